Background: an optimization exercise with open tools, aiming at small area and a short achievable clock period. Do not read the settings as production practice.
Where RTL was checked, it was by simulation tests only, not by an equivalence proof against the original.
Runs are listed by start time; runs that overlapped did not see each other's results, and the first one shown may already differ from the original design.
The series may have gaps, and a smaller design here may also do less where the tests do not look.
Only the layout flow was run in runs 2, 4 to 13, 15, 18, 22, 24 and 25; the RTL was not checked for function there.

[design/flow/design.v]
`timescale 1ns / 1ps
module get_conv_target_angle(
input signed [19:0] target_angle,
output reg signed [19:0] target_angle_conv,
output reg [2:0] quadrant_loc
    );
  always@(*)
    begin
        if ((target_angle >{16'd90,4'd0}) && (target_angle <= {16'd180,4'd0})) target_angle_conv = target_angle - {16'd90,4'd0};
        else if ((target_angle >{16'd180,4'd0}) && (target_angle <= {16'd270,4'd0})) target_angle_conv = target_angle - {16'd180,4'd0};
        else if ((target_angle > {16'd270,4'd0}) && (target_angle <= {16'd360,4'd0})) target_angle_conv = target_angle - {16'd360,4'd0};
        else target_angle_conv = target_angle;
    end 
  always@(*)
    begin
        if ((target_angle >{16'd90,4'd0}) && (target_angle <= {16'd180,4'd0})) quadrant_loc = 3'd2;
        else if ((target_angle >{16'd180,4'd0}) && (target_angle <= {16'd270,4'd0})) quadrant_loc = 3'd3;
        else if ((target_angle > {16'd270,4'd0}) && (target_angle <= {16'd360,4'd0})) quadrant_loc = 3'd4;
        else quadrant_loc = 3'd1;
    end    
endmodule
`timescale 1ns / 1ps
module output_mapping(
input signed [19:0] x, 
input signed [19:0] y,
input [2:0] quadrant_loc,
output reg signed [19:0] x_res,
output reg signed [19:0] y_res
    );
always@(*)
    begin
        if (quadrant_loc == 3'd2) x_res = -y;
        else if (quadrant_loc == 3'd3) x_res = -x;
        else  x_res = x; 
    end
 always@(*)
   begin
     if (quadrant_loc == 3'd2)       y_res = x;
     else if (quadrant_loc == 3'd3)  y_res = -y;
     else                            y_res = y; 
   end
endmodule
`timescale 1ns / 1ps
module cordic_sin_cos(clk,rst,target_angle,x_res,y_res);
 input clk,rst;   
 input signed [19:0] target_angle;    
 output reg signed [19:0] x_res;  
 output reg signed [19:0] y_res;  
 wire signed [19:0] x_res_comb;  
 wire signed [19:0] y_res_comb;  
 reg signed [19:0] x [9:0];   
 reg signed [19:0] y [9:0];   
 wire signed[19:0] arc_tan [8:0];   
 reg  signed[19:0] z[8:0];   
 reg  d[8:0];  
 wire signed [19:0] target_angle_conv;   
 wire [2:0] quadrant_loc;  
 assign arc_tan[0] = {{6{1'b0}},10'b0000101101,4'b0000};    
 assign arc_tan[1] = {{6{1'b0}},10'b0000011010,4'b1001};    
 assign arc_tan[2] = {{6{1'b0}},10'b0000001110,4'b0000};    
 assign arc_tan[3] = {{6{1'b0}},10'b0000000111,4'b0010};    
 assign arc_tan[4] = {{6{1'b0}},10'b0000000011,4'b1001};    
 assign arc_tan[5] = {{6{1'b0}},10'b0000000001,4'b1100};    
 assign arc_tan[6] = {{6{1'b0}},10'b0000000000,4'b1110};    
 assign arc_tan[7] = {{6{1'b0}},10'b0000000000,4'b0111};    
 assign arc_tan[8] = {{6{1'b0}},10'b0000000000,4'b0011};    
 get_conv_target_angle conv_angle(.target_angle(target_angle),.target_angle_conv(target_angle_conv),.quadrant_loc(quadrant_loc));
 output_mapping out_map(.x(x[9][19:0]),.y(y[9][19:0]),.quadrant_loc(quadrant_loc),.x_res(x_res_comb),.y_res(y_res_comb));
 always@(posedge clk)
  begin
    if (rst == 0)
       begin
         x_res [19:0]     <= 20'b0;
         y_res [19:0]     <= 20'b0;  
       end 
    else 
       begin
         x_res [19:0] <= x_res_comb;
         y_res [19:0] <= y_res_comb;
       end
  end
 always@(*)
   begin
      x[0] = 20'b00001001101101110001;  
      y[0] = 20'b00000000000000000000;  
      z[0] = target_angle_conv;  
      d[0] = (z[0][19] == 0) ? 1 : 0;   
   end
 always@(*)
   begin
     x[1] = (d[0] == 1) ? (x[0] - y[0]) : (x[0]+y[0]);
     y[1] = (d[0] == 1) ? (y[0] + x[0]) : (y[0]-x[0]);
     z[1] = (d[0] == 1) ? (z[0] - arc_tan[0]) : (z[0]+arc_tan[0]);
     d[1] = (z[1][19] == 0) ? 1 : 0;
     x[2] = (d[1] == 1) ? (x[1] - (y[1]>>>1)) : (x[1]+(y[1]>>>1));
     y[2] = (d[1] == 1) ? (y[1] + (x[1]>>>1)) : (y[1]-(x[1]>>>1));
     z[2] = (d[1] == 1) ? (z[1] - arc_tan[1]) : (z[1]+arc_tan[1]);
     d[2] = (z[2][19] == 0) ? 1 : 0;   
     x[3] = (d[2] == 1) ? (x[2] - (y[2]>>>2)) : (x[2]+(y[2]>>>2));
     y[3] = (d[2] == 1) ? (y[2] + (x[2]>>>2)) : (y[2]-(x[2]>>>2));
     z[3] = (d[2] == 1) ? (z[2] - arc_tan[2]) : (z[2]+arc_tan[2]);
     d[3] = (z[3][19] == 0) ? 1 : 0; 
     x[4] = (d[3] == 1) ? (x[3] - (y[3]>>>3)) : (x[3]+(y[3]>>>3));
     y[4] = (d[3] == 1) ? (y[3] + (x[3]>>>3)) : (y[3]-(x[3]>>>3));
     z[4] = (d[3] == 1) ? (z[3] - arc_tan[3]) : (z[3]+arc_tan[3]);
     d[4] = (z[4][19] == 0) ? 1 : 0; 
     x[5] = (d[4] == 1) ? (x[4] - (y[4]>>>4)) : (x[4]+(y[4]>>>4));
     y[5] = (d[4] == 1) ? (y[4] + (x[4]>>>4)) : (y[4]-(x[4]>>>4));
     z[5] = (d[4] == 1) ? (z[4] - arc_tan[4]) : (z[4]+arc_tan[4]);
     d[5] = (z[5][19] == 0) ? 1 : 0; 
     x[6] = (d[5] == 1) ? (x[5] - (y[5]>>>5)) : (x[5]+(y[5]>>>5));
     y[6] = (d[5] == 1) ? (y[5] + (x[5]>>>5)) : (y[5]-(x[5]>>>5));
     z[6] = (d[5] == 1) ? (z[5] - arc_tan[5]) : (z[5]+arc_tan[5]);
     d[6] = (z[6][19] == 0) ? 1 : 0; 
     x[7] = (d[6] == 1) ? (x[6] - (y[6]>>>6)) : (x[6]+(y[6]>>>6));
     y[7] = (d[6] == 1) ? (y[6] + (x[6]>>>6)) : (y[6]-(x[6]>>>6));
     z[7] = (d[6] == 1) ? (z[6] - arc_tan[6]) : (z[6]+arc_tan[6]);
     d[7] = (z[7][19] == 0) ? 1 : 0; 
     x[8] = (d[7] == 1) ? (x[7] - (y[7]>>>7)) : (x[7]+(y[7]>>>7));
     y[8] = (d[7] == 1) ? (y[7] + (x[7]>>>7)) : (y[7]-(x[7]>>>7));
     z[8] = (d[7] == 1) ? (z[7] - arc_tan[7]) : (z[7]+arc_tan[7]);
     d[8] = (z[8][19] == 0) ? 1 : 0; 
     x[9] = (d[8] == 1) ? (x[8] - (y[8]>>>8)) : (x[8]+(y[8]>>>8));
     y[9] = (d[8] == 1) ? (y[8] + (x[8]>>>8)) : (y[8]-(x[8]>>>8));
     z[9] = (d[8] == 1) ? (z[8] - arc_tan[8]) : (z[8]+arc_tan[8]);
     d[9] = (z[9][19] == 0) ? 1 : 0; 
   end
endmodule
[design/flow/constraint.sdc]
create_clock -name core_clock -period 35.0 [get_ports {clk}]
set_input_delay 7.0000 -clock core_clock [delete_from_list [all_inputs] [get_ports {clk}]]
set_output_delay 7.0000 -clock core_clock [all_outputs]
set_load 0.01 [all_outputs]
[design/flow/run.sh]
#!/bin/bash
# synth_recipe.tcl (not shown) runs the flow's synth.tcl, then flattens the netlist and writes it again
# the make line also repeats each setting of config.mk as NAME=value (left out here)
make -C /OpenROAD-flow-scripts/flow DESIGN_CONFIG=/design/flow/config.mk WORK_HOME=/design/flow/orfs CLKGATE_MAP_FILE= SYNTH_SCRIPT=/design/flow/synth_recipe.tcl finish
[design/flow/config.mk]
export PLATFORM = sky130hd
export DESIGN_NAME = cordic_sin_cos
export DESIGN_NICKNAME = cordic_sin_cos
export VERILOG_FILES = /design/flow/design.v
export SDC_FILE = /design/flow/constraint.sdc
export NUM_CORES = 4
export LEC_CHECK = 0
export CAP_MARGIN = 20
export CORE_MARGIN = 2
export CORE_UTILIZATION = 40
export SLEW_MARGIN = 20
==> run_results.csv, run 1 <==
group,metric,value,unit
status,status,"no timing/DRC/antenna violations",
setup_path,cp_common_cell,"a21oi_1",
setup_path,criticalPathCategory,"in2reg",
clock_tree,h-tree-depth,2,
worst_hold_path,hold_path_class,"in2reg",
drt,drc,0,
cells_and_area,diodes,0,
synthesis,async_reset_ff_frac,0,
synthesis,synth_top_area_cell,"ha_1",
synthesis,synth.area.top_cells,"ha_1 (23%), xnor2_1 (13%), a21oi_1 (6.4%)",
drt,drtIter0Drc,1362,
synthesis,synth_edf_count,0,
global_routing,grt_overflow,0,
drt,vias,21800,
setup_path,required,35.22,ns
worst_hold_path,hold_path_depth,4,
global_routing,grt_usage,0.209,
placed_design,dp_cells,3894,
synthesis,yosysSeqAreaShare,0.0355,
drt,via_per_inst,5.55,
synthesis,synth_top_area_frac,0.226,
flow_run,max_cap_viol_count,0,
synthesis,synth_area_per_cell,7.25,um2
setup_path,slowest_stage,"or4_4",
timing,setup_ws,1.89,ns
worst_hold_path,hold_end,"y_res[2]$_SDFF_PN0_",
clock_tree,cts_buffers,5,
cells_and_area,final_common_cell,"ha_1",
setup_path,worstSetupEndpointType,"flop",
synthesis,synth_fa_ha_area_frac,0.243,
placed_design,pre_cts_ws,0.215,ns
drt,drtPass1Iterations,9,
clock_tree,clk_pin_slew_worst_paths,0.06,ns
global_routing,antenna_found_initial,0,
setup_path,max_stage_delay,0.61,ns
timing,tightest_slew,1.11,ns
worst_hold_path,min_from,"rst",
global_routing,grt_first_pass_wirelength,103000,um
cells_and_area,final_net_count,3612,
synthesis,netlist_area,22600,um2
synthesis,ys.flop_type,"dfxtp_1",
synthesis,yosysUniqueCellTypes,97,
placed_design,place.gp.congestion,0.932,
timing,fin_crit,33.11,ns
setup_path,cp_data_arrival_time,33.33,ns
floorplanning,core,56100,um2
clock_tree,clock_path_buffers,2,
clock_tree,hold_buffers,0,
drt,routed_wl,64200,um
synthesis,yosys.area_share.simple,0.195,
placed_design,dp_hpwl,54200,um
global_routing,grt_max_degree,44,
timing,post-route-period-util,0.946,
drt,post_drt_wl_per_cell,16.4,um
placed_design,numPortBuffers,61,
floorplanning,initial_core_util,0.403,
setup_path,cp-start-kind,"primary input",
synthesis,syn_nets,3562,
cells_and_area,final_cells,3920,
clock_tree,ctsRootBufferMaster,"clkbuf_16",
cells_and_area,drive_gt1_frac,0.0471,
synthesis,synth-compound-area-share,0.282,
floorplanning,dieArea,58300,um2
timing,final_hold_viol_count,0,
clock_tree,cts_tree,"built",
floorplanning,die_y,242,um
timing,drv_slew,0,
cells_and_area,final_cell_mix,"ha_1 (408), xnor2_1 (321), a21oi_1 (280), nor2_1 (270), nand2_1 (211)",
drt,detail-route-antenna-nets,0,
timing,setup_viol,0,
timing,slew_headroom,0.254,
floorplanning,die_w,242,um
timing,max_freq,30.2,MHz
synthesis,synthMuxAreaShare,0.0141,
setup_path,worstPathMaxFanout,23,
floorplanning,boundaryPins,62,
global_routing,first_global_vias,20100,
synthesis,synth_cells,3113,
synthesis,synth_top_family_by_area,"compound AO/OA/AOI/OAI gates",
timing,holdWs,7.56,ns
synthesis,synth_xor_area_frac,0.185,
floorplanning,placementRows,87,
clock_tree,clock-sinks,40,
synthesis,ys.warnings.count,11,
synthesis,ys_ff_latch,40,
cells_and_area,area_growth,9.43,%
[flip-flops by register name, indices dropped and copies added (netlist names)]
| signal | flops |
|---|---|
| x_res | 20 |
| y_res | 20 |
[critical path, delay by kind of cell]
family	cells	cell delay, ns
simple gates	34	7.83
buf+inv	9	1.79
xor+xnor	8	1.56
compound gates	65	12.05
fa+ha+maj	9	3.06
[cell type report]
class / count / area [um2]
Inverter: 215 / 822
Tap cell: 756 / 946
Multi-Input combinational cell: 2804 / 21000
Clock inverter: 2 / 38.8
Sequential cell: 40 / 801
Fill cell: 5839 / 31400
Timing Repair Buffer: 97 / 940
Clock buffer: 6 / 139
[worst max path at each step]
stage                    start              endpoint  cells past startpoint
6_report       target_angle[1]  x_res[19]$_SDFF_PN0_                    125
3_5_place_dp   target_angle[7]  x_res[19]$_SDFF_PN0_                    119
4_1_cts        target_angle[7]  x_res[19]$_SDFF_PN0_                    118
2_1_floorplan  target_angle[0]  x_res[18]$_SDFF_PN0_                    129
3_3_place_gp   target_angle[7]  x_res[18]$_SDFF_PN0_                    117
5_1_grt        target_angle[1]  x_res[18]$_SDFF_PN0_                    136
[cells by family after synthesis]
family,after synthesis
AO/OA/AOI/OAI,981
multiplexers,29
other,1
XOR/XNOR,470
AND/OR/NAND/NOR,895
buffers and inverters,270
adder cells (fa/ha/maj),427
flip-flops,40
[synth_stat cells, drive strengths merged, types with 42 or more instances]
master,count
a21o,104
a21oi,290
clkbuf,47
ha,408
inv,211
nand2,212
nand3,42
nor2,273
nor2b,57
nor3,73
o21a,71
o21ai,208
o21bai,78
or3,44
xnor2,327
xor2,141
[timing repair]
action / in CTS / in global routing
setup buffers: 0 / 17
gates resized for setup: 0 / 67
setup endpoints to repair: 0 / 33
hold endpoints to repair: 0 / 0
[metrics by stage]
stage	area, um2	setup TNS (ns)	utilization
6_report	24700	0	0.440
5_1_grt	24700	-0.0702	0.440
4_1_cts	24300	0	0.433
3_5_place_dp	24100	0	0.429
3_3_place_gp	24100	0	0.429
2_1_floorplan	22600	0	-
[metal layers]
metal,share of wire,vias up,global-route usage
met4,0.018,0,0.0354
met3,0.026,62,0.00566
met2,0.47,402,0.371
met1,0.48,9943,0.284
li1,-,11300,-
met5,0,-,0
Power of run 1 is left out: the tool's default activity adds up to more than one toggle a clock period on the data nets, which glitch-free logic cannot reach.
==> inputs of run 2 (changes only) <==
==> design/flow/design.v (replaced) <==
module get_conv_target_angle(
 input [19:0] target_angle,
 output [11:0] z0,
 output q2,
 output q3
);
 wire [19:0] a = target_angle;
 wire lowa = ~|a[19:13];
 wire gt1440 = (a[12] | (a[11] | (a[10] & (a[9] | (a[8] & (a[7] & (a[6] | (a[5] & (a[4] | (a[3] | (a[2] | (a[1] | a[0]))))))))))));
 wire gt2880 = (a[12] | (a[11] & (a[10] | (a[9] & (a[8] & (a[7] | (a[6] & (a[5] | (a[4] | (a[3] | (a[2] | (a[1] | a[0]))))))))))));
 wire gt4320 = (a[12] & (a[11] | (a[10] | (a[9] | (a[8] | (a[7] & (a[6] & (a[5] & (a[4] | (a[3] | (a[2] | (a[1] | a[0]))))))))))));
 wire gt5760 = (a[12] & (a[11] | (a[10] & (a[9] & (a[8] | (a[7] & (a[6] | (a[5] | (a[4] | (a[3] | (a[2] | (a[1] | a[0]))))))))))));
 assign q2 = lowa & gt1440 & ~gt2880;
 assign q3 = lowa & gt2880 & ~gt4320;
 wire q4 = lowa & gt4320 & ~gt5760;
 wire satp = ~a[19] & ~(lowa & ~gt5760);
 wire satn = a[19] & ~((a[18] & (a[17] & (a[16] & (a[15] & (a[14] & (a[13] & (a[12] & (a[11] & (a[10] | (a[9] | (a[8] & (a[7] & a[6])))))))))))));
 reg [6:0] zh;
 always @(*) begin
  if (satp) zh = 7'd50;
  else if (satn) zh = 7'd78;
  else if (q2) zh = a[11:5] - 7'd45;
  else if (q3) zh = a[11:5] - 7'd90;
  else if (q4) zh = a[11:5] - 7'd52;
  else zh = a[11:5];
 end
 assign z0 = {zh, a[4:0] & {5{~(satp | satn)}}};
endmodule
module output_mapping(
 input [16:0] x,
 input [16:0] y,
 input q2,
 input q3,
 output [16:0] x_res,
 output [16:0] y_res
);
 assign x_res = x + (q2 | q3);
 assign y_res = y + q3;
endmodule
module cordic_sin_cos(clk, rst, target_angle, x_res, y_res);
 input clk, rst;
 input [19:0] target_angle;
 output reg [19:0] x_res;
 output reg [19:0] y_res;
 wire [11:0] z0;
 wire q2, q3;
 get_conv_target_angle conv_angle(.target_angle(target_angle), .z0(z0), .q2(q2), .q3(q3));
 wire [8:0] d;   
 wire [11:0] zs0 = z0;
 wire [11:0] zs0_u = zs0 ^ 12'd2048;
 assign d[0] = ~zs0[11];
 reg dr1;
 always @(*) begin
  case (d[0:0])
   1'b0: dr1 = (zs0_u[11] | (zs0_u[10] & (zs0_u[9] | (zs0_u[8] & (zs0_u[7] | (zs0_u[6] | (zs0_u[5] & zs0_u[4])))))));
   1'b1: dr1 = (zs0_u[11] & (zs0_u[10] | (zs0_u[9] & (zs0_u[8] | (zs0_u[7] & (zs0_u[6] & (zs0_u[5] | zs0_u[4])))))));
  endcase
 end
 assign d[1] = dr1;
 reg dr2;
 always @(*) begin
  case (d[1:0])
   2'b00: dr2 = (zs0_u[11] | (zs0_u[10] | (zs0_u[9] & (zs0_u[8] & (zs0_u[7] & (zs0_u[6] | (zs0_u[5] | (zs0_u[4] | (zs0_u[3] | (zs0_u[2] & (zs0_u[1] & zs0_u[0])))))))))));
   2'b10: dr2 = (zs0_u[11] | (zs0_u[10] & (zs0_u[9] & (zs0_u[8] | (zs0_u[7] & (zs0_u[6] & (zs0_u[5] | (zs0_u[4] & (zs0_u[3] & (zs0_u[2] | (zs0_u[1] | zs0_u[0])))))))))));
   2'b01: dr2 = (zs0_u[11] & (zs0_u[10] | (zs0_u[9] | (zs0_u[8] & (zs0_u[7] | (zs0_u[6] | (zs0_u[5] & (zs0_u[4] | (zs0_u[3] | (zs0_u[2] & (zs0_u[1] & zs0_u[0])))))))))));
   2'b11: dr2 = (zs0_u[11] & (zs0_u[10] & (zs0_u[9] | (zs0_u[8] | (zs0_u[7] | (zs0_u[6] & (zs0_u[5] & (zs0_u[4] & (zs0_u[3] & (zs0_u[2] | (zs0_u[1] | zs0_u[0])))))))))));
  endcase
 end
 assign d[2] = dr2;
 reg dr3;
 always @(*) begin
  case (d[2:0])
   3'b000: dr3 = (zs0_u[11] | (zs0_u[10] | (zs0_u[9] & (zs0_u[8] | (zs0_u[7] & (zs0_u[6] | (zs0_u[5] & (zs0_u[4] | (zs0_u[3] | (zs0_u[2] & (zs0_u[1] & zs0_u[0])))))))))));
   3'b100: dr3 = (zs0_u[11] | (zs0_u[10] & (zs0_u[9] | (zs0_u[8] | (zs0_u[7] | (zs0_u[6] & (zs0_u[5] & (zs0_u[4] | (zs0_u[3] | (zs0_u[2] & (zs0_u[1] & zs0_u[0])))))))))));
   3'b010: dr3 = (zs0_u[11] | (zs0_u[10] & (zs0_u[9] | (zs0_u[8] & (zs0_u[7] & (zs0_u[6] & (zs0_u[5] & (zs0_u[4] & (zs0_u[3] & (zs0_u[2] | (zs0_u[1] | zs0_u[0])))))))))));
   3'b110: dr3 = (zs0_u[11] | (zs0_u[10] & (zs0_u[9] & (zs0_u[8] & (zs0_u[7] & (zs0_u[6] | (zs0_u[5] & (zs0_u[4] & (zs0_u[3] & (zs0_u[2] | (zs0_u[1] | zs0_u[0])))))))))));
   3'b001: dr3 = (zs0_u[11] & (zs0_u[10] | (zs0_u[9] | (zs0_u[8] | (zs0_u[7] | (zs0_u[6] & (zs0_u[5] | (zs0_u[4] | (zs0_u[3] | (zs0_u[2] & (zs0_u[1] & zs0_u[0])))))))))));
   3'b101: dr3 = (zs0_u[11] & (zs0_u[10] | (zs0_u[9] & (zs0_u[8] | (zs0_u[7] | (zs0_u[6] | (zs0_u[5] | (zs0_u[4] | (zs0_u[3] | (zs0_u[2] & (zs0_u[1] & zs0_u[0])))))))))));
   3'b011: dr3 = (zs0_u[11] & (zs0_u[10] | (zs0_u[9] & (zs0_u[8] & (zs0_u[7] & (zs0_u[6] | (zs0_u[5] | (zs0_u[4] & (zs0_u[3] & (zs0_u[2] | (zs0_u[1] | zs0_u[0])))))))))));
   3'b111: dr3 = (zs0_u[11] & (zs0_u[10] & (zs0_u[9] | (zs0_u[8] & (zs0_u[7] | (zs0_u[6] & (zs0_u[5] | (zs0_u[4] & (zs0_u[3] & (zs0_u[2] | (zs0_u[1] | zs0_u[0])))))))))));
  endcase
 end
 assign d[3] = dr3;
 reg [7:0] zk4;
 always @(*) begin
  case (d[3:0])
   4'b0000: zk4 = 8'd203;
   4'b1000: zk4 = 8'd231;
   4'b0100: zk4 = 8'd11;
   4'b1100: zk4 = 8'd39;
   4'b0010: zk4 = 8'd121;
   4'b1010: zk4 = 8'd149;
   4'b0110: zk4 = 8'd185;
   4'b1110: zk4 = 8'd213;
   4'b0001: zk4 = 8'd43;
   4'b1001: zk4 = 8'd71;
   4'b0101: zk4 = 8'd107;
   4'b1101: zk4 = 8'd135;
   4'b0011: zk4 = 8'd217;
   4'b1011: zk4 = 8'd245;
   4'b0111: zk4 = 8'd25;
   4'b1111: zk4 = 8'd53;
  endcase
 end
 wire [7:0] zs4 = zs0[7:0] + zk4;
 wire [7:0] zs4_u = zs4 ^ 8'd128;
 assign d[4] = ~zs4[7];
 reg dr5;
 always @(*) begin
  case (d[4:4])
   1'b0: dr5 = (zs4_u[7] | (zs4_u[6] & (zs4_u[5] | (zs4_u[4] | (zs4_u[3] | (zs4_u[2] & (zs4_u[1] & zs4_u[0])))))));
   1'b1: dr5 = (zs4_u[7] & (zs4_u[6] | (zs4_u[5] & (zs4_u[4] & (zs4_u[3] & (zs4_u[2] | (zs4_u[1] | zs4_u[0])))))));
  endcase
 end
 assign d[5] = dr5;
 reg dr6;
 always @(*) begin
  case (d[5:4])
   2'b00: dr6 = (zs4_u[7] | (zs4_u[6] | (zs4_u[5] & (zs4_u[4] | (zs4_u[3] & (zs4_u[2] | (zs4_u[1] & zs4_u[0])))))));
   2'b10: dr6 = (zs4_u[7] | (zs4_u[6] & (zs4_u[5] & (zs4_u[4] | (zs4_u[3] | (zs4_u[2] | (zs4_u[1] & zs4_u[0])))))));
   2'b01: dr6 = (zs4_u[7] & (zs4_u[6] | (zs4_u[5] | (zs4_u[4] & (zs4_u[3] & (zs4_u[2] & (zs4_u[1] | zs4_u[0])))))));
   2'b11: dr6 = (zs4_u[7] & (zs4_u[6] & (zs4_u[5] | (zs4_u[4] & (zs4_u[3] | (zs4_u[2] & (zs4_u[1] | zs4_u[0])))))));
  endcase
 end
 assign d[6] = dr6;
 reg [5:0] zk7;
 always @(*) begin
  case (d[6:4])
   3'b000: zk7 = 6'd35;
   3'b100: zk7 = 6'd7;
   3'b010: zk7 = 6'd43;
   3'b110: zk7 = 6'd15;
   3'b001: zk7 = 6'd49;
   3'b101: zk7 = 6'd21;
   3'b011: zk7 = 6'd57;
   3'b111: zk7 = 6'd29;
  endcase
 end
 wire [5:0] zs7 = zs4[5:0] + zk7;
 wire [5:0] zs7_u = zs7 ^ 6'd32;
 assign d[7] = ~zs7[5];
 reg dr8;
 always @(*) begin
  case (d[7:7])
   1'b0: dr8 = (zs7_u[5] | (zs7_u[4] & (zs7_u[3] & (zs7_u[2] | (zs7_u[1] | zs7_u[0])))));
   1'b1: dr8 = (zs7_u[5] & (zs7_u[4] | (zs7_u[3] | (zs7_u[2] & (zs7_u[1] & zs7_u[0])))));
  endcase
 end
 assign d[8] = dr8;
 wire [7:0] ti = {q3, q2, d[5:0]};
 wire [16:0] xt, yt;
 wire [255:0] tbx0 = 256'h302d4bf3302d4bf3302d4bf3302d4bf3daf46d09daf46d09cfd2b40ccfd2b40c;
 wire [255:0] tby0 = 256'hdaf46d09daf46d09daf46d09daf46d09cfd2b40ccfd2b40c250b92f6250b92f6;
 assign xt[0] = tbx0[ti];
 assign yt[0] = tby0[ti];
 wire [255:0] tbx1 = 256'h7e8a4ff96ce3264e7e8a4ff96ce3264eb08c9f283bb0a3e98175b006931cd9b1;
 wire [255:0] tby1 = 256'hb08c9f283bb0a3e9b08c9f283bb0a3e98175b006931cd9b14f7360d7c44f5c16;
 assign xt[1] = tbx1[ti];
 assign yt[1] = tby1[ti];
 wire [255:0] tbx2 = 256'ha52f6b6a35c4e59aa52f6b6a35c4e59ab74e4748fdadac1b5ad09495ca3b1a65;
 wire [255:0] tby2 = 256'hb74e4748fdadac1bb74e4748fdadac1b5ad09495ca3b1a6548b1b8b7025253e4;
 assign xt[2] = tbx2[ti];
 assign yt[2] = tby2[ti];
 wire [255:0] tbx3 = 256'h4ad0364e507e1b774ad0364e507e1b77c8b1e950e5c852e5b52fc9b1af81e488;
 wire [255:0] tby3 = 256'hc8b1e950e5c852e5c8b1e950e5c852e5b52fc9b1af81e488374e16af1a37ad1a;
 assign xt[3] = tbx3[ti];
 assign yt[3] = tby3[ti];
 wire [255:0] tbx4 = 256'h4623d7966bebc4624623d7966bebc462dc46bfbcc2829dc5b9dc286994143b9d;
 wire [255:0] tby4 = 256'hdc46bfbcc2829dc5dc46bfbcc2829dc5b9dc286994143b9d23b940433d7d623a;
 assign xt[4] = tbx4[ti];
 assign yt[4] = tby4[ti];
 wire [255:0] tbx5 = 256'h35258775aee1a4ac35258775aee1a4ac6f4f1fef08870d08cada788a511e5b53;
 wire [255:0] tby5 = 256'h6f4f1fef08870d086f4f1fef08870d08cada788a511e5b5390b0e010f778f2f7;
 assign xt[5] = tbx5[ti];
 assign yt[5] = tby5[ti];
 wire [255:0] tbx6 = 256'h2436286e76146c242436286e76146c244d6c40c8ec7dc94ddbc9d79189eb93db;
 wire [255:0] tby6 = 256'h4d6c40c8ec7dc94d4d6c40c8ec7dc94ddbc9d79189eb93dbb293bf37138236b2;
 assign xt[6] = tbx6[ti];
 assign yt[6] = tby6[ti];
 wire [255:0] tbx7 = 256'h69e0235e7ac4079669e0235e7ac40796c38546f8e09d5e3c961fdca1853bf869;
 wire [255:0] tby7 = 256'hc38546f8e09d5e3cc38546f8e09d5e3c961fdca1853bf8693c7ab9071f62a1c3;
 assign xt[7] = tbx7[ti];
 assign yt[7] = tby7[ti];
 wire [255:0] tbx8 = 256'h17703ab42d5c0ee817703ab42d5c0ee87ee5602d4bf95881e88fc54bd2a3f117;
 wire [255:0] tby8 = 256'h7ee5602d4bf958817ee5602d4bf95881e88fc54bd2a3f117811a9fd2b406a77e;
 assign xt[8] = tbx8[ti];
 assign yt[8] = tby8[ti];
 wire [255:0] tbx9 = 256'h76201a4c3258046e76201a4c3258046eec4570d964f15dc889dfe5b3cda7fb91;
 wire [255:0] tby9 = 256'hec4570d964f15dc8ec4570d964f15dc889dfe5b3cda7fb9113ba8f269b0ea237;
 assign xt[9] = tbx9[ti];
 assign yt[9] = tby9[ti];
 wire [255:0] tbx10 = 256'h8595a5edb7a5a9a18595a5edb7a5a9a11f3f0f8b2e0f03077a6a5a12485a565e;
 wire [255:0] tby10 = 256'h1f3f0f8b2e0f03071f3f0f8b2e0f03077a6a5a12485a565ee0c0f074d1f0fcf8;
 assign xt[10] = tbx10[ti];
 assign yt[10] = tby10[ti];
 wire [255:0] tbx11 = 256'h3e140c142830287c3e140c142830287c687d597d416541e9c1ebf3ebd7cfd783;
 wire [255:0] tby11 = 256'h687d597d416541e9687d597d416541e9c1ebf3ebd7cfd7839782a682be9abe16;
 assign xt[11] = tbx11[ti];
 assign yt[11] = tby11[ti];
 wire [255:0] tbx12 = 256'h119253dbca498800119253dbca4988057734f6b290d3115fee6dac2435b677f;
 wire [255:0] tby12 = 256'h57734f6b290d311557734f6b290d3115fee6dac2435b677fa88cb094d6f2ceea;
 assign xt[12] = tbx12[ti];
 assign yt[12] = tby12[ti];
 wire [255:0] tbx13 = 256'h89bd3004200cbd9189bd3004200cbd91132b655d45592b377642cffbdff3426e;
 wire [255:0] tby13 = 256'h132b655d45592b37132b655d45592b377642cffbdff3426eecd49aa2baa6d4c8;
 assign xt[13] = tbx13[ti];
 assign yt[13] = tby13[ti];
 wire [255:0] tbx14 = 256'h309911881188990c309911881188990c6533771177113359cf66ee77ee7766f3;
 wire [255:0] tby14 = 256'h65337711771133596533771177113359cf66ee77ee7766f39acc88ee88eecca6;
 assign xt[14] = tbx14[ti];
 assign yt[14] = tby14[ti];
 wire [255:0] tbx15 = 256'h98109900990819009810990099081905317533553351735f67ef66ff66f7e6f;
 wire [255:0] tby15 = 256'h53175335533517355317533553351735f67ef66ff66f7e6face8accaaccae8ca;
 assign xt[15] = tbx15[ti];
 assign yt[15] = tby15[ti];
 wire [255:0] tbx16 = 256'h7fff7ffe7ffefffe7fff7ffe7ffefffeeaaaeaa8eaa8aaa88000800180010001;
 wire [255:0] tby16 = 256'heaaaeaa8eaa8aaa8eaaaeaa8eaa8aaa880008001800100011555155715575557;
 assign xt[16] = tbx16[ti];
 assign yt[16] = tby16[ti];
 wire qn = q2 | q3;
 wire [16:0] tx6 = $signed(yt) >>> 6;
 wire [16:0] ty6 = $signed(xt) >>> 6;
 wire cx6 = d[6] ^ q3;
 wire cy6 = ~(d[6] ^ qn);
 wire [17:0] xs7 = {xt, 1'b1} + {tx6 ^ {17{d[6]}}, cx6};
 wire [17:0] ys7 = {yt, 1'b1} + {ty6 ^ {17{~d[6]}}, cy6};
 wire [16:0] x7 = xs7[17:1];
 wire [16:0] y7 = ys7[17:1];
 wire [16:0] tx7 = $signed(y7) >>> 7;
 wire [16:0] ty7 = $signed(x7) >>> 7;
 wire cx7 = d[7] ^ q3;
 wire cy7 = ~(d[7] ^ qn);
 wire [17:0] xs8 = {x7, 1'b1} + {tx7 ^ {17{d[7]}}, cx7};
 wire [17:0] ys8 = {y7, 1'b1} + {ty7 ^ {17{~d[7]}}, cy7};
 wire [16:0] x8 = xs8[17:1];
 wire [16:0] y8 = ys8[17:1];
 wire [16:0] tx8 = $signed(y8) >>> 8;
 wire [16:0] ty8 = $signed(x8) >>> 8;
 wire cx8 = d[8] ^ q3;
 wire cy8 = ~(d[8] ^ qn);
 wire [17:0] xs9 = {x8, 1'b1} + {tx8 ^ {17{d[8]}}, cx8};
 wire [17:0] ys9 = {y8, 1'b1} + {ty8 ^ {17{~d[8]}}, cy8};
 wire [16:0] x9 = xs9[17:1];
 wire [16:0] y9 = ys9[17:1];
 wire [16:0] xo, yo;
 output_mapping out_map(.x(x9), .y(y9), .q2(q2), .q3(q3), .x_res(xo), .y_res(yo));
 always @(posedge clk) begin
  if (rst == 1'b0) begin
   x_res <= 20'd0;
   y_res <= 20'd0;
  end else begin
   x_res <= {{3{xo[16]}}, xo};
   y_res <= {{3{yo[16]}}, yo};
  end
 end
endmodule
==> run_results.csv, run 2 <==
group,metric,value,unit
setup_path,crit_start,"target_angle[8]",
timing,setup_viol,0,
cells_and_area,final_common_cell,"nor2_1",
cells_and_area,final_net_count,1995,
synthesis,synth_top_area_frac,0.126,
cells_and_area,drive_gt1_frac,0.0445,
timing,post-route-period-util,0.719,
synthesis,ys.warnings.count,2,
clock_tree,clk_pin_slew_worst_paths,0.05,ns
drt,drtPass1Iterations,6,
synthesis,ys.flop_type,"dfxtp_1",
floorplanning,die_w,181,um
synthesis,synth_common_cells,"nor2_1 (188), a21oi_1 (183), nand2_1 (160), o21ai_0 (138), xnor2_1 (131)",
floorplanning,core,30700,um2
worst_hold_path,hold_path_class,"in2reg",
setup_path,criticalPathCategory,"in2reg",
placed_design,pre_cts_ws,10.09,ns
timing,holdWs,8.01,ns
placed_design,dp_hpwl,36500,um
synthesis,ys_ff_latch,34,
global_routing,grt_first_pass_wirelength,74900,um
global_routing,antenna_found_initial,0,
timing,fin_crit,25.18,ns
timing,max_freq,39.7,MHz
clock_tree,hold_buffers,0,
timing,rsz0062_at_grt,"no",
setup_path,max_stage_delay,0.77,ns
floorplanning,placementRows,64,
cells_and_area,fillCellCount,3206,
timing,setup_ws,9.82,ns
cells_and_area,diodes,0,
setup_path,slowest_stage,"clkdlybuf4s50_1",
global_routing,grt_overflow,0,
setup_path,cp_data_arrival_time,25.35,ns
floorplanning,initial_core_util,0.406,
placed_design,numPortBuffers,61,
clock_tree,ctsRootBufferMaster,"clkbuf_16",
timing,tightest_slew,1.19,ns
placed_design,place.gp.congestion,1.02,
setup_path,worstPathMaxFanout,46,
timing,tns,0,ns
setup_path,cp_common_cell,"a21o_1",
floorplanning,dieArea,32600,um2
global_routing,grt_max_degree,71,
timing,slew_headroom,0.199,
clock_tree,cts_setup_buffers,0,
global_routing,first_global_vias,13300,
floorplanning,die_y,181,um
synthesis,netlist_area,12500,um2
synthesis,synth_area_per_cell,6.75,um2
drt,drtIter0Drc,1442,
cells_and_area,final_cell_mix,"nor2_1 (186), a21oi_1 (183), nand2_1 (160), o21ai_0 (138), xnor2_1 (131)",
synthesis,synth_top_area_cell,"ha_1",
clock_tree,cts_buffers,5,
flow_run,max_cap_viol_count,0,
global_routing,grt_usage,0.279,
clock_tree,clock_path_buffers,2,
synthesis,synth.most_common_cell,"nor2_1",
setup_path,worstSetupEndpointType,"flop",
clock_tree,clock-sinks,34,
status,status,"no timing/DRC/antenna violations",
clock_tree,h-tree-depth,2,
clock_tree,cts_tree,"built",
drt,routed_wl,47200,um
timing,final_hold_viol_count,0,
cells_and_area,reg.largest.list,"x_res: 17 flops, y_res: 17 flops",
drt,detail-route-antenna-nets,0,
clock_tree,cts-resized-gates,0,
synthesis,yosysSeqAreaShare,0.0546,
synthesis,synth.area.top_cells,"ha_1 (13%), xnor2_1 (9.2%), a21oi_1 (7.3%)",
synthesis,syn_nets,1999,
synthesis,synth_cells,1845,
worst_hold_path,min_from,"rst",
synthesis,async_reset_ff_frac,0,
cells_and_area,area_growth,8.47,%
timing,drv_slew,0,
setup_path,required,35.17,ns
drt,vias,14400,
setup_path,cp-start-kind,"primary input",
floorplanning,boundaryPins,62,
synthesis,synth_edf_count,0,
drt,drc,0,
drt,post_drt_wl_per_cell,21.1,um
drt,via_per_inst,6.44,
synthesis,yosysUniqueCellTypes,97,
## run 2: cell types whose count changed in the layout (fill, tap and decap cells not counted), sizes merged, moves of 29 or more
cell	change
or3	-29
a21oi	-106
o21ai	-65
o21bai	-61
nor2	-84
nor2b	-44
ha	-283
nand2	-52
xnor2	-195
o21a	-54
xor2	-80
inv	-147
a21o	-57
## run 2: metal layers
layer,part of all wire,GRT usage,routed length [um]
met1,0.45,0.402,21500
met4,0.036,0.101,1710
met3,0.081,0.0289,3830
met5,0,0,0
met2,0.43,0.430,20200
## run 2: critical path, delay by kind of cell
family          cells  cell delay (ns)
compound gates     36             8.93
xor+xnor            8             1.79
fa+ha+maj           4             1.26
buf+inv             8             2.74
simple gates       14             3.52
## run 2: cells by family after synthesis
logic type,Yosys count,synth area share
flops,34,0.0546
fa+ha+maj,132,0.137
mux,18,0.0205
xor+xnor,195,0.141
simple gates,664,0.258
compound gates,640,0.336
buf+inv,162,0.0531
## run 2: metrics by stage
stage                     cell area (um2)  utilization  cells
after floorplan                     12500            -   1845
after global placement              13400        0.436   2230
after detailed placement            13400        0.436   2230
after CTS                           13500        0.441   2238
after global routing                13500        0.441   2238
final                               13500        0.441   2238
## run 2: final cells by class
| class | count | area, um2 | area share |
|---|---|---|---|
| clock inverter | 1 | 5.00 | 0.000370 |
| clock buffer | 7 | 143 | 0.0106 |
| timing repair buffer | 88 | 813 | 0.0602 |
| inverter | 63 | 244 | 0.0180 |
| multi-input combinational | 1649 | 11100 | 0.824 |
| sequential | 34 | 681 | 0.0504 |
| tap | 396 | 495 | 0.0367 |
## run 2: path summary, 6_finish.rpt
path | to | cells past startpoint
setup / recovery | x_res[16]$_SDFF_PN0_ | 70
hold / removal | y_res[13]$_SDFF_PN0_ | 2
Power of run 2 is left out for the same reason.
==> inputs of run 3 (changes only) <==
--- a/design/flow/design.v
+++ b/design/flow/design.v
@@ -219,6 +219,6 @@
  assign yt[16] = tby16[ti];
  wire qn = q2 | q3;
- wire [16:0] tx6 = $signed(yt) >>> 6;
- wire [16:0] ty6 = $signed(xt) >>> 6;
+ wire [16:0] tx6 = {{6{yt[16]}}, yt[16:6]};
+ wire [16:0] ty6 = {{6{xt[16]}}, xt[16:6]};
  wire cx6 = d[6] ^ q3;
  wire cy6 = ~(d[6] ^ qn);
@@ -227,6 +227,6 @@
  wire [16:0] x7 = xs7[17:1];
  wire [16:0] y7 = ys7[17:1];
- wire [16:0] tx7 = $signed(y7) >>> 7;
- wire [16:0] ty7 = $signed(x7) >>> 7;
+ wire [16:0] tx7 = {{7{y7[16]}}, y7[16:7]};
+ wire [16:0] ty7 = {{7{x7[16]}}, x7[16:7]};
  wire cx7 = d[7] ^ q3;
  wire cy7 = ~(d[7] ^ qn);
@@ -235,6 +235,6 @@
  wire [16:0] x8 = xs8[17:1];
  wire [16:0] y8 = ys8[17:1];
- wire [16:0] tx8 = $signed(y8) >>> 8;
- wire [16:0] ty8 = $signed(x8) >>> 8;
+ wire [16:0] tx8 = {{8{y8[16]}}, y8[16:8]};
+ wire [16:0] ty8 = {{8{x8[16]}}, x8[16:8]};
  wire cx8 = d[8] ^ q3;
  wire cy8 = ~(d[8] ^ qn);
==> run_results.csv, run 3 <==
group,metric,value,unit
floorplanning,initial_core_util,0.408,
drt,drc,0,
synthesis,synth_top_area_cell,"ha_1",
clock_tree,cts_buffers,5,
setup_path,worstSetupEndpointType,"flop",
synthesis,synth_top_area_frac,0.130,
drt,vias,13700,
placed_design,dp_cells,2145,
floorplanning,placementRows,63,
clock_tree,cts-resized-gates,0,
synthesis,synth_fa_ha_area_frac,0.141,
cells_and_area,diodes,0,
drt,detail-route-antenna-nets,0,
floorplanning,core,29800,um2
setup_path,crit_start,"target_angle[2]",
clock_tree,cts_tree,"built",
synthesis,synth_xor_area_frac,0.134,
timing,tightest_slew,1.20,ns
timing,rsz0062_at_grt,"no",
clock_tree,clk_pin_slew_worst_paths,0.06,ns
cells_and_area,reg.largest.list,"x_res: 17 flops, y_res: 17 flops",
setup_path,cp-start-kind,"primary input",
drt,routed_wl,45300,um
cells_and_area,final_cell_mix,"a21oi_1 (175), nand2_1 (154), nor2_1 (150), ha_1 (126), xnor2_1 (121)",
clock_tree,h-tree-depth,2,
synthesis,netlist_area,12200,um2
worst_hold_path,min_from,"rst",
setup_path,cp_data_arrival_time,26.90,ns
timing,drv_slew,0,
synthesis,synth_area_per_cell,6.92,um2
synthesis,yosysUniqueCellTypes,105,
clock_tree,clock_path_buffers,2,
floorplanning,dieArea,31800,um2
global_routing,first_global_vias,12600,
drt,post_drt_wl_per_cell,21.0,um
cells_and_area,final_net_count,1917,
placed_design,numPortBuffers,61,
setup_path,cp_top_family,"compound AO/OA/AOI/OAI gates",
synthesis,synth-compound-area-share,0.378,
global_routing,grt_max_degree,64,
clock_tree,clock-sinks,34,
cells_and_area,drive_gt1_frac,0.0584,
drt,via_per_inst,6.38,
synthesis,synth.most_common_cell,"a21oi_1",
drt,drtIter0Drc,1582,
synthesis,ys_ff_latch,34,
clock_tree,hold_buffers,0,
global_routing,grt_first_pass_wirelength,71400,um
setup_path,worstPathMaxFanout,63,
placed_design,place.gp.congestion,1.05,
synthesis,ys.flop_type,"dfxtp_1",
flow_run,max_cap_viol_count,0,
timing,post-route-period-util,0.764,
synthesis,synthMuxAreaShare,0.00504,
setup_path,cp_common_cell,"a21o_1",
timing,tns,0,ns
floorplanning,boundaryPins,62,
synthesis,async_reset_ff_frac,0,
synthesis,yosysSeqAreaShare,0.0560,
cells_and_area,final_cells,2153,
clock_tree,cts_setup_buffers,0,
setup_path,required,35.17,ns
placed_design,dp_hpwl,36100,um
timing,setup_viol,0,
setup_path,crit_buf_inv,8,
cells_and_area,final_common_cell,"a21oi_1",
timing,slew_headroom,0.199,
worst_hold_path,hold_end,"y_res[11]$_SDFF_PN0_",
timing,holdWs,7.95,ns
synthesis,ys.warnings.count,2,
synthesis,synth.area.top_cells,"ha_1 (13%), xnor2_1 (8.7%), a21oi_1 (7.2%)",
global_routing,antenna_found_initial,0,
synthesis,synth_common_cells,"a21oi_1 (175), nand2_1 (154), nor2_1 (153), ha_1 (126), xnor2_1 (121)",
worst_hold_path,hold_path_depth,2,
drt,drtPass1Iterations,7,
synthesis,yosys.area_share.simple,0.231,
synthesis,synth_edf_count,0,
floorplanning,die_y,178,um
synthesis,synth_top_family_by_area,"compound AO/OA/AOI/OAI gates",
cells_and_area,area_growth,8.75,%
worst_hold_path,hold_path_class,"in2reg",
timing,max_freq,37.4,MHz
timing,final_hold_viol_count,0,
clock_tree,ctsRootBufferMaster,"clkbuf_16",
floorplanning,die_w,178,um
global_routing,grt_usage,0.281,
synthesis,synth_cells,1758,
cells_and_area,fin_util,0.444,
setup_path,criticalPathCategory,"in2reg",
global_routing,grt_overflow,0,
timing,fin_crit,26.73,ns
status,status,"no timing/DRC/antenna violations",
synthesis,syn_nets,1913,
setup_path,slowest_stage,"nor2_1",
setup_path,max_stage_delay,0.96,ns
-- run 3: worst max-delay path by stage --
stage                           endpoint  slack [ns]  cells after the start
CTS                 x_res[16]$_SDFF_PN0_        8.82                     84
finish              x_res[16]$_SDFF_PN0_        8.27                     80
detailed placement  x_res[16]$_SDFF_PN0_        8.65                     84
floorplan           x_res[16]$_SDFF_PN0_       11.99                     83
global route        x_res[16]$_SDFF_PN0_        6.85                     86
global placement    x_res[16]$_SDFF_PN0_        8.73                     82
-- run 3: layer usage --
metal  track usage  share of wire
met3        0.0318          0.080
met1         0.403           0.46
met4        0.0830          0.032
met2         0.441           0.42
met5             0              0
-- run 3: layout make-up --
| class | instances | area, um2 |
|---|---|---|
| multi-input combinational | 1562 | 10800 |
| clock inverter | 3 | 21.3 |
| sequential | 34 | 681 |
| clock buffer | 5 | 125 |
| fill | 3115 | 16600 |
| tap | 390 | 488 |
| inverter | 71 | 267 |
| timing repair buffer | 88 | 813 |
-- run 3: cell families (layout without fill, tap and decap cells) --
family | Yosys count | after routing
DFF | 34 | 34
xor gates and xnor gates | 186 | 186
and+or+nand+nor | 570 | 570
AOI/OAI and AO/OA | 667 | 667
adders and majority gates | 133 | 133
muxes | 6 | 6
buffers and inverters | 162 | 167
-- run 3: stage by stage --
stage	worst slack, ns	cell area (um2)
floorplan	11.99	12200
global placement	8.73	13100
detailed placement	8.65	13100
CTS	8.82	13200
global route	6.85	13200
finish	8.27	13200
Power of run 3 is left out for the same reason.
==> inputs of run 4 (changes only) <==
--- a/design/flow/design.v
+++ b/design/flow/design.v
@@ -148,74 +148,76 @@
  end
  assign d[8] = dr8;
- wire [7:0] ti = {q3, q2, d[5:0]};
- wire [16:0] xt, yt;
- wire [255:0] tbx0 = 256'h302d4bf3302d4bf3302d4bf3302d4bf3daf46d09daf46d09cfd2b40ccfd2b40c;
- wire [255:0] tby0 = 256'hdaf46d09daf46d09daf46d09daf46d09cfd2b40ccfd2b40c250b92f6250b92f6;
- assign xt[0] = tbx0[ti];
- assign yt[0] = tby0[ti];
- wire [255:0] tbx1 = 256'h7e8a4ff96ce3264e7e8a4ff96ce3264eb08c9f283bb0a3e98175b006931cd9b1;
- wire [255:0] tby1 = 256'hb08c9f283bb0a3e9b08c9f283bb0a3e98175b006931cd9b14f7360d7c44f5c16;
- assign xt[1] = tbx1[ti];
- assign yt[1] = tby1[ti];
- wire [255:0] tbx2 = 256'ha52f6b6a35c4e59aa52f6b6a35c4e59ab74e4748fdadac1b5ad09495ca3b1a65;
- wire [255:0] tby2 = 256'hb74e4748fdadac1bb74e4748fdadac1b5ad09495ca3b1a6548b1b8b7025253e4;
- assign xt[2] = tbx2[ti];
- assign yt[2] = tby2[ti];
- wire [255:0] tbx3 = 256'h4ad0364e507e1b774ad0364e507e1b77c8b1e950e5c852e5b52fc9b1af81e488;
- wire [255:0] tby3 = 256'hc8b1e950e5c852e5c8b1e950e5c852e5b52fc9b1af81e488374e16af1a37ad1a;
- assign xt[3] = tbx3[ti];
- assign yt[3] = tby3[ti];
- wire [255:0] tbx4 = 256'h4623d7966bebc4624623d7966bebc462dc46bfbcc2829dc5b9dc286994143b9d;
- wire [255:0] tby4 = 256'hdc46bfbcc2829dc5dc46bfbcc2829dc5b9dc286994143b9d23b940433d7d623a;
- assign xt[4] = tbx4[ti];
- assign yt[4] = tby4[ti];
- wire [255:0] tbx5 = 256'h35258775aee1a4ac35258775aee1a4ac6f4f1fef08870d08cada788a511e5b53;
- wire [255:0] tby5 = 256'h6f4f1fef08870d086f4f1fef08870d08cada788a511e5b5390b0e010f778f2f7;
- assign xt[5] = tbx5[ti];
- assign yt[5] = tby5[ti];
- wire [255:0] tbx6 = 256'h2436286e76146c242436286e76146c244d6c40c8ec7dc94ddbc9d79189eb93db;
- wire [255:0] tby6 = 256'h4d6c40c8ec7dc94d4d6c40c8ec7dc94ddbc9d79189eb93dbb293bf37138236b2;
- assign xt[6] = tbx6[ti];
- assign yt[6] = tby6[ti];
- wire [255:0] tbx7 = 256'h69e0235e7ac4079669e0235e7ac40796c38546f8e09d5e3c961fdca1853bf869;
- wire [255:0] tby7 = 256'hc38546f8e09d5e3cc38546f8e09d5e3c961fdca1853bf8693c7ab9071f62a1c3;
- assign xt[7] = tbx7[ti];
- assign yt[7] = tby7[ti];
- wire [255:0] tbx8 = 256'h17703ab42d5c0ee817703ab42d5c0ee87ee5602d4bf95881e88fc54bd2a3f117;
- wire [255:0] tby8 = 256'h7ee5602d4bf958817ee5602d4bf95881e88fc54bd2a3f117811a9fd2b406a77e;
- assign xt[8] = tbx8[ti];
- assign yt[8] = tby8[ti];
- wire [255:0] tbx9 = 256'h76201a4c3258046e76201a4c3258046eec4570d964f15dc889dfe5b3cda7fb91;
- wire [255:0] tby9 = 256'hec4570d964f15dc8ec4570d964f15dc889dfe5b3cda7fb9113ba8f269b0ea237;
- assign xt[9] = tbx9[ti];
- assign yt[9] = tby9[ti];
- wire [255:0] tbx10 = 256'h8595a5edb7a5a9a18595a5edb7a5a9a11f3f0f8b2e0f03077a6a5a12485a565e;
- wire [255:0] tby10 = 256'h1f3f0f8b2e0f03071f3f0f8b2e0f03077a6a5a12485a565ee0c0f074d1f0fcf8;
- assign xt[10] = tbx10[ti];
- assign yt[10] = tby10[ti];
- wire [255:0] tbx11 = 256'h3e140c142830287c3e140c142830287c687d597d416541e9c1ebf3ebd7cfd783;
- wire [255:0] tby11 = 256'h687d597d416541e9687d597d416541e9c1ebf3ebd7cfd7839782a682be9abe16;
- assign xt[11] = tbx11[ti];
- assign yt[11] = tby11[ti];
- wire [255:0] tbx12 = 256'h119253dbca498800119253dbca4988057734f6b290d3115fee6dac2435b677f;
- wire [255:0] tby12 = 256'h57734f6b290d311557734f6b290d3115fee6dac2435b677fa88cb094d6f2ceea;
- assign xt[12] = tbx12[ti];
- assign yt[12] = tby12[ti];
- wire [255:0] tbx13 = 256'h89bd3004200cbd9189bd3004200cbd91132b655d45592b377642cffbdff3426e;
- wire [255:0] tby13 = 256'h132b655d45592b37132b655d45592b377642cffbdff3426eecd49aa2baa6d4c8;
- assign xt[13] = tbx13[ti];
- assign yt[13] = tby13[ti];
- wire [255:0] tbx14 = 256'h309911881188990c309911881188990c6533771177113359cf66ee77ee7766f3;
- wire [255:0] tby14 = 256'h65337711771133596533771177113359cf66ee77ee7766f39acc88ee88eecca6;
- assign xt[14] = tbx14[ti];
- assign yt[14] = tby14[ti];
- wire [255:0] tbx15 = 256'h98109900990819009810990099081905317533553351735f67ef66ff66f7e6f;
- wire [255:0] tby15 = 256'h53175335533517355317533553351735f67ef66ff66f7e6face8accaaccae8ca;
- assign xt[15] = tbx15[ti];
- assign yt[15] = tby15[ti];
- wire [255:0] tbx16 = 256'h7fff7ffe7ffefffe7fff7ffe7ffefffeeaaaeaa8eaa8aaa88000800180010001;
- wire [255:0] tby16 = 256'heaaaeaa8eaa8aaa8eaaaeaa8eaa8aaa880008001800100011555155715575557;
- assign xt[16] = tbx16[ti];
- assign yt[16] = tby16[ti];
+ wire [5:0] ti = d[5:0];
+ wire [16:0] xm, ym;
+ wire [63:0] tbx0 = 64'hcfd2b40ccfd2b40c;
+ wire [63:0] tby0 = 64'h250b92f6250b92f6;
+ assign xm[0] = tbx0[ti];
+ assign ym[0] = tby0[ti];
+ wire [63:0] tbx1 = 64'h8175b006931cd9b1;
+ wire [63:0] tby1 = 64'h4f7360d7c44f5c16;
+ assign xm[1] = tbx1[ti];
+ assign ym[1] = tby1[ti];
+ wire [63:0] tbx2 = 64'h5ad09495ca3b1a65;
+ wire [63:0] tby2 = 64'h48b1b8b7025253e4;
+ assign xm[2] = tbx2[ti];
+ assign ym[2] = tby2[ti];
+ wire [63:0] tbx3 = 64'hb52fc9b1af81e488;
+ wire [63:0] tby3 = 64'h374e16af1a37ad1a;
+ assign xm[3] = tbx3[ti];
+ assign ym[3] = tby3[ti];
+ wire [63:0] tbx4 = 64'hb9dc286994143b9d;
+ wire [63:0] tby4 = 64'h23b940433d7d623a;
+ assign xm[4] = tbx4[ti];
+ assign ym[4] = tby4[ti];
+ wire [63:0] tbx5 = 64'hcada788a511e5b53;
+ wire [63:0] tby5 = 64'h90b0e010f778f2f7;
+ assign xm[5] = tbx5[ti];
+ assign ym[5] = tby5[ti];
+ wire [63:0] tbx6 = 64'hdbc9d79189eb93db;
+ wire [63:0] tby6 = 64'hb293bf37138236b2;
+ assign xm[6] = tbx6[ti];
+ assign ym[6] = tby6[ti];
+ wire [63:0] tbx7 = 64'h961fdca1853bf869;
+ wire [63:0] tby7 = 64'h3c7ab9071f62a1c3;
+ assign xm[7] = tbx7[ti];
+ assign ym[7] = tby7[ti];
+ wire [63:0] tbx8 = 64'he88fc54bd2a3f117;
+ wire [63:0] tby8 = 64'h811a9fd2b406a77e;
+ assign xm[8] = tbx8[ti];
+ assign ym[8] = tby8[ti];
+ wire [63:0] tbx9 = 64'h89dfe5b3cda7fb91;
+ wire [63:0] tby9 = 64'h13ba8f269b0ea237;
+ assign xm[9] = tbx9[ti];
+ assign ym[9] = tby9[ti];
+ wire [63:0] tbx10 = 64'h7a6a5a12485a565e;
+ wire [63:0] tby10 = 64'he0c0f074d1f0fcf8;
+ assign xm[10] = tbx10[ti];
+ assign ym[10] = tby10[ti];
+ wire [63:0] tbx11 = 64'hc1ebf3ebd7cfd783;
+ wire [63:0] tby11 = 64'h9782a682be9abe16;
+ assign xm[11] = tbx11[ti];
+ assign ym[11] = tby11[ti];
+ wire [63:0] tbx12 = 64'hfee6dac2435b677f;
+ wire [63:0] tby12 = 64'ha88cb094d6f2ceea;
+ assign xm[12] = tbx12[ti];
+ assign ym[12] = tby12[ti];
+ wire [63:0] tbx13 = 64'h7642cffbdff3426e;
+ wire [63:0] tby13 = 64'hecd49aa2baa6d4c8;
+ assign xm[13] = tbx13[ti];
+ assign ym[13] = tby13[ti];
+ wire [63:0] tbx14 = 64'hcf66ee77ee7766f3;
+ wire [63:0] tby14 = 64'h9acc88ee88eecca6;
+ assign xm[14] = tbx14[ti];
+ assign ym[14] = tby14[ti];
+ wire [63:0] tbx15 = 64'hf67ef66ff66f7e6f;
+ wire [63:0] tby15 = 64'hace8accaaccae8ca;
+ assign xm[15] = tbx15[ti];
+ assign ym[15] = tby15[ti];
+ wire [63:0] tbx16 = 64'h8000800180010001;
+ wire [63:0] tby16 = 64'h1555155715575557;
+ assign xm[16] = tbx16[ti];
+ assign ym[16] = tby16[ti];
+ wire [16:0] xt = q2 ? ~ym : (q3 ? ~xm : xm);
+ wire [16:0] yt = q2 ? xm : (q3 ? ~ym : ym);
  wire qn = q2 | q3;
  wire [16:0] tx6 = {{6{yt[16]}}, yt[16:6]};
@@ -223,24 +225,18 @@
  wire cx6 = d[6] ^ q3;
  wire cy6 = ~(d[6] ^ qn);
- wire [17:0] xs7 = {xt, 1'b1} + {tx6 ^ {17{d[6]}}, cx6};
- wire [17:0] ys7 = {yt, 1'b1} + {ty6 ^ {17{~d[6]}}, cy6};
- wire [16:0] x7 = xs7[17:1];
- wire [16:0] y7 = ys7[17:1];
+ wire [16:0] x7 = xt + (tx6 ^ {17{d[6]}}) + cx6;
+ wire [16:0] y7 = yt + (ty6 ^ {17{~d[6]}}) + cy6;
  wire [16:0] tx7 = {{7{y7[16]}}, y7[16:7]};
  wire [16:0] ty7 = {{7{x7[16]}}, x7[16:7]};
  wire cx7 = d[7] ^ q3;
  wire cy7 = ~(d[7] ^ qn);
- wire [17:0] xs8 = {x7, 1'b1} + {tx7 ^ {17{d[7]}}, cx7};
- wire [17:0] ys8 = {y7, 1'b1} + {ty7 ^ {17{~d[7]}}, cy7};
- wire [16:0] x8 = xs8[17:1];
- wire [16:0] y8 = ys8[17:1];
+ wire [16:0] x8 = x7 + (tx7 ^ {17{d[7]}}) + cx7;
+ wire [16:0] y8 = y7 + (ty7 ^ {17{~d[7]}}) + cy7;
  wire [16:0] tx8 = {{8{y8[16]}}, y8[16:8]};
  wire [16:0] ty8 = {{8{x8[16]}}, x8[16:8]};
  wire cx8 = d[8] ^ q3;
  wire cy8 = ~(d[8] ^ qn);
- wire [17:0] xs9 = {x8, 1'b1} + {tx8 ^ {17{d[8]}}, cx8};
- wire [17:0] ys9 = {y8, 1'b1} + {ty8 ^ {17{~d[8]}}, cy8};
- wire [16:0] x9 = xs9[17:1];
- wire [16:0] y9 = ys9[17:1];
+ wire [16:0] x9 = x8 + (tx8 ^ {17{d[8]}}) + cx8;
+ wire [16:0] y9 = y8 + (ty8 ^ {17{~d[8]}}) + cy8;
  wire [16:0] xo, yo;
  output_mapping out_map(.x(x9), .y(y9), .q2(q2), .q3(q3), .x_res(xo), .y_res(yo));
--- a/design/flow/config.mk
+++ b/design/flow/config.mk
@@ -6,4 +6,5 @@
 export NUM_CORES = 4
 export LEC_CHECK = 0
+export ABC_AREA = 1
 export CAP_MARGIN = 20
 export CORE_MARGIN = 2
==> run_results.csv, run 4 <==
group,metric,value,unit
setup_path,cp-start-kind,"primary input",
synthesis,synth_top_area_cell,"ha_1",
global_routing,grt_first_pass_wirelength,63400,um
setup_path,criticalPathCategory,"in2reg",
floorplanning,initial_core_util,0.406,
timing,final_hold_viol_count,0,
cells_and_area,area_growth,7.89,%
synthesis,synth.most_common_cell,"nand2_1",
placed_design,numPortBuffers,61,
timing,tns,0,ns
clock_tree,cts_tree,"built",
placed_design,dp_hpwl,34000,um
status,status,"no timing/DRC/antenna violations",
setup_path,cp_data_arrival_time,23.42,ns
timing,fin_crit,23.24,ns
cells_and_area,reg.largest.list,"x_res: 17 flops, y_res: 17 flops",
synthesis,synth.area.top_cells,"ha_1 (16%), nand2_1 (12%), xor2_1 (8.9%)",
drt,routed_wl,41100,um
synthesis,yosysUniqueCellTypes,68,
clock_tree,cts_setup_buffers,0,
worst_hold_path,hold_end,"x_res[0]$_SDFF_PN0_",
setup_path,slowest_stage,"clkdlybuf4s50_1",
clock_tree,h-tree-depth,2,
worst_hold_path,hold_path_depth,4,
setup_path,worstPathMaxFanout,62,
timing,tightest_slew,0.796,ns
cells_and_area,fin_util,0.438,
floorplanning,dieArea,29500,um2
clock_tree,cts-resized-gates,0,
timing,rsz0062_at_grt,"no",
worst_hold_path,min_from,"rst",
drt,vias,11900,
drt,via_per_inst,5.49,
cells_and_area,seqCellArea,681,um2
synthesis,synth_edf_count,0,
cells_and_area,drive_gt1_frac,0.0834,
clock_tree,hold_buffers,0,
synthesis,ys.flop_type,"dfxtp_1",
drt,drtPass1Iterations,7,
flow_run,max_cap_viol_count,0,
cells_and_area,diodes,0,
global_routing,grt_overflow,0,
cells_and_area,fillCellCount,3028,
placed_design,place.gp.congestion,1.05,
synthesis,synth_cells,1785,
synthesis,synth_top_area_frac,0.162,
global_routing,grt_max_degree,63,
synthesis,async_reset_ff_frac,0,
timing,drv_slew,0,
setup_path,critical_path_cell_count,89,
clock_tree,clock_path_buffers,2,
synthesis,synth_common_cells,"nand2_1 (346), inv_1 (253), ha_1 (146), o21ai_0 (142), a21oi_1 (139)",
drt,detail-route-antenna-nets,0,
floorplanning,die_w,172,um
drt,drc,0,
floorplanning,placementRows,61,
cells_and_area,final_net_count,1979,
drt,post_drt_wl_per_cell,18.9,um
cells_and_area,multiInputGateArea,9140,um2
setup_path,max_stage_delay,0.61,ns
setup_path,cp_top_family,"simple AND/OR/NAND/NOR gates",
setup_path,worstSetupEndpointType,"flop",
timing,setup_viol,0,
clock_tree,clock-sinks,34,
floorplanning,die_y,172,um
timing,slew_headroom,0.466,
setup_path,cp_common_cell,"nand2_1",
floorplanning,core,27800,um2
clock_tree,ctsRootBufferMaster,"clkbuf_16",
clock_tree,cts_buffers,5,
worst_hold_path,hold_path_class,"in2reg",
global_routing,grt_usage,0.276,
drt,drtIter0Drc,1072,
synthesis,ys_ff_latch,34,
cells_and_area,final_common_cell,"nand2_1",
timing,post-route-period-util,0.664,
clock_tree,clk_pin_slew_worst_paths,0.05,ns
synthesis,netlist_area,11300,um2
timing,max_freq,43.0,MHz
cells_and_area,final_cell_mix,"nand2_1 (346), inv_1 (253), ha_1 (146), o21ai_0 (142), a21oi_1 (139)",
global_routing,antenna_found_initial,0,
setup_path,required,35.18,ns
synthesis,synth_area_per_cell,6.32,um2
synthesis,yosysSeqAreaShare,0.0604,
synthesis,ys.warnings.count,2,
global_routing,first_global_vias,11400,
floorplanning,boundaryPins,62,
synthesis,syn_nets,1966,
setup_path,crit_buf_inv,15,
## run 4: cell count changes in the layout (fill, tap and decap cells not counted), sizes merged, moves of 41 or more
cell	before	now
xor2	65	121
nand3	51	92
nand2	154	396
xnor2	121	34
inv	70	288
a21o	55	9
## run 4: area by class of cell
class / count / share of cell area
timing repair buffer: 64 / 0.0520
sequential: 34 / 0.0560
inverter: 290 / 0.0909
multi-input combinational: 1403 / 0.751
clock buffer: 7 / 0.0109
tap: 378 / 0.0389
## run 4: cells by family after synthesis
| kind of cell | after synthesis | share of synthesized area |
|---|---|---|
| buffers and inverters | 348 | 0.129 |
| flip-flops | 34 | 0.0604 |
| XOR/XNOR | 155 | 0.125 |
| AND/OR/NAND/NOR | 673 | 0.283 |
| AO/OA/AOI/OAI | 416 | 0.217 |
| adder cells (fa/ha/maj) | 159 | 0.185 |
## run 4: metrics by stage
stage          worst slack [ns]  std cells  cell area, um2  hold WS (ns)
3_3_place_gp              11.75       2169           12000          7.74
3_5_place_dp              11.73       2169           12000          7.74
6_report                  11.76       2176           12200          7.49
4_1_cts                   11.94       2176           12200          7.49
2_1_floorplan             15.62       1785           11300          7.14
5_1_grt                   10.11       2176           12200          7.55
## run 4: worst max-delay path by stage
stage | start | end | slack, ns
global placement | target_angle[9] | x_res[16]$_SDFF_PN0_ | 11.75
finish | target_angle[9] | x_res[16]$_SDFF_PN0_ | 11.76
global route | target_angle[8] | x_res[16]$_SDFF_PN0_ | 10.11
detailed placement | target_angle[8] | x_res[16]$_SDFF_PN0_ | 11.73
floorplan | target_angle[11] | x_res[16]$_SDFF_PN0_ | 15.62
CTS | target_angle[8] | x_res[16]$_SDFF_PN0_ | 11.94
## run 4: routing by layer
layer	wire length [um]	GRT usage	vias to the layer above
li1	-	-	5870
met1	16800	0.335	5440
met2	19400	0.482	491
met3	2700	0.0318	135
met4	2150	0.137	0
met5	0	0	-
Power of run 4 is left out for the same reason.
==> inputs of run 5 (changes only) <==
--- a/design/flow/design.v
+++ b/design/flow/design.v
@@ -225,18 +225,624 @@
  wire cx6 = d[6] ^ q3;
  wire cy6 = ~(d[6] ^ qn);
- wire [16:0] x7 = xt + (tx6 ^ {17{d[6]}}) + cx6;
- wire [16:0] y7 = yt + (ty6 ^ {17{~d[6]}}) + cy6;
+ wire ax6_p0 = xt[0] ^ (tx6[0] ^ d[6]);
+ wire ax6_g0 = xt[0] & (tx6[0] ^ d[6]);
+ wire ax6_p1 = xt[1] ^ (tx6[1] ^ d[6]);
+ wire ax6_g1 = xt[1] & (tx6[1] ^ d[6]);
+ wire ax6_p2 = xt[2] ^ (tx6[2] ^ d[6]);
+ wire ax6_g2 = xt[2] & (tx6[2] ^ d[6]);
+ wire ax6_p3 = xt[3] ^ (tx6[3] ^ d[6]);
+ wire ax6_g3 = xt[3] & (tx6[3] ^ d[6]);
+ wire ax6_p4 = xt[4] ^ (tx6[4] ^ d[6]);
+ wire ax6_g4 = xt[4] & (tx6[4] ^ d[6]);
+ wire ax6_p5 = xt[5] ^ (tx6[5] ^ d[6]);
+ wire ax6_g5 = xt[5] & (tx6[5] ^ d[6]);
+ wire ax6_p6 = xt[6] ^ (tx6[6] ^ d[6]);
+ wire ax6_g6 = xt[6] & (tx6[6] ^ d[6]);
+ wire ax6_p7 = xt[7] ^ (tx6[7] ^ d[6]);
+ wire ax6_g7 = xt[7] & (tx6[7] ^ d[6]);
+ wire ax6_p8 = xt[8] ^ (tx6[8] ^ d[6]);
+ wire ax6_g8 = xt[8] & (tx6[8] ^ d[6]);
+ wire ax6_p9 = xt[9] ^ (tx6[9] ^ d[6]);
+ wire ax6_g9 = xt[9] & (tx6[9] ^ d[6]);
+ wire ax6_p10 = xt[10] ^ (tx6[10] ^ d[6]);
+ wire ax6_g10 = xt[10] & (tx6[10] ^ d[6]);
+ wire ax6_p11 = xt[11] ^ (tx6[11] ^ d[6]);
+ wire ax6_g11 = xt[11] & (tx6[11] ^ d[6]);
+ wire ax6_p12 = xt[12] ^ (tx6[12] ^ d[6]);
+ wire ax6_g12 = xt[12] & (tx6[12] ^ d[6]);
+ wire ax6_p13 = xt[13] ^ (tx6[13] ^ d[6]);
+ wire ax6_g13 = xt[13] & (tx6[13] ^ d[6]);
+ wire ax6_p14 = xt[14] ^ (tx6[14] ^ d[6]);
+ wire ax6_g14 = xt[14] & (tx6[14] ^ d[6]);
+ wire ax6_p15 = xt[15] ^ (tx6[15] ^ d[6]);
+ wire ax6_g15 = xt[15] & (tx6[15] ^ d[6]);
+ wire ax6_p16 = xt[16] ^ (tx6[16] ^ d[6]);
+ wire ax6_g16 = xt[16] & (tx6[16] ^ d[6]);
+ wire ax6_G0_m1 = ax6_g0 | (ax6_p0 & cx6);
+ wire ax6_G2_1 = ax6_g2 | (ax6_p2 & ax6_g1);
+ wire ax6_P2_1 = ax6_p2 & ax6_p1;
+ wire ax6_G4_3 = ax6_g4 | (ax6_p4 & ax6_g3);
+ wire ax6_P4_3 = ax6_p4 & ax6_p3;
+ wire ax6_G6_5 = ax6_g6 | (ax6_p6 & ax6_g5);
+ wire ax6_P6_5 = ax6_p6 & ax6_p5;
+ wire ax6_G8_7 = ax6_g8 | (ax6_p8 & ax6_g7);
+ wire ax6_P8_7 = ax6_p8 & ax6_p7;
+ wire ax6_G10_9 = ax6_g10 | (ax6_p10 & ax6_g9);
+ wire ax6_P10_9 = ax6_p10 & ax6_p9;
+ wire ax6_G12_11 = ax6_g12 | (ax6_p12 & ax6_g11);
+ wire ax6_P12_11 = ax6_p12 & ax6_p11;
+ wire ax6_G14_13 = ax6_g14 | (ax6_p14 & ax6_g13);
+ wire ax6_P14_13 = ax6_p14 & ax6_p13;
+ wire ax6_G1_m1 = ax6_g1 | (ax6_p1 & ax6_G0_m1);
+ wire ax6_G2_m1 = ax6_G2_1 | (ax6_P2_1 & ax6_G0_m1);
+ wire ax6_G5_3 = ax6_g5 | (ax6_p5 & ax6_G4_3);
+ wire ax6_P5_3 = ax6_p5 & ax6_P4_3;
+ wire ax6_G6_3 = ax6_G6_5 | (ax6_P6_5 & ax6_G4_3);
+ wire ax6_P6_3 = ax6_P6_5 & ax6_P4_3;
+ wire ax6_G9_7 = ax6_g9 | (ax6_p9 & ax6_G8_7);
+ wire ax6_P9_7 = ax6_p9 & ax6_P8_7;
+ wire ax6_G10_7 = ax6_G10_9 | (ax6_P10_9 & ax6_G8_7);
+ wire ax6_P10_7 = ax6_P10_9 & ax6_P8_7;
+ wire ax6_G13_11 = ax6_g13 | (ax6_p13 & ax6_G12_11);
+ wire ax6_P13_11 = ax6_p13 & ax6_P12_11;
+ wire ax6_G14_11 = ax6_G14_13 | (ax6_P14_13 & ax6_G12_11);
+ wire ax6_P14_11 = ax6_P14_13 & ax6_P12_11;
+ wire ax6_G3_m1 = ax6_g3 | (ax6_p3 & ax6_G2_m1);
+ wire ax6_G4_m1 = ax6_G4_3 | (ax6_P4_3 & ax6_G2_m1);
+ wire ax6_G5_m1 = ax6_G5_3 | (ax6_P5_3 & ax6_G2_m1);
+ wire ax6_G6_m1 = ax6_G6_3 | (ax6_P6_3 & ax6_G2_m1);
+ wire ax6_G11_7 = ax6_g11 | (ax6_p11 & ax6_G10_7);
+ wire ax6_P11_7 = ax6_p11 & ax6_P10_7;
+ wire ax6_G12_7 = ax6_G12_11 | (ax6_P12_11 & ax6_G10_7);
+ wire ax6_P12_7 = ax6_P12_11 & ax6_P10_7;
+ wire ax6_G13_7 = ax6_G13_11 | (ax6_P13_11 & ax6_G10_7);
+ wire ax6_P13_7 = ax6_P13_11 & ax6_P10_7;
+ wire ax6_G14_7 = ax6_G14_11 | (ax6_P14_11 & ax6_G10_7);
+ wire ax6_P14_7 = ax6_P14_11 & ax6_P10_7;
+ wire ax6_G7_m1 = ax6_g7 | (ax6_p7 & ax6_G6_m1);
+ wire ax6_G8_m1 = ax6_G8_7 | (ax6_P8_7 & ax6_G6_m1);
+ wire ax6_G9_m1 = ax6_G9_7 | (ax6_P9_7 & ax6_G6_m1);
+ wire ax6_G10_m1 = ax6_G10_7 | (ax6_P10_7 & ax6_G6_m1);
+ wire ax6_G11_m1 = ax6_G11_7 | (ax6_P11_7 & ax6_G6_m1);
+ wire ax6_G12_m1 = ax6_G12_7 | (ax6_P12_7 & ax6_G6_m1);
+ wire ax6_G13_m1 = ax6_G13_7 | (ax6_P13_7 & ax6_G6_m1);
+ wire ax6_G14_m1 = ax6_G14_7 | (ax6_P14_7 & ax6_G6_m1);
+ wire ax6_G15_m1 = ax6_g15 | (ax6_p15 & ax6_G14_m1);
+ wire ax6_s0 = ax6_p0 ^ cx6;
+ wire ax6_s1 = ax6_p1 ^ ax6_G0_m1;
+ wire ax6_s2 = ax6_p2 ^ ax6_G1_m1;
+ wire ax6_s3 = ax6_p3 ^ ax6_G2_m1;
+ wire ax6_s4 = ax6_p4 ^ ax6_G3_m1;
+ wire ax6_s5 = ax6_p5 ^ ax6_G4_m1;
+ wire ax6_s6 = ax6_p6 ^ ax6_G5_m1;
+ wire ax6_s7 = ax6_p7 ^ ax6_G6_m1;
+ wire ax6_s8 = ax6_p8 ^ ax6_G7_m1;
+ wire ax6_s9 = ax6_p9 ^ ax6_G8_m1;
+ wire ax6_s10 = ax6_p10 ^ ax6_G9_m1;
+ wire ax6_s11 = ax6_p11 ^ ax6_G10_m1;
+ wire ax6_s12 = ax6_p12 ^ ax6_G11_m1;
+ wire ax6_s13 = ax6_p13 ^ ax6_G12_m1;
+ wire ax6_s14 = ax6_p14 ^ ax6_G13_m1;
+ wire ax6_s15 = ax6_p15 ^ ax6_G14_m1;
+ wire ax6_s16 = ax6_p16 ^ ax6_G15_m1;
+ wire ay6_p0 = yt[0] ^ (ty6[0] ^ ~d[6]);
+ wire ay6_g0 = yt[0] & (ty6[0] ^ ~d[6]);
+ wire ay6_p1 = yt[1] ^ (ty6[1] ^ ~d[6]);
+ wire ay6_g1 = yt[1] & (ty6[1] ^ ~d[6]);
+ wire ay6_p2 = yt[2] ^ (ty6[2] ^ ~d[6]);
+ wire ay6_g2 = yt[2] & (ty6[2] ^ ~d[6]);
+ wire ay6_p3 = yt[3] ^ (ty6[3] ^ ~d[6]);
+ wire ay6_g3 = yt[3] & (ty6[3] ^ ~d[6]);
+ wire ay6_p4 = yt[4] ^ (ty6[4] ^ ~d[6]);
+ wire ay6_g4 = yt[4] & (ty6[4] ^ ~d[6]);
+ wire ay6_p5 = yt[5] ^ (ty6[5] ^ ~d[6]);
+ wire ay6_g5 = yt[5] & (ty6[5] ^ ~d[6]);
+ wire ay6_p6 = yt[6] ^ (ty6[6] ^ ~d[6]);
+ wire ay6_g6 = yt[6] & (ty6[6] ^ ~d[6]);
+ wire ay6_p7 = yt[7] ^ (ty6[7] ^ ~d[6]);
+ wire ay6_g7 = yt[7] & (ty6[7] ^ ~d[6]);
+ wire ay6_p8 = yt[8] ^ (ty6[8] ^ ~d[6]);
+ wire ay6_g8 = yt[8] & (ty6[8] ^ ~d[6]);
+ wire ay6_p9 = yt[9] ^ (ty6[9] ^ ~d[6]);
+ wire ay6_g9 = yt[9] & (ty6[9] ^ ~d[6]);
+ wire ay6_p10 = yt[10] ^ (ty6[10] ^ ~d[6]);
+ wire ay6_g10 = yt[10] & (ty6[10] ^ ~d[6]);
+ wire ay6_p11 = yt[11] ^ (ty6[11] ^ ~d[6]);
+ wire ay6_g11 = yt[11] & (ty6[11] ^ ~d[6]);
+ wire ay6_p12 = yt[12] ^ (ty6[12] ^ ~d[6]);
+ wire ay6_g12 = yt[12] & (ty6[12] ^ ~d[6]);
+ wire ay6_p13 = yt[13] ^ (ty6[13] ^ ~d[6]);
+ wire ay6_g13 = yt[13] & (ty6[13] ^ ~d[6]);
+ wire ay6_p14 = yt[14] ^ (ty6[14] ^ ~d[6]);
+ wire ay6_g14 = yt[14] & (ty6[14] ^ ~d[6]);
+ wire ay6_p15 = yt[15] ^ (ty6[15] ^ ~d[6]);
+ wire ay6_g15 = yt[15] & (ty6[15] ^ ~d[6]);
+ wire ay6_p16 = yt[16] ^ (ty6[16] ^ ~d[6]);
+ wire ay6_g16 = yt[16] & (ty6[16] ^ ~d[6]);
+ wire ay6_G0_m1 = ay6_g0 | (ay6_p0 & cy6);
+ wire ay6_G2_1 = ay6_g2 | (ay6_p2 & ay6_g1);
+ wire ay6_P2_1 = ay6_p2 & ay6_p1;
+ wire ay6_G4_3 = ay6_g4 | (ay6_p4 & ay6_g3);
+ wire ay6_P4_3 = ay6_p4 & ay6_p3;
+ wire ay6_G6_5 = ay6_g6 | (ay6_p6 & ay6_g5);
+ wire ay6_P6_5 = ay6_p6 & ay6_p5;
+ wire ay6_G8_7 = ay6_g8 | (ay6_p8 & ay6_g7);
+ wire ay6_P8_7 = ay6_p8 & ay6_p7;
+ wire ay6_G10_9 = ay6_g10 | (ay6_p10 & ay6_g9);
+ wire ay6_P10_9 = ay6_p10 & ay6_p9;
+ wire ay6_G12_11 = ay6_g12 | (ay6_p12 & ay6_g11);
+ wire ay6_P12_11 = ay6_p12 & ay6_p11;
+ wire ay6_G14_13 = ay6_g14 | (ay6_p14 & ay6_g13);
+ wire ay6_P14_13 = ay6_p14 & ay6_p13;
+ wire ay6_G1_m1 = ay6_g1 | (ay6_p1 & ay6_G0_m1);
+ wire ay6_G2_m1 = ay6_G2_1 | (ay6_P2_1 & ay6_G0_m1);
+ wire ay6_G5_3 = ay6_g5 | (ay6_p5 & ay6_G4_3);
+ wire ay6_P5_3 = ay6_p5 & ay6_P4_3;
+ wire ay6_G6_3 = ay6_G6_5 | (ay6_P6_5 & ay6_G4_3);
+ wire ay6_P6_3 = ay6_P6_5 & ay6_P4_3;
+ wire ay6_G9_7 = ay6_g9 | (ay6_p9 & ay6_G8_7);
+ wire ay6_P9_7 = ay6_p9 & ay6_P8_7;
+ wire ay6_G10_7 = ay6_G10_9 | (ay6_P10_9 & ay6_G8_7);
+ wire ay6_P10_7 = ay6_P10_9 & ay6_P8_7;
+ wire ay6_G13_11 = ay6_g13 | (ay6_p13 & ay6_G12_11);
+ wire ay6_P13_11 = ay6_p13 & ay6_P12_11;
+ wire ay6_G14_11 = ay6_G14_13 | (ay6_P14_13 & ay6_G12_11);
+ wire ay6_P14_11 = ay6_P14_13 & ay6_P12_11;
+ wire ay6_G3_m1 = ay6_g3 | (ay6_p3 & ay6_G2_m1);
+ wire ay6_G4_m1 = ay6_G4_3 | (ay6_P4_3 & ay6_G2_m1);
+ wire ay6_G5_m1 = ay6_G5_3 | (ay6_P5_3 & ay6_G2_m1);
+ wire ay6_G6_m1 = ay6_G6_3 | (ay6_P6_3 & ay6_G2_m1);
+ wire ay6_G11_7 = ay6_g11 | (ay6_p11 & ay6_G10_7);
+ wire ay6_P11_7 = ay6_p11 & ay6_P10_7;
+ wire ay6_G12_7 = ay6_G12_11 | (ay6_P12_11 & ay6_G10_7);
+ wire ay6_P12_7 = ay6_P12_11 & ay6_P10_7;
+ wire ay6_G13_7 = ay6_G13_11 | (ay6_P13_11 & ay6_G10_7);
+ wire ay6_P13_7 = ay6_P13_11 & ay6_P10_7;
+ wire ay6_G14_7 = ay6_G14_11 | (ay6_P14_11 & ay6_G10_7);
+ wire ay6_P14_7 = ay6_P14_11 & ay6_P10_7;
+ wire ay6_G7_m1 = ay6_g7 | (ay6_p7 & ay6_G6_m1);
+ wire ay6_G8_m1 = ay6_G8_7 | (ay6_P8_7 & ay6_G6_m1);
+ wire ay6_G9_m1 = ay6_G9_7 | (ay6_P9_7 & ay6_G6_m1);
+ wire ay6_G10_m1 = ay6_G10_7 | (ay6_P10_7 & ay6_G6_m1);
+ wire ay6_G11_m1 = ay6_G11_7 | (ay6_P11_7 & ay6_G6_m1);
+ wire ay6_G12_m1 = ay6_G12_7 | (ay6_P12_7 & ay6_G6_m1);
+ wire ay6_G13_m1 = ay6_G13_7 | (ay6_P13_7 & ay6_G6_m1);
+ wire ay6_G14_m1 = ay6_G14_7 | (ay6_P14_7 & ay6_G6_m1);
+ wire ay6_G15_m1 = ay6_g15 | (ay6_p15 & ay6_G14_m1);
+ wire ay6_s0 = ay6_p0 ^ cy6;
+ wire ay6_s1 = ay6_p1 ^ ay6_G0_m1;
+ wire ay6_s2 = ay6_p2 ^ ay6_G1_m1;
+ wire ay6_s3 = ay6_p3 ^ ay6_G2_m1;
+ wire ay6_s4 = ay6_p4 ^ ay6_G3_m1;
+ wire ay6_s5 = ay6_p5 ^ ay6_G4_m1;
+ wire ay6_s6 = ay6_p6 ^ ay6_G5_m1;
+ wire ay6_s7 = ay6_p7 ^ ay6_G6_m1;
+ wire ay6_s8 = ay6_p8 ^ ay6_G7_m1;
+ wire ay6_s9 = ay6_p9 ^ ay6_G8_m1;
+ wire ay6_s10 = ay6_p10 ^ ay6_G9_m1;
+ wire ay6_s11 = ay6_p11 ^ ay6_G10_m1;
+ wire ay6_s12 = ay6_p12 ^ ay6_G11_m1;
+ wire ay6_s13 = ay6_p13 ^ ay6_G12_m1;
+ wire ay6_s14 = ay6_p14 ^ ay6_G13_m1;
+ wire ay6_s15 = ay6_p15 ^ ay6_G14_m1;
+ wire ay6_s16 = ay6_p16 ^ ay6_G15_m1;
+ wire [16:0] x7 = {ax6_s16, ax6_s15, ax6_s14, ax6_s13, ax6_s12, ax6_s11, ax6_s10, ax6_s9, ax6_s8, ax6_s7, ax6_s6, ax6_s5, ax6_s4, ax6_s3, ax6_s2, ax6_s1, ax6_s0};
+ wire [16:0] y7 = {ay6_s16, ay6_s15, ay6_s14, ay6_s13, ay6_s12, ay6_s11, ay6_s10, ay6_s9, ay6_s8, ay6_s7, ay6_s6, ay6_s5, ay6_s4, ay6_s3, ay6_s2, ay6_s1, ay6_s0};
  wire [16:0] tx7 = {{7{y7[16]}}, y7[16:7]};
  wire [16:0] ty7 = {{7{x7[16]}}, x7[16:7]};
  wire cx7 = d[7] ^ q3;
  wire cy7 = ~(d[7] ^ qn);
- wire [16:0] x8 = x7 + (tx7 ^ {17{d[7]}}) + cx7;
- wire [16:0] y8 = y7 + (ty7 ^ {17{~d[7]}}) + cy7;
+ wire ax7_p0 = x7[0] ^ (tx7[0] ^ d[7]);
+ wire ax7_g0 = x7[0] & (tx7[0] ^ d[7]);
+ wire ax7_p1 = x7[1] ^ (tx7[1] ^ d[7]);
+ wire ax7_g1 = x7[1] & (tx7[1] ^ d[7]);
+ wire ax7_p2 = x7[2] ^ (tx7[2] ^ d[7]);
+ wire ax7_g2 = x7[2] & (tx7[2] ^ d[7]);
+ wire ax7_p3 = x7[3] ^ (tx7[3] ^ d[7]);
+ wire ax7_g3 = x7[3] & (tx7[3] ^ d[7]);
+ wire ax7_p4 = x7[4] ^ (tx7[4] ^ d[7]);
+ wire ax7_g4 = x7[4] & (tx7[4] ^ d[7]);
+ wire ax7_p5 = x7[5] ^ (tx7[5] ^ d[7]);
+ wire ax7_g5 = x7[5] & (tx7[5] ^ d[7]);
+ wire ax7_p6 = x7[6] ^ (tx7[6] ^ d[7]);
+ wire ax7_g6 = x7[6] & (tx7[6] ^ d[7]);
+ wire ax7_p7 = x7[7] ^ (tx7[7] ^ d[7]);
+ wire ax7_g7 = x7[7] & (tx7[7] ^ d[7]);
+ wire ax7_p8 = x7[8] ^ (tx7[8] ^ d[7]);
+ wire ax7_g8 = x7[8] & (tx7[8] ^ d[7]);
+ wire ax7_p9 = x7[9] ^ (tx7[9] ^ d[7]);
+ wire ax7_g9 = x7[9] & (tx7[9] ^ d[7]);
+ wire ax7_p10 = x7[10] ^ (tx7[10] ^ d[7]);
+ wire ax7_g10 = x7[10] & (tx7[10] ^ d[7]);
+ wire ax7_p11 = x7[11] ^ (tx7[11] ^ d[7]);
+ wire ax7_g11 = x7[11] & (tx7[11] ^ d[7]);
+ wire ax7_p12 = x7[12] ^ (tx7[12] ^ d[7]);
+ wire ax7_g12 = x7[12] & (tx7[12] ^ d[7]);
+ wire ax7_p13 = x7[13] ^ (tx7[13] ^ d[7]);
+ wire ax7_g13 = x7[13] & (tx7[13] ^ d[7]);
+ wire ax7_p14 = x7[14] ^ (tx7[14] ^ d[7]);
+ wire ax7_g14 = x7[14] & (tx7[14] ^ d[7]);
+ wire ax7_p15 = x7[15] ^ (tx7[15] ^ d[7]);
+ wire ax7_g15 = x7[15] & (tx7[15] ^ d[7]);
+ wire ax7_p16 = x7[16] ^ (tx7[16] ^ d[7]);
+ wire ax7_g16 = x7[16] & (tx7[16] ^ d[7]);
+ wire ax7_G0_m1 = ax7_g0 | (ax7_p0 & cx7);
+ wire ax7_G2_1 = ax7_g2 | (ax7_p2 & ax7_g1);
+ wire ax7_P2_1 = ax7_p2 & ax7_p1;
+ wire ax7_G4_3 = ax7_g4 | (ax7_p4 & ax7_g3);
+ wire ax7_P4_3 = ax7_p4 & ax7_p3;
+ wire ax7_G6_5 = ax7_g6 | (ax7_p6 & ax7_g5);
+ wire ax7_P6_5 = ax7_p6 & ax7_p5;
+ wire ax7_G8_7 = ax7_g8 | (ax7_p8 & ax7_g7);
+ wire ax7_P8_7 = ax7_p8 & ax7_p7;
+ wire ax7_G10_9 = ax7_g10 | (ax7_p10 & ax7_g9);
+ wire ax7_P10_9 = ax7_p10 & ax7_p9;
+ wire ax7_G12_11 = ax7_g12 | (ax7_p12 & ax7_g11);
+ wire ax7_P12_11 = ax7_p12 & ax7_p11;
+ wire ax7_G14_13 = ax7_g14 | (ax7_p14 & ax7_g13);
+ wire ax7_P14_13 = ax7_p14 & ax7_p13;
+ wire ax7_G1_m1 = ax7_g1 | (ax7_p1 & ax7_G0_m1);
+ wire ax7_G2_m1 = ax7_G2_1 | (ax7_P2_1 & ax7_G0_m1);
+ wire ax7_G5_3 = ax7_g5 | (ax7_p5 & ax7_G4_3);
+ wire ax7_P5_3 = ax7_p5 & ax7_P4_3;
+ wire ax7_G6_3 = ax7_G6_5 | (ax7_P6_5 & ax7_G4_3);
+ wire ax7_P6_3 = ax7_P6_5 & ax7_P4_3;
+ wire ax7_G9_7 = ax7_g9 | (ax7_p9 & ax7_G8_7);
+ wire ax7_P9_7 = ax7_p9 & ax7_P8_7;
+ wire ax7_G10_7 = ax7_G10_9 | (ax7_P10_9 & ax7_G8_7);
+ wire ax7_P10_7 = ax7_P10_9 & ax7_P8_7;
+ wire ax7_G13_11 = ax7_g13 | (ax7_p13 & ax7_G12_11);
+ wire ax7_P13_11 = ax7_p13 & ax7_P12_11;
+ wire ax7_G14_11 = ax7_G14_13 | (ax7_P14_13 & ax7_G12_11);
+ wire ax7_P14_11 = ax7_P14_13 & ax7_P12_11;
+ wire ax7_G3_m1 = ax7_g3 | (ax7_p3 & ax7_G2_m1);
+ wire ax7_G4_m1 = ax7_G4_3 | (ax7_P4_3 & ax7_G2_m1);
+ wire ax7_G5_m1 = ax7_G5_3 | (ax7_P5_3 & ax7_G2_m1);
+ wire ax7_G6_m1 = ax7_G6_3 | (ax7_P6_3 & ax7_G2_m1);
+ wire ax7_G11_7 = ax7_g11 | (ax7_p11 & ax7_G10_7);
+ wire ax7_P11_7 = ax7_p11 & ax7_P10_7;
+ wire ax7_G12_7 = ax7_G12_11 | (ax7_P12_11 & ax7_G10_7);
+ wire ax7_P12_7 = ax7_P12_11 & ax7_P10_7;
+ wire ax7_G13_7 = ax7_G13_11 | (ax7_P13_11 & ax7_G10_7);
+ wire ax7_P13_7 = ax7_P13_11 & ax7_P10_7;
+ wire ax7_G14_7 = ax7_G14_11 | (ax7_P14_11 & ax7_G10_7);
+ wire ax7_P14_7 = ax7_P14_11 & ax7_P10_7;
+ wire ax7_G7_m1 = ax7_g7 | (ax7_p7 & ax7_G6_m1);
+ wire ax7_G8_m1 = ax7_G8_7 | (ax7_P8_7 & ax7_G6_m1);
+ wire ax7_G9_m1 = ax7_G9_7 | (ax7_P9_7 & ax7_G6_m1);
+ wire ax7_G10_m1 = ax7_G10_7 | (ax7_P10_7 & ax7_G6_m1);
+ wire ax7_G11_m1 = ax7_G11_7 | (ax7_P11_7 & ax7_G6_m1);
+ wire ax7_G12_m1 = ax7_G12_7 | (ax7_P12_7 & ax7_G6_m1);
+ wire ax7_G13_m1 = ax7_G13_7 | (ax7_P13_7 & ax7_G6_m1);
+ wire ax7_G14_m1 = ax7_G14_7 | (ax7_P14_7 & ax7_G6_m1);
+ wire ax7_G15_m1 = ax7_g15 | (ax7_p15 & ax7_G14_m1);
+ wire ax7_s0 = ax7_p0 ^ cx7;
+ wire ax7_s1 = ax7_p1 ^ ax7_G0_m1;
+ wire ax7_s2 = ax7_p2 ^ ax7_G1_m1;
+ wire ax7_s3 = ax7_p3 ^ ax7_G2_m1;
+ wire ax7_s4 = ax7_p4 ^ ax7_G3_m1;
+ wire ax7_s5 = ax7_p5 ^ ax7_G4_m1;
+ wire ax7_s6 = ax7_p6 ^ ax7_G5_m1;
+ wire ax7_s7 = ax7_p7 ^ ax7_G6_m1;
+ wire ax7_s8 = ax7_p8 ^ ax7_G7_m1;
+ wire ax7_s9 = ax7_p9 ^ ax7_G8_m1;
+ wire ax7_s10 = ax7_p10 ^ ax7_G9_m1;
+ wire ax7_s11 = ax7_p11 ^ ax7_G10_m1;
+ wire ax7_s12 = ax7_p12 ^ ax7_G11_m1;
+ wire ax7_s13 = ax7_p13 ^ ax7_G12_m1;
+ wire ax7_s14 = ax7_p14 ^ ax7_G13_m1;
+ wire ax7_s15 = ax7_p15 ^ ax7_G14_m1;
+ wire ax7_s16 = ax7_p16 ^ ax7_G15_m1;
+ wire ay7_p0 = y7[0] ^ (ty7[0] ^ ~d[7]);
+ wire ay7_g0 = y7[0] & (ty7[0] ^ ~d[7]);
+ wire ay7_p1 = y7[1] ^ (ty7[1] ^ ~d[7]);
+ wire ay7_g1 = y7[1] & (ty7[1] ^ ~d[7]);
+ wire ay7_p2 = y7[2] ^ (ty7[2] ^ ~d[7]);
+ wire ay7_g2 = y7[2] & (ty7[2] ^ ~d[7]);
+ wire ay7_p3 = y7[3] ^ (ty7[3] ^ ~d[7]);
+ wire ay7_g3 = y7[3] & (ty7[3] ^ ~d[7]);
+ wire ay7_p4 = y7[4] ^ (ty7[4] ^ ~d[7]);
+ wire ay7_g4 = y7[4] & (ty7[4] ^ ~d[7]);
+ wire ay7_p5 = y7[5] ^ (ty7[5] ^ ~d[7]);
+ wire ay7_g5 = y7[5] & (ty7[5] ^ ~d[7]);
+ wire ay7_p6 = y7[6] ^ (ty7[6] ^ ~d[7]);
+ wire ay7_g6 = y7[6] & (ty7[6] ^ ~d[7]);
+ wire ay7_p7 = y7[7] ^ (ty7[7] ^ ~d[7]);
+ wire ay7_g7 = y7[7] & (ty7[7] ^ ~d[7]);
+ wire ay7_p8 = y7[8] ^ (ty7[8] ^ ~d[7]);
+ wire ay7_g8 = y7[8] & (ty7[8] ^ ~d[7]);
+ wire ay7_p9 = y7[9] ^ (ty7[9] ^ ~d[7]);
+ wire ay7_g9 = y7[9] & (ty7[9] ^ ~d[7]);
+ wire ay7_p10 = y7[10] ^ (ty7[10] ^ ~d[7]);
+ wire ay7_g10 = y7[10] & (ty7[10] ^ ~d[7]);
+ wire ay7_p11 = y7[11] ^ (ty7[11] ^ ~d[7]);
+ wire ay7_g11 = y7[11] & (ty7[11] ^ ~d[7]);
+ wire ay7_p12 = y7[12] ^ (ty7[12] ^ ~d[7]);
+ wire ay7_g12 = y7[12] & (ty7[12] ^ ~d[7]);
+ wire ay7_p13 = y7[13] ^ (ty7[13] ^ ~d[7]);
+ wire ay7_g13 = y7[13] & (ty7[13] ^ ~d[7]);
+ wire ay7_p14 = y7[14] ^ (ty7[14] ^ ~d[7]);
+ wire ay7_g14 = y7[14] & (ty7[14] ^ ~d[7]);
+ wire ay7_p15 = y7[15] ^ (ty7[15] ^ ~d[7]);
+ wire ay7_g15 = y7[15] & (ty7[15] ^ ~d[7]);
+ wire ay7_p16 = y7[16] ^ (ty7[16] ^ ~d[7]);
+ wire ay7_g16 = y7[16] & (ty7[16] ^ ~d[7]);
+ wire ay7_G0_m1 = ay7_g0 | (ay7_p0 & cy7);
+ wire ay7_G2_1 = ay7_g2 | (ay7_p2 & ay7_g1);
+ wire ay7_P2_1 = ay7_p2 & ay7_p1;
+ wire ay7_G4_3 = ay7_g4 | (ay7_p4 & ay7_g3);
+ wire ay7_P4_3 = ay7_p4 & ay7_p3;
+ wire ay7_G6_5 = ay7_g6 | (ay7_p6 & ay7_g5);
+ wire ay7_P6_5 = ay7_p6 & ay7_p5;
+ wire ay7_G8_7 = ay7_g8 | (ay7_p8 & ay7_g7);
+ wire ay7_P8_7 = ay7_p8 & ay7_p7;
+ wire ay7_G10_9 = ay7_g10 | (ay7_p10 & ay7_g9);
+ wire ay7_P10_9 = ay7_p10 & ay7_p9;
+ wire ay7_G12_11 = ay7_g12 | (ay7_p12 & ay7_g11);
+ wire ay7_P12_11 = ay7_p12 & ay7_p11;
+ wire ay7_G14_13 = ay7_g14 | (ay7_p14 & ay7_g13);
+ wire ay7_P14_13 = ay7_p14 & ay7_p13;
+ wire ay7_G1_m1 = ay7_g1 | (ay7_p1 & ay7_G0_m1);
+ wire ay7_G2_m1 = ay7_G2_1 | (ay7_P2_1 & ay7_G0_m1);
+ wire ay7_G5_3 = ay7_g5 | (ay7_p5 & ay7_G4_3);
+ wire ay7_P5_3 = ay7_p5 & ay7_P4_3;
+ wire ay7_G6_3 = ay7_G6_5 | (ay7_P6_5 & ay7_G4_3);
+ wire ay7_P6_3 = ay7_P6_5 & ay7_P4_3;
+ wire ay7_G9_7 = ay7_g9 | (ay7_p9 & ay7_G8_7);
+ wire ay7_P9_7 = ay7_p9 & ay7_P8_7;
+ wire ay7_G10_7 = ay7_G10_9 | (ay7_P10_9 & ay7_G8_7);
+ wire ay7_P10_7 = ay7_P10_9 & ay7_P8_7;
+ wire ay7_G13_11 = ay7_g13 | (ay7_p13 & ay7_G12_11);
+ wire ay7_P13_11 = ay7_p13 & ay7_P12_11;
+ wire ay7_G14_11 = ay7_G14_13 | (ay7_P14_13 & ay7_G12_11);
+ wire ay7_P14_11 = ay7_P14_13 & ay7_P12_11;
+ wire ay7_G3_m1 = ay7_g3 | (ay7_p3 & ay7_G2_m1);
+ wire ay7_G4_m1 = ay7_G4_3 | (ay7_P4_3 & ay7_G2_m1);
+ wire ay7_G5_m1 = ay7_G5_3 | (ay7_P5_3 & ay7_G2_m1);
+ wire ay7_G6_m1 = ay7_G6_3 | (ay7_P6_3 & ay7_G2_m1);
+ wire ay7_G11_7 = ay7_g11 | (ay7_p11 & ay7_G10_7);
+ wire ay7_P11_7 = ay7_p11 & ay7_P10_7;
+ wire ay7_G12_7 = ay7_G12_11 | (ay7_P12_11 & ay7_G10_7);
+ wire ay7_P12_7 = ay7_P12_11 & ay7_P10_7;
+ wire ay7_G13_7 = ay7_G13_11 | (ay7_P13_11 & ay7_G10_7);
+ wire ay7_P13_7 = ay7_P13_11 & ay7_P10_7;
+ wire ay7_G14_7 = ay7_G14_11 | (ay7_P14_11 & ay7_G10_7);
+ wire ay7_P14_7 = ay7_P14_11 & ay7_P10_7;
+ wire ay7_G7_m1 = ay7_g7 | (ay7_p7 & ay7_G6_m1);
+ wire ay7_G8_m1 = ay7_G8_7 | (ay7_P8_7 & ay7_G6_m1);
+ wire ay7_G9_m1 = ay7_G9_7 | (ay7_P9_7 & ay7_G6_m1);
+ wire ay7_G10_m1 = ay7_G10_7 | (ay7_P10_7 & ay7_G6_m1);
+ wire ay7_G11_m1 = ay7_G11_7 | (ay7_P11_7 & ay7_G6_m1);
+ wire ay7_G12_m1 = ay7_G12_7 | (ay7_P12_7 & ay7_G6_m1);
+ wire ay7_G13_m1 = ay7_G13_7 | (ay7_P13_7 & ay7_G6_m1);
+ wire ay7_G14_m1 = ay7_G14_7 | (ay7_P14_7 & ay7_G6_m1);
+ wire ay7_G15_m1 = ay7_g15 | (ay7_p15 & ay7_G14_m1);
+ wire ay7_s0 = ay7_p0 ^ cy7;
+ wire ay7_s1 = ay7_p1 ^ ay7_G0_m1;
+ wire ay7_s2 = ay7_p2 ^ ay7_G1_m1;
+ wire ay7_s3 = ay7_p3 ^ ay7_G2_m1;
+ wire ay7_s4 = ay7_p4 ^ ay7_G3_m1;
+ wire ay7_s5 = ay7_p5 ^ ay7_G4_m1;
+ wire ay7_s6 = ay7_p6 ^ ay7_G5_m1;
+ wire ay7_s7 = ay7_p7 ^ ay7_G6_m1;
+ wire ay7_s8 = ay7_p8 ^ ay7_G7_m1;
+ wire ay7_s9 = ay7_p9 ^ ay7_G8_m1;
+ wire ay7_s10 = ay7_p10 ^ ay7_G9_m1;
+ wire ay7_s11 = ay7_p11 ^ ay7_G10_m1;
+ wire ay7_s12 = ay7_p12 ^ ay7_G11_m1;
+ wire ay7_s13 = ay7_p13 ^ ay7_G12_m1;
+ wire ay7_s14 = ay7_p14 ^ ay7_G13_m1;
+ wire ay7_s15 = ay7_p15 ^ ay7_G14_m1;
+ wire ay7_s16 = ay7_p16 ^ ay7_G15_m1;
+ wire [16:0] x8 = {ax7_s16, ax7_s15, ax7_s14, ax7_s13, ax7_s12, ax7_s11, ax7_s10, ax7_s9, ax7_s8, ax7_s7, ax7_s6, ax7_s5, ax7_s4, ax7_s3, ax7_s2, ax7_s1, ax7_s0};
+ wire [16:0] y8 = {ay7_s16, ay7_s15, ay7_s14, ay7_s13, ay7_s12, ay7_s11, ay7_s10, ay7_s9, ay7_s8, ay7_s7, ay7_s6, ay7_s5, ay7_s4, ay7_s3, ay7_s2, ay7_s1, ay7_s0};
  wire [16:0] tx8 = {{8{y8[16]}}, y8[16:8]};
  wire [16:0] ty8 = {{8{x8[16]}}, x8[16:8]};
  wire cx8 = d[8] ^ q3;
  wire cy8 = ~(d[8] ^ qn);
- wire [16:0] x9 = x8 + (tx8 ^ {17{d[8]}}) + cx8;
- wire [16:0] y9 = y8 + (ty8 ^ {17{~d[8]}}) + cy8;
+ wire ax8_p0 = x8[0] ^ (tx8[0] ^ d[8]);
+ wire ax8_g0 = x8[0] & (tx8[0] ^ d[8]);
+ wire ax8_p1 = x8[1] ^ (tx8[1] ^ d[8]);
+ wire ax8_g1 = x8[1] & (tx8[1] ^ d[8]);
+ wire ax8_p2 = x8[2] ^ (tx8[2] ^ d[8]);
+ wire ax8_g2 = x8[2] & (tx8[2] ^ d[8]);
+ wire ax8_p3 = x8[3] ^ (tx8[3] ^ d[8]);
+ wire ax8_g3 = x8[3] & (tx8[3] ^ d[8]);
+ wire ax8_p4 = x8[4] ^ (tx8[4] ^ d[8]);
+ wire ax8_g4 = x8[4] & (tx8[4] ^ d[8]);
+ wire ax8_p5 = x8[5] ^ (tx8[5] ^ d[8]);
+ wire ax8_g5 = x8[5] & (tx8[5] ^ d[8]);
+ wire ax8_p6 = x8[6] ^ (tx8[6] ^ d[8]);
+ wire ax8_g6 = x8[6] & (tx8[6] ^ d[8]);
+ wire ax8_p7 = x8[7] ^ (tx8[7] ^ d[8]);
+ wire ax8_g7 = x8[7] & (tx8[7] ^ d[8]);
+ wire ax8_p8 = x8[8] ^ (tx8[8] ^ d[8]);
+ wire ax8_g8 = x8[8] & (tx8[8] ^ d[8]);
+ wire ax8_p9 = x8[9] ^ (tx8[9] ^ d[8]);
+ wire ax8_g9 = x8[9] & (tx8[9] ^ d[8]);
+ wire ax8_p10 = x8[10] ^ (tx8[10] ^ d[8]);
+ wire ax8_g10 = x8[10] & (tx8[10] ^ d[8]);
+ wire ax8_p11 = x8[11] ^ (tx8[11] ^ d[8]);
+ wire ax8_g11 = x8[11] & (tx8[11] ^ d[8]);
+ wire ax8_p12 = x8[12] ^ (tx8[12] ^ d[8]);
+ wire ax8_g12 = x8[12] & (tx8[12] ^ d[8]);
+ wire ax8_p13 = x8[13] ^ (tx8[13] ^ d[8]);
+ wire ax8_g13 = x8[13] & (tx8[13] ^ d[8]);
+ wire ax8_p14 = x8[14] ^ (tx8[14] ^ d[8]);
+ wire ax8_g14 = x8[14] & (tx8[14] ^ d[8]);
+ wire ax8_p15 = x8[15] ^ (tx8[15] ^ d[8]);
+ wire ax8_g15 = x8[15] & (tx8[15] ^ d[8]);
+ wire ax8_p16 = x8[16] ^ (tx8[16] ^ d[8]);
+ wire ax8_g16 = x8[16] & (tx8[16] ^ d[8]);
+ wire ax8_G0_m1 = ax8_g0 | (ax8_p0 & cx8);
+ wire ax8_G2_1 = ax8_g2 | (ax8_p2 & ax8_g1);
+ wire ax8_P2_1 = ax8_p2 & ax8_p1;
+ wire ax8_G4_3 = ax8_g4 | (ax8_p4 & ax8_g3);
+ wire ax8_P4_3 = ax8_p4 & ax8_p3;
+ wire ax8_G6_5 = ax8_g6 | (ax8_p6 & ax8_g5);
+ wire ax8_P6_5 = ax8_p6 & ax8_p5;
+ wire ax8_G8_7 = ax8_g8 | (ax8_p8 & ax8_g7);
+ wire ax8_P8_7 = ax8_p8 & ax8_p7;
+ wire ax8_G10_9 = ax8_g10 | (ax8_p10 & ax8_g9);
+ wire ax8_P10_9 = ax8_p10 & ax8_p9;
+ wire ax8_G12_11 = ax8_g12 | (ax8_p12 & ax8_g11);
+ wire ax8_P12_11 = ax8_p12 & ax8_p11;
+ wire ax8_G14_13 = ax8_g14 | (ax8_p14 & ax8_g13);
+ wire ax8_P14_13 = ax8_p14 & ax8_p13;
+ wire ax8_G1_m1 = ax8_g1 | (ax8_p1 & ax8_G0_m1);
+ wire ax8_G2_m1 = ax8_G2_1 | (ax8_P2_1 & ax8_G0_m1);
+ wire ax8_G5_3 = ax8_g5 | (ax8_p5 & ax8_G4_3);
+ wire ax8_P5_3 = ax8_p5 & ax8_P4_3;
+ wire ax8_G6_3 = ax8_G6_5 | (ax8_P6_5 & ax8_G4_3);
+ wire ax8_P6_3 = ax8_P6_5 & ax8_P4_3;
+ wire ax8_G9_7 = ax8_g9 | (ax8_p9 & ax8_G8_7);
+ wire ax8_P9_7 = ax8_p9 & ax8_P8_7;
+ wire ax8_G10_7 = ax8_G10_9 | (ax8_P10_9 & ax8_G8_7);
+ wire ax8_P10_7 = ax8_P10_9 & ax8_P8_7;
+ wire ax8_G13_11 = ax8_g13 | (ax8_p13 & ax8_G12_11);
+ wire ax8_P13_11 = ax8_p13 & ax8_P12_11;
+ wire ax8_G14_11 = ax8_G14_13 | (ax8_P14_13 & ax8_G12_11);
+ wire ax8_P14_11 = ax8_P14_13 & ax8_P12_11;
+ wire ax8_G3_m1 = ax8_g3 | (ax8_p3 & ax8_G2_m1);
+ wire ax8_G4_m1 = ax8_G4_3 | (ax8_P4_3 & ax8_G2_m1);
+ wire ax8_G5_m1 = ax8_G5_3 | (ax8_P5_3 & ax8_G2_m1);
+ wire ax8_G6_m1 = ax8_G6_3 | (ax8_P6_3 & ax8_G2_m1);
+ wire ax8_G11_7 = ax8_g11 | (ax8_p11 & ax8_G10_7);
+ wire ax8_P11_7 = ax8_p11 & ax8_P10_7;
+ wire ax8_G12_7 = ax8_G12_11 | (ax8_P12_11 & ax8_G10_7);
+ wire ax8_P12_7 = ax8_P12_11 & ax8_P10_7;
+ wire ax8_G13_7 = ax8_G13_11 | (ax8_P13_11 & ax8_G10_7);
+ wire ax8_P13_7 = ax8_P13_11 & ax8_P10_7;
+ wire ax8_G14_7 = ax8_G14_11 | (ax8_P14_11 & ax8_G10_7);
+ wire ax8_P14_7 = ax8_P14_11 & ax8_P10_7;
+ wire ax8_G7_m1 = ax8_g7 | (ax8_p7 & ax8_G6_m1);
+ wire ax8_G8_m1 = ax8_G8_7 | (ax8_P8_7 & ax8_G6_m1);
+ wire ax8_G9_m1 = ax8_G9_7 | (ax8_P9_7 & ax8_G6_m1);
+ wire ax8_G10_m1 = ax8_G10_7 | (ax8_P10_7 & ax8_G6_m1);
+ wire ax8_G11_m1 = ax8_G11_7 | (ax8_P11_7 & ax8_G6_m1);
+ wire ax8_G12_m1 = ax8_G12_7 | (ax8_P12_7 & ax8_G6_m1);
+ wire ax8_G13_m1 = ax8_G13_7 | (ax8_P13_7 & ax8_G6_m1);
+ wire ax8_G14_m1 = ax8_G14_7 | (ax8_P14_7 & ax8_G6_m1);
+ wire ax8_G15_m1 = ax8_g15 | (ax8_p15 & ax8_G14_m1);
+ wire ax8_s0 = ax8_p0 ^ cx8;
+ wire ax8_s1 = ax8_p1 ^ ax8_G0_m1;
+ wire ax8_s2 = ax8_p2 ^ ax8_G1_m1;
+ wire ax8_s3 = ax8_p3 ^ ax8_G2_m1;
+ wire ax8_s4 = ax8_p4 ^ ax8_G3_m1;
+ wire ax8_s5 = ax8_p5 ^ ax8_G4_m1;
+ wire ax8_s6 = ax8_p6 ^ ax8_G5_m1;
+ wire ax8_s7 = ax8_p7 ^ ax8_G6_m1;
+ wire ax8_s8 = ax8_p8 ^ ax8_G7_m1;
+ wire ax8_s9 = ax8_p9 ^ ax8_G8_m1;
+ wire ax8_s10 = ax8_p10 ^ ax8_G9_m1;
+ wire ax8_s11 = ax8_p11 ^ ax8_G10_m1;
+ wire ax8_s12 = ax8_p12 ^ ax8_G11_m1;
+ wire ax8_s13 = ax8_p13 ^ ax8_G12_m1;
+ wire ax8_s14 = ax8_p14 ^ ax8_G13_m1;
+ wire ax8_s15 = ax8_p15 ^ ax8_G14_m1;
+ wire ax8_s16 = ax8_p16 ^ ax8_G15_m1;
+ wire ay8_p0 = y8[0] ^ (ty8[0] ^ ~d[8]);
+ wire ay8_g0 = y8[0] & (ty8[0] ^ ~d[8]);
+ wire ay8_p1 = y8[1] ^ (ty8[1] ^ ~d[8]);
+ wire ay8_g1 = y8[1] & (ty8[1] ^ ~d[8]);
+ wire ay8_p2 = y8[2] ^ (ty8[2] ^ ~d[8]);
+ wire ay8_g2 = y8[2] & (ty8[2] ^ ~d[8]);
+ wire ay8_p3 = y8[3] ^ (ty8[3] ^ ~d[8]);
+ wire ay8_g3 = y8[3] & (ty8[3] ^ ~d[8]);
+ wire ay8_p4 = y8[4] ^ (ty8[4] ^ ~d[8]);
+ wire ay8_g4 = y8[4] & (ty8[4] ^ ~d[8]);
+ wire ay8_p5 = y8[5] ^ (ty8[5] ^ ~d[8]);
+ wire ay8_g5 = y8[5] & (ty8[5] ^ ~d[8]);
+ wire ay8_p6 = y8[6] ^ (ty8[6] ^ ~d[8]);
+ wire ay8_g6 = y8[6] & (ty8[6] ^ ~d[8]);
+ wire ay8_p7 = y8[7] ^ (ty8[7] ^ ~d[8]);
+ wire ay8_g7 = y8[7] & (ty8[7] ^ ~d[8]);
+ wire ay8_p8 = y8[8] ^ (ty8[8] ^ ~d[8]);
+ wire ay8_g8 = y8[8] & (ty8[8] ^ ~d[8]);
+ wire ay8_p9 = y8[9] ^ (ty8[9] ^ ~d[8]);
+ wire ay8_g9 = y8[9] & (ty8[9] ^ ~d[8]);
+ wire ay8_p10 = y8[10] ^ (ty8[10] ^ ~d[8]);
+ wire ay8_g10 = y8[10] & (ty8[10] ^ ~d[8]);
+ wire ay8_p11 = y8[11] ^ (ty8[11] ^ ~d[8]);
+ wire ay8_g11 = y8[11] & (ty8[11] ^ ~d[8]);
+ wire ay8_p12 = y8[12] ^ (ty8[12] ^ ~d[8]);
+ wire ay8_g12 = y8[12] & (ty8[12] ^ ~d[8]);
+ wire ay8_p13 = y8[13] ^ (ty8[13] ^ ~d[8]);
+ wire ay8_g13 = y8[13] & (ty8[13] ^ ~d[8]);
+ wire ay8_p14 = y8[14] ^ (ty8[14] ^ ~d[8]);
+ wire ay8_g14 = y8[14] & (ty8[14] ^ ~d[8]);
+ wire ay8_p15 = y8[15] ^ (ty8[15] ^ ~d[8]);
+ wire ay8_g15 = y8[15] & (ty8[15] ^ ~d[8]);
+ wire ay8_p16 = y8[16] ^ (ty8[16] ^ ~d[8]);
+ wire ay8_g16 = y8[16] & (ty8[16] ^ ~d[8]);
+ wire ay8_G0_m1 = ay8_g0 | (ay8_p0 & cy8);
+ wire ay8_G2_1 = ay8_g2 | (ay8_p2 & ay8_g1);
+ wire ay8_P2_1 = ay8_p2 & ay8_p1;
+ wire ay8_G4_3 = ay8_g4 | (ay8_p4 & ay8_g3);
+ wire ay8_P4_3 = ay8_p4 & ay8_p3;
+ wire ay8_G6_5 = ay8_g6 | (ay8_p6 & ay8_g5);
+ wire ay8_P6_5 = ay8_p6 & ay8_p5;
+ wire ay8_G8_7 = ay8_g8 | (ay8_p8 & ay8_g7);
+ wire ay8_P8_7 = ay8_p8 & ay8_p7;
+ wire ay8_G10_9 = ay8_g10 | (ay8_p10 & ay8_g9);
+ wire ay8_P10_9 = ay8_p10 & ay8_p9;
+ wire ay8_G12_11 = ay8_g12 | (ay8_p12 & ay8_g11);
+ wire ay8_P12_11 = ay8_p12 & ay8_p11;
+ wire ay8_G14_13 = ay8_g14 | (ay8_p14 & ay8_g13);
+ wire ay8_P14_13 = ay8_p14 & ay8_p13;
+ wire ay8_G1_m1 = ay8_g1 | (ay8_p1 & ay8_G0_m1);
+ wire ay8_G2_m1 = ay8_G2_1 | (ay8_P2_1 & ay8_G0_m1);
+ wire ay8_G5_3 = ay8_g5 | (ay8_p5 & ay8_G4_3);
+ wire ay8_P5_3 = ay8_p5 & ay8_P4_3;
+ wire ay8_G6_3 = ay8_G6_5 | (ay8_P6_5 & ay8_G4_3);
+ wire ay8_P6_3 = ay8_P6_5 & ay8_P4_3;
+ wire ay8_G9_7 = ay8_g9 | (ay8_p9 & ay8_G8_7);
+ wire ay8_P9_7 = ay8_p9 & ay8_P8_7;
+ wire ay8_G10_7 = ay8_G10_9 | (ay8_P10_9 & ay8_G8_7);
+ wire ay8_P10_7 = ay8_P10_9 & ay8_P8_7;
+ wire ay8_G13_11 = ay8_g13 | (ay8_p13 & ay8_G12_11);
+ wire ay8_P13_11 = ay8_p13 & ay8_P12_11;
+ wire ay8_G14_11 = ay8_G14_13 | (ay8_P14_13 & ay8_G12_11);
+ wire ay8_P14_11 = ay8_P14_13 & ay8_P12_11;
+ wire ay8_G3_m1 = ay8_g3 | (ay8_p3 & ay8_G2_m1);
+ wire ay8_G4_m1 = ay8_G4_3 | (ay8_P4_3 & ay8_G2_m1);
+ wire ay8_G5_m1 = ay8_G5_3 | (ay8_P5_3 & ay8_G2_m1);
+ wire ay8_G6_m1 = ay8_G6_3 | (ay8_P6_3 & ay8_G2_m1);
+ wire ay8_G11_7 = ay8_g11 | (ay8_p11 & ay8_G10_7);
+ wire ay8_P11_7 = ay8_p11 & ay8_P10_7;
+ wire ay8_G12_7 = ay8_G12_11 | (ay8_P12_11 & ay8_G10_7);
+ wire ay8_P12_7 = ay8_P12_11 & ay8_P10_7;
+ wire ay8_G13_7 = ay8_G13_11 | (ay8_P13_11 & ay8_G10_7);
+ wire ay8_P13_7 = ay8_P13_11 & ay8_P10_7;
+ wire ay8_G14_7 = ay8_G14_11 | (ay8_P14_11 & ay8_G10_7);
+ wire ay8_P14_7 = ay8_P14_11 & ay8_P10_7;
+ wire ay8_G7_m1 = ay8_g7 | (ay8_p7 & ay8_G6_m1);
+ wire ay8_G8_m1 = ay8_G8_7 | (ay8_P8_7 & ay8_G6_m1);
+ wire ay8_G9_m1 = ay8_G9_7 | (ay8_P9_7 & ay8_G6_m1);
+ wire ay8_G10_m1 = ay8_G10_7 | (ay8_P10_7 & ay8_G6_m1);
+ wire ay8_G11_m1 = ay8_G11_7 | (ay8_P11_7 & ay8_G6_m1);
+ wire ay8_G12_m1 = ay8_G12_7 | (ay8_P12_7 & ay8_G6_m1);
+ wire ay8_G13_m1 = ay8_G13_7 | (ay8_P13_7 & ay8_G6_m1);
+ wire ay8_G14_m1 = ay8_G14_7 | (ay8_P14_7 & ay8_G6_m1);
+ wire ay8_G15_m1 = ay8_g15 | (ay8_p15 & ay8_G14_m1);
+ wire ay8_s0 = ay8_p0 ^ cy8;
+ wire ay8_s1 = ay8_p1 ^ ay8_G0_m1;
+ wire ay8_s2 = ay8_p2 ^ ay8_G1_m1;
+ wire ay8_s3 = ay8_p3 ^ ay8_G2_m1;
+ wire ay8_s4 = ay8_p4 ^ ay8_G3_m1;
+ wire ay8_s5 = ay8_p5 ^ ay8_G4_m1;
+ wire ay8_s6 = ay8_p6 ^ ay8_G5_m1;
+ wire ay8_s7 = ay8_p7 ^ ay8_G6_m1;
+ wire ay8_s8 = ay8_p8 ^ ay8_G7_m1;
+ wire ay8_s9 = ay8_p9 ^ ay8_G8_m1;
+ wire ay8_s10 = ay8_p10 ^ ay8_G9_m1;
+ wire ay8_s11 = ay8_p11 ^ ay8_G10_m1;
+ wire ay8_s12 = ay8_p12 ^ ay8_G11_m1;
+ wire ay8_s13 = ay8_p13 ^ ay8_G12_m1;
+ wire ay8_s14 = ay8_p14 ^ ay8_G13_m1;
+ wire ay8_s15 = ay8_p15 ^ ay8_G14_m1;
+ wire ay8_s16 = ay8_p16 ^ ay8_G15_m1;
+ wire [16:0] x9 = {ax8_s16, ax8_s15, ax8_s14, ax8_s13, ax8_s12, ax8_s11, ax8_s10, ax8_s9, ax8_s8, ax8_s7, ax8_s6, ax8_s5, ax8_s4, ax8_s3, ax8_s2, ax8_s1, ax8_s0};
+ wire [16:0] y9 = {ay8_s16, ay8_s15, ay8_s14, ay8_s13, ay8_s12, ay8_s11, ay8_s10, ay8_s9, ay8_s8, ay8_s7, ay8_s6, ay8_s5, ay8_s4, ay8_s3, ay8_s2, ay8_s1, ay8_s0};
  wire [16:0] xo, yo;
  output_mapping out_map(.x(x9), .y(y9), .q2(q2), .q3(q3), .x_res(xo), .y_res(yo));
==> run_results.csv, run 5 <==
group,metric,value,unit
status,status,"no timing/DRC/antenna violations",
timing,drv_slew,0,
flow_run,max_cap_viol_count,0,
cells_and_area,reg.largest.list,"x_res: 17 flops, y_res: 17 flops",
setup_path,critical_path_cell_count,92,
worst_hold_path,hold_path_class,"in2reg",
timing,setup_viol,0,
synthesis,synth.area.top_cells,"nand2_1 (13%), ha_1 (13%), xor2_1 (7.6%)",
clock_tree,cts_setup_buffers,0,
timing,fin_crit,25.78,ns
timing,rsz0062_at_grt,"no",
floorplanning,dieArea,28400,um2
floorplanning,core,26700,um2
setup_path,crit_buf_inv,11,
cells_and_area,final_net_count,1903,
placed_design,dp_hpwl,32400,um
drt,drtPass1Iterations,6,
floorplanning,die_w,168,um
worst_hold_path,hold_path_depth,3,
cells_and_area,final_cells,2080,
timing,max_freq,38.8,MHz
setup_path,cp-start-kind,"primary input",
floorplanning,boundaryPins,62,
cells_and_area,fin_util,0.438,
synthesis,synth_cells,1729,
drt,vias,11400,
synthesis,synth_edf_count,0,
cells_and_area,area_growth,8.28,%
synthesis,ys_ff_latch,34,
drt,drc,0,
setup_path,required,35.17,ns
drt,via_per_inst,5.48,
synthesis,netlist_area,10800,um2
floorplanning,die_y,168,um
global_routing,grt_first_pass_wirelength,61100,um
floorplanning,initial_core_util,0.405,
clock_tree,cts-resized-gates,0,
setup_path,cp_data_arrival_time,25.95,ns
drt,detail-route-antenna-nets,0,
timing,tns,0,ns
timing,slew_headroom,0.287,
clock_tree,h-tree-depth,2,
cells_and_area,final_cell_mix,"nand2_1 (385), inv_1 (218), nor2_1 (139), o21ai_0 (117), ha_1 (112)",
setup_path,worstPathMaxFanout,71,
setup_path,max_stage_delay,0.62,ns
clock_tree,cts_tree,"built",
global_routing,antenna_found_initial,0,
drt,post_drt_wl_per_cell,18.7,um
cells_and_area,diodes,0,
synthesis,syn_nets,1894,
global_routing,grt_max_degree,72,
setup_path,criticalPathCategory,"in2reg",
synthesis,synth_top_area_cell,"nand2_1",
global_routing,grt_overflow,0,
timing,tightest_slew,1.07,ns
placed_design,place.gp.congestion,1.05,
synthesis,ys.warnings.count,2,
timing,final_hold_viol_count,0,
setup_path,worstSetupEndpointType,"flop",
placed_design,dp_cells,2072,
global_routing,grt_usage,0.273,
setup_path,cp_common_cell,"nand2_1",
clock_tree,hold_buffers,0,
drt,drtIter0Drc,918,
worst_hold_path,min_from,"rst",
synthesis,synth_top_area_frac,0.134,
setup_path,crit_start,"target_angle[8]",
clock_tree,ctsRootBufferMaster,"clkbuf_16",
synthesis,yosysUniqueCellTypes,60,
synthesis,yosysSeqAreaShare,0.0629,
synthesis,ys.flop_type,"dfxtp_1",
synthesis,async_reset_ff_frac,0,
clock_tree,cts_buffers,5,
cells_and_area,drive_gt1_frac,0.0713,
synthesis,synth_area_per_cell,6.26,um2
synthesis,synth.most_common_cell,"nand2_1",
drt,routed_wl,38900,um
setup_path,slowest_stage,"xor2_1",
placed_design,numPortBuffers,61,
synthesis,synth_common_cells,"nand2_1 (385), inv_1 (218), nor2_1 (139), o21ai_0 (117), ha_1 (112)",
cells_and_area,final_common_cell,"nand2_1",
clock_tree,clock-sinks,34,
global_routing,first_global_vias,11000,
timing,post-route-period-util,0.737,
floorplanning,placementRows,60,
setup_path,cp_top_family,"simple AND/OR/NAND/NOR gates",
clock_tree,clk_pin_slew_worst_paths,0.06,ns
clock_tree,clock_path_buffers,2,
==> run 5: changes by cell type after synthesis, sizes merged, moves of 23 or more <==
cell	before	now
xnor2	34	59
a21oi	142	77
ha	146	112
xor2	121	94
inv	288	249
nand2	396	419
a21o	9	36
==> run 5: worst paths after layout <==
kind | end | slack (ns)
hold / removal | y_res[0]$_SDFF_PN0_ | 7.99
setup / recovery | y_res[16]$_SDFF_PN0_ | 9.22
==> run 5: layer usage <==
metal | share of wire | track usage | vias up | routed length, um
met5 | 0 | 0 | - | 0
met4 | 0.056 | 0.135 | 0 | 2170
met3 | 0.046 | 0.0203 | 109 | 1810
met2 | 0.48 | 0.491 | 398 | 18700
met1 | 0.42 | 0.327 | 5226 | 16300
li1 | - | - | 5657 | -
==> run 5: worst min-delay path, stage by stage <==
cell and delay [ns]:
clkdlybuf4s50_1 0.98, nand2_1 0.22, inv_1 0.03
==> run 5: kinds of logic after synthesis <==
family                   after synthesis  share of synthesized area
AND/OR/NAND/NOR                      737                      0.311
XOR/XNOR                             154                      0.126
flip-flops                            34                     0.0629
buffers and inverters                313                      0.121
AO/OA/AOI/OAI                        348                      0.192
adder cells (fa/ha/maj)              143                      0.187
==> run 5: through the flow <==
step	cell area (um2)	hold WS [ns]	worst slack, ns
after floorplan	10800	7.16	14.55
after global placement	11500	7.74	9.20
after detailed placement	11500	7.74	9.14
after CTS	11700	7.99	9.38
after global routing	11700	8.04	7.75
final	11700	7.99	9.22
==> run 5: final cells by class <==
| type | count | area [um2] |
|---|---|---|
| multi-input combinational | 1382 | 8830 |
| fill | 2879 | 15000 |
| tap | 341 | 427 |
| inverter | 250 | 943 |
| timing repair buffer | 65 | 641 |
| clock buffer | 5 | 125 |
| sequential | 34 | 681 |
| clock inverter | 3 | 68.8 |
Power of run 5 is left out for the same reason.
==> inputs of run 6 (changes only) <==
==> design/flow/design.v (replaced) <==
module get_conv_target_angle(
 input [19:0] target_angle,
 output [11:0] z0,
 output q2,
 output q3
);
 wire [19:0] a = target_angle;
 wire lowa = ~|a[19:13];
 wire gt1440 = (a[12] | (a[11] | (a[10] & (a[9] | (a[8] & (a[7] & (a[6] | (a[5] & (a[4] | (a[3] | (a[2] | (a[1] | a[0]))))))))))));
 wire gt2880 = (a[12] | (a[11] & (a[10] | (a[9] & (a[8] & (a[7] | (a[6] & (a[5] | (a[4] | (a[3] | (a[2] | (a[1] | a[0]))))))))))));
 wire gt4320 = (a[12] & (a[11] | (a[10] | (a[9] | (a[8] | (a[7] & (a[6] & (a[5] & (a[4] | (a[3] | (a[2] | (a[1] | a[0]))))))))))));
 wire gt5760 = (a[12] & (a[11] | (a[10] & (a[9] & (a[8] | (a[7] & (a[6] | (a[5] | (a[4] | (a[3] | (a[2] | (a[1] | a[0]))))))))))));
 assign q2 = lowa & gt1440 & ~gt2880;
 assign q3 = lowa & gt2880 & ~gt4320;
 wire q4 = lowa & gt4320 & ~gt5760;
 wire satp = ~a[19] & ~(lowa & ~gt5760);
 wire satn = a[19] & ~((a[18] & (a[17] & (a[16] & (a[15] & (a[14] & (a[13] & (a[12] & (a[11] & (a[10] | (a[9] | (a[8] & (a[7] & a[6])))))))))))));
 reg [6:0] zh;
 always @(*) begin
  if (satp) zh = 7'd50;
  else if (satn) zh = 7'd78;
  else if (q2) zh = a[11:5] - 7'd45;
  else if (q3) zh = a[11:5] - 7'd90;
  else if (q4) zh = a[11:5] - 7'd52;
  else zh = a[11:5];
 end
 assign z0 = {zh, a[4:0] & {5{~(satp | satn)}}};
endmodule
module output_mapping(
 input [16:0] x,
 input [16:0] y,
 input q2,
 input q3,
 output [16:0] x_res,
 output [16:0] y_res
);
 assign x_res = x + (q2 | q3);
 assign y_res = y + q3;
endmodule
module cordic_sin_cos(clk, rst, target_angle, x_res, y_res);
 input clk, rst;
 input [19:0] target_angle;
 output reg [19:0] x_res;
 output reg [19:0] y_res;
 wire [11:0] z0;
 wire q2, q3;
 get_conv_target_angle conv_angle(.target_angle(target_angle), .z0(z0), .q2(q2), .q3(q3));
 wire [8:0] d;   
 wire [11:0] zs0 = z0;
 wire [11:0] zs0_u = zs0 ^ 12'd2048;
 assign d[0] = ~zs0[11];
 reg dr1;
 always @(*) begin
  case (d[0:0])
   1'b0: dr1 = (zs0_u[11] | (zs0_u[10] & (zs0_u[9] | (zs0_u[8] & (zs0_u[7] | (zs0_u[6] | (zs0_u[5] & zs0_u[4])))))));
   1'b1: dr1 = (zs0_u[11] & (zs0_u[10] | (zs0_u[9] & (zs0_u[8] | (zs0_u[7] & (zs0_u[6] & (zs0_u[5] | zs0_u[4])))))));
  endcase
 end
 assign d[1] = dr1;
 reg dr2;
 always @(*) begin
  case (d[1:0])
   2'b00: dr2 = (zs0_u[11] | (zs0_u[10] | (zs0_u[9] & (zs0_u[8] & (zs0_u[7] & (zs0_u[6] | (zs0_u[5] | (zs0_u[4] | (zs0_u[3] | (zs0_u[2] & (zs0_u[1] & zs0_u[0])))))))))));
   2'b10: dr2 = (zs0_u[11] | (zs0_u[10] & (zs0_u[9] & (zs0_u[8] | (zs0_u[7] & (zs0_u[6] & (zs0_u[5] | (zs0_u[4] & (zs0_u[3] & (zs0_u[2] | (zs0_u[1] | zs0_u[0])))))))))));
   2'b01: dr2 = (zs0_u[11] & (zs0_u[10] | (zs0_u[9] | (zs0_u[8] & (zs0_u[7] | (zs0_u[6] | (zs0_u[5] & (zs0_u[4] | (zs0_u[3] | (zs0_u[2] & (zs0_u[1] & zs0_u[0])))))))))));
   2'b11: dr2 = (zs0_u[11] & (zs0_u[10] & (zs0_u[9] | (zs0_u[8] | (zs0_u[7] | (zs0_u[6] & (zs0_u[5] & (zs0_u[4] & (zs0_u[3] & (zs0_u[2] | (zs0_u[1] | zs0_u[0])))))))))));
  endcase
 end
 assign d[2] = dr2;
 reg dr3;
 always @(*) begin
  case (d[2:0])
   3'b000: dr3 = (zs0_u[11] | (zs0_u[10] | (zs0_u[9] & (zs0_u[8] | (zs0_u[7] & (zs0_u[6] | (zs0_u[5] & (zs0_u[4] | (zs0_u[3] | (zs0_u[2] & (zs0_u[1] & zs0_u[0])))))))))));
   3'b100: dr3 = (zs0_u[11] | (zs0_u[10] & (zs0_u[9] | (zs0_u[8] | (zs0_u[7] | (zs0_u[6] & (zs0_u[5] & (zs0_u[4] | (zs0_u[3] | (zs0_u[2] & (zs0_u[1] & zs0_u[0])))))))))));
   3'b010: dr3 = (zs0_u[11] | (zs0_u[10] & (zs0_u[9] | (zs0_u[8] & (zs0_u[7] & (zs0_u[6] & (zs0_u[5] & (zs0_u[4] & (zs0_u[3] & (zs0_u[2] | (zs0_u[1] | zs0_u[0])))))))))));
   3'b110: dr3 = (zs0_u[11] | (zs0_u[10] & (zs0_u[9] & (zs0_u[8] & (zs0_u[7] & (zs0_u[6] | (zs0_u[5] & (zs0_u[4] & (zs0_u[3] & (zs0_u[2] | (zs0_u[1] | zs0_u[0])))))))))));
   3'b001: dr3 = (zs0_u[11] & (zs0_u[10] | (zs0_u[9] | (zs0_u[8] | (zs0_u[7] | (zs0_u[6] & (zs0_u[5] | (zs0_u[4] | (zs0_u[3] | (zs0_u[2] & (zs0_u[1] & zs0_u[0])))))))))));
   3'b101: dr3 = (zs0_u[11] & (zs0_u[10] | (zs0_u[9] & (zs0_u[8] | (zs0_u[7] | (zs0_u[6] | (zs0_u[5] | (zs0_u[4] | (zs0_u[3] | (zs0_u[2] & (zs0_u[1] & zs0_u[0])))))))))));
   3'b011: dr3 = (zs0_u[11] & (zs0_u[10] | (zs0_u[9] & (zs0_u[8] & (zs0_u[7] & (zs0_u[6] | (zs0_u[5] | (zs0_u[4] & (zs0_u[3] & (zs0_u[2] | (zs0_u[1] | zs0_u[0])))))))))));
   3'b111: dr3 = (zs0_u[11] & (zs0_u[10] & (zs0_u[9] | (zs0_u[8] & (zs0_u[7] | (zs0_u[6] & (zs0_u[5] | (zs0_u[4] & (zs0_u[3] & (zs0_u[2] | (zs0_u[1] | zs0_u[0])))))))))));
  endcase
 end
 assign d[3] = dr3;
 reg [7:0] zk4;
 always @(*) begin
  case (d[3:0])
   4'b0000: zk4 = 8'd203;
   4'b1000: zk4 = 8'd231;
   4'b0100: zk4 = 8'd11;
   4'b1100: zk4 = 8'd39;
   4'b0010: zk4 = 8'd121;
   4'b1010: zk4 = 8'd149;
   4'b0110: zk4 = 8'd185;
   4'b1110: zk4 = 8'd213;
   4'b0001: zk4 = 8'd43;
   4'b1001: zk4 = 8'd71;
   4'b0101: zk4 = 8'd107;
   4'b1101: zk4 = 8'd135;
   4'b0011: zk4 = 8'd217;
   4'b1011: zk4 = 8'd245;
   4'b0111: zk4 = 8'd25;
   4'b1111: zk4 = 8'd53;
  endcase
 end
 wire [7:0] zs4 = zs0[7:0] + zk4;
 wire [7:0] zs4_u = zs4 ^ 8'd128;
 assign d[4] = ~zs4[7];
 reg dr5;
 always @(*) begin
  case (d[4:4])
   1'b0: dr5 = (zs4_u[7] | (zs4_u[6] & (zs4_u[5] | (zs4_u[4] | (zs4_u[3] | (zs4_u[2] & (zs4_u[1] & zs4_u[0])))))));
   1'b1: dr5 = (zs4_u[7] & (zs4_u[6] | (zs4_u[5] & (zs4_u[4] & (zs4_u[3] & (zs4_u[2] | (zs4_u[1] | zs4_u[0])))))));
  endcase
 end
 assign d[5] = dr5;
 reg dr6;
 always @(*) begin
  case (d[5:4])
   2'b00: dr6 = (zs4_u[7] | (zs4_u[6] | (zs4_u[5] & (zs4_u[4] | (zs4_u[3] & (zs4_u[2] | (zs4_u[1] & zs4_u[0])))))));
   2'b10: dr6 = (zs4_u[7] | (zs4_u[6] & (zs4_u[5] & (zs4_u[4] | (zs4_u[3] | (zs4_u[2] | (zs4_u[1] & zs4_u[0])))))));
   2'b01: dr6 = (zs4_u[7] & (zs4_u[6] | (zs4_u[5] | (zs4_u[4] & (zs4_u[3] & (zs4_u[2] & (zs4_u[1] | zs4_u[0])))))));
   2'b11: dr6 = (zs4_u[7] & (zs4_u[6] & (zs4_u[5] | (zs4_u[4] & (zs4_u[3] | (zs4_u[2] & (zs4_u[1] | zs4_u[0])))))));
  endcase
 end
 assign d[6] = dr6;
 reg [5:0] zk7;
 always @(*) begin
  case (d[6:4])
   3'b000: zk7 = 6'd35;
   3'b100: zk7 = 6'd7;
   3'b010: zk7 = 6'd43;
   3'b110: zk7 = 6'd15;
   3'b001: zk7 = 6'd49;
   3'b101: zk7 = 6'd21;
   3'b011: zk7 = 6'd57;
   3'b111: zk7 = 6'd29;
  endcase
 end
 wire [5:0] zs7 = zs4[5:0] + zk7;
 wire [5:0] zs7_u = zs7 ^ 6'd32;
 assign d[7] = ~zs7[5];
 reg dr8;
 always @(*) begin
  case (d[7:7])
   1'b0: dr8 = (zs7_u[5] | (zs7_u[4] & (zs7_u[3] & (zs7_u[2] | (zs7_u[1] | zs7_u[0])))));
   1'b1: dr8 = (zs7_u[5] & (zs7_u[4] | (zs7_u[3] | (zs7_u[2] & (zs7_u[1] & zs7_u[0])))));
  endcase
 end
 assign d[8] = dr8;
 wire [4:0] ti = d[4:0];
 wire [16:0] xm, ym;
 wire [31:0] tbx0 = 32'hddbbddbb;
 wire [31:0] tby0 = 32'hae37ae37;
 assign xm[0] = tbx0[ti];
 assign ym[0] = tby0[ti];
 wire [31:0] tbx1 = 32'h13bf3ef4;
 wire [31:0] tby1 = 32'hfa8bb85;
 assign xm[1] = tbx1[ti];
 assign ym[1] = tby1[ti];
 wire [31:0] tbx2 = 32'hd0febd3c;
 wire [31:0] tby2 = 32'h6d2aeb43;
 assign xm[2] = tbx2[ti];
 assign ym[2] = tby2[ti];
 wire [31:0] tbx3 = 32'h82c9d375;
 wire [31:0] tby3 = 32'hc9336c7;
 assign xm[3] = tbx3[ti];
 assign ym[3] = tby3[ti];
 wire [31:0] tbx4 = 32'h26d00b50;
 wire [31:0] tby4 = 32'h54b552dd;
 assign xm[4] = tbx4[ti];
 assign ym[4] = tby4[ti];
 wire [31:0] tbx5 = 32'h8b3c3cc1;
 wire [31:0] tby5 = 32'h126969b7;
 assign xm[5] = tbx5[ti];
 assign ym[5] = tby5[ti];
 wire [31:0] tbx6 = 32'hcaeff753;
 wire [31:0] tby6 = 32'h908aaef6;
 assign xm[6] = tbx6[ti];
 assign ym[6] = tby6[ti];
 wire [31:0] tbx7 = 32'haf37ecf5;
 wire [31:0] tby7 = 32'ha6e89af;
 assign xm[7] = tbx7[ti];
 assign ym[7] = tby7[ti];
 wire [31:0] tbx8 = 32'h94f3cf29;
 wire [31:0] tby8 = 32'h3da69a43;
 assign xm[8] = tbx8[ti];
 assign ym[8] = tby8[ti];
 wire [31:0] tbx9 = 32'hfbbffddf;
 wire [31:0] tby9 = 32'ha22aabba;
 assign xm[9] = tbx9[ti];
 assign ym[9] = tby9[ti];
 wire [31:0] tbx10 = 32'h5e6e767a;
 wire [31:0] tby10 = 32'hf8c8ece0;
 assign xm[10] = tbx10[ti];
 assign ym[10] = tby10[ti];
 wire [31:0] tbx11 = 32'h7c766e3e;
 wire [31:0] tby11 = 32'he9ecc868;
 assign xm[11] = tbx11[ti];
 assign ym[11] = tby11[ti];
 wire [31:0] tbx12 = 32'h6a7a5e56;
 wire [31:0] tby12 = 32'hc0e0f8fc;
 assign xm[12] = tbx12[ti];
 assign ym[12] = tby12[ti];
 wire [31:0] tbx13 = 32'hf6d24b6f;
 wire [31:0] tby13 = 32'hacb4d2ca;
 assign xm[13] = tbx13[ti];
 assign ym[13] = tby13[ti];
 wire [31:0] tbx14 = 32'hcf766ef3;
 wire [31:0] tby14 = 32'h9aecc8a6;
 assign xm[14] = tbx14[ti];
 assign ym[14] = tby14[ti];
 wire [31:0] tbx15 = 32'hf66e766f;
 wire [31:0] tby15 = 32'hacc8ecca;
 assign xm[15] = tbx15[ti];
 assign ym[15] = tby15[ti];
 wire [31:0] tbx16 = 32'h80000001;
 wire [31:0] tby16 = 32'h15555557;
 assign xm[16] = tbx16[ti];
 assign ym[16] = tby16[ti];
 wire [16:0] xt = q2 ? ~ym : (q3 ? ~xm : xm);
 wire [16:0] yt = q2 ? xm : (q3 ? ~ym : ym);
 wire qn = q2 | q3;
 wire [16:0] tx5 = {{5{yt[16]}}, yt[16:5]};
 wire [16:0] ty5 = {{5{xt[16]}}, xt[16:5]};
 wire cx5 = d[5] ^ q3;
 wire cy5 = ~(d[5] ^ qn);
 wire [16:0] x6 = xt + (tx5 ^ {17{d[5]}}) + cx5;
 wire [16:0] y6 = yt + (ty5 ^ {17{~d[5]}}) + cy5;
 wire [16:0] tx6 = {{6{y6[16]}}, y6[16:6]};
 wire [16:0] ty6 = {{6{x6[16]}}, x6[16:6]};
 wire cx6 = d[6] ^ q3;
 wire cy6 = ~(d[6] ^ qn);
 wire [16:0] x7 = x6 + (tx6 ^ {17{d[6]}}) + cx6;
 wire [16:0] y7 = y6 + (ty6 ^ {17{~d[6]}}) + cy6;
 wire [16:0] tx7 = {{7{y7[16]}}, y7[16:7]};
 wire [16:0] ty7 = {{7{x7[16]}}, x7[16:7]};
 wire cx7 = d[7] ^ q3;
 wire cy7 = ~(d[7] ^ qn);
 wire [16:0] x8 = x7 + (tx7 ^ {17{d[7]}}) + cx7;
 wire [16:0] y8 = y7 + (ty7 ^ {17{~d[7]}}) + cy7;
 wire [16:0] tx8 = {{8{y8[16]}}, y8[16:8]};
 wire [16:0] ty8 = {{8{x8[16]}}, x8[16:8]};
 wire cx8 = d[8] ^ q3;
 wire cy8 = ~(d[8] ^ qn);
 wire [16:0] x9 = x8 + (tx8 ^ {17{d[8]}}) + cx8;
 wire [16:0] y9 = y8 + (ty8 ^ {17{~d[8]}}) + cy8;
 wire [16:0] xo, yo;
 output_mapping out_map(.x(x9), .y(y9), .q2(q2), .q3(q3), .x_res(xo), .y_res(yo));
 always @(posedge clk) begin
  if (rst == 1'b0) begin
   x_res <= 20'd0;
   y_res <= 20'd0;
  end else begin
   x_res <= {{3{xo[16]}}, xo};
   y_res <= {{3{yo[16]}}, yo};
  end
 end
endmodule
==> run_results.csv, run 6 <==
group,metric,value,unit
cells_and_area,reg.largest.list,"x_res: 17 flops, y_res: 17 flops",
synthesis,ys.flop_type,"dfxtp_1",
setup_path,max_stage_delay,0.58,ns
placed_design,dp_hpwl,28300,um
global_routing,gr-usage-met3,0.00416,
timing,drv_slew,0,
clock_tree,cts_buffers,5,
placed_design,numPortBuffers,61,
cells_and_area,diodes,0,
global_routing,antenna_found_initial,0,
floorplanning,initial_core_util,0.405,
global_routing,grt_overflow,0,
cells_and_area,area_growth,8.57,%
synthesis,synth_edf_count,0,
setup_path,criticalPathCategory,"in2reg",
clock_tree,hold_buffers,0,
cells_and_area,final_net_count,2022,
synthesis,synth_fa_ha_area_frac,0.224,
synthesis,synth_common_cells,"inv_1 (298), nand2_1 (279), ha_1 (180), xor2_1 (174), a21oi_1 (144)",
synthesis,synth_top_family_by_area,"simple AND/OR/NAND/NOR gates",
floorplanning,die_w,174,um
global_routing,grt_usage,0.217,
synthesis,ys.warnings.count,2,
drt,via_per_inst,5.02,
synthesis,synth.area.top_cells,"ha_1 (19%), xor2_1 (13%), inv_1 (9.7%)",
synthesis,synth_top_area_frac,0.194,
floorplanning,placementRows,62,
timing,setup_viol,0,
clock_tree,ctsRootBufferMaster,"clkbuf_16",
floorplanning,boundaryPins,62,
setup_path,worstSetupEndpointType,"flop",
cells_and_area,final_common_cell,"inv_1",
clock_tree,clk_pin_slew_worst_paths,0.05,ns
synthesis,netlist_area,11600,um2
synthesis,synthMuxAreaShare,0,
synthesis,synth_cells,1776,
cells_and_area,final_cell_mix,"inv_1 (298), nand2_1 (279), ha_1 (180), xor2_1 (174), a21oi_1 (144)",
synthesis,synth_top_area_cell,"ha_1",
setup_path,required,35.16,ns
setup_path,cp-start-kind,"primary input",
synthesis,yosys.area_share.simple,0.233,
drt,drtIter0Drc,650,
synthesis,syn_nets,1995,
clock_tree,h-tree-depth,2,
floorplanning,core,28600,um2
global_routing,grt_util_met1,0.259,
global_routing,busiest_layer,"met2",
setup_path,cp_common_cell,"nand2_1",
drt,drtPass1Iterations,5,
synthesis,yosysUniqueCellTypes,58,
worst_hold_path,hold_path_class,"in2reg",
placed_design,place_area,12400,um2
drt,detail-route-antenna-nets,0,
clock_tree,clock_path_buffers,2,
timing,fin_crit,25.82,ns
timing,max_freq,38.7,MHz
cells_and_area,multiInputGateArea,9390,um2
synthesis,synth-compound-area-share,0.186,
drt,routed_wl,32800,um
global_routing,grt_first_pass_wirelength,53800,um
timing,slew_headroom,0.530,
synthesis,async_reset_ff_frac,0,
global_routing,grt_max_degree,49,
flow_run,max_cap_viol_count,0,
global_routing,first_global_vias,10600,
timing,tightest_slew,0.698,ns
synthesis,ys_ff_latch,34,
cells_and_area,fin_util,0.439,
setup_path,worstPathMaxFanout,48,
synthesis,synth.most_common_cell,"inv_1",
cells_and_area,fin_area,12600,um2
placed_design,place.gp.congestion,0.918,
timing,post-route-period-util,0.738,
status,status,"no timing/DRC/antenna violations",
setup_path,slowest_stage,"xor2_1",
synthesis,yosysSeqAreaShare,0.0588,
clock_tree,cts_setup_buffers,0,
setup_path,cp_data_arrival_time,25.97,ns
drt,drc,0,
floorplanning,dieArea,30300,um2
cells_and_area,drive_gt1_frac,0.0626,
timing,tns,0,ns
floorplanning,die_y,174,um
cells_and_area,fillCellCount,3006,
synthesis,synth_xor_area_frac,0.168,
drt,vias,11000,
clock_tree,cts-resized-gates,0,
clock_tree,cts_tree,"built",
drt,post_drt_wl_per_cell,15.0,um
timing,rsz0062_at_grt,"no",
clock_tree,clock-sinks,34,
timing,final_hold_viol_count,0,
synthesis,synth_area_per_cell,6.52,um2
global_routing,met2_usage,0.412,
cells_and_area,seqCellArea,681,um2
run 6: area by class of cell:
class                           count  area share
Clock inverter                      1    0.000398
Sequential cell                    34      0.0541
Tap cell                          384      0.0382
Clock buffer                        7      0.0113
Multi-Input combinational cell   1371       0.747
Inverter                          326      0.0980
Timing Repair Buffer               65      0.0509
run 6: final timing paths:
path,from,to,depth (start not counted)
worst min-delay path,rst,y_res[0]$_SDFF_PN0_,4
worst max-delay path,target_angle[2],y_res[16]$_SDFF_PN0_,118
run 6: critical path, delay by kind of cell:
kind / cells / cell delay (ns)
buf+inv: 18 / 3.39
xor+xnor: 5 / 1.36
fa+ha+maj: 8 / 2.86
simple gates: 57 / 6.24
compound gates: 30 / 5.01
run 6: cell families after synthesis:
logic type      count (synthesis)
compound gates                376
fa+ha+maj                     197
xor+xnor                      214
flops                          34
simple gates                  584
buf+inv                       371
run 6: layer usage:
layer | up-vias | wire [um]
li1 | 5819 | -
met1 | 4904 | 14200
met2 | 207 | 16500
met3 | 54 | 757
met4 | 0 | 1360
met5 | - | 0
run 6: metrics by stage:
step	cells	hold WS (ns)	setup WS [ns]
6_report	2188	7.49	9.18
5_1_grt	2188	7.53	7.08
4_1_cts	2188	7.48	9.26
3_5_place_dp	2180	7.73	9.04
3_3_place_gp	2180	7.74	9.42
2_1_floorplan	1776	7.14	13.58
Power of run 6 is left out for the same reason.
==> inputs of run 7 (changes only) <==
--- a/design/flow/design.v
+++ b/design/flow/design.v
@@ -30,11 +30,9 @@
  input [16:0] x,
  input [16:0] y,
- input q2,
- input q3,
  output [16:0] x_res,
  output [16:0] y_res
 );
- assign x_res = x + (q2 | q3);
- assign y_res = y + q3;
+ assign x_res = x;
+ assign y_res = y;
 endmodule
 module cordic_sin_cos(clk, rst, target_angle, x_res, y_res);
@@ -148,103 +146,101 @@
  end
  assign d[8] = dr8;
- wire [4:0] ti = d[4:0];
- wire [16:0] xm, ym;
- wire [31:0] tbx0 = 32'hddbbddbb;
- wire [31:0] tby0 = 32'hae37ae37;
- assign xm[0] = tbx0[ti];
- assign ym[0] = tby0[ti];
- wire [31:0] tbx1 = 32'h13bf3ef4;
- wire [31:0] tby1 = 32'hfa8bb85;
- assign xm[1] = tbx1[ti];
- assign ym[1] = tby1[ti];
- wire [31:0] tbx2 = 32'hd0febd3c;
- wire [31:0] tby2 = 32'h6d2aeb43;
- assign xm[2] = tbx2[ti];
- assign ym[2] = tby2[ti];
- wire [31:0] tbx3 = 32'h82c9d375;
- wire [31:0] tby3 = 32'hc9336c7;
- assign xm[3] = tbx3[ti];
- assign ym[3] = tby3[ti];
- wire [31:0] tbx4 = 32'h26d00b50;
- wire [31:0] tby4 = 32'h54b552dd;
- assign xm[4] = tbx4[ti];
- assign ym[4] = tby4[ti];
- wire [31:0] tbx5 = 32'h8b3c3cc1;
- wire [31:0] tby5 = 32'h126969b7;
- assign xm[5] = tbx5[ti];
- assign ym[5] = tby5[ti];
- wire [31:0] tbx6 = 32'hcaeff753;
- wire [31:0] tby6 = 32'h908aaef6;
- assign xm[6] = tbx6[ti];
- assign ym[6] = tby6[ti];
- wire [31:0] tbx7 = 32'haf37ecf5;
- wire [31:0] tby7 = 32'ha6e89af;
- assign xm[7] = tbx7[ti];
- assign ym[7] = tby7[ti];
- wire [31:0] tbx8 = 32'h94f3cf29;
- wire [31:0] tby8 = 32'h3da69a43;
- assign xm[8] = tbx8[ti];
- assign ym[8] = tby8[ti];
- wire [31:0] tbx9 = 32'hfbbffddf;
- wire [31:0] tby9 = 32'ha22aabba;
- assign xm[9] = tbx9[ti];
- assign ym[9] = tby9[ti];
- wire [31:0] tbx10 = 32'h5e6e767a;
- wire [31:0] tby10 = 32'hf8c8ece0;
- assign xm[10] = tbx10[ti];
- assign ym[10] = tby10[ti];
- wire [31:0] tbx11 = 32'h7c766e3e;
- wire [31:0] tby11 = 32'he9ecc868;
- assign xm[11] = tbx11[ti];
- assign ym[11] = tby11[ti];
- wire [31:0] tbx12 = 32'h6a7a5e56;
- wire [31:0] tby12 = 32'hc0e0f8fc;
- assign xm[12] = tbx12[ti];
- assign ym[12] = tby12[ti];
- wire [31:0] tbx13 = 32'hf6d24b6f;
- wire [31:0] tby13 = 32'hacb4d2ca;
- assign xm[13] = tbx13[ti];
- assign ym[13] = tby13[ti];
- wire [31:0] tbx14 = 32'hcf766ef3;
- wire [31:0] tby14 = 32'h9aecc8a6;
- assign xm[14] = tbx14[ti];
- assign ym[14] = tby14[ti];
- wire [31:0] tbx15 = 32'hf66e766f;
- wire [31:0] tby15 = 32'hacc8ecca;
- assign xm[15] = tbx15[ti];
- assign ym[15] = tby15[ti];
- wire [31:0] tbx16 = 32'h80000001;
- wire [31:0] tby16 = 32'h15555557;
- assign xm[16] = tbx16[ti];
- assign ym[16] = tby16[ti];
- wire [16:0] xt = q2 ? ~ym : (q3 ? ~xm : xm);
- wire [16:0] yt = q2 ? xm : (q3 ? ~ym : ym);
+ wire [7:0] ti = {q3, q2, d[5:0]};
+ wire [16:0] xt, yt;
+ wire [255:0] tbx0 = 256'hcfd2b40ccfd2b40ccfd2b40ccfd2b40c250b92f6250b92f6cfd2b40ccfd2b40c;
+ wire [255:0] tby0 = 256'h250b92f6250b92f6250b92f6250b92f6cfd2b40ccfd2b40c250b92f6250b92f6;
+ assign xt[0] = tbx0[ti];
+ assign yt[0] = tby0[ti];
+ wire [255:0] tbx1 = 256'h4ea7040a5cce6dbd4ea7040a5cce6dbd6a78f221e144cee08175b006931cd9b1;
+ wire [255:0] tby1 = 256'h6a78f221e144cee06a78f221e144cee08175b006931cd9b14f7360d7c44f5c16;
+ assign xt[1] = tbx1[ti];
+ assign yt[1] = tby1[ti];
+ wire [255:0] tbx2 = 256'h9527209b15e5e7d89527209b15e5e7d827ca4a40e71d8d125ad09495ca3b1a65;
+ wire [255:0] tby2 = 256'h27ca4a40e71d8d1227ca4a40e71d8d125ad09495ca3b1a6548b1b8b7025253e4;
+ assign xt[2] = tbx2[ti];
+ assign yt[2] = tby2[ti];
+ wire [255:0] tbx3 = 256'h6ad87d2e707e1b756ad87d2e707e1b7558b5ec58fd6872ecb52fc9b1af81e488;
+ wire [255:0] tby3 = 256'h58b5ec58fd6872ec58b5ec58fd6872ecb52fc9b1af81e488374e16af1a37ad1a;
+ assign xt[3] = tbx3[ti];
+ assign yt[3] = tby3[ti];
+ wire [255:0] tbx4 = 256'h4623d5d66bebc4604623d5d66bebc4605c46bebcc2029dc4b9dc286994143b9d;
+ wire [255:0] tby4 = 256'h5c46bebcc2029dc45c46bebcc2029dc4b9dc286994143b9d23b940433d7d623a;
+ assign xt[4] = tbx4[ti];
+ assign yt[4] = tby4[ti];
+ wire [255:0] tbx5 = 256'h35258575aee1a4ae35258575aee1a4aeef4f1eef08070d09cada788a511e5b53;
+ wire [255:0] tby5 = 256'hef4f1eef08070d09ef4f1eef08070d09cada788a511e5b5390b0e010f778f2f7;
+ assign xt[5] = tbx5[ti];
+ assign yt[5] = tby5[ti];
+ wire [255:0] tbx6 = 256'h24362a6e76146c2424362a6e76146c244d6c41c8ecfdc94ddbc9d79189eb93db;
+ wire [255:0] tby6 = 256'h4d6c41c8ecfdc94d4d6c41c8ecfdc94ddbc9d79189eb93dbb293bf37138236b2;
+ assign xt[6] = tbx6[ti];
+ assign yt[6] = tby6[ti];
+ wire [255:0] tbx7 = 256'h69e0235e7ac4079669e0235e7ac40796c38546f8e09d5e3c961fdca1853bf869;
+ wire [255:0] tby7 = 256'hc38546f8e09d5e3cc38546f8e09d5e3c961fdca1853bf8693c7ab9071f62a1c3;
+ assign xt[7] = tbx7[ti];
+ assign yt[7] = tby7[ti];
+ wire [255:0] tbx8 = 256'h17703ab42d5c0ee817703ab42d5c0ee87ee5602d4bf95881e88fc54bd2a3f117;
+ wire [255:0] tby8 = 256'h7ee5602d4bf958817ee5602d4bf95881e88fc54bd2a3f117811a9fd2b406a77e;
+ assign xt[8] = tbx8[ti];
+ assign yt[8] = tby8[ti];
+ wire [255:0] tbx9 = 256'h76201a4c3258046e76201a4c3258046eec4570d964f15dc889dfe5b3cda7fb91;
+ wire [255:0] tby9 = 256'hec4570d964f15dc8ec4570d964f15dc889dfe5b3cda7fb9113ba8f269b0ea237;
+ assign xt[9] = tbx9[ti];
+ assign yt[9] = tby9[ti];
+ wire [255:0] tbx10 = 256'h8595a5edb7a5a9a18595a5edb7a5a9a11f3f0f8b2e0f03077a6a5a12485a565e;
+ wire [255:0] tby10 = 256'h1f3f0f8b2e0f03071f3f0f8b2e0f03077a6a5a12485a565ee0c0f074d1f0fcf8;
+ assign xt[10] = tbx10[ti];
+ assign yt[10] = tby10[ti];
+ wire [255:0] tbx11 = 256'h3e140c142830287c3e140c142830287c687d597d416541e9c1ebf3ebd7cfd783;
+ wire [255:0] tby11 = 256'h687d597d416541e9687d597d416541e9c1ebf3ebd7cfd7839782a682be9abe16;
+ assign xt[11] = tbx11[ti];
+ assign yt[11] = tby11[ti];
+ wire [255:0] tbx12 = 256'h119253dbca498800119253dbca4988057734f6b290d3115fee6dac2435b677f;
+ wire [255:0] tby12 = 256'h57734f6b290d311557734f6b290d3115fee6dac2435b677fa88cb094d6f2ceea;
+ assign xt[12] = tbx12[ti];
+ assign yt[12] = tby12[ti];
+ wire [255:0] tbx13 = 256'h89bd3004200cbd9189bd3004200cbd91132b655d45592b377642cffbdff3426e;
+ wire [255:0] tby13 = 256'h132b655d45592b37132b655d45592b377642cffbdff3426eecd49aa2baa6d4c8;
+ assign xt[13] = tbx13[ti];
+ assign yt[13] = tby13[ti];
+ wire [255:0] tbx14 = 256'h309911881188990c309911881188990c6533771177113359cf66ee77ee7766f3;
+ wire [255:0] tby14 = 256'h65337711771133596533771177113359cf66ee77ee7766f39acc88ee88eecca6;
+ assign xt[14] = tbx14[ti];
+ assign yt[14] = tby14[ti];
+ wire [255:0] tbx15 = 256'h98109900990819009810990099081905317533553351735f67ef66ff66f7e6f;
+ wire [255:0] tby15 = 256'h53175335533517355317533553351735f67ef66ff66f7e6face8accaaccae8ca;
+ assign xt[15] = tbx15[ti];
+ assign yt[15] = tby15[ti];
+ wire [255:0] tbx16 = 256'h7fff7ffe7ffefffe7fff7ffe7ffefffeeaaaeaa8eaa8aaa88000800180010001;
+ wire [255:0] tby16 = 256'heaaaeaa8eaa8aaa8eaaaeaa8eaa8aaa880008001800100011555155715575557;
+ assign xt[16] = tbx16[ti];
+ assign yt[16] = tby16[ti];
  wire qn = q2 | q3;
- wire [16:0] tx5 = {{5{yt[16]}}, yt[16:5]};
- wire [16:0] ty5 = {{5{xt[16]}}, xt[16:5]};
- wire cx5 = d[5] ^ q3;
- wire cy5 = ~(d[5] ^ qn);
- wire [16:0] x6 = xt + (tx5 ^ {17{d[5]}}) + cx5;
- wire [16:0] y6 = yt + (ty5 ^ {17{~d[5]}}) + cy5;
- wire [16:0] tx6 = {{6{y6[16]}}, y6[16:6]};
- wire [16:0] ty6 = {{6{x6[16]}}, x6[16:6]};
- wire cx6 = d[6] ^ q3;
- wire cy6 = ~(d[6] ^ qn);
- wire [16:0] x7 = x6 + (tx6 ^ {17{d[6]}}) + cx6;
- wire [16:0] y7 = y6 + (ty6 ^ {17{~d[6]}}) + cy6;
+ wire [16:0] tx6 = {{6{yt[16]}}, yt[16:6]};
+ wire [16:0] ty6 = {{6{xt[16]}}, xt[16:6]};
+ wire zx6 = ~|xt[5:0];
+ wire zy6 = ~|yt[5:0];
+ wire cx6 = q3 ? ~(d[6] ^ zy6) : d[6];
+ wire cy6 = qn ? (d[6] ^ zx6) : ~d[6];
+ wire [16:0] x7 = xt + (tx6 ^ {17{d[6]}}) + cx6;
+ wire [16:0] y7 = yt + (ty6 ^ {17{~d[6]}}) + cy6;
  wire [16:0] tx7 = {{7{y7[16]}}, y7[16:7]};
  wire [16:0] ty7 = {{7{x7[16]}}, x7[16:7]};
- wire cx7 = d[7] ^ q3;
- wire cy7 = ~(d[7] ^ qn);
+ wire zx7 = ~|x7[6:0];
+ wire zy7 = ~|y7[6:0];
+ wire cx7 = q3 ? ~(d[7] ^ zy7) : d[7];
+ wire cy7 = qn ? (d[7] ^ zx7) : ~d[7];
  wire [16:0] x8 = x7 + (tx7 ^ {17{d[7]}}) + cx7;
  wire [16:0] y8 = y7 + (ty7 ^ {17{~d[7]}}) + cy7;
  wire [16:0] tx8 = {{8{y8[16]}}, y8[16:8]};
  wire [16:0] ty8 = {{8{x8[16]}}, x8[16:8]};
- wire cx8 = d[8] ^ q3;
- wire cy8 = ~(d[8] ^ qn);
+ wire zx8 = ~|x8[7:0];
+ wire zy8 = ~|y8[7:0];
+ wire cx8 = q3 ? ~(d[8] ^ zy8) : d[8];
+ wire cy8 = qn ? (d[8] ^ zx8) : ~d[8];
  wire [16:0] x9 = x8 + (tx8 ^ {17{d[8]}}) + cx8;
  wire [16:0] y9 = y8 + (ty8 ^ {17{~d[8]}}) + cy8;
  wire [16:0] xo, yo;
- output_mapping out_map(.x(x9), .y(y9), .q2(q2), .q3(q3), .x_res(xo), .y_res(yo));
+ output_mapping out_map(.x(x9), .y(y9), .x_res(xo), .y_res(yo));
  always @(posedge clk) begin
   if (rst == 1'b0) begin
==> run_results.csv, run 7 <==
group,metric,value,unit
synthesis,netlist_area,11300,um2
setup_path,worstSetupEndpointType,"flop",
timing,tns,0,ns
timing,rsz0062_at_grt,"no",
worst_hold_path,hold_end,"y_res[0]$_SDFF_PN0_",
synthesis,synth_area_per_cell,5.92,um2
timing,post-route-period-util,0.720,
floorplanning,dieArea,29600,um2
worst_hold_path,hold_path_class,"in2reg",
clock_tree,cts_tree,"built",
clock_tree,clock-sinks,34,
clock_tree,clock_path_buffers,2,
drt,wl_met3,3570,um
synthesis,synth_common_cells,"nand2_1 (400), inv_1 (213), nor2_1 (183), a21oi_1 (180), o21ai_0 (134)",
floorplanning,die_y,172,um
cells_and_area,final_cells,2293,
worst_hold_path,min_from,"rst",
timing,final_hold_viol_count,0,
placed_design,pre_cts_ws,9.87,ns
cells_and_area,final_net_count,2064,
floorplanning,die_w,172,um
global_routing,grt_max_degree,74,
drt,vias,13400,
clock_tree,ctsRootBufferMaster,"clkbuf_16",
cells_and_area,drive_gt1_frac,0.0642,
clock_tree,hold_buffers,0,
global_routing,grt_usage,0.335,
synthesis,synth.most_common_cell,"nand2_1",
setup_path,cp_common_cell,"nand2_1",
placed_design,place.gp.congestion,1.07,
timing,fin_crit,25.19,ns
clock_tree,cts_buffers,5,
timing,setup_viol,0,
timing,max_freq,39.7,MHz
floorplanning,boundaryPins,62,
clock_tree,h-tree-depth,2,
placed_design,dp_hpwl,41100,um
floorplanning,initial_core_util,0.407,
cells_and_area,reg.largest.list,"x_res: 17 flops, y_res: 17 flops",
drt,post_drt_wl_per_cell,21.7,um
synthesis,synth_top_area_frac,0.133,
clock_tree,clk_pin_slew_worst_paths,0.05,ns
setup_path,cp-start-kind,"primary input",
cells_and_area,diodes,0,
synthesis,synth_top_area_cell,"nand2_1",
worst_hold_path,hold_path_depth,4,
synthesis,async_reset_ff_frac,0,
clock_tree,cts_setup_buffers,0,
setup_path,max_stage_delay,0.76,ns
drt,via_per_inst,5.82,
drt,drc,0,
setup_path,required,35.17,ns
global_routing,antenna_found_initial,0,
synthesis,ys_ff_latch,34,
drt,drtPass1Iterations,8,
synthesis,synth.area.top_cells,"nand2_1 (13%), ha_1 (13%), xor2_1 (8.0%)",
synthesis,ys.warnings.count,2,
floorplanning,placementRows,61,
setup_path,cp_data_arrival_time,25.36,ns
synthesis,yosysUniqueCellTypes,62,
cells_and_area,final_cell_mix,"nand2_1 (400), inv_1 (213), nor2_1 (183), a21oi_1 (180), o21ai_0 (134)",
drt,wl_met2,22400,um
flow_run,max_cap_viol_count,0,
drt,drtIter0Drc,1429,
cells_and_area,fillCellCount,3120,
setup_path,worstPathMaxFanout,73,
synthesis,ys.flop_type,"dfxtp_1",
drt,dr.max_layer_used,"met4",
floorplanning,core,27800,um2
global_routing,grt_first_pass_wirelength,74800,um
status,status,"no timing/DRC/antenna violations",
timing,drv_slew,0,
timing,setup_ws,9.81,ns
timing,tightest_slew,1.12,ns
drt,wl_met1,19400,um
cells_and_area,area_growth,8.12,%
synthesis,syn_nets,2059,
drt,detail-route-antenna-nets,0,
cells_and_area,final_common_cell,"nand2_1",
global_routing,first_global_vias,12500,
synthesis,yosysSeqAreaShare,0.0602,
clock_tree,cts-resized-gates,0,
placed_design,numPortBuffers,61,
placed_design,dp_cells,2285,
timing,slew_headroom,0.245,
synthesis,synth_cells,1909,
setup_path,slowest_stage,"clkdlybuf4s50_1",
drt,routed_wl,49800,um
synthesis,synth_edf_count,0,
global_routing,grt_overflow,0,
setup_path,criticalPathCategory,"in2reg",
-- run 7: cell types whose count changed in the layout (fill, tap and decap cells not counted), moves of 13 or more --
cell      change
ha_1         -65
o21bai_1     -13
nor2_1       +79
o211ai_1     +23
nand2_1     +121
o21ai_0      +13
inv_1        -85
nand3_1      +24
a21oi_1      +36
xor2_1       -71
-- run 7: layer usage --
layer  GRT usage  up-vias
li1            -     6426
met1       0.404     6086
met2       0.552      654
met3      0.0332      188
met4       0.252        0
met5           0        -
-- run 7: cell type report --
| cell class | instances | area, um2 | share of cell area |
|---|---|---|---|
| timing repair buffer | 69 | 671 | 0.0549 |
| sequential | 34 | 681 | 0.0557 |
| multi-input combinational | 1556 | 9320 | 0.762 |
| tap | 378 | 473 | 0.0387 |
| inverter | 248 | 935 | 0.0765 |
| clock inverter | 2 | 12.5 | 0.00102 |
| clock buffer | 6 | 139 | 0.0114 |
-- run 7: through the flow --
stage | hold WS (ns) | area (um2) | utilization
global placement | 7.74 | 12100 | 0.435
CTS | 7.47 | 12200 | 0.440
floorplan | 7.29 | 11300 | -
detailed placement | 7.74 | 12100 | 0.435
global route | 7.52 | 12200 | 0.440
finish | 7.48 | 12200 | 0.440
-- run 7: logic make-up (layout without fill, tap and decap cells) --
logic type	Yosys count	after routing	synth area share
mux	1	1	0.000885
flops	34	34	0.0602
buf+inv	319	325	0.116
fa+ha+maj	128	128	0.150
xor+xnor	127	127	0.0984
compound gates	472	472	0.247
simple gates	828	828	0.327
-- run 7: worst max-delay path: cells and delay by family --
kind	cells	cell delay, ns
buffers and inverters	8	2.25
adders and majority gates	6	2.59
xor gates and xnor gates	5	1.19
and+or+nand+nor	39	7.17
AOI/OAI and AO/OA	25	5.02
-- run 7: worst max-delay path by stage --
stage | startpoint | end | slack [ns] | cells past startpoint
after floorplan | target_angle[8] | x_res[15]$_SDFF_PN0_ | 15.08 | 90
after global placement | target_angle[8] | x_res[16]$_SDFF_PN0_ | 9.83 | 83
after detailed placement | target_angle[8] | x_res[16]$_SDFF_PN0_ | 9.87 | 84
after CTS | target_angle[8] | x_res[16]$_SDFF_PN0_ | 10.10 | 84
after global routing | target_angle[8] | x_res[16]$_SDFF_PN0_ | 8.61 | 90
final | target_angle[8] | x_res[16]$_SDFF_PN0_ | 9.81 | 83
Power of run 7 is left out for the same reason.
==> inputs of run 8 (changes only) <==
--- a/design/flow/design.v
+++ b/design/flow/design.v
@@ -146,83 +146,99 @@
  end
  assign d[8] = dr8;
- wire [7:0] ti = {q3, q2, d[5:0]};
+ wire [5:0] ti = {q3, q2, d[3:0]};
  wire [16:0] xt, yt;
- wire [255:0] tbx0 = 256'hcfd2b40ccfd2b40ccfd2b40ccfd2b40c250b92f6250b92f6cfd2b40ccfd2b40c;
- wire [255:0] tby0 = 256'h250b92f6250b92f6250b92f6250b92f6cfd2b40ccfd2b40c250b92f6250b92f6;
+ wire [63:0] tbx0 = 64'hf0f0f0f01a1af0f0;
+ wire [63:0] tby0 = 64'h1a1a1a1af0f01a1a;
  assign xt[0] = tbx0[ti];
  assign yt[0] = tby0[ti];
- wire [255:0] tbx1 = 256'h4ea7040a5cce6dbd4ea7040a5cce6dbd6a78f221e144cee08175b006931cd9b1;
- wire [255:0] tby1 = 256'h6a78f221e144cee06a78f221e144cee08175b006931cd9b14f7360d7c44f5c16;
+ wire [63:0] tbx1 = 64'h828d828d33d6727d;
+ wire [63:0] tby1 = 64'h33d633d6727d29cc;
  assign xt[1] = tbx1[ti];
  assign yt[1] = tby1[ti];
- wire [255:0] tbx2 = 256'h9527209b15e5e7d89527209b15e5e7d827ca4a40e71d8d125ad09495ca3b1a65;
- wire [255:0] tby2 = 256'h27ca4a40e71d8d1227ca4a40e71d8d125ad09495ca3b1a6548b1b8b7025253e4;
+ wire [63:0] tbx2 = 64'h3eff3effeea9cc02;
+ wire [63:0] tby2 = 64'heea9eea9cc02d577;
  assign xt[2] = tbx2[ti];
  assign yt[2] = tby2[ti];
- wire [255:0] tbx3 = 256'h6ad87d2e707e1b756ad87d2e707e1b7558b5ec58fd6872ecb52fc9b1af81e488;
- wire [255:0] tby3 = 256'h58b5ec58fd6872ec58b5ec58fd6872ecb52fc9b1af81e488374e16af1a37ad1a;
+ wire [63:0] tbx3 = 64'h40824082d714be7d;
+ wire [63:0] tby3 = 64'hd714d714be7d28eb;
  assign xt[3] = tbx3[ti];
  assign yt[3] = tby3[ti];
- wire [255:0] tbx4 = 256'h4623d5d66bebc4604623d5d66bebc4605c46bebcc2029dc4b9dc286994143b9d;
- wire [255:0] tby4 = 256'h5c46bebcc2029dc45c46bebcc2029dc4b9dc286994143b9d23b940433d7d623a;
+ wire [63:0] tbx4 = 64'h4ad24ad2d2b4b42d;
+ wire [63:0] tby4 = 64'hd2b4d2b4b42d2d4b;
  assign xt[4] = tbx4[ti];
  assign yt[4] = tby4[ti];
- wire [255:0] tbx5 = 256'h35258575aee1a4ae35258575aee1a4aeef4f1eef08070d09cada788a511e5b53;
- wire [255:0] tby5 = 256'hef4f1eef08070d09ef4f1eef08070d09cada788a511e5b5390b0e010f778f2f7;
+ wire [63:0] tbx5 = 64'hc893c8939336366c;
+ wire [63:0] tby5 = 64'h93369336366c6cc9;
  assign xt[5] = tbx5[ti];
  assign yt[5] = tby5[ti];
- wire [255:0] tbx6 = 256'h24362a6e76146c2424362a6e76146c244d6c41c8ecfdc94ddbc9d79189eb93db;
- wire [255:0] tby6 = 256'h4d6c41c8ecfdc94d4d6c41c8ecfdc94ddbc9d79189eb93dbb293bf37138236b2;
+ wire [63:0] tbx6 = 64'h76ee76eeee888811;
+ wire [63:0] tby6 = 64'hee88ee8888111177;
  assign xt[6] = tbx6[ti];
  assign yt[6] = tby6[ti];
- wire [255:0] tbx7 = 256'h69e0235e7ac4079669e0235e7ac40796c38546f8e09d5e3c961fdca1853bf869;
- wire [255:0] tby7 = 256'hc38546f8e09d5e3cc38546f8e09d5e3c961fdca1853bf8693c7ab9071f62a1c3;
+ wire [63:0] tbx7 = 64'h4ad24ad2d2b4b42d;
+ wire [63:0] tby7 = 64'hd2b4d2b4b42d2d4b;
  assign xt[7] = tbx7[ti];
  assign yt[7] = tby7[ti];
- wire [255:0] tbx8 = 256'h17703ab42d5c0ee817703ab42d5c0ee87ee5602d4bf95881e88fc54bd2a3f117;
- wire [255:0] tby8 = 256'h7ee5602d4bf958817ee5602d4bf95881e88fc54bd2a3f117811a9fd2b406a77e;
+ wire [63:0] tbx8 = 64'h376c376c6cc9c993;
+ wire [63:0] tby8 = 64'h6cc96cc9c9939336;
  assign xt[8] = tbx8[ti];
  assign yt[8] = tby8[ti];
- wire [255:0] tbx9 = 256'h76201a4c3258046e76201a4c3258046eec4570d964f15dc889dfe5b3cda7fb91;
- wire [255:0] tby9 = 256'hec4570d964f15dc8ec4570d964f15dc889dfe5b3cda7fb9113ba8f269b0ea237;
+ wire [63:0] tbx9 = 64'h28142814417dd7eb;
+ wire [63:0] tby9 = 64'h417d417dd7ebbe82;
  assign xt[9] = tbx9[ti];
  assign yt[9] = tby9[ti];
- wire [255:0] tbx10 = 256'h8595a5edb7a5a9a18595a5edb7a5a9a11f3f0f8b2e0f03077a6a5a12485a565e;
- wire [255:0] tby10 = 256'h1f3f0f8b2e0f03071f3f0f8b2e0f03077a6a5a12485a565ee0c0f074d1f0fcf8;
+ wire [63:0] tbx10 = 64'h93c993c936936c36;
+ wire [63:0] tby10 = 64'h369336936c36c96c;
  assign xt[10] = tbx10[ti];
  assign yt[10] = tby10[ti];
- wire [255:0] tbx11 = 256'h3e140c142830287c3e140c142830287c687d597d416541e9c1ebf3ebd7cfd783;
- wire [255:0] tby11 = 256'h687d597d416541e9687d597d416541e9c1ebf3ebd7cfd7839782a682be9abe16;
+ wire [63:0] tbx11 = 64'hb5adb5ad2f0b4a52;
+ wire [63:0] tby11 = 64'h2f0b2f0b4a52d0f4;
  assign xt[11] = tbx11[ti];
  assign yt[11] = tby11[ti];
- wire [255:0] tbx12 = 256'h119253dbca498800119253dbca4988057734f6b290d3115fee6dac2435b677f;
- wire [255:0] tby12 = 256'h57734f6b290d311557734f6b290d3115fee6dac2435b677fa88cb094d6f2ceea;
+ wire [63:0] tbx12 = 64'h3c3c3c3c6969c3c3;
+ wire [63:0] tby12 = 64'h69696969c3c39696;
  assign xt[12] = tbx12[ti];
  assign yt[12] = tby12[ti];
- wire [255:0] tbx13 = 256'h89bd3004200cbd9189bd3004200cbd91132b655d45592b377642cffbdff3426e;
- wire [255:0] tby13 = 256'h132b655d45592b37132b655d45592b377642cffbdff3426eecd49aa2baa6d4c8;
+ wire [63:0] tbx13 = 64'h20042004455ddffb;
+ wire [63:0] tby13 = 64'h455d455ddffbbaa2;
  assign xt[13] = tbx13[ti];
  assign yt[13] = tby13[ti];
- wire [255:0] tbx14 = 256'h309911881188990c309911881188990c6533771177113359cf66ee77ee7766f3;
- wire [255:0] tby14 = 256'h65337711771133596533771177113359cf66ee77ee7766f39acc88ee88eecca6;
+ wire [63:0] tbx14 = 64'h118811887711ee77;
+ wire [63:0] tby14 = 64'h77117711ee7788ee;
  assign xt[14] = tbx14[ti];
  assign yt[14] = tby14[ti];
- wire [255:0] tbx15 = 256'h98109900990819009810990099081905317533553351735f67ef66ff66f7e6f;
- wire [255:0] tby15 = 256'h53175335533517355317533553351735f67ef66ff66f7e6face8accaaccae8ca;
+ wire [63:0] tbx15 = 64'h99009905335f66f;
+ wire [63:0] tby15 = 64'h53355335f66facca;
  assign xt[15] = tbx15[ti];
  assign yt[15] = tby15[ti];
- wire [255:0] tbx16 = 256'h7fff7ffe7ffefffe7fff7ffe7ffefffeeaaaeaa8eaa8aaa88000800180010001;
- wire [255:0] tby16 = 256'heaaaeaa8eaa8aaa8eaaaeaa8eaa8aaa880008001800100011555155715575557;
+ wire [63:0] tbx16 = 64'h7ffe7ffeeaa88001;
+ wire [63:0] tby16 = 64'heaa8eaa880011557;
  assign xt[16] = tbx16[ti];
  assign yt[16] = tby16[ti];
  wire qn = q2 | q3;
- wire [16:0] tx6 = {{6{yt[16]}}, yt[16:6]};
- wire [16:0] ty6 = {{6{xt[16]}}, xt[16:6]};
- wire zx6 = ~|xt[5:0];
- wire zy6 = ~|yt[5:0];
+ wire [16:0] tx4 = {{4{yt[16]}}, yt[16:4]};
+ wire [16:0] ty4 = {{4{xt[16]}}, xt[16:4]};
+ wire zx4 = ~|xt[3:0];
+ wire zy4 = ~|yt[3:0];
+ wire cx4 = q3 ? ~(d[4] ^ zy4) : d[4];
+ wire cy4 = qn ? (d[4] ^ zx4) : ~d[4];
+ wire [16:0] x5 = xt + (tx4 ^ {17{d[4]}}) + cx4;
+ wire [16:0] y5 = yt + (ty4 ^ {17{~d[4]}}) + cy4;
+ wire [16:0] tx5 = {{5{y5[16]}}, y5[16:5]};
+ wire [16:0] ty5 = {{5{x5[16]}}, x5[16:5]};
+ wire zx5 = ~|x5[4:0];
+ wire zy5 = ~|y5[4:0];
+ wire cx5 = q3 ? ~(d[5] ^ zy5) : d[5];
+ wire cy5 = qn ? (d[5] ^ zx5) : ~d[5];
+ wire [16:0] x6 = x5 + (tx5 ^ {17{d[5]}}) + cx5;
+ wire [16:0] y6 = y5 + (ty5 ^ {17{~d[5]}}) + cy5;
+ wire [16:0] tx6 = {{6{y6[16]}}, y6[16:6]};
+ wire [16:0] ty6 = {{6{x6[16]}}, x6[16:6]};
+ wire zx6 = ~|x6[5:0];
+ wire zy6 = ~|y6[5:0];
  wire cx6 = q3 ? ~(d[6] ^ zy6) : d[6];
  wire cy6 = qn ? (d[6] ^ zx6) : ~d[6];
- wire [16:0] x7 = xt + (tx6 ^ {17{d[6]}}) + cx6;
- wire [16:0] y7 = yt + (ty6 ^ {17{~d[6]}}) + cy6;
+ wire [16:0] x7 = x6 + (tx6 ^ {17{d[6]}}) + cx6;
+ wire [16:0] y7 = y6 + (ty6 ^ {17{~d[6]}}) + cy6;
  wire [16:0] tx7 = {{7{y7[16]}}, y7[16:7]};
  wire [16:0] ty7 = {{7{x7[16]}}, x7[16:7]};
==> run_results.csv, run 8 <==
group,metric,value,unit
cells_and_area,final_cell_mix,"inv_1 (263), nand2_1 (239), xor2_1 (205), a21oi_1 (181), ha_1 (169)",
timing,holdWs,7.83,ns
drt,drtIter0Drc,604,
worst_hold_path,hold_end,"y_res[16]$_SDFF_PN0_",
synthesis,synth_common_cells,"inv_1 (263), nand2_1 (239), xor2_1 (205), a21oi_1 (181), ha_1 (169)",
timing,tns,0,ns
cells_and_area,final_common_cell,"inv_1",
floorplanning,initial_core_util,0.406,
timing,tightest_slew,0.872,ns
setup_path,worstSetupEndpointType,"flop",
worst_hold_path,hold_path_class,"in2reg",
cells_and_area,reg.largest.list,"x_res: 17 flops, y_res: 17 flops",
synthesis,async_reset_ff_frac,0,
clock_tree,clk_pin_slew_worst_paths,0.06,ns
drt,via_per_inst,5.12,
flow_run,max_cap_viol_count,0,
timing,max_freq,39.0,MHz
placed_design,place.gp.congestion,0.929,
clock_tree,cts_buffers,5,
drt,wl_met2,15300,um
synthesis,yosysSeqAreaShare,0.0604,
drt,routed_wl,30700,um
setup_path,max_stage_delay,0.74,ns
status,status,"no timing/DRC/antenna violations",
timing,post-route-period-util,0.732,
drt,drtPass1Iterations,5,
timing,slew_headroom,0.415,
drt,dr.max_layer_used,"met4",
clock_tree,clock_path_buffers,2,
setup_path,required,35.21,ns
global_routing,grt_usage,0.210,
cells_and_area,drive_gt1_frac,0.0443,
clock_tree,clock-sinks,34,
synthesis,yosysUniqueCellTypes,56,
floorplanning,die_y,172,um
timing,rsz0062_at_grt,"no",
clock_tree,ctsRootBufferMaster,"clkbuf_16",
synthesis,synth.most_common_cell,"inv_1",
placed_design,pre_cts_ws,9.17,ns
setup_path,cp-start-kind,"primary input",
clock_tree,cts-resized-gates,0,
setup_path,slowest_stage,"clkdlybuf4s50_1",
floorplanning,core,27800,um2
drt,vias,10800,
global_routing,first_global_vias,10300,
floorplanning,boundaryPins,62,
clock_tree,hold_buffers,0,
timing,fin_crit,25.63,ns
synthesis,synth_edf_count,0,
drt,wl_met1,13700,um
drt,post_drt_wl_per_cell,14.5,um
floorplanning,placementRows,61,
drt,drc,0,
timing,final_hold_viol_count,0,
worst_hold_path,hold_path_depth,3,
setup_path,worstPathMaxFanout,31,
synthesis,synth_top_area_frac,0.187,
timing,drv_slew,0,
global_routing,grt_max_degree,32,
placed_design,numPortBuffers,61,
timing,setup_viol,0,
placed_design,dp_hpwl,26900,um
synthesis,ys.warnings.count,2,
setup_path,cp_data_arrival_time,25.85,ns
worst_hold_path,min_from,"rst",
synthesis,synth_top_area_cell,"ha_1",
cells_and_area,diodes,0,
synthesis,netlist_area,11300,um2
drt,wl_met3,1080,um
global_routing,grt_first_pass_wirelength,50400,um
setup_path,criticalPathCategory,"in2reg",
floorplanning,die_w,172,um
global_routing,grt_overflow,0,
synthesis,synth_area_per_cell,6.62,um2
synthesis,ys_ff_latch,34,
floorplanning,dieArea,29600,um2
synthesis,syn_nets,1915,
cells_and_area,final_net_count,1949,
synthesis,synth.area.top_cells,"ha_1 (19%), xor2_1 (16%), inv_1 (8.8%)",
drt,detail-route-antenna-nets,0,
cells_and_area,fillCellCount,2922,
global_routing,antenna_found_initial,0,
synthesis,synth_cells,1703,
cells_and_area,area_growth,9.27,%
clock_tree,h-tree-depth,2,
timing,setup_ws,9.37,ns
clock_tree,cts_tree,"built",
clock_tree,cts_setup_buffers,0,
synthesis,ys.flop_type,"dfxtp_1",
setup_path,cp_common_cell,"a21oi_1",
run 8: cell count changes after synthesis, sizes merged, moves of 19 or more:
cell | before | now
ha | 115 | 169
nand2 | 438 | 263
nor2 | 198 | 136
xnor2 | 24 | 43
o21ai | 142 | 90
nand3 | 142 | 85
inv | 241 | 286
o211ai | 30 | 7
buf | 57 | 24
o21bai | 24 | 52
xor2 | 103 | 207
run 8: critical path: cells and delay by family:
family | cells | cell delay, ns
AO/OA/AOI/OAI | 41 | 6.87
AND/OR/NAND/NOR | 30 | 3.72
buffers and inverters | 16 | 2.73
XOR/XNOR | 9 | 2.79
adder cells (fa/ha/maj) | 7 | 2.66
run 8: worst max path at each step:
stage | cells after the start | from | endpoint
floorplan | 96 | target_angle[9] | x_res[16]$_SDFF_PN0_
global placement | 103 | target_angle[8] | y_res[15]$_SDFF_PN0_
global route | 103 | target_angle[8] | y_res[15]$_SDFF_PN0_
detailed placement | 105 | target_angle[8] | y_res[15]$_SDFF_PN0_
CTS | 105 | target_angle[8] | y_res[15]$_SDFF_PN0_
finish | 103 | target_angle[8] | y_res[15]$_SDFF_PN0_
run 8: per-layer routing:
layer,vias up,GRT usage
li1,5656,-
met1,4853,0.260
met2,282,0.400
met3,44,0.00572
met4,0,0.0475
met5,-,0
run 8: final cells by class:
class	count	area, um2	area share
clock inverter	1	5.00	0.000406
multi-input combinational	1346	9330	0.757
inverter	289	1090	0.0882
sequential	34	681	0.0552
timing repair buffer	61	611	0.0495
clock buffer	7	143	0.0116
tap	378	473	0.0384
run 8: stage by stage:
step / instances / utilization / cell area (um2)
global route: 2116 / 0.444 / 12300
floorplan: 1703 / - / 11300
finish: 2116 / 0.444 / 12300
global placement: 2108 / 0.438 / 12200
CTS: 2116 / 0.444 / 12300
detailed placement: 2108 / 0.438 / 12200
run 8: cell families (layout without fill, tap and decap cells):
family,after synthesis,in the layout,share of synthesized area
flops,34,34,0.0604
xor+xnor,250,250,0.196
compound gates,394,394,0.204
simple gates,512,512,0.202
fa+ha+maj,190,190,0.225
buf+inv,323,358,0.113
Power of run 8 is left out for the same reason.
==> inputs of run 9 (changes only) <==
==> design/flow/design.v: back to that of run 4 <==
--- a/design/flow/config.mk
+++ b/design/flow/config.mk
@@ -9,4 +9,4 @@
 export CAP_MARGIN = 20
 export CORE_MARGIN = 2
-export CORE_UTILIZATION = 40
+export CORE_UTILIZATION = 60
 export SLEW_MARGIN = 20
==> run_results.csv, run 9 <==
group,metric,value,unit
drt,vias,12200,
clock_tree,clock-sinks,34,
floorplanning,core,18600,um2
global_routing,grt_usage,0.361,
worst_hold_path,hold_end,"x_res[0]$_SDFF_PN0_",
flow_run,max_cap_viol_count,0,
floorplanning,die_y,141,um
synthesis,async_reset_ff_frac,0,
timing,post-route-period-util,0.668,
status,status,"no timing/DRC/antenna violations",
cells_and_area,reg.largest.list,"x_res: 17 flops, y_res: 17 flops",
clock_tree,cts_tree,"built",
worst_hold_path,min_from,"rst",
synthesis,synth_area_per_cell,6.32,um2
setup_path,required,35.17,ns
placed_design,place.gp.congestion,1.13,
drt,routed_wl,36300,um
synthesis,netlist_area,11300,um2
timing,setup_viol,0,
clock_tree,cts_buffers,5,
synthesis,yosysUniqueCellTypes,68,
setup_path,worstPathMaxFanout,75,
global_routing,antenna_found_initial,0,
timing,tns,0,ns
global_routing,grt_overflow,0,
timing,holdWs,7.86,ns
setup_path,max_stage_delay,0.73,ns
clock_tree,ctsRootBufferMaster,"clkbuf_16",
setup_path,crit_start,"target_angle[8]",
synthesis,synth_top_area_cell,"ha_1",
clock_tree,cts_setup_buffers,0,
synthesis,synth_top_area_frac,0.162,
setup_path,cp-start-kind,"primary input",
timing,rsz0062_at_grt,"no",
floorplanning,die_w,141,um
cells_and_area,area_growth,6.84,%
setup_path,criticalPathCategory,"in2reg",
timing,final_hold_viol_count,0,
setup_path,slowest_stage,"clkdlybuf4s50_1",
drt,detail-route-antenna-nets,0,
timing,tightest_slew,0.881,ns
setup_path,cp_common_cell,"nand2_1",
timing,max_freq,42.8,MHz
drt,drc,0,
cells_and_area,final_net_count,1979,
clock_tree,clock_path_buffers,2,
timing,slew_headroom,0.411,
global_routing,grt_max_degree,76,
worst_hold_path,hold_path_depth,3,
synthesis,synth.most_common_cell,"nand2_1",
synthesis,synth.area.top_cells,"ha_1 (16%), nand2_1 (12%), xor2_1 (8.9%)",
worst_hold_path,hold_path_class,"in2reg",
placed_design,dp_hpwl,29500,um
synthesis,syn_nets,1966,
synthesis,ys.flop_type,"dfxtp_1",
clock_tree,h-tree-depth,2,
clock_tree,cts-resized-gates,0,
floorplanning,placementRows,50,
cells_and_area,final_cell_mix,"nand2_1 (346), inv_1 (253), ha_1 (146), o21ai_0 (142), a21oi_1 (139)",
floorplanning,boundaryPins,62,
drt,post_drt_wl_per_cell,17.9,um
cells_and_area,final_common_cell,"nand2_1",
global_routing,grt_first_pass_wirelength,58400,um
timing,fin_crit,23.37,ns
synthesis,ys_ff_latch,34,
synthesis,yosysSeqAreaShare,0.0604,
cells_and_area,fillCellCount,1723,
cells_and_area,drive_gt1_frac,0.0850,
setup_path,worstSetupEndpointType,"flop",
cells_and_area,diodes,0,
placed_design,numPortBuffers,61,
timing,drv_slew,0,
drt,drtPass1Iterations,9,
synthesis,synth_common_cells,"nand2_1 (346), inv_1 (253), ha_1 (146), o21ai_0 (142), a21oi_1 (139)",
drt,drtIter0Drc,1335,
drt,via_per_inst,6.00,
clock_tree,hold_buffers,0,
synthesis,ys.warnings.count,2,
floorplanning,initial_core_util,0.607,
synthesis,synth_edf_count,0,
clock_tree,clk_pin_slew_worst_paths,0.06,ns
global_routing,first_global_vias,11600,
synthesis,synth_cells,1785,
floorplanning,dieArea,19900,um2
setup_path,cp_data_arrival_time,23.54,ns
run 9: cell types whose count changed in the layout (fill, tap and decap cells not counted), sizes merged, moves of 23 or more:
cell	previous run	this run
xor2	207	121
a21oi	184	142
nand2	263	396
o21bai	52	24
o21ai	90	155
ha	169	146
run 9: worst max-delay path, delay by kind of cell:
kind	cells	cell delay, ns
AND/OR/NAND/NOR	40	5.67
AO/OA/AOI/OAI	19	3.76
adder cells (fa/ha/maj)	7	2.81
buffers and inverters	14	2.62
XOR/XNOR	7	1.60
run 9: how the worst max path moves through the flow:
stage / endpoint / slack (ns) / cells after the start
final: x_res[16]$_SDFF_PN0_ / 11.63 / 87
after global routing: x_res[16]$_SDFF_PN0_ / 10.21 / 90
after CTS: x_res[16]$_SDFF_PN0_ / 11.87 / 87
after detailed placement: x_res[16]$_SDFF_PN0_ / 11.64 / 87
after global placement: x_res[16]$_SDFF_PN0_ / 11.95 / 85
after floorplan: x_res[16]$_SDFF_PN0_ / 15.62 / 99
run 9: cell families after synthesis:
family / share of synthesized area
DFF: 0.0604
adders and majority gates: 0.185
xor gates and xnor gates: 0.125
AOI/OAI and AO/OA: 0.217
and+or+nand+nor: 0.283
buffers and inverters: 0.129
run 9: cell type report:
type | instances | area, um2 | share of cell area
flip-flops and latches | 34 | 681 | 0.0565
clock inverters | 3 | 68.8 | 0.00571
multi-input cells | 1403 | 9140 | 0.759
well taps | 234 | 293 | 0.0243
inverters | 290 | 1110 | 0.0918
clock buffers | 5 | 125 | 0.0104
repair buffers | 64 | 633 | 0.0526
run 9: routing by layer:
metal / global-route usage / vias to the layer above / share of wire
met5: 0 / - / 0
met4: 0.198 / 0 / 0.065
met3: 0.0554 / 167 / 0.079
met2: 0.625 / 603 / 0.46
met1: 0.429 / 5548 / 0.39
li1: - / 5881 / -
run 9: stage by stage:
| stage | setup WS (ns) | util | area [um2] | cells |
|---|---|---|---|---|
| finish | 11.63 | 0.648 | 12000 | 2033 |
| floorplan | 15.62 | - | 11300 | 1785 |
| CTS | 11.87 | 0.648 | 12000 | 2033 |
| global route | 10.21 | 0.648 | 12000 | 2033 |
| detailed placement | 11.64 | 0.638 | 11900 | 2025 |
| global placement | 11.95 | 0.638 | 11900 | 2025 |
Power of run 9 is left out for the same reason.
==> inputs of run 10 (changes only) <==
--- a/design/flow/design.v
+++ b/design/flow/design.v
@@ -148,72 +148,72 @@
  end
  assign d[8] = dr8;
- wire [5:0] ti = d[5:0];
+ wire [6:0] ti = d[6:0];
  wire [16:0] xm, ym;
- wire [63:0] tbx0 = 64'hcfd2b40ccfd2b40c;
- wire [63:0] tby0 = 64'h250b92f6250b92f6;
+ wire [127:0] tbx0 = 128'h7d410b3bdc5082be7d410b3bdc5082be;
+ wire [127:0] tby0 = 128'hfec24567ace0012dfec24567ace0012d;
  assign xm[0] = tbx0[ti];
  assign ym[0] = tby0[ti];
- wire [63:0] tbx1 = 64'h8175b006931cd9b1;
- wire [63:0] tby1 = 64'h4f7360d7c44f5c16;
+ wire [127:0] tbx1 = 128'h8d0e02329c7e7ac03f9dbd058ffc4c72;
+ wire [127:0] tby1 = 128'hd8652ee6407f36ad03acf977c994a576;
  assign xm[1] = tbx1[ti];
  assign ym[1] = tby1[ti];
- wire [63:0] tbx2 = 64'h5ad09495ca3b1a65;
- wire [63:0] tby2 = 64'h48b1b8b7025253e4;
+ wire [127:0] tbx2 = 128'he7c00074625f9fd95bb8bb416d3f0c9a;
+ wire [127:0] tby2 = 128'ha725ad6d55fa7aa132b2a0dd5941039a;
  assign xm[2] = tbx2[ti];
  assign ym[2] = tby2[ti];
- wire [63:0] tbx3 = 64'hb52fc9b1af81e488;
- wire [63:0] tby3 = 64'h374e16af1a37ad1a;
+ wire [127:0] tbx3 = 128'h39f4de500c9e16526c7d201a68df5da;
+ wire [127:0] tby3 = 128'hf60a238f559387dd0c1f36550e31f790;
  assign xm[3] = tbx3[ti];
  assign ym[3] = tby3[ti];
- wire [63:0] tbx4 = 64'hb9dc286994143b9d;
- wire [63:0] tby4 = 64'h23b940433d7d623a;
+ wire [127:0] tbx4 = 128'h5a86d77b55aa6412c82655abdee66540;
+ wire [127:0] tby4 = 128'h500ccee2ff00cd76d14cff00b886c7f5;
  assign xm[4] = tbx4[ti];
  assign ym[4] = tby4[ti];
- wire [63:0] tbx5 = 64'hcada788a511e5b53;
- wire [63:0] tby5 = 64'h90b0e010f778f2f7;
+ wire [127:0] tbx5 = 128'h1fda097ebe6e0137ec80767c7e945ff8;
+ wire [127:0] tby5 = 128'h7aa043e828c8576e8915ecebe835f2a1;
  assign xm[5] = tbx5[ti];
  assign ym[5] = tby5[ti];
- wire [63:0] tbx6 = 64'hdbc9d79189eb93db;
- wire [63:0] tby6 = 64'hb293bf37138236b2;
+ wire [127:0] tbx6 = 128'h64c7e073e1f3f907e09fcf87ce03e726;
+ wire [127:0] tby6 = 128'hcd8e95e687a6a35e853a9a1e985e864c;
  assign xm[6] = tbx6[ti];
  assign ym[6] = tby6[ti];
- wire [63:0] tbx7 = 64'h961fdca1853bf869;
- wire [63:0] tby7 = 64'h3c7ab9071f62a1c3;
+ wire [127:0] tbx7 = 128'h5e4de675c96fc087e103f693ae67b67a;
+ wire [127:0] tby7 = 128'hf8cb8cef93ca951e8756ac3608ce24e0;
  assign xm[7] = tbx7[ti];
  assign ym[7] = tby7[ti];
- wire [63:0] tbx8 = 64'he88fc54bd2a3f117;
- wire [63:0] tby8 = 64'h811a9fd2b406a77e;
+ wire [127:0] tbx8 = 128'h1e87efd3a0abf937ec9fd505cbf7e578;
+ wire [127:0] tby8 = 128'h780e8ab60502a36e893abf5f92ae87e1;
  assign xm[8] = tbx8[ti];
  assign ym[8] = tby8[ti];
- wire [63:0] tbx9 = 64'h89dfe5b3cda7fb91;
- wire [63:0] tby9 = 64'h13ba8f269b0ea237;
+ wire [127:0] tbx9 = 128'h3bf3e38fc983dffdbffbc193f1c7cbdc;
+ wire [127:0] tby9 = 128'h62b6861a9316baab2aa29736a79e9ab9;
  assign xm[9] = tbx9[ti];
  assign ym[9] = tby9[ti];
- wire [63:0] tbx10 = 64'h7a6a5a12485a565e;
- wire [63:0] tby10 = 64'he0c0f074d1f0fcf8;
+ wire [127:0] tbx10 = 128'h51dfe58bf5c7cfe7e7f3e3afd1a7fb8a;
+ wire [127:0] tby10 = 128'hf7ba8f12af9e9a8e8ea6860ab70ea210;
  assign xm[10] = tbx10[ti];
  assign ym[10] = tby10[ti];
- wire [63:0] tbx11 = 64'hc1ebf3ebd7cfd783;
- wire [63:0] tby11 = 64'h9782a682be9abe16;
+ wire [127:0] tbx11 = 128'hc16b4373775f4f33ccf2faeecec2d683;
+ wire [127:0] tby11 = 128'h97c2d6e6eefada6699a4a0889894bc16;
  assign xm[11] = tbx11[ti];
  assign ym[11] = tby11[ti];
- wire [63:0] tbx12 = 64'hfee6dac2435b677f;
- wire [63:0] tby12 = 64'ha88cb094d6f2ceea;
+ wire [127:0] tbx12 = 128'hfee6cac2635b7f5ffafedac64353677f;
+ wire [127:0] tby12 = 128'ha88c9094c6f2eafaa0a8b09cd6f6ceea;
  assign xm[12] = tbx12[ti];
  assign ym[12] = tby12[ti];
- wire [63:0] tbx13 = 64'h7642cffbdff3426e;
- wire [63:0] tby13 = 64'hecd49aa2baa6d4c8;
+ wire [127:0] tbx13 = 128'h7642dffbfff34a6e7652cfffdffb426e;
+ wire [127:0] tby13 = 128'hecd4baa2aaa6d0c8ecf49aaabaa2d4c8;
  assign xm[13] = tbx13[ti];
  assign ym[13] = tby13[ti];
- wire [63:0] tbx14 = 64'hcf66ee77ee7766f3;
- wire [63:0] tby14 = 64'h9acc88ee88eecca6;
+ wire [127:0] tbx14 = 128'hcf66ee77ce776ef3cf76ee73ee7766f3;
+ wire [127:0] tby14 = 128'h9acc88ee98eec8a69aec88e688eecca6;
  assign xm[14] = tbx14[ti];
  assign ym[14] = tby14[ti];
- wire [63:0] tbx15 = 64'hf67ef66ff66f7e6f;
- wire [63:0] tby15 = 64'hace8accaaccae8ca;
+ wire [127:0] tbx15 = 128'hf67ef66ff66f766ff66ef66ff66f7e6f;
+ wire [127:0] tby15 = 128'hace8accaaccaeccaacc8accaaccae8ca;
  assign xm[15] = tbx15[ti];
  assign ym[15] = tby15[ti];
- wire [63:0] tbx16 = 64'h8000800180010001;
- wire [63:0] tby16 = 64'h1555155715575557;
+ wire [127:0] tbx16 = 128'h80008001800100018000800180010001;
+ wire [127:0] tby16 = 128'h15551557155755571555155715575557;
  assign xm[16] = tbx16[ti];
  assign ym[16] = tby16[ti];
@@ -221,16 +221,10 @@
  wire [16:0] yt = q2 ? xm : (q3 ? ~ym : ym);
  wire qn = q2 | q3;
- wire [16:0] tx6 = {{6{yt[16]}}, yt[16:6]};
- wire [16:0] ty6 = {{6{xt[16]}}, xt[16:6]};
- wire cx6 = d[6] ^ q3;
- wire cy6 = ~(d[6] ^ qn);
- wire [16:0] x7 = xt + (tx6 ^ {17{d[6]}}) + cx6;
- wire [16:0] y7 = yt + (ty6 ^ {17{~d[6]}}) + cy6;
- wire [16:0] tx7 = {{7{y7[16]}}, y7[16:7]};
- wire [16:0] ty7 = {{7{x7[16]}}, x7[16:7]};
+ wire [16:0] tx7 = {{7{yt[16]}}, yt[16:7]};
+ wire [16:0] ty7 = {{7{xt[16]}}, xt[16:7]};
  wire cx7 = d[7] ^ q3;
  wire cy7 = ~(d[7] ^ qn);
- wire [16:0] x8 = x7 + (tx7 ^ {17{d[7]}}) + cx7;
- wire [16:0] y8 = y7 + (ty7 ^ {17{~d[7]}}) + cy7;
+ wire [16:0] x8 = xt + (tx7 ^ {17{d[7]}}) + cx7;
+ wire [16:0] y8 = yt + (ty7 ^ {17{~d[7]}}) + cy7;
  wire [16:0] tx8 = {{8{y8[16]}}, y8[16:8]};
  wire [16:0] ty8 = {{8{x8[16]}}, x8[16:8]};
--- a/design/flow/config.mk
+++ b/design/flow/config.mk
@@ -9,4 +9,4 @@
 export CAP_MARGIN = 20
 export CORE_MARGIN = 2
-export CORE_UTILIZATION = 60
+export CORE_UTILIZATION = 40
 export SLEW_MARGIN = 20
==> run_results.csv, run 10 <==
group,metric,value,unit
status,status,"no timing/DRC/antenna violations",
global_routing,grt_first_pass_wirelength,84400,um
clock_tree,cts-resized-gates,0,
global_routing,grt_overflow,0,
setup_path,max_stage_delay,0.74,ns
cells_and_area,drive_gt1_frac,0.0661,
cells_and_area,area_growth,7.90,%
setup_path,cp_common_cell,"nand2_1",
timing,final_hold_viol_count,0,
floorplanning,boundaryPins,62,
cells_and_area,diodes,0,
synthesis,ys.warnings.count,2,
drt,vias,14500,
setup_path,cp_data_arrival_time,24.08,ns
global_routing,grt_max_degree,72,
synthesis,ys.flop_type,"dfxtp_1",
drt,drtPass1Iterations,6,
worst_hold_path,hold_path_class,"in2reg",
setup_path,required,35.18,ns
clock_tree,cts_setup_buffers,0,
clock_tree,clk_pin_slew_worst_paths,0.06,ns
floorplanning,dieArea,30400,um2
cells_and_area,final_cells,2440,
drt,detail-route-antenna-nets,0,
worst_hold_path,hold_path_depth,4,
timing,tightest_slew,1.04,ns
timing,drv_slew,0,
drt,post_drt_wl_per_cell,23.4,um
clock_tree,ctsRootBufferMaster,"clkbuf_16",
clock_tree,cts_buffers,5,
setup_path,worstPathMaxFanout,71,
clock_tree,h-tree-depth,2,
placed_design,numPortBuffers,61,
drt,routed_wl,57200,um
clock_tree,clock_path_buffers,2,
synthesis,synth_edf_count,0,
synthesis,synth.area.top_cells,"nand2_1 (19%), ha_1 (12%), nand3_1 (7.3%)",
timing,rsz0062_at_grt,"no",
timing,max_freq,41.8,MHz
synthesis,synth_common_cells,"nand2_1 (589), inv_1 (225), nand3_1 (169), nor2_1 (160), o21ai_0 (152)",
floorplanning,die_w,174,um
setup_path,worstSetupEndpointType,"flop",
synthesis,ys_ff_latch,34,
cells_and_area,final_cell_mix,"nand2_1 (589), inv_1 (225), nand3_1 (169), nor2_1 (160), o21ai_0 (152)",
floorplanning,core,28600,um2
timing,fin_crit,23.90,ns
placed_design,place.gp.congestion,1.14,
synthesis,synth.most_common_cell,"nand2_1",
synthesis,synth_top_area_cell,"nand2_1",
global_routing,first_global_vias,13500,
flow_run,max_cap_viol_count,0,
timing,slew_headroom,0.300,
global_routing,antenna_found_initial,2,
placed_design,dp_hpwl,45200,um
synthesis,synth_cells,2050,
timing,post-route-period-util,0.683,
worst_hold_path,hold_end,"y_res[16]$_SDFF_PN0_",
synthesis,syn_nets,2197,
setup_path,criticalPathCategory,"in2reg",
floorplanning,placementRows,62,
timing,tns,0,ns
worst_hold_path,min_from,"rst",
synthesis,yosysUniqueCellTypes,61,
placed_design,dp_cells,2432,
drt,drc,0,
setup_path,slowest_stage,"clkdlybuf4s50_1",
clock_tree,cts_tree,"built",
clock_tree,clock-sinks,34,
synthesis,synth_area_per_cell,5.67,um2
clock_tree,hold_buffers,0,
synthesis,synth_top_area_frac,0.190,
cells_and_area,final_common_cell,"nand2_1",
drt,drtIter0Drc,1472,
cells_and_area,final_net_count,2202,
timing,setup_viol,0,
global_routing,grt_usage,0.368,
synthesis,async_reset_ff_frac,0,
drt,via_per_inst,5.93,
cells_and_area,reg.largest.list,"x_res: 17 flops, y_res: 17 flops",
floorplanning,initial_core_util,0.406,
synthesis,netlist_area,11600,um2
synthesis,yosysSeqAreaShare,0.0585,
setup_path,cp-start-kind,"primary input",
floorplanning,die_y,174,um
run 10: cell count changes after synthesis, moves of 14 or more:
cell	delta
o21ai_1	+14
o211ai_1	+17
xor2_1	-43
nand2_1	+243
xnor2_1	-24
ha_1	-30
nor2_1	+26
nand3_1	+96
inv_1	-28
run 10: cells by family (layout without fill, tap and decap cells):
logic type	Yosys count	in the layout	share of synthesized area
xor gates and xnor gates	81	81	0.0610
and+or+nand+nor	1020	1020	0.391
adders and majority gates	125	125	0.140
buffers and inverters	343	349	0.129
DFF	34	34	0.0585
AOI/OAI and AO/OA	447	447	0.219
run 10: critical path, delay by kind of cell:
kind / cells / cell delay (ns)
simple gates: 39 / 5.95
buf+inv: 17 / 3.64
compound gates: 17 / 3.32
fa+ha+maj: 8 / 3.15
xor+xnor: 5 / 0.93
run 10: layout make-up:
| type | count | area (um2) |
|---|---|---|
| clock inverter | 3 | 68.8 |
| timing repair buffer | 81 | 761 |
| tap | 384 | 480 |
| multi-input combinational | 1673 | 9440 |
| clock buffer | 5 | 125 |
| sequential | 34 | 681 |
| inverter | 260 | 988 |
| fill | 3127 | 16100 |
run 10: layer usage:
metal	global-route usage	part of all wire	up-vias
li1	-	-	6765
met1	0.440	0.38	6558
met2	0.586	0.43	882
met3	0.0674	0.098	262
met4	0.275	0.092	4
met5	0	0.00044	-
run 10: how the worst max path moves through the flow:
stage	from	end	slack [ns]	depth (start not counted)
floorplan	target_angle[8]	x_res[16]$_SDFF_PN0_	15.40	92
global placement	target_angle[8]	x_res[16]$_SDFF_PN0_	11.74	86
detailed placement	target_angle[8]	x_res[16]$_SDFF_PN0_	11.24	92
CTS	target_angle[8]	x_res[16]$_SDFF_PN0_	11.46	86
global route	target_angle[8]	x_res[16]$_SDFF_PN0_	9.63	92
finish	target_angle[8]	x_res[16]$_SDFF_PN0_	11.10	86
run 10: through the flow:
stage	instance area (um2)	setup slack, ns	hold slack, ns	utilization
finish	12500	11.10	7.48	0.438
global route	12500	9.63	7.52	0.438
CTS	12500	11.46	7.47	0.438
detailed placement	12400	11.24	7.73	0.431
global placement	12400	11.74	7.74	0.431
floorplan	11600	15.40	7.14	-
Power of run 10 is left out for the same reason.
==> inputs of run 11 (changes only) <==
==> design/flow/design.v: back to that of run 4 <==
--- a/design/flow/config.mk
+++ b/design/flow/config.mk
@@ -6,5 +6,4 @@
 export NUM_CORES = 4
 export LEC_CHECK = 0
-export ABC_AREA = 1
 export CAP_MARGIN = 20
 export CORE_MARGIN = 2
==> run_results.csv, run 11 <==
group,metric,value,unit
status,status,"no timing/DRC/antenna violations",
timing,max_freq,38.0,MHz
placed_design,dp_cells,2045,
worst_hold_path,min_from,"rst",
cells_and_area,final_common_cell,"ha_1",
floorplanning,core,29800,um2
cells_and_area,diodes,0,
synthesis,synth_top_area_frac,0.150,
worst_hold_path,hold_end,"x_res[5]$_SDFF_PN0_",
timing,final_hold_viol_count,0,
setup_path,cp_data_arrival_time,26.50,ns
global_routing,grt_overflow,0,
timing,rsz0062_at_grt,"no",
synthesis,ys.warnings.count,2,
clock_tree,cts_tree,"built",
clock_tree,ctsRootBufferMaster,"clkbuf_16",
timing,drv_slew,0,
floorplanning,placementRows,63,
worst_hold_path,hold_path_depth,2,
synthesis,synth_common_cells,"ha_1 (146), a21oi_1 (133), nor2_1 (130), xnor2_1 (128), nand2_1 (118)",
global_routing,grt_first_pass_wirelength,72100,um
timing,setup_viol,0,
timing,slew_headroom,0.268,
synthesis,synth.most_common_cell,"ha_1",
synthesis,yosysUniqueCellTypes,115,
worst_hold_path,hold_path_class,"in2reg",
drt,post_drt_wl_per_cell,22.5,um
floorplanning,die_w,178,um
timing,tns,0,ns
synthesis,yosysSeqAreaShare,0.0561,
synthesis,ys_ff_latch,34,
setup_path,worstPathMaxFanout,43,
cells_and_area,drive_gt1_frac,0.0746,
setup_path,required,35.16,ns
synthesis,synth_edf_count,0,
synthesis,netlist_area,12100,um2
setup_path,worstSetupEndpointType,"flop",
cells_and_area,final_cells,2053,
drt,routed_wl,46300,um
synthesis,ys.flop_type,"dfxtp_1",
setup_path,cp_common_cell,"o21ai_0",
flow_run,max_cap_viol_count,0,
placed_design,numPortBuffers,61,
clock_tree,cts_buffers,5,
synthesis,async_reset_ff_frac,0,
synthesis,synth_top_area_cell,"ha_1",
cells_and_area,reg.largest.list,"x_res: 17 flops, y_res: 17 flops",
floorplanning,initial_core_util,0.407,
global_routing,grt_usage,0.290,
cells_and_area,final_net_count,1843,
clock_tree,hold_buffers,0,
timing,post-route-period-util,0.753,
floorplanning,boundaryPins,62,
cells_and_area,final_cell_mix,"ha_1 (146), a21oi_1 (132), xnor2_1 (128), nor2_1 (127), nand2_1 (118)",
cells_and_area,area_growth,8.33,%
drt,drtIter0Drc,1303,
global_routing,antenna_found_initial,0,
drt,vias,13300,
drt,drtPass1Iterations,6,
clock_tree,h-tree-depth,2,
timing,fin_crit,26.35,ns
clock_tree,clock-sinks,34,
setup_path,criticalPathCategory,"in2reg",
synthesis,synth_cells,1660,
timing,tightest_slew,1.09,ns
synthesis,synth_area_per_cell,7.31,um2
drt,detail-route-antenna-nets,0,
clock_tree,cts-resized-gates,0,
drt,drc,0,
floorplanning,dieArea,31800,um2
setup_path,cp-start-kind,"primary input",
drt,via_per_inst,6.47,
synthesis,syn_nets,1841,
global_routing,first_global_vias,12600,
setup_path,max_stage_delay,0.85,ns
global_routing,grt_max_degree,78,
setup_path,slowest_stage,"a21oi_2",
floorplanning,die_y,178,um
clock_tree,clock_path_buffers,2,
clock_tree,clk_pin_slew_worst_paths,0.05,ns
synthesis,synth.area.top_cells,"ha_1 (15%), xnor2_1 (9.2%), dfxtp_1 (5.6%)",
setup_path,crit_start,"target_angle[5]",
placed_design,dp_hpwl,36200,um
placed_design,place.gp.congestion,1.02,
clock_tree,cts_setup_buffers,0,
[run 11: cell types whose count changed after synthesis, moves of 31 or more]
cell | previous run | this run
inv_1 | 225 | 106
mux2i_1 | 0 | 31
nand2_1 | 589 | 118
nand3_1 | 169 | 44
o21ai_0 | 152 | 112
xnor2_1 | 10 | 128
xor2_1 | 71 | 34
[run 11: worst max-delay path by stage]
stage	to
final	x_res[16]$_SDFF_PN0_
after global routing	x_res[16]$_SDFF_PN0_
after CTS	x_res[16]$_SDFF_PN0_
after detailed placement	x_res[16]$_SDFF_PN0_
after global placement	x_res[16]$_SDFF_PN0_
after floorplan	x_res[16]$_SDFF_PN0_
[run 11: kinds of logic after synthesis]
logic type,count (synthesis),synth area share
flops,34,0.0561
fa+ha+maj,159,0.172
buf+inv,203,0.0720
mux,37,0.0323
compound gates,587,0.349
simple gates,474,0.195
xor+xnor,166,0.125
[run 11: area by class of cell]
class,instances,area [um2]
fill,3064,16600
multi-input combinational,1423,10600
timing repair buffer,88,813
sequential,34,681
tap,390,488
inverter,110,413
clock buffer,7,143
clock inverter,1,5.00
[run 11: layer usage]
metal  wire length [um]  track usage  up-vias
met5                  0            0        -
met4               2170        0.122        0
met3               4850       0.0682      177
met2              20800        0.478      760
met1              18500        0.363     6180
li1                   -            -     6158
[run 11: critical path, delay by kind of cell]
kind                       cells  cell delay [ns]
AOI/OAI and AO/OA             33             7.81
and+or+nand+nor               17             5.17
adders and majority gates      6             2.36
xor gates and xnor gates       6             2.21
buffers and inverters          4             1.86
[run 11: through the flow]
stage | hold WS, ns | cell area, um2 | util | worst slack, ns
detailed placement | 7.74 | 13000 | 0.436 | 8.75
global placement | 7.74 | 13000 | 0.436 | 9.13
floorplan | 7.17 | 12100 | - | 13.80
global route | 7.78 | 13100 | 0.441 | 6.87
finish | 7.76 | 13100 | 0.441 | 8.65
CTS | 7.75 | 13100 | 0.441 | 8.96
Power of run 11 is left out for the same reason.
==> inputs of run 12 (changes only) <==
--- a/design/flow/design.v
+++ b/design/flow/design.v
@@ -124,25 +124,37 @@
  end
  assign d[6] = dr6;
- reg [5:0] zk7;
+ reg dr7;
  always @(*) begin
   case (d[6:4])
-   3'b000: zk7 = 6'd35;
-   3'b100: zk7 = 6'd7;
-   3'b010: zk7 = 6'd43;
-   3'b110: zk7 = 6'd15;
-   3'b001: zk7 = 6'd49;
-   3'b101: zk7 = 6'd21;
-   3'b011: zk7 = 6'd57;
-   3'b111: zk7 = 6'd29;
-  endcase
- end
- wire [5:0] zs7 = zs4[5:0] + zk7;
- wire [5:0] zs7_u = zs7 ^ 6'd32;
- assign d[7] = ~zs7[5];
+   3'b000: dr7 = (zs4_u[7] | (zs4_u[6] | (zs4_u[5] | (zs4_u[4] & (zs4_u[3] & (zs4_u[2] & (zs4_u[1] | zs4_u[0])))))));
+   3'b100: dr7 = (zs4_u[7] | (zs4_u[6] | (zs4_u[5] & (zs4_u[4] & (zs4_u[3] & (zs4_u[2] | (zs4_u[1] | zs4_u[0])))))));
+   3'b010: dr7 = (zs4_u[7] | (zs4_u[6] & (zs4_u[5] | (zs4_u[4] & (zs4_u[3] | (zs4_u[2] & (zs4_u[1] | zs4_u[0])))))));
+   3'b110: dr7 = (zs4_u[7] | (zs4_u[6] & (zs4_u[5] & (zs4_u[4] & (zs4_u[3] | (zs4_u[2] | (zs4_u[1] | zs4_u[0])))))));
+   3'b001: dr7 = (zs4_u[7] & (zs4_u[6] | (zs4_u[5] | (zs4_u[4] | (zs4_u[3] & (zs4_u[2] & (zs4_u[1] & zs4_u[0])))))));
+   3'b101: dr7 = (zs4_u[7] & (zs4_u[6] | (zs4_u[5] & (zs4_u[4] | (zs4_u[3] & (zs4_u[2] | (zs4_u[1] & zs4_u[0])))))));
+   3'b011: dr7 = (zs4_u[7] & (zs4_u[6] & (zs4_u[5] | (zs4_u[4] | (zs4_u[3] | (zs4_u[2] & (zs4_u[1] & zs4_u[0])))))));
+   3'b111: dr7 = (zs4_u[7] & (zs4_u[6] & (zs4_u[5] & (zs4_u[4] | (zs4_u[3] | (zs4_u[2] | (zs4_u[1] & zs4_u[0])))))));
+  endcase
+ end
+ assign d[7] = dr7;
  reg dr8;
  always @(*) begin
-  case (d[7:7])
-   1'b0: dr8 = (zs7_u[5] | (zs7_u[4] & (zs7_u[3] & (zs7_u[2] | (zs7_u[1] | zs7_u[0])))));
-   1'b1: dr8 = (zs7_u[5] & (zs7_u[4] | (zs7_u[3] | (zs7_u[2] & (zs7_u[1] & zs7_u[0])))));
+  case (d[7:4])
+   4'b0000: dr8 = (zs4_u[7] | (zs4_u[6] | (zs4_u[5] | (zs4_u[4] & (zs4_u[3] | (zs4_u[2] & zs4_u[1]))))));
+   4'b1000: dr8 = (zs4_u[7] | (zs4_u[6] | (zs4_u[5] & (zs4_u[4] | (zs4_u[3] | zs4_u[2])))));
+   4'b0100: dr8 = (zs4_u[7] | (zs4_u[6] | (zs4_u[5] & (zs4_u[4] & (zs4_u[3] | (zs4_u[2] | zs4_u[1]))))));
+   4'b1100: dr8 = (zs4_u[7] | zs4_u[6]);
+   4'b0010: dr8 = (zs4_u[7] | (zs4_u[6] & (zs4_u[5] | (zs4_u[4] | (zs4_u[3] & (zs4_u[2] & zs4_u[1]))))));
+   4'b1010: dr8 = (zs4_u[7] | (zs4_u[6] & (zs4_u[5] | (zs4_u[4] & (zs4_u[3] & zs4_u[2])))));
+   4'b0110: dr8 = (zs4_u[7] | (zs4_u[6] & (zs4_u[5] & (zs4_u[4] | (zs4_u[3] & (zs4_u[2] | zs4_u[1]))))));
+   4'b1110: dr8 = (zs4_u[7] | (zs4_u[6] & (zs4_u[5] & (zs4_u[4] & zs4_u[3]))));
+   4'b0001: dr8 = (zs4_u[7] & (zs4_u[6] | (zs4_u[5] | (zs4_u[4] | zs4_u[3]))));
+   4'b1001: dr8 = (zs4_u[7] & (zs4_u[6] | (zs4_u[5] | (zs4_u[4] & (zs4_u[3] | (zs4_u[2] & zs4_u[1]))))));
+   4'b0101: dr8 = (zs4_u[7] & (zs4_u[6] | (zs4_u[5] & (zs4_u[4] | (zs4_u[3] | zs4_u[2])))));
+   4'b1101: dr8 = (zs4_u[7] & (zs4_u[6] | (zs4_u[5] & (zs4_u[4] & (zs4_u[3] | (zs4_u[2] | zs4_u[1]))))));
+   4'b0011: dr8 = (zs4_u[7] & zs4_u[6]);
+   4'b1011: dr8 = (zs4_u[7] & (zs4_u[6] & (zs4_u[5] | (zs4_u[4] | (zs4_u[3] & (zs4_u[2] & zs4_u[1]))))));
+   4'b0111: dr8 = (zs4_u[7] & (zs4_u[6] & (zs4_u[5] | (zs4_u[4] & (zs4_u[3] & zs4_u[2])))));
+   4'b1111: dr8 = (zs4_u[7] & (zs4_u[6] & (zs4_u[5] & (zs4_u[4] | (zs4_u[3] & (zs4_u[2] | zs4_u[1]))))));
   endcase
  end
--- a/design/flow/config.mk
+++ b/design/flow/config.mk
@@ -6,4 +6,5 @@
 export NUM_CORES = 4
 export LEC_CHECK = 0
+export ABC_AREA = 1
 export CAP_MARGIN = 20
 export CORE_MARGIN = 2
==> run_results.csv, run 12 <==
group,metric,value,unit
global_routing,grt_usage,0.271,
clock_tree,cts_tree,"built",
synthesis,synth.area.top_cells,"ha_1 (16%), nand2_1 (11%), xor2_1 (8.1%)",
floorplanning,dieArea,28900,um2
drt,vias,11900,
drt,drc,0,
drt,drtPass1Iterations,6,
setup_path,max_stage_delay,0.67,ns
floorplanning,initial_core_util,0.408,
setup_path,crit_buf_inv,15,
synthesis,synth_top_area_frac,0.161,
synthesis,yosysSeqAreaShare,0.0618,
global_routing,first_global_vias,11300,
synthesis,yosysUniqueCellTypes,63,
worst_hold_path,hold_path_class,"in2reg",
cells_and_area,final_cell_mix,"nand2_1 (313), inv_1 (231), o21ai_0 (157), nor2_1 (156), a21oi_1 (153)",
cells_and_area,diodes,0,
drt,post_drt_wl_per_cell,18.4,um
global_routing,grt_max_degree,76,
synthesis,synth_cells,1775,
floorplanning,boundaryPins,62,
clock_tree,cts-resized-gates,0,
timing,drv_slew,0,
timing,tightest_slew,0.843,ns
floorplanning,die_w,170,um
timing,tns,0,ns
clock_tree,h-tree-depth,2,
global_routing,grt_overflow,0,
synthesis,synth_edf_count,0,
setup_path,worstPathMaxFanout,75,
cells_and_area,final_common_cell,"nand2_1",
clock_tree,ctsRootBufferMaster,"clkbuf_16",
setup_path,cp-start-kind,"primary input",
drt,routed_wl,39400,um
cells_and_area,drive_gt1_frac,0.0730,
clock_tree,cts_buffers,5,
setup_path,slowest_stage,"clkdlybuf4s50_1",
setup_path,cp_top_family,"simple AND/OR/NAND/NOR gates",
floorplanning,core,27000,um2
synthesis,synth_area_per_cell,6.21,um2
floorplanning,die_y,170,um
placed_design,place.gp.congestion,1.05,
synthesis,synth.most_common_cell,"nand2_1",
synthesis,ys.warnings.count,2,
timing,final_hold_viol_count,0,
status,status,"no timing/DRC/antenna violations",
synthesis,synth_top_area_cell,"ha_1",
timing,setup_viol,0,
cells_and_area,fillCellCount,2913,
setup_path,criticalPathCategory,"in2reg",
setup_path,cp_common_cell,"nand2_1",
timing,setup_ws,11.57,ns
drt,drtIter0Drc,1150,
clock_tree,clk_pin_slew_worst_paths,0.05,ns
synthesis,ys_ff_latch,34,
timing,max_freq,42.7,MHz
floorplanning,placementRows,60,
synthesis,ys.flop_type,"dfxtp_1",
global_routing,antenna_found_initial,0,
synthesis,netlist_area,11000,um2
setup_path,required,35.22,ns
timing,fin_crit,23.43,ns
clock_tree,clock_path_buffers,2,
clock_tree,cts_setup_buffers,0,
drt,detail-route-antenna-nets,0,
synthesis,async_reset_ff_frac,0,
timing,slew_headroom,0.436,
flow_run,max_cap_viol_count,0,
placed_design,numPortBuffers,61,
placed_design,dp_hpwl,32500,um
placed_design,pre_cts_ws,11.47,ns
clock_tree,hold_buffers,0,
cells_and_area,reg.largest.list,"x_res: 17 flops, y_res: 17 flops",
cells_and_area,final_net_count,1972,
synthesis,syn_nets,1952,
timing,rsz0062_at_grt,"no",
setup_path,worstSetupEndpointType,"flop",
drt,via_per_inst,5.58,
timing,post-route-period-util,0.669,
cells_and_area,area_growth,8.40,%
setup_path,cp_data_arrival_time,23.65,ns
global_routing,grt_first_pass_wirelength,61800,um
clock_tree,clock-sinks,34,
synthesis,synth_common_cells,"nand2_1 (313), inv_1 (231), o21ai_0 (157), nor2_1 (156), a21oi_1 (153)",
[run 12: layout make-up]
type | count | area, um2 | area share
multi-input combinational | 1427 | 9040 | 0.757
inverter | 255 | 962 | 0.0806
timing repair buffer | 72 | 693 | 0.0580
sequential | 34 | 681 | 0.0570
tap | 341 | 427 | 0.0357
clock buffer | 5 | 125 | 0.0105
clock inverter | 2 | 10.0 | 0.000838
[run 12: cells by family (layout without fill, tap and decap cells)]
| group | count (synthesis) | in the layout | synth area share |
|---|---|---|---|
| buffers and inverters | 314 | 334 | 0.117 |
| DFF | 34 | 34 | 0.0618 |
| adders and majority gates | 155 | 155 | 0.185 |
| and+or+nand+nor | 685 | 685 | 0.285 |
| xor gates and xnor gates | 135 | 135 | 0.111 |
| AOI/OAI and AO/OA | 452 | 452 | 0.239 |
[run 12: routing by layer]
layer	wire [um]	vias to the layer above	track usage
met1	16300	5353	0.328
met2	18900	461	0.490
li1	-	5980	-
met3	2110	127	0.0193
met5	0	-	0
met4	2030	0	0.125
[run 12: per-stage QoR]
| step | hold WS [ns] | util | instances | instance area [um2] |
|---|---|---|---|---|
| after floorplan | 7.28 | - | 1775 | 11000 |
| after global placement | 7.73 | 0.437 | 2129 | 11800 |
| after detailed placement | 7.73 | 0.437 | 2129 | 11800 |
| after CTS | 7.82 | 0.442 | 2136 | 11900 |
| after global routing | 7.91 | 0.442 | 2136 | 11900 |
| final | 7.82 | 0.442 | 2136 | 11900 |
[run 12: worst paths after layout]
check / startpoint / cells past startpoint / slack, ns / to
worst min-delay path: rst / 3 / 7.82 / x_res[1]$_SDFF_PN0_
worst max-delay path: target_angle[7] / 96 / 11.57 / x_res[16]$_SDFF_PN0_
Power of run 12 is left out for the same reason.
==> inputs of run 13 (changes only) <==
--- a/design/flow/design.v
+++ b/design/flow/design.v
@@ -47,4 +47,5 @@
  get_conv_target_angle conv_angle(.target_angle(target_angle), .z0(z0), .q2(q2), .q3(q3));
  wire [8:0] d;   
+ wire qn = q2 | q3;
  wire [11:0] zs0 = z0;
  wire [11:0] zs0_u = zs0 ^ 12'd2048;
@@ -124,37 +125,25 @@
  end
  assign d[6] = dr6;
- reg dr7;
+ reg [5:0] zk7;
  always @(*) begin
   case (d[6:4])
-   3'b000: dr7 = (zs4_u[7] | (zs4_u[6] | (zs4_u[5] | (zs4_u[4] & (zs4_u[3] & (zs4_u[2] & (zs4_u[1] | zs4_u[0])))))));
-   3'b100: dr7 = (zs4_u[7] | (zs4_u[6] | (zs4_u[5] & (zs4_u[4] & (zs4_u[3] & (zs4_u[2] | (zs4_u[1] | zs4_u[0])))))));
-   3'b010: dr7 = (zs4_u[7] | (zs4_u[6] & (zs4_u[5] | (zs4_u[4] & (zs4_u[3] | (zs4_u[2] & (zs4_u[1] | zs4_u[0])))))));
-   3'b110: dr7 = (zs4_u[7] | (zs4_u[6] & (zs4_u[5] & (zs4_u[4] & (zs4_u[3] | (zs4_u[2] | (zs4_u[1] | zs4_u[0])))))));
-   3'b001: dr7 = (zs4_u[7] & (zs4_u[6] | (zs4_u[5] | (zs4_u[4] | (zs4_u[3] & (zs4_u[2] & (zs4_u[1] & zs4_u[0])))))));
-   3'b101: dr7 = (zs4_u[7] & (zs4_u[6] | (zs4_u[5] & (zs4_u[4] | (zs4_u[3] & (zs4_u[2] | (zs4_u[1] & zs4_u[0])))))));
-   3'b011: dr7 = (zs4_u[7] & (zs4_u[6] & (zs4_u[5] | (zs4_u[4] | (zs4_u[3] | (zs4_u[2] & (zs4_u[1] & zs4_u[0])))))));
-   3'b111: dr7 = (zs4_u[7] & (zs4_u[6] & (zs4_u[5] & (zs4_u[4] | (zs4_u[3] | (zs4_u[2] | (zs4_u[1] & zs4_u[0])))))));
-  endcase
- end
- assign d[7] = dr7;
+   3'b000: zk7 = 6'd35;
+   3'b100: zk7 = 6'd7;
+   3'b010: zk7 = 6'd43;
+   3'b110: zk7 = 6'd15;
+   3'b001: zk7 = 6'd49;
+   3'b101: zk7 = 6'd21;
+   3'b011: zk7 = 6'd57;
+   3'b111: zk7 = 6'd29;
+  endcase
+ end
+ wire [5:0] zs7 = zs4[5:0] + zk7;
+ wire [5:0] zs7_u = zs7 ^ 6'd32;
+ assign d[7] = ~zs7[5];
  reg dr8;
  always @(*) begin
-  case (d[7:4])
-   4'b0000: dr8 = (zs4_u[7] | (zs4_u[6] | (zs4_u[5] | (zs4_u[4] & (zs4_u[3] | (zs4_u[2] & zs4_u[1]))))));
-   4'b1000: dr8 = (zs4_u[7] | (zs4_u[6] | (zs4_u[5] & (zs4_u[4] | (zs4_u[3] | zs4_u[2])))));
-   4'b0100: dr8 = (zs4_u[7] | (zs4_u[6] | (zs4_u[5] & (zs4_u[4] & (zs4_u[3] | (zs4_u[2] | zs4_u[1]))))));
-   4'b1100: dr8 = (zs4_u[7] | zs4_u[6]);
-   4'b0010: dr8 = (zs4_u[7] | (zs4_u[6] & (zs4_u[5] | (zs4_u[4] | (zs4_u[3] & (zs4_u[2] & zs4_u[1]))))));
-   4'b1010: dr8 = (zs4_u[7] | (zs4_u[6] & (zs4_u[5] | (zs4_u[4] & (zs4_u[3] & zs4_u[2])))));
-   4'b0110: dr8 = (zs4_u[7] | (zs4_u[6] & (zs4_u[5] & (zs4_u[4] | (zs4_u[3] & (zs4_u[2] | zs4_u[1]))))));
-   4'b1110: dr8 = (zs4_u[7] | (zs4_u[6] & (zs4_u[5] & (zs4_u[4] & zs4_u[3]))));
-   4'b0001: dr8 = (zs4_u[7] & (zs4_u[6] | (zs4_u[5] | (zs4_u[4] | zs4_u[3]))));
-   4'b1001: dr8 = (zs4_u[7] & (zs4_u[6] | (zs4_u[5] | (zs4_u[4] & (zs4_u[3] | (zs4_u[2] & zs4_u[1]))))));
-   4'b0101: dr8 = (zs4_u[7] & (zs4_u[6] | (zs4_u[5] & (zs4_u[4] | (zs4_u[3] | zs4_u[2])))));
-   4'b1101: dr8 = (zs4_u[7] & (zs4_u[6] | (zs4_u[5] & (zs4_u[4] & (zs4_u[3] | (zs4_u[2] | zs4_u[1]))))));
-   4'b0011: dr8 = (zs4_u[7] & zs4_u[6]);
-   4'b1011: dr8 = (zs4_u[7] & (zs4_u[6] & (zs4_u[5] | (zs4_u[4] | (zs4_u[3] & (zs4_u[2] & zs4_u[1]))))));
-   4'b0111: dr8 = (zs4_u[7] & (zs4_u[6] & (zs4_u[5] | (zs4_u[4] & (zs4_u[3] & zs4_u[2])))));
-   4'b1111: dr8 = (zs4_u[7] & (zs4_u[6] & (zs4_u[5] & (zs4_u[4] | (zs4_u[3] & (zs4_u[2] | zs4_u[1]))))));
+  case (d[7:7])
+   1'b0: dr8 = (zs7_u[5] | (zs7_u[4] & (zs7_u[3] & (zs7_u[2] | (zs7_u[1] | zs7_u[0])))));
+   1'b1: dr8 = (zs7_u[5] & (zs7_u[4] | (zs7_u[3] | (zs7_u[2] & (zs7_u[1] & zs7_u[0])))));
   endcase
  end
@@ -230,7 +219,6 @@
  assign xm[16] = tbx16[ti];
  assign ym[16] = tby16[ti];
- wire [16:0] xt = q2 ? ~ym : (q3 ? ~xm : xm);
- wire [16:0] yt = q2 ? xm : (q3 ? ~ym : ym);
- wire qn = q2 | q3;
+ wire [16:0] xt = (q2 ? ym : xm) ^ {17{qn}};
+ wire [16:0] yt = (q2 ? xm : ym) ^ {17{q3}};
  wire [16:0] tx6 = {{6{yt[16]}}, yt[16:6]};
  wire [16:0] ty6 = {{6{xt[16]}}, xt[16:6]};
==> run_results.csv, run 13 <==
group,metric,value,unit
placed_design,numPortBuffers,61,
drt,drc,0,
cells_and_area,diodes,0,
drt,detail-route-antenna-nets,0,
setup_path,cp-start-kind,"primary input",
worst_hold_path,hold_path_class,"in2reg",
clock_tree,h-tree-depth,2,
clock_tree,cts_setup_buffers,0,
cells_and_area,drive_gt1_frac,0.0636,
synthesis,synth_cells,1758,
floorplanning,core,27000,um2
cells_and_area,final_net_count,1961,
timing,max_freq,38.0,MHz
timing,tns,0,ns
setup_path,worstPathMaxFanout,78,
timing,fin_crit,26.29,ns
timing,final_hold_viol_count,0,
synthesis,synth.area.top_cells,"ha_1 (17%), nand2_1 (11%), xor2_1 (9.5%)",
synthesis,synth_top_family_by_area,"simple AND/OR/NAND/NOR gates",
synthesis,async_reset_ff_frac,0,
synthesis,synth_xor_area_frac,0.128,
clock_tree,clk_pin_slew_worst_paths,0.06,ns
placed_design,dp_hpwl,36100,um
synthesis,yosysSeqAreaShare,0.0617,
synthesis,ys.warnings.count,2,
setup_path,cp_common_cell,"a21oi_1",
setup_path,criticalPathCategory,"in2reg",
timing,post-route-period-util,0.751,
floorplanning,placementRows,60,
synthesis,synth_top_area_frac,0.171,
global_routing,grt_usage,0.299,
flow_run,max_cap_viol_count,0,
clock_tree,ctsRootBufferMaster,"clkbuf_16",
timing,rsz0062_at_grt,"no",
cells_and_area,final_common_cell,"nand2_1",
floorplanning,die_y,170,um
drt,drtIter0Drc,1005,
cells_and_area,reg.largest.list,"x_res: 17 flops, y_res: 17 flops",
setup_path,max_stage_delay,0.74,ns
synthesis,ys.flop_type,"dfxtp_1",
synthesis,synth_fa_ha_area_frac,0.193,
synthesis,synth_top_area_cell,"ha_1",
clock_tree,cts_tree,"built",
clock_tree,cts_buffers,5,
status,status,"no timing/DRC/antenna violations",
synthesis,syn_nets,1943,
synthesis,synth-compound-area-share,0.230,
global_routing,first_global_vias,11500,
synthesis,netlist_area,11000,um2
clock_tree,cts-resized-gates,0,
setup_path,cp_data_arrival_time,26.50,ns
synthesis,synth_area_per_cell,6.27,um2
floorplanning,initial_core_util,0.408,
synthesis,synth_edf_count,0,
drt,drtPass1Iterations,5,
drt,vias,12000,
global_routing,grt_first_pass_wirelength,66300,um
drt,via_per_inst,5.65,
drt,routed_wl,43500,um
timing,tightest_slew,0.793,ns
cells_and_area,area_growth,8.44,%
placed_design,place.gp.congestion,1.05,
setup_path,required,35.21,ns
floorplanning,die_w,170,um
drt,post_drt_wl_per_cell,20.5,um
synthesis,synthMuxAreaShare,0.000908,
synthesis,yosysUniqueCellTypes,66,
clock_tree,hold_buffers,0,
global_routing,grt_max_degree,79,
setup_path,slowest_stage,"clkinv_1",
clock_tree,clock-sinks,34,
synthesis,yosys.area_share.simple,0.275,
synthesis,synth.most_common_cell,"nand2_1",
synthesis,ys_ff_latch,34,
floorplanning,dieArea,28900,um2
synthesis,synth_common_cells,"nand2_1 (327), inv_1 (218), a21oi_1 (156), nor2_1 (154), ha_1 (151)",
floorplanning,boundaryPins,62,
clock_tree,clock_path_buffers,2,
setup_path,worstSetupEndpointType,"flop",
timing,slew_headroom,0.472,
cells_and_area,final_cell_mix,"nand2_1 (327), inv_1 (218), a21oi_1 (156), nor2_1 (154), ha_1 (151)",
global_routing,antenna_found_initial,0,
timing,drv_slew,0,
timing,setup_viol,0,
global_routing,grt_overflow,0,
==> run 13: cell types whose count changed in the layout (fill, tap and decap cells not counted), sizes merged, moves of 8 or more <==
cell	delta
xor2	+13
inv	-15
ha	+9
o211ai	+10
o22ai	-8
==> run 13: per-layer routing <==
metal,part of all wire,track usage,up-vias
met5,0,0,-
met3,0.061,0.0305,127
met2,0.47,0.520,481
li1,-,-,5894
met4,0.065,0.176,0
met1,0.41,0.357,5467
==> run 13: worst paths after layout <==
path                                to  cells after the start  slack (ns)            start
setup / recovery  y_res[15]$_SDFF_PN0_                    104        8.71  target_angle[8]
hold / removal     y_res[0]$_SDFF_PN0_                      4        7.50              rst
==> run 13: layout make-up <==
type                            instances  area (um2)
Clock buffer                            7         143
Clock inverter                          1        5.00
Fill cell                            2899       15100
Inverter                              243         918
Multi-Input combinational cell       1423        9110
Sequential cell                        34         681
Tap cell                              341         427
Timing Repair Buffer                   69         671
==> run 13: critical path: cells and delay by family <==
| family | cells | cell delay [ns] |
|---|---|---|
| AND/OR/NAND/NOR | 41 | 6.41 |
| buffers and inverters | 22 | 4.39 |
| AO/OA/AOI/OAI | 30 | 4.08 |
| adder cells (fa/ha/maj) | 7 | 2.93 |
| XOR/XNOR | 4 | 1.59 |
==> run 13: cells by family (layout without fill, tap and decap cells) <==
family	Yosys count	count (layout)
fa+ha+maj	163	163
buf+inv	301	320
simple gates	669	669
compound gates	435	435
xor+xnor	155	155
mux	1	1
flops	34	34
==> run 13: stage by stage <==
stage | cell area (um2) | std cells | util | hold slack, ns | setup slack, ns
after floorplan | 11000 | 1758 | - | 7.14 | 13.86
after global placement | 11800 | 2110 | 0.437 | 7.74 | 9.02
after detailed placement | 11800 | 2110 | 0.437 | 7.74 | 8.65
after CTS | 12000 | 2118 | 0.442 | 7.50 | 8.91
after global routing | 12000 | 2118 | 0.442 | 7.54 | 6.91
final | 12000 | 2118 | 0.442 | 7.50 | 8.71
Power of run 13 is left out for the same reason.
==> inputs of run 14 (changes only) <==
--- a/design/flow/design.v
+++ b/design/flow/design.v
@@ -30,11 +30,9 @@
  input [16:0] x,
  input [16:0] y,
- input q2,
- input q3,
  output [16:0] x_res,
  output [16:0] y_res
 );
- assign x_res = x + (q2 | q3);
- assign y_res = y + q3;
+ assign x_res = x;
+ assign y_res = y;
 endmodule
 module cordic_sin_cos(clk, rst, target_angle, x_res, y_res);
@@ -47,5 +45,4 @@
  get_conv_target_angle conv_angle(.target_angle(target_angle), .z0(z0), .q2(q2), .q3(q3));
  wire [8:0] d;   
- wire qn = q2 | q3;
  wire [11:0] zs0 = z0;
  wire [11:0] zs0_u = zs0 ^ 12'd2048;
@@ -150,95 +147,103 @@
  assign d[8] = dr8;
  wire [5:0] ti = d[5:0];
- wire [16:0] xm, ym;
- wire [63:0] tbx0 = 64'hcfd2b40ccfd2b40c;
- wire [63:0] tby0 = 64'h250b92f6250b92f6;
- assign xm[0] = tbx0[ti];
- assign ym[0] = tby0[ti];
- wire [63:0] tbx1 = 64'h8175b006931cd9b1;
- wire [63:0] tby1 = 64'h4f7360d7c44f5c16;
- assign xm[1] = tbx1[ti];
- assign ym[1] = tby1[ti];
- wire [63:0] tbx2 = 64'h5ad09495ca3b1a65;
- wire [63:0] tby2 = 64'h48b1b8b7025253e4;
- assign xm[2] = tbx2[ti];
- assign ym[2] = tby2[ti];
- wire [63:0] tbx3 = 64'hb52fc9b1af81e488;
- wire [63:0] tby3 = 64'h374e16af1a37ad1a;
- assign xm[3] = tbx3[ti];
- assign ym[3] = tby3[ti];
- wire [63:0] tbx4 = 64'hb9dc286994143b9d;
- wire [63:0] tby4 = 64'h23b940433d7d623a;
- assign xm[4] = tbx4[ti];
- assign ym[4] = tby4[ti];
- wire [63:0] tbx5 = 64'hcada788a511e5b53;
- wire [63:0] tby5 = 64'h90b0e010f778f2f7;
- assign xm[5] = tbx5[ti];
- assign ym[5] = tby5[ti];
- wire [63:0] tbx6 = 64'hdbc9d79189eb93db;
- wire [63:0] tby6 = 64'hb293bf37138236b2;
- assign xm[6] = tbx6[ti];
- assign ym[6] = tby6[ti];
- wire [63:0] tbx7 = 64'h961fdca1853bf869;
- wire [63:0] tby7 = 64'h3c7ab9071f62a1c3;
- assign xm[7] = tbx7[ti];
- assign ym[7] = tby7[ti];
- wire [63:0] tbx8 = 64'he88fc54bd2a3f117;
- wire [63:0] tby8 = 64'h811a9fd2b406a77e;
- assign xm[8] = tbx8[ti];
- assign ym[8] = tby8[ti];
- wire [63:0] tbx9 = 64'h89dfe5b3cda7fb91;
- wire [63:0] tby9 = 64'h13ba8f269b0ea237;
- assign xm[9] = tbx9[ti];
- assign ym[9] = tby9[ti];
- wire [63:0] tbx10 = 64'h7a6a5a12485a565e;
- wire [63:0] tby10 = 64'he0c0f074d1f0fcf8;
- assign xm[10] = tbx10[ti];
- assign ym[10] = tby10[ti];
- wire [63:0] tbx11 = 64'hc1ebf3ebd7cfd783;
- wire [63:0] tby11 = 64'h9782a682be9abe16;
- assign xm[11] = tbx11[ti];
- assign ym[11] = tby11[ti];
- wire [63:0] tbx12 = 64'hfee6dac2435b677f;
- wire [63:0] tby12 = 64'ha88cb094d6f2ceea;
- assign xm[12] = tbx12[ti];
- assign ym[12] = tby12[ti];
- wire [63:0] tbx13 = 64'h7642cffbdff3426e;
- wire [63:0] tby13 = 64'hecd49aa2baa6d4c8;
- assign xm[13] = tbx13[ti];
- assign ym[13] = tby13[ti];
- wire [63:0] tbx14 = 64'hcf66ee77ee7766f3;
- wire [63:0] tby14 = 64'h9acc88ee88eecca6;
- assign xm[14] = tbx14[ti];
- assign ym[14] = tby14[ti];
- wire [63:0] tbx15 = 64'hf67ef66ff66f7e6f;
- wire [63:0] tby15 = 64'hace8accaaccae8ca;
- assign xm[15] = tbx15[ti];
- assign ym[15] = tby15[ti];
- wire [63:0] tbx16 = 64'h8000800180010001;
- wire [63:0] tby16 = 64'h1555155715575557;
- assign xm[16] = tbx16[ti];
- assign ym[16] = tby16[ti];
- wire [16:0] xt = (q2 ? ym : xm) ^ {17{qn}};
- wire [16:0] yt = (q2 ? xm : ym) ^ {17{q3}};
+ wire [16:0] xm;
+ wire [63:0] txm0 = 64'hcfd2b40ccfd2b40c;
+ assign xm[0] = txm0[ti];
+ wire [63:0] txm1 = 64'h8175b006931cd9b1;
+ assign xm[1] = txm1[ti];
+ wire [63:0] txm2 = 64'h5ad09495ca3b1a65;
+ assign xm[2] = txm2[ti];
+ wire [63:0] txm3 = 64'hb52fc9b1af81e488;
+ assign xm[3] = txm3[ti];
+ wire [63:0] txm4 = 64'hb9dc286994143b9d;
+ assign xm[4] = txm4[ti];
+ wire [63:0] txm5 = 64'hcada788a511e5b53;
+ assign xm[5] = txm5[ti];
+ wire [63:0] txm6 = 64'hdbc9d79189eb93db;
+ assign xm[6] = txm6[ti];
+ wire [63:0] txm7 = 64'h961fdca1853bf869;
+ assign xm[7] = txm7[ti];
+ wire [63:0] txm8 = 64'he88fc54bd2a3f117;
+ assign xm[8] = txm8[ti];
+ wire [63:0] txm9 = 64'h89dfe5b3cda7fb91;
+ assign xm[9] = txm9[ti];
+ wire [63:0] txm10 = 64'h7a6a5a12485a565e;
+ assign xm[10] = txm10[ti];
+ wire [63:0] txm11 = 64'hc1ebf3ebd7cfd783;
+ assign xm[11] = txm11[ti];
+ wire [63:0] txm12 = 64'hfee6dac2435b677f;
+ assign xm[12] = txm12[ti];
+ wire [63:0] txm13 = 64'h7642cffbdff3426e;
+ assign xm[13] = txm13[ti];
+ wire [63:0] txm14 = 64'hcf66ee77ee7766f3;
+ assign xm[14] = txm14[ti];
+ wire [63:0] txm15 = 64'hf67ef66ff66f7e6f;
+ assign xm[15] = txm15[ti];
+ wire [63:0] txm16 = 64'h8000800180010001;
+ assign xm[16] = txm16[ti];
+ wire [16:0] ym;
+ wire [63:0] tym0 = 64'h250b92f6250b92f6;
+ assign ym[0] = tym0[ti];
+ wire [63:0] tym1 = 64'h4f7360d7c44f5c16;
+ assign ym[1] = tym1[ti];
+ wire [63:0] tym2 = 64'h48b1b8b7025253e4;
+ assign ym[2] = tym2[ti];
+ wire [63:0] tym3 = 64'h374e16af1a37ad1a;
+ assign ym[3] = tym3[ti];
+ wire [63:0] tym4 = 64'h23b940433d7d623a;
+ assign ym[4] = tym4[ti];
+ wire [63:0] tym5 = 64'h90b0e010f778f2f7;
+ assign ym[5] = tym5[ti];
+ wire [63:0] tym6 = 64'hb293bf37138236b2;
+ assign ym[6] = tym6[ti];
+ wire [63:0] tym7 = 64'h3c7ab9071f62a1c3;
+ assign ym[7] = tym7[ti];
+ wire [63:0] tym8 = 64'h811a9fd2b406a77e;
+ assign ym[8] = tym8[ti];
+ wire [63:0] tym9 = 64'h13ba8f269b0ea237;
+ assign ym[9] = tym9[ti];
+ wire [63:0] tym10 = 64'he0c0f074d1f0fcf8;
+ assign ym[10] = tym10[ti];
+ wire [63:0] tym11 = 64'h9782a682be9abe16;
+ assign ym[11] = tym11[ti];
+ wire [63:0] tym12 = 64'ha88cb094d6f2ceea;
+ assign ym[12] = tym12[ti];
+ wire [63:0] tym13 = 64'hecd49aa2baa6d4c8;
+ assign ym[13] = tym13[ti];
+ wire [63:0] tym14 = 64'h9acc88ee88eecca6;
+ assign ym[14] = tym14[ti];
+ wire [63:0] tym15 = 64'hace8accaaccae8ca;
+ assign ym[15] = tym15[ti];
+ wire [63:0] tym16 = 64'h1555155715575557;
+ assign ym[16] = tym16[ti];
+ wire [16:0] xt = ((q2 ? ym : xm) ^ {17{q2 | q3}}) + (q2 | q3);
+ wire [16:0] yt = ((q2 ? xm : ym) ^ {17{q3}}) + q3;
+ wire qn = q2 | q3;
  wire [16:0] tx6 = {{6{yt[16]}}, yt[16:6]};
  wire [16:0] ty6 = {{6{xt[16]}}, xt[16:6]};
- wire cx6 = d[6] ^ q3;
- wire cy6 = ~(d[6] ^ qn);
+ wire zx6 = ~|xt[5:0];
+ wire zy6 = ~|yt[5:0];
+ wire cx6 = q3 ? ~(d[6] ^ zy6) : d[6];
+ wire cy6 = qn ? (d[6] ^ zx6) : ~d[6];
  wire [16:0] x7 = xt + (tx6 ^ {17{d[6]}}) + cx6;
  wire [16:0] y7 = yt + (ty6 ^ {17{~d[6]}}) + cy6;
  wire [16:0] tx7 = {{7{y7[16]}}, y7[16:7]};
  wire [16:0] ty7 = {{7{x7[16]}}, x7[16:7]};
- wire cx7 = d[7] ^ q3;
- wire cy7 = ~(d[7] ^ qn);
+ wire zx7 = ~|x7[6:0];
+ wire zy7 = ~|y7[6:0];
+ wire cx7 = q3 ? ~(d[7] ^ zy7) : d[7];
+ wire cy7 = qn ? (d[7] ^ zx7) : ~d[7];
  wire [16:0] x8 = x7 + (tx7 ^ {17{d[7]}}) + cx7;
  wire [16:0] y8 = y7 + (ty7 ^ {17{~d[7]}}) + cy7;
  wire [16:0] tx8 = {{8{y8[16]}}, y8[16:8]};
  wire [16:0] ty8 = {{8{x8[16]}}, x8[16:8]};
- wire cx8 = d[8] ^ q3;
- wire cy8 = ~(d[8] ^ qn);
+ wire zx8 = ~|x8[7:0];
+ wire zy8 = ~|y8[7:0];
+ wire cx8 = q3 ? ~(d[8] ^ zy8) : d[8];
+ wire cy8 = qn ? (d[8] ^ zx8) : ~d[8];
  wire [16:0] x9 = x8 + (tx8 ^ {17{d[8]}}) + cx8;
  wire [16:0] y9 = y8 + (ty8 ^ {17{~d[8]}}) + cy8;
  wire [16:0] xo, yo;
- output_mapping out_map(.x(x9), .y(y9), .q2(q2), .q3(q3), .x_res(xo), .y_res(yo));
+ output_mapping out_map(.x(x9), .y(y9), .x_res(xo), .y_res(yo));
  always @(posedge clk) begin
   if (rst == 1'b0) begin
==> run_results.csv, run 14 <==
group,metric,value,unit
clock_tree,cts-resized-gates,0,
cells_and_area,area_growth,8.30,%
setup_path,worstPathMaxFanout,57,
global_routing,grt_usage,0.284,
clock_tree,clock-sinks,34,
floorplanning,boundaryPins,62,
drt,wl_met1,16700,um
clock_tree,cts_buffers,5,
floorplanning,placementRows,60,
setup_path,worstSetupEndpointType,"flop",
synthesis,synth_edf_count,0,
flow_run,max_cap_viol_count,0,
synthesis,ys_ff_latch,34,
synthesis,ys.flop_type,"dfxtp_1",
placed_design,numPortBuffers,61,
setup_path,cp-start-kind,"primary input",
status,status,"no timing/DRC/antenna violations",
global_routing,grt_first_pass_wirelength,63700,um
synthesis,synth_top_area_frac,0.158,
floorplanning,dieArea,28400,um2
synthesis,synth.most_common_cell,"nand2_1",
drt,vias,12100,
cells_and_area,reg.largest.list,"x_res: 17 flops, y_res: 17 flops",
drt,dr.max_layer_used,"met4",
synthesis,netlist_area,10800,um2
clock_tree,ctsRootBufferMaster,"clkbuf_16",
floorplanning,core,26700,um2
clock_tree,hold_buffers,0,
worst_hold_path,hold_path_class,"in2reg",
clock_tree,clock_path_buffers,2,
synthesis,async_reset_ff_frac,0,
timing,final_hold_viol_count,0,
clock_tree,cts_setup_buffers,0,
synthesis,synth_area_per_cell,5.93,um2
clock_tree,cts_tree,"built",
timing,fin_crit,23.95,ns
clock_tree,clk_pin_slew_worst_paths,0.05,ns
timing,setup_viol,0,
cells_and_area,fin_util,0.439,
drt,wl_met2,18600,um
timing,slew_headroom,0.368,
cells_and_area,drive_gt1_frac,0.0565,
cells_and_area,final_cell_mix,"nand2_1 (455), inv_1 (189), nor2_1 (154), nand3_1 (149), a21oi_1 (139)",
timing,setup_ws,11.05,ns
floorplanning,die_y,168,um
cells_and_area,final_common_cell,"nand2_1",
setup_path,max_stage_delay,0.84,ns
drt,drtPass1Iterations,7,
cells_and_area,final_net_count,1993,
timing,max_freq,41.8,MHz
drt,drtIter0Drc,998,
clock_tree,h-tree-depth,2,
synthesis,synth_top_area_cell,"nand2_1",
synthesis,synth.area.top_cells,"nand2_1 (16%), ha_1 (14%), xor2_1 (10%)",
timing,post-route-period-util,0.684,
drt,post_drt_wl_per_cell,18.5,um
drt,detail-route-antenna-nets,0,
worst_hold_path,min_from,"rst",
drt,via_per_inst,5.54,
worst_hold_path,hold_end,"y_res[1]$_SDFF_PN0_",
placed_design,pre_cts_ws,11.08,ns
synthesis,yosysSeqAreaShare,0.0629,
drt,drc,0,
synthesis,synth_cells,1825,
setup_path,required,35.17,ns
drt,routed_wl,40400,um
global_routing,grt_overflow,0,
timing,drv_slew,0,
placed_design,place.gp.congestion,1.06,
placed_design,dp_hpwl,33200,um
global_routing,grt_max_degree,66,
global_routing,first_global_vias,11700,
floorplanning,die_w,168,um
setup_path,slowest_stage,"clkinv_1",
setup_path,criticalPathCategory,"in2reg",
synthesis,yosysUniqueCellTypes,59,
timing,rsz0062_at_grt,"no",
worst_hold_path,hold_path_depth,3,
synthesis,ys.warnings.count,2,
setup_path,cp_data_arrival_time,24.12,ns
global_routing,antenna_found_initial,0,
synthesis,syn_nets,1978,
floorplanning,initial_core_util,0.405,
drt,wl_met3,2070,um
setup_path,cp_common_cell,"nand2_1",
synthesis,synth_common_cells,"nand2_1 (455), inv_1 (189), nor2_1 (154), nand3_1 (149), a21oi_1 (139)",
timing,tns,0,ns
cells_and_area,diodes,0,
timing,tightest_slew,0.936,ns
[run 14: worst max-delay path by stage]
stage,startpoint,endpoint,slack [ns],cells after the start
final,target_angle[9],x_res[16]$_SDFF_PN0_,11.05,98
after global routing,target_angle[5],x_res[16]$_SDFF_PN0_,9.40,106
after floorplan,target_angle[9],x_res[16]$_SDFF_PN0_,15.40,110
after detailed placement,target_angle[4],x_res[16]$_SDFF_PN0_,11.08,97
after global placement,target_angle[9],x_res[16]$_SDFF_PN0_,11.14,96
after CTS,target_angle[4],x_res[16]$_SDFF_PN0_,11.26,97
[run 14: logic make-up (layout without fill, tap and decap cells)]
| logic type | count (synthesis) | count (layout) | synth area share |
|---|---|---|---|
| AND/OR/NAND/NOR | 849 | 849 | 0.344 |
| AO/OA/AOI/OAI | 381 | 381 | 0.200 |
| buffers and inverters | 280 | 296 | 0.109 |
| XOR/XNOR | 149 | 149 | 0.123 |
| adder cells (fa/ha/maj) | 131 | 131 | 0.160 |
| flip-flops | 34 | 34 | 0.0629 |
| multiplexers | 1 | 1 | 0.000925 |
[run 14: per-stage QoR]
stage          hold WS (ns)  area (um2)  instances
2_1_floorplan          7.14       10800       1825
3_5_place_dp           7.73       11600       2174
4_1_cts                7.88       11700       2182
5_1_grt                7.95       11700       2182
3_3_place_gp           7.74       11600       2174
6_report               7.89       11700       2182
[run 14: layer usage]
| layer | vias to the layer above | global-route usage |
|---|---|---|
| li1 | 6048 | - |
| met1 | 5393 | 0.342 |
| met2 | 512 | 0.490 |
| met3 | 145 | 0.0159 |
| met4 | 0 | 0.189 |
| met5 | - | 0 |
[run 14: critical path: cells and delay by family]
family	cells	cell delay (ns)
fa+ha+maj	9	3.39
xor+xnor	5	0.85
compound gates	18	3.34
buf+inv	14	3.80
simple gates	52	5.67
[run 14: layout make-up]
type                            count  area, um2
Timing Repair Buffer               69        671
Tap cell                          341        427
Sequential cell                    34        681
Inverter                          219        826
Clock buffer                        6        139
Multi-Input combinational cell   1511       8970
Fill cell                        2929      15000
Clock inverter                      2       12.5
Power of run 14 is left out for the same reason.
==> inputs of run 15 (changes only) <==
--- a/design/flow/design.v
+++ b/design/flow/design.v
@@ -48,36 +48,22 @@
  wire [11:0] zs0_u = zs0 ^ 12'd2048;
  assign d[0] = ~zs0[11];
- reg dr1;
- always @(*) begin
-  case (d[0:0])
-   1'b0: dr1 = (zs0_u[11] | (zs0_u[10] & (zs0_u[9] | (zs0_u[8] & (zs0_u[7] | (zs0_u[6] | (zs0_u[5] & zs0_u[4])))))));
-   1'b1: dr1 = (zs0_u[11] & (zs0_u[10] | (zs0_u[9] & (zs0_u[8] | (zs0_u[7] & (zs0_u[6] & (zs0_u[5] | zs0_u[4])))))));
-  endcase
- end
- assign d[1] = dr1;
- reg dr2;
- always @(*) begin
-  case (d[1:0])
-   2'b00: dr2 = (zs0_u[11] | (zs0_u[10] | (zs0_u[9] & (zs0_u[8] & (zs0_u[7] & (zs0_u[6] | (zs0_u[5] | (zs0_u[4] | (zs0_u[3] | (zs0_u[2] & (zs0_u[1] & zs0_u[0])))))))))));
-   2'b10: dr2 = (zs0_u[11] | (zs0_u[10] & (zs0_u[9] & (zs0_u[8] | (zs0_u[7] & (zs0_u[6] & (zs0_u[5] | (zs0_u[4] & (zs0_u[3] & (zs0_u[2] | (zs0_u[1] | zs0_u[0])))))))))));
-   2'b01: dr2 = (zs0_u[11] & (zs0_u[10] | (zs0_u[9] | (zs0_u[8] & (zs0_u[7] | (zs0_u[6] | (zs0_u[5] & (zs0_u[4] | (zs0_u[3] | (zs0_u[2] & (zs0_u[1] & zs0_u[0])))))))))));
-   2'b11: dr2 = (zs0_u[11] & (zs0_u[10] & (zs0_u[9] | (zs0_u[8] | (zs0_u[7] | (zs0_u[6] & (zs0_u[5] & (zs0_u[4] & (zs0_u[3] & (zs0_u[2] | (zs0_u[1] | zs0_u[0])))))))))));
-  endcase
- end
- assign d[2] = dr2;
- reg dr3;
- always @(*) begin
-  case (d[2:0])
-   3'b000: dr3 = (zs0_u[11] | (zs0_u[10] | (zs0_u[9] & (zs0_u[8] | (zs0_u[7] & (zs0_u[6] | (zs0_u[5] & (zs0_u[4] | (zs0_u[3] | (zs0_u[2] & (zs0_u[1] & zs0_u[0])))))))))));
-   3'b100: dr3 = (zs0_u[11] | (zs0_u[10] & (zs0_u[9] | (zs0_u[8] | (zs0_u[7] | (zs0_u[6] & (zs0_u[5] & (zs0_u[4] | (zs0_u[3] | (zs0_u[2] & (zs0_u[1] & zs0_u[0])))))))))));
-   3'b010: dr3 = (zs0_u[11] | (zs0_u[10] & (zs0_u[9] | (zs0_u[8] & (zs0_u[7] & (zs0_u[6] & (zs0_u[5] & (zs0_u[4] & (zs0_u[3] & (zs0_u[2] | (zs0_u[1] | zs0_u[0])))))))))));
-   3'b110: dr3 = (zs0_u[11] | (zs0_u[10] & (zs0_u[9] & (zs0_u[8] & (zs0_u[7] & (zs0_u[6] | (zs0_u[5] & (zs0_u[4] & (zs0_u[3] & (zs0_u[2] | (zs0_u[1] | zs0_u[0])))))))))));
-   3'b001: dr3 = (zs0_u[11] & (zs0_u[10] | (zs0_u[9] | (zs0_u[8] | (zs0_u[7] | (zs0_u[6] & (zs0_u[5] | (zs0_u[4] | (zs0_u[3] | (zs0_u[2] & (zs0_u[1] & zs0_u[0])))))))))));
-   3'b101: dr3 = (zs0_u[11] & (zs0_u[10] | (zs0_u[9] & (zs0_u[8] | (zs0_u[7] | (zs0_u[6] | (zs0_u[5] | (zs0_u[4] | (zs0_u[3] | (zs0_u[2] & (zs0_u[1] & zs0_u[0])))))))))));
-   3'b011: dr3 = (zs0_u[11] & (zs0_u[10] | (zs0_u[9] & (zs0_u[8] & (zs0_u[7] & (zs0_u[6] | (zs0_u[5] | (zs0_u[4] & (zs0_u[3] & (zs0_u[2] | (zs0_u[1] | zs0_u[0])))))))))));
-   3'b111: dr3 = (zs0_u[11] & (zs0_u[10] & (zs0_u[9] | (zs0_u[8] & (zs0_u[7] | (zs0_u[6] & (zs0_u[5] | (zs0_u[4] & (zs0_u[3] & (zs0_u[2] | (zs0_u[1] | zs0_u[0])))))))))));
-  endcase
- end
- assign d[3] = dr3;
+ wire c0_m720 = (zs0_u[11] | (zs0_u[10] & (zs0_u[9] | (zs0_u[8] & (zs0_u[7] | (zs0_u[6] | (zs0_u[5] & zs0_u[4])))))));
+ wire c0_0 = zs0_u[11];
+ wire c0_720 = (zs0_u[11] & (zs0_u[10] | (zs0_u[9] & (zs0_u[8] | (zs0_u[7] & (zs0_u[6] & (zs0_u[5] | zs0_u[4])))))));
+ assign d[1] = (c0_m720 & ~c0_0) | (c0_720);
+ wire c0_m1145 = (zs0_u[11] | (zs0_u[10] | (zs0_u[9] & (zs0_u[8] & (zs0_u[7] & (zs0_u[6] | (zs0_u[5] | (zs0_u[4] | (zs0_u[3] | (zs0_u[2] & (zs0_u[1] & zs0_u[0])))))))))));
+ wire c0_m295 = (zs0_u[11] | (zs0_u[10] & (zs0_u[9] & (zs0_u[8] | (zs0_u[7] & (zs0_u[6] & (zs0_u[5] | (zs0_u[4] & (zs0_u[3] & (zs0_u[2] | (zs0_u[1] | zs0_u[0])))))))))));
+ wire c0_295 = (zs0_u[11] & (zs0_u[10] | (zs0_u[9] | (zs0_u[8] & (zs0_u[7] | (zs0_u[6] | (zs0_u[5] & (zs0_u[4] | (zs0_u[3] | (zs0_u[2] & (zs0_u[1] & zs0_u[0])))))))))));
+ wire c0_1145 = (zs0_u[11] & (zs0_u[10] & (zs0_u[9] | (zs0_u[8] | (zs0_u[7] | (zs0_u[6] & (zs0_u[5] & (zs0_u[4] & (zs0_u[3] & (zs0_u[2] | (zs0_u[1] | zs0_u[0])))))))))));
+ assign d[2] = (c0_m1145 & ~c0_m720) | (c0_m295 & ~c0_0) | (c0_295 & ~c0_720) | (c0_1145);
+ wire c0_m1369 = (zs0_u[11] | (zs0_u[10] | (zs0_u[9] & (zs0_u[8] | (zs0_u[7] & (zs0_u[6] | (zs0_u[5] & (zs0_u[4] | (zs0_u[3] | (zs0_u[2] & (zs0_u[1] & zs0_u[0])))))))))));
+ wire c0_m921 = (zs0_u[11] | (zs0_u[10] & (zs0_u[9] | (zs0_u[8] | (zs0_u[7] | (zs0_u[6] & (zs0_u[5] & (zs0_u[4] | (zs0_u[3] | (zs0_u[2] & (zs0_u[1] & zs0_u[0])))))))))));
+ wire c0_m519 = (zs0_u[11] | (zs0_u[10] & (zs0_u[9] | (zs0_u[8] & (zs0_u[7] & (zs0_u[6] & (zs0_u[5] & (zs0_u[4] & (zs0_u[3] & (zs0_u[2] | (zs0_u[1] | zs0_u[0])))))))))));
+ wire c0_m71 = (zs0_u[11] | (zs0_u[10] & (zs0_u[9] & (zs0_u[8] & (zs0_u[7] & (zs0_u[6] | (zs0_u[5] & (zs0_u[4] & (zs0_u[3] & (zs0_u[2] | (zs0_u[1] | zs0_u[0])))))))))));
+ wire c0_71 = (zs0_u[11] & (zs0_u[10] | (zs0_u[9] | (zs0_u[8] | (zs0_u[7] | (zs0_u[6] & (zs0_u[5] | (zs0_u[4] | (zs0_u[3] | (zs0_u[2] & (zs0_u[1] & zs0_u[0])))))))))));
+ wire c0_519 = (zs0_u[11] & (zs0_u[10] | (zs0_u[9] & (zs0_u[8] | (zs0_u[7] | (zs0_u[6] | (zs0_u[5] | (zs0_u[4] | (zs0_u[3] | (zs0_u[2] & (zs0_u[1] & zs0_u[0])))))))))));
+ wire c0_921 = (zs0_u[11] & (zs0_u[10] | (zs0_u[9] & (zs0_u[8] & (zs0_u[7] & (zs0_u[6] | (zs0_u[5] | (zs0_u[4] & (zs0_u[3] & (zs0_u[2] | (zs0_u[1] | zs0_u[0])))))))))));
+ wire c0_1369 = (zs0_u[11] & (zs0_u[10] & (zs0_u[9] | (zs0_u[8] & (zs0_u[7] | (zs0_u[6] & (zs0_u[5] | (zs0_u[4] & (zs0_u[3] & (zs0_u[2] | (zs0_u[1] | zs0_u[0])))))))))));
+ assign d[3] = (c0_m1369 & ~c0_m1145) | (c0_m921 & ~c0_m720) | (c0_m519 & ~c0_m295) | (c0_m71 & ~c0_0) | (c0_71 & ~c0_295) | (c0_519 & ~c0_720) | (c0_921 & ~c0_1145) | (c0_1369);
  reg [7:0] zk4;
  always @(*) begin
@@ -104,22 +90,13 @@
  wire [7:0] zs4_u = zs4 ^ 8'd128;
  assign d[4] = ~zs4[7];
- reg dr5;
- always @(*) begin
-  case (d[4:4])
-   1'b0: dr5 = (zs4_u[7] | (zs4_u[6] & (zs4_u[5] | (zs4_u[4] | (zs4_u[3] | (zs4_u[2] & (zs4_u[1] & zs4_u[0])))))));
-   1'b1: dr5 = (zs4_u[7] & (zs4_u[6] | (zs4_u[5] & (zs4_u[4] & (zs4_u[3] & (zs4_u[2] | (zs4_u[1] | zs4_u[0])))))));
-  endcase
- end
- assign d[5] = dr5;
- reg dr6;
- always @(*) begin
-  case (d[5:4])
-   2'b00: dr6 = (zs4_u[7] | (zs4_u[6] | (zs4_u[5] & (zs4_u[4] | (zs4_u[3] & (zs4_u[2] | (zs4_u[1] & zs4_u[0])))))));
-   2'b10: dr6 = (zs4_u[7] | (zs4_u[6] & (zs4_u[5] & (zs4_u[4] | (zs4_u[3] | (zs4_u[2] | (zs4_u[1] & zs4_u[0])))))));
-   2'b01: dr6 = (zs4_u[7] & (zs4_u[6] | (zs4_u[5] | (zs4_u[4] & (zs4_u[3] & (zs4_u[2] & (zs4_u[1] | zs4_u[0])))))));
-   2'b11: dr6 = (zs4_u[7] & (zs4_u[6] & (zs4_u[5] | (zs4_u[4] & (zs4_u[3] | (zs4_u[2] & (zs4_u[1] | zs4_u[0])))))));
-  endcase
- end
- assign d[6] = dr6;
+ wire c4_m57 = (zs4_u[7] | (zs4_u[6] & (zs4_u[5] | (zs4_u[4] | (zs4_u[3] | (zs4_u[2] & (zs4_u[1] & zs4_u[0])))))));
+ wire c4_0 = zs4_u[7];
+ wire c4_57 = (zs4_u[7] & (zs4_u[6] | (zs4_u[5] & (zs4_u[4] & (zs4_u[3] & (zs4_u[2] | (zs4_u[1] | zs4_u[0])))))));
+ assign d[5] = (c4_m57 & ~c4_0) | (c4_57);
+ wire c4_m85 = (zs4_u[7] | (zs4_u[6] | (zs4_u[5] & (zs4_u[4] | (zs4_u[3] & (zs4_u[2] | (zs4_u[1] & zs4_u[0])))))));
+ wire c4_m29 = (zs4_u[7] | (zs4_u[6] & (zs4_u[5] & (zs4_u[4] | (zs4_u[3] | (zs4_u[2] | (zs4_u[1] & zs4_u[0])))))));
+ wire c4_29 = (zs4_u[7] & (zs4_u[6] | (zs4_u[5] | (zs4_u[4] & (zs4_u[3] & (zs4_u[2] & (zs4_u[1] | zs4_u[0])))))));
+ wire c4_85 = (zs4_u[7] & (zs4_u[6] & (zs4_u[5] | (zs4_u[4] & (zs4_u[3] | (zs4_u[2] & (zs4_u[1] | zs4_u[0])))))));
+ assign d[6] = (c4_m85 & ~c4_m57) | (c4_m29 & ~c4_0) | (c4_29 & ~c4_57) | (c4_85);
  reg [5:0] zk7;
  always @(*) begin
@@ -138,12 +115,8 @@
  wire [5:0] zs7_u = zs7 ^ 6'd32;
  assign d[7] = ~zs7[5];
- reg dr8;
- always @(*) begin
-  case (d[7:7])
-   1'b0: dr8 = (zs7_u[5] | (zs7_u[4] & (zs7_u[3] & (zs7_u[2] | (zs7_u[1] | zs7_u[0])))));
-   1'b1: dr8 = (zs7_u[5] & (zs7_u[4] | (zs7_u[3] | (zs7_u[2] & (zs7_u[1] & zs7_u[0])))));
-  endcase
- end
- assign d[8] = dr8;
+ wire c7_m7 = (zs7_u[5] | (zs7_u[4] & (zs7_u[3] & (zs7_u[2] | (zs7_u[1] | zs7_u[0])))));
+ wire c7_0 = zs7_u[5];
+ wire c7_7 = (zs7_u[5] & (zs7_u[4] | (zs7_u[3] | (zs7_u[2] & (zs7_u[1] & zs7_u[0])))));
+ assign d[8] = (c7_m7 & ~c7_0) | (c7_7);
  wire [5:0] ti = d[5:0];
  wire [16:0] xm;
==> run_results.csv, run 15 <==
group,metric,value,unit
synthesis,ys.warnings.count,2,
synthesis,yosysSeqAreaShare,0.0592,
synthesis,syn_nets,2077,
setup_path,timing.critical_path.to,"x_res[16]$_SDFF_PN0_",
setup_path,worstPathMaxFanout,34,
setup_path,slowest_stage,"clkdlybuf4s50_1",
timing,tightest_slew,0.867,ns
setup_path,critical_path_cell_count,89,
clock_tree,cts_buffers,5,
timing,tns,0,ns
global_routing,grt_max_degree,70,
drt,drtPass1Iterations,6,
synthesis,synth_common_cells,"nand2_1 (483), inv_1 (223), nand3_1 (187), nor2_1 (156), a21oi_1 (133)",
cells_and_area,reg.largest.list,"x_res: 17 flops, y_res: 17 flops",
timing,post-route-period-util,0.664,
synthesis,synth.area.top_cells,"nand2_1 (16%), ha_1 (13%), xor2_1 (9.3%)",
setup_path,cp-start-kind,"primary input",
cells_and_area,diodes,0,
timing,slew_headroom,0.420,
status,status,"no timing/DRC/antenna violations",
timing,holdWs,7.87,ns
synthesis,synth_area_per_cell,5.97,um2
clock_tree,cts_setup_buffers,0,
synthesis,synth_edf_count,0,
clock_tree,h-tree-depth,2,
synthesis,async_reset_ff_frac,0,
clock_tree,clock_path_buffers,2,
global_routing,grt_first_pass_wirelength,69600,um
clock_tree,cts_tree,"built",
floorplanning,die_y,174,um
placed_design,numPortBuffers,61,
setup_path,max_stage_delay,0.79,ns
synthesis,synth_cells,1924,
synthesis,netlist_area,11500,um2
cells_and_area,seqCellArea,681,um2
timing,setup_viol,0,
timing,max_freq,43.0,MHz
setup_path,crit_start,"target_angle[8]",
setup_path,crit_buf_inv,12,
floorplanning,initial_core_util,0.404,
setup_path,required,35.17,ns
cells_and_area,area_growth,7.75,%
floorplanning,boundaryPins,62,
cells_and_area,multiInputGateArea,9500,um2
clock_tree,cts-resized-gates,0,
cells_and_area,fillCellCount,3176,
floorplanning,core,28500,um2
timing,fin_crit,23.24,ns
flow_run,max_cap_viol_count,0,
clock_tree,hold_buffers,0,
synthesis,yosysUniqueCellTypes,63,
setup_path,cp_top_family,"simple AND/OR/NAND/NOR gates",
drt,via_per_inst,5.48,
setup_path,criticalPathCategory,"in2reg",
drt,post_drt_wl_per_cell,19.3,um
cells_and_area,final_cell_mix,"nand2_1 (483), inv_1 (223), nand3_1 (187), nor2_1 (155), a21oi_1 (133)",
cells_and_area,final_net_count,2091,
floorplanning,die_w,174,um
setup_path,cp_data_arrival_time,23.41,ns
placed_design,dp_hpwl,37300,um
clock_tree,clock-sinks,34,
global_routing,antenna_found_initial,0,
timing,rsz0062_at_grt,"no",
synthesis,synth.most_common_cell,"nand2_1",
drt,routed_wl,44900,um
cells_and_area,final_common_cell,"nand2_1",
timing,final_hold_viol_count,0,
clock_tree,ctsRootBufferMaster,"clkbuf_16",
drt,detail-route-antenna-nets,0,
global_routing,grt_overflow,0,
drt,drc,0,
cells_and_area,drive_gt1_frac,0.0676,
setup_path,worstSetupEndpointType,"flop",
placed_design,place_area,12200,um2
setup_path,cp_common_cell,"nand2_1",
worst_hold_path,hold_path_class,"in2reg",
clock_tree,clk_pin_slew_worst_paths,0.05,ns
cells_and_area,fin_area,12400,um2
timing,drv_slew,0,
synthesis,synth_top_area_cell,"nand2_1",
global_routing,first_global_vias,12000,
floorplanning,dieArea,30100,um2
drt,drtIter0Drc,1260,
floorplanning,placementRows,62,
placed_design,place.gp.congestion,1.04,
synthesis,ys_ff_latch,34,
global_routing,grt_usage,0.292,
synthesis,ys.flop_type,"dfxtp_1",
drt,vias,12700,
synthesis,synth_top_area_frac,0.158,
-- run 15: cell count changes after synthesis, sizes merged, moves of 13 or more --
cell | before | now
nand3 | 161 | 203
inv | 216 | 241
o21ai | 137 | 124
nand2 | 483 | 529
-- run 15: stage by stage --
stage | setup slack (ns) | util | cells
2_1_floorplan | 15.35 | - | 1924
3_3_place_gp | 11.94 | 0.430 | 2315
3_5_place_dp | 11.82 | 0.430 | 2315
4_1_cts | 12.03 | 0.435 | 2323
5_1_grt | 10.42 | 0.435 | 2323
6_report | 11.76 | 0.435 | 2323
-- run 15: layout make-up --
type | count | area share
clock inverter | 1 | 0.000404
multi-input combinational | 1586 | 0.767
timing repair buffer | 68 | 0.0535
sequential | 34 | 0.0550
inverter | 243 | 0.0737
clock buffer | 7 | 0.0115
tap | 384 | 0.0388
-- run 15: worst min path at each step --
stage	endpoint	start	cells past startpoint	slack (ns)
floorplan	x_res[13]$_SDFF_PN0_	rst	2	7.14
global placement	y_res[15]	y_res[15]$_SDFF_PN0_	1	7.74
detailed placement	x_res[0]	x_res[0]$_SDFF_PN0_	1	7.74
CTS	x_res[1]$_SDFF_PN0_	rst	3	7.88
global route	x_res[2]$_SDFF_PN0_	rst	3	7.98
finish	x_res[1]$_SDFF_PN0_	rst	3	7.87
-- run 15: layer usage --
layer  global-route usage  routed length [um]  vias to the layer above
met5                    0                   0                        -
met3               0.0211                2140                       80
met4               0.0939                1560                        0
met2                0.506               21000                      441
met1                0.386               20200                     5852
li1                     -                   -                     6365
-- run 15: cells by family after synthesis --
logic type,count (synthesis),synth area share
AO/OA/AOI/OAI,357,0.181
buffers and inverters,304,0.115
flip-flops,34,0.0592
XOR/XNOR,146,0.114
AND/OR/NAND/NOR,952,0.380
adder cells (fa/ha/maj),131,0.151
Power of run 15 is left out for the same reason.
==> inputs of run 16 (changes only) <==
==> design/flow/design.v: back to that of run 14 <==
--- a/design/flow/config.mk
+++ b/design/flow/config.mk
@@ -7,6 +7,6 @@
 export LEC_CHECK = 0
 export ABC_AREA = 1
-export CAP_MARGIN = 20
+export CAP_MARGIN = 85
 export CORE_MARGIN = 2
 export CORE_UTILIZATION = 40
-export SLEW_MARGIN = 20
+export SLEW_MARGIN = 85
==> run_results.csv, run 16 <==
group,metric,value,unit
placed_design,dp_hpwl,36700,um
setup_path,cp_top_family,"simple AND/OR/NAND/NOR gates",
global_routing,antenna_found_initial,0,
floorplanning,die_y,168,um
floorplanning,die_w,168,um
global_routing,grt_overflow,0,
synthesis,syn_nets,1978,
synthesis,synth_cells,1825,
timing,tightest_slew,0.264,ns
cells_and_area,final_net_count,2106,
global_routing,grt_first_pass_wirelength,67600,um
timing,drv_slew,0,
global_routing,grt_max_degree,25,
clock_tree,h-tree-depth,2,
synthesis,ys_ff_latch,34,
cells_and_area,reg.largest.list,"x_res: 17 flops, y_res: 17 flops",
cells_and_area,area_growth,46.6,%
flow_run,max_cap_viol_count,0,
timing,setup_viol,0,
setup_path,criticalPathCategory,"in2reg",
synthesis,async_reset_ff_frac,0,
setup_path,slowest_stage,"clkdlybuf4s50_1",
synthesis,synth_common_cells,"nand2_1 (455), inv_1 (189), nor2_1 (154), nand3_1 (149), a21oi_1 (139)",
placed_design,place.gp.congestion,1.06,
drt,via_per_inst,5.64,
synthesis,yosysUniqueCellTypes,59,
drt,detail-route-antenna-nets,0,
clock_tree,clk_pin_slew_worst_paths,0.05,ns
timing,rsz0062_at_grt,"no",
clock_tree,hold_buffers,0,
clock_tree,cts_buffers,5,
drt,drtIter0Drc,951,
synthesis,synth_top_area_frac,0.158,
drt,drc,0,
timing,final_hold_viol_count,0,
clock_tree,cts_tree,"built",
cells_and_area,diodes,0,
cells_and_area,final_cell_mix,"nand2_1 (401), inv_1 (162), nand3_1 (130), a21oi_1 (100), nor2_1 (97)",
setup_path,crit_buf_inv,21,
timing,post-route-period-util,0.668,
synthesis,synth_top_area_cell,"nand2_1",
cells_and_area,fin_util,0.594,
worst_hold_path,hold_path_class,"in2reg",
synthesis,synth.most_common_cell,"nand2_1",
clock_tree,clock_path_buffers,2,
timing,tns,0,ns
clock_tree,cts_setup_buffers,0,
drt,routed_wl,43900,um
synthesis,ys.warnings.count,2,
cells_and_area,drive_gt1_frac,0.307,
drt,post_drt_wl_per_cell,19.1,um
status,status,"no timing/DRC/antenna violations",
clock_tree,clock-sinks,34,
synthesis,synth_area_per_cell,5.93,um2
clock_tree,ctsRootBufferMaster,"clkbuf_16",
floorplanning,dieArea,28400,um2
timing,slew_headroom,0.823,
synthesis,synth_edf_count,0,
setup_path,worstPathMaxFanout,24,
drt,vias,12900,
clock_tree,cts-resized-gates,0,
synthesis,ys.flop_type,"dfxtp_1",
setup_path,cp_common_cell,"nand2_1",
setup_path,required,35.21,ns
cells_and_area,fillCellCount,2386,
setup_path,worstSetupEndpointType,"flop",
floorplanning,initial_core_util,0.405,
timing,fin_crit,23.37,ns
global_routing,first_global_vias,12700,
setup_path,max_stage_delay,0.54,ns
drt,drtPass1Iterations,6,
floorplanning,core,26700,um2
setup_path,cp-start-kind,"primary input",
placed_design,numPortBuffers,61,
setup_path,cp_data_arrival_time,23.58,ns
cells_and_area,final_common_cell,"nand2_1",
synthesis,netlist_area,10800,um2
timing,max_freq,42.8,MHz
synthesis,yosysSeqAreaShare,0.0629,
synthesis,synth.area.top_cells,"nand2_1 (16%), ha_1 (14%), xor2_1 (10%)",
global_routing,grt_usage,0.301,
floorplanning,boundaryPins,62,
floorplanning,placementRows,60,
run 16: cell type report:
cell class / instances / area [um2] / share of cell area
Clock inverter: 2 / 12.5 / 0.000789
Clock buffer: 6 / 139 / 0.00875
Timing Repair Buffer: 182 / 1620 / 0.102
Tap cell: 341 / 427 / 0.0269
Sequential cell: 34 / 681 / 0.0429
Inverter: 219 / 891 / 0.0561
Multi-Input combinational cell: 1511 / 12100 / 0.763
run 16: worst min-delay path, delay by kind of cell:
family          cells  cell delay (ns)
buf+inv             1             0.15
compound gates      1             0.03
simple gates        1             0.08
run 16: final timing paths:
kind	startpoint	end	slack, ns	depth (start not counted)
max	target_angle[4]	x_res[16]$_SDFF_PN0_	11.63	104
min	rst	y_res[14]$_SDFF_PN0_	7.04	3
run 16: kinds of logic after synthesis:
family,Yosys count,synth area share
AOI/OAI and AO/OA,381,0.200
xor gates and xnor gates,149,0.123
adders and majority gates,131,0.160
buffers and inverters,280,0.109
DFF,34,0.0629
muxes,1,0.000925
and+or+nand+nor,849,0.344
run 16: metal layers:
metal  track usage  routed length (um)
met1         0.340               16600
met2         0.523               21000
met3        0.0267                2320
met4         0.238                3950
met5             0                   0
run 16: per-stage QoR:
stage	setup WS [ns]	hold WS (ns)	instances	cell area, um2
2_1_floorplan	15.40	7.14	1825	10800
3_3_place_gp	11.14	7.74	2174	11600
3_5_place_dp	12.08	7.32	2276	15000
4_1_cts	12.27	7.03	2284	15100
5_1_grt	10.50	7.05	2295	15900
6_report	11.63	7.04	2295	15900
Power of run 16 is left out for the same reason.
==> inputs of run 17 (changes only) <==
--- a/design/flow/config.mk
+++ b/design/flow/config.mk
@@ -7,6 +7,6 @@
 export LEC_CHECK = 0
 export ABC_AREA = 1
-export CAP_MARGIN = 85
+export CAP_MARGIN = 60
 export CORE_MARGIN = 2
 export CORE_UTILIZATION = 40
-export SLEW_MARGIN = 85
+export SLEW_MARGIN = 60
==> run_results.csv, run 17 <==
group,metric,value,unit
cells_and_area,reg.largest.list,"x_res: 17 flops, y_res: 17 flops",
status,status,"no timing/DRC/antenna violations",
clock_tree,cts_buffers,5,
global_routing,grt_overflow,0,
synthesis,synth.area.top_cells,"nand2_1 (16%), ha_1 (14%), xor2_1 (10%)",
floorplanning,die_w,168,um
setup_path,max_stage_delay,0.46,ns
drt,detail-route-antenna-nets,0,
timing,setup_viol,0,
synthesis,syn_nets,1978,
synthesis,ys.warnings.count,2,
clock_tree,cts_setup_buffers,0,
drt,drc,0,
clock_tree,h-tree-depth,2,
timing,final_hold_viol_count,0,
synthesis,ys_ff_latch,34,
setup_path,cp-start-kind,"primary input",
placed_design,dp_hpwl,33200,um
setup_path,required,35.17,ns
timing,max_freq,42.8,MHz
synthesis,synth_cells,1825,
floorplanning,die_y,168,um
flow_run,max_cap_viol_count,0,
drt,post_drt_wl_per_cell,18.4,um
drt,routed_wl,40200,um
cells_and_area,diodes,0,
cells_and_area,final_cell_mix,"nand2_1 (455), inv_1 (189), nor2_1 (152), nand3_1 (149), a21oi_1 (139)",
setup_path,cp_data_arrival_time,23.51,ns
synthesis,synth_edf_count,0,
clock_tree,cts-resized-gates,0,
synthesis,synth.most_common_cell,"nand2_1",
drt,drtIter0Drc,921,
synthesis,synth_common_cells,"nand2_1 (455), inv_1 (189), nor2_1 (154), nand3_1 (149), a21oi_1 (139)",
setup_path,worstPathMaxFanout,42,
floorplanning,placementRows,60,
cells_and_area,fillCellCount,2864,
synthesis,netlist_area,10800,um2
floorplanning,dieArea,28400,um2
synthesis,async_reset_ff_frac,0,
synthesis,synth_area_per_cell,5.93,um2
cells_and_area,drive_gt1_frac,0.0646,
synthesis,yosysUniqueCellTypes,59,
clock_tree,cts_tree,"built",
synthesis,synth_top_area_cell,"nand2_1",
setup_path,cp_common_cell,"nand2_1",
drt,vias,12100,
global_routing,grt_max_degree,66,
global_routing,antenna_found_initial,0,
synthesis,yosysSeqAreaShare,0.0629,
setup_path,worstSetupEndpointType,"flop",
global_routing,grt_usage,0.284,
synthesis,synth_top_area_frac,0.158,
timing,rsz0062_at_grt,"no",
global_routing,first_global_vias,11800,
cells_and_area,final_common_cell,"nand2_1",
setup_path,slowest_stage,"nand2_1",
placed_design,numPortBuffers,61,
timing,drv_slew,0,
placed_design,place.gp.congestion,1.06,
clock_tree,ctsRootBufferMaster,"clkbuf_16",
floorplanning,boundaryPins,62,
clock_tree,clock_path_buffers,2,
timing,tightest_slew,0.571,ns
timing,slew_headroom,0.618,
floorplanning,initial_core_util,0.405,
timing,fin_crit,23.34,ns
drt,drtPass1Iterations,5,
cells_and_area,area_growth,9.19,%
drt,via_per_inst,5.54,
clock_tree,clock-sinks,34,
synthesis,ys.flop_type,"dfxtp_1",
floorplanning,core,26700,um2
worst_hold_path,hold_path_class,"in2reg",
clock_tree,clk_pin_slew_worst_paths,0.05,ns
setup_path,criticalPathCategory,"in2reg",
timing,tns,0,ns
clock_tree,hold_buffers,0,
timing,post-route-period-util,0.667,
global_routing,grt_first_pass_wirelength,64000,um
cells_and_area,final_net_count,1994,
## run 17: cell counts after synthesis
No cell type changed its count.
## run 17: area by class of cell
class                      instances  area (um2)  share of cell area
sequential                        34         681              0.0576
multi-input combinational       1511        9040               0.765
clock inverter                     2        12.5             0.00106
inverter                         219         827              0.0700
tap                              341         427              0.0361
timing repair buffer              70         689              0.0583
clock buffer                       6         139              0.0118
## run 17: per-layer routing
metal  track usage  part of all wire  vias up
met2         0.492              0.46      497
met5             0                 0        -
met1         0.334              0.40     5413
met4         0.195             0.081        0
li1              -                 -     6032
met3        0.0234             0.054      147
## run 17: kinds of logic (layout without fill, tap and decap cells)
logic type / after synthesis / in the layout / synth area share
AO/OA/AOI/OAI: 381 / 381 / 0.200
XOR/XNOR: 149 / 149 / 0.123
adder cells (fa/ha/maj): 131 / 131 / 0.160
buffers and inverters: 280 / 297 / 0.109
flip-flops: 34 / 34 / 0.0629
multiplexers: 1 / 1 / 0.000925
AND/OR/NAND/NOR: 849 / 849 / 0.344
## run 17: worst paths after layout
path | start | to | slack, ns | cells past startpoint
setup / recovery | target_angle[4] | x_res[16]$_SDFF_PN0_ | 11.66 | 108
hold / removal | rst | y_res[1]$_SDFF_PN0_ | 7.16 | 3
## run 17: through the flow
step | area [um2] | worst slack [ns] | std cells | hold WS [ns] | utilization
finish | 11800 | 11.66 | 2183 | 7.16 | 0.442
global route | 11800 | 10.0 | 2183 | 7.20 | 0.442
CTS | 11800 | 11.73 | 2182 | 7.16 | 0.441
detailed placement | 11600 | 11.56 | 2174 | 7.45 | 0.436
global placement | 11600 | 11.14 | 2174 | 7.74 | 0.433
floorplan | 10800 | 15.40 | 1825 | 7.14 | -
## run 17: worst max-delay path: cells and delay by family
kind	cells	cell delay [ns]
adders and majority gates	8	2.70
xor gates and xnor gates	5	1.07
AOI/OAI and AO/OA	22	3.49
and+or+nand+nor	56	6.26
buffers and inverters	17	2.81
Power of run 17 is left out for the same reason.
==> inputs of run 18 (changes only) <==
==> design/flow/design.v (replaced) <==
module get_conv_target_angle(
 input [19:0] target_angle,
 output [11:0] z0,
 output q2,
 output q3
);
 wire [19:0] a = target_angle;
 wire lowa = ~|a[19:13];
 wire gt1440 = (a[12] | (a[11] | (a[10] & (a[9] | (a[8] & (a[7] & (a[6] | (a[5] & (a[4] | (a[3] | (a[2] | (a[1] | a[0]))))))))))));
 wire gt2880 = (a[12] | (a[11] & (a[10] | (a[9] & (a[8] & (a[7] | (a[6] & (a[5] | (a[4] | (a[3] | (a[2] | (a[1] | a[0]))))))))))));
 wire gt4320 = (a[12] & (a[11] | (a[10] | (a[9] | (a[8] | (a[7] & (a[6] & (a[5] & (a[4] | (a[3] | (a[2] | (a[1] | a[0]))))))))))));
 wire gt5760 = (a[12] & (a[11] | (a[10] & (a[9] & (a[8] | (a[7] & (a[6] | (a[5] | (a[4] | (a[3] | (a[2] | (a[1] | a[0]))))))))))));
 assign q2 = lowa & gt1440 & ~gt2880;
 assign q3 = lowa & gt2880 & ~gt4320;
 wire q4 = lowa & gt4320 & ~gt5760;
 wire satp = ~a[19] & ~(lowa & ~gt5760);
 wire satn = a[19] & ~((a[18] & (a[17] & (a[16] & (a[15] & (a[14] & (a[13] & (a[12] & (a[11] & (a[10] | (a[9] | (a[8] & (a[7] & a[6])))))))))))));
 reg [6:0] zh;
 always @(*) begin
  if (satp) zh = 7'd50;
  else if (satn) zh = 7'd78;
  else if (q2) zh = a[11:5] - 7'd45;
  else if (q3) zh = a[11:5] - 7'd90;
  else if (q4) zh = a[11:5] - 7'd52;
  else zh = a[11:5];
 end
 assign z0 = {zh, a[4:0] & {5{~(satp | satn)}}};
endmodule
module output_mapping(
 input [16:0] x,
 input [16:0] y,
 output [16:0] x_res,
 output [16:0] y_res
);
 assign x_res = x;
 assign y_res = y;
endmodule
module cordic_sin_cos(clk, rst, target_angle, x_res, y_res);
 input clk, rst;
 input [19:0] target_angle;
 output reg [19:0] x_res;
 output reg [19:0] y_res;
 wire [11:0] z0;
 wire q2, q3;
 get_conv_target_angle conv_angle(.target_angle(target_angle), .z0(z0), .q2(q2), .q3(q3));
 wire [8:0] d;   
 wire [11:0] zs0 = z0;
 wire [11:0] zs0_u = zs0 ^ 12'd2048;
 assign d[0] = ~zs0[11];
 wire c0_m720 = (zs0_u[11] | (zs0_u[10] & (zs0_u[9] | (zs0_u[8] & (zs0_u[7] | (zs0_u[6] | (zs0_u[5] & zs0_u[4])))))));
 wire c0_0 = zs0_u[11];
 wire c0_720 = (zs0_u[11] & (zs0_u[10] | (zs0_u[9] & (zs0_u[8] | (zs0_u[7] & (zs0_u[6] & (zs0_u[5] | zs0_u[4])))))));
 assign d[1] = (c0_m720 & ~c0_0) | (c0_720);
 wire c0_m1145 = (zs0_u[11] | (zs0_u[10] | (zs0_u[9] & (zs0_u[8] & (zs0_u[7] & (zs0_u[6] | (zs0_u[5] | (zs0_u[4] | (zs0_u[3] | (zs0_u[2] & (zs0_u[1] & zs0_u[0])))))))))));
 wire c0_m295 = (zs0_u[11] | (zs0_u[10] & (zs0_u[9] & (zs0_u[8] | (zs0_u[7] & (zs0_u[6] & (zs0_u[5] | (zs0_u[4] & (zs0_u[3] & (zs0_u[2] | (zs0_u[1] | zs0_u[0])))))))))));
 wire c0_295 = (zs0_u[11] & (zs0_u[10] | (zs0_u[9] | (zs0_u[8] & (zs0_u[7] | (zs0_u[6] | (zs0_u[5] & (zs0_u[4] | (zs0_u[3] | (zs0_u[2] & (zs0_u[1] & zs0_u[0])))))))))));
 wire c0_1145 = (zs0_u[11] & (zs0_u[10] & (zs0_u[9] | (zs0_u[8] | (zs0_u[7] | (zs0_u[6] & (zs0_u[5] & (zs0_u[4] & (zs0_u[3] & (zs0_u[2] | (zs0_u[1] | zs0_u[0])))))))))));
 assign d[2] = (c0_m1145 & ~c0_m720) | (c0_m295 & ~c0_0) | (c0_295 & ~c0_720) | (c0_1145);
 wire c0_m1369 = (zs0_u[11] | (zs0_u[10] | (zs0_u[9] & (zs0_u[8] | (zs0_u[7] & (zs0_u[6] | (zs0_u[5] & (zs0_u[4] | (zs0_u[3] | (zs0_u[2] & (zs0_u[1] & zs0_u[0])))))))))));
 wire c0_m921 = (zs0_u[11] | (zs0_u[10] & (zs0_u[9] | (zs0_u[8] | (zs0_u[7] | (zs0_u[6] & (zs0_u[5] & (zs0_u[4] | (zs0_u[3] | (zs0_u[2] & (zs0_u[1] & zs0_u[0])))))))))));
 wire c0_m519 = (zs0_u[11] | (zs0_u[10] & (zs0_u[9] | (zs0_u[8] & (zs0_u[7] & (zs0_u[6] & (zs0_u[5] & (zs0_u[4] & (zs0_u[3] & (zs0_u[2] | (zs0_u[1] | zs0_u[0])))))))))));
 wire c0_m71 = (zs0_u[11] | (zs0_u[10] & (zs0_u[9] & (zs0_u[8] & (zs0_u[7] & (zs0_u[6] | (zs0_u[5] & (zs0_u[4] & (zs0_u[3] & (zs0_u[2] | (zs0_u[1] | zs0_u[0])))))))))));
 wire c0_71 = (zs0_u[11] & (zs0_u[10] | (zs0_u[9] | (zs0_u[8] | (zs0_u[7] | (zs0_u[6] & (zs0_u[5] | (zs0_u[4] | (zs0_u[3] | (zs0_u[2] & (zs0_u[1] & zs0_u[0])))))))))));
 wire c0_519 = (zs0_u[11] & (zs0_u[10] | (zs0_u[9] & (zs0_u[8] | (zs0_u[7] | (zs0_u[6] | (zs0_u[5] | (zs0_u[4] | (zs0_u[3] | (zs0_u[2] & (zs0_u[1] & zs0_u[0])))))))))));
 wire c0_921 = (zs0_u[11] & (zs0_u[10] | (zs0_u[9] & (zs0_u[8] & (zs0_u[7] & (zs0_u[6] | (zs0_u[5] | (zs0_u[4] & (zs0_u[3] & (zs0_u[2] | (zs0_u[1] | zs0_u[0])))))))))));
 wire c0_1369 = (zs0_u[11] & (zs0_u[10] & (zs0_u[9] | (zs0_u[8] & (zs0_u[7] | (zs0_u[6] & (zs0_u[5] | (zs0_u[4] & (zs0_u[3] & (zs0_u[2] | (zs0_u[1] | zs0_u[0])))))))))));
 assign d[3] = (c0_m1369 & ~c0_m1145) | (c0_m921 & ~c0_m720) | (c0_m519 & ~c0_m295) | (c0_m71 & ~c0_0) | (c0_71 & ~c0_295) | (c0_519 & ~c0_720) | (c0_921 & ~c0_1145) | (c0_1369);
 reg [7:0] zk4;
 always @(*) begin
  case (d[3:0])
   4'b0000: zk4 = 8'd203;
   4'b1000: zk4 = 8'd231;
   4'b0100: zk4 = 8'd11;
   4'b1100: zk4 = 8'd39;
   4'b0010: zk4 = 8'd121;
   4'b1010: zk4 = 8'd149;
   4'b0110: zk4 = 8'd185;
   4'b1110: zk4 = 8'd213;
   4'b0001: zk4 = 8'd43;
   4'b1001: zk4 = 8'd71;
   4'b0101: zk4 = 8'd107;
   4'b1101: zk4 = 8'd135;
   4'b0011: zk4 = 8'd217;
   4'b1011: zk4 = 8'd245;
   4'b0111: zk4 = 8'd25;
   4'b1111: zk4 = 8'd53;
  endcase
 end
 wire [7:0] zs4 = zs0[7:0] + zk4;
 wire [7:0] zs4_u = zs4 ^ 8'd128;
 assign d[4] = ~zs4[7];
 wire c4_m57 = (zs4_u[7] | (zs4_u[6] & (zs4_u[5] | (zs4_u[4] | (zs4_u[3] | (zs4_u[2] & (zs4_u[1] & zs4_u[0])))))));
 wire c4_0 = zs4_u[7];
 wire c4_57 = (zs4_u[7] & (zs4_u[6] | (zs4_u[5] & (zs4_u[4] & (zs4_u[3] & (zs4_u[2] | (zs4_u[1] | zs4_u[0])))))));
 assign d[5] = (c4_m57 & ~c4_0) | (c4_57);
 wire c4_m85 = (zs4_u[7] | (zs4_u[6] | (zs4_u[5] & (zs4_u[4] | (zs4_u[3] & (zs4_u[2] | (zs4_u[1] & zs4_u[0])))))));
 wire c4_m29 = (zs4_u[7] | (zs4_u[6] & (zs4_u[5] & (zs4_u[4] | (zs4_u[3] | (zs4_u[2] | (zs4_u[1] & zs4_u[0])))))));
 wire c4_29 = (zs4_u[7] & (zs4_u[6] | (zs4_u[5] | (zs4_u[4] & (zs4_u[3] & (zs4_u[2] & (zs4_u[1] | zs4_u[0])))))));
 wire c4_85 = (zs4_u[7] & (zs4_u[6] & (zs4_u[5] | (zs4_u[4] & (zs4_u[3] | (zs4_u[2] & (zs4_u[1] | zs4_u[0])))))));
 assign d[6] = (c4_m85 & ~c4_m57) | (c4_m29 & ~c4_0) | (c4_29 & ~c4_57) | (c4_85);
 reg [5:0] zk7;
 always @(*) begin
  case (d[6:4])
   3'b000: zk7 = 6'd35;
   3'b100: zk7 = 6'd7;
   3'b010: zk7 = 6'd43;
   3'b110: zk7 = 6'd15;
   3'b001: zk7 = 6'd49;
   3'b101: zk7 = 6'd21;
   3'b011: zk7 = 6'd57;
   3'b111: zk7 = 6'd29;
  endcase
 end
 wire [5:0] zs7 = zs4[5:0] + zk7;
 wire [5:0] zs7_u = zs7 ^ 6'd32;
 assign d[7] = ~zs7[5];
 wire c7_m7 = (zs7_u[5] | (zs7_u[4] & (zs7_u[3] & (zs7_u[2] | (zs7_u[1] | zs7_u[0])))));
 wire c7_0 = zs7_u[5];
 wire c7_7 = (zs7_u[5] & (zs7_u[4] | (zs7_u[3] | (zs7_u[2] & (zs7_u[1] & zs7_u[0])))));
 assign d[8] = (c7_m7 & ~c7_0) | (c7_7);
 wire [6:0] ti = d[6:0];
 wire [16:0] xm;
 wire [127:0] txm0 = 128'h7d410b3bdc5082be7d410b3bdc5082be;
 assign xm[0] = txm0[ti];
 wire [127:0] txm1 = 128'h8d0e02329c7e7ac03f9dbd058ffc4c72;
 assign xm[1] = txm1[ti];
 wire [127:0] txm2 = 128'he7c00074625f9fd95bb8bb416d3f0c9a;
 assign xm[2] = txm2[ti];
 wire [127:0] txm3 = 128'h39f4de500c9e16526c7d201a68df5da;
 assign xm[3] = txm3[ti];
 wire [127:0] txm4 = 128'h5a86d77b55aa6412c82655abdee66540;
 assign xm[4] = txm4[ti];
 wire [127:0] txm5 = 128'h1fda097ebe6e0137ec80767c7e945ff8;
 assign xm[5] = txm5[ti];
 wire [127:0] txm6 = 128'h64c7e073e1f3f907e09fcf87ce03e726;
 assign xm[6] = txm6[ti];
 wire [127:0] txm7 = 128'h5e4de675c96fc087e103f693ae67b67a;
 assign xm[7] = txm7[ti];
 wire [127:0] txm8 = 128'h1e87efd3a0abf937ec9fd505cbf7e578;
 assign xm[8] = txm8[ti];
 wire [127:0] txm9 = 128'h3bf3e38fc983dffdbffbc193f1c7cbdc;
 assign xm[9] = txm9[ti];
 wire [127:0] txm10 = 128'h51dfe58bf5c7cfe7e7f3e3afd1a7fb8a;
 assign xm[10] = txm10[ti];
 wire [127:0] txm11 = 128'hc16b4373775f4f33ccf2faeecec2d683;
 assign xm[11] = txm11[ti];
 wire [127:0] txm12 = 128'hfee6cac2635b7f5ffafedac64353677f;
 assign xm[12] = txm12[ti];
 wire [127:0] txm13 = 128'h7642dffbfff34a6e7652cfffdffb426e;
 assign xm[13] = txm13[ti];
 wire [127:0] txm14 = 128'hcf66ee77ce776ef3cf76ee73ee7766f3;
 assign xm[14] = txm14[ti];
 wire [127:0] txm15 = 128'hf67ef66ff66f766ff66ef66ff66f7e6f;
 assign xm[15] = txm15[ti];
 wire [127:0] txm16 = 128'h80008001800100018000800180010001;
 assign xm[16] = txm16[ti];
 wire [16:0] ym;
 wire [127:0] tym0 = 128'hfec24567ace0012dfec24567ace0012d;
 assign ym[0] = tym0[ti];
 wire [127:0] tym1 = 128'hd8652ee6407f36ad03acf977c994a576;
 assign ym[1] = tym1[ti];
 wire [127:0] tym2 = 128'ha725ad6d55fa7aa132b2a0dd5941039a;
 assign ym[2] = tym2[ti];
 wire [127:0] tym3 = 128'hf60a238f559387dd0c1f36550e31f790;
 assign ym[3] = tym3[ti];
 wire [127:0] tym4 = 128'h500ccee2ff00cd76d14cff00b886c7f5;
 assign ym[4] = tym4[ti];
 wire [127:0] tym5 = 128'h7aa043e828c8576e8915ecebe835f2a1;
 assign ym[5] = tym5[ti];
 wire [127:0] tym6 = 128'hcd8e95e687a6a35e853a9a1e985e864c;
 assign ym[6] = tym6[ti];
 wire [127:0] tym7 = 128'hf8cb8cef93ca951e8756ac3608ce24e0;
 assign ym[7] = tym7[ti];
 wire [127:0] tym8 = 128'h780e8ab60502a36e893abf5f92ae87e1;
 assign ym[8] = tym8[ti];
 wire [127:0] tym9 = 128'h62b6861a9316baab2aa29736a79e9ab9;
 assign ym[9] = tym9[ti];
 wire [127:0] tym10 = 128'hf7ba8f12af9e9a8e8ea6860ab70ea210;
 assign ym[10] = tym10[ti];
 wire [127:0] tym11 = 128'h97c2d6e6eefada6699a4a0889894bc16;
 assign ym[11] = tym11[ti];
 wire [127:0] tym12 = 128'ha88c9094c6f2eafaa0a8b09cd6f6ceea;
 assign ym[12] = tym12[ti];
 wire [127:0] tym13 = 128'hecd4baa2aaa6d0c8ecf49aaabaa2d4c8;
 assign ym[13] = tym13[ti];
 wire [127:0] tym14 = 128'h9acc88ee98eec8a69aec88e688eecca6;
 assign ym[14] = tym14[ti];
 wire [127:0] tym15 = 128'hace8accaaccaeccaacc8accaaccae8ca;
 assign ym[15] = tym15[ti];
 wire [127:0] tym16 = 128'h15551557155755571555155715575557;
 assign ym[16] = tym16[ti];
 wire [16:0] xt = ((q2 ? ym : xm) ^ {17{q2 | q3}}) + (q2 | q3);
 wire [16:0] yt = ((q2 ? xm : ym) ^ {17{q3}}) + q3;
 wire qn = q2 | q3;
 wire [16:0] tx7 = {{7{yt[16]}}, yt[16:7]};
 wire [16:0] ty7 = {{7{xt[16]}}, xt[16:7]};
 wire zx7 = ~|xt[6:0];
 wire zy7 = ~|yt[6:0];
 wire cx7 = q3 ? ~(d[7] ^ zy7) : d[7];
 wire cy7 = qn ? (d[7] ^ zx7) : ~d[7];
 wire [16:0] x8 = xt + (tx7 ^ {17{d[7]}}) + cx7;
 wire [16:0] y8 = yt + (ty7 ^ {17{~d[7]}}) + cy7;
 wire [16:0] tx8 = {{8{y8[16]}}, y8[16:8]};
 wire [16:0] ty8 = {{8{x8[16]}}, x8[16:8]};
 wire zx8 = ~|x8[7:0];
 wire zy8 = ~|y8[7:0];
 wire cx8 = q3 ? ~(d[8] ^ zy8) : d[8];
 wire cy8 = qn ? (d[8] ^ zx8) : ~d[8];
 wire [16:0] x9 = x8 + (tx8 ^ {17{d[8]}}) + cx8;
 wire [16:0] y9 = y8 + (ty8 ^ {17{~d[8]}}) + cy8;
 wire [16:0] xo, yo;
 output_mapping out_map(.x(x9), .y(y9), .x_res(xo), .y_res(yo));
 always @(posedge clk) begin
  if (rst == 1'b0) begin
   x_res <= 20'd0;
   y_res <= 20'd0;
  end else begin
   x_res <= {{3{xo[16]}}, xo};
   y_res <= {{3{yo[16]}}, yo};
  end
 end
endmodule
==> run_results.csv, run 18 <==
group,metric,value,unit
status,status,"no timing/DRC/antenna violations",
cells_and_area,area_growth,8.82,%
setup_path,worstPathMaxFanout,44,
setup_path,criticalPathCategory,"in2reg",
cells_and_area,seqCellArea,681,um2
synthesis,synth_area_per_cell,5.51,um2
cells_and_area,final_net_count,2223,
setup_path,cp-start-kind,"primary input",
clock_tree,cts_tree,"built",
setup_path,crit_buf_inv,13,
floorplanning,die_y,174,um
cells_and_area,reg.largest.list,"x_res: 17 flops, y_res: 17 flops",
synthesis,async_reset_ff_frac,0,
flow_run,max_cap_viol_count,0,
global_routing,grt_usage,0.409,
clock_tree,cts-resized-gates,0,
drt,vias,15300,
global_routing,grt_first_pass_wirelength,92900,um
setup_path,worstSetupEndpointType,"flop",
drt,drc,0,
floorplanning,die_w,174,um
synthesis,ys.flop_type,"dfxtp_1",
timing,post-route-period-util,0.632,
synthesis,yosysSeqAreaShare,0.0588,
clock_tree,cts_buffers,5,
synthesis,synth_edf_count,0,
global_routing,met2_usage,0.667,
setup_path,cp_top_family,"simple AND/OR/NAND/NOR gates",
synthesis,synth_common_cells,"nand2_1 (643), nand3_1 (220), inv_1 (210), nor2_1 (170), a21oi_1 (152)",
floorplanning,dieArea,30300,um2
clock_tree,clock-sinks,34,
floorplanning,initial_core_util,0.404,
global_routing,grt_max_degree,46,
timing,tns,0,ns
timing,slew_headroom,0.584,
cells_and_area,fillCellCount,3140,
timing,final_hold_viol_count,0,
drt,via_per_inst,6.12,
timing,fin_crit,22.11,ns
placed_design,dp_hpwl,49800,um
drt,drtIter0Drc,2226,
placed_design,numPortBuffers,61,
worst_hold_path,hold_path_class,"in2reg",
setup_path,cp_common_cell,"nand2_1",
floorplanning,core,28600,um2
timing,tightest_slew,0.622,ns
synthesis,synth_top_area_frac,0.209,
global_routing,antenna_found_initial,1,
setup_path,required,35.19,ns
drt,post_drt_wl_per_cell,25.4,um
drt,detail-route-antenna-nets,0,
synthesis,ys_ff_latch,34,
clock_tree,cts_setup_buffers,0,
clock_tree,clk_pin_slew_worst_paths,0.06,ns
synthesis,synth_cells,2101,
cells_and_area,final_cell_mix,"nand2_1 (642), nand3_1 (219), inv_1 (209), nor2_1 (161), a21oi_1 (152)",
global_routing,first_global_vias,14700,
setup_path,slowest_stage,"clkdlybuf4s50_1",
timing,drv_slew,0,
timing,rsz0062_at_grt,"no",
cells_and_area,multiInputGateArea,9590,um2
setup_path,max_stage_delay,0.74,ns
timing,setup_viol,0,
setup_path,cp_data_arrival_time,22.30,ns
synthesis,syn_nets,2215,
global_routing,gr-usage-met3,0.0825,
clock_tree,h-tree-depth,2,
floorplanning,boundaryPins,62,
clock_tree,ctsRootBufferMaster,"clkbuf_16",
synthesis,synth.area.top_cells,"nand2_1 (21%), nand3_1 (9.5%), ha_1 (9.0%)",
cells_and_area,drive_gt1_frac,0.0716,
timing,max_freq,45.2,MHz
clock_tree,clock_path_buffers,2,
synthesis,yosysUniqueCellTypes,65,
cells_and_area,final_common_cell,"nand2_1",
synthesis,synth_top_area_cell,"nand2_1",
placed_design,place.gp.congestion,1.17,
drt,routed_wl,63400,um
global_routing,grt_util_met1,0.469,
synthesis,synth.most_common_cell,"nand2_1",
global_routing,busiest_layer,"met2",
synthesis,ys.warnings.count,2,
global_routing,grt_overflow,0,
synthesis,netlist_area,11600,um2
clock_tree,hold_buffers,0,
drt,drtPass1Iterations,8,
floorplanning,placementRows,62,
==> run 18: per-layer routing <==
metal,up-vias,wire (um)
met5,-,0
met4,0,5870
met3,306,6610
met2,1068,27900
met1,6946,23000
li1,6953,-
==> run 18: worst paths after layout <==
path	depth (start not counted)	slack [ns]	from	endpoint
setup / recovery	77	12.89	target_angle[7]	y_res[16]$_SDFF_PN0_
hold / removal	3	7.14	rst	y_res[1]$_SDFF_PN0_
==> run 18: cell type report <==
class / instances / area share
antenna: 1 / 0.000199
clock buffer: 5 / 0.00994
clock inverter: 3 / 0.00547
inverter: 238 / 0.0711
multi-input combinational: 1750 / 0.761
sequential: 34 / 0.0541
tap: 384 / 0.0382
timing repair buffer: 80 / 0.0597
==> run 18: logic make-up after synthesis <==
logic type | Yosys count | synth area share
buffers and inverters | 317 | 0.120
AO/OA/AOI/OAI | 410 | 0.201
XOR/XNOR | 94 | 0.0748
adder cells (fa/ha/maj) | 92 | 0.105
AND/OR/NAND/NOR | 1154 | 0.440
flip-flops | 34 | 0.0588
==> run 18: metrics by stage <==
stage	utilization	setup WS (ns)	area, um2	cells	hold slack, ns
2_1_floorplan	-	16.75	11600	2101	7.14
3_3_place_gp	0.430	13.12	12300	2485	7.73
3_5_place_dp	0.432	13.17	12400	2486	7.44
4_1_cts	0.439	13.39	12600	2494	7.15
5_1_grt	0.440	11.92	12600	2494	7.17
6_report	0.440	12.89	12600	2495	7.14
==> run 18: tightest hold or removal path, stage by stage <==
cell     delay [ns]
buf_2          0.24
nand2_1        0.11
inv_1          0.03
Power of run 18 is left out for the same reason.
==> inputs of run 19 (changes only) <==
==> design/flow/design.v: back to that of run 14 <==
--- a/design/flow/config.mk
+++ b/design/flow/config.mk
@@ -9,4 +9,5 @@
 export CAP_MARGIN = 60
 export CORE_MARGIN = 2
-export CORE_UTILIZATION = 40
+export CORE_UTILIZATION = 70
+export PLACE_DENSITY = 0.85
 export SLEW_MARGIN = 60
==> run_results.csv, run 19 <==
group,metric,value,unit
status,status,"no timing/DRC/antenna violations",
clock_tree,clk_pin_slew_worst_paths,0.06,ns
synthesis,synth.most_common_cell,"nand2_1",
synthesis,synth_top_area_cell,"nand2_1",
drt,drc,0,
global_routing,grt_max_degree,69,
drt,routed_wl,38700,um
setup_path,slowest_stage,"clkdlybuf4s50_1",
setup_path,criticalPathCategory,"in2reg",
synthesis,async_reset_ff_frac,0,
synthesis,ys_ff_latch,34,
cells_and_area,final_cell_mix,"nand2_1 (453), inv_1 (188), nor2_1 (151), nand3_1 (149), a21oi_1 (138)",
cells_and_area,diodes,0,
global_routing,grt_overflow,0,
floorplanning,boundaryPins,62,
timing,max_freq,41.8,MHz
clock_tree,clock-sinks,34,
timing,tightest_slew,0.605,ns
clock_tree,ctsRootBufferMaster,"clkbuf_16",
synthesis,synth_common_cells,"nand2_1 (455), inv_1 (189), nor2_1 (154), nand3_1 (149), a21oi_1 (139)",
cells_and_area,final_common_cell,"nand2_1",
floorplanning,dieArea,16500,um2
floorplanning,core,15100,um2
drt,drtPass1Iterations,14,
setup_path,cp_data_arrival_time,24.12,ns
synthesis,synth_cells,1825,
timing,setup_viol,0,
floorplanning,initial_core_util,0.715,
drt,via_per_inst,6.49,
synthesis,syn_nets,1978,
worst_hold_path,hold_path_class,"in2reg",
timing,post-route-period-util,0.683,
drt,vias,13200,
clock_tree,hold_buffers,0,
drt,post_drt_wl_per_cell,19.0,um
setup_path,worstPathMaxFanout,49,
global_routing,grt_first_pass_wirelength,60900,um
synthesis,netlist_area,10800,um2
synthesis,ys.warnings.count,2,
clock_tree,cts_setup_buffers,0,
floorplanning,die_y,128,um
cells_and_area,drive_gt1_frac,0.0635,
timing,drv_slew,0,
setup_path,cp-start-kind,"primary input",
flow_run,max_cap_viol_count,0,
synthesis,ys.flop_type,"dfxtp_1",
timing,fin_crit,23.90,ns
global_routing,grt_usage,0.462,
placed_design,dp_hpwl,29000,um
drt,detail-route-antenna-nets,0,
setup_path,max_stage_delay,0.60,ns
setup_path,cp_common_cell,"nand2_1",
timing,final_hold_viol_count,0,
timing,slew_headroom,0.594,
synthesis,synth_area_per_cell,5.93,um2
synthesis,synth.area.top_cells,"nand2_1 (16%), ha_1 (14%), xor2_1 (10%)",
clock_tree,cts_tree,"built",
clock_tree,h-tree-depth,2,
setup_path,required,35.22,ns
global_routing,first_global_vias,12300,
clock_tree,clock_path_buffers,2,
synthesis,synth_top_area_frac,0.158,
drt,drtIter0Drc,2042,
cells_and_area,area_growth,7.71,%
synthesis,yosysUniqueCellTypes,59,
placed_design,numPortBuffers,61,
placed_design,place.gp.congestion,1.20,
cells_and_area,reg.largest.list,"x_res: 17 flops, y_res: 17 flops",
cells_and_area,final_net_count,1994,
setup_path,worstSetupEndpointType,"flop",
synthesis,synth_edf_count,0,
floorplanning,placementRows,45,
clock_tree,cts_buffers,5,
cells_and_area,fillCellCount,1134,
timing,rsz0062_at_grt,"no",
global_routing,antenna_found_initial,0,
synthesis,yosysSeqAreaShare,0.0629,
clock_tree,cts-resized-gates,0,
floorplanning,die_w,128,um
timing,tns,0,ns
-- run 19: cell types whose count changed in the layout (fill, tap and decap cells not counted), moves of 14 or more --
| cell | change |
|---|---|
| o21bai_1 | +20 |
| xor2_1 | +55 |
| nand3_1 | -70 |
| inv_1 | -21 |
| nand2_1 | -189 |
| ha_1 | +35 |
| a21oi_1 | -14 |
| o21ai_1 | -17 |
-- run 19: through the flow --
stage	hold slack, ns	cells	setup WS (ns)	instance area [um2]	utilization
floorplan	7.14	1825	15.40	10800	-
global placement	7.73	2020	11.83	11400	0.751
detailed placement	7.74	2022	11.82	11400	0.754
CTS	7.51	2030	11.69	11600	0.767
global route	7.52	2030	9.97	11700	0.770
finish	7.52	2030	11.10	11700	0.770
-- run 19: cell type report --
class / instances / area, um2 / share of cell area
multi-input cells: 1511 / 9040 / 0.775
inverters: 219 / 826 / 0.0708
well taps: 188 / 235 / 0.0202
clock buffers: 5 / 125 / 0.0107
repair buffers: 70 / 682 / 0.0585
clock inverters: 3 / 68.8 / 0.00590
flip-flops and latches: 34 / 681 / 0.0584
-- run 19: path summary, 6_finish.rpt --
| kind | slack [ns] | startpoint | cells after the start | endpoint |
|---|---|---|---|---|
| worst max-delay path | 11.10 | target_angle[8] | 105 | x_res[16]$_SDFF_PN0_ |
| worst min-delay path | 7.52 | rst | 4 | y_res[1]$_SDFF_PN0_ |
-- run 19: per-layer routing --
metal	vias to the layer above	global-route usage	share of wire
li1	6055	-	-
met1	5818	0.523	0.36
met2	1019	0.758	0.45
met3	290	0.117	0.11
met4	0	0.334	0.084
met5	-	0	0
-- run 19: logic make-up (layout without fill, tap and decap cells) --
logic type | Yosys count | count (layout) | share of synthesized area
mux | 1 | 1 | 0.000925
flops | 34 | 34 | 0.0629
fa+ha+maj | 131 | 131 | 0.160
buf+inv | 280 | 297 | 0.109
xor+xnor | 149 | 149 | 0.123
simple gates | 849 | 849 | 0.344
compound gates | 381 | 381 | 0.200
-- run 19: worst max-delay path: cells and delay by family --
kind | cells | cell delay (ns)
adder cells (fa/ha/maj) | 7 | 2.65
XOR/XNOR | 1 | 0.34
buffers and inverters | 17 | 3.28
AO/OA/AOI/OAI | 24 | 3.98
AND/OR/NAND/NOR | 56 | 6.86
Power of run 19 is left out for the same reason.
==> inputs of run 20 (changes only) <==
==> design/flow/design.v (replaced) <==
module get_conv_target_angle(
 input [19:0] target_angle,
 output [11:0] z0,
 output q2,
 output q3
);
 wire [19:0] a = target_angle;
 wire lowa = ~|a[19:13];
 wire gt1440 = (a[12] | (a[11] | (a[10] & (a[9] | (a[8] & (a[7] & (a[6] | (a[5] & (a[4] | (a[3] | (a[2] | (a[1] | a[0]))))))))))));
 wire gt2880 = (a[12] | (a[11] & (a[10] | (a[9] & (a[8] & (a[7] | (a[6] & (a[5] | (a[4] | (a[3] | (a[2] | (a[1] | a[0]))))))))))));
 wire gt4320 = (a[12] & (a[11] | (a[10] | (a[9] | (a[8] | (a[7] & (a[6] & (a[5] & (a[4] | (a[3] | (a[2] | (a[1] | a[0]))))))))))));
 wire gt5760 = (a[12] & (a[11] | (a[10] & (a[9] & (a[8] | (a[7] & (a[6] | (a[5] | (a[4] | (a[3] | (a[2] | (a[1] | a[0]))))))))))));
 assign q2 = lowa & gt1440 & ~gt2880;
 assign q3 = lowa & gt2880 & ~gt4320;
 wire q4 = lowa & gt4320 & ~gt5760;
 wire satp = ~a[19] & ~(lowa & ~gt5760);
 wire satn = a[19] & ~((a[18] & (a[17] & (a[16] & (a[15] & (a[14] & (a[13] & (a[12] & (a[11] & (a[10] | (a[9] | (a[8] & (a[7] & a[6])))))))))))));
 reg [6:0] zh;
 always @(*) begin
  if (satp) zh = 7'd50;
  else if (satn) zh = 7'd78;
  else if (q2) zh = a[11:5] - 7'd45;
  else if (q3) zh = a[11:5] - 7'd90;
  else if (q4) zh = a[11:5] - 7'd52;
  else zh = a[11:5];
 end
 assign z0 = {zh, a[4:0] & {5{~(satp | satn)}}};
endmodule
module output_mapping(
 input [16:0] x,
 input [16:0] y,
 input [8:0] d,
 input q2,
 input q3,
 output [16:0] x_res,
 output [16:0] y_res
);
 wire qn = q2 | q3;
 wire [16:0] tx6 = {{6{y[16]}}, y[16:6]};
 wire [16:0] ty6 = {{6{x[16]}}, x[16:6]};
 wire zx6 = ~|x[5:0];
 wire zy6 = ~|y[5:0];
 wire cx6 = q3 ? ~(d[6] ^ zy6) : d[6];
 wire cy6 = qn ? (d[6] ^ zx6) : ~d[6];
 wire [16:0] x7 = x + (tx6 ^ {17{d[6]}}) + cx6;
 wire [16:0] y7 = y + (ty6 ^ {17{~d[6]}}) + cy6;
 wire [16:0] tx7 = {{7{y7[16]}}, y7[16:7]};
 wire [16:0] ty7 = {{7{x7[16]}}, x7[16:7]};
 wire zx7 = ~|x7[6:0];
 wire zy7 = ~|y7[6:0];
 wire cx7 = q3 ? ~(d[7] ^ zy7) : d[7];
 wire cy7 = qn ? (d[7] ^ zx7) : ~d[7];
 wire [16:0] x8 = x7 + (tx7 ^ {17{d[7]}}) + cx7;
 wire [16:0] y8 = y7 + (ty7 ^ {17{~d[7]}}) + cy7;
 wire [16:0] tx8 = {{8{y8[16]}}, y8[16:8]};
 wire [16:0] ty8 = {{8{x8[16]}}, x8[16:8]};
 wire zx8 = ~|x8[7:0];
 wire zy8 = ~|y8[7:0];
 wire cx8 = q3 ? ~(d[8] ^ zy8) : d[8];
 wire cy8 = qn ? (d[8] ^ zx8) : ~d[8];
 wire [16:0] x9 = x8 + (tx8 ^ {17{d[8]}}) + cx8;
 wire [16:0] y9 = y8 + (ty8 ^ {17{~d[8]}}) + cy8;
 assign x_res = x9;
 assign y_res = y9;
endmodule
module cordic_sin_cos(clk, rst, target_angle, x_res, y_res);
 input clk, rst;
 input [19:0] target_angle;
 output reg [19:0] x_res;
 output reg [19:0] y_res;
 wire [11:0] z0;
 wire q2, q3;
 get_conv_target_angle conv_angle(.target_angle(target_angle), .z0(z0), .q2(q2), .q3(q3));
 wire [8:0] d;   
 wire [11:0] zs0 = z0;
 wire [11:0] zs0_u = zs0 ^ 12'd2048;
 assign d[0] = ~zs0[11];
 wire c0_m720 = (zs0_u[11] | (zs0_u[10] & (zs0_u[9] | (zs0_u[8] & (zs0_u[7] | (zs0_u[6] | (zs0_u[5] & zs0_u[4])))))));
 wire c0_0 = zs0_u[11];
 wire c0_720 = (zs0_u[11] & (zs0_u[10] | (zs0_u[9] & (zs0_u[8] | (zs0_u[7] & (zs0_u[6] & (zs0_u[5] | zs0_u[4])))))));
 assign d[1] = (c0_m720 & ~c0_0) | (c0_720);
 wire c0_m1145 = (zs0_u[11] | (zs0_u[10] | (zs0_u[9] & (zs0_u[8] & (zs0_u[7] & (zs0_u[6] | (zs0_u[5] | (zs0_u[4] | (zs0_u[3] | (zs0_u[2] & (zs0_u[1] & zs0_u[0])))))))))));
 wire c0_m295 = (zs0_u[11] | (zs0_u[10] & (zs0_u[9] & (zs0_u[8] | (zs0_u[7] & (zs0_u[6] & (zs0_u[5] | (zs0_u[4] & (zs0_u[3] & (zs0_u[2] | (zs0_u[1] | zs0_u[0])))))))))));
 wire c0_295 = (zs0_u[11] & (zs0_u[10] | (zs0_u[9] | (zs0_u[8] & (zs0_u[7] | (zs0_u[6] | (zs0_u[5] & (zs0_u[4] | (zs0_u[3] | (zs0_u[2] & (zs0_u[1] & zs0_u[0])))))))))));
 wire c0_1145 = (zs0_u[11] & (zs0_u[10] & (zs0_u[9] | (zs0_u[8] | (zs0_u[7] | (zs0_u[6] & (zs0_u[5] & (zs0_u[4] & (zs0_u[3] & (zs0_u[2] | (zs0_u[1] | zs0_u[0])))))))))));
 assign d[2] = (c0_m1145 & ~c0_m720) | (c0_m295 & ~c0_0) | (c0_295 & ~c0_720) | (c0_1145);
 wire c0_m1369 = (zs0_u[11] | (zs0_u[10] | (zs0_u[9] & (zs0_u[8] | (zs0_u[7] & (zs0_u[6] | (zs0_u[5] & (zs0_u[4] | (zs0_u[3] | (zs0_u[2] & (zs0_u[1] & zs0_u[0])))))))))));
 wire c0_m921 = (zs0_u[11] | (zs0_u[10] & (zs0_u[9] | (zs0_u[8] | (zs0_u[7] | (zs0_u[6] & (zs0_u[5] & (zs0_u[4] | (zs0_u[3] | (zs0_u[2] & (zs0_u[1] & zs0_u[0])))))))))));
 wire c0_m519 = (zs0_u[11] | (zs0_u[10] & (zs0_u[9] | (zs0_u[8] & (zs0_u[7] & (zs0_u[6] & (zs0_u[5] & (zs0_u[4] & (zs0_u[3] & (zs0_u[2] | (zs0_u[1] | zs0_u[0])))))))))));
 wire c0_m71 = (zs0_u[11] | (zs0_u[10] & (zs0_u[9] & (zs0_u[8] & (zs0_u[7] & (zs0_u[6] | (zs0_u[5] & (zs0_u[4] & (zs0_u[3] & (zs0_u[2] | (zs0_u[1] | zs0_u[0])))))))))));
 wire c0_71 = (zs0_u[11] & (zs0_u[10] | (zs0_u[9] | (zs0_u[8] | (zs0_u[7] | (zs0_u[6] & (zs0_u[5] | (zs0_u[4] | (zs0_u[3] | (zs0_u[2] & (zs0_u[1] & zs0_u[0])))))))))));
 wire c0_519 = (zs0_u[11] & (zs0_u[10] | (zs0_u[9] & (zs0_u[8] | (zs0_u[7] | (zs0_u[6] | (zs0_u[5] | (zs0_u[4] | (zs0_u[3] | (zs0_u[2] & (zs0_u[1] & zs0_u[0])))))))))));
 wire c0_921 = (zs0_u[11] & (zs0_u[10] | (zs0_u[9] & (zs0_u[8] & (zs0_u[7] & (zs0_u[6] | (zs0_u[5] | (zs0_u[4] & (zs0_u[3] & (zs0_u[2] | (zs0_u[1] | zs0_u[0])))))))))));
 wire c0_1369 = (zs0_u[11] & (zs0_u[10] & (zs0_u[9] | (zs0_u[8] & (zs0_u[7] | (zs0_u[6] & (zs0_u[5] | (zs0_u[4] & (zs0_u[3] & (zs0_u[2] | (zs0_u[1] | zs0_u[0])))))))))));
 assign d[3] = (c0_m1369 & ~c0_m1145) | (c0_m921 & ~c0_m720) | (c0_m519 & ~c0_m295) | (c0_m71 & ~c0_0) | (c0_71 & ~c0_295) | (c0_519 & ~c0_720) | (c0_921 & ~c0_1145) | (c0_1369);
 reg [7:0] zk4;
 always @(*) begin
  case (d[3:0])
   4'b0000: zk4 = 8'd203;
   4'b1000: zk4 = 8'd231;
   4'b0100: zk4 = 8'd11;
   4'b1100: zk4 = 8'd39;
   4'b0010: zk4 = 8'd121;
   4'b1010: zk4 = 8'd149;
   4'b0110: zk4 = 8'd185;
   4'b1110: zk4 = 8'd213;
   4'b0001: zk4 = 8'd43;
   4'b1001: zk4 = 8'd71;
   4'b0101: zk4 = 8'd107;
   4'b1101: zk4 = 8'd135;
   4'b0011: zk4 = 8'd217;
   4'b1011: zk4 = 8'd245;
   4'b0111: zk4 = 8'd25;
   4'b1111: zk4 = 8'd53;
  endcase
 end
 wire [7:0] zs4 = zs0[7:0] + zk4;
 wire [7:0] zs4_u = zs4 ^ 8'd128;
 assign d[4] = ~zs4[7];
 wire c4_m57 = (zs4_u[7] | (zs4_u[6] & (zs4_u[5] | (zs4_u[4] | (zs4_u[3] | (zs4_u[2] & (zs4_u[1] & zs4_u[0])))))));
 wire c4_0 = zs4_u[7];
 wire c4_57 = (zs4_u[7] & (zs4_u[6] | (zs4_u[5] & (zs4_u[4] & (zs4_u[3] & (zs4_u[2] | (zs4_u[1] | zs4_u[0])))))));
 assign d[5] = (c4_m57 & ~c4_0) | (c4_57);
 wire c4_m85 = (zs4_u[7] | (zs4_u[6] | (zs4_u[5] & (zs4_u[4] | (zs4_u[3] & (zs4_u[2] | (zs4_u[1] & zs4_u[0])))))));
 wire c4_m29 = (zs4_u[7] | (zs4_u[6] & (zs4_u[5] & (zs4_u[4] | (zs4_u[3] | (zs4_u[2] | (zs4_u[1] & zs4_u[0])))))));
 wire c4_29 = (zs4_u[7] & (zs4_u[6] | (zs4_u[5] | (zs4_u[4] & (zs4_u[3] & (zs4_u[2] & (zs4_u[1] | zs4_u[0])))))));
 wire c4_85 = (zs4_u[7] & (zs4_u[6] & (zs4_u[5] | (zs4_u[4] & (zs4_u[3] | (zs4_u[2] & (zs4_u[1] | zs4_u[0])))))));
 assign d[6] = (c4_m85 & ~c4_m57) | (c4_m29 & ~c4_0) | (c4_29 & ~c4_57) | (c4_85);
 reg [5:0] zk7;
 always @(*) begin
  case (d[6:4])
   3'b000: zk7 = 6'd35;
   3'b100: zk7 = 6'd7;
   3'b010: zk7 = 6'd43;
   3'b110: zk7 = 6'd15;
   3'b001: zk7 = 6'd49;
   3'b101: zk7 = 6'd21;
   3'b011: zk7 = 6'd57;
   3'b111: zk7 = 6'd29;
  endcase
 end
 wire [5:0] zs7 = zs4[5:0] + zk7;
 wire [5:0] zs7_u = zs7 ^ 6'd32;
 assign d[7] = ~zs7[5];
 wire c7_m7 = (zs7_u[5] | (zs7_u[4] & (zs7_u[3] & (zs7_u[2] | (zs7_u[1] | zs7_u[0])))));
 wire c7_0 = zs7_u[5];
 wire c7_7 = (zs7_u[5] & (zs7_u[4] | (zs7_u[3] | (zs7_u[2] & (zs7_u[1] & zs7_u[0])))));
 assign d[8] = (c7_m7 & ~c7_0) | (c7_7);
 wire [5:0] ti = d[5:0];
 wire [16:0] xm;
 wire [63:0] txm0 = 64'hcfd2b40ccfd2b40c;
 assign xm[0] = txm0[ti];
 wire [63:0] txm1 = 64'h8175b006931cd9b1;
 assign xm[1] = txm1[ti];
 wire [63:0] txm2 = 64'h5ad09495ca3b1a65;
 assign xm[2] = txm2[ti];
 wire [63:0] txm3 = 64'hb52fc9b1af81e488;
 assign xm[3] = txm3[ti];
 wire [63:0] txm4 = 64'hb9dc286994143b9d;
 assign xm[4] = txm4[ti];
 wire [63:0] txm5 = 64'hcada788a511e5b53;
 assign xm[5] = txm5[ti];
 wire [63:0] txm6 = 64'hdbc9d79189eb93db;
 assign xm[6] = txm6[ti];
 wire [63:0] txm7 = 64'h961fdca1853bf869;
 assign xm[7] = txm7[ti];
 wire [63:0] txm8 = 64'he88fc54bd2a3f117;
 assign xm[8] = txm8[ti];
 wire [63:0] txm9 = 64'h89dfe5b3cda7fb91;
 assign xm[9] = txm9[ti];
 wire [63:0] txm10 = 64'h7a6a5a12485a565e;
 assign xm[10] = txm10[ti];
 wire [63:0] txm11 = 64'hc1ebf3ebd7cfd783;
 assign xm[11] = txm11[ti];
 wire [63:0] txm12 = 64'hfee6dac2435b677f;
 assign xm[12] = txm12[ti];
 wire [63:0] txm13 = 64'h7642cffbdff3426e;
 assign xm[13] = txm13[ti];
 wire [63:0] txm14 = 64'hcf66ee77ee7766f3;
 assign xm[14] = txm14[ti];
 wire [63:0] txm15 = 64'hf67ef66ff66f7e6f;
 assign xm[15] = txm15[ti];
 wire [63:0] txm16 = 64'h8000800180010001;
 assign xm[16] = txm16[ti];
 wire [16:0] ym;
 wire [63:0] tym0 = 64'h250b92f6250b92f6;
 assign ym[0] = tym0[ti];
 wire [63:0] tym1 = 64'h4f7360d7c44f5c16;
 assign ym[1] = tym1[ti];
 wire [63:0] tym2 = 64'h48b1b8b7025253e4;
 assign ym[2] = tym2[ti];
 wire [63:0] tym3 = 64'h374e16af1a37ad1a;
 assign ym[3] = tym3[ti];
 wire [63:0] tym4 = 64'h23b940433d7d623a;
 assign ym[4] = tym4[ti];
 wire [63:0] tym5 = 64'h90b0e010f778f2f7;
 assign ym[5] = tym5[ti];
 wire [63:0] tym6 = 64'hb293bf37138236b2;
 assign ym[6] = tym6[ti];
 wire [63:0] tym7 = 64'h3c7ab9071f62a1c3;
 assign ym[7] = tym7[ti];
 wire [63:0] tym8 = 64'h811a9fd2b406a77e;
 assign ym[8] = tym8[ti];
 wire [63:0] tym9 = 64'h13ba8f269b0ea237;
 assign ym[9] = tym9[ti];
 wire [63:0] tym10 = 64'he0c0f074d1f0fcf8;
 assign ym[10] = tym10[ti];
 wire [63:0] tym11 = 64'h9782a682be9abe16;
 assign ym[11] = tym11[ti];
 wire [63:0] tym12 = 64'ha88cb094d6f2ceea;
 assign ym[12] = tym12[ti];
 wire [63:0] tym13 = 64'hecd49aa2baa6d4c8;
 assign ym[13] = tym13[ti];
 wire [63:0] tym14 = 64'h9acc88ee88eecca6;
 assign ym[14] = tym14[ti];
 wire [63:0] tym15 = 64'hace8accaaccae8ca;
 assign ym[15] = tym15[ti];
 wire [63:0] tym16 = 64'h1555155715575557;
 assign ym[16] = tym16[ti];
 wire [16:0] xt = ((q2 ? ym : xm) ^ {17{q2 | q3}}) + (q2 | q3);
 wire [16:0] yt = ((q2 ? xm : ym) ^ {17{q3}}) + q3;
 wire qn = q2 | q3;
 wire [16:0] xo, yo;
 output_mapping out_map(.x(xt), .y(yt), .d(d), .q2(q2), .q3(q3), .x_res(xo), .y_res(yo));
 always @(posedge clk) begin
  if (rst == 1'b0) begin
   x_res <= 20'd0;
   y_res <= 20'd0;
  end else begin
   x_res <= {{3{xo[16]}}, xo};
   y_res <= {{3{yo[16]}}, yo};
  end
 end
endmodule
--- a/design/flow/config.mk
+++ b/design/flow/config.mk
@@ -7,7 +7,7 @@
 export LEC_CHECK = 0
 export ABC_AREA = 1
-export CAP_MARGIN = 60
+export CAP_MARGIN = 20
 export CORE_MARGIN = 2
-export CORE_UTILIZATION = 70
-export PLACE_DENSITY = 0.85
-export SLEW_MARGIN = 60
+export CORE_UTILIZATION = 40
+export SLEW_MARGIN = 20
+export SYNTH_HIERARCHICAL = 1
==> run_results.csv, run 20 <==
group,metric,value,unit
status,status,"no timing/DRC/antenna violations",
floorplanning,initial_core_util,0.404,
drt,via_per_inst,5.45,
setup_path,cp-start-kind,"primary input",
placed_design,place_area,13100,um2
global_routing,grt_overflow,0,
drt,detail-route-antenna-nets,0,
setup_path,critical_path_cell_count,84,
setup_path,worstSetupEndpointType,"flop",
synthesis,synth.area.top_cells,"nand2_1 (21%), ha_1 (12%), inv_1 (8.1%)",
worst_hold_path,hold_path_class,"in2reg",
synthesis,synth_area_per_cell,5.78,um2
synthesis,synth_fa_ha_area_frac,0.140,
synthesis,synth-compound-area-share,0.166,
synthesis,synth_top_area_frac,0.211,
clock_tree,clock_path_buffers,2,
synthesis,yosys.area_share.simple,0.389,
global_routing,first_global_vias,12800,
synthesis,yosysUniqueCellTypes,60,
drt,drtPass1Iterations,6,
clock_tree,clock-sinks,34,
setup_path,required,35.22,ns
synthesis,synth.most_common_cell,"nand2_1",
timing,fin_crit,21.07,ns
synthesis,synth_edf_count,0,
drt,drc,0,
cells_and_area,final_net_count,2296,
timing,drv_slew,0,
timing,slew_headroom,0.406,
floorplanning,core,30500,um2
drt,drtIter0Drc,1387,
cells_and_area,fin_area,13300,um2
setup_path,criticalPathCategory,"in2reg",
floorplanning,placementRows,64,
clock_tree,cts_buffers,5,
timing,post-route-period-util,0.602,
clock_tree,cts-resized-gates,0,
synthesis,ys.flop_type,"dfxtp_1",
synthesis,ys.warnings.count,8,
cells_and_area,drive_gt1_frac,0.0545,
placed_design,dp_hpwl,35800,um
setup_path,worstPathMaxFanout,59,
worst_hold_path,hold_path_depth,3,
synthesis,synth_xor_area_frac,0.129,
synthesis,ys_ff_latch,34,
clock_tree,cts_tree,"built",
timing,setup_viol,0,
timing,max_freq,47.5,MHz
clock_tree,hold_buffers,0,
synthesis,synthMuxAreaShare,0.00264,
synthesis,syn_nets,2288,
clock_tree,cts_setup_buffers,0,
timing,final_hold_viol_count,0,
synthesis,synth_cells,2136,
setup_path,slowest_stage,"xor2_1",
clock_tree,clk_pin_slew_worst_paths,0.05,ns
setup_path,cp_top_family,"simple AND/OR/NAND/NOR gates",
global_routing,antenna_found_initial,0,
synthesis,synth_top_area_cell,"nand2_1",
timing,tns,0,ns
synthesis,netlist_area,12300,um2
setup_path,crit_buf_inv,13,
global_routing,grt_max_degree,82,
drt,vias,13800,
drt,post_drt_wl_per_cell,17.1,um
timing,tightest_slew,0.888,ns
global_routing,grt_usage,0.261,
floorplanning,die_y,180,um
synthesis,synth_top_family_by_area,"simple AND/OR/NAND/NOR gates",
cells_and_area,area_growth,7.46,%
cells_and_area,reg.largest.list,"x_res: 17 flops, y_res: 17 flops",
synthesis,async_reset_ff_frac,0,
cells_and_area,final_common_cell,"nand2_1",
setup_path,max_stage_delay,0.61,ns
synthesis,yosysSeqAreaShare,0.0552,
cells_and_area,diodes,0,
global_routing,grt_first_pass_wirelength,69600,um
placed_design,place.gp.congestion,1.02,
floorplanning,boundaryPins,62,
drt,routed_wl,43400,um
floorplanning,dieArea,32300,um2
synthesis,synth_common_cells,"nand2_1 (692), inv_1 (266), nand3_1 (185), ha_1 (117), a21oi_1 (115)",
timing,holdWs,7.20,ns
setup_path,cp_common_cell,"nand2_1",
clock_tree,ctsRootBufferMaster,"clkbuf_16",
flow_run,max_cap_viol_count,0,
cells_and_area,final_cell_mix,"nand2_1 (692), inv_1 (266), nand3_1 (185), ha_1 (117), a21oi_1 (115)",
floorplanning,die_w,180,um
setup_path,cp_data_arrival_time,21.29,ns
placed_design,numPortBuffers,61,
timing,rsz0062_at_grt,"no",
clock_tree,h-tree-depth,2,
## run 20: changes by cell type after synthesis, sizes merged, moves of 9 or more
cell	previous run	this run
o21a	10	1
o211ai	10	25
a21oi	141	121
o21bai	26	12
nand3	161	200
buf	45	54
xnor2	22	37
nor2	164	122
inv	216	277
nor3	10	19
nand4	10	19
nand2	483	729
## run 20: modules after synthesis (local to each module, per instance)
module	cell area (um2)	cells	copies in the design	flops+latches
output_mapping	5870	939	1	0
cordic_sin_cos	5730	1052	1	34
get_conv_target_angle	737	145	1	0
## run 20: metal layers
layer | wire length, um | vias to the layer above | track usage
met5 | 0 | - | 0
met4 | 1310 | 0 | 0.0758
li1 | - | 6941 | -
met3 | 2730 | 85 | 0.0213
met2 | 18900 | 535 | 0.423
met1 | 20400 | 6283 | 0.370
## run 20: cell families after synthesis
kind of cell               Yosys count
AOI/OAI and AO/OA                  356
xor gates and xnor gates           163
adders and majority gates          130
muxes                                2
buffers and inverters              347
and+or+nand+nor                   1104
DFF                                 34
## run 20: worst min-delay path, delay by kind of cell
kind / cells / cell delay, ns
simple gates: 1 / 0.12
buf+inv: 2 / 0.31
## run 20: worst paths after layout
path	from	to	slack, ns
max	target_angle[8]	x_res[13]$_SDFF_PN0_	13.93
min	rst	y_res[5]$_SDFF_PN0_	7.20
## run 20: layout make-up
type | instances | area, um2
clock inverters | 3 | 45.0
well taps | 396 | 495
flip-flops and latches | 34 | 681
clock buffers | 5 | 125
inverters | 279 | 1050
multi-input cells | 1755 | 10200
repair buffers | 69 | 666
fillers | 3333 | 17300
## run 20: per-stage QoR
step / utilization / cells / setup slack [ns]
6_report: 0.435 / 2541 / 13.93
5_1_grt: 0.435 / 2541 / 12.47
4_1_cts: 0.435 / 2541 / 14.14
3_5_place_dp: 0.429 / 2533 / 13.90
3_3_place_gp: 0.429 / 2533 / 14.14
2_1_floorplan: - / 2136 / 17.40
Power of run 20 is left out for the same reason.
==> inputs of run 21 (changes only) <==
--- a/design/flow/config.mk
+++ b/design/flow/config.mk
@@ -7,7 +7,7 @@
 export LEC_CHECK = 0
 export ABC_AREA = 1
-export CAP_MARGIN = 20
+export CAP_MARGIN = 70
 export CORE_MARGIN = 2
 export CORE_UTILIZATION = 40
-export SLEW_MARGIN = 20
+export SLEW_MARGIN = 70
 export SYNTH_HIERARCHICAL = 1
==> run_results.csv, run 21 <==
group,metric,value,unit
setup_path,cp_common_cell,"nand2_1",
clock_tree,clock_path_buffers,2,
drt,drtIter0Drc,1337,
placed_design,place_area,13300,um2
timing,post-route-period-util,0.582,
setup_path,required,35.17,ns
floorplanning,initial_core_util,0.404,
drt,post_drt_wl_per_cell,17.0,um
timing,fin_crit,20.35,ns
status,status,"no timing/DRC/antenna violations",
global_routing,grt_overflow,0,
floorplanning,placementRows,64,
cells_and_area,fin_area,13600,um2
synthesis,yosysUniqueCellTypes,60,
setup_path,slowest_stage,"clkdlybuf4s50_1",
cells_and_area,final_common_cell,"nand2_1",
placed_design,numPortBuffers,61,
synthesis,async_reset_ff_frac,0,
drt,via_per_inst,5.43,
synthesis,yosysSeqAreaShare,0.0552,
cells_and_area,diodes,0,
synthesis,ys.warnings.count,8,
clock_tree,clock-sinks,34,
timing,tns,0,ns
global_routing,antenna_found_initial,0,
timing,final_hold_viol_count,0,
clock_tree,cts-resized-gates,0,
timing,drv_slew,0,
clock_tree,h-tree-depth,2,
cells_and_area,area_growth,9.90,%
synthesis,netlist_area,12300,um2
floorplanning,die_w,180,um
global_routing,first_global_vias,13000,
timing,slew_headroom,0.673,
synthesis,syn_nets,2288,
clock_tree,cts_setup_buffers,0,
worst_hold_path,hold_path_class,"in2reg",
floorplanning,core,30500,um2
placed_design,place.gp.congestion,1.02,
setup_path,worstPathMaxFanout,42,
setup_path,criticalPathCategory,"in2reg",
drt,routed_wl,43500,um
clock_tree,cts_tree,"built",
placed_design,dp_hpwl,36100,um
synthesis,ys_ff_latch,34,
synthesis,synth_edf_count,0,
synthesis,synth_area_per_cell,5.78,um2
setup_path,cp-start-kind,"primary input",
timing,max_freq,49.1,MHz
synthesis,synth_cells,2136,
synthesis,synth.area.top_cells,"nand2_1 (21%), ha_1 (12%), inv_1 (8.1%)",
clock_tree,clk_pin_slew_worst_paths,0.05,ns
flow_run,max_cap_viol_count,0,
drt,drc,0,
cells_and_area,final_cell_mix,"nand2_1 (690), inv_1 (264), nand3_1 (185), ha_1 (117), a21oi_1 (110)",
cells_and_area,final_net_count,2305,
setup_path,cp_data_arrival_time,20.53,ns
drt,detail-route-antenna-nets,0,
cells_and_area,drive_gt1_frac,0.0715,
synthesis,synth_top_area_frac,0.211,
drt,drtPass1Iterations,6,
synthesis,synth_top_area_cell,"nand2_1",
synthesis,ys.flop_type,"dfxtp_1",
timing,tightest_slew,0.489,ns
clock_tree,hold_buffers,0,
setup_path,worstSetupEndpointType,"flop",
clock_tree,ctsRootBufferMaster,"clkbuf_16",
floorplanning,die_y,180,um
cells_and_area,reg.largest.list,"x_res: 17 flops, y_res: 17 flops",
global_routing,grt_max_degree,60,
clock_tree,cts_buffers,5,
timing,setup_viol,0,
synthesis,synth_common_cells,"nand2_1 (692), inv_1 (266), nand3_1 (185), ha_1 (117), a21oi_1 (115)",
global_routing,grt_usage,0.263,
synthesis,synth.most_common_cell,"nand2_1",
timing,rsz0062_at_grt,"no",
cells_and_area,fin_util,0.444,
setup_path,max_stage_delay,0.65,ns
global_routing,grt_first_pass_wirelength,69600,um
floorplanning,boundaryPins,62,
drt,vias,13900,
floorplanning,dieArea,32300,um2
worst_hold_path,hold_path_depth,3,
## run 21: cell count changes in the layout (fill, tap and decap cells not counted), sizes merged
cell / change
buf: +6
bufinv: +1
clkinvlp: -2
clkbuf: +4
## run 21: cell families (layout without fill, tap and decap cells)
family,Yosys count,after routing,share of synthesized area
and+or+nand+nor,1104,1104,0.389
AOI/OAI and AO/OA,356,356,0.166
buffers and inverters,347,365,0.118
xor gates and xnor gates,163,163,0.129
adders and majority gates,130,130,0.140
DFF,34,34,0.0552
muxes,2,2,0.00264
## run 21: critical path, delay by kind of cell
family                   cells  cell delay, ns
XOR/XNOR                     3            0.63
adder cells (fa/ha/maj)      9            3.43
buffers and inverters       17            2.46
AND/OR/NAND/NOR             49            5.52
AO/OA/AOI/OAI                8            1.45
## run 21: worst paths after layout
kind	from	end	slack, ns
max	target_angle[7]	x_res[16]$_SDFF_PN0_	14.65
min	rst	x_res[0]$_SDFF_PN0_	7.10
## run 21: through the flow
step / instances / worst slack [ns] / hold WS, ns
5_1_grt: 2550 / 13.50 / 7.12
3_5_place_dp: 2540 / 14.52 / 7.39
3_3_place_gp: 2533 / 14.14 / 7.74
6_report: 2550 / 14.65 / 7.10
2_1_floorplan: 2136 / 17.40 / 7.27
4_1_cts: 2548 / 14.77 / 7.10
## run 21: per-module statistics from Yosys (local to each module, per instance)
module / area (um2) / flip-flops and latches / times used / cells
cordic_sin_cos: 5730 / 34 / 1 / 1052
get_conv_target_angle: 737 / 0 / 1 / 145
output_mapping: 5870 / 0 / 1 / 939
## run 21: cell type report
class | count | area, um2
clock buffer | 6 | 139
clock inverter | 2 | 60.1
fill | 3371 | 17000
inverter | 279 | 1060
multi-input combinational | 1755 | 10400
sequential | 34 | 681
tap | 396 | 495
timing repair buffer | 78 | 736
## run 21: per-layer routing
metal,track usage,part of all wire
met1,0.368,0.46
met2,0.420,0.43
met3,0.0290,0.073
met4,0.0878,0.035
met5,0,0
Power of run 21 is left out for the same reason.
--- run 22: outline of the changes from run 21 ---
design/flow/design.v: 234 -> 840 lines; modules unchanged: 2
  output_mapping: edited, 37 -> 643 lines, not shown
--- a/design/flow/config.mk
+++ b/design/flow/config.mk
@@ -7,7 +7,7 @@
 export LEC_CHECK = 0
 export ABC_AREA = 1
-export CAP_MARGIN = 70
+export CAP_MARGIN = 60
 export CORE_MARGIN = 2
 export CORE_UTILIZATION = 40
-export SLEW_MARGIN = 70
+export SLEW_MARGIN = 60
 export SYNTH_HIERARCHICAL = 1
==> run_results.csv, run 22 <==
group,metric,value,unit
status,status,"no timing/DRC/antenna violations",
floorplanning,die_y,174,um
drt,post_drt_wl_per_cell,16.0,um
cells_and_area,final_net_count,2052,
timing,rsz0062_at_grt,"no",
synthesis,async_reset_ff_frac,0,
synthesis,ys.flop_type,"dfxtp_1",
clock_tree,cts-resized-gates,0,
global_routing,grt_usage,0.236,
cells_and_area,diodes,0,
cells_and_area,fillCellCount,3092,
synthesis,yosysUniqueCellTypes,64,
drt,wl_met1,15600,um
cells_and_area,fin_util,0.429,
synthesis,synth_edf_count,0,
setup_path,cp-start-kind,"primary input",
floorplanning,dieArea,30400,um2
clock_tree,ctsRootBufferMaster,"clkbuf_16",
floorplanning,initial_core_util,0.405,
setup_path,required,35.17,ns
cells_and_area,drive_gt1_frac,0.0800,
synthesis,synth_fa_ha_area_frac,0.161,
global_routing,grt_overflow,0,
setup_path,cp_common_cell,"nand2_1",
synthesis,synth_top_area_cell,"nand2_1",
timing,slew_headroom,0.594,
synthesis,synth_xor_area_frac,0.114,
setup_path,max_stage_delay,0.65,ns
timing,final_hold_viol_count,0,
clock_tree,hold_buffers,0,
synthesis,synth_top_family_by_area,"simple AND/OR/NAND/NOR gates",
drt,wl_met3,2150,um
clock_tree,cts_tree,"built",
synthesis,yosysSeqAreaShare,0.0587,
clock_tree,cts_setup_buffers,0,
timing,tightest_slew,0.609,ns
cells_and_area,multiInputGateArea,9190,um2
worst_hold_path,hold_path_class,"in2reg",
placed_design,dp_hpwl,29900,um
synthesis,synth_cells,1919,
timing,holdWs,7.10,ns
setup_path,cp_data_arrival_time,22.48,ns
floorplanning,boundaryPins,62,
global_routing,grt_max_degree,80,
timing,fin_crit,22.31,ns
timing,tns,0,ns
global_routing,first_global_vias,11400,
synthesis,synthMuxAreaShare,0.00194,
flow_run,max_cap_viol_count,0,
drt,via_per_inst,5.31,
timing,post-route-period-util,0.637,
synthesis,netlist_area,11600,um2
cells_and_area,area_growth,5.97,%
drt,drtPass1Iterations,8,
timing,max_freq,44.8,MHz
cells_and_area,seqCellArea,681,um2
synthesis,ys.warnings.count,8,
clock_tree,h-tree-depth,2,
synthesis,synth.most_common_cell,"nand2_1",
setup_path,worstPathMaxFanout,79,
drt,vias,12100,
floorplanning,core,28600,um2
cells_and_area,final_cell_mix,"nand2_1 (559), inv_1 (262), nand3_1 (153), ha_1 (103), xor2_1 (98)",
cells_and_area,reg.largest.list,"x_res: 17 flops, y_res: 17 flops",
setup_path,slowest_stage,"clkdlybuf4s50_1",
synthesis,synth-compound-area-share,0.150,
clock_tree,clk_pin_slew_worst_paths,0.05,ns
clock_tree,cts_buffers,5,
setup_path,worstSetupEndpointType,"flop",
drt,dr.max_layer_used,"met4",
cells_and_area,final_common_cell,"nand2_1",
synthesis,synth.area.top_cells,"nand2_1 (18%), ha_1 (11%), inv_1 (8.5%)",
synthesis,yosys.area_share.simple,0.361,
floorplanning,placementRows,62,
floorplanning,die_w,174,um
synthesis,syn_nets,2073,
drt,detail-route-antenna-nets,0,
synthesis,synth_common_cells,"nand2_1 (559), inv_1 (264), nand3_1 (154), ha_1 (103), xor2_1 (99)",
synthesis,synth_top_area_frac,0.181,
setup_path,criticalPathCategory,"in2reg",
global_routing,antenna_found_initial,0,
synthesis,synth_area_per_cell,6.04,um2
drt,drtIter0Drc,1139,
placed_design,place.gp.congestion,1.05,
clock_tree,clock-sinks,34,
synthesis,ys_ff_latch,34,
placed_design,numPortBuffers,61,
timing,setup_viol,0,
timing,drv_slew,0,
drt,wl_met2,17000,um
clock_tree,clock_path_buffers,2,
global_routing,grt_first_pass_wirelength,58700,um
drt,routed_wl,36500,um
drt,drc,0,
==> run 22: cell types whose count changed in the layout (fill, tap and decap cells not counted), sizes merged, moves of 9 or more <==
cell	change
nand2	-125
a21oi	-41
nand3	-34
nor2	-19
xor2	-19
fa	+16
ha	-14
o21ai	-14
nor3	-13
nand3b	+9
==> run 22: worst max-delay path: cells and delay by family <==
kind	cells	cell delay, ns
AOI/OAI and AO/OA	10	2.04
adders and majority gates	8	2.95
xor gates and xnor gates	5	0.96
buffers and inverters	17	3.35
and+or+nand+nor	42	6.08
==> run 22: cell families (layout without fill, tap and decap cells) <==
group | after synthesis | count (layout)
xor gates and xnor gates | 146 | 146
adders and majority gates | 132 | 132
and+or+nand+nor | 927 | 927
buffers and inverters | 386 | 366
muxes | 1 | 1
DFF | 34 | 34
AOI/OAI and AO/OA | 293 | 293
==> run 22: metrics by stage <==
step	area, um2	setup slack, ns	std cells
after floorplan	11600	16.13	1919
after global placement	12100	12.61	2269
after detailed placement	12100	12.58	2274
after CTS	12300	12.83	2282
after global routing	12300	11.29	2283
final	12300	12.69	2283
==> run 22: cell type report <==
type | count | area share
Multi-Input combinational cell | 1499 | 0.748
Inverter | 284 | 0.0880
Timing Repair Buffer | 74 | 0.0573
Sequential cell | 34 | 0.0554
Tap cell | 384 | 0.0391
Clock buffer | 6 | 0.0113
Clock inverter | 2 | 0.00102
==> run 22: layer usage <==
metal / track usage / up-vias
li1: - / 6080
met4: 0.103 / 0
met1: 0.300 / 5502
met5: 0 / -
met3: 0.0138 / 87
met2: 0.411 / 452
==> run 22: path summary, 6_finish.rpt <==
path / start / endpoint / slack (ns) / cells past startpoint
max: target_angle[7] / y_res[15]$_SDFF_PN0_ / 12.69 / 82
min: rst / y_res[0]$_SDFF_PN0_ / 7.10 / 3
==> run 22: per-module statistics from Yosys, one instance, submodules excluded <==
module,cells,area (um2),flops+latches,times used
output_mapping,729,5020,0,1
cordic_sin_cos,1045,5840,34,1
get_conv_target_angle,145,737,0,1
Power of run 22 is left out for the same reason.
==> inputs of run 23 (changes only) <==
==> design/flow/design.v: back to that of run 20 <==
==> run_results.csv, run 23 <==
group,metric,value,unit
setup_path,cp_common_cell,"nand2_1",
timing,setup_viol,0,
clock_tree,cts_tree,"built",
synthesis,synth.most_common_cell,"nand2_1",
synthesis,yosysUniqueCellTypes,60,
setup_path,max_stage_delay,0.64,ns
status,status,"no timing/DRC/antenna violations",
floorplanning,die_y,180,um
drt,post_drt_wl_per_cell,17.0,um
setup_path,slowest_stage,"clkdlybuf4s50_1",
clock_tree,h-tree-depth,2,
synthesis,synth_edf_count,0,
floorplanning,initial_core_util,0.404,
setup_path,cp_data_arrival_time,20.53,ns
clock_tree,cts_setup_buffers,0,
synthesis,synth-compound-area-share,0.166,
floorplanning,boundaryPins,62,
timing,final_hold_viol_count,0,
clock_tree,cts-resized-gates,0,
synthesis,netlist_area,12300,um2
synthesis,synth_cells,2136,
clock_tree,ctsRootBufferMaster,"clkbuf_16",
timing,fin_crit,20.35,ns
clock_tree,hold_buffers,0,
cells_and_area,diodes,0,
clock_tree,clk_pin_slew_worst_paths,0.05,ns
cells_and_area,drive_gt1_frac,0.0615,
synthesis,synth.area.top_cells,"nand2_1 (21%), ha_1 (12%), inv_1 (8.1%)",
worst_hold_path,hold_path_class,"in2reg",
global_routing,grt_max_degree,82,
drt,routed_wl,43300,um
clock_tree,clock-sinks,34,
drt,drtPass1Iterations,6,
synthesis,ys_ff_latch,34,
global_routing,grt_first_pass_wirelength,69200,um
synthesis,synth_common_cells,"nand2_1 (692), inv_1 (266), nand3_1 (185), ha_1 (117), a21oi_1 (115)",
floorplanning,die_w,180,um
timing,post-route-period-util,0.581,
timing,tns,0,ns
synthesis,ys.flop_type,"dfxtp_1",
placed_design,place.gp.congestion,1.02,
setup_path,crit_start,"target_angle[7]",
setup_path,required,35.18,ns
floorplanning,dieArea,32300,um2
placed_design,numPortBuffers,61,
synthesis,synth_top_area_cell,"nand2_1",
global_routing,first_global_vias,12900,
drt,vias,13700,
synthesis,synth_xor_area_frac,0.129,
cells_and_area,final_cell_mix,"nand2_1 (691), inv_1 (265), nand3_1 (185), ha_1 (117), a21oi_1 (112)",
synthesis,synth_area_per_cell,5.78,um2
drt,drtIter0Drc,1340,
setup_path,worstSetupEndpointType,"flop",
clock_tree,clock_path_buffers,2,
floorplanning,placementRows,64,
drt,detail-route-antenna-nets,0,
synthesis,ys.warnings.count,8,
synthesis,synth_top_family_by_area,"simple AND/OR/NAND/NOR gates",
synthesis,synthMuxAreaShare,0.00264,
cells_and_area,area_growth,8.35,%
timing,rsz0062_at_grt,"no",
setup_path,criticalPathCategory,"in2reg",
clock_tree,cts_buffers,5,
cells_and_area,reg.largest.list,"x_res: 17 flops, y_res: 17 flops",
timing,slew_headroom,0.611,
timing,max_freq,49.1,MHz
timing,drv_slew,0,
synthesis,synth_fa_ha_area_frac,0.140,
flow_run,max_cap_viol_count,0,
synthesis,syn_nets,2288,
global_routing,grt_overflow,0,
cells_and_area,final_common_cell,"nand2_1",
synthesis,async_reset_ff_frac,0,
cells_and_area,final_net_count,2299,
global_routing,grt_usage,0.261,
setup_path,cp-start-kind,"primary input",
synthesis,yosysSeqAreaShare,0.0552,
floorplanning,core,30500,um2
global_routing,antenna_found_initial,0,
drt,drc,0,
synthesis,synth_top_area_frac,0.211,
placed_design,dp_hpwl,35900,um
setup_path,worstPathMaxFanout,31,
synthesis,yosys.area_share.simple,0.389,
setup_path,timing.critical_path.to,"x_res[16]$_SDFF_PN0_",
timing,tightest_slew,0.578,ns
drt,via_per_inst,5.39,
[run 23: cell types whose count changed in the layout (fill, tap and decap cells not counted), moves of 8 or more]
cell / change
o21ai_0: +18
xor2_1: +9
a21oi_1: +36
nor3_1: +14
nand3_1: +32
nor2_1: +23
nand2_1: +132
nand3b_1: -8
ha_1: +14
xor2_2: +10
fa_1: -16
[run 23: worst min path at each step]
stage,start,endpoint,slack [ns],depth (start not counted)
after floorplan,rst,x_res[16]$_SDFF_PN0_,7.27,3
final,rst,x_res[7]$_SDFF_PN0_,7.10,3
after detailed placement,rst,y_res[3]$_SDFF_PN0_,7.49,3
after global placement,y_res[0]$_SDFF_PN0_,y_res[0],7.74,1
after global routing,rst,x_res[13]$_SDFF_PN0_,7.12,3
after CTS,rst,x_res[7]$_SDFF_PN0_,7.20,3
[run 23: modules after synthesis (local to each module, per instance)]
module,flops+latches,cells inside,copies in the design
cordic_sin_cos,34,1052,1
get_conv_target_angle,0,145,1
output_mapping,0,939,1
[run 23: final cells by class]
type / count / area, um2
fill: 3330 / 17100
tap: 396 / 495
sequential: 34 / 681
multi-input combinational: 1755 / 10300
timing repair buffer: 72 / 716
clock inverter: 3 / 45.0
inverter: 279 / 1050
clock buffer: 5 / 125
[run 23: cells by family after synthesis]
logic type | Yosys count
buffers and inverters | 347
and+or+nand+nor | 1104
adders and majority gates | 130
AOI/OAI and AO/OA | 356
DFF | 34
muxes | 2
xor gates and xnor gates | 163
[run 23: through the flow]
| step | cell area (um2) | utilization | setup slack (ns) | hold WS (ns) | cells |
|---|---|---|---|---|---|
| 6_report | 13400 | 0.438 | 14.65 | 7.10 | 2544 |
| 5_1_grt | 13400 | 0.438 | 13.09 | 7.12 | 2544 |
| 4_1_cts | 13300 | 0.437 | 14.70 | 7.20 | 2543 |
| 3_5_place_dp | 13200 | 0.432 | 14.47 | 7.49 | 2535 |
| 3_3_place_gp | 13100 | 0.429 | 14.14 | 7.74 | 2533 |
| 2_1_floorplan | 12300 | - | 17.40 | 7.27 | 2136 |
[run 23: worst max-delay path, delay by kind of cell]
kind | cells | cell delay, ns
simple gates | 59 | 6.12
xor+xnor | 3 | 0.75
compound gates | 4 | 0.75
fa+ha+maj | 8 | 3.14
buf+inv | 16 | 2.71
[run 23: routing by layer]
layer / global-route usage / routed length (um) / up-vias
met5: 0 / 0 / -
met2: 0.424 / 19100 / 464
met1: 0.367 / 20600 / 6226
li1: - / - / 6960
met4: 0.0725 / 1090 / 0
met3: 0.0251 / 2480 / 67
Power of run 23 is left out for the same reason.
==> inputs of run 24 (changes only) <==
--- a/design/flow/design.v
+++ b/design/flow/design.v
@@ -37,20 +37,12 @@
 );
  wire qn = q2 | q3;
- wire [16:0] tx6 = {{6{y[16]}}, y[16:6]};
- wire [16:0] ty6 = {{6{x[16]}}, x[16:6]};
- wire zx6 = ~|x[5:0];
- wire zy6 = ~|y[5:0];
- wire cx6 = q3 ? ~(d[6] ^ zy6) : d[6];
- wire cy6 = qn ? (d[6] ^ zx6) : ~d[6];
- wire [16:0] x7 = x + (tx6 ^ {17{d[6]}}) + cx6;
- wire [16:0] y7 = y + (ty6 ^ {17{~d[6]}}) + cy6;
- wire [16:0] tx7 = {{7{y7[16]}}, y7[16:7]};
- wire [16:0] ty7 = {{7{x7[16]}}, x7[16:7]};
- wire zx7 = ~|x7[6:0];
- wire zy7 = ~|y7[6:0];
+ wire [16:0] tx7 = {{7{y[16]}}, y[16:7]};
+ wire [16:0] ty7 = {{7{x[16]}}, x[16:7]};
+ wire zx7 = ~|x[6:0];
+ wire zy7 = ~|y[6:0];
  wire cx7 = q3 ? ~(d[7] ^ zy7) : d[7];
  wire cy7 = qn ? (d[7] ^ zx7) : ~d[7];
- wire [16:0] x8 = x7 + (tx7 ^ {17{d[7]}}) + cx7;
- wire [16:0] y8 = y7 + (ty7 ^ {17{~d[7]}}) + cy7;
+ wire [16:0] x8 = x + (tx7 ^ {17{d[7]}}) + cx7;
+ wire [16:0] y8 = y + (ty7 ^ {17{~d[7]}}) + cy7;
  wire [16:0] tx8 = {{8{y8[16]}}, y8[16:8]};
  wire [16:0] ty8 = {{8{x8[16]}}, x8[16:8]};
@@ -147,74 +139,74 @@
  wire c7_7 = (zs7_u[5] & (zs7_u[4] | (zs7_u[3] | (zs7_u[2] & (zs7_u[1] & zs7_u[0])))));
  assign d[8] = (c7_m7 & ~c7_0) | (c7_7);
- wire [5:0] ti = d[5:0];
+ wire [6:0] ti = d[6:0];
  wire [16:0] xm;
- wire [63:0] txm0 = 64'hcfd2b40ccfd2b40c;
+ wire [127:0] txm0 = 128'h7d410b3bdc5082be7d410b3bdc5082be;
  assign xm[0] = txm0[ti];
- wire [63:0] txm1 = 64'h8175b006931cd9b1;
+ wire [127:0] txm1 = 128'h8d0e02329c7e7ac03f9dbd058ffc4c72;
  assign xm[1] = txm1[ti];
- wire [63:0] txm2 = 64'h5ad09495ca3b1a65;
+ wire [127:0] txm2 = 128'he7c00074625f9fd95bb8bb416d3f0c9a;
  assign xm[2] = txm2[ti];
- wire [63:0] txm3 = 64'hb52fc9b1af81e488;
+ wire [127:0] txm3 = 128'h39f4de500c9e16526c7d201a68df5da;
  assign xm[3] = txm3[ti];
- wire [63:0] txm4 = 64'hb9dc286994143b9d;
+ wire [127:0] txm4 = 128'h5a86d77b55aa6412c82655abdee66540;
  assign xm[4] = txm4[ti];
- wire [63:0] txm5 = 64'hcada788a511e5b53;
+ wire [127:0] txm5 = 128'h1fda097ebe6e0137ec80767c7e945ff8;
  assign xm[5] = txm5[ti];
- wire [63:0] txm6 = 64'hdbc9d79189eb93db;
+ wire [127:0] txm6 = 128'h64c7e073e1f3f907e09fcf87ce03e726;
  assign xm[6] = txm6[ti];
- wire [63:0] txm7 = 64'h961fdca1853bf869;
+ wire [127:0] txm7 = 128'h5e4de675c96fc087e103f693ae67b67a;
  assign xm[7] = txm7[ti];
- wire [63:0] txm8 = 64'he88fc54bd2a3f117;
+ wire [127:0] txm8 = 128'h1e87efd3a0abf937ec9fd505cbf7e578;
  assign xm[8] = txm8[ti];
- wire [63:0] txm9 = 64'h89dfe5b3cda7fb91;
+ wire [127:0] txm9 = 128'h3bf3e38fc983dffdbffbc193f1c7cbdc;
  assign xm[9] = txm9[ti];
- wire [63:0] txm10 = 64'h7a6a5a12485a565e;
+ wire [127:0] txm10 = 128'h51dfe58bf5c7cfe7e7f3e3afd1a7fb8a;
  assign xm[10] = txm10[ti];
- wire [63:0] txm11 = 64'hc1ebf3ebd7cfd783;
+ wire [127:0] txm11 = 128'hc16b4373775f4f33ccf2faeecec2d683;
  assign xm[11] = txm11[ti];
- wire [63:0] txm12 = 64'hfee6dac2435b677f;
+ wire [127:0] txm12 = 128'hfee6cac2635b7f5ffafedac64353677f;
  assign xm[12] = txm12[ti];
- wire [63:0] txm13 = 64'h7642cffbdff3426e;
+ wire [127:0] txm13 = 128'h7642dffbfff34a6e7652cfffdffb426e;
  assign xm[13] = txm13[ti];
- wire [63:0] txm14 = 64'hcf66ee77ee7766f3;
+ wire [127:0] txm14 = 128'hcf66ee77ce776ef3cf76ee73ee7766f3;
  assign xm[14] = txm14[ti];
- wire [63:0] txm15 = 64'hf67ef66ff66f7e6f;
+ wire [127:0] txm15 = 128'hf67ef66ff66f766ff66ef66ff66f7e6f;
  assign xm[15] = txm15[ti];
- wire [63:0] txm16 = 64'h8000800180010001;
+ wire [127:0] txm16 = 128'h80008001800100018000800180010001;
  assign xm[16] = txm16[ti];
  wire [16:0] ym;
- wire [63:0] tym0 = 64'h250b92f6250b92f6;
+ wire [127:0] tym0 = 128'hfec24567ace0012dfec24567ace0012d;
  assign ym[0] = tym0[ti];
- wire [63:0] tym1 = 64'h4f7360d7c44f5c16;
+ wire [127:0] tym1 = 128'hd8652ee6407f36ad03acf977c994a576;
  assign ym[1] = tym1[ti];
- wire [63:0] tym2 = 64'h48b1b8b7025253e4;
+ wire [127:0] tym2 = 128'ha725ad6d55fa7aa132b2a0dd5941039a;
  assign ym[2] = tym2[ti];
- wire [63:0] tym3 = 64'h374e16af1a37ad1a;
+ wire [127:0] tym3 = 128'hf60a238f559387dd0c1f36550e31f790;
  assign ym[3] = tym3[ti];
- wire [63:0] tym4 = 64'h23b940433d7d623a;
+ wire [127:0] tym4 = 128'h500ccee2ff00cd76d14cff00b886c7f5;
  assign ym[4] = tym4[ti];
- wire [63:0] tym5 = 64'h90b0e010f778f2f7;
+ wire [127:0] tym5 = 128'h7aa043e828c8576e8915ecebe835f2a1;
  assign ym[5] = tym5[ti];
- wire [63:0] tym6 = 64'hb293bf37138236b2;
+ wire [127:0] tym6 = 128'hcd8e95e687a6a35e853a9a1e985e864c;
  assign ym[6] = tym6[ti];
- wire [63:0] tym7 = 64'h3c7ab9071f62a1c3;
+ wire [127:0] tym7 = 128'hf8cb8cef93ca951e8756ac3608ce24e0;
  assign ym[7] = tym7[ti];
- wire [63:0] tym8 = 64'h811a9fd2b406a77e;
+ wire [127:0] tym8 = 128'h780e8ab60502a36e893abf5f92ae87e1;
  assign ym[8] = tym8[ti];
- wire [63:0] tym9 = 64'h13ba8f269b0ea237;
+ wire [127:0] tym9 = 128'h62b6861a9316baab2aa29736a79e9ab9;
  assign ym[9] = tym9[ti];
- wire [63:0] tym10 = 64'he0c0f074d1f0fcf8;
+ wire [127:0] tym10 = 128'hf7ba8f12af9e9a8e8ea6860ab70ea210;
  assign ym[10] = tym10[ti];
- wire [63:0] tym11 = 64'h9782a682be9abe16;
+ wire [127:0] tym11 = 128'h97c2d6e6eefada6699a4a0889894bc16;
  assign ym[11] = tym11[ti];
- wire [63:0] tym12 = 64'ha88cb094d6f2ceea;
+ wire [127:0] tym12 = 128'ha88c9094c6f2eafaa0a8b09cd6f6ceea;
  assign ym[12] = tym12[ti];
- wire [63:0] tym13 = 64'hecd49aa2baa6d4c8;
+ wire [127:0] tym13 = 128'hecd4baa2aaa6d0c8ecf49aaabaa2d4c8;
  assign ym[13] = tym13[ti];
- wire [63:0] tym14 = 64'h9acc88ee88eecca6;
+ wire [127:0] tym14 = 128'h9acc88ee98eec8a69aec88e688eecca6;
  assign ym[14] = tym14[ti];
- wire [63:0] tym15 = 64'hace8accaaccae8ca;
+ wire [127:0] tym15 = 128'hace8accaaccaeccaacc8accaaccae8ca;
  assign ym[15] = tym15[ti];
- wire [63:0] tym16 = 64'h1555155715575557;
+ wire [127:0] tym16 = 128'h15551557155755571555155715575557;
  assign ym[16] = tym16[ti];
  wire [16:0] xt = ((q2 ? ym : xm) ^ {17{q2 | q3}}) + (q2 | q3);
==> run_results.csv, run 24 <==
group,metric,value,unit
status,status,"no timing/DRC/antenna violations",
clock_tree,clock_path_buffers,2,
floorplanning,dieArea,33700,um2
synthesis,async_reset_ff_frac,0,
setup_path,required,35.23,ns
setup_path,cp_common_cell,"nand2_1",
cells_and_area,area_growth,7.46,%
synthesis,syn_nets,2484,
timing,fin_crit,20.35,ns
global_routing,grt_first_pass_wirelength,92700,um
drt,routed_wl,61800,um
clock_tree,clk_pin_slew_worst_paths,0.05,ns
global_routing,grt_max_degree,81,
floorplanning,boundaryPins,62,
clock_tree,h-tree-depth,2,
global_routing,first_global_vias,15000,
synthesis,synth_edf_count,0,
synthesis,synth.area.top_cells,"nand2_1 (23%), nand3_1 (11%), ha_1 (8.0%)",
drt,via_per_inst,5.91,
synthesis,netlist_area,12900,um2
setup_path,criticalPathCategory,"in2reg",
worst_hold_path,hold_path_class,"in2reg",
global_routing,antenna_found_initial,0,
clock_tree,clock-sinks,34,
synthesis,synth_cells,2370,
placed_design,numPortBuffers,61,
floorplanning,die_w,184,um
cells_and_area,final_net_count,2471,
timing,rsz0062_at_grt,"no",
setup_path,slowest_stage,"clkdlybuf4s50_1",
timing,max_freq,49.1,MHz
floorplanning,placementRows,65,
floorplanning,initial_core_util,0.408,
placed_design,place.gp.congestion,1.11,
setup_path,cp-start-kind,"primary input",
global_routing,grt_usage,0.362,
timing,tns,0,ns
clock_tree,cts_setup_buffers,0,
setup_path,max_stage_delay,0.63,ns
placed_design,pre_cts_ws,14.70,ns
synthesis,synth_common_cells,"nand2_1 (805), nand3_1 (276), inv_1 (267), o21ai_0 (145), nor2_1 (136)",
timing,slew_headroom,0.595,
clock_tree,cts-resized-gates,0,
timing,post-route-period-util,0.582,
setup_path,worstPathMaxFanout,80,
timing,final_hold_viol_count,0,
drt,post_drt_wl_per_cell,22.4,um
drt,drtIter0Drc,1864,
synthesis,yosysUniqueCellTypes,68,
timing,setup_ws,14.65,ns
synthesis,synth_area_per_cell,5.45,um2
synthesis,synth.most_common_cell,"nand2_1",
drt,drc,0,
setup_path,worstSetupEndpointType,"flop",
synthesis,ys.flop_type,"dfxtp_1",
synthesis,synth_top_area_cell,"nand2_1",
timing,drv_slew,0,
worst_hold_path,hold_path_depth,3,
placed_design,dp_cells,2752,
synthesis,ys_ff_latch,34,
cells_and_area,final_cell_mix,"nand2_1 (803), nand3_1 (276), inv_1 (267), o21ai_0 (141), nor2_1 (131)",
setup_path,cp_data_arrival_time,20.58,ns
synthesis,yosysSeqAreaShare,0.0527,
drt,drtPass1Iterations,6,
global_routing,grt_overflow,0,
synthesis,synth_top_area_frac,0.234,
cells_and_area,reg.largest.list,"x_res: 17 flops, y_res: 17 flops",
timing,setup_viol,0,
clock_tree,cts_tree,"built",
floorplanning,core,31600,um2
flow_run,max_cap_viol_count,0,
cells_and_area,final_common_cell,"nand2_1",
drt,detail-route-antenna-nets,0,
drt,vias,16300,
cells_and_area,fillCellCount,3586,
placed_design,dp_hpwl,49800,um
clock_tree,cts_buffers,5,
cells_and_area,final_cells,2760,
timing,tightest_slew,0.604,ns
synthesis,ys.warnings.count,8,
cells_and_area,diodes,0,
clock_tree,hold_buffers,0,
cells_and_area,drive_gt1_frac,0.0725,
floorplanning,die_y,184,um
clock_tree,ctsRootBufferMaster,"clkbuf_16",
-- run 24: cell type report --
cell class | instances | area [um2] | area share
clock buffers | 5 | 125 | 0.00902
clock inverters | 3 | 68.8 | 0.00496
inverters | 292 | 1110 | 0.0799
multi-input cells | 1948 | 10600 | 0.765
flip-flops and latches | 34 | 681 | 0.0491
well taps | 402 | 503 | 0.0363
repair buffers | 76 | 773 | 0.0558
-- run 24: worst paths after layout --
path	from	to	slack, ns
worst min-delay path	rst	x_res[11]$_SDFF_PN0_	7.10
worst max-delay path	target_angle[7]	x_res[14]$_SDFF_PN0_	14.65
-- run 24: critical path, delay by kind of cell --
family / cells / cell delay [ns]
XOR/XNOR: 4 / 1.12
AND/OR/NAND/NOR: 40 / 6.05
buffers and inverters: 12 / 2.56
adder cells (fa/ha/maj): 7 / 2.72
AO/OA/AOI/OAI: 4 / 0.90
-- run 24: stage by stage --
step	area [um2]	util	hold WS, ns
4_1_cts	13900	0.438	7.21
3_5_place_dp	13700	0.432	7.51
3_3_place_gp	13500	0.427	7.73
2_1_floorplan	12900	-	7.27
6_report	13900	0.438	7.10
5_1_grt	13900	0.438	7.14
-- run 24: logic make-up after synthesis --
| family | Yosys count | synth area share |
|---|---|---|
| xor+xnor | 103 | 0.0744 |
| compound gates | 396 | 0.176 |
| buf+inv | 388 | 0.133 |
| mux | 2 | 0.00155 |
| flops | 34 | 0.0527 |
| fa+ha+maj | 92 | 0.0944 |
| simple gates | 1355 | 0.468 |
-- run 24: per-module statistics from Yosys, one instance, submodules excluded --
module	area, um2	cells
output_mapping	4040	669
cordic_sin_cos	8130	1556
get_conv_target_angle	737	145
-- run 24: per-layer routing --
layer	track usage	routed length [um]	up-vias	share of wire
met4	0.228	4770	0	0.077
met3	0.0521	5640	223	0.091
met5	0	0	-	0
met1	0.469	25300	7494	0.41
li1	-	-	7680	-
met2	0.565	26100	912	0.42
Power of run 24 is left out for the same reason.
==> inputs of run 25 (changes only) <==
--- a/design/flow/design.v
+++ b/design/flow/design.v
@@ -37,12 +37,20 @@
 );
  wire qn = q2 | q3;
- wire [16:0] tx7 = {{7{y[16]}}, y[16:7]};
- wire [16:0] ty7 = {{7{x[16]}}, x[16:7]};
- wire zx7 = ~|x[6:0];
- wire zy7 = ~|y[6:0];
+ wire [16:0] tx6 = {{6{y[16]}}, y[16:6]};
+ wire [16:0] ty6 = {{6{x[16]}}, x[16:6]};
+ wire zx6 = ~|x[5:0];
+ wire zy6 = ~|y[5:0];
+ wire cx6 = q3 ? ~(d[6] ^ zy6) : d[6];
+ wire cy6 = qn ? (d[6] ^ zx6) : ~d[6];
+ wire [16:0] x7 = x + (tx6 ^ {17{d[6]}}) + cx6;
+ wire [16:0] y7 = y + (ty6 ^ {17{~d[6]}}) + cy6;
+ wire [16:0] tx7 = {{7{y7[16]}}, y7[16:7]};
+ wire [16:0] ty7 = {{7{x7[16]}}, x7[16:7]};
+ wire zx7 = ~|x7[6:0];
+ wire zy7 = ~|y7[6:0];
  wire cx7 = q3 ? ~(d[7] ^ zy7) : d[7];
  wire cy7 = qn ? (d[7] ^ zx7) : ~d[7];
- wire [16:0] x8 = x + (tx7 ^ {17{d[7]}}) + cx7;
- wire [16:0] y8 = y + (ty7 ^ {17{~d[7]}}) + cy7;
+ wire [16:0] x8 = x7 + (tx7 ^ {17{d[7]}}) + cx7;
+ wire [16:0] y8 = y7 + (ty7 ^ {17{~d[7]}}) + cy7;
  wire [16:0] tx8 = {{8{y8[16]}}, y8[16:8]};
  wire [16:0] ty8 = {{8{x8[16]}}, x8[16:8]};
@@ -139,77 +147,81 @@
  wire c7_7 = (zs7_u[5] & (zs7_u[4] | (zs7_u[3] | (zs7_u[2] & (zs7_u[1] & zs7_u[0])))));
  assign d[8] = (c7_m7 & ~c7_0) | (c7_7);
- wire [6:0] ti = d[6:0];
+ wire [5:0] ti = d[5:0];
  wire [16:0] xm;
- wire [127:0] txm0 = 128'h7d410b3bdc5082be7d410b3bdc5082be;
+ wire [63:0] txm0 = 64'hcfd2b40ccfd2b40c;
  assign xm[0] = txm0[ti];
- wire [127:0] txm1 = 128'h8d0e02329c7e7ac03f9dbd058ffc4c72;
+ wire [63:0] txm1 = 64'h8175b006931cd9b1;
  assign xm[1] = txm1[ti];
- wire [127:0] txm2 = 128'he7c00074625f9fd95bb8bb416d3f0c9a;
+ wire [63:0] txm2 = 64'h5ad09495ca3b1a65;
  assign xm[2] = txm2[ti];
- wire [127:0] txm3 = 128'h39f4de500c9e16526c7d201a68df5da;
+ wire [63:0] txm3 = 64'hb52fc9b1af81e488;
  assign xm[3] = txm3[ti];
- wire [127:0] txm4 = 128'h5a86d77b55aa6412c82655abdee66540;
+ wire [63:0] txm4 = 64'hb9dc286994143b9d;
  assign xm[4] = txm4[ti];
- wire [127:0] txm5 = 128'h1fda097ebe6e0137ec80767c7e945ff8;
+ wire [63:0] txm5 = 64'hcada788a511e5b53;
  assign xm[5] = txm5[ti];
- wire [127:0] txm6 = 128'h64c7e073e1f3f907e09fcf87ce03e726;
+ wire [63:0] txm6 = 64'hdbc9d79189eb93db;
  assign xm[6] = txm6[ti];
- wire [127:0] txm7 = 128'h5e4de675c96fc087e103f693ae67b67a;
+ wire [63:0] txm7 = 64'h961fdca1853bf869;
  assign xm[7] = txm7[ti];
- wire [127:0] txm8 = 128'h1e87efd3a0abf937ec9fd505cbf7e578;
+ wire [63:0] txm8 = 64'he88fc54bd2a3f117;
  assign xm[8] = txm8[ti];
- wire [127:0] txm9 = 128'h3bf3e38fc983dffdbffbc193f1c7cbdc;
+ wire [63:0] txm9 = 64'h89dfe5b3cda7fb91;
  assign xm[9] = txm9[ti];
- wire [127:0] txm10 = 128'h51dfe58bf5c7cfe7e7f3e3afd1a7fb8a;
+ wire [63:0] txm10 = 64'h7a6a5a12485a565e;
  assign xm[10] = txm10[ti];
- wire [127:0] txm11 = 128'hc16b4373775f4f33ccf2faeecec2d683;
+ wire [63:0] txm11 = 64'hc1ebf3ebd7cfd783;
  assign xm[11] = txm11[ti];
- wire [127:0] txm12 = 128'hfee6cac2635b7f5ffafedac64353677f;
+ wire [63:0] txm12 = 64'hfee6dac2435b677f;
  assign xm[12] = txm12[ti];
- wire [127:0] txm13 = 128'h7642dffbfff34a6e7652cfffdffb426e;
+ wire [63:0] txm13 = 64'h7642cffbdff3426e;
  assign xm[13] = txm13[ti];
- wire [127:0] txm14 = 128'hcf66ee77ce776ef3cf76ee73ee7766f3;
+ wire [63:0] txm14 = 64'hcf66ee77ee7766f3;
  assign xm[14] = txm14[ti];
- wire [127:0] txm15 = 128'hf67ef66ff66f766ff66ef66ff66f7e6f;
+ wire [63:0] txm15 = 64'hf67ef66ff66f7e6f;
  assign xm[15] = txm15[ti];
- wire [127:0] txm16 = 128'h80008001800100018000800180010001;
+ wire [63:0] txm16 = 64'h8000800180010001;
  assign xm[16] = txm16[ti];
  wire [16:0] ym;
- wire [127:0] tym0 = 128'hfec24567ace0012dfec24567ace0012d;
+ wire [63:0] tym0 = 64'h250b92f6250b92f6;
  assign ym[0] = tym0[ti];
- wire [127:0] tym1 = 128'hd8652ee6407f36ad03acf977c994a576;
+ wire [63:0] tym1 = 64'h4f7360d7c44f5c16;
  assign ym[1] = tym1[ti];
- wire [127:0] tym2 = 128'ha725ad6d55fa7aa132b2a0dd5941039a;
+ wire [63:0] tym2 = 64'h48b1b8b7025253e4;
  assign ym[2] = tym2[ti];
- wire [127:0] tym3 = 128'hf60a238f559387dd0c1f36550e31f790;
+ wire [63:0] tym3 = 64'h374e16af1a37ad1a;
  assign ym[3] = tym3[ti];
- wire [127:0] tym4 = 128'h500ccee2ff00cd76d14cff00b886c7f5;
+ wire [63:0] tym4 = 64'h23b940433d7d623a;
  assign ym[4] = tym4[ti];
- wire [127:0] tym5 = 128'h7aa043e828c8576e8915ecebe835f2a1;
+ wire [63:0] tym5 = 64'h90b0e010f778f2f7;
  assign ym[5] = tym5[ti];
- wire [127:0] tym6 = 128'hcd8e95e687a6a35e853a9a1e985e864c;
+ wire [63:0] tym6 = 64'hb293bf37138236b2;
  assign ym[6] = tym6[ti];
- wire [127:0] tym7 = 128'hf8cb8cef93ca951e8756ac3608ce24e0;
+ wire [63:0] tym7 = 64'h3c7ab9071f62a1c3;
  assign ym[7] = tym7[ti];
- wire [127:0] tym8 = 128'h780e8ab60502a36e893abf5f92ae87e1;
+ wire [63:0] tym8 = 64'h811a9fd2b406a77e;
  assign ym[8] = tym8[ti];
- wire [127:0] tym9 = 128'h62b6861a9316baab2aa29736a79e9ab9;
+ wire [63:0] tym9 = 64'h13ba8f269b0ea237;
  assign ym[9] = tym9[ti];
- wire [127:0] tym10 = 128'hf7ba8f12af9e9a8e8ea6860ab70ea210;
+ wire [63:0] tym10 = 64'he0c0f074d1f0fcf8;
  assign ym[10] = tym10[ti];
- wire [127:0] tym11 = 128'h97c2d6e6eefada6699a4a0889894bc16;
+ wire [63:0] tym11 = 64'h9782a682be9abe16;
  assign ym[11] = tym11[ti];
- wire [127:0] tym12 = 128'ha88c9094c6f2eafaa0a8b09cd6f6ceea;
+ wire [63:0] tym12 = 64'ha88cb094d6f2ceea;
  assign ym[12] = tym12[ti];
- wire [127:0] tym13 = 128'hecd4baa2aaa6d0c8ecf49aaabaa2d4c8;
+ wire [63:0] tym13 = 64'hecd49aa2baa6d4c8;
  assign ym[13] = tym13[ti];
- wire [127:0] tym14 = 128'h9acc88ee98eec8a69aec88e688eecca6;
+ wire [63:0] tym14 = 64'h9acc88ee88eecca6;
  assign ym[14] = tym14[ti];
- wire [127:0] tym15 = 128'hace8accaaccaeccaacc8accaaccae8ca;
+ wire [63:0] tym15 = 64'hace8accaaccae8ca;
  assign ym[15] = tym15[ti];
- wire [127:0] tym16 = 128'h15551557155755571555155715575557;
+ wire [63:0] tym16 = 64'h1555155715575557;
  assign ym[16] = tym16[ti];
- wire [16:0] xt = ((q2 ? ym : xm) ^ {17{q2 | q3}}) + (q2 | q3);
- wire [16:0] yt = ((q2 ? xm : ym) ^ {17{q3}}) + q3;
+ wire [16:0] xs = (q2 ? ym : xm) ^ {17{q2 | q3}};
+ wire [16:0] ys = (q2 ? xm : ym) ^ {17{q3}};
+ wire [6:0] xl = xs[6:0] + (q2 | q3);
+ wire [6:0] yl = ys[6:0] + q3;
+ wire [16:0] xt = {xs[16:7], xl};
+ wire [16:0] yt = {ys[16:7], yl};
  wire qn = q2 | q3;
  wire [16:0] xo, yo;
==> run_results.csv, run 25 <==
group,metric,value,unit
drt,vias,14600,
placed_design,pre_cts_ws,14.15,ns
cells_and_area,area_growth,7.96,%
cells_and_area,final_cell_mix,"nand2_1 (737), inv_1 (287), nand3_1 (227), nor2_1 (157), o21ai_0 (120)",
global_routing,grt_overflow,0,
clock_tree,cts_buffers,5,
placed_design,dp_hpwl,38300,um
synthesis,yosysSeqAreaShare,0.0529,
setup_path,cp_top_family,"simple AND/OR/NAND/NOR gates",
clock_tree,cts_tree,"built",
synthesis,synth_top_area_frac,0.215,
flow_run,max_cap_viol_count,0,
timing,drv_slew,0,
global_routing,grt_first_pass_wirelength,73300,um
setup_path,criticalPathCategory,"in2reg",
drt,via_per_inst,5.39,
drt,drc,0,
timing,rsz0062_at_grt,"no",
synthesis,synth_area_per_cell,5.62,um2
setup_path,cp_common_cell,"nand2_1",
placed_design,numPortBuffers,61,
cells_and_area,final_net_count,2453,
setup_path,cp-start-kind,"primary input",
drt,post_drt_wl_per_cell,16.9,um
synthesis,synth_common_cells,"nand2_1 (737), inv_1 (288), nand3_1 (227), nor2_1 (161), o21ai_0 (121)",
global_routing,grt_usage,0.272,
clock_tree,cts-resized-gates,0,
status,status,"no timing/DRC/antenna violations",
timing,final_hold_viol_count,0,
clock_tree,h-tree-depth,2,
synthesis,ys.warnings.count,8,
synthesis,async_reset_ff_frac,0,
synthesis,synth.most_common_cell,"nand2_1",
cells_and_area,drive_gt1_frac,0.0660,
synthesis,ys.flop_type,"dfxtp_1",
synthesis,yosysUniqueCellTypes,68,
clock_tree,clk_pin_slew_worst_paths,0.05,ns
synthesis,synth_edf_count,0,
drt,routed_wl,45700,um
timing,tns,0,ns
placed_design,place.gp.congestion,1.03,
clock_tree,ctsRootBufferMaster,"clkbuf_16",
timing,setup_viol,0,
floorplanning,core,31600,um2
setup_path,worstSetupEndpointType,"flop",
floorplanning,dieArea,33600,um2
floorplanning,placementRows,65,
drt,detail-route-antenna-nets,0,
timing,setup_ws,14.37,ns
cells_and_area,diodes,0,
clock_tree,clock-sinks,34,
synthesis,ys_ff_latch,34,
global_routing,first_global_vias,13700,
setup_path,cp_data_arrival_time,20.80,ns
timing,post-route-period-util,0.589,
timing,slew_headroom,0.615,
worst_hold_path,hold_path_class,"in2reg",
setup_path,slowest_stage,"clkdlybuf4s50_1",
cells_and_area,seqCellArea,681,um2
timing,tightest_slew,0.575,ns
global_routing,grt_max_degree,69,
clock_tree,clock_path_buffers,2,
setup_path,crit_buf_inv,12,
cells_and_area,fillCellCount,3512,
clock_tree,hold_buffers,0,
floorplanning,die_w,183,um
cells_and_area,reg.largest.list,"x_res: 17 flops, y_res: 17 flops",
cells_and_area,multiInputGateArea,10700,um2
cells_and_area,final_common_cell,"nand2_1",
setup_path,required,35.17,ns
floorplanning,boundaryPins,62,
synthesis,synth.area.top_cells,"nand2_1 (21%), ha_1 (11%), nand3_1 (8.8%)",
synthesis,synth_cells,2292,
timing,fin_crit,20.63,ns
drt,drtIter0Drc,1230,
setup_path,worstPathMaxFanout,68,
synthesis,synth_top_area_cell,"nand2_1",
global_routing,antenna_found_initial,0,
floorplanning,die_y,183,um
timing,max_freq,48.5,MHz
setup_path,max_stage_delay,0.59,ns
clock_tree,cts_setup_buffers,0,
drt,drtPass1Iterations,6,
synthesis,syn_nets,2444,
synthesis,netlist_area,12900,um2
floorplanning,initial_core_util,0.407,
[run 25: area by class of cell]
type                       instances  area share
clock inverter                     2    0.000900
inverter                         308      0.0838
sequential                        34      0.0490
tap                              402      0.0362
timing repair buffer              73      0.0509
multi-input combinational       1879       0.769
clock buffer                       6     0.00999
[run 25: path summary, 6_finish.rpt]
path,cells past startpoint,startpoint,to
max,80,target_angle[8],x_res[14]$_SDFF_PN0_
min,3,rst,x_res[16]$_SDFF_PN0_
[run 25: cells by family (layout without fill, tap and decap cells)]
| kind of cell | Yosys count | count (layout) | synth area share |
|---|---|---|---|
| flops | 34 | 34 | 0.0529 |
| compound gates | 352 | 352 | 0.156 |
| fa+ha+maj | 130 | 130 | 0.134 |
| buf+inv | 379 | 389 | 0.122 |
| mux | 1 | 1 | 0.000778 |
| xor+xnor | 132 | 132 | 0.104 |
| simple gates | 1264 | 1264 | 0.431 |
[run 25: routing by layer]
metal	GRT usage	wire length (um)	vias to the layer above
met5	0	0	-
met4	0.0886	1630	0
met3	0.0157	2660	101
met2	0.454	20200	482
met1	0.374	21200	6569
li1	-	-	7433
[run 25: per-stage QoR]
stage               hold WS (ns)  cells  instance area, um2   util
finish                      7.10   2704               13900  0.439
global route                7.13   2704               13900  0.439
CTS                         7.20   2703               13900  0.438
detailed placement          7.49   2695               13700  0.433
global placement            7.73   2694               13700  0.432
floorplan                   7.27   2292               12900      -
[run 25: per-module statistics from Yosys (local to each module, per instance)]
module / flops+latches / times used
cordic_sin_cos: 34 / 1
get_conv_target_angle: 0 / 1
output_mapping: 0 / 1
Power of run 25 is left out for the same reason.
==> inputs of run 26 (changes only) <==
--- a/design/flow/design.v
+++ b/design/flow/design.v
@@ -218,10 +218,6 @@
  wire [63:0] tym16 = 64'h1555155715575557;
  assign ym[16] = tym16[ti];
- wire [16:0] xs = (q2 ? ym : xm) ^ {17{q2 | q3}};
- wire [16:0] ys = (q2 ? xm : ym) ^ {17{q3}};
- wire [6:0] xl = xs[6:0] + (q2 | q3);
- wire [6:0] yl = ys[6:0] + q3;
- wire [16:0] xt = {xs[16:7], xl};
- wire [16:0] yt = {ys[16:7], yl};
+ wire [16:0] xt = ((q2 ? ym : xm) ^ {17{q2 | q3}}) + (q2 | q3);
+ wire [16:0] yt = ((q2 ? xm : ym) ^ {17{q3}}) + q3;
  wire qn = q2 | q3;
  wire [16:0] xo, yo;
--- a/design/flow/config.mk
+++ b/design/flow/config.mk
@@ -9,5 +9,5 @@
 export CAP_MARGIN = 60
 export CORE_MARGIN = 2
-export CORE_UTILIZATION = 40
+export CORE_UTILIZATION = 55
 export SLEW_MARGIN = 60
 export SYNTH_HIERARCHICAL = 1
==> run_results.csv, run 26 <==
group,metric,value,unit
status,status,"no timing/DRC/antenna violations",
clock_tree,cts_setup_buffers,0,
placed_design,place.gp.congestion,1.08,
clock_tree,clock-sinks,34,
timing,tns,0,ns
synthesis,yosysSeqAreaShare,0.0552,
setup_path,max_stage_delay,0.64,ns
timing,drv_slew,0,
placed_design,dp_hpwl,33800,um
synthesis,synth_edf_count,0,
synthesis,synth_top_family_by_area,"simple AND/OR/NAND/NOR gates",
synthesis,synth_fa_ha_area_frac,0.140,
drt,drtIter0Drc,1483,
clock_tree,clk_pin_slew_worst_paths,0.05,ns
cells_and_area,diodes,0,
drt,drc,0,
floorplanning,placementRows,54,
floorplanning,boundaryPins,62,
clock_tree,cts_buffers,5,
clock_tree,cts_tree,"built",
synthesis,syn_nets,2288,
setup_path,cp_top_family,"simple AND/OR/NAND/NOR gates",
drt,vias,14100,
synthesis,synthMuxAreaShare,0.00264,
drt,drtPass1Iterations,6,
drt,routed_wl,41400,um
cells_and_area,reg.largest.list,"x_res: 17 flops, y_res: 17 flops",
synthesis,synth_top_area_frac,0.211,
timing,holdWs,7.11,ns
floorplanning,die_w,154,um
synthesis,synth_area_per_cell,5.78,um2
global_routing,grt_first_pass_wirelength,66600,um
floorplanning,initial_core_util,0.564,
global_routing,grt_overflow,0,
setup_path,criticalPathCategory,"in2reg",
global_routing,grt_usage,0.342,
synthesis,synth.area.top_cells,"nand2_1 (21%), ha_1 (12%), inv_1 (8.1%)",
cells_and_area,area_growth,6.61,%
synthesis,synth_top_area_cell,"nand2_1",
global_routing,antenna_found_initial,0,
synthesis,yosys.area_share.simple,0.389,
synthesis,synth_xor_area_frac,0.129,
cells_and_area,final_net_count,2296,
drt,post_drt_wl_per_cell,17.1,um
timing,slew_headroom,0.593,
timing,fin_crit,20.84,ns
setup_path,slowest_stage,"clkdlybuf4s50_1",
synthesis,synth_cells,2136,
setup_path,cp_data_arrival_time,21.01,ns
floorplanning,core,21900,um2
synthesis,ys.warnings.count,8,
clock_tree,ctsRootBufferMaster,"clkbuf_16",
timing,final_hold_viol_count,0,
synthesis,synth.most_common_cell,"nand2_1",
timing,setup_viol,0,
drt,via_per_inst,5.80,
worst_hold_path,hold_path_class,"in2reg",
global_routing,first_global_vias,12900,
clock_tree,cts-resized-gates,0,
setup_path,cp-start-kind,"primary input",
synthesis,yosysUniqueCellTypes,60,
synthesis,synth-compound-area-share,0.166,
drt,detail-route-antenna-nets,0,
timing,rsz0062_at_grt,"no",
timing,max_freq,48.0,MHz
synthesis,async_reset_ff_frac,0,
synthesis,ys_ff_latch,34,
setup_path,required,35.17,ns
clock_tree,h-tree-depth,2,
setup_path,crit_buf_inv,16,
floorplanning,dieArea,23600,um2
timing,post-route-period-util,0.595,
synthesis,netlist_area,12300,um2
setup_path,worstSetupEndpointType,"flop",
flow_run,max_cap_viol_count,0,
setup_path,worstPathMaxFanout,81,
synthesis,synth_common_cells,"nand2_1 (692), inv_1 (266), nand3_1 (185), ha_1 (117), a21oi_1 (115)",
floorplanning,die_y,154,um
cells_and_area,final_cell_mix,"nand2_1 (691), inv_1 (265), nand3_1 (185), ha_1 (117), a21oi_1 (114)",
clock_tree,hold_buffers,0,
cells_and_area,drive_gt1_frac,0.0592,
synthesis,ys.flop_type,"dfxtp_1",
setup_path,cp_common_cell,"nand2_1",
placed_design,numPortBuffers,61,
clock_tree,clock_path_buffers,2,
global_routing,grt_max_degree,82,
timing,tightest_slew,0.608,ns
cells_and_area,final_common_cell,"nand2_1",
## run 26: cell types whose count changed in the layout (fill, tap and decap cells not counted), moves of 12 or more
cell,previous run,this run
inv_1,287,265
nand2_1,737,691
nand3_1,227,185
nor2_1,157,108
o21ai_0,120,99
xnor2_1,24,36
xor2_1,87,107
## run 26: per-stage QoR
step	cells	worst slack [ns]	utilization	instance area (um2)
2_1_floorplan	2136	17.40	-	12300
3_3_place_gp	2415	13.67	0.591	12900
3_5_place_dp	2417	14.08	0.593	13000
4_1_cts	2425	14.32	0.600	13100
5_1_grt	2425	12.97	0.601	13200
6_report	2425	14.16	0.601	13200
## run 26: logic make-up (layout without fill, tap and decap cells)
family	after synthesis	in the layout
simple gates	1104	1104
buf+inv	347	356
flops	34	34
mux	2	2
fa+ha+maj	130	130
xor+xnor	163	163
compound gates	356	356
## run 26: cell type report
class	instances	area (um2)
Multi-Input combinational cell	1755	10200
Fill cell	2236	8740
Inverter	279	1060
Sequential cell	34	681
Timing Repair Buffer	69	669
Tap cell	280	350
Clock buffer	7	143
Clock inverter	1	5.00
## run 26: metal layers
| layer | wire length (um) | part of all wire | track usage |
|---|---|---|---|
| met1 | 18700 | 0.45 | 0.480 |
| met2 | 17900 | 0.43 | 0.548 |
| met3 | 3540 | 0.086 | 0.0392 |
| met4 | 1220 | 0.029 | 0.105 |
| met5 | 0 | 0 | 0 |
## run 26: tightest hold or removal path, delay by kind of cell
kind,cells,cell delay [ns]
simple gates,1,0.09
buf+inv,2,0.24
## run 26: worst paths after layout
kind                             from                   end  slack [ns]  cells after the start
worst max-delay path  target_angle[7]  x_res[16]$_SDFF_PN0_       14.16                     86
worst min-delay path              rst   x_res[3]$_SDFF_PN0_        7.11                      3
## run 26: per-module statistics from Yosys (local to each module, per instance)
module	times used	flops+latches	area, um2
get_conv_target_angle	1	0	737
output_mapping	1	0	5870
cordic_sin_cos	1	34	5730
Power of run 26 is left out for the same reason.
==> inputs of run 27 (changes only) <==
--- a/design/flow/design.v
+++ b/design/flow/design.v
@@ -43,6 +43,184 @@
  wire cx6 = q3 ? ~(d[6] ^ zy6) : d[6];
  wire cy6 = qn ? (d[6] ^ zx6) : ~d[6];
- wire [16:0] x7 = x + (tx6 ^ {17{d[6]}}) + cx6;
- wire [16:0] y7 = y + (ty6 ^ {17{~d[6]}}) + cy6;
+ wire ax6_p0 = x[0] ^ (tx6[0] ^ d[6]);
+ wire ax6_g0 = x[0] & (tx6[0] ^ d[6]);
+ wire ax6_p1 = x[1] ^ (tx6[1] ^ d[6]);
+ wire ax6_g1 = x[1] & (tx6[1] ^ d[6]);
+ wire ax6_p2 = x[2] ^ (tx6[2] ^ d[6]);
+ wire ax6_g2 = x[2] & (tx6[2] ^ d[6]);
+ wire ax6_p3 = x[3] ^ (tx6[3] ^ d[6]);
+ wire ax6_g3 = x[3] & (tx6[3] ^ d[6]);
+ wire ax6_p4 = x[4] ^ (tx6[4] ^ d[6]);
+ wire ax6_g4 = x[4] & (tx6[4] ^ d[6]);
+ wire ax6_p5 = x[5] ^ (tx6[5] ^ d[6]);
+ wire ax6_g5 = x[5] & (tx6[5] ^ d[6]);
+ wire ax6_p6 = x[6] ^ (tx6[6] ^ d[6]);
+ wire ax6_g6 = x[6] & (tx6[6] ^ d[6]);
+ wire ax6_p7 = x[7] ^ (tx6[7] ^ d[6]);
+ wire ax6_g7 = x[7] & (tx6[7] ^ d[6]);
+ wire ax6_p8 = x[8] ^ (tx6[8] ^ d[6]);
+ wire ax6_g8 = x[8] & (tx6[8] ^ d[6]);
+ wire ax6_p9 = x[9] ^ (tx6[9] ^ d[6]);
+ wire ax6_g9 = x[9] & (tx6[9] ^ d[6]);
+ wire ax6_p10 = x[10] ^ (tx6[10] ^ d[6]);
+ wire ax6_g10 = x[10] & (tx6[10] ^ d[6]);
+ wire ax6_p11 = x[11] ^ (tx6[11] ^ d[6]);
+ wire ax6_g11 = x[11] & (tx6[11] ^ d[6]);
+ wire ax6_p12 = x[12] ^ (tx6[12] ^ d[6]);
+ wire ax6_g12 = x[12] & (tx6[12] ^ d[6]);
+ wire ax6_p13 = x[13] ^ (tx6[13] ^ d[6]);
+ wire ax6_g13 = x[13] & (tx6[13] ^ d[6]);
+ wire ax6_p14 = x[14] ^ (tx6[14] ^ d[6]);
+ wire ax6_g14 = x[14] & (tx6[14] ^ d[6]);
+ wire ax6_p15 = x[15] ^ (tx6[15] ^ d[6]);
+ wire ax6_g15 = x[15] & (tx6[15] ^ d[6]);
+ wire ax6_p16 = x[16] ^ (tx6[16] ^ d[6]);
+ wire ax6_g16 = x[16] & (tx6[16] ^ d[6]);
+ wire ax6_bg1 = ax6_g0 | (ax6_p0 & cx6);
+ wire ax6_bg2 = ax6_g2 | (ax6_p2 & ax6_g1);
+ wire ax6_bp2 = ax6_p2 & ax6_p1;
+ wire ax6_bg3 = ax6_g4 | (ax6_p4 & ax6_g3);
+ wire ax6_bp3 = ax6_p4 & ax6_p3;
+ wire ax6_bg4 = ax6_g6 | (ax6_p6 & ax6_g5);
+ wire ax6_bp4 = ax6_p6 & ax6_p5;
+ wire ax6_bg5 = ax6_g8 | (ax6_p8 & ax6_g7);
+ wire ax6_bp5 = ax6_p8 & ax6_p7;
+ wire ax6_bg6 = ax6_g10 | (ax6_p10 & ax6_g9);
+ wire ax6_bp6 = ax6_p10 & ax6_p9;
+ wire ax6_bg7 = ax6_g12 | (ax6_p12 & ax6_g11);
+ wire ax6_bp7 = ax6_p12 & ax6_p11;
+ wire ax6_bg8 = ax6_g14 | (ax6_p14 & ax6_g13);
+ wire ax6_bp8 = ax6_p14 & ax6_p13;
+ wire ax6_bg9 = ax6_bg2 | (ax6_bp2 & ax6_bg1);
+ wire ax6_bg10 = ax6_bg4 | (ax6_bp4 & ax6_bg3);
+ wire ax6_bp10 = ax6_bp4 & ax6_bp3;
+ wire ax6_bg11 = ax6_bg6 | (ax6_bp6 & ax6_bg5);
+ wire ax6_bp11 = ax6_bp6 & ax6_bp5;
+ wire ax6_bg12 = ax6_bg8 | (ax6_bp8 & ax6_bg7);
+ wire ax6_bp12 = ax6_bp8 & ax6_bp7;
+ wire ax6_bg13 = ax6_bg10 | (ax6_bp10 & ax6_bg9);
+ wire ax6_bg14 = ax6_bg12 | (ax6_bp12 & ax6_bg11);
+ wire ax6_bp14 = ax6_bp12 & ax6_bp11;
+ wire ax6_bg15 = ax6_bg14 | (ax6_bp14 & ax6_bg13);
+ wire ax6_bg16 = ax6_bg11 | (ax6_bp11 & ax6_bg13);
+ wire ax6_bg17 = ax6_bg3 | (ax6_bp3 & ax6_bg9);
+ wire ax6_bg18 = ax6_bg5 | (ax6_bp5 & ax6_bg13);
+ wire ax6_bg19 = ax6_bg7 | (ax6_bp7 & ax6_bg16);
+ wire ax6_bg20 = ax6_g1 | (ax6_p1 & ax6_bg1);
+ wire ax6_bg21 = ax6_g3 | (ax6_p3 & ax6_bg9);
+ wire ax6_bg22 = ax6_g5 | (ax6_p5 & ax6_bg17);
+ wire ax6_bg23 = ax6_g7 | (ax6_p7 & ax6_bg13);
+ wire ax6_bg24 = ax6_g9 | (ax6_p9 & ax6_bg18);
+ wire ax6_bg25 = ax6_g11 | (ax6_p11 & ax6_bg16);
+ wire ax6_bg26 = ax6_g13 | (ax6_p13 & ax6_bg19);
+ wire ax6_bg27 = ax6_g15 | (ax6_p15 & ax6_bg15);
+ wire ax6_s0 = ax6_p0 ^ cx6;
+ wire ax6_s1 = ax6_p1 ^ ax6_bg1;
+ wire ax6_s2 = ax6_p2 ^ ax6_bg20;
+ wire ax6_s3 = ax6_p3 ^ ax6_bg9;
+ wire ax6_s4 = ax6_p4 ^ ax6_bg21;
+ wire ax6_s5 = ax6_p5 ^ ax6_bg17;
+ wire ax6_s6 = ax6_p6 ^ ax6_bg22;
+ wire ax6_s7 = ax6_p7 ^ ax6_bg13;
+ wire ax6_s8 = ax6_p8 ^ ax6_bg23;
+ wire ax6_s9 = ax6_p9 ^ ax6_bg18;
+ wire ax6_s10 = ax6_p10 ^ ax6_bg24;
+ wire ax6_s11 = ax6_p11 ^ ax6_bg16;
+ wire ax6_s12 = ax6_p12 ^ ax6_bg25;
+ wire ax6_s13 = ax6_p13 ^ ax6_bg19;
+ wire ax6_s14 = ax6_p14 ^ ax6_bg26;
+ wire ax6_s15 = ax6_p15 ^ ax6_bg15;
+ wire ax6_s16 = ax6_p16 ^ ax6_bg27;
+ wire ay6_p0 = y[0] ^ (ty6[0] ^ ~d[6]);
+ wire ay6_g0 = y[0] & (ty6[0] ^ ~d[6]);
+ wire ay6_p1 = y[1] ^ (ty6[1] ^ ~d[6]);
+ wire ay6_g1 = y[1] & (ty6[1] ^ ~d[6]);
+ wire ay6_p2 = y[2] ^ (ty6[2] ^ ~d[6]);
+ wire ay6_g2 = y[2] & (ty6[2] ^ ~d[6]);
+ wire ay6_p3 = y[3] ^ (ty6[3] ^ ~d[6]);
+ wire ay6_g3 = y[3] & (ty6[3] ^ ~d[6]);
+ wire ay6_p4 = y[4] ^ (ty6[4] ^ ~d[6]);
+ wire ay6_g4 = y[4] & (ty6[4] ^ ~d[6]);
+ wire ay6_p5 = y[5] ^ (ty6[5] ^ ~d[6]);
+ wire ay6_g5 = y[5] & (ty6[5] ^ ~d[6]);
+ wire ay6_p6 = y[6] ^ (ty6[6] ^ ~d[6]);
+ wire ay6_g6 = y[6] & (ty6[6] ^ ~d[6]);
+ wire ay6_p7 = y[7] ^ (ty6[7] ^ ~d[6]);
+ wire ay6_g7 = y[7] & (ty6[7] ^ ~d[6]);
+ wire ay6_p8 = y[8] ^ (ty6[8] ^ ~d[6]);
+ wire ay6_g8 = y[8] & (ty6[8] ^ ~d[6]);
+ wire ay6_p9 = y[9] ^ (ty6[9] ^ ~d[6]);
+ wire ay6_g9 = y[9] & (ty6[9] ^ ~d[6]);
+ wire ay6_p10 = y[10] ^ (ty6[10] ^ ~d[6]);
+ wire ay6_g10 = y[10] & (ty6[10] ^ ~d[6]);
+ wire ay6_p11 = y[11] ^ (ty6[11] ^ ~d[6]);
+ wire ay6_g11 = y[11] & (ty6[11] ^ ~d[6]);
+ wire ay6_p12 = y[12] ^ (ty6[12] ^ ~d[6]);
+ wire ay6_g12 = y[12] & (ty6[12] ^ ~d[6]);
+ wire ay6_p13 = y[13] ^ (ty6[13] ^ ~d[6]);
+ wire ay6_g13 = y[13] & (ty6[13] ^ ~d[6]);
+ wire ay6_p14 = y[14] ^ (ty6[14] ^ ~d[6]);
+ wire ay6_g14 = y[14] & (ty6[14] ^ ~d[6]);
+ wire ay6_p15 = y[15] ^ (ty6[15] ^ ~d[6]);
+ wire ay6_g15 = y[15] & (ty6[15] ^ ~d[6]);
+ wire ay6_p16 = y[16] ^ (ty6[16] ^ ~d[6]);
+ wire ay6_g16 = y[16] & (ty6[16] ^ ~d[6]);
+ wire ay6_bg1 = ay6_g0 | (ay6_p0 & cy6);
+ wire ay6_bg2 = ay6_g2 | (ay6_p2 & ay6_g1);
+ wire ay6_bp2 = ay6_p2 & ay6_p1;
+ wire ay6_bg3 = ay6_g4 | (ay6_p4 & ay6_g3);
+ wire ay6_bp3 = ay6_p4 & ay6_p3;
+ wire ay6_bg4 = ay6_g6 | (ay6_p6 & ay6_g5);
+ wire ay6_bp4 = ay6_p6 & ay6_p5;
+ wire ay6_bg5 = ay6_g8 | (ay6_p8 & ay6_g7);
+ wire ay6_bp5 = ay6_p8 & ay6_p7;
+ wire ay6_bg6 = ay6_g10 | (ay6_p10 & ay6_g9);
+ wire ay6_bp6 = ay6_p10 & ay6_p9;
+ wire ay6_bg7 = ay6_g12 | (ay6_p12 & ay6_g11);
+ wire ay6_bp7 = ay6_p12 & ay6_p11;
+ wire ay6_bg8 = ay6_g14 | (ay6_p14 & ay6_g13);
+ wire ay6_bp8 = ay6_p14 & ay6_p13;
+ wire ay6_bg9 = ay6_bg2 | (ay6_bp2 & ay6_bg1);
+ wire ay6_bg10 = ay6_bg4 | (ay6_bp4 & ay6_bg3);
+ wire ay6_bp10 = ay6_bp4 & ay6_bp3;
+ wire ay6_bg11 = ay6_bg6 | (ay6_bp6 & ay6_bg5);
+ wire ay6_bp11 = ay6_bp6 & ay6_bp5;
+ wire ay6_bg12 = ay6_bg8 | (ay6_bp8 & ay6_bg7);
+ wire ay6_bp12 = ay6_bp8 & ay6_bp7;
+ wire ay6_bg13 = ay6_bg10 | (ay6_bp10 & ay6_bg9);
+ wire ay6_bg14 = ay6_bg12 | (ay6_bp12 & ay6_bg11);
+ wire ay6_bp14 = ay6_bp12 & ay6_bp11;
+ wire ay6_bg15 = ay6_bg14 | (ay6_bp14 & ay6_bg13);
+ wire ay6_bg16 = ay6_bg11 | (ay6_bp11 & ay6_bg13);
+ wire ay6_bg17 = ay6_bg3 | (ay6_bp3 & ay6_bg9);
+ wire ay6_bg18 = ay6_bg5 | (ay6_bp5 & ay6_bg13);
+ wire ay6_bg19 = ay6_bg7 | (ay6_bp7 & ay6_bg16);
+ wire ay6_bg20 = ay6_g1 | (ay6_p1 & ay6_bg1);
+ wire ay6_bg21 = ay6_g3 | (ay6_p3 & ay6_bg9);
+ wire ay6_bg22 = ay6_g5 | (ay6_p5 & ay6_bg17);
+ wire ay6_bg23 = ay6_g7 | (ay6_p7 & ay6_bg13);
+ wire ay6_bg24 = ay6_g9 | (ay6_p9 & ay6_bg18);
+ wire ay6_bg25 = ay6_g11 | (ay6_p11 & ay6_bg16);
+ wire ay6_bg26 = ay6_g13 | (ay6_p13 & ay6_bg19);
+ wire ay6_bg27 = ay6_g15 | (ay6_p15 & ay6_bg15);
+ wire ay6_s0 = ay6_p0 ^ cy6;
+ wire ay6_s1 = ay6_p1 ^ ay6_bg1;
+ wire ay6_s2 = ay6_p2 ^ ay6_bg20;
+ wire ay6_s3 = ay6_p3 ^ ay6_bg9;
+ wire ay6_s4 = ay6_p4 ^ ay6_bg21;
+ wire ay6_s5 = ay6_p5 ^ ay6_bg17;
+ wire ay6_s6 = ay6_p6 ^ ay6_bg22;
+ wire ay6_s7 = ay6_p7 ^ ay6_bg13;
+ wire ay6_s8 = ay6_p8 ^ ay6_bg23;
+ wire ay6_s9 = ay6_p9 ^ ay6_bg18;
+ wire ay6_s10 = ay6_p10 ^ ay6_bg24;
+ wire ay6_s11 = ay6_p11 ^ ay6_bg16;
+ wire ay6_s12 = ay6_p12 ^ ay6_bg25;
+ wire ay6_s13 = ay6_p13 ^ ay6_bg19;
+ wire ay6_s14 = ay6_p14 ^ ay6_bg26;
+ wire ay6_s15 = ay6_p15 ^ ay6_bg15;
+ wire ay6_s16 = ay6_p16 ^ ay6_bg27;
+ wire [16:0] x7 = {ax6_s16, ax6_s15, ax6_s14, ax6_s13, ax6_s12, ax6_s11, ax6_s10, ax6_s9, ax6_s8, ax6_s7, ax6_s6, ax6_s5, ax6_s4, ax6_s3, ax6_s2, ax6_s1, ax6_s0};
+ wire [16:0] y7 = {ay6_s16, ay6_s15, ay6_s14, ay6_s13, ay6_s12, ay6_s11, ay6_s10, ay6_s9, ay6_s8, ay6_s7, ay6_s6, ay6_s5, ay6_s4, ay6_s3, ay6_s2, ay6_s1, ay6_s0};
  wire [16:0] tx7 = {{7{y7[16]}}, y7[16:7]};
  wire [16:0] ty7 = {{7{x7[16]}}, x7[16:7]};
@@ -51,6 +229,184 @@
  wire cx7 = q3 ? ~(d[7] ^ zy7) : d[7];
  wire cy7 = qn ? (d[7] ^ zx7) : ~d[7];
- wire [16:0] x8 = x7 + (tx7 ^ {17{d[7]}}) + cx7;
- wire [16:0] y8 = y7 + (ty7 ^ {17{~d[7]}}) + cy7;
+ wire ax7_p0 = x7[0] ^ (tx7[0] ^ d[7]);
+ wire ax7_g0 = x7[0] & (tx7[0] ^ d[7]);
+ wire ax7_p1 = x7[1] ^ (tx7[1] ^ d[7]);
+ wire ax7_g1 = x7[1] & (tx7[1] ^ d[7]);
+ wire ax7_p2 = x7[2] ^ (tx7[2] ^ d[7]);
+ wire ax7_g2 = x7[2] & (tx7[2] ^ d[7]);
+ wire ax7_p3 = x7[3] ^ (tx7[3] ^ d[7]);
+ wire ax7_g3 = x7[3] & (tx7[3] ^ d[7]);
+ wire ax7_p4 = x7[4] ^ (tx7[4] ^ d[7]);
+ wire ax7_g4 = x7[4] & (tx7[4] ^ d[7]);
+ wire ax7_p5 = x7[5] ^ (tx7[5] ^ d[7]);
+ wire ax7_g5 = x7[5] & (tx7[5] ^ d[7]);
+ wire ax7_p6 = x7[6] ^ (tx7[6] ^ d[7]);
+ wire ax7_g6 = x7[6] & (tx7[6] ^ d[7]);
+ wire ax7_p7 = x7[7] ^ (tx7[7] ^ d[7]);
+ wire ax7_g7 = x7[7] & (tx7[7] ^ d[7]);
+ wire ax7_p8 = x7[8] ^ (tx7[8] ^ d[7]);
+ wire ax7_g8 = x7[8] & (tx7[8] ^ d[7]);
+ wire ax7_p9 = x7[9] ^ (tx7[9] ^ d[7]);
+ wire ax7_g9 = x7[9] & (tx7[9] ^ d[7]);
+ wire ax7_p10 = x7[10] ^ (tx7[10] ^ d[7]);
+ wire ax7_g10 = x7[10] & (tx7[10] ^ d[7]);
+ wire ax7_p11 = x7[11] ^ (tx7[11] ^ d[7]);
+ wire ax7_g11 = x7[11] & (tx7[11] ^ d[7]);
+ wire ax7_p12 = x7[12] ^ (tx7[12] ^ d[7]);
+ wire ax7_g12 = x7[12] & (tx7[12] ^ d[7]);
+ wire ax7_p13 = x7[13] ^ (tx7[13] ^ d[7]);
+ wire ax7_g13 = x7[13] & (tx7[13] ^ d[7]);
+ wire ax7_p14 = x7[14] ^ (tx7[14] ^ d[7]);
+ wire ax7_g14 = x7[14] & (tx7[14] ^ d[7]);
+ wire ax7_p15 = x7[15] ^ (tx7[15] ^ d[7]);
+ wire ax7_g15 = x7[15] & (tx7[15] ^ d[7]);
+ wire ax7_p16 = x7[16] ^ (tx7[16] ^ d[7]);
+ wire ax7_g16 = x7[16] & (tx7[16] ^ d[7]);
+ wire ax7_bg1 = ax7_g0 | (ax7_p0 & cx7);
+ wire ax7_bg2 = ax7_g2 | (ax7_p2 & ax7_g1);
+ wire ax7_bp2 = ax7_p2 & ax7_p1;
+ wire ax7_bg3 = ax7_g4 | (ax7_p4 & ax7_g3);
+ wire ax7_bp3 = ax7_p4 & ax7_p3;
+ wire ax7_bg4 = ax7_g6 | (ax7_p6 & ax7_g5);
+ wire ax7_bp4 = ax7_p6 & ax7_p5;
+ wire ax7_bg5 = ax7_g8 | (ax7_p8 & ax7_g7);
+ wire ax7_bp5 = ax7_p8 & ax7_p7;
+ wire ax7_bg6 = ax7_g10 | (ax7_p10 & ax7_g9);
+ wire ax7_bp6 = ax7_p10 & ax7_p9;
+ wire ax7_bg7 = ax7_g12 | (ax7_p12 & ax7_g11);
+ wire ax7_bp7 = ax7_p12 & ax7_p11;
+ wire ax7_bg8 = ax7_g14 | (ax7_p14 & ax7_g13);
+ wire ax7_bp8 = ax7_p14 & ax7_p13;
+ wire ax7_bg9 = ax7_bg2 | (ax7_bp2 & ax7_bg1);
+ wire ax7_bg10 = ax7_bg4 | (ax7_bp4 & ax7_bg3);
+ wire ax7_bp10 = ax7_bp4 & ax7_bp3;
+ wire ax7_bg11 = ax7_bg6 | (ax7_bp6 & ax7_bg5);
+ wire ax7_bp11 = ax7_bp6 & ax7_bp5;
+ wire ax7_bg12 = ax7_bg8 | (ax7_bp8 & ax7_bg7);
+ wire ax7_bp12 = ax7_bp8 & ax7_bp7;
+ wire ax7_bg13 = ax7_bg10 | (ax7_bp10 & ax7_bg9);
+ wire ax7_bg14 = ax7_bg12 | (ax7_bp12 & ax7_bg11);
+ wire ax7_bp14 = ax7_bp12 & ax7_bp11;
+ wire ax7_bg15 = ax7_bg14 | (ax7_bp14 & ax7_bg13);
+ wire ax7_bg16 = ax7_bg11 | (ax7_bp11 & ax7_bg13);
+ wire ax7_bg17 = ax7_bg3 | (ax7_bp3 & ax7_bg9);
+ wire ax7_bg18 = ax7_bg5 | (ax7_bp5 & ax7_bg13);
+ wire ax7_bg19 = ax7_bg7 | (ax7_bp7 & ax7_bg16);
+ wire ax7_bg20 = ax7_g1 | (ax7_p1 & ax7_bg1);
+ wire ax7_bg21 = ax7_g3 | (ax7_p3 & ax7_bg9);
+ wire ax7_bg22 = ax7_g5 | (ax7_p5 & ax7_bg17);
+ wire ax7_bg23 = ax7_g7 | (ax7_p7 & ax7_bg13);
+ wire ax7_bg24 = ax7_g9 | (ax7_p9 & ax7_bg18);
+ wire ax7_bg25 = ax7_g11 | (ax7_p11 & ax7_bg16);
+ wire ax7_bg26 = ax7_g13 | (ax7_p13 & ax7_bg19);
+ wire ax7_bg27 = ax7_g15 | (ax7_p15 & ax7_bg15);
+ wire ax7_s0 = ax7_p0 ^ cx7;
+ wire ax7_s1 = ax7_p1 ^ ax7_bg1;
+ wire ax7_s2 = ax7_p2 ^ ax7_bg20;
+ wire ax7_s3 = ax7_p3 ^ ax7_bg9;
+ wire ax7_s4 = ax7_p4 ^ ax7_bg21;
+ wire ax7_s5 = ax7_p5 ^ ax7_bg17;
+ wire ax7_s6 = ax7_p6 ^ ax7_bg22;
+ wire ax7_s7 = ax7_p7 ^ ax7_bg13;
+ wire ax7_s8 = ax7_p8 ^ ax7_bg23;
+ wire ax7_s9 = ax7_p9 ^ ax7_bg18;
+ wire ax7_s10 = ax7_p10 ^ ax7_bg24;
+ wire ax7_s11 = ax7_p11 ^ ax7_bg16;
+ wire ax7_s12 = ax7_p12 ^ ax7_bg25;
+ wire ax7_s13 = ax7_p13 ^ ax7_bg19;
+ wire ax7_s14 = ax7_p14 ^ ax7_bg26;
+ wire ax7_s15 = ax7_p15 ^ ax7_bg15;
+ wire ax7_s16 = ax7_p16 ^ ax7_bg27;
+ wire ay7_p0 = y7[0] ^ (ty7[0] ^ ~d[7]);
+ wire ay7_g0 = y7[0] & (ty7[0] ^ ~d[7]);
+ wire ay7_p1 = y7[1] ^ (ty7[1] ^ ~d[7]);
+ wire ay7_g1 = y7[1] & (ty7[1] ^ ~d[7]);
+ wire ay7_p2 = y7[2] ^ (ty7[2] ^ ~d[7]);
+ wire ay7_g2 = y7[2] & (ty7[2] ^ ~d[7]);
+ wire ay7_p3 = y7[3] ^ (ty7[3] ^ ~d[7]);
+ wire ay7_g3 = y7[3] & (ty7[3] ^ ~d[7]);
+ wire ay7_p4 = y7[4] ^ (ty7[4] ^ ~d[7]);
+ wire ay7_g4 = y7[4] & (ty7[4] ^ ~d[7]);
+ wire ay7_p5 = y7[5] ^ (ty7[5] ^ ~d[7]);
+ wire ay7_g5 = y7[5] & (ty7[5] ^ ~d[7]);
+ wire ay7_p6 = y7[6] ^ (ty7[6] ^ ~d[7]);
+ wire ay7_g6 = y7[6] & (ty7[6] ^ ~d[7]);
+ wire ay7_p7 = y7[7] ^ (ty7[7] ^ ~d[7]);
+ wire ay7_g7 = y7[7] & (ty7[7] ^ ~d[7]);
+ wire ay7_p8 = y7[8] ^ (ty7[8] ^ ~d[7]);
+ wire ay7_g8 = y7[8] & (ty7[8] ^ ~d[7]);
+ wire ay7_p9 = y7[9] ^ (ty7[9] ^ ~d[7]);
+ wire ay7_g9 = y7[9] & (ty7[9] ^ ~d[7]);
+ wire ay7_p10 = y7[10] ^ (ty7[10] ^ ~d[7]);
+ wire ay7_g10 = y7[10] & (ty7[10] ^ ~d[7]);
+ wire ay7_p11 = y7[11] ^ (ty7[11] ^ ~d[7]);
+ wire ay7_g11 = y7[11] & (ty7[11] ^ ~d[7]);
+ wire ay7_p12 = y7[12] ^ (ty7[12] ^ ~d[7]);
+ wire ay7_g12 = y7[12] & (ty7[12] ^ ~d[7]);
+ wire ay7_p13 = y7[13] ^ (ty7[13] ^ ~d[7]);
+ wire ay7_g13 = y7[13] & (ty7[13] ^ ~d[7]);
+ wire ay7_p14 = y7[14] ^ (ty7[14] ^ ~d[7]);
+ wire ay7_g14 = y7[14] & (ty7[14] ^ ~d[7]);
+ wire ay7_p15 = y7[15] ^ (ty7[15] ^ ~d[7]);
+ wire ay7_g15 = y7[15] & (ty7[15] ^ ~d[7]);
+ wire ay7_p16 = y7[16] ^ (ty7[16] ^ ~d[7]);
+ wire ay7_g16 = y7[16] & (ty7[16] ^ ~d[7]);
+ wire ay7_bg1 = ay7_g0 | (ay7_p0 & cy7);
+ wire ay7_bg2 = ay7_g2 | (ay7_p2 & ay7_g1);
+ wire ay7_bp2 = ay7_p2 & ay7_p1;
+ wire ay7_bg3 = ay7_g4 | (ay7_p4 & ay7_g3);
+ wire ay7_bp3 = ay7_p4 & ay7_p3;
+ wire ay7_bg4 = ay7_g6 | (ay7_p6 & ay7_g5);
+ wire ay7_bp4 = ay7_p6 & ay7_p5;
+ wire ay7_bg5 = ay7_g8 | (ay7_p8 & ay7_g7);
+ wire ay7_bp5 = ay7_p8 & ay7_p7;
+ wire ay7_bg6 = ay7_g10 | (ay7_p10 & ay7_g9);
+ wire ay7_bp6 = ay7_p10 & ay7_p9;
+ wire ay7_bg7 = ay7_g12 | (ay7_p12 & ay7_g11);
+ wire ay7_bp7 = ay7_p12 & ay7_p11;
+ wire ay7_bg8 = ay7_g14 | (ay7_p14 & ay7_g13);
+ wire ay7_bp8 = ay7_p14 & ay7_p13;
+ wire ay7_bg9 = ay7_bg2 | (ay7_bp2 & ay7_bg1);
+ wire ay7_bg10 = ay7_bg4 | (ay7_bp4 & ay7_bg3);
+ wire ay7_bp10 = ay7_bp4 & ay7_bp3;
+ wire ay7_bg11 = ay7_bg6 | (ay7_bp6 & ay7_bg5);
+ wire ay7_bp11 = ay7_bp6 & ay7_bp5;
+ wire ay7_bg12 = ay7_bg8 | (ay7_bp8 & ay7_bg7);
+ wire ay7_bp12 = ay7_bp8 & ay7_bp7;
+ wire ay7_bg13 = ay7_bg10 | (ay7_bp10 & ay7_bg9);
+ wire ay7_bg14 = ay7_bg12 | (ay7_bp12 & ay7_bg11);
+ wire ay7_bp14 = ay7_bp12 & ay7_bp11;
+ wire ay7_bg15 = ay7_bg14 | (ay7_bp14 & ay7_bg13);
+ wire ay7_bg16 = ay7_bg11 | (ay7_bp11 & ay7_bg13);
+ wire ay7_bg17 = ay7_bg3 | (ay7_bp3 & ay7_bg9);
+ wire ay7_bg18 = ay7_bg5 | (ay7_bp5 & ay7_bg13);
+ wire ay7_bg19 = ay7_bg7 | (ay7_bp7 & ay7_bg16);
+ wire ay7_bg20 = ay7_g1 | (ay7_p1 & ay7_bg1);
+ wire ay7_bg21 = ay7_g3 | (ay7_p3 & ay7_bg9);
+ wire ay7_bg22 = ay7_g5 | (ay7_p5 & ay7_bg17);
+ wire ay7_bg23 = ay7_g7 | (ay7_p7 & ay7_bg13);
+ wire ay7_bg24 = ay7_g9 | (ay7_p9 & ay7_bg18);
+ wire ay7_bg25 = ay7_g11 | (ay7_p11 & ay7_bg16);
+ wire ay7_bg26 = ay7_g13 | (ay7_p13 & ay7_bg19);
+ wire ay7_bg27 = ay7_g15 | (ay7_p15 & ay7_bg15);
+ wire ay7_s0 = ay7_p0 ^ cy7;
+ wire ay7_s1 = ay7_p1 ^ ay7_bg1;
+ wire ay7_s2 = ay7_p2 ^ ay7_bg20;
+ wire ay7_s3 = ay7_p3 ^ ay7_bg9;
+ wire ay7_s4 = ay7_p4 ^ ay7_bg21;
+ wire ay7_s5 = ay7_p5 ^ ay7_bg17;
+ wire ay7_s6 = ay7_p6 ^ ay7_bg22;
+ wire ay7_s7 = ay7_p7 ^ ay7_bg13;
+ wire ay7_s8 = ay7_p8 ^ ay7_bg23;
+ wire ay7_s9 = ay7_p9 ^ ay7_bg18;
+ wire ay7_s10 = ay7_p10 ^ ay7_bg24;
+ wire ay7_s11 = ay7_p11 ^ ay7_bg16;
+ wire ay7_s12 = ay7_p12 ^ ay7_bg25;
+ wire ay7_s13 = ay7_p13 ^ ay7_bg19;
+ wire ay7_s14 = ay7_p14 ^ ay7_bg26;
+ wire ay7_s15 = ay7_p15 ^ ay7_bg15;
+ wire ay7_s16 = ay7_p16 ^ ay7_bg27;
+ wire [16:0] x8 = {ax7_s16, ax7_s15, ax7_s14, ax7_s13, ax7_s12, ax7_s11, ax7_s10, ax7_s9, ax7_s8, ax7_s7, ax7_s6, ax7_s5, ax7_s4, ax7_s3, ax7_s2, ax7_s1, ax7_s0};
+ wire [16:0] y8 = {ay7_s16, ay7_s15, ay7_s14, ay7_s13, ay7_s12, ay7_s11, ay7_s10, ay7_s9, ay7_s8, ay7_s7, ay7_s6, ay7_s5, ay7_s4, ay7_s3, ay7_s2, ay7_s1, ay7_s0};
  wire [16:0] tx8 = {{8{y8[16]}}, y8[16:8]};
  wire [16:0] ty8 = {{8{x8[16]}}, x8[16:8]};
@@ -59,6 +415,184 @@
  wire cx8 = q3 ? ~(d[8] ^ zy8) : d[8];
  wire cy8 = qn ? (d[8] ^ zx8) : ~d[8];
- wire [16:0] x9 = x8 + (tx8 ^ {17{d[8]}}) + cx8;
- wire [16:0] y9 = y8 + (ty8 ^ {17{~d[8]}}) + cy8;
+ wire ax8_p0 = x8[0] ^ (tx8[0] ^ d[8]);
+ wire ax8_g0 = x8[0] & (tx8[0] ^ d[8]);
+ wire ax8_p1 = x8[1] ^ (tx8[1] ^ d[8]);
+ wire ax8_g1 = x8[1] & (tx8[1] ^ d[8]);
+ wire ax8_p2 = x8[2] ^ (tx8[2] ^ d[8]);
+ wire ax8_g2 = x8[2] & (tx8[2] ^ d[8]);
+ wire ax8_p3 = x8[3] ^ (tx8[3] ^ d[8]);
+ wire ax8_g3 = x8[3] & (tx8[3] ^ d[8]);
+ wire ax8_p4 = x8[4] ^ (tx8[4] ^ d[8]);
+ wire ax8_g4 = x8[4] & (tx8[4] ^ d[8]);
+ wire ax8_p5 = x8[5] ^ (tx8[5] ^ d[8]);
+ wire ax8_g5 = x8[5] & (tx8[5] ^ d[8]);
+ wire ax8_p6 = x8[6] ^ (tx8[6] ^ d[8]);
+ wire ax8_g6 = x8[6] & (tx8[6] ^ d[8]);
+ wire ax8_p7 = x8[7] ^ (tx8[7] ^ d[8]);
+ wire ax8_g7 = x8[7] & (tx8[7] ^ d[8]);
+ wire ax8_p8 = x8[8] ^ (tx8[8] ^ d[8]);
+ wire ax8_g8 = x8[8] & (tx8[8] ^ d[8]);
+ wire ax8_p9 = x8[9] ^ (tx8[9] ^ d[8]);
+ wire ax8_g9 = x8[9] & (tx8[9] ^ d[8]);
+ wire ax8_p10 = x8[10] ^ (tx8[10] ^ d[8]);
+ wire ax8_g10 = x8[10] & (tx8[10] ^ d[8]);
+ wire ax8_p11 = x8[11] ^ (tx8[11] ^ d[8]);
+ wire ax8_g11 = x8[11] & (tx8[11] ^ d[8]);
+ wire ax8_p12 = x8[12] ^ (tx8[12] ^ d[8]);
+ wire ax8_g12 = x8[12] & (tx8[12] ^ d[8]);
+ wire ax8_p13 = x8[13] ^ (tx8[13] ^ d[8]);
+ wire ax8_g13 = x8[13] & (tx8[13] ^ d[8]);
+ wire ax8_p14 = x8[14] ^ (tx8[14] ^ d[8]);
+ wire ax8_g14 = x8[14] & (tx8[14] ^ d[8]);
+ wire ax8_p15 = x8[15] ^ (tx8[15] ^ d[8]);
+ wire ax8_g15 = x8[15] & (tx8[15] ^ d[8]);
+ wire ax8_p16 = x8[16] ^ (tx8[16] ^ d[8]);
+ wire ax8_g16 = x8[16] & (tx8[16] ^ d[8]);
+ wire ax8_bg1 = ax8_g0 | (ax8_p0 & cx8);
+ wire ax8_bg2 = ax8_g2 | (ax8_p2 & ax8_g1);
+ wire ax8_bp2 = ax8_p2 & ax8_p1;
+ wire ax8_bg3 = ax8_g4 | (ax8_p4 & ax8_g3);
+ wire ax8_bp3 = ax8_p4 & ax8_p3;
+ wire ax8_bg4 = ax8_g6 | (ax8_p6 & ax8_g5);
+ wire ax8_bp4 = ax8_p6 & ax8_p5;
+ wire ax8_bg5 = ax8_g8 | (ax8_p8 & ax8_g7);
+ wire ax8_bp5 = ax8_p8 & ax8_p7;
+ wire ax8_bg6 = ax8_g10 | (ax8_p10 & ax8_g9);
+ wire ax8_bp6 = ax8_p10 & ax8_p9;
+ wire ax8_bg7 = ax8_g12 | (ax8_p12 & ax8_g11);
+ wire ax8_bp7 = ax8_p12 & ax8_p11;
+ wire ax8_bg8 = ax8_g14 | (ax8_p14 & ax8_g13);
+ wire ax8_bp8 = ax8_p14 & ax8_p13;
+ wire ax8_bg9 = ax8_bg2 | (ax8_bp2 & ax8_bg1);
+ wire ax8_bg10 = ax8_bg4 | (ax8_bp4 & ax8_bg3);
+ wire ax8_bp10 = ax8_bp4 & ax8_bp3;
+ wire ax8_bg11 = ax8_bg6 | (ax8_bp6 & ax8_bg5);
+ wire ax8_bp11 = ax8_bp6 & ax8_bp5;
+ wire ax8_bg12 = ax8_bg8 | (ax8_bp8 & ax8_bg7);
+ wire ax8_bp12 = ax8_bp8 & ax8_bp7;
+ wire ax8_bg13 = ax8_bg10 | (ax8_bp10 & ax8_bg9);
+ wire ax8_bg14 = ax8_bg12 | (ax8_bp12 & ax8_bg11);
+ wire ax8_bp14 = ax8_bp12 & ax8_bp11;
+ wire ax8_bg15 = ax8_bg14 | (ax8_bp14 & ax8_bg13);
+ wire ax8_bg16 = ax8_bg11 | (ax8_bp11 & ax8_bg13);
+ wire ax8_bg17 = ax8_bg3 | (ax8_bp3 & ax8_bg9);
+ wire ax8_bg18 = ax8_bg5 | (ax8_bp5 & ax8_bg13);
+ wire ax8_bg19 = ax8_bg7 | (ax8_bp7 & ax8_bg16);
+ wire ax8_bg20 = ax8_g1 | (ax8_p1 & ax8_bg1);
+ wire ax8_bg21 = ax8_g3 | (ax8_p3 & ax8_bg9);
+ wire ax8_bg22 = ax8_g5 | (ax8_p5 & ax8_bg17);
+ wire ax8_bg23 = ax8_g7 | (ax8_p7 & ax8_bg13);
+ wire ax8_bg24 = ax8_g9 | (ax8_p9 & ax8_bg18);
+ wire ax8_bg25 = ax8_g11 | (ax8_p11 & ax8_bg16);
+ wire ax8_bg26 = ax8_g13 | (ax8_p13 & ax8_bg19);
+ wire ax8_bg27 = ax8_g15 | (ax8_p15 & ax8_bg15);
+ wire ax8_s0 = ax8_p0 ^ cx8;
+ wire ax8_s1 = ax8_p1 ^ ax8_bg1;
+ wire ax8_s2 = ax8_p2 ^ ax8_bg20;
+ wire ax8_s3 = ax8_p3 ^ ax8_bg9;
+ wire ax8_s4 = ax8_p4 ^ ax8_bg21;
+ wire ax8_s5 = ax8_p5 ^ ax8_bg17;
+ wire ax8_s6 = ax8_p6 ^ ax8_bg22;
+ wire ax8_s7 = ax8_p7 ^ ax8_bg13;
+ wire ax8_s8 = ax8_p8 ^ ax8_bg23;
+ wire ax8_s9 = ax8_p9 ^ ax8_bg18;
+ wire ax8_s10 = ax8_p10 ^ ax8_bg24;
+ wire ax8_s11 = ax8_p11 ^ ax8_bg16;
+ wire ax8_s12 = ax8_p12 ^ ax8_bg25;
+ wire ax8_s13 = ax8_p13 ^ ax8_bg19;
+ wire ax8_s14 = ax8_p14 ^ ax8_bg26;
+ wire ax8_s15 = ax8_p15 ^ ax8_bg15;
+ wire ax8_s16 = ax8_p16 ^ ax8_bg27;
+ wire ay8_p0 = y8[0] ^ (ty8[0] ^ ~d[8]);
+ wire ay8_g0 = y8[0] & (ty8[0] ^ ~d[8]);
+ wire ay8_p1 = y8[1] ^ (ty8[1] ^ ~d[8]);
+ wire ay8_g1 = y8[1] & (ty8[1] ^ ~d[8]);
+ wire ay8_p2 = y8[2] ^ (ty8[2] ^ ~d[8]);
+ wire ay8_g2 = y8[2] & (ty8[2] ^ ~d[8]);
+ wire ay8_p3 = y8[3] ^ (ty8[3] ^ ~d[8]);
+ wire ay8_g3 = y8[3] & (ty8[3] ^ ~d[8]);
+ wire ay8_p4 = y8[4] ^ (ty8[4] ^ ~d[8]);
+ wire ay8_g4 = y8[4] & (ty8[4] ^ ~d[8]);
+ wire ay8_p5 = y8[5] ^ (ty8[5] ^ ~d[8]);
+ wire ay8_g5 = y8[5] & (ty8[5] ^ ~d[8]);
+ wire ay8_p6 = y8[6] ^ (ty8[6] ^ ~d[8]);
+ wire ay8_g6 = y8[6] & (ty8[6] ^ ~d[8]);
+ wire ay8_p7 = y8[7] ^ (ty8[7] ^ ~d[8]);
+ wire ay8_g7 = y8[7] & (ty8[7] ^ ~d[8]);
+ wire ay8_p8 = y8[8] ^ (ty8[8] ^ ~d[8]);
+ wire ay8_g8 = y8[8] & (ty8[8] ^ ~d[8]);
+ wire ay8_p9 = y8[9] ^ (ty8[9] ^ ~d[8]);
+ wire ay8_g9 = y8[9] & (ty8[9] ^ ~d[8]);
+ wire ay8_p10 = y8[10] ^ (ty8[10] ^ ~d[8]);
+ wire ay8_g10 = y8[10] & (ty8[10] ^ ~d[8]);
+ wire ay8_p11 = y8[11] ^ (ty8[11] ^ ~d[8]);
+ wire ay8_g11 = y8[11] & (ty8[11] ^ ~d[8]);
+ wire ay8_p12 = y8[12] ^ (ty8[12] ^ ~d[8]);
+ wire ay8_g12 = y8[12] & (ty8[12] ^ ~d[8]);
+ wire ay8_p13 = y8[13] ^ (ty8[13] ^ ~d[8]);
+ wire ay8_g13 = y8[13] & (ty8[13] ^ ~d[8]);
+ wire ay8_p14 = y8[14] ^ (ty8[14] ^ ~d[8]);
+ wire ay8_g14 = y8[14] & (ty8[14] ^ ~d[8]);
+ wire ay8_p15 = y8[15] ^ (ty8[15] ^ ~d[8]);
+ wire ay8_g15 = y8[15] & (ty8[15] ^ ~d[8]);
+ wire ay8_p16 = y8[16] ^ (ty8[16] ^ ~d[8]);
+ wire ay8_g16 = y8[16] & (ty8[16] ^ ~d[8]);
+ wire ay8_bg1 = ay8_g0 | (ay8_p0 & cy8);
+ wire ay8_bg2 = ay8_g2 | (ay8_p2 & ay8_g1);
+ wire ay8_bp2 = ay8_p2 & ay8_p1;
+ wire ay8_bg3 = ay8_g4 | (ay8_p4 & ay8_g3);
+ wire ay8_bp3 = ay8_p4 & ay8_p3;
+ wire ay8_bg4 = ay8_g6 | (ay8_p6 & ay8_g5);
+ wire ay8_bp4 = ay8_p6 & ay8_p5;
+ wire ay8_bg5 = ay8_g8 | (ay8_p8 & ay8_g7);
+ wire ay8_bp5 = ay8_p8 & ay8_p7;
+ wire ay8_bg6 = ay8_g10 | (ay8_p10 & ay8_g9);
+ wire ay8_bp6 = ay8_p10 & ay8_p9;
+ wire ay8_bg7 = ay8_g12 | (ay8_p12 & ay8_g11);
+ wire ay8_bp7 = ay8_p12 & ay8_p11;
+ wire ay8_bg8 = ay8_g14 | (ay8_p14 & ay8_g13);
+ wire ay8_bp8 = ay8_p14 & ay8_p13;
+ wire ay8_bg9 = ay8_bg2 | (ay8_bp2 & ay8_bg1);
+ wire ay8_bg10 = ay8_bg4 | (ay8_bp4 & ay8_bg3);
+ wire ay8_bp10 = ay8_bp4 & ay8_bp3;
+ wire ay8_bg11 = ay8_bg6 | (ay8_bp6 & ay8_bg5);
+ wire ay8_bp11 = ay8_bp6 & ay8_bp5;
+ wire ay8_bg12 = ay8_bg8 | (ay8_bp8 & ay8_bg7);
+ wire ay8_bp12 = ay8_bp8 & ay8_bp7;
+ wire ay8_bg13 = ay8_bg10 | (ay8_bp10 & ay8_bg9);
+ wire ay8_bg14 = ay8_bg12 | (ay8_bp12 & ay8_bg11);
+ wire ay8_bp14 = ay8_bp12 & ay8_bp11;
+ wire ay8_bg15 = ay8_bg14 | (ay8_bp14 & ay8_bg13);
+ wire ay8_bg16 = ay8_bg11 | (ay8_bp11 & ay8_bg13);
+ wire ay8_bg17 = ay8_bg3 | (ay8_bp3 & ay8_bg9);
+ wire ay8_bg18 = ay8_bg5 | (ay8_bp5 & ay8_bg13);
+ wire ay8_bg19 = ay8_bg7 | (ay8_bp7 & ay8_bg16);
+ wire ay8_bg20 = ay8_g1 | (ay8_p1 & ay8_bg1);
+ wire ay8_bg21 = ay8_g3 | (ay8_p3 & ay8_bg9);
+ wire ay8_bg22 = ay8_g5 | (ay8_p5 & ay8_bg17);
+ wire ay8_bg23 = ay8_g7 | (ay8_p7 & ay8_bg13);
+ wire ay8_bg24 = ay8_g9 | (ay8_p9 & ay8_bg18);
+ wire ay8_bg25 = ay8_g11 | (ay8_p11 & ay8_bg16);
+ wire ay8_bg26 = ay8_g13 | (ay8_p13 & ay8_bg19);
+ wire ay8_bg27 = ay8_g15 | (ay8_p15 & ay8_bg15);
+ wire ay8_s0 = ay8_p0 ^ cy8;
+ wire ay8_s1 = ay8_p1 ^ ay8_bg1;
+ wire ay8_s2 = ay8_p2 ^ ay8_bg20;
+ wire ay8_s3 = ay8_p3 ^ ay8_bg9;
+ wire ay8_s4 = ay8_p4 ^ ay8_bg21;
+ wire ay8_s5 = ay8_p5 ^ ay8_bg17;
+ wire ay8_s6 = ay8_p6 ^ ay8_bg22;
+ wire ay8_s7 = ay8_p7 ^ ay8_bg13;
+ wire ay8_s8 = ay8_p8 ^ ay8_bg23;
+ wire ay8_s9 = ay8_p9 ^ ay8_bg18;
+ wire ay8_s10 = ay8_p10 ^ ay8_bg24;
+ wire ay8_s11 = ay8_p11 ^ ay8_bg16;
+ wire ay8_s12 = ay8_p12 ^ ay8_bg25;
+ wire ay8_s13 = ay8_p13 ^ ay8_bg19;
+ wire ay8_s14 = ay8_p14 ^ ay8_bg26;
+ wire ay8_s15 = ay8_p15 ^ ay8_bg15;
+ wire ay8_s16 = ay8_p16 ^ ay8_bg27;
+ wire [16:0] x9 = {ax8_s16, ax8_s15, ax8_s14, ax8_s13, ax8_s12, ax8_s11, ax8_s10, ax8_s9, ax8_s8, ax8_s7, ax8_s6, ax8_s5, ax8_s4, ax8_s3, ax8_s2, ax8_s1, ax8_s0};
+ wire [16:0] y9 = {ay8_s16, ay8_s15, ay8_s14, ay8_s13, ay8_s12, ay8_s11, ay8_s10, ay8_s9, ay8_s8, ay8_s7, ay8_s6, ay8_s5, ay8_s4, ay8_s3, ay8_s2, ay8_s1, ay8_s0};
  assign x_res = x9;
  assign y_res = y9;
--- a/design/flow/config.mk
+++ b/design/flow/config.mk
@@ -9,5 +9,5 @@
 export CAP_MARGIN = 60
 export CORE_MARGIN = 2
-export CORE_UTILIZATION = 55
+export CORE_UTILIZATION = 40
 export SLEW_MARGIN = 60
 export SYNTH_HIERARCHICAL = 1
==> run_results.csv, run 27 <==
group,metric,value,unit
synthesis,yosysUniqueCellTypes,62,
synthesis,ys.flop_type,"dfxtp_1",
synthesis,syn_nets,2050,
global_routing,grt_usage,0.242,
drt,detail-route-antenna-nets,0,
clock_tree,clock-sinks,34,
cells_and_area,reg.largest.list,"x_res: 17 flops, y_res: 17 flops",
timing,rsz0062_at_grt,"no",
cells_and_area,final_cell_mix,"nand2_1 (544), inv_1 (265), nand3_1 (124), ha_1 (111), nor2_1 (105)",
drt,routed_wl,36700,um
timing,post-route-period-util,0.630,
synthesis,synth.most_common_cell,"nand2_1",
synthesis,synth_edf_count,0,
placed_design,dp_hpwl,30400,um
timing,tns,0,ns
timing,setup_viol,0,
clock_tree,h-tree-depth,2,
timing,max_freq,45.4,MHz
synthesis,ys.warnings.count,8,
setup_path,slowest_stage,"clkdlybuf4s50_1",
global_routing,first_global_vias,11200,
clock_tree,cts-resized-gates,0,
clock_tree,ctsRootBufferMaster,"clkbuf_16",
synthesis,synth_area_per_cell,6.20,um2
cells_and_area,drive_gt1_frac,0.0555,
synthesis,synth_top_area_frac,0.178,
clock_tree,clock_path_buffers,2,
setup_path,cp-start-kind,"primary input",
setup_path,worstSetupEndpointType,"flop",
floorplanning,dieArea,30200,um2
synthesis,netlist_area,11500,um2
cells_and_area,final_common_cell,"nand2_1",
floorplanning,initial_core_util,0.404,
placed_design,numPortBuffers,61,
timing,drv_slew,0,
global_routing,grt_first_pass_wirelength,59400,um
cells_and_area,final_net_count,2025,
global_routing,grt_max_degree,65,
timing,final_hold_viol_count,0,
synthesis,synth.area.top_cells,"nand2_1 (18%), ha_1 (12%), fa_1 (9.5%)",
floorplanning,boundaryPins,62,
cells_and_area,fillCellCount,3150,
timing,fin_crit,22.05,ns
drt,drc,0,
global_routing,antenna_found_initial,0,
clock_tree,cts_setup_buffers,0,
setup_path,criticalPathCategory,"in2reg",
synthesis,yosysSeqAreaShare,0.0590,
synthesis,async_reset_ff_frac,0,
setup_path,cp_data_arrival_time,22.22,ns
clock_tree,cts_tree,"built",
clock_tree,hold_buffers,0,
placed_design,place.gp.congestion,1.01,
drt,post_drt_wl_per_cell,16.5,um
floorplanning,die_y,174,um
setup_path,max_stage_delay,0.62,ns
floorplanning,placementRows,62,
drt,via_per_inst,5.25,
timing,tightest_slew,0.585,ns
cells_and_area,area_growth,6.06,%
timing,slew_headroom,0.608,
setup_path,required,35.18,ns
flow_run,max_cap_viol_count,0,
status,status,"no timing/DRC/antenna violations",
global_routing,grt_overflow,0,
cells_and_area,diodes,0,
synthesis,synth_common_cells,"nand2_1 (547), inv_1 (265), nand3_1 (124), ha_1 (111), nor2_1 (109)",
drt,drtIter0Drc,1028,
clock_tree,cts_buffers,5,
drt,drtPass1Iterations,5,
synthesis,ys_ff_latch,34,
setup_path,worstPathMaxFanout,64,
synthesis,synth_top_area_cell,"nand2_1",
floorplanning,die_w,174,um
setup_path,cp_common_cell,"nand2_1",
worst_hold_path,hold_path_class,"in2reg",
synthesis,synth_cells,1862,
floorplanning,core,28500,um2
clock_tree,clk_pin_slew_worst_paths,0.05,ns
drt,vias,11700,
## run 27: changes by cell type in the layout (fill, tap and decap cells not counted), moves of 14 or more
cell     previous run  this run
nand2_1           691       544
xor2_1            107        93
nand3_1           185       124
a21oi_1           114        66
o21ai_1            39        25
fa_1               13        55
## run 27: logic make-up after synthesis
family / after synthesis / synth area share
and+or+nand+nor: 860 / 0.322
adders and majority gates: 166 / 0.216
xor gates and xnor gates: 141 / 0.110
AOI/OAI and AO/OA: 279 / 0.142
muxes: 1 / 0.000868
buffers and inverters: 381 / 0.151
DFF: 34 / 0.0590
## run 27: layer usage
metal / part of all wire / vias up / global-route usage
li1: - / 5844 / -
met1: 0.42 / 5336 / 0.298
met2: 0.49 / 402 / 0.434
met3: 0.050 / 83 / 0.0154
met4: 0.042 / 0 / 0.105
met5: 0 / - / 0
## run 27: final timing paths
check / startpoint / to / slack (ns) / depth (start not counted)
max: target_angle[7] / y_res[14]$_SDFF_PN0_ / 12.95 / 76
min: rst / x_res[6]$_SDFF_PN0_ / 7.10 / 3
## run 27: critical path, delay by kind of cell
kind	cells	cell delay [ns]
buffers and inverters	12	2.65
AND/OR/NAND/NOR	42	6.05
XOR/XNOR	7	1.97
adder cells (fa/ha/maj)	8	3.08
AO/OA/AOI/OAI	7	1.38
## run 27: metrics by stage
step / utilization / hold slack (ns) / area, um2 / setup WS [ns] / instances
finish: 0.429 / 7.10 / 12200 / 12.95 / 2221
floorplan: - / 7.27 / 11500 / 16.51 / 1862
detailed placement: 0.423 / 7.50 / 12100 / 12.85 / 2213
global route: 0.429 / 7.13 / 12200 / 11.79 / 2221
CTS: 0.427 / 7.20 / 12200 / 13.12 / 2220
global placement: 0.420 / 7.73 / 12000 / 11.85 / 2211
## run 27: layout make-up
| class | count | area [um2] | area share |
|---|---|---|---|
| multi-input combinational | 1447 | 9210 | 0.753 |
| inverter | 280 | 1060 | 0.0869 |
| sequential | 34 | 681 | 0.0556 |
| timing repair buffer | 69 | 668 | 0.0546 |
| tap | 384 | 480 | 0.0393 |
| clock buffer | 5 | 125 | 0.0102 |
| clock inverter | 2 | 10.0 | 0.000818 |
## run 27: modules after synthesis, one instance, submodules excluded
module / cell area [um2] / copies in the design / flops+latches
cordic_sin_cos: 5770 / 1 / 34
output_mapping: 5030 / 1 / 0
get_conv_target_angle: 737 / 1 / 0
Power of run 27 is left out for the same reason.
==> inputs of run 28 (changes only) <==
--- a/design/flow/config.mk
+++ b/design/flow/config.mk
@@ -11,3 +11,2 @@
 export CORE_UTILIZATION = 40
 export SLEW_MARGIN = 60
-export SYNTH_HIERARCHICAL = 1
==> run_results.csv, run 28 <==
group,metric,value,unit
timing,fin_crit,23.92,ns
floorplanning,initial_core_util,0.407,
clock_tree,h-tree-depth,2,
global_routing,antenna_found_initial,0,
clock_tree,ctsRootBufferMaster,"clkbuf_16",
synthesis,synth.area.top_cells,"nand2_1 (17%), ha_1 (12%), fa_1 (9.7%)",
drt,drtPass1Iterations,6,
clock_tree,cts_setup_buffers,0,
floorplanning,boundaryPins,62,
drt,drtIter0Drc,1071,
synthesis,synth_cells,1810,
drt,drc,0,
cells_and_area,final_common_cell,"nand2_1",
global_routing,first_global_vias,11400,
clock_tree,cts_buffers,5,
setup_path,max_stage_delay,0.67,ns
setup_path,cp-start-kind,"primary input",
cells_and_area,final_cell_mix,"nand2_1 (503), inv_1 (212), nor2_1 (146), nand3_1 (131), o21ai_0 (112)",
placed_design,numPortBuffers,61,
synthesis,synth_common_cells,"nand2_1 (506), inv_1 (214), nor2_1 (149), nand3_1 (134), o21ai_0 (113)",
timing,tns,0,ns
cells_and_area,drive_gt1_frac,0.0682,
flow_run,max_cap_viol_count,0,
global_routing,grt_max_degree,75,
setup_path,worstPathMaxFanout,63,
setup_path,cp_data_arrival_time,24.10,ns
timing,post-route-period-util,0.684,
global_routing,grt_usage,0.260,
timing,drv_slew,0,
clock_tree,cts-resized-gates,0,
floorplanning,core,27800,um2
timing,final_hold_viol_count,0,
timing,rsz0062_at_grt,"no",
drt,vias,11800,
setup_path,worstSetupEndpointType,"flop",
placed_design,place.gp.congestion,0.974,
clock_tree,clk_pin_slew_worst_paths,0.05,ns
synthesis,synth_area_per_cell,6.25,um2
cells_and_area,reg.largest.list,"x_res: 17 flops, y_res: 17 flops",
synthesis,syn_nets,1998,
synthesis,synth_edf_count,0,
floorplanning,placementRows,61,
setup_path,required,35.18,ns
drt,via_per_inst,5.37,
floorplanning,die_y,172,um
synthesis,yosysUniqueCellTypes,57,
timing,slew_headroom,0.603,
cells_and_area,fillCellCount,3056,
global_routing,grt_overflow,0,
drt,routed_wl,37800,um
synthesis,synth.most_common_cell,"nand2_1",
synthesis,async_reset_ff_frac,0,
cells_and_area,final_net_count,2004,
drt,post_drt_wl_per_cell,17.2,um
setup_path,criticalPathCategory,"in2reg",
cells_and_area,area_growth,8.20,%
synthesis,yosysSeqAreaShare,0.0602,
global_routing,grt_first_pass_wirelength,61100,um
clock_tree,clock_path_buffers,2,
clock_tree,hold_buffers,0,
synthesis,synth_top_area_cell,"nand2_1",
timing,max_freq,41.8,MHz
cells_and_area,diodes,0,
clock_tree,cts_tree,"built",
status,status,"no timing/DRC/antenna violations",
floorplanning,die_w,172,um
synthesis,synth_top_area_frac,0.168,
synthesis,ys_ff_latch,34,
worst_hold_path,hold_path_class,"in2reg",
synthesis,ys.warnings.count,2,
synthesis,ys.flop_type,"dfxtp_1",
synthesis,netlist_area,11300,um2
clock_tree,clock-sinks,34,
setup_path,cp_common_cell,"nand2_1",
timing,tightest_slew,0.591,ns
placed_design,dp_hpwl,31500,um
drt,detail-route-antenna-nets,0,
timing,setup_viol,0,
floorplanning,dieArea,29600,um2
setup_path,slowest_stage,"clkdlybuf4s50_1",
## run 28: cell types whose count changed in the layout (fill, tap and decap cells not counted), moves of 6 or more
cell      delta
inv_1       -53
a21oi_1     -13
a211oi_1    +11
o21ai_0     +25
nand2_1     -41
o211ai_1     -7
nand2_4      +6
o21ai_1      -6
nor2_1      +41
xor2_2       +8
inv_2       +19
nand3_1      +7
## run 28: metal layers
metal | up-vias | track usage | routed length, um
li1 | 5832 | - | -
met1 | 5366 | 0.317 | 15600
met2 | 491 | 0.477 | 18700
met3 | 92 | 0.0137 | 1930
met4 | 0 | 0.102 | 1530
met5 | - | 0 | 0
## run 28: path summary, 6_finish.rpt
kind / startpoint / to / slack, ns / depth (start not counted)
setup / recovery: target_angle[8] / x_res[15]$_SDFF_PN0_ / 11.08 / 91
hold / removal: rst / y_res[7]$_SDFF_PN0_ / 7.09 / 3
## run 28: area by class of cell
type / count / area (um2) / share of cell area
clock inverters: 1 / 5.00 / 0.000409
clock buffers: 7 / 143 / 0.0117
flip-flops and latches: 34 / 681 / 0.0556
inverters: 242 / 913 / 0.0746
repair buffers: 66 / 646 / 0.0528
multi-input cells: 1467 / 9380 / 0.766
well taps: 378 / 473 / 0.0387
## run 28: metrics by stage
stage                      util  setup slack [ns]  area, um2  hold WS (ns)  std cells
after floorplan               -             14.80      11300          7.10       1810
after global placement    0.432             10.35      12000          7.74       2185
after detailed placement  0.435             10.80      12100          7.38       2187
after CTS                 0.440             11.05      12200          7.09       2195
after global routing      0.440              9.53      12200          7.12       2195
final                     0.440             11.08      12200          7.09       2195
## run 28: worst max-delay path: cells and delay by family
kind,cells,cell delay (ns)
adders and majority gates,8,2.81
buffers and inverters,16,2.96
xor gates and xnor gates,2,0.49
AOI/OAI and AO/OA,17,4.69
and+or+nand+nor,48,6.12
## run 28: cell families (layout without fill, tap and decap cells)
kind of cell / Yosys count / in the layout / synth area share
AOI/OAI and AO/OA: 283 / 283 / 0.146
buffers and inverters: 309 / 316 / 0.118
and+or+nand+nor: 878 / 878 / 0.341
DFF: 34 / 34 / 0.0602
xor gates and xnor gates: 140 / 140 / 0.115
adders and majority gates: 166 / 166 / 0.220
Power of run 28 is left out for the same reason.
==> inputs of run 29 (changes only) <==
--- a/design/flow/design.v
+++ b/design/flow/design.v
@@ -752,6 +752,10 @@
  wire [63:0] tym16 = 64'h1555155715575557;
  assign ym[16] = tym16[ti];
- wire [16:0] xt = ((q2 ? ym : xm) ^ {17{q2 | q3}}) + (q2 | q3);
- wire [16:0] yt = ((q2 ? xm : ym) ^ {17{q3}}) + q3;
+ wire [16:0] xs = (q2 ? ym : xm) ^ {17{q2 | q3}};
+ wire [16:0] ys = (q2 ? xm : ym) ^ {17{q3}};
+ wire [6:0] xl = xs[6:0] + (q2 | q3);
+ wire [6:0] yl = ys[6:0] + q3;
+ wire [16:0] xt = {xs[16:7], xl};
+ wire [16:0] yt = {ys[16:7], yl};
  wire qn = q2 | q3;
  wire [16:0] xo, yo;
--- a/design/flow/config.mk
+++ b/design/flow/config.mk
@@ -11,2 +11,3 @@
 export CORE_UTILIZATION = 40
 export SLEW_MARGIN = 60
+export SYNTH_HIERARCHICAL = 1
==> run_results.csv, run 29 <==
group,metric,value,unit
floorplanning,die_y,175,um
synthesis,synth_common_cells,"nand2_1 (536), inv_1 (271), nand3_1 (152), ha_1 (111), nor2_1 (111)",
synthesis,synth_cells,1883,
placed_design,numPortBuffers,61,
synthesis,async_reset_ff_frac,0,
clock_tree,cts-resized-gates,0,
synthesis,yosysUniqueCellTypes,58,
setup_path,max_stage_delay,0.62,ns
drt,via_per_inst,5.26,
setup_path,crit_start,"target_angle[7]",
clock_tree,cts_setup_buffers,0,
clock_tree,cts_tree,"built",
clock_tree,h-tree-depth,2,
drt,post_drt_wl_per_cell,15.9,um
clock_tree,clock_path_buffers,2,
floorplanning,dieArea,30500,um2
synthesis,synth.area.top_cells,"nand2_1 (17%), ha_1 (12%), fa_1 (9.4%)",
synthesis,netlist_area,11700,um2
worst_hold_path,hold_path_class,"in2reg",
clock_tree,cts_buffers,5,
timing,max_freq,46.5,MHz
drt,drtIter0Drc,911,
timing,tns,0,ns
timing,rsz0062_at_grt,"no",
cells_and_area,drive_gt1_frac,0.0542,
timing,setup_viol,0,
timing,slew_headroom,0.553,
floorplanning,initial_core_util,0.406,
worst_hold_path,min_from,"rst",
global_routing,grt_usage,0.231,
global_routing,first_global_vias,11100,
global_routing,grt_max_degree,74,
placed_design,place.gp.congestion,1.04,
drt,routed_wl,35800,um
setup_path,criticalPathCategory,"in2reg",
setup_path,slowest_stage,"clkdlybuf4s50_1",
clock_tree,clk_pin_slew_worst_paths,0.05,ns
timing,drv_slew,0,
drt,drc,0,
floorplanning,die_w,175,um
drt,drtPass1Iterations,6,
setup_path,cp-start-kind,"primary input",
clock_tree,ctsRootBufferMaster,"clkbuf_16",
status,status,"no timing/DRC/antenna violations",
timing,post-route-period-util,0.614,
cells_and_area,final_net_count,2050,
cells_and_area,fillCellCount,3098,
synthesis,ys.flop_type,"dfxtp_1",
timing,setup_ws,13.50,ns
synthesis,synth.most_common_cell,"nand2_1",
drt,detail-route-antenna-nets,0,
synthesis,ys_ff_latch,34,
synthesis,synth_edf_count,0,
setup_path,worstPathMaxFanout,73,
floorplanning,boundaryPins,62,
floorplanning,core,28700,um2
cells_and_area,diodes,0,
flow_run,max_cap_viol_count,0,
global_routing,antenna_found_initial,0,
setup_path,worstSetupEndpointType,"flop",
drt,vias,11800,
clock_tree,clock-sinks,34,
synthesis,synth_top_area_cell,"nand2_1",
timing,tightest_slew,0.664,ns
synthesis,synth_area_per_cell,6.19,um2
cells_and_area,final_cell_mix,"nand2_1 (534), inv_1 (270), nand3_1 (152), ha_1 (111), nor2_1 (109)",
setup_path,cp_common_cell,"nand2_1",
global_routing,grt_overflow,0,
cells_and_area,reg.largest.list,"x_res: 17 flops, y_res: 17 flops",
placed_design,dp_hpwl,29400,um
synthesis,yosysSeqAreaShare,0.0584,
clock_tree,hold_buffers,0,
timing,final_hold_viol_count,0,
timing,holdWs,7.10,ns
cells_and_area,area_growth,6.39,%
synthesis,ys.warnings.count,8,
setup_path,required,35.17,ns
floorplanning,placementRows,62,
synthesis,syn_nets,2071,
placed_design,pre_cts_ws,13.04,ns
cells_and_area,final_common_cell,"nand2_1",
timing,fin_crit,21.50,ns
synthesis,synth_top_area_frac,0.172,
global_routing,grt_first_pass_wirelength,57600,um
setup_path,cp_data_arrival_time,21.68,ns
-- run 29: kinds of logic (layout without fill, tap and decap cells) --
| group | after synthesis | after routing | share of synthesized area |
|---|---|---|---|
| buffers and inverters | 383 | 363 | 0.147 |
| and+or+nand+nor | 873 | 873 | 0.325 |
| AOI/OAI and AO/OA | 284 | 284 | 0.143 |
| xor gates and xnor gates | 142 | 142 | 0.113 |
| DFF | 34 | 34 | 0.0584 |
| adders and majority gates | 166 | 166 | 0.213 |
| muxes | 1 | 1 | 0.000858 |
-- run 29: final timing paths --
kind                    to  cells past startpoint  slack (ns)
max   x_res[16]$_SDFF_PN0_                     76       13.50
min   y_res[11]$_SDFF_PN0_                      3        7.10
-- run 29: modules after synthesis, one instance, submodules excluded --
module,times used,area [um2],cells inside,flops+latches
output_mapping,1,5120,667,0
get_conv_target_angle,1,737,145,0
cordic_sin_cos,1,5800,1071,34
-- run 29: worst max-delay path, delay by kind of cell --
kind / cells / cell delay, ns
AO/OA/AOI/OAI: 13 / 2.38
XOR/XNOR: 8 / 2.16
adder cells (fa/ha/maj): 9 / 3.33
buffers and inverters: 11 / 2.78
AND/OR/NAND/NOR: 35 / 3.94
-- run 29: final cells by class --
cell class,count,area (um2),share of cell area
Tap cell,384,480,0.0387
Clock buffer,7,143,0.0115
Timing Repair Buffer,72,684,0.0552
Multi-Input combinational cell,1466,9340,0.753
Clock inverter,1,5.00,0.000403
Sequential cell,34,681,0.0548
Inverter,283,1070,0.0865
-- run 29: through the flow --
stage,util,cells,area [um2]
after floorplan,-,1883,11700
after global placement,0.424,2235,12200
after detailed placement,0.426,2239,12200
after CTS,0.431,2247,12400
after global routing,0.432,2247,12400
final,0.432,2247,12400
-- run 29: metal layers --
metal  wire length (um)  track usage  share of wire
met5                  0            0              0
met4               1730        0.104          0.048
met3               2070       0.0115          0.058
met2              16900        0.412           0.47
met1              15100        0.287           0.42
Power of run 29 is left out for the same reason.

[afterwards: timing with drivers on the ports]
How much do the figures lean on ideal ports? The routed layouts below were timed once more, with nothing changed but the port constraints. Step 1: set_driving_cell puts a clkbuf_16 on clk and a buf_2 on each other input, an assumption about the parent block. Step 2 adds t to the input delays and takes it off the output delays; t is the mean of the earliest and latest rising clock arrival at the registers after step 1. Input paths then give back, and output paths get back, about the clock's delay inside the block. a / b / c = ideal ports / drivers / drivers and shift; a / b = the first two.
run	t, ns	setup slack, ns	worst setup path at the end	worst slew at a driven data input, ns
run 1	0.321	1.890 / 1.899 / 1.578	input to register	0.06
run 2	0.309	9.824 / 9.830 / 9.521	input to register	0.04
run 3	0.310	8.266 / 8.279 / 7.969	input to register	0.04
run 4	0.323	11.755 / 11.764 / 11.442	input to register	0.05
run 5	0.317	9.222 / 9.239 / 8.922	input to register	0.04
run 6	0.316	9.183 / 9.193 / 8.878	input to register	0.03
run 7	0.312	9.805 / 9.818 / 9.506	input to register	0.04
run 8	0.307	9.369 / 9.378 / 9.071	input to register	0.03
run 9	0.322	11.630 / 11.647 / 11.325	input to register	0.03
run 10	0.319	11.098 / 11.108 / 10.789	input to register	0.06
run 11	0.315	8.655 / 8.671 / 8.356	input to register	0.04
run 12	0.312	11.568 / 11.579 / 11.267	input to register	0.03
run 13	0.323	8.713 / 8.731 / 8.408	input to register	0.04
run 14	0.317	11.049 / 11.058 / 10.741	input to register	0.04
run 15	0.312	11.765 / 11.778 / 11.466	input to register	0.05
run 16	0.307	11.628 / 11.641 / 11.333	input to register	0.04
run 17	0.310	11.663 / 11.672 / 11.362	input to register	0.03
run 18	0.328	12.886 / 12.886 / 12.559	input to register	0.06
run 19	0.321	11.097 / 11.114 / 10.793	input to register	0.05
run 20	0.298	13.928 / 13.933 / 13.635	input to register	0.04
run 21	0.298	14.645 / 14.648 / 14.350	input to register	0.04
run 22	0.306	12.694 / 12.703 / 12.397	input to register	0.03
run 23	0.303	14.649 / 14.642 / 14.338	input to register	0.04
run 24	0.305	14.646 / 14.652 / 14.347	input to register	0.04
run 25	0.301	14.374 / 14.380 / 14.079	input to register	0.04
run 26	0.297	14.164 / 14.170 / 13.873	input to register	0.04
run 27	0.307	12.954 / 12.961 / 12.654	input to register	0.03
run 28	0.306	11.077 / 11.085 / 10.779	input to register	0.03
run 29	0.303	13.496 / 13.505 / 13.202	input to register	0.04
After both steps every run listed still meets setup and hold. The setup slack of run 18, which loses most, moves by 0.000 ns with the drivers and by -0.327 ns with both steps.
